This is an optimization exercise on Yosys and OpenROAD, whose aim is small area, not a production implementation. RTL that was checked went through simulation tests only; none was proved equivalent to the original. Runs are listed by start time; runs that overlapped did not see each other's results, and the first one shown may already differ from the original design. The series may have gaps, and a smaller design here may also do less where the tests do not look. The RTL of runs 1 to 3, 9 and 19 was laid out without a check of its function. In runs 15 to 20 the design's own scripts or RTL, not TritonCTS, make the clock network. The clock input has no modelled driver; a real chip could not lean on it and would need a root buffer or a full tree. No activity file was given, so power comes from the tool's default toggle rates.

### flow/config.mk
export PLATFORM = sky130hd
export DESIGN_NAME = DE1_SoC
export DESIGN_NICKNAME = DE1_SoC
export VERILOG_FILES = /design/flow/design.v
export SDC_FILE = /design/flow/constraint.sdc
export NUM_CORES = 4
export LEC_CHECK = 0
export CAP_MARGIN = 20
export CORE_MARGIN = 2
export CORE_UTILIZATION = 40
export SLEW_MARGIN = 20
### flow/constraint.sdc
create_clock -name core_clock -period 6.5 [get_ports {CLOCK_50}]
set_input_delay 1.3000 -clock core_clock [delete_from_list [all_inputs] [get_ports {CLOCK_50}]]
set_output_delay 1.3000 -clock core_clock [all_outputs]
set_load 0.01 [all_outputs]
### flow/design.v
module D_FF_R (q, d, clk, reset);
	input logic d, clk, reset;
	output logic q;
	always_ff @(posedge clk) begin
		if (reset)
			q <= 0;
		else
			q <= d;
	end
endmodule 
module LFSR (clk, out, reset);
	input logic clk, reset;
	output logic [9:0] out;
	logic xnor_out;
	xnor xn1 (xnor_out, out[3], out[0]);
	D_FF_R dff1 (.d(xnor_out), .q(out[9]), .clk, .reset);
	D_FF_R dff2 (.d(out[9]), .q(out[8]), .clk, .reset);
	D_FF_R dff3 (.d(out[8]), .q(out[7]), .clk, .reset);
	D_FF_R dff4 (.d(out[7]), .q(out[6]), .clk, .reset);
	D_FF_R dff5 (.d(out[6]), .q(out[5]), .clk, .reset);
	D_FF_R dff6 (.d(out[5]), .q(out[4]), .clk, .reset);
	D_FF_R dff7 (.d(out[4]), .q(out[3]), .clk, .reset);
	D_FF_R dff8 (.d(out[3]), .q(out[2]), .clk, .reset);
	D_FF_R dff9 (.d(out[2]), .q(out[1]), .clk, .reset);
	D_FF_R dff10 (.d(out[1]), .q(out[0]), .clk, .reset);
endmodule 
module bird_light (in, fall, uplit, downlit, out, clk, reset);
	input logic in, fall, uplit, downlit, clk, reset;
	output logic out;
	enum logic {off, lit} ps, ns;
	always_comb begin
		case(ps)
			off: if (in & downlit) ns = lit;
				  else if (fall & uplit) ns = lit;
				  else ns = off;
			lit: if (in | fall) ns = off;
				  else ns = lit;
		endcase
	end
	always_comb begin
		case(ps)
			off: out = 1'b0;
			lit: out = 1'b1;
		endcase
	end
	always_ff @(posedge clk) begin
		if (reset)
			ps <= off;
		else
			ps <= ns;
	end
endmodule
module bird_light_center (in, fall, uplit, downlit, out, clk, reset);
	input logic in, fall, uplit, downlit, clk, reset;
	output logic out;
	enum logic {off, lit} ps, ns;
	always_comb begin
		case(ps)
			off: if (in & downlit) ns = lit;
				  else if (fall & uplit) ns = lit;
				  else ns = off;
			lit: if (in | fall) ns = off;
				  else ns = lit;
		endcase
	end
	always_comb begin
		case(ps)
			off: out = 1'b0;
			lit: out = 1'b1;
		endcase
	end
	always_ff @(posedge clk) begin
		if (reset)
			ps <= lit;
		else
			ps <= ns;
	end
endmodule
module bird (lights, push, fall, clk, reset);
	input logic push, fall, clk, reset;
	output logic [15:0] lights;
	bird_light bl0 (.in(push), .fall, .uplit(1'b0), .downlit(lights[1]), .out(lights[0]), .clk, .reset);
	bird_light bl1 (.in(push), .fall, .uplit(lights[0]), .downlit(lights[2]), .out(lights[1]), .clk, .reset);
	bird_light bl2 (.in(push), .fall, .uplit(lights[1]), .downlit(lights[3]), .out(lights[2]), .clk, .reset);
	bird_light bl3 (.in(push), .fall, .uplit(lights[2]), .downlit(lights[4]), .out(lights[3]), .clk, .reset);
	bird_light bl4 (.in(push), .fall, .uplit(lights[3]), .downlit(lights[5]), .out(lights[4]), .clk, .reset);
	bird_light bl5 (.in(push), .fall, .uplit(lights[4]), .downlit(lights[6]), .out(lights[5]), .clk, .reset);
	bird_light bl6 (.in(push), .fall, .uplit(lights[5]), .downlit(lights[7]), .out(lights[6]), .clk, .reset);
	bird_light bl7 (.in(push), .fall, .uplit(lights[6]), .downlit(lights[8]), .out(lights[7]), .clk, .reset);
	bird_light bl8 (.in(push), .fall, .uplit(lights[7]), .downlit(lights[9]), .out(lights[8]), .clk, .reset);
	bird_light bl9 (.in(push), .fall, .uplit(lights[8]), .downlit(lights[10]), .out(lights[9]), .clk, .reset);
	bird_light_center blA (.in(push), .fall, .uplit(lights[9]), .downlit(lights[11]), .out(lights[10]), .clk, .reset);
	bird_light blB (.in(push), .fall, .uplit(lights[10]), .downlit(lights[12]), .out(lights[11]), .clk, .reset);
	bird_light blC (.in(push), .fall, .uplit(lights[11]), .downlit(lights[13]), .out(lights[12]), .clk, .reset);
	bird_light blD (.in(push), .fall, .uplit(lights[12]), .downlit(lights[14]), .out(lights[13]), .clk, .reset);
	bird_light blE (.in(push), .fall, .uplit(lights[13]), .downlit(lights[15]), .out(lights[14]), .clk, .reset);
	bird_light blF (.in(push), .fall, .uplit(lights[14]), .downlit(1'b0), .out(lights[15]), .clk, .reset);
endmodule
module input_processing (A, out, clk);
	input logic A, clk;
	output logic out;
	enum logic {none, hold} ps, ns;
	always_comb begin
		case(ps)
			none: if (A) ns = hold;
					else ns = none;
			hold: if (A) ns = hold;
					else ns = none;
		endcase
	end
	always_comb begin
		case (ps)
			none: if (A) out = 1'b1;
					else out = 1'b0;
			hold: out = 1'b0;
		endcase
	end
	always_ff @(posedge clk) begin
			ps <= ns;
	end
endmodule 
module clock_counter #(parameter CYCLE = 762) (clk_in, enable, reset);
	input logic clk_in, reset;
	output logic enable;
	integer count;
	always_ff @(posedge clk_in) begin
		if (count == 0 | reset)
			count <= CYCLE;
		else
			count <= count - 1;
	end
	assign enable = (count == 0);
endmodule 
module column_driver (pattern_in, out, clk, enable, reset);
	input logic enable, clk, reset;
	input logic [15:0] pattern_in;
	output logic [15:0][15:0] out;
	always_ff @(posedge clk) begin
		if (reset)
			out <= '0;
		else if (enable) begin
			out[15] <= pattern_in;
			out[14] <= out[15];
			out[13] <= out[14];
			out[12] <= out[13];
			out[11] <= out[12];
			out[10] <= out[11];
			out[9] <= out[10];
			out[8] <= out[9];
			out[7] <= out[8];
			out[6] <= out[7];
			out[5] <= out[6];
			out[4] <= out[5];
			out[3] <= out[4];
			out[2] <= out[3];
			out[1] <= out[2];
			out[0] <= out[1];
		end
		else
			out <= out;
	end
endmodule 
module pattern_generator (difficulty_in, out, clk, enable, reset);
	input logic enable, clk, reset;
	input logic [2:0] difficulty_in;
	output logic [15:0] out;
	logic [9:0] in;
	LFSR l1 (.out(in), .clk, .reset);
	integer a, count, i, difficulty;
	always_comb begin
		case (difficulty_in)
			3'b000: difficulty = 7;
			3'b001: difficulty = 5;
			3'b010: difficulty = 5;
			3'b011: difficulty = 4;
			3'b100: difficulty = 5;
			3'b101: difficulty = 4;
			3'b110: difficulty = 4;
			3'b111: difficulty = 3;
			default: difficulty = 7;
		endcase
	end
	always_ff @(posedge clk) begin
		if (reset) begin
			out <= '0;
			count <= difficulty;
		end
		else if (enable & count == 0) begin
			count <= difficulty;
			for (i = 0; i < 16; i++) begin
				if (i < a | i > (a + 4)) 
					out[i] <= 1'b1;
				else
					out[i] <= 1'b0;
			end
		end
		else if (enable & count == 1) begin  
			a <= in % 9;
			count <= count - 1;
		end
		else if (enable) begin
			count <= count - 1;
			out <= '0;
		end
	end
endmodule
module score_keeper(green_in, red_in, stop, incr, clk, reset);
	input logic [15:0] green_in, red_in;
	input logic clk, reset;
	output logic stop, incr;
	logic incr_buffer, stop_buffer, collision;
	integer i;
	input_processing skprocess1 (.A(incr_buffer), .out(incr), .clk);
	input_processing skprocess2 (.A(stop_buffer), .out(stop), .clk);
	always_comb begin
		collision = 0;
		for (i = 0; i < 16; i++)
			if (green_in[i] & red_in[i])
				collision = 1;
	end
	always_ff @(posedge clk) begin
		if (reset) begin
			incr_buffer <= 0;
			stop_buffer <= 0;
		end
		else if (collision == 1 | red_in == 0) begin
			stop_buffer <= 1;
			incr_buffer <= 0;
		end
		else if (green_in[15] == 1) begin
			stop_buffer <= 0;
			incr_buffer <= 1;
		end
		else begin
			incr_buffer <= 0;
			stop_buffer <= 0;
		end
	end
endmodule
 module single_hex_driver (incr, carryout, hexout, clk, reset);
	input logic incr, reset, clk;
	output logic [6:0] hexout;
	output logic carryout;
	enum logic [3:0] {zero, one, two, three, four, five, six, seven, eight, nine} ps, ns;
	logic [6:0] hex0, hex1, hex2, hex3, hex4, hex5, hex6, hex7, hex8, hex9;
	assign hex0 = 7'b1000000;  
	assign hex1 = 7'b1111001;  
	assign hex2 = 7'b0100100;  
	assign hex3 = 7'b0110000;  
	assign hex4 = 7'b0011001;  
	assign hex5 = 7'b0010010;  
	assign hex6 = 7'b0000010;  
	assign hex7 = 7'b1111000;  
	assign hex8 = 7'b0000000;  
	assign hex9 = 7'b0010000;  
	always_comb begin
		case(ps)
			zero: if (incr) ns = one;
					else ns = zero;
			one: if (incr) ns = two;
					else ns = one;
			two: if (incr) ns = three;
					else ns = two;
			three: if (incr) ns = four;
					else ns = three;
			four: if (incr) ns = five;
					else ns = four;
			five: if (incr) ns = six;
					else ns = five;
			six: if (incr) ns = seven;
					else ns = six;
			seven: if (incr) ns = eight;
					else ns = seven;
			eight: if (incr) ns = nine;
					else ns = eight;
			nine: if (incr) ns = zero;
					else ns = nine;
			default: ns = zero;
		endcase
	end
	always_comb begin
		case(ps)
			zero: hexout = hex0;
			one: hexout = hex1;
			two: hexout = hex2;
			three: hexout = hex3;
			four: hexout = hex4;
			five: hexout = hex5;
			six: hexout = hex6;
			seven: hexout = hex7;
			eight: hexout = hex8;
			nine: hexout = hex9;
			default: hexout = hex0;
		endcase
	end
	always_comb begin
		case(ps)
			nine: if (incr) carryout = 1'b1;
					else carryout = 1'b0;
			default: carryout = 1'b0;
		endcase
	end
	always_ff @(posedge clk) begin
		if (reset)
			ps <= zero;
		else
			ps <= ns;
	end
 endmodule 
module difficulty_display (in, out);
	input logic [2:0] in;
	output logic [6:0] out;
	logic [6:0] hex1, hex2, hex3, hex4;
	assign hex1 = 7'b1111001;  
	assign hex2 = 7'b0100100;  
	assign hex3 = 7'b0110000;  
	assign hex4 = 7'b0011001;  
	always_comb begin
		case (in)
			3'b000: out = hex1;
			3'b001: out = hex2;
			3'b010: out = hex2;
			3'b011: out = hex3;
			3'b100: out = hex2;
			3'b101: out = hex3;
			3'b110: out = hex3;
			3'b111: out = hex4;
			default: out = hex1;
		endcase
	end
endmodule 
module screen_controller(pipe_in, bird_in, switch, red_out, green_out, clk, reset);
	input logic switch, clk, reset;
	input logic [15:0] bird_in;
	input logic [15:0][15:0] pipe_in;
	output logic [15:0][15:0] red_out, green_out;
	enum logic {on, off} ps, ns;
	logic [15:0][15:0] end_screen, running_screen;
	assign running_screen[00] = 0;
	assign running_screen[01] = 0;
	assign running_screen[02] = bird_in;
	assign running_screen[03] = 0;
	assign running_screen[04] = 0;
	assign running_screen[05] = 0;
	assign running_screen[06] = 0;
	assign running_screen[07] = 0;
	assign running_screen[08] = 0;
	assign running_screen[09] = 0;
   assign running_screen[10] = 0;
	assign running_screen[11] = 0;
	assign running_screen[12] = 0;
	assign running_screen[13] = 0;
	assign running_screen[14] = 0;
	assign running_screen[15] = 0;
	assign end_screen[00] = 16'b0011111000111000;
	assign end_screen[01] = 16'b0010001001010100;
	assign end_screen[02] = 16'b0011111000110100;
	assign end_screen[03] = 16'b0000000000000000;
	assign end_screen[04] = 16'b0001111001111000;
	assign end_screen[05] = 16'b0010000000010100;
	assign end_screen[06] = 16'b0001111001111000;
	assign end_screen[07] = 16'b0000000000000000;
	assign end_screen[08] = 16'b0011111001111000;
	assign end_screen[09] = 16'b0010101000000100;
   assign end_screen[10] = 16'b0010101001111000;
	assign end_screen[11] = 16'b0000000000000100;
	assign end_screen[12] = 16'b0011111001111000;
	assign end_screen[13] = 16'b0001101001111100;
	assign end_screen[14] = 16'b0010111001010100;
	assign end_screen[15] = 16'b0000000001010100;
	always_comb begin
		case(ps)
			on: if (switch) ns = off;
				 else ns = on;
			off: ns = off;
		endcase
	end
	always_comb begin
		case(ps)
			on: red_out = running_screen;
			off: red_out = end_screen;
		endcase
	end
	always_comb begin
		case(ps)
			on: green_out = pipe_in;
			default: green_out = '0;
		endcase
	end
	always_ff @(posedge clk) begin
		if (reset)
			ps <= on;
		else
			ps <= ns;
	end
endmodule 
module LEDDriver #(parameter FREQDIV = 0) (GPIO_1, RedPixels, GrnPixels, EnableCount, CLK, RST);
    output logic [35:0] GPIO_1;
    input logic [15:0][15:0] RedPixels ;
    input logic [15:0][15:0] GrnPixels ;
    input logic EnableCount, CLK, RST;
    reg [(FREQDIV + 3):0] Counter;
    logic [3:0] RowSelect;
    assign RowSelect = Counter[(FREQDIV + 3):FREQDIV];
    always_ff @(posedge CLK)
    begin
        if(RST) Counter <= 'b0;
        else if(EnableCount) Counter <= Counter + 1'b1;
    end
    assign GPIO_1[35:32] = RowSelect;
    assign GPIO_1[31:16] = { GrnPixels[RowSelect][0], GrnPixels[RowSelect][1], GrnPixels[RowSelect][2], GrnPixels[RowSelect][3], GrnPixels[RowSelect][4], GrnPixels[RowSelect][5], GrnPixels[RowSelect][6], GrnPixels[RowSelect][7], GrnPixels[RowSelect][8], GrnPixels[RowSelect][9], GrnPixels[RowSelect][10], GrnPixels[RowSelect][11], GrnPixels[RowSelect][12], GrnPixels[RowSelect][13], GrnPixels[RowSelect][14], GrnPixels[RowSelect][15] };
    assign GPIO_1[15:0] = { RedPixels[RowSelect][0], RedPixels[RowSelect][1], RedPixels[RowSelect][2], RedPixels[RowSelect][3], RedPixels[RowSelect][4], RedPixels[RowSelect][5], RedPixels[RowSelect][6], RedPixels[RowSelect][7], RedPixels[RowSelect][8], RedPixels[RowSelect][9], RedPixels[RowSelect][10], RedPixels[RowSelect][11], RedPixels[RowSelect][12], RedPixels[RowSelect][13], RedPixels[RowSelect][14], RedPixels[RowSelect][15] };
endmodule
module DE1_SoC (HEX0, HEX1, HEX2, HEX3, HEX4, HEX5, KEY, SW, GPIO_1, CLOCK_50);
    output logic [6:0]  HEX0, HEX1, HEX2, HEX3, HEX4, HEX5;
    input  logic [3:0]  KEY;
    input  logic [9:0]  SW;
    output logic [35:0] GPIO_1;
    input logic CLOCK_50;
    assign HEX3 = '1;
    assign HEX4 = '1;
	 logic SYSTEM_CLOCK;
	 assign SYSTEM_CLOCK = CLOCK_50;
	 logic [15:0][15:0]RedPixels;  
    logic [15:0][15:0]GrnPixels;  
	 logic RST;                    
	 assign RST = SW[9];
	 LEDDriver Driver (.CLK(SYSTEM_CLOCK), .RST, .EnableCount(1'b1), .RedPixels, .GrnPixels, .GPIO_1);
	logic playerout;
	input_processing ip1 (.A(~KEY[3]), .clk(SYSTEM_CLOCK), .out(playerout));
	logic enable1, enable2;
	clock_counter cc1 (.clk_in(SYSTEM_CLOCK), .enable(enable1), .reset(RST));
	clock_counter #(363) cc2 (.clk_in(SYSTEM_CLOCK), .enable(enable2), .reset(RST));
	logic [15:0] bird_out;
	bird b1 (.lights(bird_out), .push(playerout), .fall(enable1), .clk(SYSTEM_CLOCK), .reset(RST));
	logic stop_game, incr;
	score_keeper sk1 (.green_in(GrnPixels[2][15:0]), .red_in(RedPixels[2][15:0]), .stop(stop_game), .incr, .clk(SYSTEM_CLOCK), .reset(RST));
	logic hex0out, hex1out, hex2out;
	single_hex_driver hd1 (.incr, .carryout(hex0out), .hexout(HEX0), .clk(SYSTEM_CLOCK), .reset(RST));
	single_hex_driver hd2 (.incr(hex0out), .carryout(hex1out), .hexout(HEX1), .clk(SYSTEM_CLOCK), .reset(RST));
	single_hex_driver hd3 (.incr(hex1out), .carryout(hex2out), .hexout(HEX2), .clk(SYSTEM_CLOCK), .reset(RST));
	difficulty_display dd1 (.in(SW[2:0]), .out(HEX5));
	logic [15:0] pattern;
	logic [15:0][15:0] column_out;
	pattern_generator pg1 (.out(pattern), .difficulty_in(SW[2:0]), .clk(SYSTEM_CLOCK), .enable(enable2), .reset(RST));
	column_driver cd1 (.pattern_in(pattern), .out(column_out), .clk(SYSTEM_CLOCK), .enable(enable2), .reset(RST));
	screen_controller sc1 (.pipe_in(column_out), .bird_in(bird_out), .switch(stop_game), .red_out(RedPixels), .green_out(GrnPixels), .clk(SYSTEM_CLOCK), .reset(RST));
endmodule
### flow/run.sh
#!/bin/bash
# synth_recipe.tcl (not shown) runs the flow's synth.tcl, then flattens the netlist and writes it again
# the make line also repeats each setting of config.mk as NAME=value (left out here)
make -C /OpenROAD-flow-scripts/flow DESIGN_CONFIG=/design/flow/config.mk WORK_HOME=/design/flow/orfs CLKGATE_MAP_FILE= SYNTH_SCRIPT=/design/flow/synth_recipe.tcl finish
==> results_tabular.tex, run 1 <==
\begin{tabular}{lr}
\hline
Metric & Value \\
\hline
\multicolumn{2}{l}{\textbf{Outcome}} \\
\quad Outcome & timing/DRC/antenna clean \\
\multicolumn{2}{l}{\textbf{GRT}} \\
\quad Number of antenna violations at the first check in global routing & 0 \\
\quad Via count of the first global-routing pass & 17,400 \\
\quad Total track usage & 0.170 \\
\quad First-pass GRT wire length & 86,100 um \\
\quad Grt ovf & 0 \\
\quad Largest net degree at the start of global routing & 259 \\
\multicolumn{2}{l}{\textbf{Clocking}} \\
\quad TritonCTS sink count & 469 \\
\quad Total CTS buffers & 53 \\
\quad Clock Tree Root & sky130\_fd\_sc\_hd\_\_clkbuf\_16 \\
\quad Latest clock arrival within the worst-skew pair & 0.59 ns \\
\quad Total number of H-tree levels & 2 \\
\quad Clk pin slew, worst setup/hold paths & about 0.060 ns \\
\quad Hold buffer count at cts & 0 \\
\quad Buffer depth of the longest clock path & 3 \\
\quad Clock tree from TritonCTS & yes \\
\multicolumn{2}{l}{\textbf{Power}} \\
\quad Clk network pwr share & 0.451 \\
\quad Sequential share of power & 0.428 \\
\quad Share of power burned in combinational logic & 0.121 \\
\quad Worst voltage drop across the vdd grid & 0.176 mV \\
\quad Net Switching & roughly 1800 uW \\
\quad Internal cell power & 5330 uW \\
\quad Switching share of power & 0.252 \\
\quad PnR Total Power & 7120 uW \\
\quad Total power density per cell area & 271 nW/um2 \\
\quad Leak Pwr & just under 0.009 uW \\
\multicolumn{2}{l}{\textbf{Finish}} \\
\quad Final cell utilization of the core & 0.463 \\
\quad Number of standard cells in the layout, taps in and fillers out & roughly 3,500 \\
\quad Net count of the finished layout & 2,699 \\
\quad Top reg by flops & cd1.out \\
\quad Layout overhead on the synthesized area & 13.9\% \\
\quad Fraction of layout instances using a drive strength above 1 & 0.102 \\
\quad Number of antenna repair diodes & 0 \\
\quad Number of flip-flops under the largest register name & 256 \\
\multicolumn{2}{l}{\textbf{Detailed routing}} \\
\quad Total number of vias & about 18,000 \\
\quad Iter 0 DRT Violations & around 1,200 \\
\quad Detail-routed via count per cell & approximately 5.3 \\
\quad Routed Antenna Nets & 0 \\
\quad DRC errors left & 0 \\
\quad WL/cell & 14.8 um \\
\quad Detailed-route wire length & 51,200 um \\
\quad Detailed-routing iteration count for the pre-antenna-repair pass & 8 \\
\multicolumn{2}{l}{\textbf{Timing}} \\
\quad Max Freq & between 150 and 200 MHz \\
\quad Pin slew with the least headroom to its limit & 1.32 ns \\
\quad Worst-case headroom to the max-slew limit & 0.119 \\
\quad Pins over their slew limit & 0 \\
\quad Worst hold margin & 0.344 ns \\
\quad Final hold viol count & 0 \\
\quad Final critical-path required period & 6.19 ns \\
\quad Setup TNS & 0 ns \\
\quad Number of endpoints failing setup at the final stage & 0 \\
\quad Final critical-path share of the clock period & 0.952 \\
\quad Setup repair after global routing missed its margin & yes \\
\quad Post-Route Skew & 0.0115 ns \\
\multicolumn{2}{l}{\textbf{Placed design}} \\
\quad Total half-perimeter wirelength after legalization and detailed placement & 32,300 um \\
\quad Number of buffers added on ports & 68 \\
\quad Number of cells after detailed placement & 3,347 \\
\quad Global placer's final weighted congestion & 0.873 \\
\multicolumn{2}{l}{\textbf{Synthesis}} \\
\quad Post-synthesis register bit count & 469 \\
\quad Share of synthesized flip-flops with an asynchronous set or reset & 0 \\
\quad Most common flop cell mapped by yosys & sky130\_fd\_sc\_hd\_\_dfxtp\_1 \\
\quad Portion of netlist area occupied by mux cells & 0.0866 \\
\quad Combined area of all synthesized cells & 23,000 um2 \\
\quad XOR/XNOR share of the synthesized area & 0.0407 \\
\quad Per-instance average area after synthesis & 8.67 um2 \\
\quad Mapped Cells & 2,654 \\
\quad Sequential element share of the synthesized area & 0.436 \\
\quad Area share of fa/ha/maj cells after synthesis & 0.0198 \\
\quad Largest family of logic cells by synthesized area & simple AND/OR/NAND/NOR gates \\
\quad Complex-gate fraction of the synthesized area & 0.156 \\
\quad Simple-gate area share of the yosys netlist & 0.220 \\
\quad EDFF count, synth & 64 \\
\quad Count of cell types in the netlist & 105 \\
\quad Yosys warnings & 13 \\
\multicolumn{2}{l}{\textbf{Die}} \\
\quad I/O pins & 93 \\
\quad Initial Util & 0.407 \\
\quad DIE HEIGHT & 244 um \\
\quad Row Count & 87 \\
\quad Die Wd & 244 um \\
\quad Total Die Area & roughly 59,000 um2 \\
\quad Core box area & 56,600 um2 \\
\multicolumn{2}{l}{\textbf{Critical path}} \\
\quad Biggest fanout along the worst timing path & 7 \\
\quad Worst Setup Path Type & flip-flop to flip-flop \\
\quad Crit path DAT & around 6.5 ns \\
\quad Largest incremental delay on the critical path & 0.43 ns \\
\quad Cells along the critical path & nor3\_2 > inv\_1 > ha\_1 > nand2b\_1 > o21ai\_1 > and2\_1 > mux2i\_4 > nor2\_8 > maj3\_2 > mux2\_2 > a31o\_2 > a211oi\_4 > o31ai\_1 > ha\_1 > or3\_4 > a21oi\_2 > xnor2\_1 > ha\_1 > o31ai\_1 > a22oi\_2 > a21boi\_2 > a21o\_1 > a211o\_1 \\
\quad Highest-delay cell along the critical path & sky130\_fd\_sc\_hd\_\_mux2i\_4 \\
\quad R2R depth & 23 \\
\quad Critical Path Most Common Cell & sky130\_fd\_sc\_hd\_\_ha\_1 \\
\quad CP startpoint kind & flip-flop \\
\quad Required @ worst endpoint & between 6 and 7 ns \\
\quad Type of element capturing the critical path & flip-flop \\
\multicolumn{2}{l}{\textbf{Min path}} \\
\quad Path category of the worst min-delay check & flip-flop to flip-flop \\
\quad Hold Path Stages & 0 \\
\multicolumn{2}{l}{\textbf{Job}} \\
\quad Max Cap Viol & 0 \\
\hline
\end{tabular}
## power groups by stage
stage                     logic [uW]  registers [uW]  clock network, uW
final                            858            3050               3210
after global routing             943            3050               3420
after CTS                        846            3050               3300
after detailed placement         843            3110                  0
after global placement           833            3110                  0
after floorplan                  688            3080                  0
## worst paths after layout
path | slack [ns] | startpoint | to
max | 0.31 | pg1.l1.dff2.q$_SDFF_PP0_ | pg1.a[9]$_DFFE_PP_
min | 0.34 | sk1.incr_buffer$_SDFF_PP0_ | sk1.skprocess1.ps$_DFF_P_
max reg2reg | 0.31 | pg1.l1.dff2.q$_SDFF_PP0_ | pg1.a[9]$_DFFE_PP_
min reg2reg | 0.34 | sk1.incr_buffer$_SDFF_PP0_ | sk1.skprocess1.ps$_DFF_P_
## cell type report
| cell class | count | area (um2) |
|---|---|---|
| Clock buffer | 70 | 1500 |
| Clock inverter | 30 | 400 |
| Fill cell | 5351 | 30400 |
| Inverter | 41 | 154 |
| Multi-Input combinational cell | 1976 | 12100 |
| Sequential cell | 469 | 10000 |
| Tap cell | 756 | 946 |
| Timing Repair Buffer | 109 | 1040 |
## layer usage
| metal | up-vias | global-route usage | wire length (um) | part of all wire |
|---|---|---|---|---|
| li1 | 9241 | - | - | - |
| met1 | 8748 | 0.225 | 23600 | 0.46 |
| met2 | 334 | 0.289 | 24700 | 0.48 |
| met3 | 77 | 0.0250 | 1900 | 0.037 |
| met4 | 0 | 0.0448 | 988 | 0.019 |
| met5 | - | 0 | 0 | 0 |
## Yosys cell counts (all sizes together), types with 6 or more instances
library cell	number	area share
a21o	9	0.0029
o31ai	17	0.0055
xnor2	72	0.028
nand2	620	0.10
nand2b	24	0.0065
o21a	8	0.0026
mux4	78	0.076
or4	10	0.0033
a32oi	6	0.0029
or2	11	0.0030
ha	34	0.018
and3	11	0.0030
nor2	221	0.037
or3	14	0.0042
dfxtp	405	0.35
edfxtp	64	0.083
mux2i	14	0.0072
buf	39	0.011
a22oi	16	0.0054
a221oi	19	0.0078
a31oi	12	0.0033
mux2	6	0.0031
o21ai	69	0.015
nor2b	33	0.0090
o211ai	8	0.0033
clkbuf	142	0.023
nor3	57	0.014
xor2	34	0.013
o22ai	6	0.0016
nand3	39	0.0085
nor3b	11	0.0036
inv	40	0.0065
and2	19	0.0052
a21oi	336	0.073
nor4	41	0.011
nand4	11	0.0036
a211oi	22	0.0078
## logic make-up after synthesis
kind of cell,Yosys count
AOI/OAI and AO/OA,580
buffers and inverters,222
muxes,98
DFF,469
adders and majority gates,37
other,2
and+or+nand+nor,1140
xor gates and xnor gates,106
## placed cells by master (no fill, tap or decap), types with 10 or more instances in the layout
cell type,synthesis,final
sky130_fd_sc_hd__a211oi_1,19,19
sky130_fd_sc_hd__a21oi_1,334,334
sky130_fd_sc_hd__a221oi_1,17,17
sky130_fd_sc_hd__a22oi_1,15,15
sky130_fd_sc_hd__a31oi_1,12,12
sky130_fd_sc_hd__and2_1,19,18
sky130_fd_sc_hd__and3_1,11,11
sky130_fd_sc_hd__buf_4,19,37
sky130_fd_sc_hd__clkbuf_16,0,55
sky130_fd_sc_hd__clkdlybuf4s50_1,0,67
sky130_fd_sc_hd__conb_1,2,15
sky130_fd_sc_hd__dfxtp_1,405,403
sky130_fd_sc_hd__edfxtp_1,64,64
sky130_fd_sc_hd__ha_1,34,34
sky130_fd_sc_hd__inv_1,39,39
sky130_fd_sc_hd__mux2i_1,12,12
sky130_fd_sc_hd__mux4_2,78,78
sky130_fd_sc_hd__nand2_1,619,618
sky130_fd_sc_hd__nand2b_1,24,24
sky130_fd_sc_hd__nand3_1,39,39
sky130_fd_sc_hd__nand4_1,10,10
sky130_fd_sc_hd__nor2_1,218,217
sky130_fd_sc_hd__nor2b_1,33,33
sky130_fd_sc_hd__nor3_1,53,51
sky130_fd_sc_hd__nor3b_1,11,10
sky130_fd_sc_hd__nor4_1,40,40
sky130_fd_sc_hd__o21ai_0,59,59
sky130_fd_sc_hd__o31ai_1,17,17
sky130_fd_sc_hd__or3_1,12,12
sky130_fd_sc_hd__or4_1,10,10
sky130_fd_sc_hd__xnor2_1,71,70
sky130_fd_sc_hd__xor2_1,34,34
## timing repair
action	4_1_cts	5_1_grt
resized for setup	0	4
endpoints found under the setup margin	0	28
setup buffers	0	3
## critical path: cells and delay by family, from the launching register on
kind	cells	cell delay (ns)
adder cells (fa/ha/maj)	4	1.08
AO/OA/AOI/OAI	10	2.19
AND/OR/NAND/NOR	5	1.37
multiplexers	2	0.71
XOR/XNOR	1	0.16
buffers and inverters	1	0.10
flip-flops	1	0.32
## through the flow
| step | setup slack, ns | cell area (um2) |
|---|---|---|
| after floorplan | 0.560 | 23100 |
| after global placement | 0.305 | 24300 |
| after detailed placement | 0.219 | 24300 |
| after CTS | 0.198 | 26200 |
| after global routing | -0.0226 | 26200 |
| final | 0.311 | 26200 |
==> run 2: changes to the inputs <==
==> flow/design.v (replaced) <==
module DE1_SoC (HEX0, HEX1, HEX2, HEX3, HEX4, HEX5, KEY, SW, GPIO_1, CLOCK_50);
    output logic [6:0]  HEX0, HEX1, HEX2, HEX3, HEX4, HEX5;
    input  logic [3:0]  KEY;
    input  logic [9:0]  SW;
    output logic [35:0] GPIO_1;
    input  logic CLOCK_50;
    logic clk, rst;
    assign clk = CLOCK_50;
    assign rst = SW[9];
    assign HEX3 = '1;
    assign HEX4 = '1;
    logic [3:0] row;
    always_ff @(posedge clk) row <= rst ? 4'd0 : row + 4'd1;
    logic kprev, push;
    always_ff @(posedge clk) kprev <= ~KEY[3];
    assign push = ~KEY[3] & ~kprev;
    logic [9:0] c1;
    logic [8:0] c2;
    logic fall, scroll;
    assign fall = (c1 == 10'd0);
    assign scroll = (c2 == 9'd0);
    always_ff @(posedge clk) begin
        c1 <= (rst | fall) ? 10'd762 : c1 - 10'd1;
        c2 <= (rst | scroll) ? 9'd363 : c2 - 9'd1;
    end
    logic [15:0] bird, up, down;
    assign up = {bird[14:0], 1'b0};     
    assign down = {1'b0, bird[15:1]};   
    always_ff @(posedge clk) begin
        if (rst) bird <= 16'h0400;
        else bird <= (bird & ~{16{push | fall}}) |
                     (~bird & (({16{push}} & down) | ({16{fall}} & up)));
    end
    logic [9:0] lfsr;
    always_ff @(posedge clk) lfsr <= rst ? 10'd0 : {~(lfsr[3] ^ lfsr[0]), lfsr[9:1]};
    logic [2:0] diff, count;
    logic [3:0] a;
    logic pv;   
    always_comb begin
        case (SW[2:0])
            3'd0: diff = 3'd7;
            3'd1, 3'd2, 3'd4: diff = 3'd5;
            3'd3, 3'd5, 3'd6: diff = 3'd4;
            default: diff = 3'd3;
        endcase
    end
    function automatic logic [3:0] mod9(input logic [9:0] x);
        logic signed [5:0] t;
        t = $signed({3'b0, x[2:0]}) - $signed({3'b0, x[5:3]}) + $signed({3'b0, x[8:6]}) - $signed({5'b0, x[9]});
        if (t < 0) t = t + 6'sd9;
        else if (t >= 6'sd9) t = t - 6'sd9;
        mod9 = t[3:0];
    endfunction
    always_ff @(posedge clk) begin
        if (rst) begin
            count <= diff;
            pv <= 1'b0;
        end else if (scroll) begin
            pv <= (count == 3'd0);
            count <= (count == 3'd0) ? diff : count - 3'd1;
            if (count == 3'd1) a <= mod9(lfsr);
        end
    end
    logic [1:0] gp [0:3];
    logic [3:0] gc [0:3];
    logic [3:0] ne;
    genvar g;
    generate
        for (g = 0; g < 4; g++) begin : grp
            logic own, inc;
            logic [3:0] icode;
            assign ne[g] = ~(gc[g][3] & gc[g][0]);
            assign own = ne[g] & (gp[g] != 2'd0);
            if (g < 3) begin : mid
                assign inc = ne[g+1] & (gp[g+1] == 2'd0);
                assign icode = gc[g+1];
            end else begin : top
                assign inc = pv;
                assign icode = a;
            end
            always_ff @(posedge clk) begin
                if (rst) begin
                    gc[g][3] <= 1'b1;
                    gc[g][0] <= 1'b1;
                end else if (scroll) begin
                    if (own) gp[g] <= gp[g] - 2'd1;
                    else if (inc) begin
                        gp[g] <= 2'd3;
                        gc[g] <= icode;
                    end else begin
                        gc[g][3] <= 1'b1;
                        gc[g][0] <= 1'b1;
                    end
                end
            end
        end
    endgenerate
    localparam logic [255:0] PATS = {
        16'b0000000000000000, 16'b0000000000000000, 16'b0000000000000000, 16'b0000000000000000,
        16'b0000000000000000, 16'b0000000000000000, 16'b0000000000000000, 16'b1110000011111111,
        16'b1111000001111111, 16'b1111100000111111, 16'b1111110000011111, 16'b1111111000001111,
        16'b1111111100000111, 16'b1111111110000011, 16'b1111111111000001, 16'b1111111111100000};
    function automatic logic [15:0] pipe_pat(input logic [3:0] c);
        pipe_pat = PATS[16 * c +: 16];
    endfunction
    logic on, stop_buf, incr_buf, incr_prev, incr;
    logic col2, dead;
    assign col2 = ne[0] & (gp[0] == 2'd2);
    assign dead = ((gp[0] == 2'd2) & |(pipe_pat(gc[0]) & bird)) | (bird == 16'd0);
    assign incr = incr_buf & ~incr_prev;
    always_ff @(posedge clk) begin
        incr_prev <= incr_buf;
        if (rst) begin
            on <= 1'b1;
            stop_buf <= 1'b0;
            incr_buf <= 1'b0;
        end else begin
            on <= on & ~stop_buf;
            stop_buf <= on & dead;
            incr_buf <= on & ~dead & col2;
        end
    end
    logic [3:0] d0, d1, d2;
    logic i1, i2;
    assign i1 = incr & (d0 == 4'd9);
    assign i2 = i1 & (d1 == 4'd9);
    always_ff @(posedge clk) begin
        if (rst) begin
            d0 <= 4'd0; d1 <= 4'd0; d2 <= 4'd0;
        end else begin
            if (incr) d0 <= (d0 == 4'd9) ? 4'd0 : d0 + 4'd1;
            if (i1) d1 <= (d1 == 4'd9) ? 4'd0 : d1 + 4'd1;
            if (i2) d2 <= (d2 == 4'd9) ? 4'd0 : d2 + 4'd1;
        end
    end
    localparam logic [69:0] SEGS = {7'b0010000, 7'b0000000, 7'b1111000, 7'b0000010,
        7'b0010010, 7'b0011001, 7'b0110000, 7'b0100100, 7'b1111001, 7'b1000000};
    function automatic logic [6:0] seg(input logic [3:0] d);
        seg = SEGS[7 * d +: 7];
    endfunction
    assign HEX0 = seg(d0);
    assign HEX1 = seg(d1);
    assign HEX2 = seg(d2);
    always_comb begin
        case (SW[2:0])
            3'd0: HEX5 = 7'b1111001;
            3'd1, 3'd2, 3'd4: HEX5 = 7'b0100100;
            3'd3, 3'd5, 3'd6: HEX5 = 7'b0110000;
            default: HEX5 = 7'b0011001;
        endcase
    end
    logic [15:0] green, red, ends;
    logic [1:0] sg;
    assign sg = row[3:2];
    assign green = (on & (gp[sg] == row[1:0])) ? pipe_pat(gc[sg]) : 16'd0;
    localparam logic [255:0] ENDS = {
        16'b0000000001010100, 16'b0010111001010100, 16'b0001101001111100, 16'b0011111001111000,
        16'b0000000000000100, 16'b0010101001111000, 16'b0010101000000100, 16'b0011111001111000,
        16'b0000000000000000, 16'b0001111001111000, 16'b0010000000010100, 16'b0001111001111000,
        16'b0000000000000000, 16'b0011111000110100, 16'b0010001001010100, 16'b0011111000111000};
    assign ends = ENDS[16 * row +: 16];
    assign red = on ? ((row == 4'd2) ? bird : 16'd0) : ends;
    assign GPIO_1[35:32] = row;
    genvar j;
    generate
        for (j = 0; j < 16; j++) begin : px
            assign GPIO_1[31 - j] = green[j];
            assign GPIO_1[15 - j] = red[j];
        end
    endgenerate
endmodule
--- a/flow/config.mk
+++ b/flow/config.mk
@@ -5,6 +5,7 @@
 export SDC_FILE = /design/flow/constraint.sdc
 export NUM_CORES = 4
 export LEC_CHECK = 0
+export ABC_AREA = 1
 export CAP_MARGIN = 20
 export CORE_MARGIN = 2
 export CORE_UTILIZATION = 40
==> results_tabular.tex, run 2 <==
\begin{tabular}{lr}
\hline
Metric & Value \\
\hline
\multicolumn{2}{l}{\textbf{Power}} \\
\quad Clk network pwr share & 0.391 (-0.060) \\
\quad Sequential share of power & 0.482 (+0.054) \\
\quad Total power density per cell area & 188 nW/um2 (-31\%) \\
\quad Net Switching & 357 uW (-80\%) \\
\quad Worst voltage drop across the vdd grid & 0.113 mV (-36\%) \\
\quad Switching share of power & 0.265 (+0.0137) \\
\quad Share of power burned in combinational logic & 0.127 (+0.006) \\
\quad Internal cell power & 987 uW (-81\%) \\
\quad Leak Pwr & 0.00307 uW (-65\%) \\
\quad PnR Total Power & 1340 uW (-81\%) \\
\multicolumn{2}{l}{\textbf{Finish}} \\
\quad Fraction of layout instances using a drive strength above 1 & 0.0644 (-0.0380) \\
\quad Net count of the finished layout & 955 (-65\%) \\
\quad FF/Latch Area & 2190 um2 (-78\%) \\
\quad Largest registers in the final layout & bird: 16 flops, gc: 16 flops \\
\quad Number of antenna repair diodes & 0 (unchanged) \\
\quad Commonest cells after routing, fill and taps aside & 154 x sky130\_fd\_sc\_hd\_\_nand2\_1, 126 x sky130\_fd\_sc\_hd\_\_inv\_1, 89 x sky130\_fd\_sc\_hd\_\_nor2\_1, 75 x sky130\_fd\_sc\_hd\_\_dfxtp\_1, 70 x sky130\_fd\_sc\_hd\_\_o21ai\_0 \\
\quad Multi-input gate area in the final layout & 3220 um2 (-73\%) \\
\quad Most common cell after layout, fill and taps aside & sky130\_fd\_sc\_hd\_\_nand2\_1 \\
\quad Post-route cell area & 7160 um2 (-73\%) \\
\quad Number of standard cells in the layout, taps in and fillers out & 1,088 (-68\%) \\
\quad Fill cell count & 1,544 (-71\%) \\
\quad Final cell utilization of the core & 0.475 (+0.0112) \\
\quad Layout overhead on the synthesized area & 16.9\% \\
\multicolumn{2}{l}{\textbf{Clocking}} \\
\quad Number of gates resized after CTS & 0 (unchanged) \\
\quad Clock tree from TritonCTS & yes \\
\quad TritonCTS sink count & 98 (-79\%) \\
\quad Buffer depth of the longest clock path & 2 (-1) \\
\quad Clk pin slew, worst setup/hold paths & 0.07 ns (about the same) \\
\quad Total number of H-tree levels & 3 (+1) \\
\quad Latest clock arrival within the worst-skew pair & 0.35 ns (-0.24 ns) \\
\quad Total CTS buffers & 9 (-83\%) \\
\quad Clock Tree Root & sky130\_fd\_sc\_hd\_\_clkbuf\_16 \\
\quad Hold buffer count at cts & 0 (unchanged) \\
\quad Post-CTS setup buffer count & 0 (unchanged) \\
\multicolumn{2}{l}{\textbf{Placed design}} \\
\quad Placed instance area & 6860 um2 (-72\%) \\
\quad Number of cells after detailed placement & 1,071 (-68\%) \\
\quad Total half-perimeter wirelength after legalization and detailed placement & 9720 um (-70\%) \\
\quad Global placer's final weighted congestion & 0.821 (-6.0\%) \\
\quad Number of buffers added on ports & 68 (unchanged) \\
\multicolumn{2}{l}{\textbf{Timing}} \\
\quad Max Freq & 238 MHz (+47\%) \\
\quad Pin slew with the least headroom to its limit & 0.653 ns (-0.669 ns) \\
\quad Setup repair after global routing missed its margin & no \\
\quad Final hold viol count & 0 (unchanged) \\
\quad Final critical-path required period & 4.21 ns (-1.98 ns) \\
\quad Number of endpoints failing setup at the final stage & 0 (unchanged) \\
\quad Post-Route Skew & 0.00710 ns (-0.00443 ns) \\
\quad Setup TNS & 0 ns (unchanged) \\
\quad Final critical-path share of the clock period & 0.647 (-0.305) \\
\quad Worst-case headroom to the max-slew limit & 0.563 (+0.445) \\
\quad Pins over their slew limit & 0 (unchanged) \\
\multicolumn{2}{l}{\textbf{Synthesis}} \\
\quad Count of cell types in the netlist & 47 (-55\%) \\
\quad EDFF count, synth & 23 (-64\%) \\
\quad Share of the synthesized area in the top cell type & 0.245 (-0.107) \\
\quad Library cell with the highest instance count after synthesis & sky130\_fd\_sc\_hd\_\_nand2\_1 \\
\quad Yosys warnings & 3 (-10) \\
\quad Cell types occupying the most area after synthesis & sky130\_fd\_sc\_hd\_\_dfxtp\_1 25\%, sky130\_fd\_sc\_hd\_\_edfxtp\_1 11\%, sky130\_fd\_sc\_hd\_\_nand2\_1 9.4\% \\
\quad Most common flop cell mapped by yosys & sky130\_fd\_sc\_hd\_\_dfxtp\_1 \\
\quad Cell taking the most area after synthesis & sky130\_fd\_sc\_hd\_\_dfxtp\_1 \\
\quad Post-synthesis register bit count & 98 (-79\%) \\
\quad Synth top cells by count & 154 x sky130\_fd\_sc\_hd\_\_nand2\_1, 126 x sky130\_fd\_sc\_hd\_\_inv\_1, 89 x sky130\_fd\_sc\_hd\_\_nor2\_1 \\
\quad Per-instance average area after synthesis & 7.34 um2 (-15\%) \\
\quad Share of synthesized flip-flops with an asynchronous set or reset & 0 (unchanged) \\
\quad Sequential element share of the synthesized area & 0.358 (-0.0777) \\
\quad Mapped Cells & 834 (-69\%) \\
\quad Combined area of all synthesized cells & 6120 um2 (-73\%) \\
\multicolumn{2}{l}{\textbf{Critical path}} \\
\quad CP startpoint kind & input port \\
\quad Biggest fanout along the worst timing path & 4 (-3) \\
\quad Type of element capturing the critical path & primary output \\
\quad Required @ worst endpoint & 5.20 ns (-1.64 ns) \\
\quad Crit path DAT & 2.91 ns (-3.62 ns) \\
\quad Worst Setup Path Type & input port to primary output \\
\multicolumn{2}{l}{\textbf{Detailed routing}} \\
\quad Detailed-route wire length & 12,700 um (-75\%) \\
\quad WL/cell & 11.7 um (-21\%) \\
\quad Detailed-routing iteration count for the pre-antenna-repair pass & 4 (-4) \\
\quad Iter 0 DRT Violations & 271 (-78\%) \\
\quad Total number of vias & 5,186 (-72\%) \\
\quad DRC errors left & 0 (unchanged) \\
\quad Detail-routed via count per cell & 4.77 (-11\%) \\
\quad Routed Antenna Nets & 0 (unchanged) \\
\multicolumn{2}{l}{\textbf{Die}} \\
\quad Total Die Area & 16,300 um2 (-73\%) \\
\quad Initial Util & 0.406 (-0.000849) \\
\quad DIE HEIGHT & 128 um (-48\%) \\
\quad Die Wd & 128 um (-48\%) \\
\quad I/O pins & 93 (unchanged) \\
\quad Core box area & 15,100 um2 (-73\%) \\
\quad Row Count & 45 (-48\%) \\
\multicolumn{2}{l}{\textbf{Min path}} \\
\quad Path category of the worst min-delay check & flip-flop to flip-flop \\
\multicolumn{2}{l}{\textbf{GRT}} \\
\quad Grt ovf & 0 (unchanged) \\
\quad Largest net degree at the start of global routing & 27 (-90\%) \\
\quad Total track usage & 0.162 (-0.00747) \\
\quad Number of antenna violations at the first check in global routing & 0 (unchanged) \\
\quad First-pass GRT wire length & 21,600 um (-75\%) \\
\quad Via count of the first global-routing pass & 4,617 (-73\%) \\
\multicolumn{2}{l}{\textbf{Job}} \\
\quad Max Cap Viol & 0 (unchanged) \\
\multicolumn{2}{l}{\textbf{Outcome}} \\
\quad Outcome & timing/DRC/antenna clean \\
\hline
\end{tabular}
-- run 2: cell count changes after synthesis, sizes merged, moves of 28 or more --
cell	delta
nand2	-456
xor2	-28
nor3	-48
xnor2	-69
mux4	-78
nor4	-36
inv	+96
clkbuf	-136
a21oi	-273
edfxtp	-41
dfxtp	-330
nor2	-126
nor2b	-33
-- run 2: metrics by stage --
| step | hold WS, ns | setup slack (ns) |
|---|---|---|
| after floorplan | 0.331 | 3.19 |
| after global placement | 0.336 | 2.30 |
| after detailed placement | 0.349 | 2.29 |
| after CTS | 0.361 | 2.29 |
| after global routing | 0.369 | 2.20 |
| final | 0.357 | 2.29 |
-- run 2: logic make-up after synthesis --
kind of cell | Yosys count | share of synthesized area
other | 2 | 0.00123
flip-flops | 98 | 0.358
AO/OA/AOI/OAI | 166 | 0.154
adder cells (fa/ha/maj) | 45 | 0.0956
buffers and inverters | 170 | 0.124
AND/OR/NAND/NOR | 344 | 0.255
XOR/XNOR | 9 | 0.0129
-- run 2: final cells by class --
class / instances / share of cell area
multi-input cells: 579 / 0.450
clock inverters: 4 / 0.00472
clock buffers: 12 / 0.0360
inverters: 137 / 0.0732
well taps: 188 / 0.0328
flip-flops and latches: 98 / 0.306
repair buffers: 70 / 0.0972
-- run 2: critical path: stages --
cell	delay [ns]
sky130_fd_sc_hd__clkdlybuf4s50_1	0.50
sky130_fd_sc_hd__inv_1	0.11
sky130_fd_sc_hd__nand2_1	0.08
sky130_fd_sc_hd__o21ai_0	0.31
sky130_fd_sc_hd__clkdlybuf4s50_1	0.61
-- run 2: power by group through the flow --
| stage | Combinational (uW) | Sequential [uW] | Clock [uW] |
|---|---|---|---|
| final | 171 | 647 | 525 |
| after global routing | 199 | 649 | 563 |
| after CTS | 173 | 647 | 542 |
| after detailed placement | 172 | 661 | 0 |
| after global placement | 171 | 661 | 0 |
| after floorplan | 134 | 657 | 0 |
-- run 2: per-layer routing --
metal	routed length [um]	part of all wire	track usage	up-vias
li1	-	-	-	2816
met1	6240	0.49	0.218	2275
met2	5850	0.46	0.264	78
met3	443	0.035	0.0313	17
met4	207	0.016	0.0549	0
met5	0	0	0	-
-- run 2: worst paths after layout --
| check | slack (ns) | cells after the start | to | from |
|---|---|---|---|---|
| worst min-delay path | 0.36 | 0 | incr_prev$_DFF_P_ | incr_buf$_SDFF_PP0_ |
| worst max-delay path | 2.29 | 5 | HEX5[0] | SW[0] |
| worst max register to register | 3.48 | 16 | a[3]$_DFFE_PP_ | lfsr[0]$_SDFF_PP0_ |
| worst min register to register | 0.36 | 0 | incr_prev$_DFF_P_ | incr_buf$_SDFF_PP0_ |
==> run 3: changes to the inputs <==
--- a/flow/design.v
+++ b/flow/design.v
@@ -14,15 +14,24 @@
     logic kprev, push;
     always_ff @(posedge clk) kprev <= ~KEY[3];
     assign push = ~KEY[3] & ~kprev;
-    logic [9:0] c1;
-    logic [8:0] c2;
-    logic fall, scroll;
-    assign fall = (c1 == 10'd0);
-    assign scroll = (c2 == 9'd0);
+    logic [2:0] m7;
+    logic [3:0] m13;
+    logic [6:0] m109;
+    logic fall, scroll, t7;
     always_ff @(posedge clk) begin
-        c1 <= (rst | fall) ? 10'd762 : c1 - 10'd1;
-        c2 <= (rst | scroll) ? 9'd363 : c2 - 9'd1;
+        if (rst) begin
+            m7 <= 3'd0;
+            m13 <= 4'd0;
+            m109 <= 7'd0;
+        end else begin
+            m7 <= {m7[1:0], ~(m7[1] ^ m7[2])};
+            m13 <= {m13[2:0], ~(m13[2] ^ m13[3] ^ (m13[1] | m13[2]))};
+            m109 <= {m109[5:0], ~(m109[0] ^ m109[1] ^ m109[6] ^ (m109[4] | m109[5]))};
+        end
     end
+    assign t7 = (m7 == 3'b100);
+    assign fall = t7 & (m109 == 7'b1000000);
+    assign scroll = t7 & (m13 == 4'b1000) & (row[1:0] == 2'd3);
     logic [15:0] bird, up, down;
     assign up = {bird[14:0], 1'b0};     
     assign down = {1'b0, bird[15:1]};   
--- a/flow/config.mk
+++ b/flow/config.mk
@@ -5,7 +5,6 @@
 export SDC_FILE = /design/flow/constraint.sdc
 export NUM_CORES = 4
 export LEC_CHECK = 0
-export ABC_AREA = 1
 export CAP_MARGIN = 20
 export CORE_MARGIN = 2
 export CORE_UTILIZATION = 40
==> results_tabular.tex, run 3 <==
\begin{tabular}{lr}
\hline
Metric & Value \\
\hline
\multicolumn{2}{l}{\textbf{Outcome}} \\
\quad Outcome & timing/DRC/antenna clean \\
\multicolumn{2}{l}{\textbf{Synthesis}} \\
\quad EDFF count, synth & 23 (unchanged) \\
\quad Cell taking the most area after synthesis & sky130\_fd\_sc\_hd\_\_dfxtp\_1 \\
\quad Cell types occupying the most area after synthesis & sky130\_fd\_sc\_hd\_\_dfxtp\_1 25\%, sky130\_fd\_sc\_hd\_\_edfxtp\_1 12\%, sky130\_fd\_sc\_hd\_\_ha\_1 9.3\% \\
\quad Post-synthesis register bit count & 93 (-5.1\%) \\
\quad Count of cell types in the netlist & 65 (+38\%) \\
\quad Share of synthesized flip-flops with an asynchronous set or reset & 0 (unchanged) \\
\quad Yosys warnings & 3 (unchanged) \\
\quad Mapped Cells & 644 (-23\%) \\
\quad Synth top cells by count & 70 x sky130\_fd\_sc\_hd\_\_dfxtp\_1, 64 x sky130\_fd\_sc\_hd\_\_nor2\_1, 49 x sky130\_fd\_sc\_hd\_\_inv\_1 \\
\quad Sequential element share of the synthesized area & 0.372 (+0.0141) \\
\quad Most common flop cell mapped by yosys & sky130\_fd\_sc\_hd\_\_dfxtp\_1 \\
\quad Combined area of all synthesized cells & 5620 um2 (-8.2\%) \\
\quad Per-instance average area after synthesis & 8.73 um2 (+19\%) \\
\quad Share of the synthesized area in the top cell type & 0.249 (+0.00402) \\
\quad Library cell with the highest instance count after synthesis & sky130\_fd\_sc\_hd\_\_dfxtp\_1 \\
\multicolumn{2}{l}{\textbf{Timing}} \\
\quad Final critical-path required period & 4.42 ns (+0.216 ns) \\
\quad Final critical-path share of the clock period & 0.680 (+0.0333) \\
\quad Final hold viol count & 0 (unchanged) \\
\quad Max Freq & 226 MHz (-4.9\%) \\
\quad Worst hold margin & 0.355 ns (-0.00155 ns) \\
\quad Worst-case headroom to the max-slew limit & 0.458 (-0.106) \\
\quad Number of endpoints failing setup at the final stage & 0 (unchanged) \\
\quad Setup TNS & 0 ns (unchanged) \\
\quad Setup repair after global routing missed its margin & no \\
\quad Pin slew with the least headroom to its limit & 0.812 ns (+0.160 ns) \\
\quad Pins over their slew limit & 0 (unchanged) \\
\quad Post-Route Skew & 0.00475 ns (-0.00235 ns) \\
\multicolumn{2}{l}{\textbf{Detailed routing}} \\
\quad Iter 0 DRT Violations & 301 (+11\%) \\
\quad WL/cell & 13.8 um (+18\%) \\
\quad DRC errors left & 0 (unchanged) \\
\quad Detail-routed via count per cell & 5.29 (+11\%) \\
\quad Total number of vias & 4,609 (-11\%) \\
\quad Detailed-route wire length & 12,000 um (-5.6\%) \\
\quad Detailed-routing iteration count for the pre-antenna-repair pass & 4 (unchanged) \\
\quad Routed Antenna Nets & 0 (unchanged) \\
\multicolumn{2}{l}{\textbf{Critical path}} \\
\quad Cells along the critical path & mux4\_2 > xnor2\_1 > nand3\_2 > or2\_4 > a31oi\_4 > clkdlybuf4s50\_1 \\
\quad CP startpoint kind & flip-flop \\
\quad Family of cells with the greatest summed delay on the critical path & flip-flops \\
\quad Worst Setup Path Type & flip-flop to primary output \\
\quad Required @ worst endpoint & 5.20 ns (about the same) \\
\quad Biggest fanout along the worst timing path & 27 (+23) \\
\quad Worst path bufs/invs & 1 (-2) \\
\quad Crit path DAT & 3.12 ns (+0.21 ns) \\
\quad Highest-delay cell along the critical path & sky130\_fd\_sc\_hd\_\_dfxtp\_2 \\
\quad Type of element capturing the critical path & primary output \\
\quad Largest incremental delay on the critical path & 0.73 ns (+0.12 ns) \\
\multicolumn{2}{l}{\textbf{Clocking}} \\
\quad Clock Tree Root & sky130\_fd\_sc\_hd\_\_clkbuf\_16 \\
\quad Hold buffer count at cts & 0 (unchanged) \\
\quad Buffer depth of the longest clock path & 2 (unchanged) \\
\quad Clk pin slew, worst setup/hold paths & 0.06 ns (about the same) \\
\quad Clock tree from TritonCTS & yes \\
\quad TritonCTS sink count & 93 (-5.1\%) \\
\quad Post-CTS setup buffer count & 0 (unchanged) \\
\quad Total CTS buffers & 9 (unchanged) \\
\quad Number of gates resized after CTS & 0 (unchanged) \\
\quad Total number of H-tree levels & 3 (unchanged) \\
\quad Latest clock arrival within the worst-skew pair & 0.34 ns (about the same) \\
\multicolumn{2}{l}{\textbf{Die}} \\
\quad Total Die Area & 15,000 um2 (-7.9\%) \\
\quad Row Count & 43 (-4.4\%) \\
\quad Core box area & 13,800 um2 (-8.4\%) \\
\quad Die Wd & 123 um (-4.0\%) \\
\quad DIE HEIGHT & 123 um (-4.0\%) \\
\quad I/O pins & 93 (unchanged) \\
\quad Initial Util & 0.407 (+0.000856) \\
\multicolumn{2}{l}{\textbf{Placed design}} \\
\quad Placed instance area & 6310 um2 (-8.1\%) \\
\quad Global placer's final weighted congestion & 0.847 (+3.2\%) \\
\quad Total half-perimeter wirelength after legalization and detailed placement & 8720 um (-10\%) \\
\quad Number of buffers added on ports & 68 (unchanged) \\
\multicolumn{2}{l}{\textbf{Finish}} \\
\quad Most common cell after layout, fill and taps aside & sky130\_fd\_sc\_hd\_\_dfxtp\_1 \\
\quad Final cell utilization of the core & 0.479 (+0.00405) \\
\quad Commonest cells after routing, fill and taps aside & 69 x sky130\_fd\_sc\_hd\_\_dfxtp\_1, 67 x sky130\_fd\_sc\_hd\_\_clkdlybuf4s50\_1, 64 x sky130\_fd\_sc\_hd\_\_nor2\_1, 49 x sky130\_fd\_sc\_hd\_\_inv\_1 \\
\quad Layout overhead on the synthesized area & 17.7\% \\
\quad Largest registers in the final layout & bird: 16 flops, gc: 16 flops, lfsr: 10 flops \\
\quad Number of antenna repair diodes & 0 (unchanged) \\
\quad Fraction of layout instances using a drive strength above 1 & 0.0622 (-0.00222) \\
\quad Net count of the finished layout & 746 (-22\%) \\
\quad Fill cell count & 1,311 (-15\%) \\
\quad Post-route cell area & 6620 um2 (-7.6\%) \\
\multicolumn{2}{l}{\textbf{Power}} \\
\quad Total power density per cell area & 195 nW/um2 (+3.9\%) \\
\quad Worst voltage drop across the vdd grid & 0.140 mV (+23\%) \\
\quad PnR Total Power & 1290 uW (-3.9\%) \\
\quad Leak Pwr & 0.00246 uW (-20\%) \\
\multicolumn{2}{l}{\textbf{GRT}} \\
\quad Largest net degree at the start of global routing & 61 (+130\%) \\
\quad Grt ovf & 0 (unchanged) \\
\quad Number of antenna violations at the first check in global routing & 0 (unchanged) \\
\quad First-pass GRT wire length & 20,100 um (-7.2\%) \\
\quad Total track usage & 0.167 (+0.00474) \\
\quad Via count of the first global-routing pass & 4,236 (-8.3\%) \\
\multicolumn{2}{l}{\textbf{Min path}} \\
\quad Path category of the worst min-delay check & flip-flop to flip-flop \\
\multicolumn{2}{l}{\textbf{Job}} \\
\quad Max Cap Viol & 0 (unchanged) \\
\hline
\end{tabular}
==> run 3: layout make-up <==
class	count	area (um2)	share of cell area
inverter	49	184	0.0278
multi-input combinational	461	3110	0.470
clock buffer	10	239	0.0361
timing repair buffer	72	706	0.107
tap	180	225	0.0340
sequential	93	2090	0.316
clock inverter	6	61.3	0.00926
==> run 3: worst reg2reg max path, stage by stage (launching register included) <==
cell and delay (ns):
sky130_fd_sc_hd__dfxtp_1 0.30, sky130_fd_sc_hd__inv_1 0.05, sky130_fd_sc_hd__ha_1 0.13, sky130_fd_sc_hd__inv_1 0.05, sky130_fd_sc_hd__fa_1 0.48, sky130_fd_sc_hd__inv_1 0.04
sky130_fd_sc_hd__ha_1 0.31, sky130_fd_sc_hd__fa_1 0.65, sky130_fd_sc_hd__ha_1 0.16, sky130_fd_sc_hd__nand2b_1 0.12, sky130_fd_sc_hd__nor3b_1 0.06, sky130_fd_sc_hd__o32ai_1 0.57
sky130_fd_sc_hd__a32oi_1 0.22, sky130_fd_sc_hd__xor2_1 0.18
==> run 3: cells by family after synthesis <==
kind of cell,count (synthesis),share of synthesized area
simple gates,216,0.193
compound gates,154,0.181
buf+inv,103,0.0837
flops,93,0.372
fa+ha+maj,47,0.108
xor+xnor,17,0.0265
mux,12,0.0349
other cells,2,0.00134
==> run 3: routing by layer <==
metal | GRT usage | vias to the layer above | wire, um
li1 | - | 2326 | -
met1 | 0.220 | 2162 | 5700
met2 | 0.271 | 108 | 5580
met3 | 0.0270 | 13 | 529
met4 | 0.0740 | 0 | 223
met5 | 0 | - | 0
==> run 3: worst paths after layout <==
check,to,slack [ns],depth (start not counted),startpoint
min reg2reg,incr_prev$_DFF_P_,0.36,0,incr_buf$_SDFF_PP0_
min,incr_prev$_DFF_P_,0.36,0,incr_buf$_SDFF_PP0_
max reg2reg,a[2]$_DFFE_PP_,2.92,13,lfsr[0]$_SDFF_PP0_
max,GPIO_1[20],2.08,6,row[3]$_SDFF_PP0_
==> run 3: report_power, final <==
group	internal (uW)	switching (uW)	leakage [uW]
Combinational	64.5	80.8	0.00156
Clock	307	217	0.000145
Sequential	607	15.0	0.000750
==> run 3: through the flow <==
stage,setup slack (ns),cells
floorplan,3.18,657
global placement,2.11,854
detailed placement,2.05,854
CTS,1.67,870
global route,1.85,871
finish,2.08,871
==> run 4: changes to the inputs <==
==> flow/design.v (replaced) <==
module DE1_SoC(HEX0, HEX1, HEX2, HEX3, HEX4, HEX5, KEY, SW, GPIO_1, CLOCK_50);
  output [6:0] HEX0;
  wire [6:0] HEX0;
  output [6:0] HEX1;
  wire [6:0] HEX1;
  output [6:0] HEX2;
  wire [6:0] HEX2;
  output [6:0] HEX3;
  wire [6:0] HEX3;
  output [6:0] HEX4;
  wire [6:0] HEX4;
  output [6:0] HEX5;
  wire [6:0] HEX5;
  input [3:0] KEY;
  wire [3:0] KEY;
  input [9:0] SW;
  wire [9:0] SW;
  output [35:0] GPIO_1;
  wire [35:0] GPIO_1;
  input CLOCK_50;
  wire CLOCK_50;
  wire [2:0] _0000_;
  wire _0001_;
  wire [3:0] _0002_;
  wire _0003_;
  wire _0004_;
  wire _0005_;
  wire _0006_;
  wire _0007_;
  wire _0008_;
  wire _0009_;
  wire _0010_;
  wire _0011_;
  wire _0012_;
  wire _0013_;
  wire _0014_;
  wire _0015_;
  wire _0016_;
  wire _0017_;
  wire _0018_;
  wire _0019_;
  wire _0020_;
  wire _0021_;
  wire _0022_;
  wire _0023_;
  wire _0024_;
  wire _0025_;
  wire _0026_;
  wire _0027_;
  wire _0028_;
  wire _0029_;
  wire _0030_;
  wire _0031_;
  wire _0032_;
  wire _0033_;
  wire _0034_;
  wire _0035_;
  wire _0036_;
  wire _0037_;
  wire _0038_;
  wire _0039_;
  wire _0040_;
  wire _0041_;
  wire _0042_;
  wire _0043_;
  wire _0044_;
  wire _0045_;
  wire _0046_;
  wire _0047_;
  wire _0048_;
  wire _0049_;
  wire _0050_;
  wire _0051_;
  wire _0052_;
  wire _0053_;
  wire _0054_;
  wire _0055_;
  wire _0056_;
  wire _0057_;
  wire _0058_;
  wire _0059_;
  wire _0060_;
  wire _0061_;
  wire _0062_;
  wire _0063_;
  wire _0064_;
  wire _0065_;
  wire _0066_;
  wire _0067_;
  wire _0068_;
  wire _0069_;
  wire _0070_;
  wire _0071_;
  wire _0072_;
  wire _0073_;
  wire _0074_;
  wire _0075_;
  wire _0076_;
  wire _0077_;
  wire _0078_;
  wire _0079_;
  wire _0080_;
  wire _0081_;
  wire _0082_;
  wire _0083_;
  wire _0084_;
  wire _0085_;
  wire _0086_;
  wire _0087_;
  wire _0088_;
  wire _0089_;
  wire _0090_;
  wire _0091_;
  wire _0092_;
  wire _0093_;
  wire _0094_;
  wire _0095_;
  wire _0096_;
  wire _0097_;
  wire _0098_;
  wire _0099_;
  wire _0100_;
  wire _0101_;
  wire _0102_;
  wire _0103_;
  wire _0104_;
  wire _0105_;
  wire _0106_;
  wire _0107_;
  wire _0108_;
  wire _0109_;
  wire _0110_;
  wire _0111_;
  wire _0112_;
  wire _0113_;
  wire _0114_;
  wire _0115_;
  wire _0116_;
  wire _0117_;
  wire _0118_;
  wire _0119_;
  wire _0120_;
  wire _0121_;
  wire _0122_;
  wire _0123_;
  wire _0124_;
  wire _0125_;
  wire _0126_;
  wire _0127_;
  wire _0128_;
  wire _0129_;
  wire _0130_;
  wire _0131_;
  wire _0132_;
  wire _0133_;
  wire _0134_;
  wire _0135_;
  wire _0136_;
  wire _0137_;
  wire _0138_;
  wire _0139_;
  wire _0140_;
  wire _0141_;
  wire _0142_;
  wire _0143_;
  wire _0144_;
  wire _0145_;
  wire _0146_;
  wire _0147_;
  wire _0148_;
  wire _0149_;
  wire _0150_;
  wire _0151_;
  wire _0152_;
  wire _0153_;
  wire _0154_;
  wire _0155_;
  wire _0156_;
  wire _0157_;
  wire _0158_;
  wire _0159_;
  wire _0160_;
  wire _0161_;
  wire _0162_;
  wire _0163_;
  wire _0164_;
  wire _0165_;
  wire _0166_;
  wire _0167_;
  wire _0168_;
  wire _0169_;
  wire _0170_;
  wire _0171_;
  wire _0172_;
  wire _0173_;
  wire _0174_;
  wire _0175_;
  wire _0176_;
  wire _0177_;
  wire _0178_;
  wire _0179_;
  wire _0180_;
  wire _0181_;
  wire _0182_;
  wire _0183_;
  wire _0184_;
  wire _0185_;
  wire _0186_;
  wire _0187_;
  wire _0188_;
  wire _0189_;
  wire _0190_;
  wire _0191_;
  wire _0192_;
  wire _0193_;
  wire _0194_;
  wire _0195_;
  wire _0196_;
  wire _0197_;
  wire _0198_;
  wire _0199_;
  wire _0200_;
  wire _0201_;
  wire _0202_;
  wire _0203_;
  wire _0204_;
  wire _0205_;
  wire _0206_;
  wire _0207_;
  wire _0208_;
  wire _0209_;
  wire _0210_;
  wire _0211_;
  wire _0212_;
  wire _0213_;
  wire _0214_;
  wire _0215_;
  wire _0216_;
  wire _0217_;
  wire _0218_;
  wire _0219_;
  wire _0220_;
  wire _0221_;
  wire _0222_;
  wire _0223_;
  wire _0224_;
  wire _0225_;
  wire _0226_;
  wire _0227_;
  wire _0228_;
  wire _0229_;
  wire _0230_;
  wire _0231_;
  wire _0232_;
  wire _0233_;
  wire _0234_;
  wire _0235_;
  wire _0236_;
  wire _0237_;
  wire _0238_;
  wire _0239_;
  wire _0240_;
  wire _0241_;
  wire _0242_;
  wire _0243_;
  wire _0244_;
  wire _0245_;
  wire _0246_;
  wire _0247_;
  wire _0248_;
  wire _0249_;
  wire _0250_;
  wire _0251_;
  wire _0252_;
  wire _0253_;
  wire _0254_;
  wire _0255_;
  wire _0256_;
  wire _0257_;
  wire _0258_;
  wire _0259_;
  wire _0260_;
  wire _0261_;
  wire _0262_;
  wire _0263_;
  wire _0264_;
  wire _0265_;
  wire _0266_;
  wire _0267_;
  wire _0268_;
  wire _0269_;
  wire _0270_;
  wire _0271_;
  wire _0272_;
  wire _0273_;
  wire _0274_;
  wire _0275_;
  wire _0276_;
  wire _0277_;
  wire _0278_;
  wire _0279_;
  wire _0280_;
  wire _0281_;
  wire _0282_;
  wire _0283_;
  wire _0284_;
  wire _0285_;
  wire _0286_;
  wire _0287_;
  wire _0288_;
  wire _0289_;
  wire _0290_;
  wire _0291_;
  wire _0292_;
  wire _0293_;
  wire _0294_;
  wire _0295_;
  wire _0296_;
  wire _0297_;
  wire _0298_;
  wire _0299_;
  wire _0300_;
  wire _0301_;
  wire _0302_;
  wire _0303_;
  wire _0304_;
  wire _0305_;
  wire _0306_;
  wire _0307_;
  wire _0308_;
  wire _0309_;
  wire _0310_;
  wire _0311_;
  wire _0312_;
  wire _0313_;
  wire _0314_;
  wire _0315_;
  wire _0316_;
  wire _0317_;
  wire _0318_;
  wire _0319_;
  wire _0320_;
  wire _0321_;
  wire _0322_;
  wire _0323_;
  wire _0324_;
  wire _0325_;
  wire _0326_;
  wire _0327_;
  wire _0328_;
  wire _0329_;
  wire _0330_;
  wire _0331_;
  wire _0332_;
  wire _0333_;
  wire _0334_;
  wire _0335_;
  wire _0336_;
  wire _0337_;
  wire _0338_;
  wire _0339_;
  wire _0340_;
  wire _0341_;
  wire _0342_;
  wire _0343_;
  wire _0344_;
  wire _0345_;
  wire _0346_;
  wire _0347_;
  wire _0348_;
  wire _0349_;
  wire _0350_;
  wire _0351_;
  wire _0352_;
  wire _0353_;
  wire _0354_;
  wire _0355_;
  wire _0356_;
  wire _0357_;
  wire _0358_;
  wire _0359_;
  wire _0360_;
  wire _0361_;
  wire _0362_;
  wire _0363_;
  wire _0364_;
  wire _0365_;
  wire _0366_;
  wire _0367_;
  wire _0368_;
  wire _0369_;
  wire _0370_;
  wire _0371_;
  wire _0372_;
  wire _0373_;
  wire _0374_;
  wire _0375_;
  wire _0376_;
  wire _0377_;
  wire _0378_;
  wire _0379_;
  wire _0380_;
  wire _0381_;
  wire _0382_;
  wire _0383_;
  wire _0384_;
  wire _0385_;
  wire _0386_;
  wire _0387_;
  wire _0388_;
  wire _0389_;
  wire _0390_;
  wire _0391_;
  wire _0392_;
  wire _0393_;
  wire _0394_;
  wire _0395_;
  wire _0396_;
  wire _0397_;
  wire _0398_;
  wire _0399_;
  wire _0400_;
  wire _0401_;
  wire _0402_;
  wire _0403_;
  wire _0404_;
  wire _0405_;
  wire _0406_;
  wire _0407_;
  wire _0408_;
  wire _0409_;
  wire _0410_;
  wire _0411_;
  wire _0412_;
  wire _0413_;
  wire _0414_;
  wire _0415_;
  wire _0416_;
  wire _0417_;
  wire _0418_;
  wire _0419_;
  wire _0420_;
  wire _0421_;
  wire _0422_;
  wire _0423_;
  wire _0424_;
  wire _0425_;
  wire _0426_;
  wire _0427_;
  wire _0428_;
  wire _0429_;
  wire _0430_;
  wire _0431_;
  wire _0432_;
  wire _0433_;
  wire _0434_;
  wire _0435_;
  wire _0436_;
  wire _0437_;
  wire _0438_;
  wire _0439_;
  wire _0440_;
  wire _0441_;
  wire _0442_;
  wire _0443_;
  wire _0444_;
  wire _0445_;
  wire _0446_;
  wire _0447_;
  wire _0448_;
  wire _0449_;
  wire _0450_;
  wire _0451_;
  wire _0452_;
  wire _0453_;
  wire _0454_;
  wire _0455_;
  wire _0456_;
  wire _0457_;
  wire _0458_;
  wire _0459_;
  wire _0460_;
  wire _0461_;
  wire _0462_;
  wire _0463_;
  wire _0464_;
  wire _0465_;
  wire _0466_;
  wire _0467_;
  wire _0468_;
  wire _0469_;
  wire _0470_;
  wire _0471_;
  wire _0472_;
  wire _0473_;
  wire _0474_;
  wire [1:0] _0475_;
  wire [1:0] _0476_;
  wire [1:0] _0477_;
  wire [1:0] _0478_;
  wire [3:0] _0479_;
  wire [3:0] _0480_;
  reg [3:0] a;
  reg [15:0] bird;
  reg [2:0] count;
  reg [3:0] d0;
  reg [3:0] d1;
  reg [3:0] d2;
  reg [3:0] \gc[0] ;
  reg [3:0] \gc[1] ;
  reg [3:0] \gc[2] ;
  reg [3:0] \gc[3] ;
  reg [1:0] \gp[0] ;
  reg [1:0] \gp[1] ;
  reg [1:0] \gp[2] ;
  reg [1:0] \gp[3] ;
  wire \grp[0].own ;
  wire \grp[1].own ;
  wire \grp[2].own ;
  reg \grp[3].inc ;
  wire \grp[3].own ;
  wire i1;
  wire i2;
  wire incr;
  reg incr_buf;
  reg incr_prev;
  reg kprev;
  reg [9:0] lfsr;
  reg [6:0] m109;
  reg [3:0] m13;
  reg [2:0] m7;
  reg on;
  wire scroll;
  reg stop_buf;
  assign _0061_ = 4'h8 >> { d0[0], d0[1] };
  assign _0062_ = 4'h2 >> { _0061_, d0[2] };
  assign _0063_ = 4'h1 >> { d0[0], d0[1] };
  assign _0064_ = 4'h1 >> { _0063_, d0[3] };
  assign HEX0[5] = 4'h4 >> { _0064_, _0062_ };
  assign _0065_ = 4'h1 >> { _0063_, _0061_ };
  assign _0066_ = 4'h2 >> { _0065_, d0[2] };
  assign _0067_ = 4'h1 >> { _0066_, d0[0] };
  assign _0068_ = 4'h1 >> { _0061_, d0[2] };
  assign _0069_ = 4'h8 >> { _0068_, d0[0] };
  assign _0070_ = 4'h2 >> { _0069_, d0[3] };
  assign HEX0[4] = 4'h1 >> { _0070_, _0067_ };
  assign HEX0[2] = 4'h2 >> { HEX0[4], HEX0[5] };
  assign _0071_ = 4'h8 >> { _0061_, d0[2] };
  assign _0051_ = 4'h1 >> { _0071_, _0068_ };
  assign _0072_ = 4'h1 >> { _0051_, d0[3] };
  assign HEX0[6] = 4'h4 >> { _0072_, HEX0[2] };
  assign _0073_ = 4'h1 >> { \gp[2] [0], \gp[2] [1] };
  assign _0074_ = 4'h8 >> { \gp[2] [0], \gp[2] [1] };
  assign _0476_[1] = 4'he >> { _0074_, _0073_ };
  assign _0075_ = 4'h8 >> { d2[0], d2[1] };
  assign _0076_ = 4'h2 >> { _0075_, d2[2] };
  assign _0077_ = 4'h1 >> { _0076_, d2[3] };
  assign _0078_ = 4'h1 >> { d2[0], d2[1] };
  assign HEX2[5] = 4'h2 >> { _0078_, _0077_ };
  assign _0079_ = 4'h1 >> { _0078_, _0075_ };
  assign _0080_ = 4'h4 >> { d2[1], d2[2] };
  assign HEX2[6] = 4'h2 >> { _0080_, _0077_ };
  assign _0081_ = 4'h2 >> { HEX2[6], _0079_ };
  assign _0082_ = 4'h2 >> d2[3:2];
  assign _0083_ = 4'h1 >> { _0082_, _0079_ };
  assign HEX2[3] = 4'h1 >> { _0083_, _0081_ };
  assign _0084_ = 4'h1 >> { \gp[3] [0], \gp[3] [1] };
  assign _0085_ = 4'h8 >> { \gp[3] [0], \gp[3] [1] };
  assign _0475_[1] = 4'he >> { _0085_, _0084_ };
  assign HEX2[1] = 4'h8 >> { _0082_, _0079_ };
  assign _0086_ = 4'h1 >> { SW[0], SW[2] };
  assign HEX5[6] = 4'h4 >> { _0086_, SW[1] };
  assign _0087_ = 4'h8 >> { SW[0], SW[2] };
  assign HEX5[5] = 4'h7 >> { _0087_, SW[1] };
  assign HEX5[0] = 4'hb >> { HEX5[5], HEX5[6] };
  assign _0088_ = 4'h1 >> count[2:1];
  assign _0020_ = 4'h4 >> { _0088_, count[0] };
  assign _0089_ = 4'h8 >> { count[0], count[1] };
  assign _0090_ = 4'h1 >> { count[0], count[1] };
  assign _0091_ = 4'h1 >> { _0090_, SW[9] };
  assign _0092_ = 4'h4 >> { _0091_, _0089_ };
  assign _0093_ = 4'h1 >> { _0088_, SW[9] };
  assign _0094_ = 4'h1 >> { _0093_, HEX5[0] };
  assign _0000_[1] = 4'h1 >> { _0094_, _0092_ };
  assign _0095_ = 4'h8 >> { _0086_, SW[1] };
  assign _0096_ = 4'h1 >> { _0086_, SW[1] };
  assign _0097_ = 4'h4 >> { _0096_, _0087_ };
  assign HEX5[4] = 4'h1 >> { _0097_, _0095_ };
  assign _0098_ = 4'h8 >> { HEX5[4], _0094_ };
  assign _0099_ = 4'h2 >> { SW[9], count[0] };
  assign _0000_[0] = 4'h1 >> { _0099_, _0098_ };
  assign _0100_ = 4'h4 >> { lfsr[0], lfsr[3] };
  assign _0101_ = 4'h4 >> { lfsr[6], lfsr[9] };
  assign _0102_ = 4'h8 >> { _0101_, _0100_ };
  assign _0103_ = 4'h2 >> { lfsr[6], lfsr[9] };
  assign _0104_ = 4'h2 >> { lfsr[0], lfsr[3] };
  assign _0024_ = 4'h1 >> { _0104_, _0100_ };
  assign _0105_ = 4'h1 >> { _0103_, _0101_ };
  assign _0106_ = 4'h4 >> { _0105_, _0024_ };
  assign _0107_ = 4'h1 >> { _0106_, _0103_ };
  assign _0108_ = 4'h1 >> { _0107_, _0100_ };
  assign _0109_ = 4'h1 >> { _0108_, _0102_ };
  assign _0110_ = 4'h8 >> { _0109_, lfsr[1] };
  assign _0111_ = 4'h1 >> { _0109_, lfsr[1] };
  assign _0112_ = 4'h1 >> { _0111_, _0110_ };
  assign _0113_ = 4'h4 >> { lfsr[7], lfsr[4] };
  assign _0114_ = 4'h2 >> { lfsr[7], lfsr[4] };
  assign _0115_ = 4'h1 >> { _0114_, _0113_ };
  assign _0116_ = 4'h4 >> { _0115_, _0112_ };
  assign _0117_ = 4'h2 >> { _0115_, _0112_ };
  assign _0118_ = 4'h1 >> { _0117_, _0116_ };
  assign _0119_ = 4'h2 >> { _0105_, _0024_ };
  assign _0120_ = 4'h1 >> { _0119_, _0106_ };
  assign _0121_ = 4'h4 >> { lfsr[8], lfsr[5] };
  assign _0122_ = 4'h2 >> { lfsr[8], lfsr[5] };
  assign _0123_ = 4'h2 >> { _0122_, lfsr[2] };
  assign _0124_ = 4'h1 >> { _0123_, _0121_ };
  assign _0125_ = 4'h4 >> { _0124_, _0120_ };
  assign _0126_ = 4'h1 >> { _0110_, _0102_ };
  assign _0127_ = 4'h1 >> { _0122_, _0121_ };
  assign _0128_ = 4'h2 >> { _0127_, lfsr[2] };
  assign _0129_ = 4'h4 >> { _0127_, lfsr[2] };
  assign _0130_ = 4'h1 >> { _0129_, _0128_ };
  assign _0131_ = 4'h8 >> { _0130_, _0126_ };
  assign _0132_ = 4'h1 >> { _0130_, _0126_ };
  assign _0133_ = 4'h1 >> { _0132_, _0131_ };
  assign _0134_ = 4'h1 >> { _0116_, _0114_ };
  assign _0135_ = 4'h2 >> { _0134_, _0133_ };
  assign _0136_ = 4'h1 >> { _0135_, _0131_ };
  assign _0137_ = 4'h2 >> { _0136_, _0125_ };
  assign _0138_ = 4'h4 >> { _0137_, _0118_ };
  assign _0139_ = 4'h4 >> { _0134_, _0133_ };
  assign _0140_ = 4'h1 >> { _0139_, _0135_ };
  assign _0141_ = 4'h4 >> { _0140_, _0138_ };
  assign _0142_ = 4'h2 >> { _0124_, _0120_ };
  assign _0143_ = 4'h8 >> { _0142_, _0136_ };
  assign _0144_ = 4'h8 >> { _0143_, _0118_ };
  assign _0145_ = 4'h2 >> { _0140_, _0138_ };
  assign _0146_ = 4'h1 >> { _0145_, _0144_ };
  assign _0002_[2] = 4'h4 >> { _0146_, _0141_ };
  assign _0147_ = 4'h4 >> { _0144_, _0140_ };
  assign _0148_ = 4'h2 >> { _0137_, _0118_ };
  assign _0149_ = 4'h1 >> { _0143_, _0138_ };
  assign _0150_ = 4'h4 >> { _0149_, _0148_ };
  assign _0002_[1] = 4'he >> { _0150_, _0147_ };
  assign _0151_ = 4'h1 >> { _0142_, _0125_ };
  assign _0152_ = 4'h4 >> { _0151_, _0136_ };
  assign _0002_[3] = 4'h1 >> { _0002_[1], _0146_ };
  assign _0153_ = 4'h2 >> { _0151_, _0136_ };
  assign _0154_ = 4'h4 >> { _0153_, _0002_[3] };
  assign _0002_[0] = 4'he >> { _0154_, _0152_ };
  assign HEX2[2] = 4'h4 >> { HEX2[5], d2[0] };
  assign _0155_ = 4'h2 >> { GPIO_1[35], GPIO_1[33] };
  assign _0156_ = 4'h8 >> GPIO_1[33:32];
  assign _0157_ = 4'h1 >> { _0156_, GPIO_1[34] };
  assign _0158_ = 4'h8 >> { _0157_, _0155_ };
  assign _0159_ = 4'h8 >> { _0158_, on };
  assign GPIO_1[1] = 4'h8 >> { _0159_, bird[14] };
  assign _0160_ = 4'h8 >> { _0158_, bird[13] };
  assign _0161_ = 4'h1 >> { on, GPIO_1[33] };
  assign _0162_ = 4'h4 >> { _0161_, GPIO_1[35] };
  assign _0163_ = 4'h8 >> { _0162_, GPIO_1[32] };
  assign _0164_ = 4'h4 >> { _0161_, GPIO_1[34] };
  assign _0165_ = 4'h2 >> GPIO_1[35:34];
  assign _0166_ = 4'h1 >> { on, GPIO_1[32] };
  assign _0167_ = 4'h4 >> { _0166_, _0165_ };
  assign _0168_ = 4'h1 >> { _0167_, _0164_ };
  assign _0169_ = 4'h4 >> { _0168_, _0163_ };
  assign GPIO_1[2] = 4'hb >> { _0169_, _0160_ };
  assign _0170_ = 4'h4 >> GPIO_1[35:34];
  assign _0171_ = 4'h8 >> { _0170_, GPIO_1[33] };
  assign _0172_ = 4'h8 >> GPIO_1[35:34];
  assign _0173_ = 4'h2 >> { _0172_, GPIO_1[32] };
  assign _0174_ = 4'h1 >> { _0173_, on };
  assign _0175_ = 4'h8 >> { _0172_, GPIO_1[33] };
  assign _0176_ = 4'h2 >> { _0175_, _0174_ };
  assign _0177_ = 4'h4 >> { _0176_, _0171_ };
  assign _0178_ = 4'h8 >> { _0158_, bird[12] };
  assign GPIO_1[3] = 4'he >> { _0178_, _0177_ };
  assign _0179_ = 4'h8 >> { _0161_, GPIO_1[35] };
  assign _0180_ = 4'h1 >> { _0179_, _0166_ };
  assign _0181_ = 4'h8 >> { _0158_, bird[11] };
  assign GPIO_1[4] = 4'hd >> { _0181_, _0180_ };
  assign _0182_ = 4'h2 >> { _0171_, _0166_ };
  assign _0183_ = 4'h8 >> { _0158_, bird[10] };
  assign GPIO_1[5] = 4'he >> { _0183_, _0182_ };
  assign _0184_ = 4'h8 >> { _0158_, bird[9] };
  assign _0185_ = 4'h4 >> { _0180_, _0164_ };
  assign GPIO_1[6] = 4'hb >> { _0185_, _0184_ };
  assign GPIO_1[7] = 4'h8 >> { _0159_, bird[8] };
  assign GPIO_1[8] = 4'h8 >> { _0159_, bird[7] };
  assign _0186_ = 4'h8 >> { _0159_, bird[6] };
  assign _0187_ = 4'h1 >> GPIO_1[35:34];
  assign _0188_ = 4'h2 >> { _0187_, _0174_ };
  assign _0189_ = 4'h8 >> { _0180_, _0164_ };
  assign _0190_ = 4'h1 >> { _0189_, _0188_ };
  assign GPIO_1[9] = 4'hb >> { _0190_, _0186_ };
  assign _0191_ = 4'h8 >> { _0158_, bird[5] };
  assign GPIO_1[10] = 4'he >> { _0191_, _0176_ };
  assign _0192_ = 4'h8 >> { _0158_, bird[4] };
  assign _0193_ = 4'h1 >> { _0174_, _0162_ };
  assign GPIO_1[11] = 4'hb >> { _0193_, _0192_ };
  assign _0194_ = 4'h4 >> { _0176_, _0158_ };
  assign _0195_ = 4'h8 >> { _0159_, bird[3] };
  assign GPIO_1[12] = 4'he >> { _0195_, _0194_ };
  assign _0196_ = 4'h1 >> GPIO_1[33:32];
  assign _0480_[1] = 4'h1 >> { _0196_, _0156_ };
  assign _0197_ = 4'h8 >> { _0158_, bird[2] };
  assign _0198_ = 4'h2 >> { _0155_, GPIO_1[32] };
  assign _0199_ = 4'h1 >> { _0198_, _0175_ };
  assign _0200_ = 4'h4 >> { _0199_, _0158_ };
  assign _0201_ = 4'h1 >> { _0200_, on };
  assign GPIO_1[13] = 4'he >> { _0201_, _0197_ };
  assign GPIO_1[14] = 4'h8 >> { _0159_, bird[1] };
  assign GPIO_1[15] = 4'h8 >> { _0159_, bird[0] };
  assign _0202_ = 4'h4 >> { _0187_, \gp[0] [1] };
  assign _0203_ = 4'h4 >> { _0172_, \gp[3] [1] };
  assign _0204_ = 4'h1 >> { _0203_, _0202_ };
  assign _0205_ = 4'h4 >> { _0170_, \gp[2] [1] };
  assign _0206_ = 4'h4 >> { _0165_, \gp[1] [1] };
  assign _0207_ = 4'h1 >> { _0206_, _0205_ };
  assign _0208_ = 4'h8 >> { _0207_, _0204_ };
  assign _0209_ = 4'h1 >> { _0208_, GPIO_1[33] };
  assign _0210_ = 4'h8 >> { _0208_, GPIO_1[33] };
  assign _0211_ = 4'h1 >> { _0210_, _0209_ };
  assign _0212_ = 4'h4 >> { _0170_, \gp[2] [0] };
  assign _0213_ = 4'h4 >> { _0165_, \gp[1] [0] };
  assign _0214_ = 4'h1 >> { _0213_, _0212_ };
  assign _0215_ = 4'h4 >> { _0172_, \gp[3] [0] };
  assign _0216_ = 4'h4 >> { _0187_, \gp[0] [0] };
  assign _0217_ = 4'h1 >> { _0216_, _0215_ };
  assign _0218_ = 4'h8 >> { _0217_, _0214_ };
  assign _0219_ = 4'h1 >> { _0218_, GPIO_1[32] };
  assign _0220_ = 4'h8 >> { _0218_, GPIO_1[32] };
  assign _0221_ = 4'h1 >> { _0220_, _0219_ };
  assign _0222_ = 4'h2 >> { _0221_, on };
  assign _0223_ = 4'h4 >> { _0222_, _0211_ };
  assign _0224_ = 4'h4 >> { _0165_, \gc[1] [3] };
  assign _0225_ = 4'h4 >> { _0172_, \gc[3] [3] };
  assign _0226_ = 4'h1 >> { _0225_, _0224_ };
  assign _0227_ = 4'h4 >> { _0170_, \gc[2] [3] };
  assign _0228_ = 4'h4 >> { _0187_, \gc[0] [3] };
  assign _0229_ = 4'h1 >> { _0228_, _0227_ };
  assign _0230_ = 4'h8 >> { _0229_, _0226_ };
  assign GPIO_1[19] = 4'h2 >> { _0230_, _0223_ };
  assign _0231_ = 4'h4 >> { _0172_, \gc[3] [0] };
  assign _0232_ = 4'h4 >> { _0187_, \gc[0] [0] };
  assign _0233_ = 4'h1 >> { _0232_, _0231_ };
  assign _0234_ = 4'h4 >> { _0170_, \gc[2] [0] };
  assign _0235_ = 4'h4 >> { _0165_, \gc[1] [0] };
  assign _0236_ = 4'h1 >> { _0235_, _0234_ };
  assign _0237_ = 4'h8 >> { _0236_, _0233_ };
  assign _0238_ = 4'h4 >> { _0187_, \gc[0] [2] };
  assign _0239_ = 4'h4 >> { _0170_, \gc[2] [2] };
  assign _0240_ = 4'h1 >> { _0239_, _0238_ };
  assign _0241_ = 4'h4 >> { _0165_, \gc[1] [2] };
  assign _0242_ = 4'h4 >> { _0172_, \gc[3] [2] };
  assign _0243_ = 4'h1 >> { _0242_, _0241_ };
  assign _0244_ = 4'h8 >> { _0243_, _0240_ };
  assign _0245_ = 4'h4 >> { _0187_, \gc[0] [1] };
  assign _0246_ = 4'h4 >> { _0170_, \gc[2] [1] };
  assign _0247_ = 4'h1 >> { _0246_, _0245_ };
  assign _0248_ = 4'h4 >> { _0165_, \gc[1] [1] };
  assign _0249_ = 4'h4 >> { _0172_, \gc[3] [1] };
  assign _0250_ = 4'h1 >> { _0249_, _0248_ };
  assign _0251_ = 4'h8 >> { _0250_, _0247_ };
  assign _0252_ = 4'h1 >> { _0251_, _0244_ };
  assign _0253_ = 4'h4 >> { _0252_, _0237_ };
  assign _0254_ = 4'h8 >> { _0253_, _0223_ };
  assign GPIO_1[16] = 4'he >> { _0254_, GPIO_1[19] };
  assign _0255_ = 4'h8 >> { _0251_, _0237_ };
  assign _0256_ = 4'h8 >> { _0255_, _0244_ };
  assign GPIO_1[20] = 4'h2 >> { _0256_, GPIO_1[19] };
  assign _0257_ = 4'h8 >> { _0251_, _0244_ };
  assign GPIO_1[21] = 4'h2 >> { _0257_, GPIO_1[19] };
  assign _0258_ = 4'h8 >> { _0244_, _0237_ };
  assign GPIO_1[22] = 4'h2 >> { _0258_, GPIO_1[21] };
  assign GPIO_1[23] = 4'h2 >> { _0244_, GPIO_1[19] };
  assign _0259_ = 4'h4 >> { GPIO_1[23], _0255_ };
  assign GPIO_1[24] = 4'he >> { _0259_, _0254_ };
  assign _0260_ = 4'h1 >> { _0256_, _0252_ };
  assign GPIO_1[25] = 4'h2 >> { _0260_, GPIO_1[16] };
  assign _0261_ = 4'h1 >> { _0257_, _0254_ };
  assign GPIO_1[26] = 4'h2 >> { _0261_, GPIO_1[16] };
  assign GPIO_1[27] = 4'h2 >> { GPIO_1[22], GPIO_1[16] };
  assign GPIO_1[28] = 4'h2 >> { GPIO_1[23], GPIO_1[16] };
  assign GPIO_1[29] = 4'h2 >> { _0259_, GPIO_1[16] };
  assign _0262_ = 4'h4 >> { _0252_, _0230_ };
  assign GPIO_1[30] = 4'h2 >> { _0262_, GPIO_1[16] };
  assign _0263_ = 4'h8 >> { GPIO_1[16], _0237_ };
  assign GPIO_1[31] = 4'he >> { _0263_, GPIO_1[30] };
  assign _0264_ = 4'h4 >> { _0075_, d2[2] };
  assign _0059_ = 4'he >> { _0264_, _0076_ };
  assign _0265_ = 4'h4 >> { d2[0], d2[2] };
  assign _0266_ = 4'h8 >> { _0265_, d2[3] };
  assign _0058_ = 4'h2 >> { _0266_, _0079_ };
  assign _0267_ = 4'h8 >> d1[1:0];
  assign _0268_ = 4'h2 >> { _0267_, d1[2] };
  assign _0269_ = 4'h4 >> { _0267_, d1[2] };
  assign _0055_ = 4'he >> { _0269_, _0268_ };
  assign _0270_ = 4'h1 >> d1[2:1];
  assign _0271_ = 4'h8 >> { _0270_, d1[0] };
  assign _0272_ = 4'h8 >> { _0271_, d1[3] };
  assign _0273_ = 4'h1 >> d1[1:0];
  assign _0274_ = 4'h1 >> { _0273_, _0267_ };
  assign _0054_ = 4'h4 >> { _0274_, _0272_ };
  assign _0275_ = 4'h8 >> { _0069_, d0[3] };
  assign _0050_ = 4'h2 >> { _0275_, _0065_ };
  assign _0276_ = 4'h4 >> m7[2:1];
  assign _0277_ = 4'h4 >> { _0276_, m7[0] };
  assign _0278_ = 4'h1 >> { m109[4], m109[5] };
  assign _0279_ = 4'h4 >> { _0278_, m109[1] };
  assign _0280_ = 4'h4 >> { m109[6], m109[0] };
  assign _0281_ = 4'h1 >> { m109[2], m109[3] };
  assign _0282_ = 4'h8 >> { _0281_, _0280_ };
  assign _0283_ = 4'h8 >> { _0282_, _0279_ };
  assign _0284_ = 4'h8 >> { _0283_, _0277_ };
  assign _0285_ = 4'h8 >> { _0284_, bird[13] };
  assign _0286_ = 4'h1 >> { kprev, KEY[3] };
  assign _0287_ = 4'h8 >> { _0286_, bird[15] };
  assign _0288_ = 4'h1 >> { _0287_, bird[14] };
  assign _0289_ = 4'h4 >> { _0288_, _0285_ };
  assign _0290_ = 4'h8 >> { _0286_, bird[14] };
  assign _0291_ = 4'h8 >> { _0284_, bird[14] };
  assign _0292_ = 4'h1 >> { _0291_, _0290_ };
  assign _0030_ = 4'h4 >> { _0292_, _0289_ };
  assign _0293_ = 4'h8 >> { _0284_, bird[12] };
  assign _0294_ = 4'h1 >> { _0290_, bird[13] };
  assign _0295_ = 4'h4 >> { _0294_, _0293_ };
  assign _0296_ = 4'h8 >> { _0286_, bird[13] };
  assign _0297_ = 4'h1 >> { _0296_, _0285_ };
  assign _0029_ = 4'h4 >> { _0297_, _0295_ };
  assign _0298_ = 4'h8 >> { _0284_, bird[11] };
  assign _0299_ = 4'h1 >> { _0296_, bird[12] };
  assign _0300_ = 4'h4 >> { _0299_, _0298_ };
  assign _0301_ = 4'h8 >> { _0286_, bird[12] };
  assign _0302_ = 4'h1 >> { _0301_, _0293_ };
  assign _0028_ = 4'h4 >> { _0302_, _0300_ };
  assign _0303_ = 4'h8 >> { _0284_, bird[10] };
  assign _0304_ = 4'h1 >> { _0301_, bird[11] };
  assign _0305_ = 4'h4 >> { _0304_, _0303_ };
  assign _0306_ = 4'h8 >> { _0286_, bird[11] };
  assign _0307_ = 4'h1 >> { _0306_, _0298_ };
  assign _0027_ = 4'h4 >> { _0307_, _0305_ };
  assign _0308_ = 4'h8 >> { _0284_, bird[9] };
  assign _0309_ = 4'h1 >> { _0306_, bird[10] };
  assign _0310_ = 4'h4 >> { _0309_, _0308_ };
  assign _0311_ = 4'h8 >> { _0286_, bird[10] };
  assign _0312_ = 4'h1 >> { _0311_, _0303_ };
  assign _0026_ = 4'h4 >> { _0312_, _0310_ };
  assign _0313_ = 4'h8 >> { _0284_, bird[8] };
  assign _0314_ = 4'h1 >> { _0311_, bird[9] };
  assign _0315_ = 4'h4 >> { _0314_, _0313_ };
  assign _0316_ = 4'h8 >> { _0286_, bird[9] };
  assign _0317_ = 4'h1 >> { _0316_, _0308_ };
  assign _0040_ = 4'h4 >> { _0317_, _0315_ };
  assign _0318_ = 4'h8 >> { _0284_, bird[7] };
  assign _0319_ = 4'h1 >> { _0316_, bird[8] };
  assign _0320_ = 4'h4 >> { _0319_, _0318_ };
  assign _0321_ = 4'h8 >> { _0286_, bird[8] };
  assign _0322_ = 4'h1 >> { _0321_, _0313_ };
  assign _0039_ = 4'h4 >> { _0322_, _0320_ };
  assign _0323_ = 4'h8 >> { _0284_, bird[6] };
  assign _0324_ = 4'h1 >> { _0321_, bird[7] };
  assign _0325_ = 4'h4 >> { _0324_, _0323_ };
  assign _0326_ = 4'h8 >> { _0286_, bird[7] };
  assign _0327_ = 4'h1 >> { _0326_, _0318_ };
  assign _0038_ = 4'h4 >> { _0327_, _0325_ };
  assign _0328_ = 4'h8 >> { _0284_, bird[5] };
  assign _0329_ = 4'h1 >> { _0326_, bird[6] };
  assign _0330_ = 4'h4 >> { _0329_, _0328_ };
  assign _0331_ = 4'h8 >> { _0286_, bird[6] };
  assign _0332_ = 4'h1 >> { _0331_, _0323_ };
  assign _0037_ = 4'h4 >> { _0332_, _0330_ };
  assign _0333_ = 4'h8 >> { _0284_, bird[4] };
  assign _0334_ = 4'h1 >> { _0331_, bird[5] };
  assign _0335_ = 4'h4 >> { _0334_, _0333_ };
  assign _0336_ = 4'h8 >> { _0286_, bird[5] };
  assign _0337_ = 4'h1 >> { _0336_, _0328_ };
  assign _0036_ = 4'h4 >> { _0337_, _0335_ };
  assign _0338_ = 4'h8 >> { _0284_, bird[3] };
  assign _0339_ = 4'h1 >> { _0336_, bird[4] };
  assign _0340_ = 4'h4 >> { _0339_, _0338_ };
  assign _0341_ = 4'h8 >> { _0286_, bird[4] };
  assign _0342_ = 4'h1 >> { _0341_, _0333_ };
  assign _0035_ = 4'h4 >> { _0342_, _0340_ };
  assign _0343_ = 4'h8 >> { _0284_, bird[2] };
  assign _0344_ = 4'h1 >> { _0341_, bird[3] };
  assign _0345_ = 4'h4 >> { _0344_, _0343_ };
  assign _0346_ = 4'h8 >> { _0286_, bird[3] };
  assign _0347_ = 4'h1 >> { _0346_, _0338_ };
  assign _0034_ = 4'h4 >> { _0347_, _0345_ };
  assign _0348_ = 4'h8 >> { _0284_, bird[1] };
  assign _0349_ = 4'h1 >> { _0346_, bird[2] };
  assign _0350_ = 4'h4 >> { _0349_, _0348_ };
  assign _0351_ = 4'h8 >> { _0286_, bird[2] };
  assign _0352_ = 4'h1 >> { _0351_, _0343_ };
  assign _0033_ = 4'h4 >> { _0352_, _0350_ };
  assign _0353_ = 4'h8 >> { _0284_, bird[0] };
  assign _0354_ = 4'h1 >> { _0351_, bird[1] };
  assign _0355_ = 4'h4 >> { _0354_, _0353_ };
  assign _0356_ = 4'h8 >> { _0286_, bird[1] };
  assign _0357_ = 4'h1 >> { _0356_, _0348_ };
  assign _0032_ = 4'h4 >> { _0357_, _0355_ };
  assign _0358_ = 4'h1 >> { _0356_, bird[0] };
  assign _0359_ = 4'h1 >> { _0286_, _0284_ };
  assign _0360_ = 4'h2 >> { _0359_, bird[0] };
  assign _0025_ = 4'h1 >> { _0360_, _0358_ };
  assign _0361_ = 4'h2 >> { \gp[0] [0], \gp[0] [1] };
  assign _0362_ = 4'h4 >> { \gp[0] [0], \gp[0] [1] };
  assign _0478_[1] = 4'h1 >> { _0362_, _0361_ };
  assign _0363_ = 4'h1 >> { _0069_, _0066_ };
  assign HEX0[3] = 4'h1 >> { _0363_, d0[3] };
  assign HEX0[1] = 4'h8 >> { _0064_, _0062_ };
  assign _0364_ = 4'h2 >> m13[2:1];
  assign _0365_ = 4'h2 >> { _0364_, m13[3] };
  assign _0366_ = 4'h1 >> { m13[2], m13[0] };
  assign _0367_ = 4'h8 >> { _0366_, _0156_ };
  assign _0368_ = 4'h8 >> { _0367_, _0277_ };
  assign scroll = 4'h8 >> { _0368_, _0365_ };
  assign _0369_ = 4'h8 >> { _0156_, GPIO_1[34] };
  assign _0370_ = 4'h1 >> { _0369_, GPIO_1[35] };
  assign _0371_ = 4'h8 >> { _0175_, GPIO_1[32] };
  assign _0480_[3] = 4'h1 >> { _0371_, _0370_ };
  assign _0372_ = 4'h8 >> { _0267_, d1[2] };
  assign _0373_ = 4'h1 >> { _0372_, _0270_ };
  assign HEX1[6] = 4'h1 >> { _0373_, d1[3] };
  assign _0374_ = 4'h1 >> { _0273_, d1[3] };
  assign HEX1[5] = 4'h4 >> { _0374_, _0268_ };
  assign _0375_ = 4'h2 >> { _0270_, d1[3] };
  assign _0376_ = 4'h8 >> { _0273_, d1[2] };
  assign _0377_ = 4'h1 >> { _0376_, d1[0] };
  assign HEX1[4] = 4'h1 >> { _0377_, _0375_ };
  assign _0378_ = 4'h1 >> \gp[1] ;
  assign _0379_ = 4'h8 >> \gp[1] ;
  assign _0477_[1] = 4'he >> { _0379_, _0378_ };
  assign _0380_ = 4'h1 >> { _0372_, _0271_ };
  assign _0381_ = 4'h4 >> { _0380_, _0376_ };
  assign HEX1[3] = 4'h1 >> { _0381_, d1[3] };
  assign _0480_[2] = 4'h1 >> { _0369_, _0157_ };
  assign HEX1[2] = 4'h4 >> { HEX1[5], d1[0] };
  assign HEX1[1] = 4'h8 >> { _0374_, _0268_ };
  assign HEX1[0] = 4'h4 >> { HEX1[3], d1[1] };
  assign HEX2[0] = 4'h4 >> { HEX2[3], d2[1] };
  assign _0048_ = 4'hb >> { _0378_, \gc[1] [0] };
  assign _0006_ = 4'he >> { scroll, SW[9] };
  assign _0047_ = 4'hb >> { _0378_, \gc[1] [3] };
  assign _0382_ = 4'h8 >> { \gc[2] [0], \gc[2] [3] };
  assign \grp[2].own  = 4'h1 >> { _0382_, _0073_ };
  assign _0383_ = 4'h4 >> { scroll, SW[9] };
  assign _0384_ = 4'h8 >> { \gc[3] [0], \gc[3] [3] };
  assign _0385_ = 4'h2 >> { _0384_, _0084_ };
  assign _0386_ = 4'h1 >> { _0385_, \grp[2].own  };
  assign _0007_ = 4'h2 >> { _0386_, _0383_ };
  assign _0008_ = 4'h4 >> { _0007_, \grp[2].own  };
  assign _0009_ = 4'h2 >> { \grp[2].own , scroll };
  assign _0046_ = 4'hb >> { _0073_, \gc[2] [0] };
  assign \grp[3].own  = 4'h1 >> { _0384_, _0084_ };
  assign _0387_ = 4'h1 >> { \grp[3].own , \grp[3].inc  };
  assign _0010_ = 4'h2 >> { _0387_, _0383_ };
  assign _0045_ = 4'hb >> { _0073_, \gc[2] [3] };
  assign _0011_ = 4'h4 >> { _0010_, \grp[3].own  };
  assign _0012_ = 4'h2 >> { \grp[3].own , scroll };
  assign _0388_ = 4'h8 >> { _0099_, _0088_ };
  assign _0013_ = 4'h8 >> { _0388_, scroll };
  assign _0389_ = 4'h1 >> { \gp[0] [0], \gp[0] [1] };
  assign _0390_ = 4'h8 >> { \gc[0] [0], \gc[0] [3] };
  assign \grp[0].own  = 4'h1 >> { _0390_, _0389_ };
  assign _0044_ = 4'hb >> { _0084_, \gc[3] [0] };
  assign _0391_ = 4'h8 >> { \gc[1] [0], \gc[1] [3] };
  assign _0392_ = 4'h2 >> { _0391_, _0378_ };
  assign _0393_ = 4'h1 >> { _0392_, \grp[0].own  };
  assign _0014_ = 4'h2 >> { _0393_, _0383_ };
  assign _0043_ = 4'hb >> { _0084_, \gc[3] [3] };
  assign _0015_ = 4'h4 >> { _0014_, \grp[0].own  };
  assign _0016_ = 4'h2 >> { \grp[0].own , scroll };
  assign \grp[1].own  = 4'h1 >> { _0391_, _0378_ };
  assign _0394_ = 4'h2 >> { _0382_, _0073_ };
  assign _0395_ = 4'h1 >> { _0394_, \grp[1].own  };
  assign _0017_ = 4'h2 >> { _0395_, _0383_ };
  assign _0042_ = 4'hd >> { a[0], \grp[3].inc  };
  assign _0018_ = 4'h4 >> { _0017_, \grp[1].own  };
  assign _0041_ = 4'hd >> { a[3], \grp[3].inc  };
  assign GPIO_1[0] = 4'h8 >> { _0159_, bird[15] };
  assign _0396_ = 4'h1 >> { _0265_, _0082_ };
  assign _0397_ = 4'h1 >> { _0396_, d2[1] };
  assign _0398_ = 4'h2 >> { d2[3], d2[0] };
  assign HEX2[4] = 4'he >> { _0398_, _0397_ };
  assign _0399_ = 4'h2 >> { _0059_, d2[0] };
  assign _0400_ = 4'h2 >> { _0399_, d2[3] };
  assign _0401_ = 4'h8 >> { _0082_, _0075_ };
  assign _0060_ = 4'he >> { _0401_, _0400_ };
  assign _0402_ = 4'h1 >> { _0372_, d1[3] };
  assign _0403_ = 4'h2 >> { _0380_, d1[3] };
  assign _0056_ = 4'h1 >> { _0403_, _0402_ };
  assign HEX0[0] = 4'h4 >> { HEX0[3], d0[1] };
  assign _0404_ = 4'h1 >> { _0071_, _0070_ };
  assign _0405_ = 4'h8 >> { _0071_, d0[3] };
  assign _0052_ = 4'h1 >> { _0405_, _0404_ };
  assign incr = 4'h2 >> { incr_prev, incr_buf };
  assign i1 = 4'h8 >> { incr, _0275_ };
  assign i2 = 4'h8 >> { i1, _0272_ };
  assign _0406_ = 4'h1 >> { bird[11], bird[12] };
  assign _0407_ = 4'h1 >> { bird[9], bird[10] };
  assign _0408_ = 4'h4 >> { _0407_, bird[8] };
  assign _0409_ = 4'h8 >> { _0408_, _0406_ };
  assign _0410_ = 4'h1 >> { _0409_, \gc[0] [3] };
  assign _0411_ = 4'h1 >> { bird[2], bird[3] };
  assign _0412_ = 4'h1 >> { bird[0], bird[1] };
  assign _0413_ = 4'h8 >> { _0412_, _0411_ };
  assign _0414_ = 4'h4 >> { _0413_, bird[4] };
  assign _0415_ = 4'h2 >> { _0414_, \gc[0] [3] };
  assign _0416_ = 4'h2 >> { \gc[0] [0], bird[7] };
  assign _0417_ = 4'h1 >> { bird[6], bird[7] };
  assign _0418_ = 4'h1 >> { _0417_, \gc[0] [1] };
  assign _0419_ = 4'h1 >> { _0418_, _0416_ };
  assign _0420_ = 4'h4 >> { _0419_, _0415_ };
  assign _0421_ = 4'h4 >> { _0420_, _0410_ };
  assign _0422_ = 4'h8 >> \gc[0] [1:0];
  assign _0423_ = 4'h2 >> { \gc[0] [0], bird[9] };
  assign _0424_ = 4'h1 >> { _0423_, bird[10] };
  assign _0425_ = 4'h1 >> { _0424_, \gc[0] [1] };
  assign _0426_ = 4'h1 >> { _0425_, bird[11] };
  assign _0427_ = 4'h1 >> { _0426_, _0422_ };
  assign _0428_ = 4'h4 >> { \gc[0] [2], bird[12] };
  assign _0429_ = 4'h4 >> { _0428_, _0427_ };
  assign _0430_ = 4'h1 >> { _0429_, _0421_ };
  assign _0431_ = 4'h1 >> \gc[0] [1:0];
  assign _0432_ = 4'h8 >> { \gc[0] [2], bird[4] };
  assign _0433_ = 4'h1 >> { _0432_, bird[0] };
  assign _0434_ = 4'h1 >> { _0433_, _0431_ };
  assign _0435_ = 4'h1 >> { bird[13], bird[14] };
  assign _0436_ = 4'h4 >> { _0435_, bird[15] };
  assign _0437_ = 4'h8 >> { _0422_, bird[2] };
  assign _0438_ = 4'h8 >> { \gc[0] [1], bird[1] };
  assign _0439_ = 4'h1 >> { _0438_, _0437_ };
  assign _0440_ = 4'h8 >> { _0439_, _0436_ };
  assign _0441_ = 4'h4 >> { _0440_, _0434_ };
  assign _0442_ = 4'h8 >> { _0422_, bird[6] };
  assign _0443_ = 4'h2 >> { _0442_, _0413_ };
  assign _0444_ = 4'h2 >> { _0443_, \gc[0] [2] };
  assign _0445_ = 4'h4 >> { _0431_, \gc[0] [2] };
  assign _0446_ = 4'h8 >> \gc[0] [2:1];
  assign _0447_ = 4'h1 >> { _0446_, _0445_ };
  assign _0448_ = 4'h2 >> { _0447_, bird[5] };
  assign _0449_ = 4'h1 >> { _0448_, _0444_ };
  assign _0450_ = 4'h8 >> { _0449_, _0441_ };
  assign _0451_ = 4'h4 >> { _0450_, _0430_ };
  assign _0452_ = 4'h2 >> { _0445_, \gc[0] [3] };
  assign _0453_ = 4'h2 >> { _0452_, _0361_ };
  assign _0454_ = 4'h4 >> { _0453_, _0451_ };
  assign _0455_ = 4'h4 >> { _0417_, bird[5] };
  assign _0456_ = 4'h8 >> { _0455_, _0436_ };
  assign _0457_ = 4'h8 >> { _0456_, _0414_ };
  assign _0458_ = 4'h8 >> { _0457_, _0409_ };
  assign _0459_ = 4'h1 >> { _0458_, _0454_ };
  assign _0460_ = 4'h8 >> { _0361_, on };
  assign _0461_ = 4'h4 >> { _0460_, _0390_ };
  assign _0005_ = 4'h8 >> { _0461_, _0459_ };
  assign _0004_ = 4'h2 >> { _0459_, on };
  assign _0003_ = 4'h2 >> { stop_buf, on };
  assign _0462_ = 4'h1 >> { _0291_, bird[15] };
  assign _0463_ = 4'h2 >> { _0359_, bird[15] };
  assign _0031_ = 4'h1 >> { _0463_, _0462_ };
  assign _0464_ = 4'h2 >> { _0278_, m109[1] };
  assign _0465_ = 4'h1 >> { _0464_, _0279_ };
  assign _0466_ = 4'h2 >> { m109[6], m109[0] };
  assign _0467_ = 4'h1 >> { _0466_, _0280_ };
  assign _0468_ = 4'h2 >> { _0467_, _0465_ };
  assign _0469_ = 4'h4 >> { _0467_, _0465_ };
  assign _0023_ = 4'he >> { _0469_, _0468_ };
  assign _0470_ = 4'h4 >> { _0364_, m13[3] };
  assign _0022_ = 4'h1 >> { _0470_, _0365_ };
  assign _0471_ = 4'h2 >> m7[2:1];
  assign _0021_ = 4'h1 >> { _0471_, _0276_ };
  assign _0472_ = 4'h8 >> { _0091_, count[2] };
  assign _0473_ = 4'h1 >> { _0020_, SW[9] };
  assign _0474_ = 4'h2 >> { _0473_, HEX5[5] };
  assign _0000_[2] = 4'he >> { _0474_, _0472_ };
  assign _0019_ = 4'h2 >> { \grp[1].own , scroll };
  assign _0476_[0] = 2'h1 >> \gp[2] [0];
  assign _0479_[0] = 2'h1 >> GPIO_1[32];
  assign _0475_[0] = 2'h1 >> \gp[3] [0];
  assign _0478_[0] = 2'h1 >> \gp[0] [0];
  assign _0057_ = 2'h1 >> d2[0];
  assign _0053_ = 2'h1 >> d1[0];
  assign _0049_ = 2'h1 >> d0[0];
  assign HEX5[2] = 2'h1 >> HEX5[4];
  assign _0477_[0] = 2'h1 >> \gp[1] [0];
  assign _0001_ = 2'h1 >> KEY[3];
  always @(posedge CLOCK_50)
    if (SW[9]) \gc[2] [0] <= 1'h1;
    else if (_0009_) \gc[2] [0] <= _0044_;
  always @(posedge CLOCK_50)
    if (SW[9]) \gc[2] [3] <= 1'h1;
    else if (_0009_) \gc[2] [3] <= _0043_;
  always @(posedge CLOCK_50)
    if (_0008_) \gc[2] [1] <= \gc[3] [1];
  always @(posedge CLOCK_50)
    if (_0008_) \gc[2] [2] <= \gc[3] [2];
  always @(posedge CLOCK_50)
    if (SW[9]) m13[0] <= 1'h0;
    else m13[0] <= _0022_;
  always @(posedge CLOCK_50)
    if (SW[9]) m13[1] <= 1'h0;
    else m13[1] <= m13[0];
  always @(posedge CLOCK_50)
    if (SW[9]) m13[2] <= 1'h0;
    else m13[2] <= m13[1];
  always @(posedge CLOCK_50)
    if (SW[9]) m13[3] <= 1'h0;
    else m13[3] <= m13[2];
  always @(posedge CLOCK_50)
    if (SW[9]) m7[0] <= 1'h0;
    else m7[0] <= _0021_;
  always @(posedge CLOCK_50)
    if (SW[9]) m7[1] <= 1'h0;
    else m7[1] <= m7[0];
  always @(posedge CLOCK_50)
    if (SW[9]) m7[2] <= 1'h0;
    else m7[2] <= m7[1];
  always @(posedge CLOCK_50)
    if (SW[9]) bird[0] <= 1'h0;
    else bird[0] <= _0025_;
  always @(posedge CLOCK_50)
    if (SW[9]) bird[1] <= 1'h0;
    else bird[1] <= _0032_;
  always @(posedge CLOCK_50)
    if (SW[9]) bird[2] <= 1'h0;
    else bird[2] <= _0033_;
  always @(posedge CLOCK_50)
    if (SW[9]) bird[3] <= 1'h0;
    else bird[3] <= _0034_;
  always @(posedge CLOCK_50)
    if (SW[9]) bird[4] <= 1'h0;
    else bird[4] <= _0035_;
  always @(posedge CLOCK_50)
    if (SW[9]) bird[5] <= 1'h0;
    else bird[5] <= _0036_;
  always @(posedge CLOCK_50)
    if (SW[9]) bird[6] <= 1'h0;
    else bird[6] <= _0037_;
  always @(posedge CLOCK_50)
    if (SW[9]) bird[7] <= 1'h0;
    else bird[7] <= _0038_;
  always @(posedge CLOCK_50)
    if (SW[9]) bird[8] <= 1'h0;
    else bird[8] <= _0039_;
  always @(posedge CLOCK_50)
    if (SW[9]) bird[9] <= 1'h0;
    else bird[9] <= _0040_;
  always @(posedge CLOCK_50)
    if (SW[9]) bird[10] <= 1'h1;
    else bird[10] <= _0026_;
  always @(posedge CLOCK_50)
    if (SW[9]) bird[11] <= 1'h0;
    else bird[11] <= _0027_;
  always @(posedge CLOCK_50)
    if (SW[9]) bird[12] <= 1'h0;
    else bird[12] <= _0028_;
  always @(posedge CLOCK_50)
    if (SW[9]) bird[13] <= 1'h0;
    else bird[13] <= _0029_;
  always @(posedge CLOCK_50)
    if (SW[9]) bird[14] <= 1'h0;
    else bird[14] <= _0030_;
  always @(posedge CLOCK_50)
    if (SW[9]) bird[15] <= 1'h0;
    else bird[15] <= _0031_;
  always @(posedge CLOCK_50)
    if (SW[9]) lfsr[0] <= 1'h0;
    else lfsr[0] <= lfsr[1];
  always @(posedge CLOCK_50)
    if (SW[9]) lfsr[1] <= 1'h0;
    else lfsr[1] <= lfsr[2];
  always @(posedge CLOCK_50)
    if (SW[9]) lfsr[2] <= 1'h0;
    else lfsr[2] <= lfsr[3];
  always @(posedge CLOCK_50)
    if (SW[9]) lfsr[3] <= 1'h0;
    else lfsr[3] <= lfsr[4];
  always @(posedge CLOCK_50)
    if (SW[9]) lfsr[4] <= 1'h0;
    else lfsr[4] <= lfsr[5];
  always @(posedge CLOCK_50)
    if (SW[9]) lfsr[5] <= 1'h0;
    else lfsr[5] <= lfsr[6];
  always @(posedge CLOCK_50)
    if (SW[9]) lfsr[6] <= 1'h0;
    else lfsr[6] <= lfsr[7];
  always @(posedge CLOCK_50)
    if (SW[9]) lfsr[7] <= 1'h0;
    else lfsr[7] <= lfsr[8];
  always @(posedge CLOCK_50)
    if (SW[9]) lfsr[8] <= 1'h0;
    else lfsr[8] <= lfsr[9];
  always @(posedge CLOCK_50)
    if (SW[9]) lfsr[9] <= 1'h0;
    else lfsr[9] <= _0024_;
  always @(posedge CLOCK_50)
    if (SW[9]) \grp[3].inc  <= 1'h0;
    else if (scroll) \grp[3].inc  <= _0020_;
  reg \GPIO_1_reg[32] ;
  always @(posedge CLOCK_50)
    if (SW[9]) \GPIO_1_reg[32]  <= 1'h0;
    else \GPIO_1_reg[32]  <= _0479_[0];
  assign GPIO_1[32] = \GPIO_1_reg[32] ;
  reg \GPIO_1_reg[33] ;
  always @(posedge CLOCK_50)
    if (SW[9]) \GPIO_1_reg[33]  <= 1'h0;
    else \GPIO_1_reg[33]  <= _0480_[1];
  assign GPIO_1[33] = \GPIO_1_reg[33] ;
  reg \GPIO_1_reg[34] ;
  always @(posedge CLOCK_50)
    if (SW[9]) \GPIO_1_reg[34]  <= 1'h0;
    else \GPIO_1_reg[34]  <= _0480_[2];
  assign GPIO_1[34] = \GPIO_1_reg[34] ;
  reg \GPIO_1_reg[35] ;
  always @(posedge CLOCK_50)
    if (SW[9]) \GPIO_1_reg[35]  <= 1'h0;
    else \GPIO_1_reg[35]  <= _0480_[3];
  assign GPIO_1[35] = \GPIO_1_reg[35] ;
  always @(posedge CLOCK_50)
    if (_0006_) count[0] <= _0000_[0];
  always @(posedge CLOCK_50)
    if (_0006_) count[1] <= _0000_[1];
  always @(posedge CLOCK_50)
    if (_0006_) count[2] <= _0000_[2];
  always @(posedge CLOCK_50)
    if (SW[9]) m109[0] <= 1'h0;
    else m109[0] <= _0023_;
  always @(posedge CLOCK_50)
    if (SW[9]) m109[1] <= 1'h0;
    else m109[1] <= m109[0];
  always @(posedge CLOCK_50)
    if (SW[9]) m109[2] <= 1'h0;
    else m109[2] <= m109[1];
  always @(posedge CLOCK_50)
    if (SW[9]) m109[3] <= 1'h0;
    else m109[3] <= m109[2];
  always @(posedge CLOCK_50)
    if (SW[9]) m109[4] <= 1'h0;
    else m109[4] <= m109[3];
  always @(posedge CLOCK_50)
    if (SW[9]) m109[5] <= 1'h0;
    else m109[5] <= m109[4];
  always @(posedge CLOCK_50)
    if (SW[9]) m109[6] <= 1'h0;
    else m109[6] <= m109[5];
  always @(posedge CLOCK_50)
    incr_prev <= incr_buf;
  always @(posedge CLOCK_50)
    kprev <= _0001_;
  always @(posedge CLOCK_50)
    if (_0014_)
      if (!\grp[0].own ) \gp[0] [0] <= 1'h1;
      else \gp[0] [0] <= _0478_[0];
  always @(posedge CLOCK_50)
    if (_0014_)
      if (!\grp[0].own ) \gp[0] [1] <= 1'h1;
      else \gp[0] [1] <= _0478_[1];
  always @(posedge CLOCK_50)
    if (_0017_)
      if (!\grp[1].own ) \gp[1] [0] <= 1'h1;
      else \gp[1] [0] <= _0477_[0];
  always @(posedge CLOCK_50)
    if (_0017_)
      if (!\grp[1].own ) \gp[1] [1] <= 1'h1;
      else \gp[1] [1] <= _0477_[1];
  always @(posedge CLOCK_50)
    if (_0007_)
      if (!\grp[2].own ) \gp[2] [0] <= 1'h1;
      else \gp[2] [0] <= _0476_[0];
  always @(posedge CLOCK_50)
    if (_0007_)
      if (!\grp[2].own ) \gp[2] [1] <= 1'h1;
      else \gp[2] [1] <= _0476_[1];
  always @(posedge CLOCK_50)
    if (_0010_)
      if (!\grp[3].own ) \gp[3] [0] <= 1'h1;
      else \gp[3] [0] <= _0475_[0];
  always @(posedge CLOCK_50)
    if (_0010_)
      if (!\grp[3].own ) \gp[3] [1] <= 1'h1;
      else \gp[3] [1] <= _0475_[1];
  always @(posedge CLOCK_50)
    if (SW[9]) \gc[1] [0] <= 1'h1;
    else if (_0019_) \gc[1] [0] <= _0046_;
  always @(posedge CLOCK_50)
    if (SW[9]) \gc[1] [3] <= 1'h1;
    else if (_0019_) \gc[1] [3] <= _0045_;
  always @(posedge CLOCK_50)
    if (_0018_) \gc[1] [1] <= \gc[2] [1];
  always @(posedge CLOCK_50)
    if (_0018_) \gc[1] [2] <= \gc[2] [2];
  always @(posedge CLOCK_50)
    if (SW[9]) \gc[0] [0] <= 1'h1;
    else if (_0016_) \gc[0] [0] <= _0048_;
  always @(posedge CLOCK_50)
    if (SW[9]) \gc[0] [3] <= 1'h1;
    else if (_0016_) \gc[0] [3] <= _0047_;
  always @(posedge CLOCK_50)
    if (_0015_) \gc[0] [1] <= \gc[1] [1];
  always @(posedge CLOCK_50)
    if (_0015_) \gc[0] [2] <= \gc[1] [2];
  always @(posedge CLOCK_50)
    if (SW[9]) d0[0] <= 1'h0;
    else if (incr) d0[0] <= _0049_;
  always @(posedge CLOCK_50)
    if (SW[9]) d0[1] <= 1'h0;
    else if (incr) d0[1] <= _0050_;
  always @(posedge CLOCK_50)
    if (SW[9]) d0[2] <= 1'h0;
    else if (incr) d0[2] <= _0051_;
  always @(posedge CLOCK_50)
    if (SW[9]) d0[3] <= 1'h0;
    else if (incr) d0[3] <= _0052_;
  always @(posedge CLOCK_50)
    if (SW[9]) d1[0] <= 1'h0;
    else if (i1) d1[0] <= _0053_;
  always @(posedge CLOCK_50)
    if (SW[9]) d1[1] <= 1'h0;
    else if (i1) d1[1] <= _0054_;
  always @(posedge CLOCK_50)
    if (SW[9]) d1[2] <= 1'h0;
    else if (i1) d1[2] <= _0055_;
  always @(posedge CLOCK_50)
    if (SW[9]) d1[3] <= 1'h0;
    else if (i1) d1[3] <= _0056_;
  always @(posedge CLOCK_50)
    if (SW[9]) d2[0] <= 1'h0;
    else if (i2) d2[0] <= _0057_;
  always @(posedge CLOCK_50)
    if (SW[9]) d2[1] <= 1'h0;
    else if (i2) d2[1] <= _0058_;
  always @(posedge CLOCK_50)
    if (SW[9]) d2[2] <= 1'h0;
    else if (i2) d2[2] <= _0059_;
  always @(posedge CLOCK_50)
    if (SW[9]) d2[3] <= 1'h0;
    else if (i2) d2[3] <= _0060_;
  always @(posedge CLOCK_50)
    if (SW[9]) on <= 1'h1;
    else on <= _0003_;
  always @(posedge CLOCK_50)
    if (SW[9]) stop_buf <= 1'h0;
    else stop_buf <= _0004_;
  always @(posedge CLOCK_50)
    if (SW[9]) incr_buf <= 1'h0;
    else incr_buf <= _0005_;
  always @(posedge CLOCK_50)
    if (_0013_) a[0] <= _0002_[0];
  always @(posedge CLOCK_50)
    if (_0013_) a[1] <= _0002_[1];
  always @(posedge CLOCK_50)
    if (_0013_) a[2] <= _0002_[2];
  always @(posedge CLOCK_50)
    if (_0013_) a[3] <= _0002_[3];
  always @(posedge CLOCK_50)
    if (SW[9]) \gc[3] [0] <= 1'h1;
    else if (_0012_) \gc[3] [0] <= _0042_;
  always @(posedge CLOCK_50)
    if (SW[9]) \gc[3] [3] <= 1'h1;
    else if (_0012_) \gc[3] [3] <= _0041_;
  always @(posedge CLOCK_50)
    if (_0011_) \gc[3] [1] <= a[1];
  always @(posedge CLOCK_50)
    if (_0011_) \gc[3] [2] <= a[2];
  assign _0480_[0] = _0479_[0];
  assign _0479_[3:1] = GPIO_1[35:33];
  assign GPIO_1[18:17] = { GPIO_1[16], GPIO_1[16] };
  assign { HEX5[3], HEX5[1] } = { HEX5[0], 1'h0 };
  assign HEX4 = 7'h7f;
  assign HEX3 = 7'h7f;
endmodule
--- a/flow/config.mk
+++ b/flow/config.mk
@@ -7,5 +7,5 @@
 export LEC_CHECK = 0
 export CAP_MARGIN = 20
 export CORE_MARGIN = 2
-export CORE_UTILIZATION = 40
+export CORE_UTILIZATION = 70
 export SLEW_MARGIN = 20
==> results_tabular.tex, run 4 <==
\begin{tabular}{lr}
\hline
Metric & Value \\
\hline
\multicolumn{2}{l}{\textbf{Die}} \\
\quad DIE HEIGHT & 90.1 um (-26\%) \\
\quad I/O pins & 93 (unchanged) \\
\quad Initial Util & 0.719 (+0.313) \\
\quad Die Wd & 90.1 um (-26\%) \\
\quad Row Count & 31 (-28\%) \\
\quad Core box area & 7210 um2 (-48\%) \\
\quad Total Die Area & 8120 um2 (-46\%) \\
\multicolumn{2}{l}{\textbf{Detailed routing}} \\
\quad WL/cell & 15.3 um (+11\%) \\
\quad Detailed-route wire length & 11,400 um (-5.5\%) \\
\quad Routed Antenna Nets & 0 (unchanged) \\
\quad Detailed-routing iteration count for the pre-antenna-repair pass & 5 (+1) \\
\quad DRC errors left & 0 (unchanged) \\
\quad Iter 0 DRT Violations & 368 (+22\%) \\
\quad Total number of vias & 4,442 (-3.6\%) \\
\quad Detail-routed via count per cell & 5.99 (+13\%) \\
\multicolumn{2}{l}{\textbf{Synthesis}} \\
\quad Combined area of all synthesized cells & 5190 um2 (-7.7\%) \\
\quad Cell types occupying the most area after synthesis & sky130\_fd\_sc\_hd\_\_dfxtp\_1 27\%, sky130\_fd\_sc\_hd\_\_edfxtp\_1 13\%, sky130\_fd\_sc\_hd\_\_ha\_1 5.1\% \\
\quad Share of the synthesized area in the top cell type & 0.270 (+0.0209) \\
\quad Mapped Cells & 597 (-7.3\%) \\
\quad Library cell with the highest instance count after synthesis & sky130\_fd\_sc\_hd\_\_dfxtp\_1 \\
\quad Synth top cells by count & 70 x sky130\_fd\_sc\_hd\_\_dfxtp\_1, 65 x sky130\_fd\_sc\_hd\_\_nor2\_1, 48 x sky130\_fd\_sc\_hd\_\_nand2\_1 \\
\quad Per-instance average area after synthesis & 8.69 um2 (-0.46\%) \\
\quad Sequential element share of the synthesized area & 0.403 (+0.0311) \\
\quad Count of cell types in the netlist & 65 (unchanged) \\
\quad Post-synthesis register bit count & 93 (unchanged) \\
\quad Most common flop cell mapped by yosys & sky130\_fd\_sc\_hd\_\_dfxtp\_1 \\
\quad Share of synthesized flip-flops with an asynchronous set or reset & 0 (unchanged) \\
\quad Cell taking the most area after synthesis & sky130\_fd\_sc\_hd\_\_dfxtp\_1 \\
\quad Yosys warnings & 1 (-2) \\
\quad EDFF count, synth & 23 (unchanged) \\
\multicolumn{2}{l}{\textbf{Clocking}} \\
\quad Number of gates resized after CTS & 0 (unchanged) \\
\quad Clock Tree Root & sky130\_fd\_sc\_hd\_\_clkbuf\_8 \\
\quad Hold buffer count at cts & 0 (unchanged) \\
\quad Clock tree from TritonCTS & yes \\
\quad Total CTS buffers & 9 (unchanged) \\
\quad Buffer depth of the longest clock path & 2 (unchanged) \\
\quad TritonCTS sink count & 93 (unchanged) \\
\quad Total number of H-tree levels & 3 (unchanged) \\
\quad Clk pin slew, worst setup/hold paths & 0.09 ns (+0.03 ns) \\
\quad Post-CTS setup buffer count & 0 (unchanged) \\
\quad Latest clock arrival within the worst-skew pair & 0.36 ns (+0.02 ns) \\
\multicolumn{2}{l}{\textbf{GRT}} \\
\quad Largest net degree at the start of global routing & 64 (+4.9\%) \\
\quad Via count of the first global-routing pass & 4,096 (-3.3\%) \\
\quad Number of antenna violations at the first check in global routing & 0 (unchanged) \\
\quad Total track usage & 0.282 (+0.115) \\
\quad Grt ovf & 0 (unchanged) \\
\quad First-pass GRT wire length & 18,900 um (-6.0\%) \\
\multicolumn{2}{l}{\textbf{Timing}} \\
\quad Setup repair after global routing missed its margin & no \\
\quad Final critical-path required period & 4.49 ns (+0.0645 ns) \\
\quad Pin slew with the least headroom to its limit & 0.895 ns (+0.0823 ns) \\
\quad Setup TNS & 0 ns (unchanged) \\
\quad Post-Route Skew & 0.0104 ns (+0.00568 ns) \\
\quad Worst-case headroom to the max-slew limit & 0.399 (-0.0586) \\
\quad Number of endpoints failing setup at the final stage & 0 (unchanged) \\
\quad Final Worst Setup Slack & 2.01 ns (-0.0644 ns) \\
\quad Worst hold margin & 0.365 ns (+0.0104 ns) \\
\quad Pins over their slew limit & 0 (unchanged) \\
\quad Final hold viol count & 0 (unchanged) \\
\quad Final critical-path share of the clock period & 0.690 (+0.00992) \\
\quad Max Freq & 223 MHz (-1.4\%) \\
\multicolumn{2}{l}{\textbf{Min path}} \\
\quad Hold Path Stages & 0 (unchanged) \\
\quad Path category of the worst min-delay check & flip-flop to flip-flop \\
\multicolumn{2}{l}{\textbf{Power}} \\
\quad Total power density per cell area & 190 nW/um2 (-2.7\%) \\
\quad Leak Pwr & 0.00216 uW (-12\%) \\
\quad Worst voltage drop across the vdd grid & 0.161 mV (+15\%) \\
\multicolumn{2}{l}{\textbf{Finish}} \\
\quad Post-route cell area & 5950 um2 (-10\%) \\
\quad Fraction of layout instances using a drive strength above 1 & 0.0545 (-0.00771) \\
\quad Fill cell count & 465 (-65\%) \\
\quad Net count of the finished layout & 677 (-9.2\%) \\
\quad Commonest cells after routing, fill and taps aside & 70 x sky130\_fd\_sc\_hd\_\_dfxtp\_1, 67 x sky130\_fd\_sc\_hd\_\_clkdlybuf4s50\_1, 64 x sky130\_fd\_sc\_hd\_\_nor2\_1, 48 x sky130\_fd\_sc\_hd\_\_nand2\_1, 44 x sky130\_fd\_sc\_hd\_\_inv\_1 \\
\quad Layout overhead on the synthesized area & 14.7\% \\
\quad Number of antenna repair diodes & 0 (unchanged) \\
\quad Largest registers in the final layout & bird: 16 flops, gc: 16 flops, lfsr: 10 flops \\
\quad Most common cell after layout, fill and taps aside & sky130\_fd\_sc\_hd\_\_dfxtp\_1 \\
\multicolumn{2}{l}{\textbf{Outcome}} \\
\quad Outcome & timing/DRC/antenna clean \\
\multicolumn{2}{l}{\textbf{Placed design}} \\
\quad Placed instance area & 5740 um2 (-9.0\%) \\
\quad Global placer's final weighted congestion & 0.862 (+1.8\%) \\
\quad Total half-perimeter wirelength after legalization and detailed placement & 8160 um (-6.4\%) \\
\quad Number of buffers added on ports & 68 (unchanged) \\
\quad Place WS & 2.35 ns (+0.304 ns) \\
\multicolumn{2}{l}{\textbf{Critical path}} \\
\quad Launch instance of the worst register-to-register path & lfsr[3]\$\_SDFF\_PP0\_ \\
\quad Termination of the worst setup path & GPIO\_1[18] \\
\quad CP startpoint kind & flip-flop \\
\quad Worst setup slack for register-to-register paths & 3.42 ns (+0.50 ns) \\
\quad Launch point of the worst path & GPIO\_1\_reg[34]\$\_SDFF\_PP0\_ \\
\quad Crit path DAT & 3.19 ns (+0.07 ns) \\
\quad Worst Setup Path Type & flip-flop to primary output \\
\quad Type of element capturing the critical path & primary output \\
\quad R2R depth & 13 (unchanged) \\
\quad Required @ worst endpoint & 5.20 ns (about the same) \\
\quad Biggest fanout along the worst timing path & 19 (-30\%) \\
\quad Capture instance of the worst register-to-register path & a[0]\$\_SDFFCE\_PP1P\_ \\
\multicolumn{2}{l}{\textbf{Job}} \\
\quad Max Cap Viol & 0 (unchanged) \\
\hline
\end{tabular}
## run 4: changes by cell type after synthesis, moves of 4 or more
cell	delta
sky130_fd_sc_hd__a21oi_1	-8
sky130_fd_sc_hd__and2_1	+6
sky130_fd_sc_hd__buf_2	+4
sky130_fd_sc_hd__buf_4	+4
sky130_fd_sc_hd__clkbuf_1	-8
sky130_fd_sc_hd__ha_1	-21
sky130_fd_sc_hd__inv_1	-5
sky130_fd_sc_hd__nand3_1	-5
sky130_fd_sc_hd__nor3b_1	-11
sky130_fd_sc_hd__nor4_1	+7
sky130_fd_sc_hd__o21ai_0	+7
sky130_fd_sc_hd__or2_2	-4
sky130_fd_sc_hd__xnor2_1	+5
sky130_fd_sc_hd__xor2_1	-4
## run 4: cell type report
class	count	area [um2]	share of cell area
clock inverter	6	67.6	0.0114
tap	99	124	0.0208
clock buffer	10	138	0.0231
sequential	93	2090	0.352
multi-input combinational	419	2680	0.450
timing repair buffer	69	683	0.115
inverter	45	169	0.0284
## run 4: power breakdown
group	internal [uW]	switching (uW)	leakage [uW]
logic	46.0	59.4	0.00128
registers	604	16.3	0.000777
clock network	191	213	0.000108
## run 4: worst max-delay path, cell delays in order (launching register included)
cell	delay, ns
sky130_fd_sc_hd__dfxtp_1	0.87
sky130_fd_sc_hd__mux4_2	0.64
sky130_fd_sc_hd__xnor2_1	0.24
sky130_fd_sc_hd__nand3_2	0.22
sky130_fd_sc_hd__nor2_1	0.26
sky130_fd_sc_hd__clkdlybuf4s50_1	0.59
## run 4: how the worst min path moves through the flow
stage                   endpoint                 from  slack (ns)
2_1_floorplan  incr_prev$_DFF_P_  incr_buf$_SDFF_PP0_        0.32
3_3_place_gp   incr_prev$_DFF_P_  incr_buf$_SDFF_PP0_        0.33
3_5_place_dp   incr_prev$_DFF_P_  incr_buf$_SDFF_PP0_        0.35
4_1_cts        incr_prev$_DFF_P_  incr_buf$_SDFF_PP0_        0.37
5_1_grt        incr_prev$_DFF_P_  incr_buf$_SDFF_PP0_        0.38
6_report       incr_prev$_DFF_P_  incr_buf$_SDFF_PP0_        0.37
## run 4: per-stage QoR
stage,total power [uW],util,std cells
after CTS,1140,0.824,741
after global placement,731,0.796,725
after floorplan,712,-,610
after detailed placement,737,0.796,725
after global routing,1170,0.825,741
final,1130,0.825,741
## run 4: per-layer routing
layer | GRT usage | up-vias | share of wire
met5 | 0 | - | 0
met4 | 0.103 | 0 | 0.025
met3 | 0.0604 | 29 | 0.061
met2 | 0.493 | 182 | 0.51
met1 | 0.343 | 2090 | 0.40
li1 | - | 2141 | -
## run 4: logic make-up after synthesis
family          count (synthesis)  share of synthesized area
other cells                     2                    0.00145
flops                          93                      0.403
simple gates                  212                      0.205
xor+xnor                       18                     0.0304
fa+ha+maj                      25                     0.0661
buf+inv                        98                     0.0907
mux                             8                     0.0299
compound gates                141                      0.173
==> run 5: changes to the inputs <==
==> flow/flow/run.sh (new file) <==
#!/bin/bash
# The standard layout, with each port buffered by the smallest buffer cell.
set -euo pipefail
export BUFFER_PORTS_ARGS="-buffer_cell sky130_fd_sc_hd__buf_1"
bash standard.sh > standard.log 2>&1
==> flow/standard.sh (new file) <==
#!/bin/bash
# synth_recipe.tcl (not shown) runs the flow's synth.tcl, then flattens the netlist and writes it again
# the make line also repeats each setting of config.mk as NAME=value (left out here)
make -C /OpenROAD-flow-scripts/flow DESIGN_CONFIG=/design/flow/config.mk WORK_HOME=/design/flow/orfs CLKGATE_MAP_FILE= SYNTH_SCRIPT=/design/flow/synth_recipe.tcl "${@:-finish}"
removed: flow/run.sh
==> results_tabular.tex, run 5 <==
\begin{tabular}{lr}
\hline
Metric & Value \\
\hline
\multicolumn{2}{l}{\textbf{Synthesis}} \\
\quad Cell taking the most area after synthesis & sky130\_fd\_sc\_hd\_\_dfxtp\_1 \\
\quad Library cell with the highest instance count after synthesis & sky130\_fd\_sc\_hd\_\_dfxtp\_1 \\
\quad Share of synthesized flip-flops with an asynchronous set or reset & 0 (unchanged) \\
\quad Mapped Cells & 597 (unchanged) \\
\quad Share of the synthesized area in the top cell type & 0.270 (unchanged) \\
\quad Post-synthesis register bit count & 93 (unchanged) \\
\quad EDFF count, synth & 23 (unchanged) \\
\quad Sequential element share of the synthesized area & 0.403 (unchanged) \\
\quad Synth top cells by count & 70 x sky130\_fd\_sc\_hd\_\_dfxtp\_1, 65 x sky130\_fd\_sc\_hd\_\_nor2\_1, 48 x sky130\_fd\_sc\_hd\_\_nand2\_1 \\
\quad Most common flop cell mapped by yosys & sky130\_fd\_sc\_hd\_\_dfxtp\_1 \\
\quad Per-instance average area after synthesis & 8.69 um2 (unchanged) \\
\quad Yosys warnings & 1 (unchanged) \\
\quad Combined area of all synthesized cells & 5190 um2 (unchanged) \\
\quad Cell types occupying the most area after synthesis & sky130\_fd\_sc\_hd\_\_dfxtp\_1 27\%, sky130\_fd\_sc\_hd\_\_edfxtp\_1 13\%, sky130\_fd\_sc\_hd\_\_ha\_1 5.1\% \\
\quad Count of cell types in the netlist & 65 (unchanged) \\
\multicolumn{2}{l}{\textbf{Timing}} \\
\quad Post-Route Skew & 0.0113 ns (+0.000848 ns) \\
\quad Number of endpoints failing setup at the final stage & 0 (unchanged) \\
\quad Final critical-path required period & 4.01 ns (-0.481 ns) \\
\quad Pin slew with the least headroom to its limit & 0.872 ns (-0.0222 ns) \\
\quad Setup repair after global routing missed its margin & no \\
\quad Final Worst Setup Slack & 2.49 ns (+0.481 ns) \\
\quad Final hold viol count & 0 (unchanged) \\
\quad Setup TNS & 0 ns (unchanged) \\
\quad Max Freq & 250 MHz (+12\%) \\
\quad Worst-case headroom to the max-slew limit & 0.414 (+0.0149) \\
\quad Final critical-path share of the clock period & 0.616 (-0.0739) \\
\quad Pins over their slew limit & 0 (unchanged) \\
\multicolumn{2}{l}{\textbf{Critical path}} \\
\quad Required @ worst endpoint & 5.20 ns (about the same) \\
\quad Capture instance of the worst register-to-register path & a[0]\$\_SDFFCE\_PP1P\_ \\
\quad Launch instance of the worst register-to-register path & lfsr[3]\$\_SDFF\_PP0\_ \\
\quad Worst setup slack for register-to-register paths & 3.42 ns (about the same) \\
\quad Cells along the critical path & mux4\_2 > or2\_4 > nor2\_2 > nor2\_1 > a211oi\_2 > buf\_1 \\
\quad Crit path DAT & 2.71 ns (-0.48 ns) \\
\quad Type of element capturing the critical path & primary output \\
\quad R2R depth & 13 (unchanged) \\
\quad Worst path bufs/invs & 1 (unchanged) \\
\quad Highest-delay cell along the critical path & sky130\_fd\_sc\_hd\_\_dfxtp\_1 \\
\quad Worst Setup Path Type & flip-flop to primary output \\
\quad CP startpoint kind & flip-flop \\
\quad Biggest fanout along the worst timing path & 20 (+1) \\
\quad Largest incremental delay on the critical path & 0.83 ns (-0.04 ns) \\
\quad Family of cells with the greatest summed delay on the critical path & flip-flops \\
\multicolumn{2}{l}{\textbf{Die}} \\
\quad Total Die Area & 8120 um2 (unchanged) \\
\quad DIE HEIGHT & 90.1 um (unchanged) \\
\quad Die Wd & 90.1 um (unchanged) \\
\quad Initial Util & 0.719 (unchanged) \\
\quad Core box area & 7210 um2 (unchanged) \\
\quad I/O pins & 93 (unchanged) \\
\quad Row Count & 31 (unchanged) \\
\multicolumn{2}{l}{\textbf{Finish}} \\
\quad Largest registers in the final layout & bird: 16 flops, gc: 16 flops, lfsr: 10 flops \\
\quad Post-route cell area & 5530 um2 (-7.0\%) \\
\quad Multi-input gate area in the final layout & 2680 um2 (unchanged) \\
\quad Number of antenna repair diodes & 0 (unchanged) \\
\quad Final cell utilization of the core & 0.767 (-0.0579) \\
\quad Fill cell count & 544 (+17\%) \\
\quad Number of standard cells in the layout, taps in and fillers out & 741 (unchanged) \\
\quad Layout overhead on the synthesized area & 6.63\% \\
\quad FF/Latch Area & 2090 um2 (unchanged) \\
\quad Most common cell after layout, fill and taps aside & sky130\_fd\_sc\_hd\_\_dfxtp\_1 \\
\quad Commonest cells after routing, fill and taps aside & 70 x sky130\_fd\_sc\_hd\_\_dfxtp\_1, 67 x sky130\_fd\_sc\_hd\_\_buf\_1, 64 x sky130\_fd\_sc\_hd\_\_nor2\_1, 48 x sky130\_fd\_sc\_hd\_\_nand2\_1, 44 x sky130\_fd\_sc\_hd\_\_inv\_1 \\
\quad Fraction of layout instances using a drive strength above 1 & 0.0545 (unchanged) \\
\quad Net count of the finished layout & 677 (unchanged) \\
\multicolumn{2}{l}{\textbf{GRT}} \\
\quad Number of antenna violations at the first check in global routing & 0 (unchanged) \\
\quad Largest net degree at the start of global routing & 64 (unchanged) \\
\quad Grt ovf & 0 (unchanged) \\
\quad Total track usage & 0.267 (-0.0146) \\
\quad First-pass GRT wire length & 18,100 um (-4.0\%) \\
\quad Via count of the first global-routing pass & 3,946 (-3.7\%) \\
\multicolumn{2}{l}{\textbf{Min path}} \\
\quad Launch point of the worst hold path & incr\_buf\$\_SDFF\_PP0\_ \\
\quad Path category of the worst min-delay check & flip-flop to flip-flop \\
\quad Hold Path Stages & 0 (unchanged) \\
\quad Hold EP & incr\_prev\$\_DFF\_P\_ \\
\multicolumn{2}{l}{\textbf{Clocking}} \\
\quad Hold buffer count at cts & 0 (unchanged) \\
\quad TritonCTS sink count & 93 (unchanged) \\
\quad Clk pin slew, worst setup/hold paths & 0.09 ns (about the same) \\
\quad Total CTS buffers & 9 (unchanged) \\
\quad Total number of H-tree levels & 3 (unchanged) \\
\quad Clock tree from TritonCTS & yes \\
\quad Clock Tree Root & sky130\_fd\_sc\_hd\_\_clkbuf\_8 \\
\quad Buffer depth of the longest clock path & 2 (unchanged) \\
\quad Number of gates resized after CTS & 0 (unchanged) \\
\quad Latest clock arrival within the worst-skew pair & 0.36 ns (about the same) \\
\quad Post-CTS setup buffer count & 0 (unchanged) \\
\multicolumn{2}{l}{\textbf{Placed design}} \\
\quad Place WS & 2.87 ns (+0.515 ns) \\
\quad Total half-perimeter wirelength after legalization and detailed placement & 7510 um (-8.0\%) \\
\quad Number of buffers added on ports & 68 (unchanged) \\
\quad Placed instance area & 5320 um2 (-7.3\%) \\
\quad Global placer's final weighted congestion & 0.833 (-3.5\%) \\
\quad Number of cells after detailed placement & 725 (unchanged) \\
\multicolumn{2}{l}{\textbf{Power}} \\
\quad Switching share of power & 0.257 (+0.00191) \\
\quad Sequential share of power & 0.554 (+0.005) \\
\quad Clk network pwr share & 0.362 (+0.004) \\
\quad Net Switching & 288 uW (-0.28\%) \\
\quad Total power density per cell area & 202 nW/um2 (+6.5\%) \\
\quad Internal cell power & 831 uW (-1.3\%) \\
\quad Leak Pwr & 0.00200 uW (-7.5\%) \\
\quad Worst voltage drop across the vdd grid & 0.144 mV (-11\%) \\
\quad Share of power burned in combinational logic & 0.084 (-0.009) \\
\multicolumn{2}{l}{\textbf{Detailed routing}} \\
\quad DRC errors left & 0 (unchanged) \\
\quad Detail-routed via count per cell & 5.90 (-1.6\%) \\
\quad WL/cell & 14.2 um (-7.1\%) \\
\quad Total number of vias & 4,369 (-1.6\%) \\
\quad Detailed-routing iteration count for the pre-antenna-repair pass & 5 (unchanged) \\
\quad Iter 0 DRT Violations & 377 (+2.4\%) \\
\quad Detailed-route wire length & 10,600 um (-7.1\%) \\
\quad Routed Antenna Nets & 0 (unchanged) \\
\multicolumn{2}{l}{\textbf{Job}} \\
\quad Max Cap Viol & 0 (unchanged) \\
\multicolumn{2}{l}{\textbf{Outcome}} \\
\quad Outcome & timing/DRC/antenna clean \\
\hline
\end{tabular}
==> run 5: cell count changes in the layout (fill, tap and decap cells not counted) <==
cell                              previous run  this run
sky130_fd_sc_hd__buf_1                       0        67
sky130_fd_sc_hd__clkdlybuf4s50_1            67         0
sky130_fd_sc_hd__buf_2                       1         0
sky130_fd_sc_hd__clkinvlp_4                  0         1
sky130_fd_sc_hd__inv_4                       1         0
sky130_fd_sc_hd__clkbuf_2                    0         1
==> run 5: through the flow <==
stage,total power (uW),hold slack [ns]
2_1_floorplan,712,0.324
3_3_place_gp,720,0.334
3_5_place_dp,725,0.343
4_1_cts,1120,0.372
5_1_grt,1160,0.368
6_report,1120,0.374
==> run 5: worst register-to-register path: cells and delay by family, from the launching register on <==
| family | cells | cell delay [ns] |
|---|---|---|
| AO/OA/AOI/OAI | 1 | 0.08 |
| adder cells (fa/ha/maj) | 5 | 1.74 |
| buffers and inverters | 4 | 0.28 |
| flip-flops | 1 | 0.32 |
| AND/OR/NAND/NOR | 2 | 0.28 |
| multiplexers | 1 | 0.15 |
==> run 5: area by class of cell <==
class	instances	area share
Clock buffer	10	0.0249
Clock inverter	6	0.0124
Multi-Input combinational cell	419	0.484
Sequential cell	93	0.378
Timing Repair Buffer	69	0.0477
Tap cell	99	0.0224
Inverter	45	0.0305
==> run 5: worst max-delay path by stage <==
stage | startpoint | to | slack, ns | cells past startpoint
after floorplan | SW[0] | HEX5[3] | 3.18 | 3
after global placement | GPIO_1_reg[35]$_SDFF_PP0_ | GPIO_1[30] | 2.93 | 6
after detailed placement | GPIO_1_reg[35]$_SDFF_PP0_ | GPIO_1[30] | 2.87 | 6
after CTS | GPIO_1_reg[35]$_SDFF_PP0_ | GPIO_1[30] | 2.47 | 6
after global routing | GPIO_1_reg[35]$_SDFF_PP0_ | GPIO_1[30] | 2.30 | 6
final | GPIO_1_reg[35]$_SDFF_PP0_ | GPIO_1[30] | 2.49 | 6
==> run 5: power by group through the flow <==
stage          Combinational [uW]  Clock (uW)  Sequential (uW)
2_1_floorplan                87.9           0              624
3_3_place_gp                 88.3           0              632
3_5_place_dp                 92.2           0              633
4_1_cts                      93.2         408              620
5_1_grt                       105         433              623
6_report                     93.7         405              620
==> run 5: logic make-up after synthesis <==
group | synth area share
fa+ha+maj | 0.0661
other cells | 0.00145
simple gates | 0.205
xor+xnor | 0.0304
buf+inv | 0.0907
compound gates | 0.173
flops | 0.403
mux | 0.0299
==> run 5: metal layers <==
metal  part of all wire  wire, um  track usage
met2               0.49      5150        0.446
met4              0.012       123       0.0756
met3              0.066       701       0.0511
met5                  0         0            0
met1               0.43      4580        0.357
==> run 6: changes to the inputs <==
==> flow/run.sh (new file) <==
#!/bin/bash
# synth_recipe.tcl (not shown) runs the flow's synth.tcl, then flattens the netlist and writes it again
# the make line also repeats each setting of config.mk as NAME=value (left out here)
make -C /OpenROAD-flow-scripts/flow DESIGN_CONFIG=/design/flow/config.mk WORK_HOME=/design/flow/orfs CLKGATE_MAP_FILE= SYNTH_SCRIPT=/design/flow/synth_recipe.tcl finish
--- a/flow/config.mk
+++ b/flow/config.mk
@@ -8,4 +8,6 @@
 export CAP_MARGIN = 20
 export CORE_MARGIN = 2
 export CORE_UTILIZATION = 70
+export CTS_BUF_LIST = sky130_fd_sc_hd__clkbuf_4 sky130_fd_sc_hd__clkbuf_8
+export CTS_CLUSTER_SIZE = 40
 export SLEW_MARGIN = 20
removed: flow/flow/run.sh
removed: flow/standard.sh
==> results_tabular.tex, run 6 <==
\begin{tabular}{lr}
\hline
Metric & Value \\
\hline
\multicolumn{2}{l}{\textbf{Synthesis}} \\
\quad Per-instance average area after synthesis & 8.69 um2 (unchanged) \\
\quad Most common flop cell mapped by yosys & sky130\_fd\_sc\_hd\_\_dfxtp\_1 \\
\quad Cell types occupying the most area after synthesis & sky130\_fd\_sc\_hd\_\_dfxtp\_1 27\%, sky130\_fd\_sc\_hd\_\_edfxtp\_1 13\%, sky130\_fd\_sc\_hd\_\_ha\_1 5.1\% \\
\quad Share of synthesized flip-flops with an asynchronous set or reset & 0 (unchanged) \\
\quad Cell taking the most area after synthesis & sky130\_fd\_sc\_hd\_\_dfxtp\_1 \\
\quad Count of cell types in the netlist & 65 (unchanged) \\
\quad Yosys warnings & 1 (unchanged) \\
\quad Post-synthesis register bit count & 93 (unchanged) \\
\quad EDFF count, synth & 23 (unchanged) \\
\quad Synth top cells by count & 70 x sky130\_fd\_sc\_hd\_\_dfxtp\_1, 65 x sky130\_fd\_sc\_hd\_\_nor2\_1, 48 x sky130\_fd\_sc\_hd\_\_nand2\_1 \\
\quad Library cell with the highest instance count after synthesis & sky130\_fd\_sc\_hd\_\_dfxtp\_1 \\
\quad Combined area of all synthesized cells & 5190 um2 (unchanged) \\
\quad Share of the synthesized area in the top cell type & 0.270 (unchanged) \\
\quad Mapped Cells & 597 (unchanged) \\
\quad Sequential element share of the synthesized area & 0.403 (unchanged) \\
\multicolumn{2}{l}{\textbf{Timing}} \\
\quad Final critical-path required period & 4.49 ns (+0.481 ns) \\
\quad Pins over their slew limit & 0 (unchanged) \\
\quad Max Freq & 223 MHz (-11\%) \\
\quad Final hold viol count & 0 (unchanged) \\
\quad Worst-case headroom to the max-slew limit & 0.399 (-0.0149) \\
\quad Pin slew with the least headroom to its limit & 0.895 ns (+0.0222 ns) \\
\quad Final critical-path share of the clock period & 0.690 (+0.0739) \\
\quad Final Worst Setup Slack & 2.01 ns (-0.481 ns) \\
\quad Setup repair after global routing missed its margin & no \\
\quad Number of endpoints failing setup at the final stage & 0 (unchanged) \\
\quad Post-Route Skew & 0.0104 ns (-0.000848 ns) \\
\quad Setup TNS & 0 ns (unchanged) \\
\multicolumn{2}{l}{\textbf{Critical path}} \\
\quad Largest incremental delay on the critical path & 0.87 ns (+0.04 ns) \\
\quad Type of element capturing the critical path & primary output \\
\quad R2R depth & 13 (unchanged) \\
\quad Launch instance of the worst register-to-register path & lfsr[3]\$\_SDFF\_PP0\_ \\
\quad Launch point of the worst path & GPIO\_1\_reg[34]\$\_SDFF\_PP0\_ \\
\quad Required @ worst endpoint & 5.20 ns (about the same) \\
\quad Termination of the worst setup path & GPIO\_1[18] \\
\quad Highest-delay cell along the critical path & sky130\_fd\_sc\_hd\_\_dfxtp\_1 \\
\quad Crit path DAT & 3.19 ns (+0.48 ns) \\
\quad Worst Setup Path Type & flip-flop to primary output \\
\quad Biggest fanout along the worst timing path & 19 (-5.0\%) \\
\quad Capture instance of the worst register-to-register path & a[0]\$\_SDFFCE\_PP1P\_ \\
\quad Cells along the critical path & mux4\_2 > xnor2\_1 > nand3\_2 > nor2\_1 > clkdlybuf4s50\_1 \\
\quad CP startpoint kind & flip-flop \\
\quad Worst setup slack for register-to-register paths & 3.42 ns (about the same) \\
\multicolumn{2}{l}{\textbf{Power}} \\
\quad Worst voltage drop across the vdd grid & 0.161 mV (+12\%) \\
\quad Total power density per cell area & 190 nW/um2 (-6.1\%) \\
\quad Sequential share of power & 0.549 (-0.005) \\
\quad Switching share of power & 0.255 (-0.00191) \\
\quad Clk network pwr share & 0.358 (-0.004) \\
\quad Internal cell power & 841 uW (+1.3\%) \\
\quad Net Switching & 288 uW (+0.28\%) \\
\quad Share of power burned in combinational logic & 0.093 (+0.009) \\
\quad Leak Pwr & 0.00216 uW (+8.1\%) \\
\multicolumn{2}{l}{\textbf{Min path}} \\
\quad Path category of the worst min-delay check & flip-flop to flip-flop \\
\multicolumn{2}{l}{\textbf{Finish}} \\
\quad Layout overhead on the synthesized area & 14.7\% \\
\quad Commonest cells after routing, fill and taps aside & 70 x sky130\_fd\_sc\_hd\_\_dfxtp\_1, 67 x sky130\_fd\_sc\_hd\_\_clkdlybuf4s50\_1, 64 x sky130\_fd\_sc\_hd\_\_nor2\_1, 48 x sky130\_fd\_sc\_hd\_\_nand2\_1, 44 x sky130\_fd\_sc\_hd\_\_inv\_1 \\
\quad Most common cell after layout, fill and taps aside & sky130\_fd\_sc\_hd\_\_dfxtp\_1 \\
\quad Fraction of layout instances using a drive strength above 1 & 0.0545 (unchanged) \\
\quad Net count of the finished layout & 677 (unchanged) \\
\quad Number of antenna repair diodes & 0 (unchanged) \\
\quad Largest registers in the final layout & bird: 16 flops, gc: 16 flops, lfsr: 10 flops \\
\multicolumn{2}{l}{\textbf{Clocking}} \\
\quad TritonCTS sink count & 93 (unchanged) \\
\quad Hold buffer count at cts & 0 (unchanged) \\
\quad Clock Tree Root & sky130\_fd\_sc\_hd\_\_clkbuf\_8 \\
\quad Clk pin slew, worst setup/hold paths & 0.09 ns (about the same) \\
\quad Number of gates resized after CTS & 0 (unchanged) \\
\quad Buffer depth of the longest clock path & 2 (unchanged) \\
\quad Latest clock arrival within the worst-skew pair & 0.36 ns (about the same) \\
\quad Total number of H-tree levels & 3 (unchanged) \\
\quad Post-CTS setup buffer count & 0 (unchanged) \\
\quad Total CTS buffers & 9 (unchanged) \\
\quad Clock tree from TritonCTS & yes \\
\multicolumn{2}{l}{\textbf{GRT}} \\
\quad Met1 usage in global routing & 0.343 (-0.0145) \\
\quad First-pass GRT wire length & 18,900 um (+4.2\%) \\
\quad Via count of the first global-routing pass & 4,096 (+3.8\%) \\
\quad Grt ovf & 0 (unchanged) \\
\quad Grt peak-use layer & met2 \\
\quad M3 GR Usage & 0.0604 (+0.00922) \\
\quad Total track usage & 0.282 (+0.0146) \\
\quad Largest net degree at the start of global routing & 64 (unchanged) \\
\quad GR Util met2 & 0.493 (+0.0470) \\
\quad Number of antenna violations at the first check in global routing & 0 (unchanged) \\
\multicolumn{2}{l}{\textbf{Placed design}} \\
\quad Global placer's final weighted congestion & 0.862 (+3.6\%) \\
\quad Number of buffers added on ports & 68 (unchanged) \\
\quad Place WS & 2.35 ns (-0.515 ns) \\
\quad Total half-perimeter wirelength after legalization and detailed placement & 8160 um (+8.6\%) \\
\multicolumn{2}{l}{\textbf{Detailed routing}} \\
\quad WL/cell & 15.3 um (+7.6\%) \\
\quad Detailed-routing iteration count for the pre-antenna-repair pass & 5 (unchanged) \\
\quad Iter 0 DRT Violations & 368 (-2.4\%) \\
\quad Detailed-route wire length & 11,400 um (+7.6\%) \\
\quad Routed Antenna Nets & 0 (unchanged) \\
\quad Detail-routed via count per cell & 5.99 (+1.7\%) \\
\quad DRC errors left & 0 (unchanged) \\
\quad Total number of vias & 4,442 (+1.7\%) \\
\multicolumn{2}{l}{\textbf{Die}} \\
\quad DIE HEIGHT & 90.1 um (unchanged) \\
\quad Total Die Area & 8120 um2 (unchanged) \\
\quad Core box area & 7210 um2 (unchanged) \\
\quad I/O pins & 93 (unchanged) \\
\quad Initial Util & 0.719 (unchanged) \\
\quad Die Wd & 90.1 um (unchanged) \\
\quad Row Count & 31 (unchanged) \\
\multicolumn{2}{l}{\textbf{Job}} \\
\quad Max Cap Viol & 0 (unchanged) \\
\multicolumn{2}{l}{\textbf{Outcome}} \\
\quad Outcome & timing/DRC/antenna clean \\
\hline
\end{tabular}
## run 6: cell types whose count changed in the layout (fill, tap and decap cells not counted)
| cell | previous run | this run |
|---|---|---|
| sky130_fd_sc_hd__clkdlybuf4s50_1 | 0 | 67 |
| sky130_fd_sc_hd__clkinvlp_4 | 1 | 0 |
| sky130_fd_sc_hd__buf_2 | 0 | 1 |
| sky130_fd_sc_hd__clkbuf_2 | 1 | 0 |
| sky130_fd_sc_hd__buf_1 | 67 | 0 |
| sky130_fd_sc_hd__inv_4 | 0 | 1 |
## run 6: per-stage QoR
stage / util / power (uW) / area, um2 / instances / hold slack, ns
2_1_floorplan: - / 712 / 5240 / 610 / 0.324
3_3_place_gp: 0.796 / 731 / 5740 / 725 / 0.333
3_5_place_dp: 0.796 / 737 / 5740 / 725 / 0.346
4_1_cts: 0.824 / 1140 / 5950 / 741 / 0.366
5_1_grt: 0.825 / 1170 / 5950 / 741 / 0.382
6_report: 0.825 / 1130 / 5950 / 741 / 0.365
## run 6: final cells by class
cell class	count	area (um2)
Tap cell	99	124
Timing Repair Buffer	69	683
Clock inverter	6	67.6
Clock buffer	10	138
Sequential cell	93	2090
Fill cell	465	1260
Inverter	45	169
Multi-Input combinational cell	419	2680
## run 6: power by group through the flow
stage | sequential [uW] | combinational (uW) | clock [uW]
after global placement | 632 | 98.6 | 0
after floorplan | 624 | 87.9 | 0
final | 620 | 105 | 404
after CTS | 620 | 105 | 410
after detailed placement | 633 | 104 | 0
after global routing | 623 | 116 | 434
## run 6: kinds of logic after synthesis
kind of cell / after synthesis / synth area share
simple gates: 212 / 0.205
buf+inv: 98 / 0.0907
xor+xnor: 18 / 0.0304
other cells: 2 / 0.00145
mux: 8 / 0.0299
flops: 93 / 0.403
fa+ha+maj: 25 / 0.0661
compound gates: 141 / 0.173
## run 6: critical path: cells and delay by family (launching register included)
kind	cells	cell delay, ns
flip-flops	1	0.87
multiplexers	1	0.64
buffers and inverters	1	0.59
AND/OR/NAND/NOR	2	0.48
XOR/XNOR	1	0.24
## run 6: routing by layer
layer | share of wire | wire (um)
met4 | 0.025 | 283
met3 | 0.061 | 693
met1 | 0.40 | 4600
met5 | 0 | 0
met2 | 0.51 | 5790
## run 6: worst min-delay path by stage
stage	start	slack (ns)	end	depth (start not counted)
finish	incr_buf$_SDFF_PP0_	0.37	incr_prev$_DFF_P_	0
CTS	incr_buf$_SDFF_PP0_	0.37	incr_prev$_DFF_P_	0
floorplan	incr_buf$_SDFF_PP0_	0.32	incr_prev$_DFF_P_	0
global placement	incr_buf$_SDFF_PP0_	0.33	incr_prev$_DFF_P_	0
detailed placement	incr_buf$_SDFF_PP0_	0.35	incr_prev$_DFF_P_	0
global route	incr_buf$_SDFF_PP0_	0.38	incr_prev$_DFF_P_	0
==> run 7: changes to the inputs <==
==> flow/flow/run.sh (new file) <==
#!/bin/bash
# The standard layout, with each port buffered by the smallest buffer cell and
# the clock sinks clustered into large groups.
set -euo pipefail
export BUFFER_PORTS_ARGS="-buffer_cell sky130_fd_sc_hd__buf_1"
export CTS_ARGS="-sink_clustering_enable -repair_clock_nets -sink_clustering_size 50 -sink_clustering_max_diameter 300"
bash standard.sh > standard.log 2>&1
==> flow/standard.sh (new file) <==
#!/bin/bash
# synth_recipe.tcl (not shown) runs the flow's synth.tcl, then flattens the netlist and writes it again
# the make line also repeats each setting of config.mk as NAME=value (left out here)
make -C /OpenROAD-flow-scripts/flow DESIGN_CONFIG=/design/flow/config.mk WORK_HOME=/design/flow/orfs CLKGATE_MAP_FILE= SYNTH_SCRIPT=/design/flow/synth_recipe.tcl "${@:-finish}"
--- a/flow/config.mk
+++ b/flow/config.mk
@@ -8,6 +8,4 @@
 export CAP_MARGIN = 20
 export CORE_MARGIN = 2
 export CORE_UTILIZATION = 70
-export CTS_BUF_LIST = sky130_fd_sc_hd__clkbuf_4 sky130_fd_sc_hd__clkbuf_8
-export CTS_CLUSTER_SIZE = 40
 export SLEW_MARGIN = 20
removed: flow/run.sh
==> results_tabular.tex, run 7 <==
\begin{tabular}{lr}
\hline
Metric & Value \\
\hline
\multicolumn{2}{l}{\textbf{Outcome}} \\
\quad Outcome & timing/DRC/antenna clean \\
\multicolumn{2}{l}{\textbf{Die}} \\
\quad I/O pins & 93 (unchanged) \\
\quad Die Wd & 90.1 um (unchanged) \\
\quad Initial Util & 0.719 (unchanged) \\
\quad Total Die Area & 8120 um2 (unchanged) \\
\quad Row Count & 31 (unchanged) \\
\quad Core box area & 7210 um2 (unchanged) \\
\quad DIE HEIGHT & 90.1 um (unchanged) \\
\multicolumn{2}{l}{\textbf{Detailed routing}} \\
\quad DRC errors left & 0 (unchanged) \\
\quad Total number of vias & 4,369 (-1.6\%) \\
\quad Detail-routed via count per cell & 5.90 (-1.6\%) \\
\quad Detailed-route wire length & 10,600 um (-7.1\%) \\
\quad Iter 0 DRT Violations & 377 (+2.4\%) \\
\quad Detailed-routing iteration count for the pre-antenna-repair pass & 5 (unchanged) \\
\quad Routed Antenna Nets & 0 (unchanged) \\
\quad WL/cell & 14.2 um (-7.1\%) \\
\multicolumn{2}{l}{\textbf{Timing}} \\
\quad Setup repair after global routing missed its margin & no \\
\quad Post-Route Skew & 0.0113 ns (+0.000848 ns) \\
\quad Final critical-path share of the clock period & 0.616 (-0.0739) \\
\quad Setup TNS & 0 ns (unchanged) \\
\quad Final hold viol count & 0 (unchanged) \\
\quad Final critical-path required period & 4.01 ns (-0.481 ns) \\
\quad Pin slew with the least headroom to its limit & 0.872 ns (-0.0222 ns) \\
\quad Number of endpoints failing setup at the final stage & 0 (unchanged) \\
\quad Pins over their slew limit & 0 (unchanged) \\
\quad Worst-case headroom to the max-slew limit & 0.414 (+0.0149) \\
\quad Max Freq & 250 MHz (+12\%) \\
\multicolumn{2}{l}{\textbf{Finish}} \\
\quad Number of antenna repair diodes & 0 (unchanged) \\
\quad Largest registers in the final layout & bird: 16 flops, gc: 16 flops, lfsr: 10 flops \\
\quad Net count of the finished layout & 677 (unchanged) \\
\quad Fraction of layout instances using a drive strength above 1 & 0.0545 (unchanged) \\
\quad Layout overhead on the synthesized area & 6.63\% \\
\quad Commonest cells after routing, fill and taps aside & 70 x sky130\_fd\_sc\_hd\_\_dfxtp\_1, 67 x sky130\_fd\_sc\_hd\_\_buf\_1, 64 x sky130\_fd\_sc\_hd\_\_nor2\_1, 48 x sky130\_fd\_sc\_hd\_\_nand2\_1, 44 x sky130\_fd\_sc\_hd\_\_inv\_1 \\
\quad Post-route cell area & 5530 um2 (-7.0\%) \\
\quad Most common cell after layout, fill and taps aside & sky130\_fd\_sc\_hd\_\_dfxtp\_1 \\
\quad Final cell utilization of the core & 0.767 (-0.0579) \\
\multicolumn{2}{l}{\textbf{Critical path}} \\
\quad Cells along the critical path & mux4\_2 > or2\_4 > nor2\_2 > nor2\_1 > a211oi\_2 > buf\_1 \\
\quad Type of element capturing the critical path & primary output \\
\quad Biggest fanout along the worst timing path & 20 (+1) \\
\quad Crit path DAT & 2.71 ns (-0.48 ns) \\
\quad Highest-delay cell along the critical path & sky130\_fd\_sc\_hd\_\_dfxtp\_1 \\
\quad Family of cells with the greatest summed delay on the critical path & flip-flops \\
\quad Worst path bufs/invs & 1 (unchanged) \\
\quad CP startpoint kind & flip-flop \\
\quad Largest incremental delay on the critical path & 0.83 ns (-0.04 ns) \\
\quad Worst Setup Path Type & flip-flop to primary output \\
\quad Required @ worst endpoint & 5.20 ns (about the same) \\
\multicolumn{2}{l}{\textbf{Job}} \\
\quad Max Cap Viol & 0 (unchanged) \\
\multicolumn{2}{l}{\textbf{Min path}} \\
\quad Path category of the worst min-delay check & flip-flop to flip-flop \\
\multicolumn{2}{l}{\textbf{Clocking}} \\
\quad Clock Tree Root & sky130\_fd\_sc\_hd\_\_clkbuf\_8 \\
\quad Buffer depth of the longest clock path & 2 (unchanged) \\
\quad TritonCTS sink count & 93 (unchanged) \\
\quad Total number of H-tree levels & 3 (unchanged) \\
\quad Post-CTS setup buffer count & 0 (unchanged) \\
\quad Total CTS buffers & 9 (unchanged) \\
\quad Hold buffer count at cts & 0 (unchanged) \\
\quad Latest clock arrival within the worst-skew pair & 0.36 ns (about the same) \\
\quad Clock tree from TritonCTS & yes \\
\quad Clk pin slew, worst setup/hold paths & 0.09 ns (about the same) \\
\quad Number of gates resized after CTS & 0 (unchanged) \\
\multicolumn{2}{l}{\textbf{Synthesis}} \\
\quad Library cell with the highest instance count after synthesis & sky130\_fd\_sc\_hd\_\_dfxtp\_1 \\
\quad Count of cell types in the netlist & 65 (unchanged) \\
\quad Mapped Cells & 597 (unchanged) \\
\quad Most common flop cell mapped by yosys & sky130\_fd\_sc\_hd\_\_dfxtp\_1 \\
\quad Share of the synthesized area in the top cell type & 0.270 (unchanged) \\
\quad Yosys warnings & 1 (unchanged) \\
\quad Post-synthesis register bit count & 93 (unchanged) \\
\quad Share of synthesized flip-flops with an asynchronous set or reset & 0 (unchanged) \\
\quad Combined area of all synthesized cells & 5190 um2 (unchanged) \\
\quad Cell types occupying the most area after synthesis & sky130\_fd\_sc\_hd\_\_dfxtp\_1 27\%, sky130\_fd\_sc\_hd\_\_edfxtp\_1 13\%, sky130\_fd\_sc\_hd\_\_ha\_1 5.1\% \\
\quad EDFF count, synth & 23 (unchanged) \\
\quad Per-instance average area after synthesis & 8.69 um2 (unchanged) \\
\quad Synth top cells by count & 70 x sky130\_fd\_sc\_hd\_\_dfxtp\_1, 65 x sky130\_fd\_sc\_hd\_\_nor2\_1, 48 x sky130\_fd\_sc\_hd\_\_nand2\_1 \\
\quad Sequential element share of the synthesized area & 0.403 (unchanged) \\
\quad Cell taking the most area after synthesis & sky130\_fd\_sc\_hd\_\_dfxtp\_1 \\
\multicolumn{2}{l}{\textbf{GRT}} \\
\quad Grt ovf & 0 (unchanged) \\
\quad Largest net degree at the start of global routing & 64 (unchanged) \\
\quad Total track usage & 0.267 (-0.0146) \\
\quad First-pass GRT wire length & 18,100 um (-4.0\%) \\
\quad Via count of the first global-routing pass & 3,946 (-3.7\%) \\
\quad Number of antenna violations at the first check in global routing & 0 (unchanged) \\
\multicolumn{2}{l}{\textbf{Power}} \\
\quad Worst voltage drop across the vdd grid & 0.144 mV (-11\%) \\
\quad Leak Pwr & 0.00200 uW (-7.5\%) \\
\quad Net Switching & 288 uW (-0.28\%) \\
\quad Sequential share of power & 0.554 (+0.005) \\
\quad Internal cell power & 831 uW (-1.3\%) \\
\quad Switching share of power & 0.257 (+0.00191) \\
\quad Share of power burned in combinational logic & 0.084 (-0.009) \\
\quad Total power density per cell area & 202 nW/um2 (+6.5\%) \\
\quad Clk network pwr share & 0.362 (+0.004) \\
\multicolumn{2}{l}{\textbf{Placed design}} \\
\quad Total half-perimeter wirelength after legalization and detailed placement & 7510 um (-8.0\%) \\
\quad Placed instance area & 5320 um2 (-7.3\%) \\
\quad Number of buffers added on ports & 68 (unchanged) \\
\quad Global placer's final weighted congestion & 0.833 (-3.5\%) \\
\hline
\end{tabular}
[run 7: cell counts after synthesis]
Identical to the previous run, type by type.
[run 7: kinds of logic after synthesis]
family                     count (synthesis)  synth area share
muxes                                      8            0.0299
adders and majority gates                 25            0.0661
xor gates and xnor gates                  18            0.0304
AOI/OAI and AO/OA                        141             0.173
and+or+nand+nor                          212             0.205
other                                      2           0.00145
buffers and inverters                     98            0.0907
DFF                                       93             0.403
[run 7: power groups by stage]
stage / combinational (uW) / sequential [uW] / clock (uW)
2_1_floorplan: 87.9 / 624 / 0
3_3_place_gp: 88.3 / 632 / 0
6_report: 93.7 / 620 / 405
4_1_cts: 93.2 / 620 / 408
5_1_grt: 105 / 623 / 433
3_5_place_dp: 92.2 / 633 / 0
[run 7: routing by layer]
layer | wire length, um | part of all wire | vias to the layer above | GRT usage
met5 | 0 | 0 | - | 0
met4 | 123 | 0.012 | 0 | 0.0756
met1 | 4580 | 0.43 | 2046 | 0.357
met2 | 5150 | 0.49 | 170 | 0.446
li1 | - | - | 2139 | -
met3 | 701 | 0.066 | 14 | 0.0511
[run 7: cell type report]
class | count | area, um2
Inverter | 45 | 169
Clock inverter | 6 | 68.8
Timing Repair Buffer | 69 | 264
Sequential cell | 93 | 2090
Multi-Input combinational cell | 419 | 2680
Fill cell | 544 | 1680
Tap cell | 99 | 124
Clock buffer | 10 | 138
[run 7: final timing paths]
path	startpoint	to	slack, ns	cells after the start
max reg2reg	lfsr[3]$_SDFF_PP0_	a[0]$_SDFFCE_PP1P_	3.42	13
max	GPIO_1_reg[35]$_SDFF_PP0_	GPIO_1[30]	2.49	6
min reg2reg	incr_buf$_SDFF_PP0_	incr_prev$_DFF_P_	0.37	0
min	incr_buf$_SDFF_PP0_	incr_prev$_DFF_P_	0.37	0
[run 7: metrics by stage]
| step | instances | hold WS, ns | power, uW | setup slack (ns) |
|---|---|---|---|---|
| after CTS | 741 | 0.372 | 1120 | 2.47 |
| after floorplan | 610 | 0.324 | 712 | 3.18 |
| after global routing | 741 | 0.368 | 1160 | 2.30 |
| final | 741 | 0.374 | 1120 | 2.49 |
| after detailed placement | 725 | 0.343 | 725 | 2.87 |
| after global placement | 725 | 0.334 | 720 | 2.93 |
[run 7: worst reg2reg max path, cell delays in order, from the launching register on]
cell	delay, ns
sky130_fd_sc_hd__dfxtp_1	0.32
sky130_fd_sc_hd__inv_1	0.05
sky130_fd_sc_hd__ha_1	0.26
sky130_fd_sc_hd__inv_1	0.05
sky130_fd_sc_hd__fa_1	0.38
sky130_fd_sc_hd__mux2i_1	0.15
sky130_fd_sc_hd__ha_1	0.27
sky130_fd_sc_hd__fa_1	0.37
sky130_fd_sc_hd__inv_1	0.07
sky130_fd_sc_hd__fa_1	0.46
sky130_fd_sc_hd__inv_1	0.11
sky130_fd_sc_hd__nand4_1	0.16
sky130_fd_sc_hd__nand2_1	0.12
sky130_fd_sc_hd__o21ai_0	0.08
==> run 8: changes to the inputs <==
==> flow/flow/run.sh (replaced) <==
#!/bin/bash
set -euo pipefail
export BUFFER_PORTS_ARGS="-buffer_cell sky130_fd_sc_hd__buf_1"
export CTS_ARGS="-sink_clustering_enable -repair_clock_nets -sink_clustering_size 100 -sink_clustering_max_diameter 1000 -buf_list {sky130_fd_sc_hd__clkbuf_16}"
bash standard.sh > standard.log 2>&1
==> results_tabular.tex, run 8 <==
\begin{tabular}{lr}
\hline
Metric & Value \\
\hline
\multicolumn{2}{l}{\textbf{Outcome}} \\
\quad Outcome & timing/DRC/antenna clean \\
\multicolumn{2}{l}{\textbf{Die}} \\
\quad I/O pins & 93 (unchanged) \\
\quad Die Wd & 90.1 um (unchanged) \\
\quad DIE HEIGHT & 90.1 um (unchanged) \\
\quad Initial Util & 0.719 (unchanged) \\
\quad Total Die Area & 8120 um2 (unchanged) \\
\quad Row Count & 31 (unchanged) \\
\quad Core box area & 7210 um2 (unchanged) \\
\multicolumn{2}{l}{\textbf{Synthesis}} \\
\quad Synth top cells by count & 70 x sky130\_fd\_sc\_hd\_\_dfxtp\_1, 65 x sky130\_fd\_sc\_hd\_\_nor2\_1, 48 x sky130\_fd\_sc\_hd\_\_nand2\_1 \\
\quad Cell types occupying the most area after synthesis & sky130\_fd\_sc\_hd\_\_dfxtp\_1 27\%, sky130\_fd\_sc\_hd\_\_edfxtp\_1 13\%, sky130\_fd\_sc\_hd\_\_ha\_1 5.1\% \\
\quad Library cell with the highest instance count after synthesis & sky130\_fd\_sc\_hd\_\_dfxtp\_1 \\
\quad Mapped Cells & 597 (unchanged) \\
\quad Combined area of all synthesized cells & 5190 um2 (unchanged) \\
\quad Most common flop cell mapped by yosys & sky130\_fd\_sc\_hd\_\_dfxtp\_1 \\
\quad Share of the synthesized area in the top cell type & 0.270 (unchanged) \\
\quad Per-instance average area after synthesis & 8.69 um2 (unchanged) \\
\quad Count of cell types in the netlist & 65 (unchanged) \\
\quad Yosys warnings & 1 (unchanged) \\
\quad Sequential element share of the synthesized area & 0.403 (unchanged) \\
\quad Post-synthesis register bit count & 93 (unchanged) \\
\quad Cell taking the most area after synthesis & sky130\_fd\_sc\_hd\_\_dfxtp\_1 \\
\quad EDFF count, synth & 23 (unchanged) \\
\quad Share of synthesized flip-flops with an asynchronous set or reset & 0 (unchanged) \\
\multicolumn{2}{l}{\textbf{Critical path}} \\
\quad Highest-delay cell along the critical path & sky130\_fd\_sc\_hd\_\_dfxtp\_1 \\
\quad Crit path DAT & 2.68 ns (-0.03 ns) \\
\quad Family of cells with the greatest summed delay on the critical path & flip-flops \\
\quad Required @ worst endpoint & 5.20 ns (about the same) \\
\quad Type of element capturing the critical path & primary output \\
\quad Biggest fanout along the worst timing path & 20 (unchanged) \\
\quad CP startpoint kind & flip-flop \\
\quad Worst path bufs/invs & 1 (unchanged) \\
\quad Worst setup slack for register-to-register paths & 3.43 ns (about the same) \\
\quad Largest incremental delay on the critical path & 0.81 ns (-0.02 ns) \\
\quad Cells along the critical path & mux4\_2 > or2\_4 > nor2\_2 > nor2\_1 > a211oi\_2 > buf\_1 \\
\quad Worst Setup Path Type & flip-flop to primary output \\
\multicolumn{2}{l}{\textbf{Placed design}} \\
\quad Number of buffers added on ports & 68 (unchanged) \\
\quad Place WS & 2.87 ns (unchanged) \\
\quad Global placer's final weighted congestion & 0.833 (unchanged) \\
\quad Number of cells after detailed placement & 725 (unchanged) \\
\quad Total half-perimeter wirelength after legalization and detailed placement & 7510 um (unchanged) \\
\multicolumn{2}{l}{\textbf{GRT}} \\
\quad Via count of the first global-routing pass & 3,999 (+1.3\%) \\
\quad Grt ovf & 0 (unchanged) \\
\quad Largest net degree at the start of global routing & 64 (unchanged) \\
\quad Total track usage & 0.273 (+0.00545) \\
\quad First-pass GRT wire length & 18,300 um (+0.99\%) \\
\quad Number of antenna violations at the first check in global routing & 0 (unchanged) \\
\multicolumn{2}{l}{\textbf{Timing}} \\
\quad Pin slew with the least headroom to its limit & 0.919 ns (+0.0462 ns) \\
\quad Final hold viol count & 0 (unchanged) \\
\quad Post-Route Skew & 0.00719 ns (-0.00409 ns) \\
\quad Final Worst Setup Slack & 2.52 ns (+0.0305 ns) \\
\quad Setup TNS & 0 ns (unchanged) \\
\quad Final critical-path required period & 3.98 ns (-0.0305 ns) \\
\quad Number of endpoints failing setup at the final stage & 0 (unchanged) \\
\quad Setup repair after global routing missed its margin & no \\
\quad Pins over their slew limit & 0 (unchanged) \\
\quad Worst-case headroom to the max-slew limit & 0.383 (-0.0311) \\
\quad Final critical-path share of the clock period & 0.612 (-0.00469) \\
\quad Max Freq & 252 MHz (+0.77\%) \\
\multicolumn{2}{l}{\textbf{Clocking}} \\
\quad Total number of H-tree levels & 3 (unchanged) \\
\quad Clock tree from TritonCTS & yes \\
\quad Total CTS buffers & 9 (unchanged) \\
\quad TritonCTS sink count & 93 (unchanged) \\
\quad Buffer depth of the longest clock path & 2 (unchanged) \\
\quad Latest clock arrival within the worst-skew pair & 0.34 ns (-0.02 ns) \\
\quad Clk pin slew, worst setup/hold paths & 0.06 ns (-0.03 ns) \\
\quad Hold buffer count at cts & 0 (unchanged) \\
\quad Number of gates resized after CTS & 0 (unchanged) \\
\quad Post-CTS setup buffer count & 0 (unchanged) \\
\quad Clock Tree Root & sky130\_fd\_sc\_hd\_\_clkbuf\_16 \\
\multicolumn{2}{l}{\textbf{Detailed routing}} \\
\quad WL/cell & 14.6 um (+2.4\%) \\
\quad Detailed-routing iteration count for the pre-antenna-repair pass & 5 (unchanged) \\
\quad DRC errors left & 0 (unchanged) \\
\quad Detail-routed via count per cell & 5.89 (-0.11\%) \\
\quad Total number of vias & 4,364 (-0.11\%) \\
\quad Routed Antenna Nets & 0 (unchanged) \\
\quad Detailed-route wire length & 10,800 um (+2.4\%) \\
\quad Iter 0 DRT Violations & 371 (-1.6\%) \\
\multicolumn{2}{l}{\textbf{Power}} \\
\quad Worst voltage drop across the vdd grid & 0.163 mV (+13\%) \\
\quad Total power density per cell area & 222 nW/um2 (+9.7\%) \\
\quad Leak Pwr & 0.00204 uW (+2.0\%) \\
\quad PnR Total Power & 1250 uW (+12\%) \\
\multicolumn{2}{l}{\textbf{Finish}} \\
\quad Largest registers in the final layout & bird: 16 flops, gc: 16 flops, lfsr: 10 flops \\
\quad Commonest cells after routing, fill and taps aside & 70 x sky130\_fd\_sc\_hd\_\_dfxtp\_1, 67 x sky130\_fd\_sc\_hd\_\_buf\_1, 64 x sky130\_fd\_sc\_hd\_\_nor2\_1, 48 x sky130\_fd\_sc\_hd\_\_nand2\_1, 44 x sky130\_fd\_sc\_hd\_\_inv\_1 \\
\quad Most common cell after layout, fill and taps aside & sky130\_fd\_sc\_hd\_\_dfxtp\_1 \\
\quad Number of antenna repair diodes & 0 (unchanged) \\
\quad Net count of the finished layout & 677 (unchanged) \\
\quad Layout overhead on the synthesized area & 8.39\% \\
\quad Final cell utilization of the core & 0.780 (+0.0127) \\
\quad Fraction of layout instances using a drive strength above 1 & 0.0530 (-0.00156) \\
\quad Number of standard cells in the layout, taps in and fillers out & 741 (unchanged) \\
\multicolumn{2}{l}{\textbf{Min path}} \\
\quad Path category of the worst min-delay check & flip-flop to flip-flop \\
\multicolumn{2}{l}{\textbf{Job}} \\
\quad Max Cap Viol & 0 (unchanged) \\
\hline
\end{tabular}
==> run 8: cell types whose count changed in the layout (fill, tap and decap cells not counted) <==
cell,delta
sky130_fd_sc_hd__clkinv_1,+1
sky130_fd_sc_hd__clkbuf_16,+9
sky130_fd_sc_hd__clkbuf_8,-10
==> run 8: final timing paths <==
check,start,cells past startpoint,to
hold reg to reg,incr_buf$_SDFF_PP0_,0,incr_prev$_DFF_P_
setup / recovery,GPIO_1_reg[35]$_SDFF_PP0_,6,GPIO_1[30]
hold / removal,incr_buf$_SDFF_PP0_,0,incr_prev$_DFF_P_
setup reg to reg,lfsr[3]$_SDFF_PP0_,13,a[0]$_SDFFCE_PP1P_
==> run 8: cell type report <==
class                           instances  area (um2)
Multi-Input combinational cell        419        2680
Sequential cell                        93        2090
Fill cell                             520        1590
Timing Repair Buffer                   69         264
Clock buffer                            9         225
Inverter                               45         169
Tap cell                               99         124
Clock inverter                          7        72.6
==> run 8: worst register-to-register path: cells and delay by family (launching register included) <==
kind | cells | cell delay, ns
flops | 1 | 0.31
compound gates | 1 | 0.08
mux | 1 | 0.15
simple gates | 2 | 0.26
fa+ha+maj | 5 | 1.74
buf+inv | 4 | 0.29
==> run 8: cell families (layout without fill, tap and decap cells) <==
logic type	after synthesis	after routing	synth area share
adder cells (fa/ha/maj)	25	25	0.0661
other	2	15	0.00145
multiplexers	8	8	0.0299
XOR/XNOR	18	18	0.0304
buffers and inverters	98	130	0.0907
AND/OR/NAND/NOR	212	212	0.205
AO/OA/AOI/OAI	141	141	0.173
flip-flops	93	93	0.403
==> run 8: metal layers <==
metal | global-route usage | routed length, um | up-vias
met1 | 0.358 | 4710 | 2049
met5 | 0 | 0 | -
li1 | - | - | 2147
met3 | 0.0411 | 661 | 19
met4 | 0.109 | 193 | 0
met2 | 0.455 | 5250 | 149
==> run 8: where the power goes <==
group / switching [uW] / internal [uW]
combinational: 58.7 / 35.7
clock: 232 / 300
sequential: 16.4 / 604
total: 307 / 940
==> run 8: stage by stage <==
stage / hold slack (ns) / cell area, um2
global placement: 0.334 / 5320
global route: 0.366 / 5620
detailed placement: 0.343 / 5320
finish: 0.367 / 5620
CTS: 0.367 / 5620
floorplan: 0.324 / 5240
==> run 9: changes to the inputs <==
==> flow/design.v (replaced) <==
module DE1_SoC (HEX0, HEX1, HEX2, HEX3, HEX4, HEX5, KEY, SW, GPIO_1, CLOCK_50);
    output logic [6:0]  HEX0, HEX1, HEX2, HEX3, HEX4, HEX5;
    input  logic [3:0]  KEY;
    input  logic [9:0]  SW;
    output logic [35:0] GPIO_1;
    input  logic CLOCK_50;
    logic clk, rst;
    assign clk = CLOCK_50;
    assign rst = SW[9];
    assign HEX3 = '1;
    assign HEX4 = '1;
    logic [3:0] row;
    always_ff @(posedge clk) row <= rst ? 4'd0 : row + 4'd1;
    logic kprev, push;
    always_ff @(posedge clk) kprev <= ~KEY[3];
    assign push = ~KEY[3] & ~kprev;
    logic [2:0] m7;
    logic [3:0] m13;
    logic [6:0] m109;
    logic fall, scroll, t7;
    always_ff @(posedge clk) begin
        if (rst) begin
            m7 <= 3'd0;
            m13 <= 4'd0;
            m109 <= 7'd0;
        end else begin
            m7 <= {m7[1:0], ~(m7[1] ^ m7[2])};
            m13 <= {m13[2:0], ~(m13[2] ^ m13[3] ^ (m13[1] | m13[2]))};
            m109 <= {m109[5:0], ~(m109[0] ^ m109[1] ^ m109[6] ^ (m109[4] | m109[5]))};
        end
    end
    assign t7 = (m7 == 3'b100);
    assign fall = t7 & (m109 == 7'b1000000);
    assign scroll = t7 & (m13 == 4'b1000) & (row[1:0] == 2'd3);
    logic [15:0] bird, up, down;
    assign up = {bird[14:0], 1'b0};     
    assign down = {1'b0, bird[15:1]};   
    always_ff @(posedge clk) begin
        if (rst) bird <= 16'h0400;
        else bird <= (bird & ~{16{push | fall}}) |
                     (~bird & (({16{push}} & down) | ({16{fall}} & up)));
    end
    logic [9:0] lfsr;
    always_ff @(posedge clk) lfsr <= rst ? 10'd0 : {~(lfsr[3] ^ lfsr[0]), lfsr[9:1]};
    logic [2:0] diff, count;
    logic [3:0] a;
    logic pv;   
    always_comb begin
        case (SW[2:0])
            3'd0: diff = 3'd7;
            3'd1, 3'd2, 3'd4: diff = 3'd5;
            3'd3, 3'd5, 3'd6: diff = 3'd4;
            default: diff = 3'd3;
        endcase
    end
    function automatic logic [3:0] mod9(input logic [9:0] x);
        logic signed [5:0] t;
        t = $signed({3'b0, x[2:0]}) - $signed({3'b0, x[5:3]}) + $signed({3'b0, x[8:6]}) - $signed({5'b0, x[9]});
        if (t < 0) t = t + 6'sd9;
        else if (t >= 6'sd9) t = t - 6'sd9;
        mod9 = t[3:0];
    endfunction
    always_ff @(posedge clk) begin
        if (rst) begin
            count <= diff;
            pv <= 1'b0;
        end else if (scroll) begin
            pv <= (count == 3'd0);
            count <= (count == 3'd0) ? diff : count - 3'd1;
            if (count == 3'd1) a <= mod9(lfsr);
        end
    end
    logic [1:0] gp [0:3];
    logic [3:0] gc [0:3];
    logic [3:0] ne;
    genvar g;
    generate
        for (g = 0; g < 4; g++) begin : grp
            logic own, inc;
            logic [3:0] icode;
            assign ne[g] = ~(gc[g][3] & gc[g][0]);
            assign own = ne[g] & (gp[g] != 2'd0);
            if (g < 3) begin : mid
                assign inc = ne[g+1] & (gp[g+1] == 2'd0);
                assign icode = gc[g+1];
            end else begin : top
                assign inc = pv;
                assign icode = a;
            end
            always_ff @(posedge clk) begin
                if (rst) begin
                    gc[g][3] <= 1'b1;
                    gc[g][0] <= 1'b1;
                end else if (scroll) begin
                    gp[g] <= inc ? 2'd3 : gp[g] - 2'd1;
                    if (inc) gc[g] <= icode;
                    else if (!own) begin
                        gc[g][3] <= 1'b1;
                        gc[g][0] <= 1'b1;
                    end
                end
            end
        end
    endgenerate
    localparam logic [255:0] PATS = {
        16'b0000000000000000, 16'b0000000000000000, 16'b0000000000000000, 16'b0000000000000000,
        16'b0000000000000000, 16'b0000000000000000, 16'b0000000000000000, 16'b1110000011111111,
        16'b1111000001111111, 16'b1111100000111111, 16'b1111110000011111, 16'b1111111000001111,
        16'b1111111100000111, 16'b1111111110000011, 16'b1111111111000001, 16'b1111111111100000};
    function automatic logic [15:0] pipe_pat(input logic [3:0] c);
        pipe_pat = PATS[16 * c +: 16];
    endfunction
    logic on, stop_buf, incr_buf, incr_prev, incr;
    logic col2, dead;
    assign col2 = ne[0] & (gp[0] == 2'd2);
    assign dead = ((gp[0] == 2'd2) & |(pipe_pat(gc[0]) & bird)) | (bird == 16'd0);
    assign incr = incr_buf & ~incr_prev;
    always_ff @(posedge clk) begin
        incr_prev <= incr_buf;
        if (rst) begin
            on <= 1'b1;
            stop_buf <= 1'b0;
            incr_buf <= 1'b0;
        end else begin
            on <= on & ~stop_buf;
            stop_buf <= on & dead;
            incr_buf <= on & ~dead & col2;
        end
    end
    logic [3:0] d0, d1, d2;
    logic i1, i2;
    assign i1 = incr & (d0 == 4'd9);
    assign i2 = i1 & (d1 == 4'd9);
    always_ff @(posedge clk) begin
        if (rst) begin
            d0 <= 4'd0; d1 <= 4'd0; d2 <= 4'd0;
        end else begin
            if (incr) d0 <= (d0 == 4'd9) ? 4'd0 : d0 + 4'd1;
            if (i1) d1 <= (d1 == 4'd9) ? 4'd0 : d1 + 4'd1;
            if (i2) d2 <= (d2 == 4'd9) ? 4'd0 : d2 + 4'd1;
        end
    end
    localparam logic [69:0] SEGS = {7'b0010000, 7'b0000000, 7'b1111000, 7'b0000010,
        7'b0010010, 7'b0011001, 7'b0110000, 7'b0100100, 7'b1111001, 7'b1000000};
    function automatic logic [6:0] seg(input logic [3:0] d);
        seg = SEGS[7 * d +: 7];
    endfunction
    assign HEX0 = seg(d0);
    assign HEX1 = seg(d1);
    assign HEX2 = seg(d2);
    always_comb begin
        case (SW[2:0])
            3'd0: HEX5 = 7'b1111001;
            3'd1, 3'd2, 3'd4: HEX5 = 7'b0100100;
            3'd3, 3'd5, 3'd6: HEX5 = 7'b0110000;
            default: HEX5 = 7'b0011001;
        endcase
    end
    logic [15:0] green, red, ends;
    logic [1:0] sg;
    assign sg = row[3:2];
    assign green = (on & (gp[sg] == row[1:0])) ? pipe_pat(gc[sg]) : 16'd0;
    localparam logic [255:0] ENDS = {
        16'b0000000001010100, 16'b0010111001010100, 16'b0001101001111100, 16'b0011111001111000,
        16'b0000000000000100, 16'b0010101001111000, 16'b0010101000000100, 16'b0011111001111000,
        16'b0000000000000000, 16'b0001111001111000, 16'b0010000000010100, 16'b0001111001111000,
        16'b0000000000000000, 16'b0011111000110100, 16'b0010001001010100, 16'b0011111000111000};
    assign ends = ENDS[16 * row +: 16];
    assign red = on ? ((row == 4'd2) ? bird : 16'd0) : ends;
    assign GPIO_1[35:32] = row;
    genvar j;
    generate
        for (j = 0; j < 16; j++) begin : px
            assign GPIO_1[31 - j] = green[j];
            assign GPIO_1[15 - j] = red[j];
        end
    endgenerate
endmodule
==> flow/flow/run.sh (replaced) <==
#!/bin/bash
# The standard layout (standard.sh), with three changes:
#  - synthesis uses flow/synth.tcl (ABC with &deepsyn, no adder extraction);
#  - each port is buffered with the smallest buffer cell;
#  - clock tree synthesis inserts no dummy loads.
set -euo pipefail
here=$(pwd)
export FLOW_ABC_SCRIPT=$here/flow/deep.abc
export BUFFER_PORTS_ARGS="-buffer_cell sky130_fd_sc_hd__buf_1"
export CTS_ARGS="-sink_clustering_enable -repair_clock_nets -dont_use_dummy_load"
sed "s#SYNTH_SCRIPT=[^ ]*#SYNTH_SCRIPT=$here/flow/synth.tcl#" standard.sh > own_standard.sh
bash own_standard.sh > standard.log 2>&1
==> flow/flow/deep.abc (new file) <==
strash
dc2
&get -n
&deepsyn -T 60
&put
dch -f
map -a
topo
==> flow/flow/synth.tcl (new file) <==
# The standard synthesis script (synth_recipe.tcl), except that Yosys's
# extract_fa is skipped and ABC maps with flow/deep.abc (&deepsyn), so that
# all combinational logic is optimised by ABC. Registers are unchanged.
proc synth {args} { yosys synth -nofsm -noshare {*}$args }
proc extract_fa {args} { }
proc abc {args} {
  set i [lsearch -exact $args -script]
  if {$i >= 0} { lset args [expr {$i + 1}] $::env(FLOW_ABC_SCRIPT) }
  yosys abc {*}$args
}
source $::env(SCRIPTS_DIR)/synth.tcl
# left out here: clear keep_hierarchy, flatten, clean up, hide names made inside functions, write 1_2_yosys.v
==> results_tabular.tex, run 9 <==
\begin{tabular}{lr}
\hline
Metric & Value \\
\hline
\multicolumn{2}{l}{\textbf{GRT}} \\
\quad Largest net degree at the start of global routing & 39 (-39\%) \\
\quad Grt ovf & 0 (unchanged) \\
\quad Number of antenna violations at the first check in global routing & 0 (unchanged) \\
\quad First-pass GRT wire length & 16,900 um (-7.7\%) \\
\quad Via count of the first global-routing pass & 3,926 (-1.8\%) \\
\quad Total track usage & 0.284 (+0.0115) \\
\multicolumn{2}{l}{\textbf{Timing}} \\
\quad Final Worst Setup Slack & 2.04 ns (-0.488 ns) \\
\quad Final hold viol count & 0 (unchanged) \\
\quad Final critical-path required period & 4.46 ns (+0.488 ns) \\
\quad Worst-case headroom to the max-slew limit & 0.404 (+0.0213) \\
\quad Final critical-path share of the clock period & 0.687 (+0.0750) \\
\quad Max Freq & 224 MHz (-11\%) \\
\quad Post-Route Skew & 0.0325 ns (+0.0253 ns) \\
\quad Worst hold margin & 0.401 ns (+0.0343 ns) \\
\quad Number of endpoints failing setup at the final stage & 0 (unchanged) \\
\quad Setup TNS & 0 ns (unchanged) \\
\quad Pins over their slew limit & 0 (unchanged) \\
\quad Setup repair after global routing missed its margin & no \\
\quad Pin slew with the least headroom to its limit & 0.890 ns (-0.0283 ns) \\
\multicolumn{2}{l}{\textbf{Detailed routing}} \\
\quad Detail-routed via count per cell & 5.76 (-2.3\%) \\
\quad WL/cell & 12.9 um (-11\%) \\
\quad Detailed-route wire length & 10,100 um (-6.3\%) \\
\quad Iter 0 DRT Violations & 299 (-19\%) \\
\quad DRC errors left & 0 (unchanged) \\
\quad Detailed-routing iteration count for the pre-antenna-repair pass & 5 (unchanged) \\
\quad Routed Antenna Nets & 0 (unchanged) \\
\quad Total number of vias & 4,507 (+3.3\%) \\
\multicolumn{2}{l}{\textbf{Synthesis}} \\
\quad Simple-gate area share of the yosys netlist & 0.251 (+0.0460) \\
\quad Mapped Cells & 633 (+6.0\%) \\
\quad Share of the synthesized area in the top cell type & 0.304 (+0.0334) \\
\quad Area share of fa/ha/maj cells after synthesis & 0 (-0.0661) \\
\quad Combined area of all synthesized cells & 4620 um2 (-11\%) \\
\quad XOR/XNOR share of the synthesized area & 0.0114 (-0.0190) \\
\quad Most common flop cell mapped by yosys & sky130\_fd\_sc\_hd\_\_dfxtp\_1 \\
\quad Share of synthesized flip-flops with an asynchronous set or reset & 0 (unchanged) \\
\quad Count of cell types in the netlist & 32 (-51\%) \\
\quad Portion of netlist area occupied by mux cells & 0 (-0.0299) \\
\quad Cell taking the most area after synthesis & sky130\_fd\_sc\_hd\_\_dfxtp\_1 \\
\quad Cell types occupying the most area after synthesis & sky130\_fd\_sc\_hd\_\_dfxtp\_1 30\%, sky130\_fd\_sc\_hd\_\_edfxtp\_1 15\%, sky130\_fd\_sc\_hd\_\_nor2\_1 12\% \\
\quad Complex-gate fraction of the synthesized area & 0.166 (-0.00752) \\
\quad Per-instance average area after synthesis & 7.29 um2 (-16\%) \\
\quad Post-synthesis register bit count & 93 (unchanged) \\
\quad Synth top cells by count & 144 x sky130\_fd\_sc\_hd\_\_nor2\_1, 108 x sky130\_fd\_sc\_hd\_\_clkinv\_1, 71 x sky130\_fd\_sc\_hd\_\_nand2\_1 \\
\quad Largest family of logic cells by synthesized area & simple AND/OR/NAND/NOR gates \\
\quad EDFF count, synth & 23 (unchanged) \\
\quad Sequential element share of the synthesized area & 0.453 (+0.0499) \\
\quad Yosys warnings & 3 (+2) \\
\quad Library cell with the highest instance count after synthesis & sky130\_fd\_sc\_hd\_\_nor2\_1 \\
\multicolumn{2}{l}{\textbf{Finish}} \\
\quad Net count of the finished layout & 723 (+6.8\%) \\
\quad Fill cell count & 480 (-7.7\%) \\
\quad Commonest cells after routing, fill and taps aside & 144 x sky130\_fd\_sc\_hd\_\_nor2\_1, 108 x sky130\_fd\_sc\_hd\_\_clkinv\_1, 71 x sky130\_fd\_sc\_hd\_\_nand2\_1, 70 x sky130\_fd\_sc\_hd\_\_dfxtp\_1, 68 x sky130\_fd\_sc\_hd\_\_buf\_1 \\
\quad Number of antenna repair diodes & 0 (unchanged) \\
\quad Number of standard cells in the layout, taps in and fillers out & 783 (+5.7\%) \\
\quad Most common cell after layout, fill and taps aside & sky130\_fd\_sc\_hd\_\_nor2\_1 \\
\quad Largest registers in the final layout & bird: 16 flops, gc: 16 flops, lfsr: 10 flops \\
\quad Fraction of layout instances using a drive strength above 1 & 0.0255 (-0.0275) \\
\quad Layout overhead on the synthesized area & 8.59\% \\
\multicolumn{2}{l}{\textbf{Clocking}} \\
\quad TritonCTS sink count & 93 (unchanged) \\
\quad Total number of H-tree levels & 3 (unchanged) \\
\quad Total CTS buffers & 9 (unchanged) \\
\quad Number of gates resized after CTS & 0 (unchanged) \\
\quad Hold buffer count at cts & 0 (unchanged) \\
\quad Clock tree from TritonCTS & yes \\
\quad Clk pin slew, worst setup/hold paths & 0.07 ns (about the same) \\
\quad Buffer depth of the longest clock path & 2 (unchanged) \\
\quad Clock Tree Root & sky130\_fd\_sc\_hd\_\_clkbuf\_8 \\
\quad Post-CTS setup buffer count & 0 (unchanged) \\
\quad Latest clock arrival within the worst-skew pair & 0.36 ns (+0.02 ns) \\
\multicolumn{2}{l}{\textbf{Placed design}} \\
\quad Number of buffers added on ports & 68 (unchanged) \\
\quad Global placer's final weighted congestion & 0.936 (+12\%) \\
\quad Total half-perimeter wirelength after legalization and detailed placement & 7580 um (+0.99\%) \\
\quad Place WS & 2.49 ns (-0.373 ns) \\
\quad Number of cells after detailed placement & 774 (+6.8\%) \\
\multicolumn{2}{l}{\textbf{Critical path}} \\
\quad Largest incremental delay on the critical path & 0.48 ns (-0.33 ns) \\
\quad Required @ worst endpoint & 5.20 ns (about the same) \\
\quad Worst Setup Path Type & flip-flop to primary output \\
\quad Type of element capturing the critical path & primary output \\
\quad Cells along the critical path & clkinv\_1 > nor2\_1 > clkinv\_1 > nor2\_1 > a21oi\_1 > o221ai\_1 > xor2\_1 > o211ai\_1 > nor2\_1 > clkinv\_1 > nor3\_1 > or2\_2 > buf\_1 \\
\quad Highest-delay cell along the critical path & sky130\_fd\_sc\_hd\_\_dfxtp\_1 \\
\quad Worst setup slack for register-to-register paths & 2.72 ns (-0.71 ns) \\
\quad Family of cells with the greatest summed delay on the critical path & simple AND/OR/NAND/NOR gates \\
\quad Worst path bufs/invs & 4 (+3) \\
\quad Biggest fanout along the worst timing path & 8 (-60\%) \\
\quad CP startpoint kind & flip-flop \\
\quad Crit path DAT & 3.16 ns (+0.48 ns) \\
\multicolumn{2}{l}{\textbf{Die}} \\
\quad I/O pins & 93 (unchanged) \\
\quad Core box area & 6350 um2 (-12\%) \\
\quad DIE HEIGHT & 85.2 um (-5.4\%) \\
\quad Die Wd & 85.2 um (-5.4\%) \\
\quad Row Count & 29 (-6.5\%) \\
\quad Total Die Area & 7260 um2 (-11\%) \\
\quad Initial Util & 0.727 (+0.00788) \\
\multicolumn{2}{l}{\textbf{Power}} \\
\quad Internal cell power & 819 uW (-13\%) \\
\quad Clk network pwr share & 0.257 (-0.170) \\
\quad Worst voltage drop across the vdd grid & 0.197 mV (+21\%) \\
\quad Sequential share of power & 0.590 (+0.092) \\
\quad Total power density per cell area & 228 nW/um2 (+3.0\%) \\
\quad Leak Pwr & 0.00189 uW (-7.2\%) \\
\quad Share of power burned in combinational logic & 0.154 (+0.078) \\
\quad Net Switching & 325 uW (+5.8\%) \\
\quad Switching share of power & 0.284 (+0.0376) \\
\quad PnR Total Power & 1140 uW (-8.2\%) \\
\multicolumn{2}{l}{\textbf{Job}} \\
\quad Max Cap Viol & 0 (unchanged) \\
\multicolumn{2}{l}{\textbf{Outcome}} \\
\quad Outcome & timing/DRC/antenna clean \\
\multicolumn{2}{l}{\textbf{Min path}} \\
\quad Path category of the worst min-delay check & flip-flop to flip-flop \\
\hline
\end{tabular}
[run 9: final timing paths]
| check | depth (start not counted) | end | startpoint |
|---|---|---|---|
| hold reg to reg | 0 | incr_prev$_DFF_P_ | incr_buf$_SDFF_PP0_ |
| setup / recovery | 13 | GPIO_1[24] | row[3]$_SDFF_PP0_ |
| setup reg to reg | 10 | gc[0][2]$_DFFE_PP_ | row[0]$_SDFF_PP0_ |
| hold / removal | 0 | incr_prev$_DFF_P_ | incr_buf$_SDFF_PP0_ |
[run 9: metrics by stage]
step,instance area [um2],utilization
after floorplan,4670,-
after CTS,5010,0.790
after detailed placement,4890,0.770
after global routing,5010,0.790
final,5010,0.790
after global placement,4890,0.770
[run 9: kinds of logic (layout without fill, tap and decap cells)]
family | Yosys count | in the layout
buf+inv | 126 | 186
compound gates | 125 | 125
flops | 93 | 93
other cells | 2 | 15
simple gates | 281 | 281
xor+xnor | 6 | 6
[run 9: power by group through the flow]
| stage | logic [uW] | registers, uW | clock network (uW) |
|---|---|---|---|
| 2_1_floorplan | 142 | 675 | 0 |
| 3_3_place_gp | 167 | 686 | 0 |
| 3_5_place_dp | 172 | 687 | 0 |
| 4_1_cts | 174 | 674 | 299 |
| 5_1_grt | 199 | 681 | 318 |
| 6_report | 176 | 675 | 294 |
[run 9: layout make-up]
class / instances / area (um2) / area share
sequential: 93 / 2090 / 0.417
multi-input combinational: 427 / 2030 / 0.406
tap: 77 / 96.3 / 0.0192
inverter: 108 / 405 / 0.0809
clock buffer: 9 / 124 / 0.0247
timing repair buffer: 69 / 263 / 0.0524
[run 9: routing by layer]
metal	global-route usage	vias to the layer above	share of wire
met4	0.110	0	0.018
met3	0.0389	29	0.066
met2	0.469	191	0.48
met1	0.382	2056	0.44
li1	-	2231	-
met5	0	-	0
==> run 10: changes to the inputs <==
--- a/flow/design.v
+++ b/flow/design.v
@@ -54,11 +54,11 @@
         endcase
     end
     function automatic logic [3:0] mod9(input logic [9:0] x);
-        logic signed [5:0] t;
-        t = $signed({3'b0, x[2:0]}) - $signed({3'b0, x[5:3]}) + $signed({3'b0, x[8:6]}) - $signed({5'b0, x[9]});
-        if (t < 0) t = t + 6'sd9;
-        else if (t >= 6'sd9) t = t - 6'sd9;
-        mod9 = t[3:0];
+        logic [4:0] u;
+        u = {2'b0, x[2:0]} + {2'b0, ~x[5:3]} + {2'b0, x[8:6]} + {4'b0, ~x[9]} + 5'd1;
+        if (u >= 5'd18) u = u - 5'd18;
+        else if (u >= 5'd9) u = u - 5'd9;
+        mod9 = u[3:0];
     endfunction
     always_ff @(posedge clk) begin
         if (rst) begin
==> results_tabular.tex, run 10 <==
\begin{tabular}{lr}
\hline
Metric & Value \\
\hline
\multicolumn{2}{l}{\textbf{Synthesis}} \\
\quad XOR/XNOR share of the synthesized area & 0.0152 (+0.00384) \\
\quad Cell taking the most area after synthesis & sky130\_fd\_sc\_hd\_\_dfxtp\_1 \\
\quad Yosys warnings & 3 (unchanged) \\
\quad EDFF count, synth & 23 (unchanged) \\
\quad Library cell with the highest instance count after synthesis & sky130\_fd\_sc\_hd\_\_nor2\_1 \\
\quad Count of cell types in the netlist & 30 (-6.3\%) \\
\quad Share of synthesized flip-flops with an asynchronous set or reset & 0 (unchanged) \\
\quad Area share of fa/ha/maj cells after synthesis & 0 (unchanged) \\
\quad Portion of netlist area occupied by mux cells & 0 (unchanged) \\
\quad Share of the synthesized area in the top cell type & 0.304 (+0.000825) \\
\quad Cell types occupying the most area after synthesis & sky130\_fd\_sc\_hd\_\_dfxtp\_1 30\%, sky130\_fd\_sc\_hd\_\_edfxtp\_1 15\%, sky130\_fd\_sc\_hd\_\_nor2\_1 11\% \\
\quad Largest family of logic cells by synthesized area & simple AND/OR/NAND/NOR gates \\
\quad Sequential element share of the synthesized area & 0.454 (+0.00123) \\
\quad Complex-gate fraction of the synthesized area & 0.171 (+0.00507) \\
\quad Most common flop cell mapped by yosys & sky130\_fd\_sc\_hd\_\_dfxtp\_1 \\
\quad Post-synthesis register bit count & 93 (unchanged) \\
\quad Per-instance average area after synthesis & 7.25 um2 (-0.59\%) \\
\quad Mapped Cells & 635 (+0.32\%) \\
\quad Synth top cells by count & 138 x sky130\_fd\_sc\_hd\_\_nor2\_1, 115 x sky130\_fd\_sc\_hd\_\_clkinv\_1, 70 x sky130\_fd\_sc\_hd\_\_dfxtp\_1, 70 x sky130\_fd\_sc\_hd\_\_nand2\_1, 47 x sky130\_fd\_sc\_hd\_\_a21oi\_1 \\
\quad Simple-gate area share of the yosys netlist & 0.235 (-0.0162) \\
\quad Combined area of all synthesized cells & 4600 um2 (-0.27\%) \\
\multicolumn{2}{l}{\textbf{Finish}} \\
\quad Most common cell after layout, fill and taps aside & sky130\_fd\_sc\_hd\_\_nor2\_1 \\
\quad Net count of the finished layout & 725 (+0.28\%) \\
\quad Number of antenna repair diodes & 0 (unchanged) \\
\quad Largest registers in the final layout & bird: 16 flops, gc: 16 flops, lfsr: 10 flops \\
\quad Fill cell count & 501 (+4.4\%) \\
\quad Layout overhead on the synthesized area & 8.64\% (about the same) \\
\quad Fraction of layout instances using a drive strength above 1 & 0.0198 (-0.00572) \\
\quad Number of standard cells in the layout, taps in and fillers out & 785 (+0.26\%) \\
\quad Post-route cell area & 5000 um2 (-0.22\%) \\
\quad Final cell utilization of the core & 0.788 (-0.00177) \\
\quad Commonest cells after routing, fill and taps aside & 138 x sky130\_fd\_sc\_hd\_\_nor2\_1, 115 x sky130\_fd\_sc\_hd\_\_clkinv\_1, 70 x sky130\_fd\_sc\_hd\_\_nand2\_1, 70 x sky130\_fd\_sc\_hd\_\_dfxtp\_1, 67 x sky130\_fd\_sc\_hd\_\_buf\_1 \\
\multicolumn{2}{l}{\textbf{Die}} \\
\quad I/O pins & 93 (unchanged) \\
\quad Total Die Area & 7240 um2 (-0.26\%) \\
\quad Die Wd & 85.1 um (-0.13\%) \\
\quad Row Count & 29 (unchanged) \\
\quad Core box area & 6350 um2 (unchanged) \\
\quad Initial Util & 0.725 (-0.00197) \\
\quad DIE HEIGHT & 85.1 um (-0.13\%) \\
\multicolumn{2}{l}{\textbf{Clocking}} \\
\quad Latest clock arrival within the worst-skew pair & 0.36 ns (about the same) \\
\quad Clock Tree Root & sky130\_fd\_sc\_hd\_\_clkbuf\_8 \\
\quad Total CTS buffers & 9 (unchanged) \\
\quad TritonCTS sink count & 93 (unchanged) \\
\quad Hold buffer count at cts & 0 (unchanged) \\
\quad Number of gates resized after CTS & 0 (unchanged) \\
\quad Buffer depth of the longest clock path & 2 (unchanged) \\
\quad Post-CTS setup buffer count & 0 (unchanged) \\
\quad Clock tree from TritonCTS & yes \\
\quad Total number of H-tree levels & 3 (unchanged) \\
\quad Clk pin slew, worst setup/hold paths & 0.09 ns (+0.02 ns) \\
\multicolumn{2}{l}{\textbf{Detailed routing}} \\
\quad Detailed-route wire length & 10,300 um (+1.6\%) \\
\quad Routed Antenna Nets & 0 (unchanged) \\
\quad Iter 0 DRT Violations & 324 (+8.4\%) \\
\quad Total number of vias & 4,369 (-3.1\%) \\
\quad Detail-routed via count per cell & 5.57 (-3.3\%) \\
\quad DRC errors left & 0 (unchanged) \\
\quad WL/cell & 13.1 um (+1.3\%) \\
\quad Detailed-routing iteration count for the pre-antenna-repair pass & 5 (unchanged) \\
\multicolumn{2}{l}{\textbf{Placed design}} \\
\quad Number of buffers added on ports & 68 (unchanged) \\
\quad Global placer's final weighted congestion & 0.887 (-5.3\%) \\
\quad Placed instance area & 4880 um2 (-0.23\%) \\
\quad Total half-perimeter wirelength after legalization and detailed placement & 7690 um (+1.5\%) \\
\quad Number of cells after detailed placement & 776 (+0.26\%) \\
\multicolumn{2}{l}{\textbf{Timing}} \\
\quad Pins over their slew limit & 0 (unchanged) \\
\quad Setup repair after global routing missed its margin & no \\
\quad Final critical-path required period & 4.31 ns (-0.155 ns) \\
\quad Final critical-path share of the clock period & 0.663 (-0.0239) \\
\quad Worst-case headroom to the max-slew limit & 0.408 (+0.00359) \\
\quad Max Freq & 232 MHz (+3.6\%) \\
\quad Number of endpoints failing setup at the final stage & 0 (unchanged) \\
\quad Setup TNS & 0 ns (unchanged) \\
\quad Final hold viol count & 0 (unchanged) \\
\quad Pin slew with the least headroom to its limit & 0.885 ns (-0.00537 ns) \\
\quad Post-Route Skew & 0.0161 ns (-0.0164 ns) \\
\multicolumn{2}{l}{\textbf{Min path}} \\
\quad Path category of the worst min-delay check & flip-flop to flip-flop \\
\multicolumn{2}{l}{\textbf{Critical path}} \\
\quad Critical Path Most Common Cell & sky130\_fd\_sc\_hd\_\_nor2\_1 \\
\quad Crit path DAT & 3.01 ns (-0.15 ns) \\
\quad CP startpoint kind & flip-flop \\
\quad Family of cells with the greatest summed delay on the critical path & simple AND/OR/NAND/NOR gates \\
\quad Largest incremental delay on the critical path & 0.44 ns (-0.04 ns) \\
\quad Biggest fanout along the worst timing path & 6 (-2) \\
\quad Cells along the critical path & clkinv\_1 > nor2\_1 > clkinv\_1 > o22ai\_1 > nor2\_1 > a21oi\_1 > o211ai\_1 > nor2\_1 > clkinv\_1 > nor2\_1 > nand2\_1 > nand2\_1 > buf\_1 \\
\quad Highest-delay cell along the critical path & sky130\_fd\_sc\_hd\_\_dfxtp\_1 \\
\quad Type of element capturing the critical path & primary output \\
\quad Worst Setup Path Type & flip-flop to primary output \\
\quad Worst path bufs/invs & 4 (unchanged) \\
\quad Required @ worst endpoint & 5.20 ns (about the same) \\
\multicolumn{2}{l}{\textbf{GRT}} \\
\quad Via count of the first global-routing pass & 3,957 (+0.79\%) \\
\quad Total track usage & 0.289 (+0.00436) \\
\quad Largest net degree at the start of global routing & 42 (+7.7\%) \\
\quad Number of antenna violations at the first check in global routing & 0 (unchanged) \\
\quad First-pass GRT wire length & 17,000 um (+0.98\%) \\
\quad Grt ovf & 0 (unchanged) \\
\multicolumn{2}{l}{\textbf{Power}} \\
\quad Worst voltage drop across the vdd grid & 0.176 mV (-10\%) \\
\quad PnR Total Power & 1140 uW (-0.25\%) \\
\quad Leak Pwr & 0.00188 uW (-0.51\%) \\
\quad Total power density per cell area & 228 nW/um2 (about the same) \\
\multicolumn{2}{l}{\textbf{Job}} \\
\quad Max Cap Viol & 0 (unchanged) \\
\multicolumn{2}{l}{\textbf{Outcome}} \\
\quad Outcome & timing/DRC/antenna clean \\
\hline
\end{tabular}
-- run 10: cell count changes after synthesis, moves of 4 or more --
| cell | delta |
|---|---|
| sky130_fd_sc_hd__nand3_1 | -9 |
| sky130_fd_sc_hd__a21oi_1 | +9 |
| sky130_fd_sc_hd__a22oi_1 | +4 |
| sky130_fd_sc_hd__nor2_1 | -6 |
| sky130_fd_sc_hd__clkinv_1 | +7 |
| sky130_fd_sc_hd__nor3_1 | +4 |
| sky130_fd_sc_hd__o211ai_1 | -4 |
-- run 10: cells by family after synthesis --
group,count (synthesis)
compound gates,134
xor+xnor,8
buf+inv,133
flops,93
other cells,2
simple gates,265
-- run 10: power breakdown --
group	switching, uW	total (uW)	internal (uW)
logic	107	168	60.6
registers	46.9	674	627
clock network	176	300	124
-- run 10: layout make-up --
type	instances	area, um2	share of cell area
repair buffers	69	264	0.0528
multi-input cells	422	1990	0.399
clock buffers	9	124	0.0248
inverters	115	432	0.0863
well taps	77	96.3	0.0193
flip-flops and latches	93	2090	0.418
-- run 10: path summary, 6_finish.rpt --
check	startpoint	to	slack [ns]	cells past startpoint
setup / recovery	row[2]$_SDFF_PP0_	GPIO_1[24]	2.19	13
hold / removal	incr_buf$_SDFF_PP0_	incr_prev$_DFF_P_	0.37	0
setup reg to reg	row[0]$_SDFF_PP0_	gc[1][0]$_SDFFE_PP1P_	3.24	10
hold reg to reg	incr_buf$_SDFF_PP0_	incr_prev$_DFF_P_	0.37	0
-- run 10: through the flow --
step           worst slack, ns  hold slack, ns
2_1_floorplan             2.87           0.351
3_3_place_gp              2.81           0.359
3_5_place_dp              2.71           0.368
4_1_cts                   2.29           0.378
5_1_grt                   1.92           0.399
6_report                  2.19           0.374
-- run 10: metal layers --
metal  part of all wire  global-route usage  vias to the layer above
met2               0.49               0.501                      168
met4              0.016               0.107                        0
li1                   -                   -                     2219
met1               0.43               0.361                     1959
met5                  0                   0                        -
met3              0.067              0.0477                       23
==> run 11: changes to the inputs <==
==> flow/flow/deep.abc (replaced) <==
strash
dc2
&get -n
&deepsyn -T 60
&put
dch -f
amap -m
topo
--- a/flow/config.mk
+++ b/flow/config.mk
@@ -7,5 +7,5 @@
 export LEC_CHECK = 0
 export CAP_MARGIN = 20
 export CORE_MARGIN = 2
-export CORE_UTILIZATION = 70
+export CORE_UTILIZATION = 85
 export SLEW_MARGIN = 20
==> results_tabular.tex, run 11 <==
\begin{tabular}{lr}
\hline
Metric & Value \\
\hline
\multicolumn{2}{l}{\textbf{Synthesis}} \\
\quad Cell types occupying the most area after synthesis & sky130\_fd\_sc\_hd\_\_dfxtp\_1 31\%, sky130\_fd\_sc\_hd\_\_edfxtp\_1 15\%, sky130\_fd\_sc\_hd\_\_nor2\_1 9.4\% \\
\quad Most common flop cell mapped by yosys & sky130\_fd\_sc\_hd\_\_dfxtp\_1 \\
\quad Share of synthesized flip-flops with an asynchronous set or reset & 0 (unchanged) \\
\quad EDFF count, synth & 23 (unchanged) \\
\quad Combined area of all synthesized cells & 4470 um2 (-3.0\%) \\
\quad Mapped Cells & 565 (-11\%) \\
\quad Per-instance average area after synthesis & 7.91 um2 (+9.0\%) \\
\quad Cell taking the most area after synthesis & sky130\_fd\_sc\_hd\_\_dfxtp\_1 \\
\quad Yosys warnings & 3 (unchanged) \\
\quad Share of the synthesized area in the top cell type & 0.314 (+0.00938) \\
\quad Synth top cells by count & 112 x sky130\_fd\_sc\_hd\_\_nor2\_1, 86 x sky130\_fd\_sc\_hd\_\_clkinv\_1, 70 x sky130\_fd\_sc\_hd\_\_dfxtp\_1 \\
\quad Post-synthesis register bit count & 93 (unchanged) \\
\quad Sequential element share of the synthesized area & 0.468 (+0.0140) \\
\quad Count of cell types in the netlist & 35 (+17\%) \\
\quad Library cell with the highest instance count after synthesis & sky130\_fd\_sc\_hd\_\_nor2\_1 \\
\multicolumn{2}{l}{\textbf{Die}} \\
\quad Die Wd & 76.5 um (-10\%) \\
\quad Initial Util & 0.880 (+0.155) \\
\quad Row Count & 26 (-10\%) \\
\quad DIE HEIGHT & 76.5 um (-10\%) \\
\multicolumn{2}{l}{\textbf{Outcome}} \\
\quad Stage reached & 3\_1\_place\_gp\_skip\_io \\
\quad Error that ended the run & [ERROR GPL-0301] Utilization 101.988 \% exceeds 100\%. \\
\quad Outcome & did not finish \\
\hline
\end{tabular}
## run 11: cell count changes after synthesis, sizes merged, moves of 18 or more
cell / before / now
nor2: 138 / 112
a21oi: 47 / 29
o22ai: 10 / 29
a22oi: 20 / 1
nand2: 70 / 37
clkinv: 115 / 86
## run 11: cell families after synthesis
kind of cell | count (synthesis) | synth area share
AOI/OAI and AO/OA | 161 | 0.232
buffers and inverters | 104 | 0.103
DFF | 93 | 0.468
other | 2 | 0.00168
and+or+nand+nor | 205 | 0.196
==> run 12: changes to the inputs <==
--- a/flow/flow/run.sh
+++ b/flow/flow/run.sh
@@ -7,6 +7,7 @@
 here=$(pwd)
 export FLOW_ABC_SCRIPT=$here/flow/deep.abc
 export BUFFER_PORTS_ARGS="-buffer_cell sky130_fd_sc_hd__buf_1"
+export SKIP_REPAIR_TIE_FANOUT=1
 export CTS_ARGS="-sink_clustering_enable -repair_clock_nets -dont_use_dummy_load"
 sed "s#SYNTH_SCRIPT=[^ ]*#SYNTH_SCRIPT=$here/flow/synth.tcl#" standard.sh > own_standard.sh
 bash own_standard.sh > standard.log 2>&1
--- a/flow/config.mk
+++ b/flow/config.mk
@@ -7,5 +7,5 @@
 export LEC_CHECK = 0
 export CAP_MARGIN = 20
 export CORE_MARGIN = 2
-export CORE_UTILIZATION = 85
+export CORE_UTILIZATION = 70
 export SLEW_MARGIN = 20
==> results_tabular.tex, run 12 <==
\begin{tabular}{lr}
\hline
Metric & Value \\
\hline
\multicolumn{2}{l}{\textbf{Power}} \\
\quad Net Switching & between 200 and 250 uW \\
\quad Sequential share of power & 0.614 \\
\quad Total power density per cell area & 207 nW/um2 \\
\quad Share of power burned in combinational logic & 0.091 \\
\quad Switching share of power & 0.241 \\
\quad Internal cell power & 755 uW \\
\quad Clk network pwr share & 0.296 \\
\quad Leak Pwr & 0.00165 uW \\
\quad PnR Total Power & roughly 1000 uW \\
\quad Worst voltage drop across the vdd grid & 0.164 mV \\
\multicolumn{2}{l}{\textbf{Critical path}} \\
\quad Biggest fanout along the worst timing path & 7 \\
\quad Type of element capturing the critical path & primary output \\
\quad CP startpoint kind & flip-flop \\
\quad Required @ worst endpoint & $\sim$5.2 ns \\
\quad Highest-delay cell along the critical path & sky130\_fd\_sc\_hd\_\_dfxtp\_1 \\
\quad Worst setup slack for register-to-register paths & between 2 and 3 ns \\
\quad R2R depth & 10 \\
\quad Launch point of the worst path & row[2]\$\_SDFF\_PP0\_ \\
\quad Worst Setup Path Type & flip-flop to primary output \\
\quad Largest incremental delay on the critical path & approximately 0.41 ns \\
\quad Termination of the worst setup path & GPIO\_1[31] \\
\quad Capture instance of the worst register-to-register path & gc[3][0]\$\_SDFFE\_PP1P\_ \\
\quad Cells along the critical path & clkinv\_1 > nor2\_1 > clkinv\_1 > o221ai\_1 > o21ai\_0 > a211o\_1 > nor3\_1 > nor2\_1 > clkinv\_1 > o21ai\_0 > o21ai\_0 > buf\_1 \\
\quad Launch instance of the worst register-to-register path & row[0]\$\_SDFF\_PP0\_ \\
\quad Crit path DAT & around 3.2 ns \\
\multicolumn{2}{l}{\textbf{Timing}} \\
\quad Max Freq & roughly 220 MHz \\
\quad Pin slew with the least headroom to its limit & 0.868 ns \\
\quad Worst-case headroom to the max-slew limit & 0.421 \\
\quad Setup TNS & 0 ns \\
\quad Post-Route Skew & 0.0232 ns \\
\quad Number of endpoints failing setup at the final stage & 0 \\
\quad Worst hold margin & approximately 0.36 ns \\
\quad Final critical-path required period & roughly 4.5 ns \\
\quad Final critical-path share of the clock period & 0.698 \\
\quad Pins over their slew limit & 0 \\
\quad Final hold viol count & 0 \\
\quad Setup repair after global routing missed its margin & no \\
\multicolumn{2}{l}{\textbf{Placed design}} \\
\quad Global placer's final weighted congestion & 0.899 \\
\quad Total half-perimeter wirelength after legalization and detailed placement & 7480 um \\
\quad Placed instance area & 4690 um2 \\
\quad Number of buffers added on ports & 68 \\
\multicolumn{2}{l}{\textbf{Die}} \\
\quad I/O pins & slightly above 90 \\
\quad Total Die Area & 7040 um2 \\
\quad Die Wd & 83.9 um (+9.7\%) \\
\quad DIE HEIGHT & 83.9 um (+9.7\%) \\
\quad Initial Util & 0.712 (-0.169) \\
\quad Core box area & 6280 um2 \\
\quad Row Count & 29 (+12\%) \\
\multicolumn{2}{l}{\textbf{Synthesis}} \\
\quad Share of the synthesized area in the top cell type & 0.314 (unchanged) \\
\quad Yosys warnings & 3 (unchanged) \\
\quad Sequential element share of the synthesized area & 0.468 (unchanged) \\
\quad Synth top cells by count & 112 x sky130\_fd\_sc\_hd\_\_nor2\_1, 86 x sky130\_fd\_sc\_hd\_\_clkinv\_1, 70 x sky130\_fd\_sc\_hd\_\_dfxtp\_1 \\
\quad Most common flop cell mapped by yosys & sky130\_fd\_sc\_hd\_\_dfxtp\_1 \\
\quad Per-instance average area after synthesis & 7.91 um2 (unchanged) \\
\quad Mapped Cells & 565 (unchanged) \\
\quad Post-synthesis register bit count & 93 (unchanged) \\
\quad EDFF count, synth & 23 (unchanged) \\
\quad Cell taking the most area after synthesis & sky130\_fd\_sc\_hd\_\_dfxtp\_1 \\
\quad Count of cell types in the netlist & 35 (unchanged) \\
\quad Library cell with the highest instance count after synthesis & sky130\_fd\_sc\_hd\_\_nor2\_1 \\
\quad Combined area of all synthesized cells & 4470 um2 (unchanged) \\
\quad Cell types occupying the most area after synthesis & sky130\_fd\_sc\_hd\_\_dfxtp\_1 31\%, sky130\_fd\_sc\_hd\_\_edfxtp\_1 15\%, sky130\_fd\_sc\_hd\_\_nor2\_1 9.4\% \\
\quad Share of synthesized flip-flops with an asynchronous set or reset & 0 (unchanged) \\
\multicolumn{2}{l}{\textbf{Finish}} \\
\quad Fraction of layout instances using a drive strength above 1 & 0.0176 \\
\quad Final cell utilization of the core & 0.767 \\
\quad Commonest cells after routing, fill and taps aside & 112 x sky130\_fd\_sc\_hd\_\_nor2\_1, 86 x sky130\_fd\_sc\_hd\_\_clkinv\_1, 70 x sky130\_fd\_sc\_hd\_\_dfxtp\_1, 67 x sky130\_fd\_sc\_hd\_\_buf\_1, 42 x sky130\_fd\_sc\_hd\_\_o21ai\_0 \\
\quad Largest registers in the final layout & bird: 16 flops, gc: 16 flops, lfsr: 10 flops \\
\quad Number of antenna repair diodes & 0 \\
\quad Fill cell count & 496 \\
\quad Layout overhead on the synthesized area & 7.82\% \\
\quad Net count of the finished layout & 642 \\
\quad Multi-input gate area in the final layout & 1920 um2 \\
\quad FF/Latch Area & 2090 um2 \\
\quad Most common cell after layout, fill and taps aside & sky130\_fd\_sc\_hd\_\_nor2\_1 \\
\quad Post-route cell area & $\sim$4800 um2 \\
\multicolumn{2}{l}{\textbf{Clocking}} \\
\quad Latest clock arrival within the worst-skew pair & 0.35 ns \\
\quad Total number of H-tree levels & 3 \\
\quad Clock tree from TritonCTS & yes \\
\quad Clock Tree Root & sky130\_fd\_sc\_hd\_\_clkbuf\_8 \\
\quad Post-CTS setup buffer count & 0 \\
\quad Hold buffer count at cts & 0 \\
\quad Number of gates resized after CTS & 0 \\
\quad TritonCTS sink count & a little over 90 \\
\quad Clk pin slew, worst setup/hold paths & $\sim$0.08 ns \\
\quad Total CTS buffers & 9 \\
\quad Buffer depth of the longest clock path & 2 \\
\multicolumn{2}{l}{\textbf{Min path}} \\
\quad Path category of the worst min-delay check & flip-flop to flip-flop \\
\quad Launch point of the worst hold path & incr\_buf\$\_SDFF\_PP0\_ \\
\multicolumn{2}{l}{\textbf{GRT}} \\
\quad Total track usage & 0.284 \\
\quad Via count of the first global-routing pass & $\sim$3,900 \\
\quad Largest net degree at the start of global routing & 43 \\
\quad Grt ovf & 0 \\
\quad Number of antenna violations at the first check in global routing & 0 \\
\quad First-pass GRT wire length & 16,500 um \\
\multicolumn{2}{l}{\textbf{Detailed routing}} \\
\quad DRC errors left & 0 \\
\quad Iter 0 DRT Violations & 257 \\
\quad Routed Antenna Nets & 0 \\
\quad Total number of vias & 4,197 \\
\quad WL/cell & 14.1 um \\
\quad Detailed-routing iteration count for the pre-antenna-repair pass & 4 \\
\quad Detailed-route wire length & 9890 um \\
\quad Detail-routed via count per cell & 5.98 \\
\multicolumn{2}{l}{\textbf{Job}} \\
\quad Max Cap Viol & 0 \\
\multicolumn{2}{l}{\textbf{Outcome}} \\
\quad Outcome & timing/DRC/antenna clean \\
\hline
\end{tabular}
[run 12: cell counts after synthesis]
No cell type changed its count.
[run 12: power groups by stage]
stage / clock (uW) / sequential, uW / combinational (uW)
floorplan: 0 / 622 / 71.4
global placement: 0 / 623 / 85.9
detailed placement: 0 / 624 / 89.4
CTS: 297 / 610 / 89.8
global route: 317 / 612 / 102
finish: 294 / 610 / 90.2
[run 12: cell type report]
| type | count | area share |
|---|---|---|
| Inverter | 86 | 0.0670 |
| Timing Repair Buffer | 69 | 0.0548 |
| Clock buffer | 9 | 0.0257 |
| Sequential cell | 93 | 0.434 |
| Tap cell | 77 | 0.0200 |
| Multi-Input combinational cell | 368 | 0.398 |
[run 12: stage by stage]
| stage | cells | setup WS, ns |
|---|---|---|
| 3_3_place_gp | 693 | 2.55 |
| 6_report | 702 | 1.96 |
| 5_1_grt | 702 | 1.58 |
| 3_5_place_dp | 693 | 2.37 |
| 2_1_floorplan | 565 | 2.61 |
| 4_1_cts | 702 | 1.99 |
[run 12: worst min path at each step]
stage                   endpoint  slack, ns  cells after the start
6_report       incr_prev$_DFF_P_       0.36                      0
3_3_place_gp   incr_prev$_DFF_P_       0.37                      0
3_5_place_dp   incr_prev$_DFF_P_       0.34                      0
2_1_floorplan  incr_prev$_DFF_P_       0.32                      0
5_1_grt        incr_prev$_DFF_P_       0.37                      0
4_1_cts        incr_prev$_DFF_P_       0.36                      0
[run 12: logic make-up after synthesis]
kind of cell    Yosys count  synth area share
other cells               2           0.00168
simple gates            205             0.196
buf+inv                 104             0.103
flops                    93             0.468
compound gates          161             0.232
[run 12: routing by layer]
metal | vias up | part of all wire | track usage
met5 | - | 0 | 0
met4 | 0 | 0.019 | 0.114
met3 | 19 | 0.065 | 0.0435
met2 | 155 | 0.49 | 0.491
met1 | 1945 | 0.43 | 0.355
li1 | 2078 | - | -
[run 12: worst max-delay path: cells and delay by family, from the launching register on]
kind,cells,cell delay (ns)
buffers and inverters,4,0.69
flip-flops,1,0.41
AO/OA/AOI/OAI,5,0.85
AND/OR/NAND/NOR,3,0.95
==> run 13: changes to the inputs <==
--- a/flow/design.v
+++ b/flow/design.v
@@ -102,18 +102,30 @@
             end
         end
     endgenerate
-    localparam logic [255:0] PATS = {
-        16'b0000000000000000, 16'b0000000000000000, 16'b0000000000000000, 16'b0000000000000000,
-        16'b0000000000000000, 16'b0000000000000000, 16'b0000000000000000, 16'b1110000011111111,
-        16'b1111000001111111, 16'b1111100000111111, 16'b1111110000011111, 16'b1111111000001111,
-        16'b1111111100000111, 16'b1111111110000011, 16'b1111111111000001, 16'b1111111111100000};
     function automatic logic [15:0] pipe_pat(input logic [3:0] c);
-        pipe_pat = PATS[16 * c +: 16];
+        logic [15:0] p;
+        p[0] = ~((~c[0] & ~c[1] & ~c[2] & ~c[3]) | (c[0] & c[3]));
+        p[1] = ~((~c[1] & ~c[2] & ~c[3]) | (c[0] & c[3]));
+        p[2] = (c[0] & c[1] & ~c[3]) | (~c[0] & c[3]) | (c[2] & ~c[3]);
+        p[3] = (c[2] & ~c[3]) | (~c[0] & c[3]);
+        p[4] = (~c[0] & c[3]) | (c[0] & c[2] & ~c[3]) | (c[1] & c[2] & ~c[3]);
+        p[5] = (~c[0] & ~c[1] & ~c[2]) | (c[1] & c[2] & ~c[3]);
+        p[6] = (~c[1] & ~c[2] & ~c[3]) | (c[0] & c[1] & c[2] & ~c[3]) | (~c[0] & c[3]);
+        p[7] = (~c[1] & ~c[2] & ~c[3]) | (~c[0] & ~c[2]);
+        p[8] = (~c[2] & ~c[3]);
+        p[9] = (~c[2] & ~c[3]) | (~c[0] & ~c[1] & ~c[3]);
+        p[10] = ~((c[1] & c[2]) | (c[3]));
+        p[11] = ~((c[0] & c[1] & c[2]) | (c[3]));
+        p[12] = (~c[3]);
+        p[13] = ~((c[0] & c[3]));
+        p[14] = ~((c[0] & c[3]));
+        p[15] = ~((c[0] & c[3]));
+        pipe_pat = p;
     endfunction
     logic on, stop_buf, incr_buf, incr_prev, incr;
     logic col2, dead;
     assign col2 = ne[0] & (gp[0] == 2'd2);
-    assign dead = ((gp[0] == 2'd2) & |(pipe_pat(gc[0]) & bird)) | (bird == 16'd0);
+    assign dead = |(pipe_pat(gc[0] | {4{gp[0] != 2'd2}}) & bird) | (bird == 16'd0);
     assign incr = incr_buf & ~incr_prev;
     always_ff @(posedge clk) begin
         incr_prev <= incr_buf;
@@ -127,24 +139,38 @@
             incr_buf <= on & ~dead & col2;
         end
     end
+    function automatic logic [6:0] seg(input logic [3:0] c);
+        seg[0] = ~((~c[3]) | (~c[1]) | (~c[0] & ~c[2]));
+        seg[1] = (~c[0] & ~c[1] & c[2]) | (~c[0] & ~c[3]);
+        seg[2] = (c[0] & ~c[1] & ~c[2]);
+        seg[3] = (c[1] & c[3]);
+        seg[4] = (c[1] & c[3]) | (~c[1] & c[2]);
+        seg[5] = (c[1] & ~c[2]) | (c[0] & c[3]);
+        seg[6] = ~((~c[1]) | (~c[0] & c[2]));
+    endfunction
+    function automatic logic [3:0] dnext(input logic [3:0] c);
+        dnext[0] = ~((~c[0] & c[1]) | (c[2] & c[3]));
+        dnext[1] = (~c[3]) | (~c[1] & c[2]);
+        dnext[2] = (~c[1]) | (c[2] & c[3]);
+        dnext[3] = (c[1]) | (c[0] & c[3]);
+    endfunction
+    function automatic logic dnine(input logic [3:0] c);
+        dnine = (~c[1] & ~c[3]);
+    endfunction
+    localparam logic [3:0] DZERO = 4'd7;
     logic [3:0] d0, d1, d2;
     logic i1, i2;
-    assign i1 = incr & (d0 == 4'd9);
-    assign i2 = i1 & (d1 == 4'd9);
-    always_ff @(posedge clk) begin
-        if (rst) begin
-            d0 <= 4'd0; d1 <= 4'd0; d2 <= 4'd0;
+    assign i1 = incr & dnine(d0);
+    assign i2 = i1 & dnine(d1);
+    always_ff @(posedge clk) begin
+        if (rst) begin
+            d0 <= DZERO; d1 <= DZERO; d2 <= DZERO;
         end else begin
-            if (incr) d0 <= (d0 == 4'd9) ? 4'd0 : d0 + 4'd1;
-            if (i1) d1 <= (d1 == 4'd9) ? 4'd0 : d1 + 4'd1;
-            if (i2) d2 <= (d2 == 4'd9) ? 4'd0 : d2 + 4'd1;
-        end
-    end
-    localparam logic [69:0] SEGS = {7'b0010000, 7'b0000000, 7'b1111000, 7'b0000010,
-        7'b0010010, 7'b0011001, 7'b0110000, 7'b0100100, 7'b1111001, 7'b1000000};
-    function automatic logic [6:0] seg(input logic [3:0] d);
-        seg = SEGS[7 * d +: 7];
-    endfunction
+            if (incr) d0 <= dnext(d0);
+            if (i1) d1 <= dnext(d1);
+            if (i2) d2 <= dnext(d2);
+        end
+    end
     assign HEX0 = seg(d0);
     assign HEX1 = seg(d1);
     assign HEX2 = seg(d2);
@@ -159,7 +185,7 @@
     logic [15:0] green, red, ends;
     logic [1:0] sg;
     assign sg = row[3:2];
-    assign green = (on & (gp[sg] == row[1:0])) ? pipe_pat(gc[sg]) : 16'd0;
+    assign green = pipe_pat(gc[sg] | {4{~on | (gp[sg] != row[1:0])}});
     localparam logic [255:0] ENDS = {
         16'b0000000001010100, 16'b0010111001010100, 16'b0001101001111100, 16'b0011111001111000,
         16'b0000000000000100, 16'b0010101001111000, 16'b0010101000000100, 16'b0011111001111000,
==> results_tabular.tex, run 13 <==
\begin{tabular}{lr}
\hline
Metric & Value \\
\hline
\multicolumn{2}{l}{\textbf{Outcome}} \\
\quad Outcome & timing/DRC/antenna clean \\
\multicolumn{2}{l}{\textbf{Die}} \\
\quad DIE HEIGHT & 82.9 um (-1.2\%) \\
\quad Total Die Area & 6870 um2 (-2.4\%) \\
\quad Core box area & 5960 um2 (-5.1\%) \\
\quad I/O pins & 93 (unchanged) \\
\quad Die Wd & 82.9 um (-1.2\%) \\
\quad Initial Util & 0.731 (+0.0197) \\
\quad Row Count & 28 (-3.4\%) \\
\multicolumn{2}{l}{\textbf{Synthesis}} \\
\quad Per-instance average area after synthesis & 8.20 um2 (+3.8\%) \\
\quad Sequential element share of the synthesized area & 0.480 (+0.0120) \\
\quad Synth top cells by count & 101 x sky130\_fd\_sc\_hd\_\_nor2\_1, 81 x sky130\_fd\_sc\_hd\_\_clkinv\_1, 70 x sky130\_fd\_sc\_hd\_\_dfxtp\_1 \\
\quad Cell taking the most area after synthesis & sky130\_fd\_sc\_hd\_\_dfxtp\_1 \\
\quad Mapped Cells & 531 (-6.0\%) \\
\quad Combined area of all synthesized cells & 4360 um2 (-2.5\%) \\
\quad Cell types occupying the most area after synthesis & sky130\_fd\_sc\_hd\_\_dfxtp\_1 32\%, sky130\_fd\_sc\_hd\_\_edfxtp\_1 16\%, sky130\_fd\_sc\_hd\_\_nor2\_1 8.7\% \\
\quad Share of the synthesized area in the top cell type & 0.322 (+0.00802) \\
\quad Share of synthesized flip-flops with an asynchronous set or reset & 0 (unchanged) \\
\quad Library cell with the highest instance count after synthesis & sky130\_fd\_sc\_hd\_\_nor2\_1 \\
\quad Yosys warnings & 3 (unchanged) \\
\quad Post-synthesis register bit count & 93 (unchanged) \\
\quad Most common flop cell mapped by yosys & sky130\_fd\_sc\_hd\_\_dfxtp\_1 \\
\quad Count of cell types in the netlist & 37 (+5.7\%) \\
\quad EDFF count, synth & 23 (unchanged) \\
\multicolumn{2}{l}{\textbf{Timing}} \\
\quad Max Freq & 190 MHz (-14\%) \\
\quad Worst hold margin & 0.363 ns (+0.0000820 ns) \\
\quad Pin slew with the least headroom to its limit & 0.823 ns (-0.0447 ns) \\
\quad Final critical-path required period & 5.26 ns (+0.720 ns) \\
\quad Final hold viol count & 0 (unchanged) \\
\quad Final critical-path share of the clock period & 0.809 (+0.111) \\
\quad Pins over their slew limit & 0 (unchanged) \\
\quad Setup TNS & 0 ns (unchanged) \\
\quad Worst-case headroom to the max-slew limit & 0.451 (+0.0298) \\
\quad Setup repair after global routing missed its margin & no \\
\quad Post-Route Skew & 0.0197 ns (-0.00350 ns) \\
\quad Number of endpoints failing setup at the final stage & 0 (unchanged) \\
\multicolumn{2}{l}{\textbf{Detailed routing}} \\
\quad Iter 0 DRT Violations & 342 (+33\%) \\
\quad WL/cell & 14.2 um (+0.64\%) \\
\quad Detailed-route wire length & 9460 um (-4.4\%) \\
\quad Total number of vias & 4,022 (-4.2\%) \\
\quad DRC errors left & 0 (unchanged) \\
\quad Detail-routed via count per cell & 6.03 (+0.86\%) \\
\quad Detailed-routing iteration count for the pre-antenna-repair pass & 5 (+1) \\
\quad Routed Antenna Nets & 0 (unchanged) \\
\multicolumn{2}{l}{\textbf{Placed design}} \\
\quad Number of buffers added on ports & 68 (unchanged) \\
\quad Total half-perimeter wirelength after legalization and detailed placement & 6880 um (-7.9\%) \\
\quad Global placer's final weighted congestion & 0.870 (-3.2\%) \\
\multicolumn{2}{l}{\textbf{Clocking}} \\
\quad Latest clock arrival within the worst-skew pair & 0.34 ns (about the same) \\
\quad Number of gates resized after CTS & 0 (unchanged) \\
\quad Buffer depth of the longest clock path & 2 (unchanged) \\
\quad Total CTS buffers & 9 (unchanged) \\
\quad Clock tree from TritonCTS & yes \\
\quad Clk pin slew, worst setup/hold paths & 0.07 ns (about the same) \\
\quad Hold buffer count at cts & 0 (unchanged) \\
\quad Total number of H-tree levels & 3 (unchanged) \\
\quad TritonCTS sink count & 93 (unchanged) \\
\quad Post-CTS setup buffer count & 0 (unchanged) \\
\quad Clock Tree Root & sky130\_fd\_sc\_hd\_\_clkbuf\_8 \\
\multicolumn{2}{l}{\textbf{Critical path}} \\
\quad Launch instance of the worst register-to-register path & lfsr[1]\$\_SDFF\_PP0\_ \\
\quad Launch point of the worst path & row[3]\$\_SDFF\_PP0\_ \\
\quad Largest incremental delay on the critical path & 0.67 ns (+0.26 ns) \\
\quad R2R depth & 15 (+5) \\
\quad Capture instance of the worst register-to-register path & a[2]\$\_DFFE\_PP\_ \\
\quad Crit path DAT & 3.96 ns (+0.72 ns) \\
\quad CP startpoint kind & flip-flop \\
\quad Highest-delay cell along the critical path & sky130\_fd\_sc\_hd\_\_a2111oi\_1 \\
\quad Type of element capturing the critical path & primary output \\
\quad Biggest fanout along the worst timing path & 7 (unchanged) \\
\quad Worst path bufs/invs & 5 (+1) \\
\quad Worst Setup Path Type & flip-flop to primary output \\
\quad Required @ worst endpoint & 5.20 ns (about the same) \\
\quad Family of cells with the greatest summed delay on the critical path & compound AO/OA/AOI/OAI gates \\
\quad Critical Path Most Common Cell & sky130\_fd\_sc\_hd\_\_clkinv\_1 \\
\quad Cells along the critical path & clkinv\_1 > nor2\_1 > clkinv\_1 > o22ai\_1 > a221oi\_1 > a221oi\_1 > o211ai\_1 > a2111oi\_1 > clkinv\_1 > nor2\_1 > nand2\_1 > clkinv\_1 > nor2\_1 > a21o\_1 > buf\_1 \\
\quad Worst setup slack for register-to-register paths & 3.55 ns (+0.75 ns) \\
\multicolumn{2}{l}{\textbf{GRT}} \\
\quad Total track usage & 0.273 (-0.0103) \\
\quad Number of antenna violations at the first check in global routing & 0 (unchanged) \\
\quad Via count of the first global-routing pass & 3,648 (-5.8\%) \\
\quad Grt ovf & 0 (unchanged) \\
\quad Largest net degree at the start of global routing & 35 (-19\%) \\
\quad First-pass GRT wire length & 15,800 um (-4.3\%) \\
\multicolumn{2}{l}{\textbf{Power}} \\
\quad Worst voltage drop across the vdd grid & 0.186 mV (+13\%) \\
\quad Total power density per cell area & 215 nW/um2 (+3.9\%) \\
\quad Leak Pwr & 0.00162 uW (-2.1\%) \\
\quad PnR Total Power & 1010 uW (+1.6\%) \\
\multicolumn{2}{l}{\textbf{Finish}} \\
\quad Fraction of layout instances using a drive strength above 1 & 0.0186 (+0.000981) \\
\quad Layout overhead on the synthesized area & 8.13\% \\
\quad Fill cell count & 431 (-13\%) \\
\quad Largest registers in the final layout & bird: 16 flops, gc: 16 flops, lfsr: 10 flops \\
\quad Most common cell after layout, fill and taps aside & sky130\_fd\_sc\_hd\_\_nor2\_1 \\
\quad Commonest cells after routing, fill and taps aside & 101 x sky130\_fd\_sc\_hd\_\_nor2\_1, 81 x sky130\_fd\_sc\_hd\_\_clkinv\_1, 70 x sky130\_fd\_sc\_hd\_\_dfxtp\_1, 68 x sky130\_fd\_sc\_hd\_\_buf\_1, 38 x sky130\_fd\_sc\_hd\_\_nand2\_1 \\
\quad Net count of the finished layout & 609 (-5.1\%) \\
\quad Number of antenna repair diodes & 0 (unchanged) \\
\multicolumn{2}{l}{\textbf{Min path}} \\
\quad Launch point of the worst hold path & incr\_buf\$\_SDFF\_PP0\_ \\
\quad Hold Path Stages & 0 (unchanged) \\
\quad Path category of the worst min-delay check & flip-flop to flip-flop \\
\quad Hold EP & incr\_prev\$\_DFF\_P\_ \\
\multicolumn{2}{l}{\textbf{Job}} \\
\quad Max Cap Viol & 0 (unchanged) \\
\hline
\end{tabular}
## run 13: cell count changes in the layout (fill, tap and decap cells not counted), moves of 5 or more
cell                       change
sky130_fd_sc_hd__nor3_1        -7
sky130_fd_sc_hd__nor2_1       -11
sky130_fd_sc_hd__o21ai_0      -15
sky130_fd_sc_hd__clkinv_1      -5
sky130_fd_sc_hd__nor4_1        -6
sky130_fd_sc_hd__o22a_1        +6
sky130_fd_sc_hd__a21oi_1       -7
## run 13: cells by family after synthesis
family          after synthesis  share of synthesized area
flops                        93                      0.480
compound gates              152                      0.238
other cells                   2                    0.00172
buf+inv                      99                      0.101
simple gates                185                      0.180
## run 13: final cells by class
cell class	instances	area (um2)	share of cell area
tap	75	93.8	0.0199
inverter	81	304	0.0646
clock buffer	9	124	0.0263
timing repair buffer	70	270	0.0574
multi-input combinational	339	1830	0.388
sequential	93	2090	0.444
## run 13: worst max-delay path by stage
stage | to | slack (ns) | cells past startpoint
detailed placement | GPIO_1[29] | 1.48 | 15
CTS | GPIO_1[29] | 1.10 | 15
finish | GPIO_1[29] | 1.24 | 15
floorplan | GPIO_1[29] | 1.51 | 14
global route | GPIO_1[29] | 0.69 | 15
global placement | GPIO_1[29] | 1.69 | 15
## run 13: stage by stage
stage	cells	util	instance area, um2	setup slack (ns)
CTS	667	0.791	4710	1.10
global placement	658	0.770	4580	1.69
finish	667	0.791	4710	1.24
global route	667	0.791	4710	0.690
detailed placement	658	0.770	4580	1.48
floorplan	531	-	4360	1.51
## run 13: worst reg2reg max path, delay by kind of cell, from the launching register on
family / cells / cell delay, ns
compound gates: 7 / 1.16
flops: 1 / 0.36
simple gates: 7 / 1.08
buf+inv: 1 / 0.11
## run 13: report_power, final
| group | internal, uW | switching [uW] |
|---|---|---|
| Combinational | 34.0 | 73.1 |
| Clock | 124 | 166 |
| Sequential | 604 | 9.42 |
## run 13: metal layers
layer  track usage  vias up  part of all wire  wire length, um
met5             0        -                 0                0
met4         0.103        0             0.020              187
met3        0.0427       27             0.066              626
met2         0.460      184              0.48             4560
met1         0.356     1833              0.43             4090
li1              -     1978                 -                -
==> run 14: changes to the inputs <==
--- a/flow/design.v
+++ b/flow/design.v
@@ -14,34 +14,43 @@
     logic kprev, push;
     always_ff @(posedge clk) kprev <= ~KEY[3];
     assign push = ~KEY[3] & ~kprev;
-    logic [2:0] m7;
-    logic [3:0] m13;
-    logic [6:0] m109;
+    localparam logic [2:0] M7_INV = 3'b010;
+    localparam logic [3:0] M13_INV = 4'b1010;
+    localparam logic [6:0] M109_INV = 7'b1010101;
+    logic [2:0] m7, m7_q;
+    logic [3:0] m13, m13_q;
+    logic [6:0] m109, m109_q;
     logic fall, scroll, t7;
-    always_ff @(posedge clk) begin
-        if (rst) begin
-            m7 <= 3'd0;
-            m13 <= 4'd0;
-            m109 <= 7'd0;
+    assign m7 = m7_q ^ M7_INV;
+    assign m13 = m13_q ^ M13_INV;
+    assign m109 = m109_q ^ M109_INV;
+    always_ff @(posedge clk) begin
+        if (rst) begin
+            m7_q <= M7_INV;
+            m13_q <= M13_INV;
+            m109_q <= M109_INV;
         end else begin
-            m7 <= {m7[1:0], ~(m7[1] ^ m7[2])};
-            m13 <= {m13[2:0], ~(m13[2] ^ m13[3] ^ (m13[1] | m13[2]))};
-            m109 <= {m109[5:0], ~(m109[0] ^ m109[1] ^ m109[6] ^ (m109[4] | m109[5]))};
+            m7_q <= {m7[1:0], ~(m7[1] ^ m7[2])} ^ M7_INV;
+            m13_q <= {m13[2:0], ~(m13[2] ^ m13[3] ^ (m13[1] | m13[2]))} ^ M13_INV;
+            m109_q <= {m109[5:0], ~(m109[0] ^ m109[1] ^ m109[6] ^ (m109[4] | m109[5]))} ^ M109_INV;
         end
     end
     assign t7 = (m7 == 3'b100);
     assign fall = t7 & (m109 == 7'b1000000);
     assign scroll = t7 & (m13 == 4'b1000) & (row[1:0] == 2'd3);
-    logic [15:0] bird, up, down;
+    logic [15:0] bird, bird_n, up, down;
+    assign bird = ~bird_n;
     assign up = {bird[14:0], 1'b0};     
     assign down = {1'b0, bird[15:1]};   
     always_ff @(posedge clk) begin
-        if (rst) bird <= 16'h0400;
-        else bird <= (bird & ~{16{push | fall}}) |
-                     (~bird & (({16{push}} & down) | ({16{fall}} & up)));
-    end
-    logic [9:0] lfsr;
-    always_ff @(posedge clk) lfsr <= rst ? 10'd0 : {~(lfsr[3] ^ lfsr[0]), lfsr[9:1]};
+        if (rst) bird_n <= ~16'h0400;
+        else bird_n <= ~((bird & ~{16{push | fall}}) |
+                         (~bird & (({16{push}} & down) | ({16{fall}} & up))));
+    end
+    localparam logic [9:0] LFSR_INV = 10'b1010101010;
+    logic [9:0] lfsr, lfsr_q;
+    assign lfsr = lfsr_q ^ LFSR_INV;
+    always_ff @(posedge clk) lfsr_q <= (rst ? 10'd0 : {~(lfsr[3] ^ lfsr[0]), lfsr[9:1]}) ^ LFSR_INV;
     logic [2:0] diff, count;
     logic [3:0] a;
     logic pv;   
@@ -71,12 +80,14 @@
         end
     end
     logic [1:0] gp [0:3];
+    logic [1:0] gp_n [0:3];   
     logic [3:0] gc [0:3];
     logic [3:0] ne;
     genvar g;
     generate
         for (g = 0; g < 4; g++) begin : grp
             logic own, inc;
+            assign gp[g] = ~gp_n[g];
             logic [3:0] icode;
             assign ne[g] = ~(gc[g][3] & gc[g][0]);
             assign own = ne[g] & (gp[g] != 2'd0);
@@ -92,7 +103,7 @@
                     gc[g][3] <= 1'b1;
                     gc[g][0] <= 1'b1;
                 end else if (scroll) begin
-                    gp[g] <= inc ? 2'd3 : gp[g] - 2'd1;
+                    gp_n[g] <= ~(inc ? 2'd3 : gp[g] - 2'd1);
                     if (inc) gc[g] <= icode;
                     else if (!own) begin
                         gc[g][3] <= 1'b1;
==> flow/flow/run.sh (replaced) <==
#!/bin/bash
# The standard layout (standard.sh), with these changes:
#  - synthesis uses flow/synth.tcl: no adder extraction, and ABC maps with
#    flow/deep.abc (&deepsyn) for each seed in FLOW_ABC_SEEDS, keeping the
#    smallest netlist (registers are the standard synthesis's);
#  - each port is buffered with the smallest buffer cell;
#  - one tie cell drives all constant outputs;
#  - clock tree synthesis inserts no dummy loads.
set -euo pipefail
here=$(pwd)
export FLOW_ABC_SCRIPT=$here/flow/deep.abc
export FLOW_ABC_SEEDS="0 1 2 3"
export BUFFER_PORTS_ARGS="-buffer_cell sky130_fd_sc_hd__buf_1"
export SKIP_REPAIR_TIE_FANOUT=1
export CTS_ARGS="-sink_clustering_enable -repair_clock_nets -dont_use_dummy_load"
sed "s#SYNTH_SCRIPT=[^ ]*#SYNTH_SCRIPT=$here/flow/synth.tcl#" standard.sh > own_standard.sh
bash own_standard.sh > standard.log 2>&1
==> flow/flow/deep.abc (replaced) <==
strash
dc2
&get -n
&deepsyn -T 30 -S SEED
&put
dch -f
amap -m
topo
==> flow/flow/synth.tcl (replaced) <==
# The standard synthesis script (synth_recipe.tcl), except that Yosys's
# extract_fa is skipped and ABC maps with flow/deep.abc (&deepsyn), run with
# several random seeds, keeping the smallest result. Registers are unchanged.
proc synth {args} { yosys synth -nofsm -noshare {*}$args }
proc extract_fa {args} { }
proc abc {args} {
  set i [lsearch -exact $args -script]
  set j [lsearch -exact $args -liberty]
  set lib [lindex $args [expr {$j + 1}]]
  set template [read [open $::env(FLOW_ABC_SCRIPT)]]
  set best -1
  design -save flow_pre_abc
  foreach seed $::env(FLOW_ABC_SEEDS) {
    design -load flow_pre_abc
    set script [file join $::env(OBJECTS_DIR) "flow_abc_$seed.abc"]
    set f [open $script w]
    puts $f [string map [list SEED $seed] $template]
    close $f
    set a $args
    lset a [expr {$i + 1}] $script
    yosys abc {*}$a
    set rpt [file join $::env(OBJECTS_DIR) "flow_abc_$seed.stat"]
    tee -q -o $rpt stat -liberty $lib
    regexp {Chip area for module[^:]*:\s*([0-9.]+)} [read [open $rpt]] -> area
    puts "ABC seed $seed: area $area"
    if {$best < 0 || $area < $best} {
      set best $area
      design -save flow_best_abc
    }
  }
  design -load flow_best_abc
  puts "ABC best area $best"
}
source $::env(SCRIPTS_DIR)/synth.tcl
# left out here: clear keep_hierarchy, flatten, clean up, hide names made inside functions, write 1_2_yosys.v
==> results_tabular.tex, run 14 <==
\begin{tabular}{lr}
\hline
Metric & Value \\
\hline
\multicolumn{2}{l}{\textbf{Outcome}} \\
\quad Outcome & timing/DRC/antenna clean \\
\multicolumn{2}{l}{\textbf{Synthesis}} \\
\quad Mapped Cells & 514 (-3.2\%) \\
\quad Per-instance average area after synthesis & 8.33 um2 (+1.5\%) \\
\quad Synth top cells by count & 102 x sky130\_fd\_sc\_hd\_\_nor2\_1, 70 x sky130\_fd\_sc\_hd\_\_dfxtp\_1, 53 x sky130\_fd\_sc\_hd\_\_clkinv\_1 \\
\quad Yosys warnings & 4 (+1) \\
\quad Combined area of all synthesized cells & 4280 um2 (-1.7\%) \\
\quad Count of cell types in the netlist & 41 (+11\%) \\
\quad Post-synthesis register bit count & 93 (unchanged) \\
\quad Library cell with the highest instance count after synthesis & sky130\_fd\_sc\_hd\_\_nor2\_1 \\
\quad Share of synthesized flip-flops with an asynchronous set or reset & 0 (unchanged) \\
\quad Share of the synthesized area in the top cell type & 0.327 (+0.00564) \\
\quad Sequential element share of the synthesized area & 0.489 (+0.00842) \\
\quad Most common flop cell mapped by yosys & sky130\_fd\_sc\_hd\_\_dfxtp\_1 \\
\quad EDFF count, synth & 23 (unchanged) \\
\quad Cell taking the most area after synthesis & sky130\_fd\_sc\_hd\_\_dfxtp\_1 \\
\quad Cell types occupying the most area after synthesis & sky130\_fd\_sc\_hd\_\_dfxtp\_1 33\%, sky130\_fd\_sc\_hd\_\_edfxtp\_1 16\%, sky130\_fd\_sc\_hd\_\_nor2\_1 8.9\% \\
\multicolumn{2}{l}{\textbf{Clocking}} \\
\quad Buffer depth of the longest clock path & 2 (unchanged) \\
\quad Clock tree from TritonCTS & yes \\
\quad Number of gates resized after CTS & 0 (unchanged) \\
\quad Total number of H-tree levels & 3 (unchanged) \\
\quad Total CTS buffers & 9 (unchanged) \\
\quad Latest clock arrival within the worst-skew pair & 0.35 ns (about the same) \\
\quad Clock Tree Root & sky130\_fd\_sc\_hd\_\_clkbuf\_8 \\
\quad TritonCTS sink count & 93 (unchanged) \\
\quad Post-CTS setup buffer count & 0 (unchanged) \\
\quad Hold buffer count at cts & 0 (unchanged) \\
\quad Clk pin slew, worst setup/hold paths & 0.08 ns (about the same) \\
\multicolumn{2}{l}{\textbf{Detailed routing}} \\
\quad Iter 0 DRT Violations & 242 (-29\%) \\
\quad Detailed-routing iteration count for the pre-antenna-repair pass & 4 (-1) \\
\quad Detailed-route wire length & 9370 um (-0.94\%) \\
\quad DRC errors left & 0 (unchanged) \\
\quad Routed Antenna Nets & 0 (unchanged) \\
\quad Total number of vias & 3,976 (-1.1\%) \\
\quad Detail-routed via count per cell & 6.13 (+1.6\%) \\
\quad WL/cell & 14.4 um (+1.8\%) \\
\multicolumn{2}{l}{\textbf{Power}} \\
\quad Switching share of power & 0.310 (+0.0640) \\
\quad Worst voltage drop across the vdd grid & 0.186 mV (-0.14\%) \\
\quad Share of power burned in combinational logic & 0.199 (+0.093) \\
\quad Total power density per cell area & 272 nW/um2 (+27\%) \\
\quad Leak Pwr & 0.00162 uW (about the same) \\
\quad PnR Total Power & 1260 uW (+25\%) \\
\quad Net Switching & 390 uW (+57\%) \\
\quad Internal cell power & 870 uW (+14\%) \\
\quad Clk network pwr share & 0.233 (-0.054) \\
\quad Sequential share of power & 0.568 (-0.039) \\
\multicolumn{2}{l}{\textbf{Job}} \\
\quad Max Cap Viol & 0 (unchanged) \\
\multicolumn{2}{l}{\textbf{Timing}} \\
\quad Worst hold margin & 0.348 ns (-0.0152 ns) \\
\quad Pin slew with the least headroom to its limit & 1.17 ns (+0.346 ns) \\
\quad Final critical-path required period & 5.47 ns (+0.215 ns) \\
\quad Setup repair after global routing missed its margin & no \\
\quad Final critical-path share of the clock period & 0.842 (+0.0331) \\
\quad Setup TNS & 0 ns (unchanged) \\
\quad Max Freq & 183 MHz (-3.9\%) \\
\quad Pins over their slew limit & 0 (unchanged) \\
\quad Final hold viol count & 0 (unchanged) \\
\quad Worst-case headroom to the max-slew limit & 0.200 (-0.251) \\
\quad Post-Route Skew & 0.0214 ns (+0.00176 ns) \\
\quad Number of endpoints failing setup at the final stage & 0 (unchanged) \\
\multicolumn{2}{l}{\textbf{Critical path}} \\
\quad Worst Setup Path Type & flip-flop to primary output \\
\quad CP startpoint kind & flip-flop \\
\quad Biggest fanout along the worst timing path & 7 (unchanged) \\
\quad Crit path DAT & 4.17 ns (+0.21 ns) \\
\quad Required @ worst endpoint & 5.20 ns (about the same) \\
\quad Type of element capturing the critical path & primary output \\
\multicolumn{2}{l}{\textbf{Finish}} \\
\quad Largest registers in the final layout & bird\_n: 16 flops, gc: 16 flops, lfsr\_q: 10 flops \\
\quad Fraction of layout instances using a drive strength above 1 & 0.0174 (-0.00116) \\
\quad Net count of the finished layout & 591 (-3.0\%) \\
\quad Layout overhead on the synthesized area & 8.07\% (about the same) \\
\quad Final cell utilization of the core & 0.781 (-0.00948) \\
\quad Commonest cells after routing, fill and taps aside & 102 x sky130\_fd\_sc\_hd\_\_nor2\_1, 70 x sky130\_fd\_sc\_hd\_\_dfxtp\_1, 68 x sky130\_fd\_sc\_hd\_\_buf\_1, 53 x sky130\_fd\_sc\_hd\_\_clkinv\_1, 50 x sky130\_fd\_sc\_hd\_\_o21ai\_0 \\
\quad Fill cell count & 422 (-2.1\%) \\
\quad Number of antenna repair diodes & 0 (unchanged) \\
\quad Most common cell after layout, fill and taps aside & sky130\_fd\_sc\_hd\_\_nor2\_1 \\
\quad FF/Latch Area & 2090 um2 (unchanged) \\
\quad Multi-input gate area in the final layout & 1850 um2 (+1.6\%) \\
\multicolumn{2}{l}{\textbf{GRT}} \\
\quad Largest net degree at the start of global routing & 30 (-14\%) \\
\quad Number of antenna violations at the first check in global routing & 0 (unchanged) \\
\quad First-pass GRT wire length & 15,000 um (-5.0\%) \\
\quad Grt ovf & 0 (unchanged) \\
\quad Via count of the first global-routing pass & 3,406 (-6.6\%) \\
\quad Total track usage & 0.287 (+0.0134) \\
\multicolumn{2}{l}{\textbf{Placed design}} \\
\quad Total half-perimeter wirelength after legalization and detailed placement & 6840 um (-0.66\%) \\
\quad Number of buffers added on ports & 68 (unchanged) \\
\quad Global placer's final weighted congestion & 0.921 (+5.9\%) \\
\multicolumn{2}{l}{\textbf{Die}} \\
\quad Initial Util & 0.723 (-0.00835) \\
\quad Die Wd & 82.2 um (-0.83\%) \\
\quad Core box area & 5920 um2 (-0.59\%) \\
\quad Row Count & 28 (unchanged) \\
\quad I/O pins & 93 (unchanged) \\
\quad Total Die Area & 6760 um2 (-1.6\%) \\
\quad DIE HEIGHT & 82.2 um (-0.83\%) \\
\multicolumn{2}{l}{\textbf{Min path}} \\
\quad Path category of the worst min-delay check & flip-flop to flip-flop \\
\hline
\end{tabular}
run 14: cell types whose count changed in the layout (fill, tap and decap cells not counted), moves of 8 or more:
cell                       change
sky130_fd_sc_hd__a21oi_1      +11
sky130_fd_sc_hd__clkinv_1     -28
sky130_fd_sc_hd__nor3_1        -9
sky130_fd_sc_hd__o21ai_0      +23
sky130_fd_sc_hd__o221ai_1      +8
sky130_fd_sc_hd__o22a_1        -9
sky130_fd_sc_hd__o22ai_1      -17
run 14: metrics by stage:
| stage | area (um2) | worst slack, ns | cells |
|---|---|---|---|
| after floorplan | 4280 | 1.72 | 514 |
| after global placement | 4500 | 1.88 | 640 |
| after detailed placement | 4500 | 1.60 | 640 |
| after CTS | 4630 | 1.21 | 649 |
| after global routing | 4630 | 0.780 | 649 |
| final | 4630 | 1.03 | 649 |
run 14: kinds of logic after synthesis:
family                 Yosys count  share of synthesized area
AOI/OAI and AO/OA              166                      0.253
buffers and inverters           71                     0.0780
DFF                             93                      0.489
other                            2                    0.00175
and+or+nand+nor                182                      0.179
run 14: layout make-up:
class / count / area share
sequential: 93 / 0.452
multi-input combinational: 350 / 0.401
tap: 75 / 0.0203
inverter: 53 / 0.0430
timing repair buffer: 69 / 0.0568
clock buffer: 9 / 0.0268
run 14: layer usage:
metal	wire length, um	vias to the layer above	track usage	share of wire
li1	-	1938	-	-
met1	4190	1848	0.364	0.45
met2	4410	165	0.468	0.47
met3	572	25	0.0630	0.061
met4	199	0	0.130	0.021
met5	0	-	0	0
run 14: worst max-delay path, cell delays in order, from the launching register on:
cell and delay (ns):
sky130_fd_sc_hd__dfxtp_1 0.45, sky130_fd_sc_hd__clkinv_1 0.18, sky130_fd_sc_hd__nor2_1 0.36, sky130_fd_sc_hd__clkinv_1 0.24
sky130_fd_sc_hd__o22ai_1 0.16, sky130_fd_sc_hd__nor2_1 0.08, sky130_fd_sc_hd__nand2_1 0.07, sky130_fd_sc_hd__o2111ai_1 0.14
sky130_fd_sc_hd__a2111oi_0 0.95, sky130_fd_sc_hd__clkinv_1 0.37, sky130_fd_sc_hd__nor2_1 0.27, sky130_fd_sc_hd__nand2_1 0.13
sky130_fd_sc_hd__clkinv_1 0.09, sky130_fd_sc_hd__nor2_1 0.05, sky130_fd_sc_hd__a21o_1 0.19, sky130_fd_sc_hd__buf_1 0.12
run 14: worst paths after layout:
kind / start / slack (ns) / cells after the start / end
hold reg to reg: incr_buf$_SDFF_PP0_ / 0.35 / 0 / incr_prev$_DFF_P_
setup reg to reg: row[0]$_SDFF_PP0_ / 3.09 / 8 / gc[0][2]$_DFFE_PP_
hold / removal: incr_buf$_SDFF_PP0_ / 0.35 / 0 / incr_prev$_DFF_P_
setup / recovery: row[3]$_SDFF_PP0_ / 1.03 / 15 / GPIO_1[29]
run 14: power by group through the flow:
stage / registers [uW] / clock network (uW) / logic [uW]
CTS: 713 / 297 / 247
floorplan: 707 / 0 / 195
detailed placement: 726 / 0 / 245
global placement: 726 / 0 / 239
global route: 724 / 319 / 283
finish: 716 / 293 / 250
==> run 15: changes to the inputs <==
--- a/flow/flow/run.sh
+++ b/flow/flow/run.sh
@@ -5,13 +5,17 @@
 #    smallest netlist (registers are the standard synthesis's);
 #  - each port is buffered with the smallest buffer cell;
 #  - one tie cell drives all constant outputs;
-#  - clock tree synthesis inserts no dummy loads.
+#  - the clock tree is flow/cts.tcl: the clock port drives MY_NBUF buffers,
+#    each driving one cluster of the registers.
 set -euo pipefail
 here=$(pwd)
 export FLOW_ABC_SCRIPT=$here/flow/deep.abc
 export FLOW_ABC_SEEDS="0 1 2 3"
 export BUFFER_PORTS_ARGS="-buffer_cell sky130_fd_sc_hd__buf_1"
 export SKIP_REPAIR_TIE_FANOUT=1
-export CTS_ARGS="-sink_clustering_enable -repair_clock_nets -dont_use_dummy_load"
+export MY_CLKBUF=sky130_fd_sc_hd__clkbuf_16
+export MY_NBUF=4
 sed "s#SYNTH_SCRIPT=[^ ]*#SYNTH_SCRIPT=$here/flow/synth.tcl#" standard.sh > own_standard.sh
+bash own_standard.sh place > standard_place.log 2>&1
+bash own_standard.sh run RUN_SCRIPT=$here/flow/cts.tcl > cts.log 2>&1
 bash own_standard.sh > standard.log 2>&1
==> flow/flow/cts.tcl (new file) <==
# Clock tree of NBUF buffers of type MY_CLKBUF, each driving one cluster of the
# clock sinks (k-means on the sink locations), all driven by the clock port.
source $::env(SCRIPTS_DIR)/load.tcl
erase_non_stage_variables cts
load_design 3_place.odb 3_place.sdc
set_dont_use $::env(DONT_USE_CELLS)
set block [ord::get_db_block]
set clk [$block findNet CLOCK_50]
$clk setSigType CLOCK
set k $::env(MY_NBUF)
set sinks {}
foreach it [$clk getITerms] {
  set bb [[$it getInst] getBBox]
  lappend sinks [list $it [expr {([$bb xMin] + [$bb xMax]) / 2.0}] [expr {([$bb yMin] + [$bb yMax]) / 2.0}]]
}
# k-means, seeded by sinks spread along the list sorted by x
set sorted [lsort -real -index 1 $sinks]
set n [llength $sorted]
set cent {}
for {set i 0} {$i < $k} {incr i} {
  set s [lindex $sorted [expr {int(($i + 0.5) * $n / $k)}]]
  lappend cent [list [lindex $s 1] [lindex $s 2]]
}
for {set iter 0} {$iter < 50} {incr iter} {
  set assign {}
  foreach s $sinks {
    set best 0; set bd 1e30
    for {set i 0} {$i < $k} {incr i} {
      set c [lindex $cent $i]
      set d [expr {pow([lindex $s 1] - [lindex $c 0], 2) + pow([lindex $s 2] - [lindex $c 1], 2)}]
      if {$d < $bd} { set bd $d; set best $i }
    }
    lappend assign $best
  }
  set newc {}
  for {set i 0} {$i < $k} {incr i} {
    set sx 0; set sy 0; set m 0
    foreach s $sinks a $assign { if {$a == $i} { set sx [expr {$sx + [lindex $s 1]}]; set sy [expr {$sy + [lindex $s 2]}]; incr m } }
    if {$m > 0} { lappend newc [list [expr {$sx / $m}] [expr {$sy / $m}]] } else { lappend newc [lindex $cent $i] }
  }
  set cent $newc
}
set master [[ord::get_db] findMaster $::env(MY_CLKBUF)]
for {set i 0} {$i < $k} {incr i} {
  set buf [odb::dbInst_create $block $master clkbuf_$i]
  set net [odb::dbNet_create $block clknet_$i]
  $net setSigType CLOCK
  set m 0
  foreach s $sinks a $assign { if {$a == $i} { set it [lindex $s 0]; $it disconnect; $it connect $net; incr m } }
  [$buf findITerm A] connect $clk
  [$buf findITerm X] connect $net
  set c [lindex $cent $i]
  $buf setLocation [expr {int([lindex $c 0])}] [expr {int([lindex $c 1])}]
  $buf setPlacementStatus PLACED
  puts "clock buffer $i drives $m sinks"
}
detailed_placement
set_propagated_clock [all_clocks]
estimate_parasitics -placement
report_clock_skew
orfs_write_db $::env(RESULTS_DIR)/4_1_cts.odb
orfs_write_sdc $::env(RESULTS_DIR)/4_cts.sdc
==> results_tabular.tex, run 15 <==
\begin{tabular}{lr}
\hline
Metric & Value \\
\hline
\multicolumn{2}{l}{\textbf{Finish}} \\
\quad Net count of the finished layout & 586 (-0.85\%) \\
\quad Final cell utilization of the core & 0.777 (-0.00401) \\
\quad Most common cell after layout, fill and taps aside & sky130\_fd\_sc\_hd\_\_nor2\_1 \\
\quad Layout overhead on the synthesized area & 7.51\% \\
\quad Fraction of layout instances using a drive strength above 1 & 0.00879 (-0.00863) \\
\quad Largest registers in the final layout & bird\_n: 16 flops, gc: 16 flops, lfsr\_q: 10 flops \\
\quad Number of antenna repair diodes & 0 (unchanged) \\
\quad Commonest cells after routing, fill and taps aside & 102 x sky130\_fd\_sc\_hd\_\_nor2\_1, 70 x sky130\_fd\_sc\_hd\_\_dfxtp\_1, 68 x sky130\_fd\_sc\_hd\_\_buf\_1, 53 x sky130\_fd\_sc\_hd\_\_clkinv\_1, 50 x sky130\_fd\_sc\_hd\_\_o21ai\_0 \\
\multicolumn{2}{l}{\textbf{Synthesis}} \\
\quad Combined area of all synthesized cells & 4280 um2 (unchanged) \\
\quad Mapped Cells & 514 (unchanged) \\
\quad EDFF count, synth & 23 (unchanged) \\
\quad Yosys warnings & 4 (unchanged) \\
\quad Share of the synthesized area in the top cell type & 0.327 (unchanged) \\
\quad Synth top cells by count & 102 x sky130\_fd\_sc\_hd\_\_nor2\_1, 70 x sky130\_fd\_sc\_hd\_\_dfxtp\_1, 53 x sky130\_fd\_sc\_hd\_\_clkinv\_1 \\
\quad Cell taking the most area after synthesis & sky130\_fd\_sc\_hd\_\_dfxtp\_1 \\
\quad Library cell with the highest instance count after synthesis & sky130\_fd\_sc\_hd\_\_nor2\_1 \\
\quad Most common flop cell mapped by yosys & sky130\_fd\_sc\_hd\_\_dfxtp\_1 \\
\quad Cell types occupying the most area after synthesis & sky130\_fd\_sc\_hd\_\_dfxtp\_1 33\%, sky130\_fd\_sc\_hd\_\_edfxtp\_1 16\%, sky130\_fd\_sc\_hd\_\_nor2\_1 8.9\% \\
\quad Count of cell types in the netlist & 41 (unchanged) \\
\quad Sequential element share of the synthesized area & 0.489 (unchanged) \\
\quad Post-synthesis register bit count & 93 (unchanged) \\
\quad Share of synthesized flip-flops with an asynchronous set or reset & 0 (unchanged) \\
\quad Per-instance average area after synthesis & 8.33 um2 (unchanged) \\
\multicolumn{2}{l}{\textbf{Clocking}} \\
\quad Latest clock arrival within the worst-skew pair & 0.17 ns (-0.18 ns) \\
\quad Clk pin slew, worst setup/hold paths & 0.10 ns (+0.02 ns) \\
\multicolumn{2}{l}{\textbf{Critical path}} \\
\quad Highest-delay cell along the critical path & sky130\_fd\_sc\_hd\_\_a2111oi\_0 \\
\quad Largest incremental delay on the critical path & 0.92 ns (-0.03 ns) \\
\quad CP startpoint kind & flip-flop \\
\quad Worst Setup Path Type & flip-flop to primary output \\
\quad Cells along the critical path & clkinv\_1 > nor2\_1 > clkinv\_1 > o22ai\_1 > nor2\_1 > nand2\_1 > o2111ai\_1 > a2111oi\_0 > clkinv\_1 > nor2\_1 > nand2\_1 > clkinv\_1 > nor2\_1 > a21o\_1 > buf\_1 \\
\quad Biggest fanout along the worst timing path & 7 (unchanged) \\
\quad Required @ worst endpoint & 5.20 ns (about the same) \\
\quad Crit path DAT & 4.05 ns (-0.12 ns) \\
\quad Type of element capturing the critical path & primary output \\
\multicolumn{2}{l}{\textbf{Timing}} \\
\quad Pins over their slew limit & 0 (unchanged) \\
\quad Max Freq & 187 MHz (+2.3\%) \\
\quad Setup repair after global routing missed its margin & no \\
\quad Worst hold margin & 0.368 ns (+0.0204 ns) \\
\quad Worst-case headroom to the max-slew limit & 0.227 (+0.0271) \\
\quad Number of endpoints failing setup at the final stage & 0 (unchanged) \\
\quad Final hold viol count & 0 (unchanged) \\
\quad Final critical-path required period & 5.35 ns (-0.123 ns) \\
\quad Setup TNS & 0 ns (unchanged) \\
\quad Pin slew with the least headroom to its limit & 1.13 ns (-0.0396 ns) \\
\quad Post-Route Skew & 0.0380 ns (+0.0166 ns) \\
\quad Final critical-path share of the clock period & 0.823 (-0.0190) \\
\multicolumn{2}{l}{\textbf{GRT}} \\
\quad Grt ovf & 0 (unchanged) \\
\quad Total track usage & 0.275 (-0.0116) \\
\quad First-pass GRT wire length & 15,100 um (+0.37\%) \\
\quad Largest net degree at the start of global routing & 31 (+3.3\%) \\
\quad GR Util met2 & 0.487 (+0.0194) \\
\quad Grt peak-use layer & met2 \\
\quad M3 GR Usage & 0.0250 (-0.0380) \\
\quad Met1 usage in global routing & 0.366 (+0.00281) \\
\quad Number of antenna violations at the first check in global routing & 0 (unchanged) \\
\quad Via count of the first global-routing pass & 3,376 (-0.88\%) \\
\multicolumn{2}{l}{\textbf{Detailed routing}} \\
\quad WL/cell & 14.7 um (+1.5\%) \\
\quad Iter 0 DRT Violations & 212 (-12\%) \\
\quad Detailed-route wire length & 9440 um (+0.70\%) \\
\quad Detailed-routing iteration count for the pre-antenna-repair pass & 5 (+1) \\
\quad Total number of vias & 3,926 (-1.3\%) \\
\quad Detail-routed via count per cell & 6.10 (-0.49\%) \\
\quad Routed Antenna Nets & 0 (unchanged) \\
\quad DRC errors left & 0 (unchanged) \\
\multicolumn{2}{l}{\textbf{Power}} \\
\quad Worst voltage drop across the vdd grid & 0.203 mV (+9.3\%) \\
\quad Leak Pwr & 0.00161 uW (-0.95\%) \\
\quad Total power density per cell area & 265 nW/um2 (-2.8\%) \\
\multicolumn{2}{l}{\textbf{Placed design}} \\
\quad Total half-perimeter wirelength after legalization and detailed placement & 6840 um (unchanged) \\
\quad Global placer's final weighted congestion & 0.921 (unchanged) \\
\quad Number of buffers added on ports & 68 (unchanged) \\
\multicolumn{2}{l}{\textbf{Die}} \\
\quad Die Wd & 82.2 um (unchanged) \\
\quad DIE HEIGHT & 82.2 um (unchanged) \\
\quad Core box area & 5920 um2 (unchanged) \\
\quad I/O pins & 93 (unchanged) \\
\quad Initial Util & 0.723 (unchanged) \\
\quad Row Count & 28 (unchanged) \\
\quad Total Die Area & 6760 um2 (unchanged) \\
\multicolumn{2}{l}{\textbf{Job}} \\
\quad Max Cap Viol & 0 (unchanged) \\
\multicolumn{2}{l}{\textbf{Outcome}} \\
\quad Outcome & timing/DRC/antenna clean \\
\multicolumn{2}{l}{\textbf{Min path}} \\
\quad Path category of the worst min-delay check & flip-flop to flip-flop \\
\hline
\end{tabular}
run 15: cell families (layout without fill, tap and decap cells):
kind of cell / count (synthesis) / count (layout) / synth area share
flip-flops: 93 / 93 / 0.489
AO/OA/AOI/OAI: 166 / 166 / 0.253
buffers and inverters: 71 / 126 / 0.0780
AND/OR/NAND/NOR: 182 / 182 / 0.179
other: 2 / 2 / 0.00175
run 15: final timing paths:
check                                    startpoint                 end  slack (ns)  cells past startpoint
worst min-delay path            incr_buf$_SDFF_PP0_   incr_prev$_DFF_P_        0.37                      0
worst min register to register  incr_buf$_SDFF_PP0_   incr_prev$_DFF_P_        0.37                      0
worst max-delay path              row[3]$_SDFF_PP0_          GPIO_1[29]        1.15                     15
worst max register to register    row[0]$_SDFF_PP0_  gc[0][2]$_DFFE_PP_        3.11                      8
run 15: area by class of cell:
class	instances	area, um2
plain buffers	4	100
fillers	421	1320
inverters	53	199
multi-input cells	350	1850
flip-flops and latches	93	2090
well taps	75	93.8
repair buffers	69	263
run 15: where the power goes:
part,internal [uW],switching [uW]
clock network,112,137
registers,643,74.0
logic,102,149
run 15: critical path, delay by kind of cell (launching register included):
family          cells  cell delay [ns]
compound gates      4             1.45
buf+inv             5             1.01
simple gates        6             0.96
flops               1             0.46
run 15: through the flow:
stage | instances | total power (uW) | cell area, um2 | setup slack (ns)
after global placement | 640 | 965 | 4500 | 1.88
after floorplan | 514 | 901 | 4280 | 1.72
final | 644 | 1220 | 4600 | 1.15
after global routing | 644 | 1280 | 4600 | 0.819
after detailed placement | 640 | 971 | 4500 | 1.60
run 15: metal layers:
metal	up-vias	wire length, um
met3	16	637
li1	1938	-
met4	0	130
met2	172	4570
met1	1800	4100
met5	-	0
==> run 16: changes to the inputs <==
--- a/flow/flow/cts.tcl
+++ b/flow/flow/cts.tcl
@@ -1,5 +1,6 @@
 # Clock tree of NBUF buffers of type MY_CLKBUF, each driving one cluster of the
-# clock sinks (k-means on the sink locations), all driven by the clock port.
+# clock sinks (k-means on the sink locations, with clusters of equal size),
+# all driven by the clock port.
 source $::env(SCRIPTS_DIR)/load.tcl
 erase_non_stage_variables cts
 load_design 3_place.odb 3_place.sdc
@@ -21,16 +22,25 @@
   set s [lindex $sorted [expr {int(($i + 0.5) * $n / $k)}]]
   lappend cent [list [lindex $s 1] [lindex $s 2]]
 }
-for {set iter 0} {$iter < 50} {incr iter} {
-  set assign {}
+set cap [expr {($n + $k - 1) / $k}]
+for {set iter 0} {$iter < 30} {incr iter} {
+  # balanced assignment: closest (sink, cluster) pairs first, at most cap sinks per cluster
+  set pairs {}
+  set si 0
   foreach s $sinks {
-    set best 0; set bd 1e30
     for {set i 0} {$i < $k} {incr i} {
       set c [lindex $cent $i]
-      set d [expr {pow([lindex $s 1] - [lindex $c 0], 2) + pow([lindex $s 2] - [lindex $c 1], 2)}]
-      if {$d < $bd} { set bd $d; set best $i }
+      lappend pairs [list [expr {pow([lindex $s 1] - [lindex $c 0], 2) + pow([lindex $s 2] - [lindex $c 1], 2)}] $si $i]
     }
-    lappend assign $best
+    incr si
+  }
+  set assign [lrepeat $n -1]
+  set fill [lrepeat $k 0]
+  foreach p [lsort -real -index 0 $pairs] {
+    lassign $p d si i
+    if {[lindex $assign $si] >= 0 || [lindex $fill $i] >= $cap} continue
+    lset assign $si $i
+    lset fill $i [expr {[lindex $fill $i] + 1}]
   }
   set newc {}
   for {set i 0} {$i < $k} {incr i} {
==> results_tabular.tex, run 16 <==
\begin{tabular}{lr}
\hline
Metric & Value \\
\hline
\multicolumn{2}{l}{\textbf{Power}} \\
\quad Internal cell power & 858 uW (about the same) \\
\quad Switching share of power & 0.296 (about the same) \\
\quad Share of power burned in combinational logic & 0.205 (about the same) \\
\quad Worst voltage drop across the vdd grid & 0.213 mV (+4.8\%) \\
\quad Total power density per cell area & 265 nW/um2 (about the same) \\
\quad Leak Pwr & 0.00161 uW (unchanged) \\
\quad Net Switching & 360 uW (about the same) \\
\quad Sequential share of power & 0.588 (about the same) \\
\quad Clk network pwr share & 0.207 (+0.002) \\
\multicolumn{2}{l}{\textbf{Detailed routing}} \\
\quad Detailed-routing iteration count for the pre-antenna-repair pass & 5 (unchanged) \\
\quad DRC errors left & 0 (unchanged) \\
\quad Routed Antenna Nets & 0 (unchanged) \\
\quad WL/cell & 14.8 um (+1.0\%) \\
\quad Detailed-route wire length & 9530 um (+1.0\%) \\
\quad Iter 0 DRT Violations & 260 (+23\%) \\
\quad Detail-routed via count per cell & 6.13 (+0.56\%) \\
\quad Total number of vias & 3,948 (+0.56\%) \\
\multicolumn{2}{l}{\textbf{Critical path}} \\
\quad R2R depth & 8 (unchanged) \\
\quad Biggest fanout along the worst timing path & 7 (unchanged) \\
\quad Type of element capturing the critical path & primary output \\
\quad Required @ worst endpoint & 5.20 ns (about the same) \\
\quad Capture instance of the worst register-to-register path & gc[0][2]\$\_DFFE\_PP\_ \\
\quad Worst setup slack for register-to-register paths & 3.08 ns (-0.03 ns) \\
\quad Worst Setup Path Type & flip-flop to primary output \\
\quad Crit path DAT & 4.04 ns (about the same) \\
\quad Launch instance of the worst register-to-register path & row[0]\$\_SDFF\_PP0\_ \\
\quad CP startpoint kind & flip-flop \\
\multicolumn{2}{l}{\textbf{Timing}} \\
\quad Max Freq & 187 MHz (+0.18\%) \\
\quad Final critical-path share of the clock period & 0.821 (-0.00148) \\
\quad Number of endpoints failing setup at the final stage & 0 (unchanged) \\
\quad Final critical-path required period & 5.34 ns (-0.00960 ns) \\
\quad Pins over their slew limit & 0 (unchanged) \\
\quad Setup TNS & 0 ns (unchanged) \\
\quad Worst-case headroom to the max-slew limit & 0.210 (-0.0174) \\
\quad Pin slew with the least headroom to its limit & 1.16 ns (+0.0255 ns) \\
\quad Post-Route Skew & 0.0115 ns (-0.0265 ns) \\
\quad Final hold viol count & 0 (unchanged) \\
\quad Setup repair after global routing missed its margin & no \\
\multicolumn{2}{l}{\textbf{Min path}} \\
\quad Hold Path Stages & 0 (unchanged) \\
\quad Path category of the worst min-delay check & flip-flop to flip-flop \\
\quad Launch point of the worst hold path & incr\_buf\$\_SDFF\_PP0\_ \\
\quad Hold EP & incr\_prev\$\_DFF\_P\_ \\
\multicolumn{2}{l}{\textbf{GRT}} \\
\quad Grt ovf & 0 (unchanged) \\
\quad Via count of the first global-routing pass & 3,385 (+0.27\%) \\
\quad First-pass GRT wire length & 15,200 um (+0.82\%) \\
\quad Largest net degree at the start of global routing & 30 (-3.2\%) \\
\quad Total track usage & 0.278 (+0.00272) \\
\quad Number of antenna violations at the first check in global routing & 0 (unchanged) \\
\multicolumn{2}{l}{\textbf{Clocking}} \\
\quad Clk pin slew, worst setup/hold paths & 0.09 ns (about the same) \\
\quad Latest clock arrival within the worst-skew pair & 0.16 ns (about the same) \\
\multicolumn{2}{l}{\textbf{Finish}} \\
\quad Layout overhead on the synthesized area & 7.51\% (unchanged) \\
\quad Fill cell count & 417 (-0.95\%) \\
\quad Commonest cells after routing, fill and taps aside & 102 x sky130\_fd\_sc\_hd\_\_nor2\_1, 70 x sky130\_fd\_sc\_hd\_\_dfxtp\_1, 68 x sky130\_fd\_sc\_hd\_\_buf\_1, 53 x sky130\_fd\_sc\_hd\_\_clkinv\_1, 50 x sky130\_fd\_sc\_hd\_\_o21ai\_0 \\
\quad Number of antenna repair diodes & 0 (unchanged) \\
\quad Most common cell after layout, fill and taps aside & sky130\_fd\_sc\_hd\_\_nor2\_1 \\
\quad Post-route cell area & 4600 um2 (unchanged) \\
\quad Largest registers in the final layout & bird\_n: 16 flops, gc: 16 flops, lfsr\_q: 10 flops \\
\quad Net count of the finished layout & 586 (unchanged) \\
\quad Fraction of layout instances using a drive strength above 1 & 0.00879 (unchanged) \\
\multicolumn{2}{l}{\textbf{Die}} \\
\quad Die Wd & 82.2 um (unchanged) \\
\quad Core box area & 5920 um2 (unchanged) \\
\quad Row Count & 28 (unchanged) \\
\quad Initial Util & 0.723 (unchanged) \\
\quad I/O pins & 93 (unchanged) \\
\quad Total Die Area & 6760 um2 (unchanged) \\
\quad DIE HEIGHT & 82.2 um (unchanged) \\
\multicolumn{2}{l}{\textbf{Job}} \\
\quad Max Cap Viol & 0 (unchanged) \\
\multicolumn{2}{l}{\textbf{Synthesis}} \\
\quad Cell taking the most area after synthesis & sky130\_fd\_sc\_hd\_\_dfxtp\_1 \\
\quad Post-synthesis register bit count & 93 (unchanged) \\
\quad Synth top cells by count & 102 x sky130\_fd\_sc\_hd\_\_nor2\_1, 70 x sky130\_fd\_sc\_hd\_\_dfxtp\_1, 53 x sky130\_fd\_sc\_hd\_\_clkinv\_1 \\
\quad Combined area of all synthesized cells & 4280 um2 (unchanged) \\
\quad Share of synthesized flip-flops with an asynchronous set or reset & 0 (unchanged) \\
\quad Most common flop cell mapped by yosys & sky130\_fd\_sc\_hd\_\_dfxtp\_1 \\
\quad Cell types occupying the most area after synthesis & sky130\_fd\_sc\_hd\_\_dfxtp\_1 33\%, sky130\_fd\_sc\_hd\_\_edfxtp\_1 16\%, sky130\_fd\_sc\_hd\_\_nor2\_1 8.9\% \\
\quad Sequential element share of the synthesized area & 0.489 (unchanged) \\
\quad Mapped Cells & 514 (unchanged) \\
\quad Per-instance average area after synthesis & 8.33 um2 (unchanged) \\
\quad Count of cell types in the netlist & 41 (unchanged) \\
\quad Yosys warnings & 4 (unchanged) \\
\quad Share of the synthesized area in the top cell type & 0.327 (unchanged) \\
\quad Library cell with the highest instance count after synthesis & sky130\_fd\_sc\_hd\_\_nor2\_1 \\
\quad EDFF count, synth & 23 (unchanged) \\
\multicolumn{2}{l}{\textbf{Placed design}} \\
\quad Global placer's final weighted congestion & 0.921 (unchanged) \\
\quad Number of buffers added on ports & 68 (unchanged) \\
\quad Total half-perimeter wirelength after legalization and detailed placement & 6840 um (unchanged) \\
\quad Placed instance area & 4500 um2 (unchanged) \\
\multicolumn{2}{l}{\textbf{Outcome}} \\
\quad Outcome & timing/DRC/antenna clean \\
\hline
\end{tabular}
[run 16: cell counts after synthesis]
Identical to the previous run, type by type.
[run 16: power by group through the flow]
stage | registers [uW] | logic [uW] | clock network (uW)
6_report | 716 | 250 | 252
5_1_grt | 724 | 283 | 276
3_3_place_gp | 726 | 239 | 0
3_5_place_dp | 726 | 245 | 0
2_1_floorplan | 707 | 195 | 0
[run 16: layout make-up]
class / count / area, um2 / area share
inverters: 53 / 199 / 0.0432
flip-flops and latches: 93 / 2090 / 0.455
repair buffers: 69 / 263 / 0.0571
multi-input cells: 350 / 1850 / 0.403
well taps: 75 / 93.8 / 0.0204
plain buffers: 4 / 100 / 0.0218
[run 16: stage by stage]
step           total power [uW]  setup WS (ns)  hold slack [ns]  cells  utilization
2_1_floorplan               901           1.72            0.332    514            -
3_3_place_gp                965           1.88            0.343    640        0.760
3_5_place_dp                971           1.60            0.351    640        0.760
5_1_grt                    1280          0.825            0.379    644        0.777
6_report                   1220           1.16            0.367    644        0.777
[run 16: critical path, cell delays in order, from the launching register on]
cell and delay (ns):
sky130_fd_sc_hd__dfxtp_1 0.46, sky130_fd_sc_hd__clkinv_1 0.17, sky130_fd_sc_hd__nor2_1 0.36, sky130_fd_sc_hd__clkinv_1 0.26
sky130_fd_sc_hd__o22ai_1 0.21, sky130_fd_sc_hd__nor2_1 0.08, sky130_fd_sc_hd__nand2_1 0.07, sky130_fd_sc_hd__o2111ai_1 0.13
sky130_fd_sc_hd__a2111oi_0 0.92, sky130_fd_sc_hd__clkinv_1 0.37, sky130_fd_sc_hd__nor2_1 0.28, sky130_fd_sc_hd__nand2_1 0.13
sky130_fd_sc_hd__clkinv_1 0.09, sky130_fd_sc_hd__nor2_1 0.05, sky130_fd_sc_hd__a21o_1 0.19, sky130_fd_sc_hd__buf_1 0.12
[run 16: worst max path at each step]
stage                 startpoint    endpoint  slack, ns  depth (start not counted)
2_1_floorplan  row[3]$_SDFF_PP0_  GPIO_1[29]       1.72                         14
3_3_place_gp   row[3]$_SDFF_PP0_  GPIO_1[29]       1.88                         15
3_5_place_dp   row[3]$_SDFF_PP0_  GPIO_1[29]       1.60                         15
5_1_grt        row[3]$_SDFF_PP0_  GPIO_1[29]       0.82                         15
6_report       row[3]$_SDFF_PP0_  GPIO_1[29]       1.16                         15
[run 16: logic make-up after synthesis]
family          share of synthesized area
flops                               0.489
simple gates                        0.179
compound gates                      0.253
other cells                       0.00175
buf+inv                            0.0780
[run 16: per-layer routing]
layer	vias to the layer above	GRT usage	routed length [um]
li1	1929	-	-
met1	1812	0.368	4040
met2	185	0.498	4610
met3	22	0.0207	685
met4	0	0.0600	194
met5	-	0	0
==> run 17: changes to the inputs <==
--- a/flow/config.mk
+++ b/flow/config.mk
@@ -7,5 +7,5 @@
 export LEC_CHECK = 0
 export CAP_MARGIN = 20
 export CORE_MARGIN = 2
-export CORE_UTILIZATION = 70
+export CORE_UTILIZATION = 80
 export SLEW_MARGIN = 20
==> results_tabular.tex, run 17 <==
\begin{tabular}{lr}
\hline
Metric & Value \\
\hline
\multicolumn{2}{l}{\textbf{Timing}} \\
\quad Pins over their slew limit & 0 (unchanged) \\
\quad Setup TNS & 0 ns (unchanged) \\
\quad Post-Route Skew & 0.00964 ns (-0.00182 ns) \\
\quad Final hold viol count & 0 (unchanged) \\
\quad Final critical-path share of the clock period & 0.776 (-0.0452) \\
\quad Pin slew with the least headroom to its limit & 0.977 ns (-0.178 ns) \\
\quad Final Worst Setup Slack & 1.46 ns (+0.294 ns) \\
\quad Setup repair after global routing missed its margin & no \\
\quad Final critical-path required period & 5.04 ns (-0.294 ns) \\
\quad Max Freq & 198 MHz (+5.8\%) \\
\quad Worst-case headroom to the max-slew limit & 0.346 (+0.136) \\
\quad Number of endpoints failing setup at the final stage & 0 (unchanged) \\
\multicolumn{2}{l}{\textbf{GRT}} \\
\quad Largest net degree at the start of global routing & 30 (unchanged) \\
\quad Number of antenna violations at the first check in global routing & 0 (unchanged) \\
\quad Via count of the first global-routing pass & 3,797 (+12\%) \\
\quad Grt ovf & 0 (unchanged) \\
\quad First-pass GRT wire length & 17,400 um (+14\%) \\
\quad Total track usage & 0.349 (+0.0712) \\
\multicolumn{2}{l}{\textbf{Power}} \\
\quad Leak Pwr & 0.00161 uW (+0.30\%) \\
\quad PnR Total Power & 1230 uW (+1.3\%) \\
\quad Worst voltage drop across the vdd grid & 0.286 mV (+34\%) \\
\quad Total power density per cell area & 268 nW/um2 (+1.2\%) \\
\multicolumn{2}{l}{\textbf{Clocking}} \\
\quad Clk pin slew, worst setup/hold paths & 0.09 ns (about the same) \\
\quad Latest clock arrival within the worst-skew pair & 0.16 ns (about the same) \\
\multicolumn{2}{l}{\textbf{Detailed routing}} \\
\quad Total number of vias & 4,131 (+4.6\%) \\
\quad Iter 0 DRT Violations & 454 (+75\%) \\
\quad Detailed-routing iteration count for the pre-antenna-repair pass & 5 (unchanged) \\
\quad Detail-routed via count per cell & 6.45 (+5.3\%) \\
\quad DRC errors left & 0 (unchanged) \\
\quad Detailed-route wire length & 10,400 um (+8.7\%) \\
\quad WL/cell & 16.2 um (+9.4\%) \\
\quad Routed Antenna Nets & 0 (unchanged) \\
\multicolumn{2}{l}{\textbf{Finish}} \\
\quad Multi-input gate area in the final layout & 1860 um2 (about the same) \\
\quad Commonest cells after routing, fill and taps aside & 102 x sky130\_fd\_sc\_hd\_\_nor2\_1, 70 x sky130\_fd\_sc\_hd\_\_dfxtp\_1, 68 x sky130\_fd\_sc\_hd\_\_buf\_1, 53 x sky130\_fd\_sc\_hd\_\_clkinv\_1, 50 x sky130\_fd\_sc\_hd\_\_o21ai\_0 \\
\quad Largest registers in the final layout & bird\_n: 16 flops, gc: 16 flops, lfsr\_q: 10 flops \\
\quad Net count of the finished layout & 587 (+0.17\%) \\
\quad Number of antenna repair diodes & 0 (unchanged) \\
\quad Most common cell after layout, fill and taps aside & sky130\_fd\_sc\_hd\_\_nor2\_1 \\
\quad Fill cell count & 253 (-39\%) \\
\quad FF/Latch Area & 2090 um2 (unchanged) \\
\quad Fraction of layout instances using a drive strength above 1 & 0.0105 (+0.00174) \\
\quad Layout overhead on the synthesized area & 7.57\% (about the same) \\
\multicolumn{2}{l}{\textbf{Placed design}} \\
\quad Global placer's final weighted congestion & 0.947 (+2.9\%) \\
\quad Total half-perimeter wirelength after legalization and detailed placement & 7300 um (+6.8\%) \\
\quad Number of buffers added on ports & 68 (unchanged) \\
\quad Place WS & 1.54 ns (-0.0578 ns) \\
\multicolumn{2}{l}{\textbf{Die}} \\
\quad DIE HEIGHT & 77.1 um (-6.1\%) \\
\quad Die Wd & 77.1 um (-6.1\%) \\
\quad I/O pins & 93 (unchanged) \\
\quad Row Count & 26 (-7.1\%) \\
\quad Total Die Area & 5950 um2 (-12\%) \\
\quad Core box area & 5140 um2 (-13\%) \\
\quad Initial Util & 0.833 (+0.110) \\
\multicolumn{2}{l}{\textbf{Critical path}} \\
\quad Required @ worst endpoint & 5.20 ns (about the same) \\
\quad Launch instance of the worst register-to-register path & row[0]\$\_SDFF\_PP0\_ \\
\quad R2R depth & 8 (unchanged) \\
\quad Capture instance of the worst register-to-register path & gc[2][1]\$\_DFFE\_PP\_ \\
\quad Worst setup slack for register-to-register paths & 3.02 ns (-0.06 ns) \\
\quad Crit path DAT & 3.74 ns (-0.30 ns) \\
\quad Type of element capturing the critical path & primary output \\
\quad Worst Setup Path Type & flip-flop to primary output \\
\quad Highest-delay cell along the critical path & sky130\_fd\_sc\_hd\_\_a2111oi\_1 \\
\quad Cells along the critical path & clkinv\_1 > nor2\_1 > clkinv\_1 > o22ai\_1 > nor2\_1 > nand2\_1 > o2111ai\_1 > a2111oi\_1 > clkinv\_1 > nor2\_1 > nand2\_1 > clkinv\_1 > nor2\_1 > a21o\_1 > buf\_1 \\
\quad Largest incremental delay on the critical path & 0.70 ns (-0.22 ns) \\
\quad CP startpoint kind & flip-flop \\
\quad Biggest fanout along the worst timing path & 7 (unchanged) \\
\multicolumn{2}{l}{\textbf{Synthesis}} \\
\quad Sequential element share of the synthesized area & 0.489 (unchanged) \\
\quad Cell taking the most area after synthesis & sky130\_fd\_sc\_hd\_\_dfxtp\_1 \\
\quad Cell types occupying the most area after synthesis & sky130\_fd\_sc\_hd\_\_dfxtp\_1 33\%, sky130\_fd\_sc\_hd\_\_edfxtp\_1 16\%, sky130\_fd\_sc\_hd\_\_nor2\_1 8.9\% \\
\quad Combined area of all synthesized cells & 4280 um2 (unchanged) \\
\quad Synth top cells by count & 102 x sky130\_fd\_sc\_hd\_\_nor2\_1, 70 x sky130\_fd\_sc\_hd\_\_dfxtp\_1, 53 x sky130\_fd\_sc\_hd\_\_clkinv\_1 \\
\quad Share of the synthesized area in the top cell type & 0.327 (unchanged) \\
\quad Share of synthesized flip-flops with an asynchronous set or reset & 0 (unchanged) \\
\quad Most common flop cell mapped by yosys & sky130\_fd\_sc\_hd\_\_dfxtp\_1 \\
\quad Per-instance average area after synthesis & 8.33 um2 (unchanged) \\
\quad Count of cell types in the netlist & 41 (unchanged) \\
\quad Library cell with the highest instance count after synthesis & sky130\_fd\_sc\_hd\_\_nor2\_1 \\
\quad Mapped Cells & 514 (unchanged) \\
\quad Yosys warnings & 4 (unchanged) \\
\quad Post-synthesis register bit count & 93 (unchanged) \\
\quad EDFF count, synth & 23 (unchanged) \\
\multicolumn{2}{l}{\textbf{Min path}} \\
\quad Hold Path Stages & 0 (unchanged) \\
\quad Hold EP & incr\_prev\$\_DFF\_P\_ \\
\quad Path category of the worst min-delay check & flip-flop to flip-flop \\
\quad Launch point of the worst hold path & incr\_buf\$\_SDFF\_PP0\_ \\
\multicolumn{2}{l}{\textbf{Outcome}} \\
\quad Outcome & timing/DRC/antenna clean \\
\multicolumn{2}{l}{\textbf{Job}} \\
\quad Max Cap Viol & 0 (unchanged) \\
\hline
\end{tabular}
run 17: cell counts after synthesis:
No cell type changed its count.
run 17: power by group:
group / leakage (uW) / switching, uW / internal, uW
Clock: 0.0000493 / 141 / 113
Combinational: 0.000779 / 161 / 103
Sequential: 0.000782 / 72.8 / 643
run 17: final cells by class:
type / instances / share of cell area
sequential: 93 / 0.454
multi-input combinational: 350 / 0.403
timing repair buffer: 70 / 0.0587
inverter: 53 / 0.0432
buffer: 4 / 0.0217
tap: 70 / 0.0190
run 17: worst max-delay path by stage:
stage               cells after the start               from  slack [ns]         end
floorplan                              14  row[3]$_SDFF_PP0_        1.72  GPIO_1[29]
global placement                       15  row[3]$_SDFF_PP0_        1.87  GPIO_1[29]
detailed placement                     15  row[3]$_SDFF_PP0_        1.54  GPIO_1[29]
global route                           15  row[3]$_SDFF_PP0_        1.15  GPIO_1[29]
finish                                 15  row[3]$_SDFF_PP0_        1.46  GPIO_1[29]
run 17: logic make-up (layout without fill, tap and decap cells):
logic type / count (synthesis) / in the layout / synth area share
flops: 93 / 93 / 0.489
buf+inv: 71 / 127 / 0.0780
other cells: 2 / 2 / 0.00175
compound gates: 166 / 166 / 0.253
simple gates: 182 / 182 / 0.179
run 17: worst max-delay path: cells and delay by family (launching register included):
kind                   cells  cell delay, ns
buffers and inverters      5            0.93
AO/OA/AOI/OAI              4            1.20
AND/OR/NAND/NOR            6            0.97
flip-flops                 1            0.49
run 17: stage by stage:
step                cells  hold slack (ns)  area (um2)   util
floorplan             514            0.332        4280      -
global placement      636            0.348        4500  0.876
detailed placement    636            0.355        4500  0.876
global route          640            0.381        4600  0.896
finish                640            0.368        4600  0.896
run 17: routing by layer:
| metal | vias up | wire (um) | global-route usage |
|---|---|---|---|
| li1 | 1944 | - | - |
| met1 | 1869 | 3850 | 0.432 |
| met2 | 270 | 5240 | 0.643 |
| met3 | 48 | 913 | 0.0271 |
| met4 | 0 | 354 | 0.111 |
| met5 | - | 0 | 0 |
==> run 18: changes to the inputs <==
--- a/flow/flow/run.sh
+++ b/flow/flow/run.sh
@@ -10,7 +10,7 @@
 set -euo pipefail
 here=$(pwd)
 export FLOW_ABC_SCRIPT=$here/flow/deep.abc
-export FLOW_ABC_SEEDS="0 1 2 3"
+export FLOW_ABC_SEEDS="0 1 2 3 4 5"
 export BUFFER_PORTS_ARGS="-buffer_cell sky130_fd_sc_hd__buf_1"
 export SKIP_REPAIR_TIE_FANOUT=1
 export MY_CLKBUF=sky130_fd_sc_hd__clkbuf_16
--- a/flow/config.mk
+++ b/flow/config.mk
@@ -7,5 +7,5 @@
 export LEC_CHECK = 0
 export CAP_MARGIN = 20
 export CORE_MARGIN = 2
-export CORE_UTILIZATION = 80
+export CORE_UTILIZATION = 70
 export SLEW_MARGIN = 20
==> results_tabular.tex, run 18 <==
\begin{tabular}{lr}
\hline
Metric & Value \\
\hline
\multicolumn{2}{l}{\textbf{Synthesis}} \\
\quad EDFF count, synth & 23 (unchanged) \\
\quad Area share of fa/ha/maj cells after synthesis & 0 (unchanged) \\
\quad Synth top cells by count & 102 x sky130\_fd\_sc\_hd\_\_nor2\_1, 70 x sky130\_fd\_sc\_hd\_\_dfxtp\_1, 53 x sky130\_fd\_sc\_hd\_\_clkinv\_1 \\
\quad Combined area of all synthesized cells & 4280 um2 (unchanged) \\
\quad Share of synthesized flip-flops with an asynchronous set or reset & 0 (unchanged) \\
\quad Mapped Cells & 514 (unchanged) \\
\quad Count of cell types in the netlist & 41 (unchanged) \\
\quad Cell taking the most area after synthesis & sky130\_fd\_sc\_hd\_\_dfxtp\_1 \\
\quad Share of the synthesized area in the top cell type & 0.327 (unchanged) \\
\quad XOR/XNOR share of the synthesized area & 0 (unchanged) \\
\quad Library cell with the highest instance count after synthesis & sky130\_fd\_sc\_hd\_\_nor2\_1 \\
\quad Simple-gate area share of the yosys netlist & 0.179 (unchanged) \\
\quad Yosys warnings & 4 (unchanged) \\
\quad Cell types occupying the most area after synthesis & sky130\_fd\_sc\_hd\_\_dfxtp\_1 33\%, sky130\_fd\_sc\_hd\_\_edfxtp\_1 16\%, sky130\_fd\_sc\_hd\_\_nor2\_1 8.9\% \\
\quad Per-instance average area after synthesis & 8.33 um2 (unchanged) \\
\quad Complex-gate fraction of the synthesized area & 0.253 (unchanged) \\
\quad Sequential element share of the synthesized area & 0.489 (unchanged) \\
\quad Post-synthesis register bit count & 93 (unchanged) \\
\quad Largest family of logic cells by synthesized area & compound AO/OA/AOI/OAI gates \\
\quad Most common flop cell mapped by yosys & sky130\_fd\_sc\_hd\_\_dfxtp\_1 \\
\quad Portion of netlist area occupied by mux cells & 0 (unchanged) \\
\multicolumn{2}{l}{\textbf{Timing}} \\
\quad Pins over their slew limit & 0 (unchanged) \\
\quad Setup TNS & 0 ns (unchanged) \\
\quad Setup repair after global routing missed its margin & no \\
\quad Worst-case headroom to the max-slew limit & 0.210 (-0.136) \\
\quad Post-Route Skew & 0.0115 ns (+0.00182 ns) \\
\quad Final hold viol count & 0 (unchanged) \\
\quad Final critical-path share of the clock period & 0.821 (+0.0452) \\
\quad Pin slew with the least headroom to its limit & 1.16 ns (+0.178 ns) \\
\quad Max Freq & 187 MHz (-5.5\%) \\
\quad Number of endpoints failing setup at the final stage & 0 (unchanged) \\
\quad Final critical-path required period & 5.34 ns (+0.294 ns) \\
\multicolumn{2}{l}{\textbf{GRT}} \\
\quad Grt ovf & 0 (unchanged) \\
\quad Number of antenna violations at the first check in global routing & 0 (unchanged) \\
\quad Largest net degree at the start of global routing & 30 (unchanged) \\
\quad First-pass GRT wire length & 15,200 um (-13\%) \\
\quad Via count of the first global-routing pass & 3,385 (-11\%) \\
\quad Total track usage & 0.278 (-0.0712) \\
\multicolumn{2}{l}{\textbf{Finish}} \\
\quad FF/Latch Area & 2090 um2 (unchanged) \\
\quad Fill cell count & 417 (+65\%) \\
\quad Number of antenna repair diodes & 0 (unchanged) \\
\quad Multi-input gate area in the final layout & 1850 um2 (about the same) \\
\quad Fraction of layout instances using a drive strength above 1 & 0.00879 (-0.00174) \\
\quad Layout overhead on the synthesized area & 7.51\% (about the same) \\
\quad Most common cell after layout, fill and taps aside & sky130\_fd\_sc\_hd\_\_nor2\_1 \\
\quad Net count of the finished layout & 586 (-0.17\%) \\
\quad Largest registers in the final layout & bird\_n: 16 flops, gc: 16 flops, lfsr\_q: 10 flops \\
\quad Post-route cell area & 4600 um2 (about the same) \\
\quad Commonest cells after routing, fill and taps aside & 102 x sky130\_fd\_sc\_hd\_\_nor2\_1, 70 x sky130\_fd\_sc\_hd\_\_dfxtp\_1, 68 x sky130\_fd\_sc\_hd\_\_buf\_1, 53 x sky130\_fd\_sc\_hd\_\_clkinv\_1, 50 x sky130\_fd\_sc\_hd\_\_o21ai\_0 \\
\multicolumn{2}{l}{\textbf{Detailed routing}} \\
\quad Routed Antenna Nets & 0 (unchanged) \\
\quad WL/cell & 14.8 um (-8.6\%) \\
\quad Total number of vias & 3,948 (-4.4\%) \\
\quad Iter 0 DRT Violations & 260 (-43\%) \\
\quad Detail-routed via count per cell & 6.13 (-5.0\%) \\
\quad Detailed-routing iteration count for the pre-antenna-repair pass & 5 (unchanged) \\
\quad DRC errors left & 0 (unchanged) \\
\quad Detailed-route wire length & 9530 um (-8.0\%) \\
\multicolumn{2}{l}{\textbf{Die}} \\
\quad Total Die Area & 6760 um2 (+14\%) \\
\quad Die Wd & 82.2 um (+6.5\%) \\
\quad DIE HEIGHT & 82.2 um (+6.5\%) \\
\quad I/O pins & 93 (unchanged) \\
\quad Core box area & 5920 um2 (+15\%) \\
\quad Row Count & 28 (+7.7\%) \\
\quad Initial Util & 0.723 (-0.110) \\
\multicolumn{2}{l}{\textbf{Critical path}} \\
\quad CP startpoint kind & flip-flop \\
\quad Worst Setup Path Type & flip-flop to primary output \\
\quad Crit path DAT & 4.04 ns (+0.30 ns) \\
\quad Required @ worst endpoint & 5.20 ns (about the same) \\
\quad Biggest fanout along the worst timing path & 7 (unchanged) \\
\quad Type of element capturing the critical path & primary output \\
\multicolumn{2}{l}{\textbf{Outcome}} \\
\quad Outcome & timing/DRC/antenna clean \\
\multicolumn{2}{l}{\textbf{Min path}} \\
\quad Path category of the worst min-delay check & flip-flop to flip-flop \\
\multicolumn{2}{l}{\textbf{Placed design}} \\
\quad Total half-perimeter wirelength after legalization and detailed placement & 6840 um (-6.3\%) \\
\quad Global placer's final weighted congestion & 0.921 (-2.8\%) \\
\quad Placed instance area & 4500 um2 (about the same) \\
\quad Number of buffers added on ports & 68 (unchanged) \\
\multicolumn{2}{l}{\textbf{Power}} \\
\quad Total power density per cell area & 265 nW/um2 (-1.2\%) \\
\quad Leak Pwr & 0.00161 uW (-0.30\%) \\
\quad Worst voltage drop across the vdd grid & 0.213 mV (-25\%) \\
\multicolumn{2}{l}{\textbf{Clocking}} \\
\quad Clk pin slew, worst setup/hold paths & 0.09 ns (about the same) \\
\quad Latest clock arrival within the worst-skew pair & 0.16 ns (about the same) \\
\multicolumn{2}{l}{\textbf{Job}} \\
\quad Max Cap Viol & 0 (unchanged) \\
\hline
\end{tabular}
==> run 18: cell types whose count changed in the layout (fill, tap and decap cells not counted) <==
cell                        before  now
sky130_fd_sc_hd__a2111oi_1       1    0
sky130_fd_sc_hd__a2111oi_0       0    1
sky130_fd_sc_hd__buf_4           2    1
==> run 18: layout make-up <==
type                    count  share of cell area
plain buffers               4              0.0218
repair buffers             69              0.0571
well taps                  75              0.0204
multi-input cells         350               0.403
inverters                  53              0.0432
flip-flops and latches     93               0.455
==> run 18: cell families (layout without fill, tap and decap cells) <==
family / Yosys count / after routing
compound gates: 166 / 166
flops: 93 / 93
buf+inv: 71 / 126
other cells: 2 / 2
simple gates: 182 / 182
==> run 18: path summary, 6_finish.rpt <==
| path | startpoint | end | slack, ns | cells past startpoint |
|---|---|---|---|---|
| setup reg to reg | row[0]$_SDFF_PP0_ | gc[0][2]$_DFFE_PP_ | 3.08 | 8 |
| setup / recovery | row[3]$_SDFF_PP0_ | GPIO_1[29] | 1.16 | 15 |
| hold / removal | incr_buf$_SDFF_PP0_ | incr_prev$_DFF_P_ | 0.37 | 0 |
| hold reg to reg | incr_buf$_SDFF_PP0_ | incr_prev$_DFF_P_ | 0.37 | 0 |
==> run 18: per-stage QoR <==
stage | power, uW | hold slack, ns | instances | utilization | setup slack (ns)
after floorplan | 901 | 0.332 | 514 | - | 1.72
after global placement | 965 | 0.343 | 640 | 0.760 | 1.88
after detailed placement | 971 | 0.351 | 640 | 0.760 | 1.60
after global routing | 1280 | 0.379 | 644 | 0.777 | 0.825
final | 1220 | 0.367 | 644 | 0.777 | 1.16
==> run 18: layer usage <==
| metal | GRT usage | routed length [um] | vias to the layer above |
|---|---|---|---|
| li1 | - | - | 1929 |
| met1 | 0.368 | 4040 | 1812 |
| met2 | 0.498 | 4610 | 185 |
| met3 | 0.0207 | 685 | 22 |
| met4 | 0.0600 | 194 | 0 |
| met5 | 0 | 0 | - |
==> run 18: critical path, stage by stage (launching register included) <==
cell	delay, ns
sky130_fd_sc_hd__dfxtp_1	0.46
sky130_fd_sc_hd__clkinv_1	0.17
sky130_fd_sc_hd__nor2_1	0.36
sky130_fd_sc_hd__clkinv_1	0.26
sky130_fd_sc_hd__o22ai_1	0.21
sky130_fd_sc_hd__nor2_1	0.08
sky130_fd_sc_hd__nand2_1	0.07
sky130_fd_sc_hd__o2111ai_1	0.13
sky130_fd_sc_hd__a2111oi_0	0.92
sky130_fd_sc_hd__clkinv_1	0.37
sky130_fd_sc_hd__nor2_1	0.28
sky130_fd_sc_hd__nand2_1	0.13
sky130_fd_sc_hd__clkinv_1	0.09
sky130_fd_sc_hd__nor2_1	0.05
sky130_fd_sc_hd__a21o_1	0.19
sky130_fd_sc_hd__buf_1	0.12
==> run 18: power breakdown <==
part / internal (uW) / leakage, uW / switching [uW]
combinational: 102 / 0.000774 / 148
clock: 113 / 0.0000493 / 140
sequential: 643 / 0.000782 / 72.8
==> run 19: changes to the inputs <==
--- a/flow/design.v
+++ b/flow/design.v
@@ -90,7 +90,7 @@
             assign gp[g] = ~gp_n[g];
             logic [3:0] icode;
             assign ne[g] = ~(gc[g][3] & gc[g][0]);
-            assign own = ne[g] & (gp[g] != 2'd0);
+            assign own = (gp[g] != 2'd0);
             if (g < 3) begin : mid
                 assign inc = ne[g+1] & (gp[g+1] == 2'd0);
                 assign icode = gc[g+1];
--- a/flow/flow/run.sh
+++ b/flow/flow/run.sh
@@ -10,7 +10,7 @@
 set -euo pipefail
 here=$(pwd)
 export FLOW_ABC_SCRIPT=$here/flow/deep.abc
-export FLOW_ABC_SEEDS="0 1 2 3 4 5"
+export FLOW_ABC_SEEDS="0 1 2 3"
 export BUFFER_PORTS_ARGS="-buffer_cell sky130_fd_sc_hd__buf_1"
 export SKIP_REPAIR_TIE_FANOUT=1
 export MY_CLKBUF=sky130_fd_sc_hd__clkbuf_16
==> results_tabular.tex, run 19 <==
\begin{tabular}{lr}
\hline
Metric & Value \\
\hline
\multicolumn{2}{l}{\textbf{Outcome}} \\
\quad Outcome & timing/DRC/antenna clean \\
\multicolumn{2}{l}{\textbf{Timing}} \\
\quad Setup repair after global routing missed its margin & no \\
\quad Pin slew with the least headroom to its limit & 0.872 ns (-0.284 ns) \\
\quad Final critical-path required period & 4.40 ns (-0.936 ns) \\
\quad Max Freq & 227 MHz (+21\%) \\
\quad Final hold viol count & 0 (unchanged) \\
\quad Final critical-path share of the clock period & 0.677 (-0.144) \\
\quad Worst hold margin & 0.360 ns (-0.00665 ns) \\
\quad Post-Route Skew & 0.00952 ns (-0.00194 ns) \\
\quad Number of endpoints failing setup at the final stage & 0 (unchanged) \\
\quad Worst-case headroom to the max-slew limit & 0.417 (+0.207) \\
\quad Setup TNS & 0 ns (unchanged) \\
\quad Pins over their slew limit & 0 (unchanged) \\
\multicolumn{2}{l}{\textbf{Critical path}} \\
\quad Worst setup slack for register-to-register paths & 2.97 ns (-0.11 ns) \\
\quad Biggest fanout along the worst timing path & 12 (+5) \\
\quad R2R depth & 10 (+2) \\
\quad Worst Setup Path Type & flip-flop to primary output \\
\quad Largest incremental delay on the critical path & 0.55 ns (-0.37 ns) \\
\quad Highest-delay cell along the critical path & sky130\_fd\_sc\_hd\_\_dfxtp\_1 \\
\quad Number of logic stages on the critical path including buffering & 14 (-1) \\
\quad Crit path DAT & 3.10 ns (-0.94 ns) \\
\quad Family of cells with the greatest summed delay on the critical path & compound AO/OA/AOI/OAI gates \\
\quad Type of element capturing the critical path & primary output \\
\quad Worst path bufs/invs & 4 (-1) \\
\quad Cells along the critical path & clkinv\_1 > nor2\_1 > clkinv\_1 > o221ai\_1 > nor2\_1 > a21oi\_1 > o2111ai\_1 > nor2\_1 > clkinv\_1 > a21oi\_1 > o22ai\_1 > nor2\_1 > nor2\_1 > buf\_1 \\
\quad Required @ worst endpoint & 5.20 ns (about the same) \\
\quad Critical Path Most Common Cell & sky130\_fd\_sc\_hd\_\_nor2\_1 \\
\quad CP startpoint kind & flip-flop \\
\multicolumn{2}{l}{\textbf{Finish}} \\
\quad Commonest cells after routing, fill and taps aside & 104 x sky130\_fd\_sc\_hd\_\_nor2\_1, 70 x sky130\_fd\_sc\_hd\_\_dfxtp\_1, 68 x sky130\_fd\_sc\_hd\_\_buf\_1, 63 x sky130\_fd\_sc\_hd\_\_clkinv\_1, 45 x sky130\_fd\_sc\_hd\_\_o21ai\_0 \\
\quad Final cell utilization of the core & 0.779 (+0.00152) \\
\quad Most common cell after layout, fill and taps aside & sky130\_fd\_sc\_hd\_\_nor2\_1 \\
\quad Fraction of layout instances using a drive strength above 1 & 0.00859 (-0.000196) \\
\quad Number of antenna repair diodes & 0 (unchanged) \\
\quad FF/Latch Area & 2090 um2 (unchanged) \\
\quad Number of standard cells in the layout, taps in and fillers out & 657 (+2.0\%) \\
\quad Fill cell count & 426 (+2.2\%) \\
\quad Largest registers in the final layout & bird\_n: 16 flops, gc: 16 flops, lfsr\_q: 10 flops \\
\quad Net count of the finished layout & 599 (+2.2\%) \\
\quad Multi-input gate area in the final layout & 1850 um2 (about the same) \\
\quad Post-route cell area & 4640 um2 (+0.79\%) \\
\quad Layout overhead on the synthesized area & 7.45\% (about the same) \\
\multicolumn{2}{l}{\textbf{Synthesis}} \\
\quad XOR/XNOR share of the synthesized area & 0 (unchanged) \\
\quad Cell taking the most area after synthesis & sky130\_fd\_sc\_hd\_\_dfxtp\_1 \\
\quad Combined area of all synthesized cells & 4320 um2 (+0.85\%) \\
\quad Share of the synthesized area in the top cell type & 0.325 (-0.00275) \\
\quad Count of cell types in the netlist & 41 (unchanged) \\
\quad Sequential element share of the synthesized area & 0.485 (-0.00411) \\
\quad Per-instance average area after synthesis & 8.19 um2 (-1.6\%) \\
\quad Mapped Cells & 527 (+2.5\%) \\
\quad Most common flop cell mapped by yosys & sky130\_fd\_sc\_hd\_\_dfxtp\_1 \\
\quad Portion of netlist area occupied by mux cells & 0 (unchanged) \\
\quad Cell types occupying the most area after synthesis & sky130\_fd\_sc\_hd\_\_dfxtp\_1 32\%, sky130\_fd\_sc\_hd\_\_edfxtp\_1 16\%, sky130\_fd\_sc\_hd\_\_nor2\_1 9.0\% \\
\quad Post-synthesis register bit count & 93 (unchanged) \\
\quad Share of synthesized flip-flops with an asynchronous set or reset & 0 (unchanged) \\
\quad Simple-gate area share of the yosys netlist & 0.191 (+0.0118) \\
\quad Largest family of logic cells by synthesized area & compound AO/OA/AOI/OAI gates \\
\quad EDFF count, synth & 23 (unchanged) \\
\quad Synth top cells by count & 104 x sky130\_fd\_sc\_hd\_\_nor2\_1, 70 x sky130\_fd\_sc\_hd\_\_dfxtp\_1, 63 x sky130\_fd\_sc\_hd\_\_clkinv\_1 \\
\quad Yosys warnings & 4 (unchanged) \\
\quad Library cell with the highest instance count after synthesis & sky130\_fd\_sc\_hd\_\_nor2\_1 \\
\quad Area share of fa/ha/maj cells after synthesis & 0 (unchanged) \\
\quad Complex-gate fraction of the synthesized area & 0.237 (-0.0157) \\
\multicolumn{2}{l}{\textbf{Min path}} \\
\quad Path category of the worst min-delay check & flip-flop to flip-flop \\
\quad Hold Path Stages & 0 (unchanged) \\
\multicolumn{2}{l}{\textbf{Detailed routing}} \\
\quad Detailed-routing iteration count for the pre-antenna-repair pass & 5 (unchanged) \\
\quad Total number of vias & 4,035 (+2.2\%) \\
\quad Detail-routed via count per cell & 6.14 (+0.18\%) \\
\quad Detailed-route wire length & 9510 um (-0.21\%) \\
\quad DRC errors left & 0 (unchanged) \\
\quad Routed Antenna Nets & 0 (unchanged) \\
\quad Iter 0 DRT Violations & 289 (+11\%) \\
\quad WL/cell & 14.5 um (-2.2\%) \\
\multicolumn{2}{l}{\textbf{Die}} \\
\quad Initial Util & 0.725 (+0.00184) \\
\quad Total Die Area & 6810 um2 (+0.80\%) \\
\quad I/O pins & 93 (unchanged) \\
\quad DIE HEIGHT & 82.5 um (+0.40\%) \\
\quad Die Wd & 82.5 um (+0.40\%) \\
\quad Row Count & 28 (unchanged) \\
\quad Core box area & 5960 um2 (+0.59\%) \\
\multicolumn{2}{l}{\textbf{Clocking}} \\
\quad Clk pin slew, worst setup/hold paths & 0.09 ns (about the same) \\
\quad Latest clock arrival within the worst-skew pair & 0.16 ns (about the same) \\
\multicolumn{2}{l}{\textbf{Placed design}} \\
\quad Number of cells after detailed placement & 653 (+2.0\%) \\
\quad Number of buffers added on ports & 68 (unchanged) \\
\quad Placed instance area & 4540 um2 (+0.81\%) \\
\quad Global placer's final weighted congestion & 0.900 (-2.3\%) \\
\quad Total half-perimeter wirelength after legalization and detailed placement & 7000 um (+2.4\%) \\
\multicolumn{2}{l}{\textbf{GRT}} \\
\quad Largest net degree at the start of global routing & 31 (+3.3\%) \\
\quad First-pass GRT wire length & 14,900 um (-2.4\%) \\
\quad Grt ovf & 0 (unchanged) \\
\quad Total track usage & 0.269 (-0.00848) \\
\quad Via count of the first global-routing pass & 3,399 (+0.41\%) \\
\quad Number of antenna violations at the first check in global routing & 0 (unchanged) \\
\multicolumn{2}{l}{\textbf{Power}} \\
\quad Leak Pwr & 0.00159 uW (-0.71\%) \\
\quad Worst voltage drop across the vdd grid & 0.236 mV (+11\%) \\
\quad Total power density per cell area & 248 nW/um2 (-6.4\%) \\
\multicolumn{2}{l}{\textbf{Job}} \\
\quad Max Cap Viol & 0 (unchanged) \\
\hline
\end{tabular}
==> run 19: cell count changes after synthesis, moves of 4 or more <==
cell / delta
sky130_fd_sc_hd__o221ai_1: +6
sky130_fd_sc_hd__a31oi_1: +5
sky130_fd_sc_hd__o22a_1: -6
sky130_fd_sc_hd__o21ai_0: -5
sky130_fd_sc_hd__clkinv_1: +10
sky130_fd_sc_hd__nor3_1: +4
==> run 19: cell type report <==
class                      instances  area share
sequential                        93       0.451
tap                               75      0.0202
buffer                             4      0.0216
inverter                          63      0.0510
multi-input combinational        353       0.400
timing repair buffer              69      0.0566
==> run 19: final timing paths <==
check                            from                    end
hold reg to reg   incr_buf$_SDFF_PP0_      incr_prev$_DFF_P_
setup / recovery    row[3]$_SDFF_PP0_             GPIO_1[24]
setup reg to reg    row[0]$_SDFF_PP0_  gc[3][3]$_SDFFE_PP1P_
hold / removal    incr_buf$_SDFF_PP0_      incr_prev$_DFF_P_
==> run 19: report_power, final <==
| group | total [uW] | internal [uW] | leakage [uW] | switching, uW |
|---|---|---|---|---|
| Combinational | 185 | 76.7 | 0.000762 | 108 |
| Sequential | 711 | 639 | 0.000782 | 72.6 |
| Clock | 253 | 113 | 0.0000493 | 141 |
==> run 19: kinds of logic after synthesis <==
logic type,Yosys count
simple gates,193
other cells,2
buf+inv,81
flops,93
compound gates,158
==> run 19: stage by stage <==
stage          total power, uW  worst slack [ns]
5_1_grt                   1200              1.91
2_1_floorplan              848              2.45
6_report                  1150              2.10
3_5_place_dp               903              2.40
3_3_place_gp               896              2.44
==> run 19: metal layers <==
layer	part of all wire	vias to the layer above	global-route usage	routed length [um]
met5	0	-	0	0
met4	0.017	0	0.0607	157
met3	0.081	26	0.0207	771
met2	0.48	206	0.491	4540
met1	0.43	1829	0.349	4040
li1	-	1974	-	-
==> run 20: changes to the inputs <==
--- a/flow/design.v
+++ b/flow/design.v
@@ -90,7 +90,7 @@
             assign gp[g] = ~gp_n[g];
             logic [3:0] icode;
             assign ne[g] = ~(gc[g][3] & gc[g][0]);
-            assign own = (gp[g] != 2'd0);
+            assign own = ne[g] & (gp[g] != 2'd0);
             if (g < 3) begin : mid
                 assign inc = ne[g+1] & (gp[g+1] == 2'd0);
                 assign icode = gc[g+1];
--- a/flow/flow/run.sh
+++ b/flow/flow/run.sh
@@ -14,7 +14,7 @@
 export BUFFER_PORTS_ARGS="-buffer_cell sky130_fd_sc_hd__buf_1"
 export SKIP_REPAIR_TIE_FANOUT=1
 export MY_CLKBUF=sky130_fd_sc_hd__clkbuf_16
-export MY_NBUF=4
+export MY_NBUF=3
 sed "s#SYNTH_SCRIPT=[^ ]*#SYNTH_SCRIPT=$here/flow/synth.tcl#" standard.sh > own_standard.sh
 bash own_standard.sh place > standard_place.log 2>&1
 bash own_standard.sh run RUN_SCRIPT=$here/flow/cts.tcl > cts.log 2>&1
==> results_tabular.tex, run 20 <==
\begin{tabular}{lr}
\hline
Metric & Value \\
\hline
\multicolumn{2}{l}{\textbf{Die}} \\
\quad DIE HEIGHT & 82.2 um (-0.40\%) \\
\quad I/O pins & 93 (unchanged) \\
\quad Total Die Area & 6760 um2 (-0.80\%) \\
\quad Initial Util & 0.723 (-0.00184) \\
\quad Core box area & 5920 um2 (-0.59\%) \\
\quad Row Count & 28 (unchanged) \\
\quad Die Wd & 82.2 um (-0.40\%) \\
\multicolumn{2}{l}{\textbf{Finish}} \\
\quad Largest registers in the final layout & bird\_n: 16 flops, gc: 16 flops, lfsr\_q: 10 flops \\
\quad Fraction of layout instances using a drive strength above 1 & 0.00704 (-0.00155) \\
\quad Layout overhead on the synthesized area & 6.93\% \\
\quad Fill cell count & 430 (+0.94\%) \\
\quad Net count of the finished layout & 585 (-2.3\%) \\
\quad Commonest cells after routing, fill and taps aside & 102 x sky130\_fd\_sc\_hd\_\_nor2\_1, 70 x sky130\_fd\_sc\_hd\_\_dfxtp\_1, 68 x sky130\_fd\_sc\_hd\_\_buf\_1, 53 x sky130\_fd\_sc\_hd\_\_clkinv\_1, 50 x sky130\_fd\_sc\_hd\_\_o21ai\_0 \\
\quad Most common cell after layout, fill and taps aside & sky130\_fd\_sc\_hd\_\_nor2\_1 \\
\quad Number of antenna repair diodes & 0 (unchanged) \\
\quad Number of standard cells in the layout, taps in and fillers out & 643 (-2.1\%) \\
\multicolumn{2}{l}{\textbf{Detailed routing}} \\
\quad Wire length on met1 & 4040 um (-0.12\%) \\
\quad Amount of wire on met2 after detailed routing & 4490 um (-1.0\%) \\
\quad Highest signal layer in the routed design & met4 \\
\quad DRC errors left & 0 (unchanged) \\
\quad Detailed-route wire length & 9360 um (-1.6\%) \\
\quad Routed Antenna Nets & 0 (unchanged) \\
\quad Detail-routed via count per cell & 6.12 (-0.33\%) \\
\quad Iter 0 DRT Violations & 215 (-26\%) \\
\quad WL/cell & 14.6 um (+0.54\%) \\
\quad Detailed-routing iteration count for the pre-antenna-repair pass & 5 (unchanged) \\
\quad Total number of vias & 3,936 (-2.5\%) \\
\quad Metal3 WL & 661 um (-14\%) \\
\multicolumn{2}{l}{\textbf{Timing}} \\
\quad Final critical-path share of the clock period & 0.813 (+0.136) \\
\quad Final Worst Setup Slack & 1.22 ns (-0.881 ns) \\
\quad Number of endpoints failing setup at the final stage & 0 (unchanged) \\
\quad Worst-case headroom to the max-slew limit & 0.244 (-0.173) \\
\quad Pins over their slew limit & 0 (unchanged) \\
\quad Final hold viol count & 0 (unchanged) \\
\quad Post-Route Skew & 0.0178 ns (+0.00828 ns) \\
\quad Setup TNS & 0 ns (unchanged) \\
\quad Max Freq & 189 MHz (-17\%) \\
\quad Final critical-path required period & 5.28 ns (+0.881 ns) \\
\quad Pin slew with the least headroom to its limit & 1.11 ns (+0.234 ns) \\
\quad Setup repair after global routing missed its margin & no \\
\multicolumn{2}{l}{\textbf{Critical path}} \\
\quad Worst Setup Path Type & flip-flop to primary output \\
\quad Biggest fanout along the worst timing path & 7 (-5) \\
\quad Required @ worst endpoint & 5.20 ns (about the same) \\
\quad CP startpoint kind & flip-flop \\
\quad R2R depth & 8 (-2) \\
\quad Crit path DAT & 3.98 ns (+0.88 ns) \\
\quad Type of element capturing the critical path & primary output \\
\multicolumn{2}{l}{\textbf{GRT}} \\
\quad Number of antenna violations at the first check in global routing & 0 (unchanged) \\
\quad First-pass GRT wire length & 15,000 um (+0.65\%) \\
\quad Largest net degree at the start of global routing & 32 (+3.2\%) \\
\quad Total track usage & 0.271 (+0.00128) \\
\quad Via count of the first global-routing pass & 3,377 (-0.65\%) \\
\quad Grt ovf & 0 (unchanged) \\
\multicolumn{2}{l}{\textbf{Job}} \\
\quad Max Cap Viol & 0 (unchanged) \\
\multicolumn{2}{l}{\textbf{Clocking}} \\
\quad Clk pin slew, worst setup/hold paths & 0.12 ns (+0.03 ns) \\
\quad Latest clock arrival within the worst-skew pair & 0.18 ns (+0.02 ns) \\
\multicolumn{2}{l}{\textbf{Synthesis}} \\
\quad Simple-gate area share of the yosys netlist & 0.179 (-0.0118) \\
\quad Yosys warnings & 4 (unchanged) \\
\quad Synth top cells by count & 102 x sky130\_fd\_sc\_hd\_\_nor2\_1, 70 x sky130\_fd\_sc\_hd\_\_dfxtp\_1, 53 x sky130\_fd\_sc\_hd\_\_clkinv\_1 \\
\quad Portion of netlist area occupied by mux cells & 0 (unchanged) \\
\quad Cell types occupying the most area after synthesis & sky130\_fd\_sc\_hd\_\_dfxtp\_1 33\%, sky130\_fd\_sc\_hd\_\_edfxtp\_1 16\%, sky130\_fd\_sc\_hd\_\_nor2\_1 8.9\% \\
\quad Share of the synthesized area in the top cell type & 0.327 (+0.00275) \\
\quad EDFF count, synth & 23 (unchanged) \\
\quad Complex-gate fraction of the synthesized area & 0.253 (+0.0157) \\
\quad Share of synthesized flip-flops with an asynchronous set or reset & 0 (unchanged) \\
\quad Area share of fa/ha/maj cells after synthesis & 0 (unchanged) \\
\quad Largest family of logic cells by synthesized area & compound AO/OA/AOI/OAI gates \\
\quad Mapped Cells & 514 (-2.5\%) \\
\quad Post-synthesis register bit count & 93 (unchanged) \\
\quad XOR/XNOR share of the synthesized area & 0 (unchanged) \\
\quad Cell taking the most area after synthesis & sky130\_fd\_sc\_hd\_\_dfxtp\_1 \\
\quad Sequential element share of the synthesized area & 0.489 (+0.00411) \\
\quad Most common flop cell mapped by yosys & sky130\_fd\_sc\_hd\_\_dfxtp\_1 \\
\quad Combined area of all synthesized cells & 4280 um2 (-0.84\%) \\
\quad Library cell with the highest instance count after synthesis & sky130\_fd\_sc\_hd\_\_nor2\_1 \\
\quad Per-instance average area after synthesis & 8.33 um2 (+1.7\%) \\
\quad Count of cell types in the netlist & 41 (unchanged) \\
\multicolumn{2}{l}{\textbf{Placed design}} \\
\quad Global placer's final weighted congestion & 0.921 (+2.3\%) \\
\quad Number of cells after detailed placement & 640 (-2.0\%) \\
\quad Total half-perimeter wirelength after legalization and detailed placement & 6840 um (-2.3\%) \\
\quad Place WS & 1.60 ns (-0.802 ns) \\
\quad Number of buffers added on ports & 68 (unchanged) \\
\multicolumn{2}{l}{\textbf{Power}} \\
\quad Leak Pwr & 0.00159 uW (about the same) \\
\quad Worst voltage drop across the vdd grid & 0.184 mV (-22\%) \\
\quad PnR Total Power & 1190 uW (+4.0\%) \\
\quad Total power density per cell area & 261 nW/um2 (+5.4\%) \\
\multicolumn{2}{l}{\textbf{Min path}} \\
\quad Hold Path Stages & 0 (unchanged) \\
\quad Path category of the worst min-delay check & flip-flop to flip-flop \\
\multicolumn{2}{l}{\textbf{Outcome}} \\
\quad Outcome & timing/DRC/antenna clean \\
\hline
\end{tabular}
[run 20: area by class of cell]
cell class / instances / area (um2) / area share
repair buffers: 69 / 263 / 0.0574
flip-flops and latches: 93 / 2090 / 0.457
plain buffers: 3 / 75.1 / 0.0164
well taps: 75 / 93.8 / 0.0205
inverters: 53 / 199 / 0.0435
multi-input cells: 350 / 1850 / 0.405
[run 20: power breakdown]
part	internal, uW	switching [uW]	total, uW	leakage (uW)
Clock	86.1	142	229	0.0000370
Sequential	643	73.4	716	0.000782
Combinational	102	148	250	0.000774
Total	831	363	1190	0.00159
[run 20: kinds of logic (layout without fill, tap and decap cells)]
group / Yosys count / after routing
flip-flops: 93 / 93
AND/OR/NAND/NOR: 182 / 182
buffers and inverters: 71 / 125
other: 2 / 2
AO/OA/AOI/OAI: 166 / 166
[run 20: path summary, 6_finish.rpt]
path	startpoint	end	slack (ns)
min reg2reg	incr_buf$_SDFF_PP0_	incr_prev$_DFF_P_	0.37
min	incr_buf$_SDFF_PP0_	incr_prev$_DFF_P_	0.37
max	row[3]$_SDFF_PP0_	GPIO_1[29]	1.22
max reg2reg	row[0]$_SDFF_PP0_	gc[0][2]$_DFFE_PP_	3.11
[run 20: worst max-delay path: stages, from the launching register on]
cell	delay (ns)
sky130_fd_sc_hd__dfxtp_1	0.48
sky130_fd_sc_hd__clkinv_1	0.18
sky130_fd_sc_hd__nor2_1	0.36
sky130_fd_sc_hd__clkinv_1	0.24
sky130_fd_sc_hd__o22ai_1	0.15
sky130_fd_sc_hd__nor2_1	0.08
sky130_fd_sc_hd__nand2_1	0.07
sky130_fd_sc_hd__o2111ai_1	0.14
sky130_fd_sc_hd__a2111oi_0	0.90
sky130_fd_sc_hd__clkinv_1	0.37
sky130_fd_sc_hd__nor2_1	0.27
sky130_fd_sc_hd__nand2_1	0.12
sky130_fd_sc_hd__clkinv_1	0.09
sky130_fd_sc_hd__nor2_1	0.05
sky130_fd_sc_hd__a21o_1	0.19
sky130_fd_sc_hd__buf_1	0.12
[run 20: per-stage QoR]
step	util	instance area [um2]	hold slack [ns]
after floorplan	-	4280	0.332
after global placement	0.760	4500	0.343
after detailed placement	0.760	4500	0.351
after global routing	0.773	4580	0.378
final	0.773	4580	0.370
[run 20: metal layers]
metal,vias up,track usage
li1,1931,-
met1,1800,0.356
met2,184,0.481
met3,21,0.0217
met4,0,0.0683
met5,-,0

port drivers added, routing unchanged:
How much do the figures lean on ideal ports? The routed layouts below were timed once more, with nothing changed but the port constraints. Step 1 sets driving cells, clkbuf_16 on the clock port and buf_2 on the other inputs (assumed; they add their load-dependent delay and slew). Step 2 also shifts input and output timing later by t, the mid clock arrival at the registers, as if the neighbouring blocks saw the same clock. Three values: ideal ports, drivers, drivers and shift; two values: the first two.
run	shift t [ns]	setup slack, ns	latest minus earliest clock arrival (ns)	worst slew at a driven data input, ns
run 1	0.641	0.311 / 0.311 / 0.311	0.016 / 0.016	0.06
run 2	0.394	2.294 / 2.274 / 2.274	0.009 / 0.009	0.04
run 3	0.383	2.078 / 2.036 / 2.256	0.005 / 0.005	0.04
run 4	0.390	2.013 / 1.981 / 2.335	0.011 / 0.011	0.03
run 5	0.391	2.494 / 2.460 / 2.850	0.013 / 0.013	0.03
run 6	0.390	2.013 / 1.981 / 2.335	0.011 / 0.011	0.03
run 7	0.391	2.494 / 2.460 / 2.850	0.013 / 0.013	0.03
run 8	0.379	2.524 / 2.486 / 2.865	0.008 / 0.007	0.03
run 9	0.371	2.037 / 2.009 / 2.381	0.033 / 0.033	0.03
run 10	0.378	2.192 / 2.163 / 2.541	0.017 / 0.016	0.03
run 12	0.371	1.964 / 1.935 / 2.306	0.023 / 0.024	0.03
run 13	0.361	1.244 / 1.217 / 1.578	0.020 / 0.020	0.03
run 14	0.368	1.029 / 1.001 / 1.369	0.022 / 0.022	0.03
run 15	0.222	1.152 / 1.080 / 1.302	0.038 / 0.038	0.03
run 16	0.228	1.162 / 1.085 / 1.313	0.011 / 0.012	0.03
run 17	0.227	1.455 / 1.380 / 1.607	0.009 / 0.010	0.03
run 18	0.228	1.162 / 1.085 / 1.313	0.011 / 0.012	0.03
run 19	0.224	2.098 / 2.025 / 2.248	0.010 / 0.009	0.03
run 20	0.233	1.217 / 1.154 / 1.387	0.019 / 0.019	0.03
After both steps setup and hold are still met in every run listed. The setup slack of run 2, which loses most, moves by -0.020 ns with the drivers and by -0.020 ns with both steps.
